Source: an optimization exercise on an open RTL-to-GDS flow (aim: small area). Production flows keep margins and buffers that such runs may drop.
In this exercise RTL edits were held to simulation tests only and were not proved equivalent to the original.
Runs are listed by start time; runs that overlapped did not see each other's results, and the first one shown may already differ from the original design.
The series may have gaps, and a smaller design here may also do less where the tests do not look.
The clock cells of runs 22 to 41 come from the design's own scripts or RTL, not from TritonCTS.
No driver is modelled on the clock port, so clock power and skew are understated where the tree is cut down; a real chip needs a root buffer or a tree.
Power and IR drop assume default switching activity.

## config.mk

```make
export PLATFORM = sky130hd
export DESIGN_NAME = esaxi
export DESIGN_NICKNAME = esaxi
export VERILOG_FILES = /design/flow/design.v
export SDC_FILE = /design/flow/constraint.sdc
export NUM_CORES = 4
export LEC_CHECK = 0
export CAP_MARGIN = 20
export CORE_MARGIN = 2
export CORE_UTILIZATION = 40
export SLEW_MARGIN = 20
```

## constraint.sdc

```tcl
create_clock -name core_clock -period 10.0 [get_ports {s_axi_aclk}]
set_input_delay 2.0000 -clock core_clock [delete_from_list [all_inputs] [get_ports {s_axi_aclk}]]
set_output_delay 2.0000 -clock core_clock [all_outputs]
set_load 0.01 [all_outputs]
```

## design.v

```verilog
module packet2emesh #(parameter AW = 32,    
		      parameter PW = 104)   
   (
    input [PW-1:0]  packet_in,    
    output 	    write_in,     
    output [1:0]    datamode_in,  
    output [4:0]    ctrlmode_in,  
    output [AW-1:0] dstaddr_in,   
    output [AW-1:0] srcaddr_in,   
    output [AW-1:0] data_in       
    );
   assign write_in          = packet_in[0];
   assign datamode_in[1:0]  = packet_in[2:1];
   assign ctrlmode_in[4:0]  = packet_in[7:3];
   assign dstaddr_in[31:0]  = packet_in[39:8];
   assign data_in[31:0]     = packet_in[71:40];
   assign srcaddr_in[31:0]  = packet_in[103:72];
endmodule  
module emesh2packet #(parameter AW = 32,    
		      parameter PW = 104)   
   (
    input 	    write_out,     
    input [1:0]     datamode_out,  
    input [4:0]     ctrlmode_out,  
    input [AW-1:0]  dstaddr_out,   
    input [AW-1:0]  data_out,      
    input [AW-1:0]  srcaddr_out,   
    output [PW-1:0] packet_out     
    );
   assign packet_out[0]      = write_out;
   assign packet_out[2:1]    = datamode_out[1:0];
   assign packet_out[7:3]    = ctrlmode_out[4:0];
   assign packet_out[39:8]   = dstaddr_out[31:0];
   assign packet_out[71:40]  = data_out[31:0];
   assign packet_out[103:72] = srcaddr_out[31:0];
endmodule  
module esaxi ( 
   wr_access, wr_packet, rd_access, rd_packet, rr_wait, s_axi_arready,
   s_axi_awready, s_axi_bid, s_axi_bresp, s_axi_bvalid, s_axi_rid,
   s_axi_rdata, s_axi_rlast, s_axi_rresp, s_axi_rvalid, s_axi_wready,
   wr_wait, rd_wait, rr_access, rr_packet, s_axi_aclk, s_axi_aresetn,
   s_axi_arid, s_axi_araddr, s_axi_arburst, s_axi_arcache,
   s_axi_arlock, s_axi_arlen, s_axi_arprot, s_axi_arqos, s_axi_arsize,
   s_axi_arvalid, s_axi_awid, s_axi_awaddr, s_axi_awburst,
   s_axi_awcache, s_axi_awlock, s_axi_awlen, s_axi_awprot,
   s_axi_awqos, s_axi_awsize, s_axi_awvalid, s_axi_bready,
   s_axi_rready, s_axi_wid, s_axi_wdata, s_axi_wlast, s_axi_wstrb,
   s_axi_wvalid
   );
   parameter          S_IDW               = 12;
   parameter          PW                  = 104;
   parameter [AW-1:0] RETURN_ADDR         = 0;
   parameter          AW                  = 32;
   parameter          DW                  = 32;
   parameter         TW                  = 16;   
   output 	   wr_access;   
   output [PW-1:0] wr_packet;
   input 	   wr_wait;
   output 	   rd_access;   
   output [PW-1:0] rd_packet;
   input 	   rd_wait;
   input 	   rr_access;         
   input [PW-1:0]  rr_packet;
   output 	   rr_wait;
   input 	  s_axi_aclk;
   input 	  s_axi_aresetn;
   input [S_IDW-1:0] s_axi_arid;     
   input [31:0]    s_axi_araddr;
   input [1:0] 	   s_axi_arburst;
   input [3:0] 	   s_axi_arcache;
   input  	   s_axi_arlock;
   input [7:0] 	   s_axi_arlen;
   input [2:0] 	   s_axi_arprot;
   input [3:0] 	   s_axi_arqos;
   output 	   s_axi_arready;
   input [2:0] 	   s_axi_arsize;
   input 	   s_axi_arvalid;
   input [S_IDW-1:0] s_axi_awid;     
   input [31:0]    s_axi_awaddr;
   input [1:0] 	   s_axi_awburst;
   input [3:0] 	   s_axi_awcache;
   input  	   s_axi_awlock;
   input [7:0] 	   s_axi_awlen;
   input [2:0] 	   s_axi_awprot;
   input [3:0] 	   s_axi_awqos;   
   input [2:0] 	   s_axi_awsize;
   input 	   s_axi_awvalid;
   output 	   s_axi_awready;
   output [S_IDW-1:0] s_axi_bid;     
   output [1:0]     s_axi_bresp;
   output 	    s_axi_bvalid;
   input 	    s_axi_bready;
   output [S_IDW-1:0] s_axi_rid;     
   output [31:0]      s_axi_rdata;
   output 	      s_axi_rlast;   
   output [1:0]       s_axi_rresp;
   output 	      s_axi_rvalid;
   input 	      s_axi_rready;
   input [S_IDW-1:0]  s_axi_wid;     
   input [31:0]       s_axi_wdata;
   input 	      s_axi_wlast;   
   input [3:0] 	      s_axi_wstrb;
   input 	      s_axi_wvalid;
   output 	      s_axi_wready;
   reg 		      s_axi_awready;
   reg 		      s_axi_wready;
   reg 		      s_axi_bvalid;
   reg [1:0] 	      s_axi_bresp;
   reg 		      s_axi_arready;
   reg [31:0] 	      axi_awaddr;   
   reg [1:0] 	      axi_awburst;
   reg [2:0] 	      axi_awsize;
   reg [S_IDW-1:0]    axi_bid;      
   reg [31:0] 	      axi_araddr;
   reg [7:0] 	      axi_arlen;
   reg [1:0] 	      axi_arburst;
   reg [2:0] 	      axi_arsize;
   reg [31:0] 	      s_axi_rdata;
   reg [1:0] 	      s_axi_rresp;
   reg 		      s_axi_rlast;
   reg 		      s_axi_rvalid;
   reg [S_IDW-1:0]      s_axi_rid;
   reg 		      read_active;
   reg [31:0] 	      read_addr;
   reg 		      write_active;
   reg 		      b_wait;       
   reg 		      wr_access;
   reg [1:0] 	      wr_datamode;
   reg [31:0] 	      wr_dstaddr;
   reg [31:0] 	      wr_data;
   reg [31:0] 	      wr_data_reg;
   reg [31:0] 	      wr_dstaddr_reg;
   reg [1:0] 	      wr_datamode_reg;
   reg 		      rd_access;
   reg [1:0] 	      rd_datamode;
   reg [31:0] 	      rd_dstaddr;
   reg [31:0] 	      rd_srcaddr;   
   reg 		      pre_wr_en;     
   reg 		      ractive_reg;   
   reg 		      rnext;
   wire 	      last_wr_beat;
   wire 	      last_rd_beat;
   wire [31:0] 	      rr_mux_data;
   wire [DW-1:0]      rr_data;
   wire [31:0] 	      rr_return_data;
   reg [TW-1:0]       timeout_counter;
   emesh2packet e2p_wr (
		     .packet_out	(wr_packet[PW-1:0]),
		     .write_out		(1'b1),
		     .datamode_out	(wr_datamode[1:0]),
		     .ctrlmode_out	(5'b0),
		     .dstaddr_out	(wr_dstaddr[AW-1:0]),
		     .data_out		(wr_data[DW-1:0]),
		     .srcaddr_out	(32'b0) 
		     );
   emesh2packet e2p_rd (
		     .packet_out	(rd_packet[PW-1:0]),
		     .write_out		(1'b0),
		     .datamode_out	(rd_datamode[1:0]),
		     .ctrlmode_out	(5'b0),
		     .dstaddr_out	(rd_dstaddr[AW-1:0]),
		     .data_out		(32'b0),
		     .srcaddr_out	(rd_srcaddr[AW-1:0])
		     );   
   packet2emesh p2e_rr (
			  .write_in		(),
			  .datamode_in		(),
			  .ctrlmode_in		(),
			  .dstaddr_in		(),
			  .data_in		(rr_data[DW-1:0]),
			  .srcaddr_in		(),
			  .packet_in		(rr_packet[PW-1:0])
			  );
   assign  last_wr_beat = s_axi_wready & s_axi_wvalid & s_axi_wlast;
   always @(posedge s_axi_aclk ) 
     begin
      if(~s_axi_aresetn)  
	begin
           s_axi_awready <= 1'b1;  
           write_active  <= 1'b0;           
	end 
      else 
	begin
           if( ~s_axi_awready & ~write_active & ~b_wait )
             s_axi_awready <= 1'b1;
           else if( s_axi_awvalid )
             s_axi_awready <= 1'b0;
           if( s_axi_awready & s_axi_awvalid )
             write_active <= 1'b1;
           else if( last_wr_beat )
             write_active <= 1'b0;         
	end  
     end  
   always @( posedge s_axi_aclk ) 
     if (~s_axi_aresetn)  
       begin
          axi_bid[S_IDW-1:0] <= 'd0;   
          axi_awaddr[31:0]   <= 32'd0;
          axi_awsize[2:0]    <= 3'd0;
          axi_awburst[1:0]   <= 2'd0;         
       end 
     else 
       begin	  
          if( s_axi_awready & s_axi_awvalid ) 
	    begin	     
	       axi_bid[S_IDW-1:0] <= s_axi_awid[S_IDW-1:0];
               axi_awaddr[31:0]   <= s_axi_awaddr[31:0];
               axi_awsize[2:0]    <= s_axi_awsize[2:0];   
               axi_awburst[1:0]   <= s_axi_awburst[1:0];  
            end 
	  else if( s_axi_wvalid & s_axi_wready ) 
            if( axi_awburst == 2'b01 ) 
	      begin  
		 axi_awaddr[31:2] <= axi_awaddr[31:2] + 32'd1;
		 axi_awaddr[1:0]  <= 2'b0;		 
	      end 
       end  
    assign s_axi_bid = axi_bid;
   always @ (posedge s_axi_aclk)
     if(~s_axi_aresetn) 
       s_axi_wready <= 1'b0;      
     else
       begin
	  if( last_wr_beat )
	    s_axi_wready <= 1'b0;
	  else if( write_active )
	    s_axi_wready <= ~wr_wait;
       end                             
   always @( posedge s_axi_aclk )
     if (~s_axi_aresetn) 
       begin
          s_axi_bvalid      <= 1'b0;
          s_axi_bresp[1:0]  <= 2'b0;
          b_wait            <= 1'b0;         
       end 
     else 
       begin         
         if( last_wr_beat ) 
	   begin
              s_axi_bvalid      <= 1'b1;
              s_axi_bresp[1:0]  <= 2'b0;            
              b_wait            <= ~s_axi_bready;   
         end 
	 else if (s_axi_bready & s_axi_bvalid) 
	   begin	    
              s_axi_bvalid <= 1'b0;
              b_wait       <= 1'b0;            
           end
       end  
   assign  last_rd_beat = s_axi_rvalid & s_axi_rlast & s_axi_rready;
   always @( posedge s_axi_aclk ) 
     if (~s_axi_aresetn) 
       begin	  
         s_axi_arready <= 1'b0;
         read_active   <= 1'b0;         
       end 
     else 
       begin    
          if( ~s_axi_arready & ~read_active )
            s_axi_arready <= 1'b1;
          else if( s_axi_arvalid )
            s_axi_arready <= 1'b0;
          if( s_axi_arready & s_axi_arvalid )
            read_active <= 1'b1;
          else if( last_rd_beat )
            read_active <= 1'b0;         
       end  
   always @( posedge s_axi_aclk ) 
      if (~s_axi_aresetn) 
	begin
           axi_araddr[31:0]   <= 0;
           axi_arlen          <= 8'd0;
           axi_arburst        <= 2'd0;
           axi_arsize[2:0]    <= 3'b0;
           s_axi_rlast        <= 1'b0;
           s_axi_rid[S_IDW-1:0] <= 'd0;         
	end
      else 
	begin         
         if( s_axi_arready & s_axi_arvalid ) 
	   begin	      
              axi_araddr[31:0]   <= s_axi_araddr[31:0];  
              axi_arlen[7:0]     <= s_axi_arlen[7:0];
              axi_arburst        <= s_axi_arburst;
              axi_arsize         <= s_axi_arsize;
              s_axi_rlast        <= ~(|s_axi_arlen[7:0]);
              s_axi_rid[S_IDW-1:0] <= s_axi_arid[S_IDW-1:0];              
         end 
	 else if( s_axi_rvalid & s_axi_rready) 
	   begin	      
              axi_arlen[7:0] <= axi_arlen[7:0] - 1;
              if(axi_arlen[7:0] == 8'd1)
		s_axi_rlast <= 1'b1;              
              if( s_axi_arburst == 2'b01) 
		begin  
		   axi_araddr[31:2] <= axi_araddr[31:2] + 1;
		   axi_araddr[1:0]  <= 2'b0;   
		end
           end  
	end  
   always @( posedge s_axi_aclk ) 
     if (~s_axi_aresetn) 
       begin
          wr_data_reg[31:0]     <= 32'd0;	  
          wr_dstaddr_reg[31:0]  <= 32'd0;	 
          wr_datamode_reg[1:0]  <= 2'd0;
          wr_access             <= 1'b0;
          pre_wr_en               <= 1'b0;
       end 
     else 
       begin
	  pre_wr_en                 <= s_axi_wready & s_axi_wvalid;
          wr_access               <= pre_wr_en;
	  wr_datamode_reg[1:0]    <= axi_awsize[1:0];	
          wr_dstaddr_reg[31:2]    <= axi_awaddr[31:2];  
	  if(s_axi_wstrb[0]) 
	    begin
	       wr_data_reg[31:0]   <= s_axi_wdata[31:0];
	       wr_dstaddr_reg[1:0] <= 2'd0;
	    end
	  else if(s_axi_wstrb[1])
	    begin
	       wr_data_reg[31:0]   <= {8'd0, s_axi_wdata[31:8]};
	       wr_dstaddr_reg[1:0] <= 2'd1;
	    end
	  else if(s_axi_wstrb[2])
	    begin
	       wr_data_reg[31:0]   <= {16'd0, s_axi_wdata[31:16]};
	       wr_dstaddr_reg[1:0] <= 2'd2;
	    end
	  else
	    begin
	       wr_data_reg[31:0]   <= {24'd0, s_axi_wdata[31:24]};
	       wr_dstaddr_reg[1:0] <= 2'd3;
	    end
       end  
   always @( posedge s_axi_aclk )     
     begin
        wr_data[31:0]     <= wr_data_reg[31:0];	  
        wr_dstaddr[31:0]  <= wr_dstaddr_reg[31:0];	  
        wr_datamode[1:0]  <= wr_datamode_reg[1:0];	  
     end
   always @( posedge s_axi_aclk )
     if (~s_axi_aresetn) 
       begin
	  rd_access         <= 1'b0;      
	  rd_datamode[1:0]  <= 2'd0;
	  rd_dstaddr[31:0]  <= 32'd0;
	  rd_srcaddr[31:0]  <= 32'd0;	 
          ractive_reg       <= 1'b0;
          rnext             <= 1'b0;          
      end 
     else
       begin
          ractive_reg       <= read_active;
          rnext             <= s_axi_rvalid & s_axi_rready & ~s_axi_rlast;    
          rd_access         <= ( ~ractive_reg & read_active ) | rnext;       
	  rd_datamode[1:0]  <= axi_arsize[1:0];
	  rd_dstaddr[31:0]  <= axi_araddr[31:0];
	  rd_srcaddr[31:0]  <= RETURN_ADDR;
       end
   assign rr_wait = 1'b0;
   assign rr_return_access     = rr_access | rr_timeout_access;
   assign rr_return_data[31:0] = rr_timeout_access ? 32'hDEADBEEF :
				                         rr_data[31:0];
   always @( posedge s_axi_aclk ) 
      if (!s_axi_aresetn) 
	begin
           s_axi_rvalid       <= 1'b0;
           s_axi_rdata[31:0]  <= 32'd0;
           s_axi_rresp        <= 2'd0;	   
	end 
      else 
	begin
         if( rr_return_access ) 
	   begin
              s_axi_rvalid <= 1'b1;
              s_axi_rresp  <= rr_timeout_access ? 2'b10 : 2'b00;
            case( axi_arsize[1:0] )
              2'b00:   s_axi_rdata[31:0] <= {4{rr_return_data[7:0]}};   
              2'b01:   s_axi_rdata[31:0] <= {2{rr_return_data[15:0]}};  
              default: s_axi_rdata[31:0] <= rr_return_data[31:0];       
            endcase  
           end 
	 else if( s_axi_rready ) 
           s_axi_rvalid <= 1'b0;
	end  
   reg [1:0] timeout_state;     
   always @ (posedge s_axi_aclk)
     if(!s_axi_aresetn)
       timeout_state[1:0] <= 2'b00;
     else
       case(timeout_state[1:0])
	 2'b00    : timeout_state[1:0] <= (s_axi_arvalid & s_axi_arready ) ? 2'b01 : 
						                                     2'b00;
	 2'b01   : timeout_state[1:0] <=  rr_access     ? 2'b00    :
						   counter_expired ? 2'b10 : 
						                     2'b01;
	 2'b10 : timeout_state[1:0] <= 2'b00;	 
	 default : timeout_state[1:0]          <= 2'b00;
       endcase  
   always @ (posedge s_axi_aclk)
     if(timeout_state[1:0]==2'b00)
       timeout_counter[TW-1:0] <= {(TW){1'b1}};   
     else if (timeout_state[1:0]==2'b01)   
       timeout_counter[TW-1:0] <= timeout_counter[TW-1:0] - 1'b1;
   assign counter_expired     = ~(|timeout_counter[TW-1:0]);
   assign rr_timeout_access = (timeout_state[1:0]==2'b10);
endmodule  
```

## run.sh

```bash
#!/bin/bash
# synth_recipe.tcl (not shown) runs the flow's synth.tcl, then flattens the netlist and writes it again
# the make line also repeats each setting of config.mk as NAME=value (left out here)
make -C /OpenROAD-flow-scripts/flow DESIGN_CONFIG=/design/flow/config.mk WORK_HOME=/design/flow/orfs CLKGATE_MAP_FILE= SYNTH_SCRIPT=/design/flow/synth_recipe.tcl finish
```

==> results of run 1 <==
## worst paths after layout
kind / startpoint / end / cells after the start
hold / removal: wr_dstaddr_reg[18] / wr_dstaddr[18] / 0
setup / recovery: s_axi_wstrb[1] / wr_data_reg[21] / 5
setup reg to reg: axi_awaddr[4] / axi_awaddr[17] / 5
hold reg to reg: wr_dstaddr_reg[18] / wr_dstaddr[18] / 0
## power by group through the flow
stage               sequential (mW)  combinational, mW  clock, mW
floorplan                      1.48              0.183          0
global placement               1.47              0.349          0
detailed placement             1.47              0.350          0
CTS                            1.44              0.352       1.37
global route                   1.45              0.384       1.42
finish                         1.44              0.350       1.33
## synthesized netlist by cell type, types with 2 or more instances
cell type    n
a21oi_1    145
nor4_2       4
o221a_2      2
nor4_1       9
nand4_2      2
inv_1       19
clkbuf_1    73
nor3_1      17
o211ai_1     4
and3_1      16
a31oi_1      3
o21ai_0     91
ha_1         6
o22ai_1      2
nand3_1     51
nand4_1     19
a211oi_1    15
or4_1        5
nand2b_1    15
and4b_1      2
buf_1        5
and2_1      65
dfxtp_1    331
nand2_1    156
nor2b_1      5
xor2_1      37
nand3b_1     2
mux2i_1     31
a311oi_1     5
xnor2_1     32
a22oi_1      8
conb_1       2
or2_2        2
or3_1        6
and4_1       6
buf_4      112
nor3_2       9
nand4b_1     2
o21ai_1      2
nor2_1      71
## through the flow
step           cell area, um^2  instances  power (mW)
2_1_floorplan            13300       1514        1.66
3_3_place_gp             16100       2075        1.82
3_5_place_dp             16100       2075        1.82
4_1_cts                  17300       2140        3.17
5_1_grt                  17300       2142        3.26
6_report                 17300       2142        3.13
## critical path, stage by stage
cell and delay, ns:
clkdlybuf4s50_1 1.04, clkinv_1 0.53, nor2_1 0.52, a22oi_1 0.14, nor2_1 0.12
## layer usage
metal  up-vias  wire (um)  track usage, %
li1       5159          -               -
met1      4743      14600            24.4
met2       378      16100            32.2
met3        65       2290            4.19
met4         0       1040            7.46
met5         -          0               0
## logic make-up (layout without fill, tap and decap cells)
kind of cell	after synthesis	after routing	share of synthesized area (%)
muxes	31	31	2.42
other	2	114	0.0585
AOI/OAI and AO/OA	282	282	12.0
DFF	331	331	51.6
buffers and inverters	212	436	9.54
adders and majority gates	6	6	0.585
and+or+nand+nor	471	471	19.1
xor gates and xnor gates	69	69	4.71
## layout make-up
class | instances | area, um^2 | area share, %
diodes | 2 | 5.00 | 0.0289
well taps | 402 | 503 | 2.90
repair buffers | 351 | 3490 | 20.2
clock buffers | 53 | 1070 | 6.16
multi-input cells | 971 | 5410 | 31.2
inverters | 20 | 77.6 | 0.448
clock inverters | 12 | 141 | 0.816
flip-flops and latches | 331 | 6630 | 38.3
==> qor.json, run 1 <==
{
  "global_route": {
    "overflow": 0,
    "grt_pass1_vias": 9559,
    "grt_util_all_layers_pct": 19.3,
    "grt_max_degree": 105,
    "grt_pass1_wl_mm": 51.7,
    "antenna_violations_before_repair": 2
  },
  "placement": {
    "dp.final_hpwl_mm": 23.6,
    "port_buffers": 343,
    "post-place-ws_ns": 5.60,
    "gp_congestion": 0.840
  },
  "status": {
    "status": "finished clean"
  },
  "clock_tree": {
    "cts_made_buffers": 37,
    "clockRootBuffer": "clkbuf_16",
    "tritoncts": "yes",
    "cts_setup_buffers": 0,
    "cts.clk_slew.worst_paths_ns": 0.06,
    "clock_path_buffers": 3,
    "clock_latency_reported_for_the_late_side_of_the_worst_skew_pair_ns": 0.53,
    "cts-hold-fix-buffers": 0,
    "htree_levels": 2,
    "cts_sinks": 331,
    "cts_repair_resize_count": 0
  },
  "pwr": {
    "power_switching_uw": 752,
    "p_comb_share_pct": 11.2,
    "power_per_standard_cell_area_nw_per_um2": 180,
    "intPower_mw": 2.37,
    "clock_power_share_pct": 42.6,
    "share_seq_of_total_power_pct": 46.2,
    "ir_drop_worst_case_vdd_mv": 0.0980,
    "switching_share_pct": 24.1,
    "p_leak_nw": 6.64
  },
  "layout": {
    "layout.cells.most_common": "clkdlybuf4s50_1",
    "final_nets": 2019,
    "drive_gt1_share_pct": 5.29,
    "num-fill-cells": 2892,
    "mostFrequentLayoutCells": "clkdlybuf4s50_1, dfxtp_1, nand2_1",
    "utilization_pct": 54.9,
    "layout-area-overhead-vs-synth_pct": 34.9
  },
  "yosys": {
    "synth_cell_type_count": 55,
    "number_of_synthesized_flops_with_an_enable_pin": 0,
    "synth.largest_area_cell": "dfxtp_1",
    "post_synth.cell_area_avg_um2": 9.15,
    "proportion_of_synthesized_chip_area_in_sequential_cells_pct": 51.6,
    "netlist_top_cells_area": "dfxtp_1, buf_4, a21oi_1",
    "yosys.area.top_type_share_pct": 51.6,
    "synth-async-reset-ratio_pct": 0,
    "yosys_register_bits": 331,
    "ys.warnings.count": 4,
    "mappedNetlistArea_um2": 12800,
    "cell_count_after_synthesis": 1404,
    "synth_top_flop_cell": "dfxtp_1"
  },
  "worst_setup_path": {
    "arrival_time_at_the_worst_endpoint_ns": 4.35,
    "setup.worst_path.start_class": "input pin",
    "cp_data_required_time_ns": 10.46,
    "worst-setup-path-type": "input pin to flop",
    "r2r_slack_ns": 7.82,
    "cp_max_fo": 27,
    "timing.critical_path.to_type": "flop"
  },
  "route": {
    "dr.first_iter.drc_count": 434,
    "routed-via-count": 10300,
    "drt-vias-per-instance": 4.83,
    "wire_per_inst_um": 15.9,
    "iteration_count_of_the_initial_detailed_routing_pass": 6,
    "drtAntennaViolNets": 0,
    "drc": 0,
    "totalWireLength_mm": 34.0
  },
  "timing": {
    "tcrit_tclk_final_pct": 38.9,
    "maxSlewHeadroom_pct": 33.4,
    "fin_tns_setup_ns": 0,
    "timing.final.setup_violations": 0,
    "fmaxAchievable_mhz": 257,
    "grt_setup_unrepaired": "no",
    "clock-skew-final_ns": 0.0204,
    "period_needed_ns": 3.89,
    "final_critical_path_setup_slack_ns": 6.11,
    "fin_worst_hold_slack_ns": 0.318,
    "report.final.slew_viol_count": 0,
    "hold_viol_final": 0,
    "timing_worst_slew_pin_value_ns": 0.999
  },
  "die": {
    "row_count": 65,
    "floorplan.die.width_um": 183,
    "floorplan.die.height_um": 183,
    "initial_utilization_pct": 40.7,
    "floorplan.core_area_um2": 31600,
    "fp.dieArea_um2": 33600,
    "boundaryPins": 578
  },
  "min_path": {
    "min-delay-path-class": "flop to flop"
  },
  "run": {
    "number_of_max_cap_violations": 0
  }
}
==> inputs of run 2 (changes only) <==
==> design.v (replaced) <==
module packet2emesh #(parameter AW = 32,    
		      parameter PW = 104)   
   (
    input [PW-1:0]  packet_in,    
    output 	    write_in,     
    output [1:0]    datamode_in,  
    output [4:0]    ctrlmode_in,  
    output [AW-1:0] dstaddr_in,   
    output [AW-1:0] srcaddr_in,   
    output [AW-1:0] data_in       
    );
   assign write_in          = packet_in[0];
   assign datamode_in[1:0]  = packet_in[2:1];
   assign ctrlmode_in[4:0]  = packet_in[7:3];
   assign dstaddr_in[31:0]  = packet_in[39:8];
   assign data_in[31:0]     = packet_in[71:40];
   assign srcaddr_in[31:0]  = packet_in[103:72];
endmodule  
module emesh2packet #(parameter AW = 32,    
		      parameter PW = 104)   
   (
    input 	    write_out,     
    input [1:0]     datamode_out,  
    input [4:0]     ctrlmode_out,  
    input [AW-1:0]  dstaddr_out,   
    input [AW-1:0]  data_out,      
    input [AW-1:0]  srcaddr_out,   
    output [PW-1:0] packet_out     
    );
   assign packet_out[0]      = write_out;
   assign packet_out[2:1]    = datamode_out[1:0];
   assign packet_out[7:3]    = ctrlmode_out[4:0];
   assign packet_out[39:8]   = dstaddr_out[31:0];
   assign packet_out[71:40]  = data_out[31:0];
   assign packet_out[103:72] = srcaddr_out[31:0];
endmodule  
module esaxi ( 
   wr_access, wr_packet, rd_access, rd_packet, rr_wait, s_axi_arready,
   s_axi_awready, s_axi_bid, s_axi_bresp, s_axi_bvalid, s_axi_rid,
   s_axi_rdata, s_axi_rlast, s_axi_rresp, s_axi_rvalid, s_axi_wready,
   wr_wait, rd_wait, rr_access, rr_packet, s_axi_aclk, s_axi_aresetn,
   s_axi_arid, s_axi_araddr, s_axi_arburst, s_axi_arcache,
   s_axi_arlock, s_axi_arlen, s_axi_arprot, s_axi_arqos, s_axi_arsize,
   s_axi_arvalid, s_axi_awid, s_axi_awaddr, s_axi_awburst,
   s_axi_awcache, s_axi_awlock, s_axi_awlen, s_axi_awprot,
   s_axi_awqos, s_axi_awsize, s_axi_awvalid, s_axi_bready,
   s_axi_rready, s_axi_wid, s_axi_wdata, s_axi_wlast, s_axi_wstrb,
   s_axi_wvalid
   );
   parameter          S_IDW               = 12;
   parameter          PW                  = 104;
   parameter [AW-1:0] RETURN_ADDR         = 0;
   parameter          AW                  = 32;
   parameter          DW                  = 32;
   output 	   wr_access;   
   output [PW-1:0] wr_packet;
   input 	   wr_wait;
   output 	   rd_access;   
   output [PW-1:0] rd_packet;
   input 	   rd_wait;
   input 	   rr_access;         
   input [PW-1:0]  rr_packet;
   output 	   rr_wait;
   input 	  s_axi_aclk;
   input 	  s_axi_aresetn;
   input [S_IDW-1:0] s_axi_arid;     
   input [31:0]    s_axi_araddr;
   input [1:0] 	   s_axi_arburst;
   input [3:0] 	   s_axi_arcache;
   input  	   s_axi_arlock;
   input [7:0] 	   s_axi_arlen;
   input [2:0] 	   s_axi_arprot;
   input [3:0] 	   s_axi_arqos;
   output 	   s_axi_arready;
   input [2:0] 	   s_axi_arsize;
   input 	   s_axi_arvalid;
   input [S_IDW-1:0] s_axi_awid;     
   input [31:0]    s_axi_awaddr;
   input [1:0] 	   s_axi_awburst;
   input [3:0] 	   s_axi_awcache;
   input  	   s_axi_awlock;
   input [7:0] 	   s_axi_awlen;
   input [2:0] 	   s_axi_awprot;
   input [3:0] 	   s_axi_awqos;   
   input [2:0] 	   s_axi_awsize;
   input 	   s_axi_awvalid;
   output 	   s_axi_awready;
   output [S_IDW-1:0] s_axi_bid;     
   output [1:0]     s_axi_bresp;
   output 	    s_axi_bvalid;
   input 	    s_axi_bready;
   output [S_IDW-1:0] s_axi_rid;     
   output [31:0]      s_axi_rdata;
   output 	      s_axi_rlast;   
   output [1:0]       s_axi_rresp;
   output 	      s_axi_rvalid;
   input 	      s_axi_rready;
   input [S_IDW-1:0]  s_axi_wid;     
   input [31:0]       s_axi_wdata;
   input 	      s_axi_wlast;   
   input [3:0] 	      s_axi_wstrb;
   input 	      s_axi_wvalid;
   output 	      s_axi_wready;
   reg 		      s_axi_awready;
   reg 		      s_axi_wready;
   reg 		      s_axi_bvalid;
   reg 		      s_axi_arready;
   reg 		      s_axi_rvalid;
   reg [31:0] 	      s_axi_rdata;
   reg 		      rresp_err;
   reg [S_IDW-1:0]    s_axi_rid;
   reg [S_IDW-1:0]    axi_bid;
   reg 		      wr_access;
   reg 		      rd_access;
   reg 		      write_active;
   reg 		      b_wait;
   reg 		      pre_wr_en;
   reg 		      read_active;
   reg 		      rd_next;       
   wire 	      aw_fire      = s_axi_awready & s_axi_awvalid;
   wire 	      w_fire       = s_axi_wready  & s_axi_wvalid;
   wire 	      last_wr_beat = w_fire & s_axi_wlast;
   wire 	      ar_fire      = s_axi_arready & s_axi_arvalid;
   wire 	      r_fire       = s_axi_rvalid  & s_axi_rready;
   wire 	      last_rd_beat = r_fire & s_axi_rlast;
   always @(posedge s_axi_aclk)
     if (~s_axi_aresetn)
       begin
	  s_axi_awready <= 1'b1;
	  write_active  <= 1'b0;
	  s_axi_wready  <= 1'b0;
	  s_axi_bvalid  <= 1'b0;
	  b_wait        <= 1'b0;
	  pre_wr_en     <= 1'b0;
	  wr_access     <= 1'b0;
       end
     else
       begin
	  if (~s_axi_awready & ~write_active & ~b_wait)
	    s_axi_awready <= 1'b1;
	  else if (s_axi_awvalid)
	    s_axi_awready <= 1'b0;
	  if (aw_fire)
	    write_active <= 1'b1;
	  else if (last_wr_beat)
	    write_active <= 1'b0;
	  if (last_wr_beat)
	    s_axi_wready <= 1'b0;
	  else if (write_active)
	    s_axi_wready <= ~wr_wait;
	  if (last_wr_beat)
	    begin
	       s_axi_bvalid <= 1'b1;
	       b_wait       <= ~s_axi_bready;
	    end
	  else if (s_axi_bready & s_axi_bvalid)
	    begin
	       s_axi_bvalid <= 1'b0;
	       b_wait       <= 1'b0;
	    end
	  pre_wr_en <= w_fire;
	  wr_access <= pre_wr_en;
       end
   assign s_axi_bid   = axi_bid;
   assign s_axi_bresp = 2'b00;
   reg [31:2] 	      wr_addr;
   reg [1:0] 	      wr_size;
   reg 		      wr_incr;
   always @(posedge s_axi_aclk)
     if (s_axi_awready)
       begin
	  axi_bid <= aw_fire ? s_axi_awid : axi_bid;
	  wr_addr <= s_axi_awaddr[31:2];
	  wr_size <= s_axi_awsize[1:0];
	  wr_incr <= (s_axi_awburst == 2'b01);
       end
     else if (wr_access & wr_incr)
       wr_addr <= wr_addr + 30'd1;
   reg [31:0] 	      wr_data_reg, wr_data;
   reg [1:0] 	      wr_lane_reg, wr_lane;
   always @(posedge s_axi_aclk)
     begin
	if (s_axi_wstrb[0])
	  begin
	     wr_data_reg <= s_axi_wdata;
	     wr_lane_reg <= 2'd0;
	  end
	else if (s_axi_wstrb[1])
	  begin
	     wr_data_reg <= {8'd0, s_axi_wdata[31:8]};
	     wr_lane_reg <= 2'd1;
	  end
	else if (s_axi_wstrb[2])
	  begin
	     wr_data_reg <= {16'd0, s_axi_wdata[31:16]};
	     wr_lane_reg <= 2'd2;
	  end
	else
	  begin
	     wr_data_reg <= {24'd0, s_axi_wdata[31:24]};
	     wr_lane_reg <= 2'd3;
	  end
	wr_data <= wr_data_reg;
	wr_lane <= wr_lane_reg;
     end
   emesh2packet e2p_wr (
		     .packet_out	(wr_packet[PW-1:0]),
		     .write_out		(1'b1),
		     .datamode_out	(wr_size[1:0]),
		     .ctrlmode_out	(5'b0),
		     .dstaddr_out	({wr_addr[31:2], wr_lane[1:0]}),
		     .data_out		(wr_data[DW-1:0]),
		     .srcaddr_out	(32'b0)
		     );
   reg [31:0] 	      rd_addr;
   reg [1:0] 	      rd_size;
   reg [7:0] 	      rd_len;
   always @(posedge s_axi_aclk)
     if (~s_axi_aresetn)
       begin
	  s_axi_arready <= 1'b0;
	  read_active   <= 1'b0;
	  rd_next       <= 1'b0;
	  rd_access     <= 1'b0;
       end
     else
       begin
	  if (~s_axi_arready & ~read_active)
	    s_axi_arready <= 1'b1;
	  else if (s_axi_arvalid)
	    s_axi_arready <= 1'b0;
	  if (ar_fire)
	    read_active <= 1'b1;
	  else if (last_rd_beat)
	    read_active <= 1'b0;
	  rd_next   <= ar_fire | (r_fire & ~s_axi_rlast);
	  rd_access <= rd_next;
       end
   always @(posedge s_axi_aclk)
     if (s_axi_arready)
       begin
	  rd_addr   <= s_axi_araddr;
	  rd_size   <= s_axi_arsize[1:0];
	  rd_len    <= s_axi_arlen;
	  s_axi_rid <= s_axi_arid;
       end
     else if (r_fire)
       begin
	  rd_len <= rd_len - 8'd1;
	  if (s_axi_arburst == 2'b01)
	    rd_addr <= {rd_addr[31:2] + 30'd1, 2'b00};
       end
   assign s_axi_rlast = ~(|rd_len);
   emesh2packet e2p_rd (
		     .packet_out	(rd_packet[PW-1:0]),
		     .write_out		(1'b0),
		     .datamode_out	(rd_size[1:0]),
		     .ctrlmode_out	(5'b0),
		     .dstaddr_out	(rd_addr[AW-1:0]),
		     .data_out		(32'b0),
		     .srcaddr_out	(RETURN_ADDR)
		     );
   wire [DW-1:0]      rr_data;
   reg 		      tmo_armed;
   reg 		      tmo_expired;
   reg [15:0] 	      tmo_count;
   packet2emesh p2e_rr (
			  .write_in		(),
			  .datamode_in		(),
			  .ctrlmode_in		(),
			  .dstaddr_in		(),
			  .data_in		(rr_data[DW-1:0]),
			  .srcaddr_in		(),
			  .packet_in		(rr_packet[PW-1:0])
			  );
   assign rr_wait = 1'b0;
   wire 	      rr_return_access = rr_access | tmo_expired;
   wire [31:0] 	      rr_return_data   = tmo_expired ? 32'hDEADBEEF : rr_data;
   always @(posedge s_axi_aclk)
     if (~s_axi_aresetn)
       s_axi_rvalid <= 1'b0;
     else if (rr_return_access)
       s_axi_rvalid <= 1'b1;
     else if (s_axi_rready)
       s_axi_rvalid <= 1'b0;
   always @(posedge s_axi_aclk)
     if (~s_axi_rvalid)
       begin
	  rresp_err <= tmo_expired;
	  case (rd_size)
	    2'b00:   s_axi_rdata <= {4{rr_return_data[7:0]}};
	    2'b01:   s_axi_rdata <= {2{rr_return_data[15:0]}};
	    default: s_axi_rdata <= rr_return_data;
	  endcase
       end
   assign s_axi_rresp = {rresp_err, 1'b0};
   wire tmo_zero = ~(|tmo_count);
   always @(posedge s_axi_aclk)
     if (~s_axi_aresetn)
       begin
	  tmo_armed   <= 1'b0;
	  tmo_expired <= 1'b0;
       end
     else
       begin
	  tmo_armed   <= tmo_armed ? (~rr_access & ~tmo_zero) :
			 (~tmo_expired & ar_fire);
	  tmo_expired <= tmo_armed & ~rr_access & tmo_zero;
       end
   always @(posedge s_axi_aclk)
     if (tmo_armed)
       tmo_count <= tmo_count - 16'd1;
     else
       tmo_count <= 16'hFFFF;
endmodule  
==> run 2 against run 1 <==
Against the previous run: maximum frequency is 11% lower; combinational power is 17% higher; sequential share of layout area is 1.8 points higher.
==> qor.json, run 2 <==
{
  "clock_tree": {
    "clock_path_buffers": 3,
    "htree_levels": 1,
    "cts_sinks": 230,
    "clock_latency_reported_for_the_late_side_of_the_worst_skew_pair_ns": 0.53,
    "cts_setup_buffers": 0,
    "cts-hold-fix-buffers": 0,
    "cts_made_buffers": 26,
    "tritoncts": "yes",
    "clockRootBuffer": "clkbuf_16",
    "cts.clk_slew.worst_paths_ns": 0.06,
    "cts_repair_resize_count": 0
  },
  "pwr": {
    "power_mw": 2.60,
    "ir_drop_worst_case_vdd_mv": 0.165,
    "power_per_standard_cell_area_nw_per_um2": 175,
    "p_leak_nw": 5.63
  },
  "die": {
    "boundaryPins": 578,
    "fp.dieArea_um2": 27700,
    "floorplan.core_area_um2": 26000,
    "floorplan.die.width_um": 166,
    "initial_utilization_pct": 40.6,
    "row_count": 59,
    "floorplan.die.height_um": 166
  },
  "global_route": {
    "grt_pass1_wl_mm": 44.9,
    "overflow": 0,
    "grt_max_degree": 68,
    "antenna_violations_before_repair": 5,
    "grt_util_all_layers_pct": 20.5,
    "grt_pass1_vias": 7769
  },
  "worst_setup_path": {
    "critical-path-max-stage-delay_ns": 0.66,
    "crit_chain": "nor3_1, and4b_1, clkdlybuf4s50_1",
    "reg2reg_from": "s_axi_arready",
    "r2r_slack_ns": 7.55,
    "worst_r2r_endpoint": "rd_addr[15]",
    "worst-setup-path-type": "flop to output port",
    "cp_max_fo": 4,
    "setup.worst_path.start_class": "flop",
    "arrival_time_at_the_worst_endpoint_ns": 2.35,
    "ff2ff_path_depth": 4,
    "timing.critical_path.to_type": "output port",
    "cp_slowest_cell": "clkdlybuf4s50_1",
    "cp_data_required_time_ns": 8.00
  },
  "placement": {
    "dp.final_hpwl_mm": 21.8,
    "port_buffers": 343,
    "post-place-ws_ns": 5.69,
    "gp_congestion": 0.798
  },
  "timing": {
    "maxSlewHeadroom_pct": 32.7,
    "final_critical_path_setup_slack_ns": 5.65,
    "tcrit_tclk_final_pct": 43.5,
    "fin_tns_setup_ns": 0,
    "period_needed_ns": 4.35,
    "clock-skew-final_ns": 0.00696,
    "hold_viol_final": 0,
    "timing.final.setup_violations": 0,
    "grt_setup_unrepaired": "no",
    "fmaxAchievable_mhz": 230,
    "report.final.slew_viol_count": 0,
    "timing_worst_slew_pin_value_ns": 1.01
  },
  "yosys": {
    "ys.warnings.count": 1,
    "netlist_top_cells_area": "edfxtp_1, dfxtp_1, buf_4",
    "synth_top_flop_cell": "edfxtp_1",
    "synth.largest_area_cell": "edfxtp_1",
    "post-synth-top-count-cell": "edfxtp_1",
    "yosys_register_bits": 230,
    "proportion_of_synthesized_chip_area_in_sequential_cells_pct": 56.1,
    "cell_count_after_synthesis": 1004,
    "post_synth.cell_area_avg_um2": 10.5,
    "synth-async-reset-ratio_pct": 0,
    "number_of_synthesized_flops_with_an_enable_pin": 132,
    "synth_cell_type_count": 49,
    "mappedNetlistArea_um2": 10600,
    "synth_top_cells_by_count": "edfxtp_1, buf_4, nand2_1, dfxtp_1, o21ai_0",
    "yosys.area.top_type_share_pct": 37.5
  },
  "min_path": {
    "holdCritStartpoint": "wr_data_reg[10]",
    "min-delay-path-class": "flop to flop",
    "worstHoldEndpoint": "wr_data[10]",
    "timing.hold.worst_path_depth": 0
  },
  "status": {
    "status": "finished clean"
  },
  "layout": {
    "area_occupied_by_registers_um2": 5930,
    "layout.cells.most_common": "clkdlybuf4s50_1",
    "layout-area-overhead-vs-synth_pct": 40.3,
    "multi_input_area_um2": 3980,
    "mostFrequentLayoutCells": "clkdlybuf4s50_1, edfxtp_1, conb_1",
    "largest_register_ffs": 64,
    "num-fill-cells": 2320,
    "drive_gt1_share_pct": 5.24,
    "final_nets": 1642
  },
  "route": {
    "drtAntennaViolNets": 0,
    "drc": 0,
    "drt-vias-per-instance": 4.93,
    "wire_per_inst_um": 17.6,
    "totalWireLength_mm": 29.8,
    "dr.first_iter.drc_count": 601,
    "routed-via-count": 8359,
    "iteration_count_of_the_initial_detailed_routing_pass": 5
  },
  "run": {
    "number_of_max_cap_violations": 0
  }
}
## run 2: cell types whose count changed in the layout (fill, tap and decap cells not counted), sizes merged, moves of 18 or more
cell | previous run | this run
a21oi | 145 | 23
a31oi | 3 | 28
and2 | 65 | 15
clkbuf | 53 | 34
dfxtp | 331 | 98
edfxtp | 0 | 132
mux2i | 31 | 13
nand2 | 156 | 104
o31ai | 0 | 18
or4 | 6 | 24
## run 2: power breakdown
group / switching [mW] / internal [mW] / total [mW]
Clock: 0.384 / 0.645 / 1.03
Sequential: 0.0611 / 1.10 / 1.16
Combinational: 0.191 / 0.217 / 0.409
Total: 0.636 / 1.96 / 2.60
## run 2: area by class of cell
type	instances	share of cell area, %
multi-input cells	710	26.8
inverters	18	0.456
well taps	335	2.83
clock inverters	13	1.29
diodes	5	0.0845
flip-flops and latches	230	40.0
repair buffers	350	23.5
clock buffers	34	4.96
## run 2: critical path, delay by kind of cell (launching register included)
kind                   cells  cell delay (ns)
flip-flops                 1             0.43
buffers and inverters      1             0.66
AND/OR/NAND/NOR            2             0.73
## run 2: cells by family (layout without fill, tap and decap cells)
group	after synthesis	in the layout	synth area share, %
AND/OR/NAND/NOR	355	355	17.4
flip-flops	230	230	56.1
AO/OA/AOI/OAI	178	178	10.3
buffers and inverters	174	415	10.2
XOR/XNOR	41	41	3.40
multiplexers	19	19	1.87
adder cells (fa/ha/maj)	5	5	0.593
other	2	117	0.0711
## run 2: metal layers
metal	vias up	share of wire (%)	track usage [%]
li1	4058	-	-
met1	3928	42	26.3
met2	318	47	33.4
met3	51	7.9	5.89
met4	4	2.9	6.63
met5	-	0.091	0
## run 2: worst max-delay path by stage
stage                          start               to  depth (start not counted)
floorplan           s_axi_arburst[1]       rd_addr[0]                          2
global placement      s_axi_wstrb[1]  wr_data_reg[18]                          4
detailed placement    s_axi_wstrb[1]  wr_data_reg[17]                          4
CTS                        rd_len[2]      s_axi_rlast                          3
global route               rd_len[2]      s_axi_rlast                          3
finish                     rd_len[2]      s_axi_rlast                          3
## run 2: stage by stage
| step | area (um^2) | utilization (%) | cells | hold WS [ns] |
|---|---|---|---|---|
| global route | 14800 | 57.0 | 1692 | 0.325 |
| CTS | 14800 | 56.9 | 1690 | 0.326 |
| finish | 14800 | 57.0 | 1695 | 0.322 |
| detailed placement | 13900 | 53.4 | 1643 | 0.312 |
| floorplan | 11000 | - | 1114 | 0.310 |
| global placement | 13900 | 53.4 | 1643 | 0.310 |
==> inputs of run 3 (changes only) <==
==> flow/run.sh (new file) <==
#!/bin/bash
# Standard ORFS layout (bash standard.sh) with three changes to how the layout is made:
#  - port buffers use the smallest buffer cell (buf_1) instead of the default choice;
#  - constant outputs share tie cells (at most TIE_FANOUT ports per tie cell);
#  - the clock tree uses clkbuf_4 buffers and no dummy loads.
set -euo pipefail
here=$(pwd)
export BUFFER_PORTS_ARGS="-buffer_cell sky130_fd_sc_hd__buf_1"
export SKIP_REPAIR_TIE_FANOUT=1
export POST_FLOORPLAN_TCL="$here/flow/ties.tcl"
export TIE_FANOUT=${TIE_FANOUT:-16}
export CTS_ARGS="-sink_clustering_enable -repair_clock_nets -buf_list sky130_fd_sc_hd__clkbuf_4 -dont_use_dummy_load"
bash standard.sh finish > standard_flow.log 2>&1
==> flow/ties.tcl (new file) <==
# Run after floorplan with SKIP_REPAIR_TIE_FANOUT=1: split the single tie cells
# that synthesis made so that each drives at most TIE_FANOUT loads.
foreach tie_var {TIELO_CELL_AND_PORT TIEHI_CELL_AND_PORT} {
  set tie_cell_name [lindex $::env($tie_var) 0]
  set tie_lib_name [get_name [get_property [lindex [get_lib_cell $tie_cell_name] 0] library]]
  set tie_pin $tie_lib_name/$tie_cell_name/[lindex $::env($tie_var) 1]
  repair_tie_fanout -separation $::env(TIE_SEPARATION) -max_fanout $::env(TIE_FANOUT) $tie_pin
}
==> standard.sh (new file) <==
#!/bin/bash
# synth_recipe.tcl (not shown) runs the flow's synth.tcl, then flattens the netlist and writes it again
# the make line also repeats each setting of config.mk as NAME=value (left out here)
make -C /OpenROAD-flow-scripts/flow DESIGN_CONFIG=/design/flow/config.mk WORK_HOME=/design/flow/orfs CLKGATE_MAP_FILE= SYNTH_SCRIPT=/design/flow/synth_recipe.tcl "${@:-finish}"
removed: run.sh
==> run 3 against run 2 <==
Against the previous run: maximum frequency is 7.7% higher; sequential share of layout area is 8.6 points higher; combinational power down 29%; routed wire length shrank 5.9%; die area stayed put; still clean on timing, DRC and antenna.
==> qor.json, run 3 <==
{
  "clock_tree": {
    "cts.clk_slew.worst_paths_ns": 0.06,
    "tritoncts": "yes",
    "cts_made_buffers": 61,
    "clock_latency_reported_for_the_late_side_of_the_worst_skew_pair_ns": 0.68,
    "htree_levels": 2,
    "cts-hold-fix-buffers": 0,
    "clock_path_buffers": 3,
    "cts_setup_buffers": 0,
    "cts_repair_resize_count": 0,
    "cts_sinks": 230,
    "clockRootBuffer": "clkbuf_4"
  },
  "timing": {
    "grt_setup_unrepaired": "no",
    "report.final.slew_viol_count": 0,
    "tcrit_tclk_final_pct": 40.4,
    "maxSlewHeadroom_pct": 34.5,
    "period_needed_ns": 4.04,
    "timing_worst_slew_pin_value_ns": 0.979,
    "fmaxAchievable_mhz": 247,
    "hold_viol_final": 0,
    "timing.final.setup_violations": 0,
    "clock-skew-final_ns": 0.0698,
    "fin_tns_setup_ns": 0,
    "final_critical_path_setup_slack_ns": 5.96
  },
  "yosys": {
    "synth_top_cells_by_count": "edfxtp_1, buf_4, nand2_1, dfxtp_1, o21ai_0",
    "synth_cell_type_count": 49,
    "ys.warnings.count": 1,
    "proportion_of_synthesized_chip_area_in_sequential_cells_pct": 56.1,
    "mappedNetlistArea_um2": 10600,
    "netlist_top_cells_area": "edfxtp_1, dfxtp_1, buf_4",
    "yosys_register_bits": 230,
    "synth-async-reset-ratio_pct": 0,
    "post_synth.cell_area_avg_um2": 10.5,
    "post-synth-top-count-cell": "edfxtp_1",
    "synth.largest_area_cell": "edfxtp_1",
    "number_of_synthesized_flops_with_an_enable_pin": 132,
    "cell_count_after_synthesis": 1004,
    "yosys.area.top_type_share_pct": 37.5,
    "synth_top_flop_cell": "edfxtp_1"
  },
  "worst_setup_path": {
    "crit_start": "rd_len[2]",
    "r2r_slack_ns": 7.55,
    "setup.worst_path.start_class": "flop",
    "arrival_time_at_the_worst_endpoint_ns": 2.04,
    "timing.critical_path.to_type": "output port",
    "reg2reg_from": "s_axi_arready",
    "cp_max_fo": 4,
    "cp_data_required_time_ns": 8.00,
    "ff2ff_path_depth": 4,
    "worst-setup-path-type": "flop to output port"
  },
  "layout": {
    "layout-area-overhead-vs-synth_pct": 15.5,
    "area_occupied_by_registers_um2": 5930,
    "largest_register_ffs": 64,
    "mostFrequentLayoutCells": "buf_1, edfxtp_1, conb_1",
    "layout.cells.most_common": "buf_1",
    "num-fill-cells": 2580,
    "multi_input_area_um2": 3980,
    "final_nets": 1677,
    "cell_area_after_layout_um2": 12200,
    "drive_gt1_share_pct": 6.65
  },
  "route": {
    "totalWireLength_mm": 28.0,
    "drc": 0,
    "routed-via-count": 8579,
    "iteration_count_of_the_initial_detailed_routing_pass": 5,
    "drtAntennaViolNets": 0,
    "drt-vias-per-instance": 5.03,
    "dr.first_iter.drc_count": 550,
    "wire_per_inst_um": 16.4
  },
  "global_route": {
    "grt_pass1_wl_mm": 43.3,
    "grt_util_all_layers_pct": 19.4,
    "grt_pass1_vias": 8133,
    "overflow": 0,
    "antenna_violations_before_repair": 3,
    "grt_max_degree": 67
  },
  "placement": {
    "dp.final_hpwl_mm": 20.4,
    "post-place-ws_ns": 6.59,
    "gp_congestion": 0.842,
    "place_area_um2": 11700,
    "port_buffers": 343
  },
  "pwr": {
    "ir_drop_worst_case_vdd_mv": 0.128,
    "power_per_standard_cell_area_nw_per_um2": 169,
    "p_leak_nw": 4.52
  },
  "min_path": {
    "holdCritStartpoint": "wr_data_reg[14]",
    "min-delay-path-class": "flop to flop",
    "timing.hold.worst_path_depth": 0
  },
  "die": {
    "fp.dieArea_um2": 27700,
    "row_count": 59,
    "floorplan.core_area_um2": 26000,
    "boundaryPins": 578,
    "initial_utilization_pct": 40.6,
    "floorplan.die.width_um": 166,
    "floorplan.die.height_um": 166
  },
  "status": {
    "status": "finished clean"
  },
  "run": {
    "number_of_max_cap_violations": 0
  }
}
-- run 3: changes by cell type in the layout (fill, tap and decap cells not counted) --
cell	change
clkinv_2	-5
buf_1	+342
clkinv_1	-1
bufinv_16	-5
clkbuf_8	-1
clkbuf_1	-4
inv_4	-2
clkbuf_4	+61
clkbuf_16	-28
clkdlybuf4s50_1	-343
diode_2	-2
-- run 3: kinds of logic (layout without fill, tap and decap cells) --
kind of cell               after synthesis  in the layout  share of synthesized area, %
and+or+nand+nor                        355            355                          17.4
DFF                                    230            230                          56.1
adders and majority gates                5              5                         0.593
xor gates and xnor gates                41             41                          3.40
other                                    2            115                        0.0711
buffers and inverters                  174            429                          10.2
AOI/OAI and AO/OA                      178            178                          10.3
muxes                                   19             19                          1.87
-- run 3: path summary, 6_finish.rpt --
check | end
setup / recovery | s_axi_rlast
hold / removal | wr_data[14]
hold reg to reg | wr_data[14]
setup reg to reg | rd_addr[8]
-- run 3: critical path: stages, from the launching register on --
cell and delay [ns]:
edfxtp_1 0.43, nor3_1 0.39, and4b_1 0.34, buf_1 0.24
-- run 3: layout make-up --
cell class,instances,area share [%]
Antenna cell,3,0.0616
Multi-Input combinational cell,710,32.6
Clock buffer,61,3.75
Timing Repair Buffer,350,11.0
Sequential cell,230,48.6
Tap cell,335,3.44
Inverter,18,0.554
-- run 3: where the power goes --
part | internal (mW) | total (mW) | switching [mW]
Combinational | 0.100 | 0.289 | 0.189
Clock | 0.274 | 0.608 | 0.335
Sequential | 1.10 | 1.16 | 0.0601
-- run 3: stage by stage --
stage	total power, mW	hold slack [ns]	utilization [%]	instances
after global routing	2.17	0.303	46.9	1706
after CTS	2.09	0.295	46.9	1704
after global placement	1.46	0.310	45.1	1643
final	2.06	0.299	46.9	1707
after floorplan	1.37	0.310	-	1004
after detailed placement	1.47	0.312	45.1	1643
-- run 3: per-layer routing --
| layer | GRT usage [%] | vias to the layer above | wire [um] |
|---|---|---|---|
| met3 | 5.58 | 65 | 2420 |
| met5 | 0 | - | 0 |
| met1 | 24.7 | 3998 | 11700 |
| met2 | 30.8 | 392 | 12900 |
| met4 | 8.77 | 0 | 922 |
| li1 | - | 4124 | - |
==> inputs of run 4 (changes only) <==
--- a/design.v
+++ b/design.v
@@ -169,11 +169,13 @@
    always @(posedge s_axi_aclk)
-     if (s_axi_awready)
-       begin
-	  axi_bid <= aw_fire ? s_axi_awid : axi_bid;
-	  wr_addr <= s_axi_awaddr[31:2];
-	  wr_size <= s_axi_awsize[1:0];
-	  wr_incr <= (s_axi_awburst == 2'b01);
-       end
-     else if (wr_access & wr_incr)
-       wr_addr <= wr_addr + 30'd1;
+     begin
+	if (aw_fire)
+	  axi_bid <= s_axi_awid;
+	if (s_axi_awready)
+	  begin
+	     wr_size <= s_axi_awsize[1:0];
+	     wr_incr <= (s_axi_awburst == 2'b01);
+	  end
+	wr_addr <= s_axi_awready ? s_axi_awaddr[31:2] :
+		   wr_addr + {29'd0, wr_access & wr_incr};
+     end
    reg [31:0] 	      wr_data_reg, wr_data;
@@ -238,16 +240,17 @@
        end
+   wire 	      rd_incr = r_fire & (s_axi_arburst == 2'b01);
    always @(posedge s_axi_aclk)
-     if (s_axi_arready)
-       begin
-	  rd_addr   <= s_axi_araddr;
-	  rd_size   <= s_axi_arsize[1:0];
-	  rd_len    <= s_axi_arlen;
-	  s_axi_rid <= s_axi_arid;
-       end
-     else if (r_fire)
-       begin
-	  rd_len <= rd_len - 8'd1;
-	  if (s_axi_arburst == 2'b01)
-	    rd_addr <= {rd_addr[31:2] + 30'd1, 2'b00};
-       end
+     begin
+	if (s_axi_arready)
+	  begin
+	     rd_size   <= s_axi_arsize[1:0];
+	     s_axi_rid <= s_axi_arid;
+	  end
+	rd_addr[31:2] <= s_axi_arready ? s_axi_araddr[31:2] :
+			 rd_addr[31:2] + {29'd0, rd_incr};
+	rd_addr[1:0]  <= s_axi_arready ? s_axi_araddr[1:0] :
+			 rd_addr[1:0] & {2{~rd_incr}};
+	rd_len        <= s_axi_arready ? s_axi_arlen :
+			 rd_len - {7'd0, r_fire};
+     end
    assign s_axi_rlast = ~(|rd_len);
@@ -265,3 +268,3 @@
    reg 		      tmo_expired;
-   reg [15:0] 	      tmo_count;
+   reg [16:0] 	      tmo_count;
    packet2emesh p2e_rr (
@@ -296,3 +299,3 @@
    assign s_axi_rresp = {rresp_err, 1'b0};
-   wire tmo_zero = ~(|tmo_count);
+   wire tmo_zero = &tmo_count;
    always @(posedge s_axi_aclk)
@@ -311,5 +314,5 @@
      if (tmo_armed)
-       tmo_count <= tmo_count - 16'd1;
+       tmo_count <= {tmo_count[15:0], tmo_count[16] ^ tmo_count[13]};
      else
-       tmo_count <= 16'hFFFF;
+       tmo_count <= 17'h001FC;
 endmodule  
==> run 4 against run 3 <==
Against the previous run: the flow now stops in 3_2_place_iop; synthesized cell count shrank 1.8%; synthesized area fell by 7.2%.
==> qor.json, run 4 <==
{
  "yosys": {
    "yosys_register_bits": 231,
    "post_synth.cell_area_avg_um2": 9.94,
    "mappedNetlistArea_um2": 9800,
    "synth-async-reset-ratio_pct": 0,
    "cell_count_after_synthesis": 986,
    "synth_top_flop_cell": "dfxtp_1",
    "number_of_synthesized_flops_with_an_enable_pin": 62,
    "synth_cell_type_count": 49,
    "yosys.area.top_type_share_pct": 34.5,
    "netlist_top_cells_area": "dfxtp_1, edfxtp_1, buf_4",
    "synth.largest_area_cell": "dfxtp_1",
    "synth_top_cells_by_count": "dfxtp_1, buf_4, nand2_1, o21ai_0, nor2_1",
    "post-synth-top-count-cell": "dfxtp_1",
    "ys.warnings.count": 1,
    "proportion_of_synthesized_chip_area_in_sequential_cells_pct": 53.5
  },
  "status": {
    "status": "aborted with a tool error",
    "outcome.stop_stage": "3_2_place_iop",
    "first_error_in_the_log": "[ERROR PPL-0024] Number of IO pins (578) exceeds maximum number of available positions (574). Increase the die perimeter from 642.00um to 786.08um."
  },
  "die": {
    "floorplan.die.width_um": 161,
    "initial_utilization_pct": 40.5,
    "floorplan.die.height_um": 161,
    "row_count": 57
  }
}
==> run 4: logic make-up after synthesis <==
logic type      count (synthesis)  share of synthesized area [%]
xor+xnor                       33                           2.95
fa+ha+maj                       7                          0.894
compound gates                170                           10.7
simple gates                  346                           18.5
mux                            21                           2.25
other cells                     2                         0.0767
flops                         231                           53.5
buf+inv                       176                           11.1
==> inputs of run 5 (changes only) <==
==> flow/run.sh (replaced) <==
#!/bin/bash
# Standard ORFS layout (bash standard.sh) with three changes to how the layout is made:
#  - port buffers use the smallest buffer cell (buf_1) instead of the default choice;
#  - constant outputs keep the one tie cell per value that synthesis made
#    (no repair_tie_fanout);
#  - the clock tree uses clkbuf_4 buffers and no dummy loads.
set -euo pipefail
export BUFFER_PORTS_ARGS="-buffer_cell sky130_fd_sc_hd__buf_1"
export SKIP_REPAIR_TIE_FANOUT=1
export CTS_ARGS="-sink_clustering_enable -repair_clock_nets -buf_list sky130_fd_sc_hd__clkbuf_4 -dont_use_dummy_load"
bash standard.sh finish > standard_flow.log 2>&1
removed: flow/ties.tcl
==> run 5 against run 4 <==
Against the previous run: the run again fails in 3_2_place_iop; synthesized cell count did not move; synthesized area unchanged.
==> qor.json, run 5 <==
{
  "yosys": {
    "synth.largest_area_cell": "dfxtp_1",
    "yosys.area.top_type_share_pct": 34.5,
    "ys.warnings.count": 1,
    "synth_top_cells_by_count": "dfxtp_1, buf_4, nand2_1, o21ai_0, nor2_1",
    "yosys_register_bits": 231,
    "netlist_top_cells_area": "dfxtp_1, edfxtp_1, buf_4",
    "mappedNetlistArea_um2": 9800,
    "post_synth.cell_area_avg_um2": 9.94,
    "post-synth-top-count-cell": "dfxtp_1",
    "synth_top_flop_cell": "dfxtp_1",
    "synth_cell_type_count": 49,
    "number_of_synthesized_flops_with_an_enable_pin": 62,
    "cell_count_after_synthesis": 986,
    "synth-async-reset-ratio_pct": 0,
    "proportion_of_synthesized_chip_area_in_sequential_cells_pct": 53.5
  },
  "status": {
    "first_error_in_the_log": "[ERROR PPL-0024] Number of IO pins (578) exceeds maximum number of available positions (574). Increase the die perimeter from 642.00um to 786.08um.",
    "status": "aborted with a tool error",
    "outcome.stop_stage": "3_2_place_iop"
  },
  "die": {
    "floorplan.die.height_um": 161,
    "initial_utilization_pct": 40.5,
    "floorplan.die.width_um": 161,
    "row_count": 57
  }
}
## run 5: cell counts after synthesis
No cell type changed its count.
## run 5: kinds of logic after synthesis
family,Yosys count,share of synthesized area [%]
mux,21,2.25
xor+xnor,33,2.95
simple gates,346,18.5
other cells,2,0.0767
flops,231,53.5
fa+ha+maj,7,0.894
buf+inv,176,11.1
compound gates,170,10.7
==> inputs of run 6 (changes only) <==
==> flow/run.sh (replaced) <==
#!/bin/bash
# Standard ORFS layout (bash standard.sh) with three changes to how the layout is made:
#  - port buffers use the smallest buffer cell (buf_1) instead of the default choice;
#  - constant outputs share tie cells (at most TIE_FANOUT ports per tie cell);
#  - the clock tree uses clkbuf_4 buffers and no dummy loads.
set -euo pipefail
here=$(pwd)
export BUFFER_PORTS_ARGS="-buffer_cell sky130_fd_sc_hd__buf_1"
export SKIP_REPAIR_TIE_FANOUT=1
export POST_FLOORPLAN_TCL="$here/flow/ties.tcl"
export TIE_FANOUT=${TIE_FANOUT:-16}
export CTS_ARGS="-sink_clustering_enable -repair_clock_nets -buf_list sky130_fd_sc_hd__clkbuf_4 -dont_use_dummy_load"
bash standard.sh finish > standard_flow.log 2>&1
==> flow/ties.tcl (new file) <==
# Run after floorplan with SKIP_REPAIR_TIE_FANOUT=1: split the single tie cells
# that synthesis made so that each drives at most TIE_FANOUT loads.
foreach tie_var {TIELO_CELL_AND_PORT TIEHI_CELL_AND_PORT} {
  set tie_cell_name [lindex $::env($tie_var) 0]
  set tie_lib_name [get_name [get_property [lindex [get_lib_cell $tie_cell_name] 0] library]]
  set tie_pin $tie_lib_name/$tie_cell_name/[lindex $::env($tie_var) 1]
  repair_tie_fanout -separation $::env(TIE_SEPARATION) -max_fanout $::env(TIE_FANOUT) $tie_pin
}
--- a/config.mk
+++ b/config.mk
@@ -9,3 +9,3 @@
 export CORE_MARGIN = 2
-export CORE_UTILIZATION = 40
+export CORE_UTILIZATION = 25
 export SLEW_MARGIN = 20
==> run 6 against run 5 <==
Against the previous run: synthesized cell count is the same; the run now finishes clean; synthesized area is the same.
==> qor.json, run 6 <==
{
  "status": {
    "status": "finished clean"
  },
  "layout": {
    "mostFrequentLayoutCells": "buf_1, dfxtp_1, conb_1",
    "largest_register_ffs": 64,
    "final_nets": 1673,
    "num-fill-cells": 4159,
    "layout-area-overhead-vs-synth_pct": 19.7,
    "layout.cells.most_common": "buf_1",
    "utilization_pct": 30.4,
    "drive_gt1_share_pct": 7.04
  },
  "pwr": {
    "p_leak_nw": 4.51,
    "power_switching_uw": 600,
    "switching_share_pct": 29.0,
    "power_per_standard_cell_area_nw_per_um2": 176,
    "p_comb_share_pct": 14.1,
    "ir_drop_worst_case_vdd_mv": 0.0802,
    "intPower_mw": 1.47,
    "share_seq_of_total_power_pct": 54.4,
    "clock_power_share_pct": 31.5
  },
  "die": {
    "row_count": 72,
    "floorplan.die.height_um": 202,
    "fp.dieArea_um2": 40800,
    "floorplan.core_area_um2": 38600,
    "boundaryPins": 578,
    "floorplan.die.width_um": 202,
    "initial_utilization_pct": 25.3
  },
  "timing": {
    "grt_setup_unrepaired": "no",
    "fin_tns_setup_ns": 0,
    "fin_worst_hold_slack_ns": 0.311,
    "clock-skew-final_ns": 0.0498,
    "fmaxAchievable_mhz": 252,
    "timing_worst_slew_pin_value_ns": 0.903,
    "hold_viol_final": 0,
    "maxSlewHeadroom_pct": 39.8,
    "tcrit_tclk_final_pct": 39.7,
    "timing.final.setup_violations": 0,
    "period_needed_ns": 3.97,
    "report.final.slew_viol_count": 0
  },
  "worst_setup_path": {
    "cp_data_required_time_ns": 8.00,
    "worst-setup-path-type": "flop to output port",
    "reg2reg_from": "s_axi_rvalid",
    "arrival_time_at_the_worst_endpoint_ns": 1.97,
    "cp_max_fo": 4,
    "timing.critical_path.to_type": "output port",
    "worst_r2r_endpoint": "rd_addr[26]",
    "r2r_slack_ns": 7.18,
    "setup.worst_path.start_class": "flop",
    "ff2ff_path_depth": 8
  },
  "yosys": {
    "synth_simple_gate_area_share_pct": 18.5,
    "post-synth-top-count-cell": "dfxtp_1",
    "synth_cell_type_count": 49,
    "proportion_of_synthesized_chip_area_in_sequential_cells_pct": 53.5,
    "post_synth_xor_xnor_area_pct": 2.95,
    "synth-async-reset-ratio_pct": 0,
    "yosys.area.top_type_share_pct": 34.5,
    "synth.mux.area_fraction_pct": 2.25,
    "netlist_top_cells_area": "dfxtp_1, edfxtp_1, buf_4",
    "largest_family_of_logic_cells_by_synthesized_area": "simple AND/OR/NAND/NOR gates",
    "synth_compound_gate_area_share_pct": 10.7,
    "yosys_register_bits": 231,
    "post_synth_adder_cell_area_pct": 0.894,
    "synth_top_flop_cell": "dfxtp_1",
    "mappedNetlistArea_um2": 9800,
    "ys.warnings.count": 1,
    "synth.largest_area_cell": "dfxtp_1",
    "cell_count_after_synthesis": 986,
    "synth_top_cells_by_count": "dfxtp_1, buf_4, nand2_1, o21ai_0, nor2_1",
    "number_of_synthesized_flops_with_an_enable_pin": 62,
    "post_synth.cell_area_avg_um2": 9.94
  },
  "min_path": {
    "holdCritStartpoint": "wr_data_reg[19]",
    "worstHoldEndpoint": "wr_data[19]",
    "timing.hold.worst_path_depth": 0,
    "min-delay-path-class": "flop to flop"
  },
  "clock_tree": {
    "cts-hold-fix-buffers": 0,
    "cts_setup_buffers": 0,
    "htree_levels": 3,
    "cts.clk_slew.worst_paths_ns": 0.05,
    "tritoncts": "yes",
    "clock_path_buffers": 3,
    "clockRootBuffer": "clkbuf_4",
    "cts_repair_resize_count": 0,
    "clock_latency_reported_for_the_late_side_of_the_worst_skew_pair_ns": 0.67,
    "cts_sinks": 231,
    "cts_made_buffers": 68
  },
  "placement": {
    "port_buffers": 343,
    "gp_congestion": 0.877,
    "dp.final_hpwl_mm": 21.2
  },
  "route": {
    "dr.first_iter.drc_count": 289,
    "drc": 0,
    "iteration_count_of_the_initial_detailed_routing_pass": 4,
    "routed-via-count": 8323,
    "drtAntennaViolNets": 0,
    "drt-vias-per-instance": 4.42,
    "wire_per_inst_um": 14.8,
    "totalWireLength_mm": 27.8
  },
  "global_route": {
    "grt_util_all_layers_pct": 13.2,
    "antenna_violations_before_repair": 3,
    "grt_pass1_wl_mm": 42.6,
    "grt_pass1_vias": 8130,
    "overflow": 0,
    "grt_max_degree": 66
  },
  "run": {
    "number_of_max_cap_violations": 0
  }
}
run 6: through the flow:
step	cells	power, mW	setup slack (ns)	area (um^2)
after global placement	1812	1.43	5.31	11200
after floorplan	986	1.33	6.34	9800
after detailed placement	1812	1.43	5.27	11200
after global routing	1884	2.20	5.74	11700
final	1884	2.07	6.03	11700
after CTS	1880	2.11	5.88	11700
run 6: worst max path at each step:
| stage | cells after the start | slack (ns) | to | start |
|---|---|---|---|---|
| 2_1_floorplan | 8 | 6.34 | rd_addr[21] | s_axi_arburst[1] |
| 3_3_place_gp | 9 | 5.31 | rd_addr[30] | s_axi_rready |
| 3_5_place_dp | 9 | 5.27 | rd_addr[30] | s_axi_rready |
| 4_1_cts | 4 | 5.88 | s_axi_rlast | rd_len[4] |
| 5_1_grt | 4 | 5.74 | s_axi_rlast | rd_len[4] |
| 6_report | 4 | 6.03 | s_axi_rlast | rd_len[4] |
run 6: power groups by stage:
stage	Combinational, mW	Sequential, mW	Clock [mW]
floorplan	0.173	1.16	0
global placement	0.290	1.14	0
detailed placement	0.293	1.14	0
CTS	0.294	1.12	0.693
global route	0.327	1.13	0.737
finish	0.292	1.12	0.651
run 6: critical path, cell delays in order, from the launching register on:
cell and delay (ns):
dfxtp_1 0.34, nor4_1 0.42, nand2_1 0.24, inv_1 0.12, buf_1 0.18
run 6: cells by family after synthesis:
group | count (synthesis)
AOI/OAI and AO/OA | 170
xor gates and xnor gates | 33
adders and majority gates | 7
buffers and inverters | 176
DFF | 231
muxes | 21
other | 2
and+or+nand+nor | 346
run 6: final cells by class:
class | count | area [um^2] | area share, %
antenna | 3 | 7.51 | 0.0640
clock buffer | 68 | 510 | 4.35
timing repair buffer | 350 | 1350 | 11.5
inverter | 25 | 93.8 | 0.800
multi-input combinational | 689 | 3870 | 33.0
tap | 518 | 648 | 5.53
sequential | 231 | 5250 | 44.7
run 6: per-layer routing:
| layer | vias up | GRT usage, % | part of all wire [%] |
|---|---|---|---|
| met4 | 4 | 5.04 | 2.3 |
| met1 | 3850 | 15.6 | 41 |
| met2 | 396 | 21.7 | 47 |
| met3 | 58 | 4.97 | 9.5 |
| li1 | 4015 | - | - |
| met5 | - | 0 | 0.093 |
==> inputs of run 7 (changes only) <==
==> flow/run.sh (replaced) <==
#!/bin/bash
# Standard ORFS layout (bash standard.sh) with three changes to how the layout is made:
#  - port buffers use the smallest buffer cell (buf_1) instead of the default choice;
#  - constant outputs keep the one tie cell per value that synthesis made
#    (no repair_tie_fanout);
#  - the clock tree uses clkbuf_4 buffers and no dummy loads.
set -euo pipefail
export BUFFER_PORTS_ARGS="-buffer_cell sky130_fd_sc_hd__buf_1"
export SKIP_REPAIR_TIE_FANOUT=1
export CTS_ARGS="-sink_clustering_enable -repair_clock_nets -buf_list sky130_fd_sc_hd__clkbuf_4 -dont_use_dummy_load"
bash standard.sh finish > standard_flow.log 2>&1
removed: flow/ties.tcl
==> run 7 against run 6 <==
Against the previous run: synthesized cell count unchanged; synthesized area is the same; sequential share of layout area rose by 1.7 points; sequential power about the same; clock skew increased by 0.0071 ns; combinational power grew 2%; largest cell class unchanged; via count decreased by 3.0%; critical path depth unchanged; clock power is 0.9% lower; clock-buffer cell count decreased by 2.
==> qor.json, run 7 <==
{
  "route": {
    "drtAntennaViolNets": 0,
    "routed-via-count": 8077,
    "drt-vias-per-instance": 4.56,
    "drc": 0,
    "wire_per_inst_um": 16.4,
    "totalWireLength_mm": 29.2,
    "iteration_count_of_the_initial_detailed_routing_pass": 5,
    "dr.first_iter.drc_count": 361
  },
  "timing": {
    "period_needed_ns": 3.96,
    "clock-skew-final_ns": 0.0570,
    "maxSlewHeadroom_pct": 36.9,
    "final_critical_path_setup_slack_ns": 6.04,
    "report.final.slew_viol_count": 0,
    "fin_tns_setup_ns": 0,
    "timing.final.setup_violations": 0,
    "tcrit_tclk_final_pct": 39.6,
    "hold_viol_final": 0,
    "timing_worst_slew_pin_value_ns": 0.947,
    "grt_setup_unrepaired": "no",
    "fmaxAchievable_mhz": 253
  },
  "worst_setup_path": {
    "timing.critical_path.to_type": "output port",
    "setup.worst_path.start_class": "flop",
    "cp_data_required_time_ns": 8.00,
    "cp_num_buf_inv": 2,
    "critPathTopFamily": "simple AND/OR/NAND/NOR gates",
    "critical-path-max-stage-delay_ns": 0.41,
    "worst-setup-path-type": "flop to output port",
    "ff2ff_path_depth": 7,
    "crit_chain": "nor4_1, nand2_1, inv_1, buf_1",
    "arrival_time_at_the_worst_endpoint_ns": 1.96,
    "cp_max_fo": 4,
    "cp_slowest_cell": "nor4_1",
    "critical_path_depth": 4
  },
  "yosys": {
    "mappedNetlistArea_um2": 9800,
    "ys.warnings.count": 1,
    "cell_count_after_synthesis": 986,
    "post-synth-top-count-cell": "dfxtp_1",
    "post_synth.cell_area_avg_um2": 9.94,
    "netlist_top_cells_area": "dfxtp_1, edfxtp_1, buf_4",
    "synth_cell_type_count": 49,
    "yosys_register_bits": 231,
    "synth_top_cells_by_count": "dfxtp_1, buf_4, nand2_1, o21ai_0, nor2_1",
    "synth_top_flop_cell": "dfxtp_1",
    "proportion_of_synthesized_chip_area_in_sequential_cells_pct": 53.5,
    "yosys.area.top_type_share_pct": 34.5,
    "number_of_synthesized_flops_with_an_enable_pin": 62,
    "synth-async-reset-ratio_pct": 0,
    "synth.largest_area_cell": "dfxtp_1"
  },
  "clock_tree": {
    "clock_latency_reported_for_the_late_side_of_the_worst_skew_pair_ns": 0.68,
    "cts-hold-fix-buffers": 0,
    "cts_sinks": 231,
    "cts_repair_resize_count": 0,
    "cts.clk_slew.worst_paths_ns": 0.05,
    "htree_levels": 3,
    "clock_path_buffers": 3,
    "tritoncts": "yes",
    "cts_made_buffers": 66,
    "clockRootBuffer": "clkbuf_4",
    "cts_setup_buffers": 0
  },
  "placement": {
    "port_buffers": 343,
    "dp.final_hpwl_mm": 22.0,
    "post-place-ws_ns": 5.60,
    "gp_congestion": 0.874
  },
  "die": {
    "row_count": 72,
    "initial_utilization_pct": 25.3,
    "fp.dieArea_um2": 40800,
    "floorplan.core_area_um2": 38600,
    "boundaryPins": 578,
    "floorplan.die.width_um": 202,
    "floorplan.die.height_um": 202
  },
  "global_route": {
    "grt_pass1_vias": 7962,
    "grt_max_degree": 112,
    "grt_pass1_wl_mm": 43.9,
    "antenna_violations_before_repair": 6,
    "grt_util_all_layers_pct": 14.0,
    "overflow": 0
  },
  "min_path": {
    "timing.hold.worst_path_depth": 0,
    "min-delay-path-class": "flop to flop"
  },
  "pwr": {
    "share_seq_of_total_power_pct": 54.3,
    "p_comb_share_pct": 14.5,
    "intPower_mw": 1.46,
    "clock_power_share_pct": 31.2,
    "power_switching_uw": 609,
    "p_leak_nw": 4.15,
    "power_per_standard_cell_area_nw_per_um2": 183,
    "ir_drop_worst_case_vdd_mv": 0.0959,
    "power_mw": 2.07,
    "switching_share_pct": 29.5
  },
  "layout": {
    "drive_gt1_share_pct": 7.50,
    "largest_register_ffs": 64,
    "final_nets": 1563,
    "num-fill-cells": 4142,
    "layout-area-overhead-vs-synth_pct": 15.4,
    "mostFrequentLayoutCells": "buf_1, dfxtp_1, nand2_1",
    "layout.cells.most_common": "buf_1"
  },
  "run": {
    "number_of_max_cap_violations": 0
  },
  "status": {
    "status": "finished clean"
  }
}
==> run 7: cell counts after synthesis <==
No cell type changed its count.
==> run 7: per-layer routing <==
layer | global-route usage (%) | part of all wire (%) | vias up | wire, um
li1 | - | - | 3913 | -
met1 | 15.0 | 37 | 3720 | 10900
met2 | 24.5 | 49 | 374 | 14400
met3 | 5.47 | 10 | 60 | 2930
met4 | 6.28 | 2.8 | 10 | 826
met5 | 0 | 0.23 | - | 68
==> run 7: final timing paths <==
path,startpoint,endpoint,slack (ns)
setup reg to reg,wr_access,wr_addr[28],7.27
hold reg to reg,wr_data_reg[26],wr_data[26],0.31
hold / removal,wr_data_reg[26],wr_data[26],0.31
setup / recovery,rd_len[4],s_axi_rlast,6.04
==> run 7: kinds of logic (layout without fill, tap and decap cells) <==
kind of cell	Yosys count	in the layout	synth area share, %
flip-flops	231	231	53.5
adder cells (fa/ha/maj)	7	7	0.894
other	2	4	0.0767
XOR/XNOR	33	33	2.95
AO/OA/AOI/OAI	170	170	10.7
buffers and inverters	176	443	11.1
multiplexers	21	21	2.25
AND/OR/NAND/NOR	346	346	18.5
==> run 7: cell type report <==
type	count	area [um^2]	share of cell area, %
tap	518	648	5.73
antenna	2	5.00	0.0443
inverter	25	93.8	0.830
sequential	231	5250	46.4
clock buffer	66	495	4.38
multi-input combinational	579	3460	30.6
timing repair buffer	352	1360	12.0
==> run 7: power by group through the flow <==
stage	sequential, mW	clock (mW)	combinational (mW)
global placement	1.14	0	0.296
floorplan	1.16	0	0.173
CTS	1.12	0.689	0.302
finish	1.12	0.645	0.299
global route	1.13	0.731	0.332
detailed placement	1.14	0	0.301
==> run 7: per-stage QoR <==
stage	instance area [um^2]	cells	utilization [%]	hold slack [ns]
floorplan	9800	986	-	0.310
global placement	10800	1705	28.0	0.311
detailed placement	10800	1705	28.0	0.312
CTS	11300	1771	29.2	0.313
global route	11300	1773	29.2	0.328
finish	11300	1773	29.2	0.315
==> inputs of run 8 (changes only) <==
--- a/design.v
+++ b/design.v
@@ -168,2 +168,14 @@
    reg 		      wr_incr;
+   wire [31:2] 	      wr_carry;
+   wire [31:2] 	      wr_addr_inc;
+   assign wr_carry[2] = wr_access & wr_incr;
+   genvar 	      gi;
+   generate
+      for (gi = 2; gi < 32; gi = gi + 1) begin : g_wr_inc
+	 assign wr_addr_inc[gi] = wr_addr[gi] ^ wr_carry[gi];
+	 if (gi < 31) begin : g_c
+	    assign wr_carry[gi+1] = wr_carry[gi] & wr_addr[gi];
+	 end
+      end
+   endgenerate
    always @(posedge s_axi_aclk)
@@ -177,4 +189,3 @@
 	  end
-	wr_addr <= s_axi_awready ? s_axi_awaddr[31:2] :
-		   wr_addr + {29'd0, wr_access & wr_incr};
+	wr_addr <= s_axi_awready ? s_axi_awaddr[31:2] : wr_addr_inc;
      end
@@ -241,2 +252,22 @@
    wire 	      rd_incr = r_fire & (s_axi_arburst == 2'b01);
+   wire [31:2] 	      rd_carry;
+   wire [31:2] 	      rd_addr_inc;
+   wire [7:0] 	      rd_borrow;
+   wire [7:0] 	      rd_len_dec;
+   assign rd_carry[2]  = rd_incr;
+   assign rd_borrow[0] = r_fire;
+   generate
+      for (gi = 2; gi < 32; gi = gi + 1) begin : g_rd_inc
+	 assign rd_addr_inc[gi] = rd_addr[gi] ^ rd_carry[gi];
+	 if (gi < 31) begin : g_c
+	    assign rd_carry[gi+1] = rd_carry[gi] & rd_addr[gi];
+	 end
+      end
+      for (gi = 0; gi < 8; gi = gi + 1) begin : g_rd_dec
+	 assign rd_len_dec[gi] = rd_len[gi] ^ rd_borrow[gi];
+	 if (gi < 7) begin : g_b
+	    assign rd_borrow[gi+1] = rd_borrow[gi] & ~rd_len[gi];
+	 end
+      end
+   endgenerate
    always @(posedge s_axi_aclk)
@@ -248,8 +279,6 @@
 	  end
-	rd_addr[31:2] <= s_axi_arready ? s_axi_araddr[31:2] :
-			 rd_addr[31:2] + {29'd0, rd_incr};
+	rd_addr[31:2] <= s_axi_arready ? s_axi_araddr[31:2] : rd_addr_inc;
 	rd_addr[1:0]  <= s_axi_arready ? s_axi_araddr[1:0] :
 			 rd_addr[1:0] & {2{~rd_incr}};
-	rd_len        <= s_axi_arready ? s_axi_arlen :
-			 rd_len - {7'd0, r_fire};
+	rd_len        <= s_axi_arready ? s_axi_arlen : rd_len_dec;
      end
--- a/config.mk
+++ b/config.mk
@@ -7,2 +7,3 @@
 export LEC_CHECK = 0
+export ABC_AREA = 1
 export CAP_MARGIN = 20
==> run 8 against run 7 <==
Against the previous run: routed wire length fell by 13%; worst setup slack got worse by 4.0 ns; clock power rose by 1%; highest routed layer unchanged; cell area fell by 5.8%; non-clock buffer count fell by 3; clock skew rose by 0.029 ns; sequential power barely moved; critical endpoint is now rd_addr[31].
==> qor.json, run 8 <==
{
  "status": {
    "status": "finished clean"
  },
  "yosys": {
    "synth_top_cells_by_count": "nand2_1, dfxtp_1, buf_4, inv_1, ha_1",
    "synth.largest_area_cell": "dfxtp_1",
    "mappedNetlistArea_um2": 9220,
    "cell_count_after_synthesis": 924,
    "synth-async-reset-ratio_pct": 0,
    "yosys.area.top_type_share_pct": 36.7,
    "netlist_top_cells_area": "dfxtp_1, edfxtp_1, nand2_1",
    "yosys_register_bits": 231,
    "post-synth-top-count-cell": "nand2_1",
    "proportion_of_synthesized_chip_area_in_sequential_cells_pct": 56.9,
    "synth_top_flop_cell": "dfxtp_1",
    "post_synth.cell_area_avg_um2": 9.97,
    "synth_cell_type_count": 32,
    "ys.warnings.count": 1,
    "number_of_synthesized_flops_with_an_enable_pin": 62
  },
  "worst_setup_path": {
    "worst_r2r_endpoint": "rd_addr[31]",
    "setup.worst_path.start_class": "input pin",
    "cp_max_fo": 4,
    "cp_slowest_cell": "ha_1",
    "critical-path-max-stage-delay_ns": 0.25,
    "timing.critical_path.to_type": "flop",
    "arrival_time_at_the_worst_endpoint_ns": 8.46,
    "timing.critical_path.mode_cell": "ha_1",
    "crit_start": "s_axi_rready",
    "cp_data_required_time_ns": 10.49,
    "crit_end": "rd_addr[31]",
    "reg2reg_from": "s_axi_rvalid",
    "worst-setup-path-type": "input pin to flop",
    "ff2ff_path_depth": 35,
    "r2r_slack_ns": 3.13
  },
  "timing": {
    "timing_worst_slew_pin_value_ns": 0.861,
    "grt_setup_unrepaired": "no",
    "tcrit_tclk_final_pct": 79.7,
    "period_needed_ns": 7.97,
    "fin_tns_setup_ns": 0,
    "maxSlewHeadroom_pct": 42.5,
    "fmaxAchievable_mhz": 125,
    "hold_viol_final": 0,
    "report.final.slew_viol_count": 0,
    "clock-skew-final_ns": 0.0855,
    "timing.final.setup_violations": 0
  },
  "pwr": {
    "clock_power_share_pct": 32.3,
    "ir_drop_worst_case_vdd_mv": 0.103,
    "power_mw": 2.02,
    "switching_share_pct": 28.5,
    "p_comb_share_pct": 13.6,
    "power_switching_uw": 575,
    "p_leak_nw": 4.75,
    "intPower_mw": 1.45,
    "share_seq_of_total_power_pct": 54.1,
    "power_per_standard_cell_area_nw_per_um2": 190
  },
  "placement": {
    "dp.final_hpwl_mm": 19.3,
    "port_buffers": 343,
    "gp_congestion": 0.860
  },
  "clock_tree": {
    "cts_repair_resize_count": 0,
    "cts_setup_buffers": 0,
    "cts_made_buffers": 67,
    "htree_levels": 3,
    "clock_latency_reported_for_the_late_side_of_the_worst_skew_pair_ns": 0.71,
    "cts-hold-fix-buffers": 0,
    "clock_path_buffers": 3,
    "cts_sinks": 231,
    "cts.clk_slew.worst_paths_ns": 0.06,
    "tritoncts": "yes",
    "clockRootBuffer": "clkbuf_4"
  },
  "layout": {
    "layout.cells.most_common": "buf_1",
    "final_nets": 1567,
    "largest_register_ffs": 64,
    "mostFrequentLayoutCells": "buf_1, nand2_1, dfxtp_1",
    "layout-area-overhead-vs-synth_pct": 15.5,
    "utilization_pct": 29.2,
    "num-fill-cells": 3919,
    "drive_gt1_share_pct": 7.76
  },
  "min_path": {
    "min-delay-path-class": "flop to flop"
  },
  "die": {
    "boundaryPins": 578,
    "floorplan.die.height_um": 196,
    "initial_utilization_pct": 25.3,
    "floorplan.die.width_um": 196,
    "floorplan.core_area_um2": 36400,
    "fp.dieArea_um2": 38400,
    "row_count": 70
  },
  "global_route": {
    "grt_pass1_wl_mm": 37.9,
    "antenna_violations_before_repair": 6,
    "grt_max_degree": 112,
    "grt_pass1_vias": 7029,
    "overflow": 0,
    "grt_util_all_layers_pct": 13.1
  },
  "route": {
    "totalWireLength_mm": 25.4,
    "iteration_count_of_the_initial_detailed_routing_pass": 4,
    "drc": 0,
    "dr.first_iter.drc_count": 181,
    "wire_per_inst_um": 15.2,
    "drt-vias-per-instance": 4.14,
    "routed-via-count": 6927,
    "drtAntennaViolNets": 0
  },
  "run": {
    "number_of_max_cap_violations": 0
  }
}
[run 8: per-stage QoR]
step / instances / instance area, um^2 / hold slack [ns] / setup slack, ns
finish: 1672 / 10600 / 0.296 / 2.03
global route: 1671 / 10600 / 0.296 / 1.80
CTS: 1667 / 10600 / 0.296 / 1.94
detailed placement: 1600 / 10100 / 0.312 / 1.21
global placement: 1600 / 10100 / 0.311 / 1.26
floorplan: 924 / 9220 / 0.310 / 2.47
[run 8: worst max-delay path, delay by kind of cell]
family / cells / cell delay, ns
AO/OA/AOI/OAI: 1 / 0.08
XOR/XNOR: 1 / 0.13
adder cells (fa/ha/maj): 29 / 5.61
buffers and inverters: 3 / 0.33
AND/OR/NAND/NOR: 2 / 0.29
[run 8: cells by family after synthesis]
logic type               share of synthesized area, %
buffers and inverters                            13.9
other                                          0.0815
flip-flops                                       56.9
XOR/XNOR                                        0.380
AND/OR/NAND/NOR                                  14.2
AO/OA/AOI/OAI                                    5.69
adder cells (fa/ha/maj)                          8.82
[run 8: power by group through the flow]
| stage | Combinational (mW) | Clock, mW | Sequential (mW) |
|---|---|---|---|
| after global placement | 0.274 | 0 | 1.11 |
| after detailed placement | 0.279 | 0 | 1.11 |
| final | 0.275 | 0.653 | 1.09 |
| after floorplan | 0.156 | 0 | 1.14 |
| after global routing | 0.312 | 0.745 | 1.10 |
| after CTS | 0.280 | 0.689 | 1.09 |
[run 8: worst min-delay path by stage]
| stage | start | endpoint | slack, ns | cells past startpoint |
|---|---|---|---|---|
| 6_report | wr_data_reg[30] | wr_data[30] | 0.30 | 0 |
| 5_1_grt | wr_data_reg[30] | wr_data[30] | 0.30 | 0 |
| 4_1_cts | wr_data_reg[30] | wr_data[30] | 0.30 | 0 |
| 3_5_place_dp | wr_data_reg[30] | wr_data[30] | 0.31 | 0 |
| 3_3_place_gp | wr_data_reg[3] | wr_data[3] | 0.31 | 0 |
| 2_1_floorplan | wr_data_reg[0] | wr_data[0] | 0.31 | 0 |
[run 8: final cells by class]
type | instances | area [um^2] | share of cell area (%)
inverter | 72 | 273 | 2.56
antenna | 5 | 12.5 | 0.118
sequential | 231 | 5250 | 49.3
clock buffer | 67 | 503 | 4.73
multi-input combinational | 480 | 2690 | 25.3
timing repair buffer | 349 | 1330 | 12.5
tap | 468 | 586 | 5.50
[run 8: layer usage]
metal  global-route usage [%]  routed length (um)  vias to the layer above
li1                         -                   -                     3423
met2                     22.9               12200                      345
met4                     6.54                 817                        4
met3                     5.78                2860                       55
met5                        0                  26                        -
met1                     13.3                9450                     3100
==> inputs of run 9 (changes only) <==
--- a/flow/run.sh
+++ b/flow/run.sh
@@ -9,3 +9,3 @@
 export SKIP_REPAIR_TIE_FANOUT=1
-export CTS_ARGS="-sink_clustering_enable -repair_clock_nets -buf_list sky130_fd_sc_hd__clkbuf_4 -dont_use_dummy_load"
+export CTS_ARGS="-sink_clustering_enable -repair_clock_nets -buf_list sky130_fd_sc_hd__clkbuf_8 -sink_clustering_size 12 -sink_clustering_max_diameter 50 -dont_use_dummy_load"
 bash standard.sh finish > standard_flow.log 2>&1
==> run 9 against run 8 <==
Against the previous run: sequential power barely moved; still clean; via count is 3.2% lower; critical endpoint unchanged; combinational power hardly changed; final cell count shrank 2.6%; clock-buffer cell count shrank 39; critical path depth unchanged; register-to-register slack improved by 0.04 ns.
==> qor.json, run 9 <==
{
  "placement": {
    "place.detailed.instances": 1600,
    "port_buffers": 343,
    "gp_congestion": 0.860,
    "dp.final_hpwl_mm": 19.3
  },
  "timing": {
    "tcrit_tclk_final_pct": 80.5,
    "timing.final.setup_violations": 0,
    "report.final.slew_viol_count": 0,
    "grt_setup_unrepaired": "no",
    "hold_viol_final": 0,
    "timing_worst_slew_pin_value_ns": 0.867,
    "period_needed_ns": 8.05,
    "fmaxAchievable_mhz": 124,
    "fin_tns_setup_ns": 0,
    "maxSlewHeadroom_pct": 42.1,
    "clock-skew-final_ns": 0.102
  },
  "route": {
    "drt-vias-per-instance": 4.12,
    "detailroute.wirelength.met3_mm": 2.40,
    "drtAntennaViolNets": 0,
    "iteration_count_of_the_initial_detailed_routing_pass": 6,
    "dr.max_layer_used": "met5",
    "wire_per_inst_um": 15.3,
    "dr.first_iter.drc_count": 201,
    "drc": 0,
    "detailroute.wirelength.met2_mm": 12.2,
    "routed-via-count": 6705,
    "routedLengthMet1_mm": 9.54,
    "totalWireLength_mm": 24.9
  },
  "yosys": {
    "synth_top_flop_cell": "dfxtp_1",
    "synth_top_cells_by_count": "nand2_1, dfxtp_1, buf_4, inv_1, ha_1",
    "number_of_synthesized_flops_with_an_enable_pin": 62,
    "synth-async-reset-ratio_pct": 0,
    "ys.warnings.count": 1,
    "mappedNetlistArea_um2": 9220,
    "netlist_top_cells_area": "dfxtp_1, edfxtp_1, nand2_1",
    "synth_cell_type_count": 32,
    "yosys_register_bits": 231,
    "synth.largest_area_cell": "dfxtp_1",
    "proportion_of_synthesized_chip_area_in_sequential_cells_pct": 56.9,
    "yosys.area.top_type_share_pct": 36.7,
    "post_synth.cell_area_avg_um2": 9.97,
    "post-synth-top-count-cell": "nand2_1",
    "cell_count_after_synthesis": 924
  },
  "clock_tree": {
    "clock_latency_reported_for_the_late_side_of_the_worst_skew_pair_ns": 0.61,
    "cts_setup_buffers": 0,
    "cts_sinks": 231,
    "cts.clk_slew.worst_paths_ns": 0.09,
    "cts_repair_resize_count": 0,
    "htree_levels": 1,
    "clock_path_buffers": 3,
    "clockRootBuffer": "clkbuf_8",
    "cts_made_buffers": 28,
    "cts-hold-fix-buffers": 0,
    "tritoncts": "yes"
  },
  "layout": {
    "layout.cells.most_common": "buf_1",
    "num-fill-cells": 3905,
    "final_nets": 1528,
    "final_non_filler_cell_total": 1628,
    "multi_input_area_um2": 2690,
    "largest_register_ffs": 64,
    "antennaDiodeCount": 0,
    "area_occupied_by_registers_um2": 5250,
    "mostFrequentLayoutCells": "buf_1, nand2_1, dfxtp_1",
    "drive_gt1_share_pct": 4.66,
    "layout-area-overhead-vs-synth_pct": 14.1
  },
  "pwr": {
    "p_leak_nw": 4.64,
    "ir_drop_worst_case_vdd_mv": 0.143,
    "share_seq_of_total_power_pct": 56.8,
    "power_per_standard_cell_area_nw_per_um2": 183,
    "power_switching_uw": 534,
    "p_comb_share_pct": 14.3,
    "intPower_mw": 1.39,
    "clock_power_share_pct": 28.9,
    "switching_share_pct": 27.8
  },
  "die": {
    "boundaryPins": 578,
    "row_count": 70,
    "fp.dieArea_um2": 38400,
    "floorplan.core_area_um2": 36400,
    "floorplan.die.width_um": 196,
    "floorplan.die.height_um": 196,
    "initial_utilization_pct": 25.3
  },
  "global_route": {
    "antenna_violations_before_repair": 4,
    "grt_util_all_layers_pct": 12.5,
    "grt_max_degree": 112,
    "grt_pass1_wl_mm": 36.8,
    "grt_pass1_vias": 6689,
    "overflow": 0
  },
  "worst_setup_path": {
    "critical-path-max-stage-delay_ns": 0.25,
    "cp_slowest_cell": "ha_1",
    "cp_data_required_time_ns": 10.40,
    "setup.worst_path.start_class": "input pin",
    "timing.critical_path.mode_cell": "ha_1",
    "worst-setup-path-type": "input pin to flop",
    "cp_max_fo": 4,
    "timing.critical_path.to_type": "flop",
    "arrival_time_at_the_worst_endpoint_ns": 8.45
  },
  "run": {
    "number_of_max_cap_violations": 0
  },
  "status": {
    "status": "finished clean"
  },
  "min_path": {
    "min-delay-path-class": "flop to flop"
  }
}
[run 9: cell counts after synthesis]
Identical to the previous run, type by type.
[run 9: cell type report]
cell class / count / area share [%]
timing repair buffer: 349 / 12.7
clock buffer: 28 / 3.67
inverter: 72 / 2.59
sequential: 231 / 49.9
tap: 468 / 5.57
multi-input combinational: 480 / 25.6
[run 9: worst paths after layout]
kind | start | end | slack (ns) | depth (start not counted)
max | s_axi_rready | rd_addr[31] | 1.95 | 36
min | wr_data_reg[9] | wr_data[9] | 0.30 | 0
max reg2reg | s_axi_rvalid | rd_addr[31] | 3.17 | 35
min reg2reg | wr_data_reg[9] | wr_data[9] | 0.30 | 0
[run 9: power groups by stage]
stage               Sequential [mW]  Combinational, mW  Clock [mW]
floorplan                      1.14              0.156           0
global placement               1.11              0.274           0
detailed placement             1.11              0.279           0
CTS                            1.09              0.280       0.590
global route                   1.10              0.312       0.617
finish                         1.09              0.274       0.555
[run 9: cells by family after synthesis]
group | Yosys count | share of synthesized area [%]
simple gates | 324 | 14.2
flops | 231 | 56.9
buf+inv | 213 | 13.9
compound gates | 85 | 5.69
fa+ha+maj | 65 | 8.82
xor+xnor | 4 | 0.380
other cells | 2 | 0.0815
[run 9: layer usage]
| metal | vias to the layer above | global-route usage (%) |
|---|---|---|
| li1 | 3321 | - |
| met1 | 3033 | 13.4 |
| met2 | 295 | 23.1 |
| met3 | 52 | 3.87 |
| met4 | 4 | 4.55 |
| met5 | - | 0 |
[run 9: stage by stage]
step / cell area (um^2) / util [%] / hold WS (ns) / worst slack [ns] / total power [mW]
after detailed placement: 10100 / 27.8 / 0.312 / 1.21 / 1.39
after CTS: 10500 / 28.9 / 0.307 / 1.83 / 1.96
after global placement: 10100 / 27.8 / 0.311 / 1.26 / 1.39
after floorplan: 9220 / - / 0.310 / 2.47 / 1.30
after global routing: 10500 / 28.9 / 0.309 / 1.65 / 2.03
final: 10500 / 28.9 / 0.305 / 1.95 / 1.92
[run 9: worst max-delay path: cells and delay by family]
kind / cells / cell delay, ns
compound gates: 1 / 0.08
xor+xnor: 1 / 0.13
fa+ha+maj: 29 / 5.62
buf+inv: 3 / 0.33
simple gates: 2 / 0.29
==> inputs of run 10 (changes only) <==
--- a/flow/run.sh
+++ b/flow/run.sh
@@ -9,3 +9,3 @@
 export SKIP_REPAIR_TIE_FANOUT=1
-export CTS_ARGS="-sink_clustering_enable -repair_clock_nets -buf_list sky130_fd_sc_hd__clkbuf_8 -sink_clustering_size 12 -sink_clustering_max_diameter 50 -dont_use_dummy_load"
+export CTS_ARGS="-sink_clustering_enable -repair_clock_nets -buf_list sky130_fd_sc_hd__clkbuf_16 -sink_clustering_size 20 -sink_clustering_max_diameter 60 -dont_use_dummy_load"
 bash standard.sh finish > standard_flow.log 2>&1
==> run 10 against run 9 <==
Against the previous run: flip-flop and latch count unchanged; first-iteration DRC count up 4.0%; sequential share of layout area down 0.89 points; via count about the same; total power up 9.0%; final cell count down 0.31%.
==> qor.json, run 10 <==
{
  "placement": {
    "post-place-ws_ns": 1.21,
    "gp_congestion": 0.860,
    "port_buffers": 343,
    "dp.final_hpwl_mm": 19.3
  },
  "clock_tree": {
    "htree_levels": 1,
    "cts_sinks": 231,
    "clock_path_buffers": 3,
    "clock_latency_reported_for_the_late_side_of_the_worst_skew_pair_ns": 0.55,
    "cts_setup_buffers": 0,
    "cts-hold-fix-buffers": 0,
    "cts_repair_resize_count": 0,
    "clockRootBuffer": "clkbuf_16",
    "cts_made_buffers": 23,
    "cts.clk_slew.worst_paths_ns": 0.06,
    "tritoncts": "yes"
  },
  "worst_setup_path": {
    "cp_max_fo": 4,
    "worst-setup-path-type": "input pin to flop",
    "cp_data_required_time_ns": 10.34,
    "cp_num_buf_inv": 3,
    "critPathTopFamily": "adder cells",
    "critical-path-max-stage-delay_ns": 0.25,
    "critical_path_depth": 36,
    "timing.critical_path.to_type": "flop",
    "timing.critical_path.mode_cell": "ha_1",
    "arrival_time_at_the_worst_endpoint_ns": 8.44,
    "cp_slowest_cell": "ha_1",
    "setup.worst_path.start_class": "input pin",
    "ff2ff_path_depth": 35
  },
  "timing": {
    "clock-skew-final_ns": 0.0850,
    "fin_tns_setup_ns": 0,
    "period_needed_ns": 8.10,
    "fmaxAchievable_mhz": 123,
    "timing.final.setup_violations": 0,
    "report.final.slew_viol_count": 0,
    "grt_setup_unrepaired": "no",
    "final_critical_path_setup_slack_ns": 1.90,
    "tcrit_tclk_final_pct": 81.0,
    "maxSlewHeadroom_pct": 42.5,
    "timing_worst_slew_pin_value_ns": 0.861,
    "hold_viol_final": 0
  },
  "pwr": {
    "p_leak_nw": 4.73,
    "p_comb_share_pct": 13.1,
    "switching_share_pct": 26.4,
    "ir_drop_worst_case_vdd_mv": 0.108,
    "intPower_mw": 1.54,
    "power_per_standard_cell_area_nw_per_um2": 196,
    "share_seq_of_total_power_pct": 52.2,
    "power_switching_uw": 552,
    "clock_power_share_pct": 34.7
  },
  "yosys": {
    "yosys_register_bits": 231,
    "synth.largest_area_cell": "dfxtp_1",
    "largest_family_of_logic_cells_by_synthesized_area": "simple AND/OR/NAND/NOR gates",
    "post-synth-top-count-cell": "nand2_1",
    "ys.warnings.count": 1,
    "cell_count_after_synthesis": 924,
    "synth-async-reset-ratio_pct": 0,
    "synth_cell_type_count": 32,
    "synth_simple_gate_area_share_pct": 14.2,
    "proportion_of_synthesized_chip_area_in_sequential_cells_pct": 56.9,
    "synth_top_flop_cell": "dfxtp_1",
    "yosys.area.top_type_share_pct": 36.7,
    "post_synth_xor_xnor_area_pct": 0.380,
    "synth_top_cells_by_count": "nand2_1, dfxtp_1, buf_4, inv_1, ha_1",
    "post_synth_adder_cell_area_pct": 8.82,
    "netlist_top_cells_area": "dfxtp_1, edfxtp_1, nand2_1",
    "synth.mux.area_fraction_pct": 0,
    "mappedNetlistArea_um2": 9220,
    "number_of_synthesized_flops_with_an_enable_pin": 62,
    "post_synth.cell_area_avg_um2": 9.97,
    "synth_compound_gate_area_share_pct": 5.69
  },
  "layout": {
    "final_nets": 1523,
    "layout.cells.most_common": "buf_1",
    "multi_input_area_um2": 2690,
    "antennaDiodeCount": 0,
    "mostFrequentLayoutCells": "buf_1, nand2_1, dfxtp_1",
    "largest_register_ffs": 64,
    "drive_gt1_share_pct": 4.24,
    "layout-area-overhead-vs-synth_pct": 16.1,
    "area_occupied_by_registers_um2": 5250,
    "num-fill-cells": 3878
  },
  "die": {
    "floorplan.die.height_um": 196,
    "boundaryPins": 578,
    "floorplan.die.width_um": 196,
    "fp.dieArea_um2": 38400,
    "row_count": 70,
    "floorplan.core_area_um2": 36400,
    "initial_utilization_pct": 25.3
  },
  "route": {
    "drt-vias-per-instance": 4.13,
    "drtAntennaViolNets": 0,
    "wire_per_inst_um": 15.3,
    "dr.first_iter.drc_count": 209,
    "drc": 0,
    "routed-via-count": 6702,
    "totalWireLength_mm": 24.9,
    "iteration_count_of_the_initial_detailed_routing_pass": 4
  },
  "status": {
    "status": "finished clean"
  },
  "min_path": {
    "timing.hold.worst_path_depth": 0,
    "min-delay-path-class": "flop to flop"
  },
  "global_route": {
    "antenna_violations_before_repair": 4,
    "grt_pass1_vias": 6613,
    "grt_pass1_wl_mm": 36.8,
    "grt_max_degree": 112,
    "grt_util_all_layers_pct": 12.5,
    "overflow": 0
  },
  "run": {
    "number_of_max_cap_violations": 0
  }
}
==> run 10: cell count changes in the layout (fill, tap and decap cells not counted), sizes merged <==
| cell | change |
|---|---|
| clkbuf | -5 |
==> run 10: layout make-up <==
| class | count | area share (%) |
|---|---|---|
| well taps | 468 | 5.47 |
| flip-flops and latches | 231 | 49.0 |
| inverters | 72 | 2.55 |
| repair buffers | 349 | 12.5 |
| multi-input cells | 480 | 25.1 |
| clock buffers | 23 | 5.38 |
==> run 10: layer usage <==
metal | up-vias | track usage, % | routed length, um
li1 | 3320 | - | -
met1 | 3043 | 13.4 | 9490
met2 | 291 | 23.1 | 12200
met3 | 44 | 4.04 | 2540
met4 | 4 | 4.04 | 593
met5 | - | 0 | 28
==> run 10: power by group through the flow <==
stage	clock network (mW)	registers [mW]	logic [mW]
finish	0.727	1.09	0.275
global route	0.791	1.10	0.312
CTS	0.757	1.09	0.280
detailed placement	0	1.11	0.279
global placement	0	1.11	0.274
floorplan	0	1.14	0.156
==> run 10: cell families (layout without fill, tap and decap cells) <==
| group | Yosys count | after routing |
|---|---|---|
| XOR/XNOR | 4 | 4 |
| AND/OR/NAND/NOR | 324 | 324 |
| AO/OA/AOI/OAI | 85 | 85 |
| flip-flops | 231 | 231 |
| adder cells (fa/ha/maj) | 65 | 65 |
| buffers and inverters | 213 | 444 |
| other | 2 | 2 |
==> run 10: through the flow <==
stage / area (um^2) / utilization, % / hold slack (ns) / instances / total power [mW]
final: 10700 / 29.4 / 0.301 / 1623 / 2.09
after global routing: 10700 / 29.4 / 0.306 / 1623 / 2.20
after CTS: 10700 / 29.4 / 0.303 / 1623 / 2.13
after detailed placement: 10100 / 27.8 / 0.312 / 1600 / 1.39
after global placement: 10100 / 27.8 / 0.311 / 1600 / 1.39
after floorplan: 9220 / - / 0.310 / 924 / 1.30
==> run 10: worst register-to-register path, delay by kind of cell, from the launching register on <==
family,cells,cell delay [ns]
flip-flops,1,0.32
XOR/XNOR,1,0.13
AO/OA/AOI/OAI,1,0.08
buffers and inverters,2,0.25
AND/OR/NAND/NOR,2,0.29
adder cells (fa/ha/maj),29,5.61
==> run 10: path summary, 6_finish.rpt <==
check / start / end / slack (ns)
max reg2reg: s_axi_rvalid / rd_addr[31] / 3.12
min reg2reg: wr_data_reg[31] / wr_data[31] / 0.30
max: s_axi_rready / rd_addr[31] / 1.90
min: wr_data_reg[31] / wr_data[31] / 0.30
==> inputs of run 11 (changes only) <==
==> flow/run.sh (replaced) <==
#!/bin/bash
# Standard ORFS layout (bash standard.sh) with these changes to how the layout is made:
#  - synthesis is synth_recipe.tcl unchanged, except that Yosys's abc call maps
#    the logic with flow/area.abc (an area-oriented ABC script);
#  - port buffers use the smallest buffer cell (buf_1);
#  - constant outputs keep the one tie cell per value that synthesis made
#    (no repair_tie_fanout);
#  - the clock tree uses clkbuf_8 buffers, sink clusters of up to 12 flops
#    within 50 um, and no dummy loads.
set -euo pipefail
here=$(pwd)
export FLOW_SYNTH_TCL="$here/synth_recipe.tcl"
export MY_ABC_SCRIPT="$here/flow/area.abc"
export BUFFER_PORTS_ARGS="-buffer_cell sky130_fd_sc_hd__buf_1"
export SKIP_REPAIR_TIE_FANOUT=1
export CTS_ARGS="-sink_clustering_enable -repair_clock_nets -buf_list sky130_fd_sc_hd__clkbuf_8 -sink_clustering_size 12 -sink_clustering_max_diameter 50 -dont_use_dummy_load"
bash standard.sh SYNTH_SCRIPT="$here/flow/synth_wrap.tcl" finish > standard_flow.log 2>&1
==> flow/area.abc (new file) <==
strash
dch
amap
topo
==> flow/synth_wrap.tcl (new file) <==
proc abc {args} {
  set i [lsearch -exact $args -script]
  if {$i >= 0 && [info exists ::env(MY_ABC_SCRIPT)] && $::env(MY_ABC_SCRIPT) ne ""} {
    lset args [expr {$i + 1}] $::env(MY_ABC_SCRIPT)
  }
  yosys abc {*}$args
}
source $::env(FLOW_SYNTH_TCL)
==> run 11 against run 10 <==
Against the previous run: still clean; global-route usage down 1.2 points; via count shrank 6.8%; clock skew decreased by 0.0032 ns; routed wire length is 11% lower; synthesized cell count shrank 20%; sequential power about the same; critical path depth is the same; clock-buffer cell count rose by 4; utilization grew 0.14 points; cell area decreased by 4.7%; first-iteration DRC count fell by 3.8%; sequential share of layout area up 2.4 points; critical path type unchanged; largest power group unchanged.
==> qor.json, run 11 <==
{
  "status": {
    "status": "finished clean"
  },
  "die": {
    "row_count": 68,
    "floorplan.die.height_um": 191,
    "fp.dieArea_um2": 36600,
    "floorplan.core_area_um2": 34500,
    "floorplan.die.width_um": 191,
    "initial_utilization_pct": 25.4,
    "boundaryPins": 578
  },
  "route": {
    "drtAntennaViolNets": 0,
    "iteration_count_of_the_initial_detailed_routing_pass": 6,
    "drc": 0,
    "wire_per_inst_um": 15.2,
    "totalWireLength_mm": 22.2,
    "drt-vias-per-instance": 4.30,
    "dr.first_iter.drc_count": 201,
    "routed-via-count": 6248
  },
  "layout": {
    "antennaDiodeCount": 0,
    "layout.cells.most_common": "buf_1",
    "utilization_pct": 29.5,
    "final_nets": 1366,
    "layout-area-overhead-vs-synth_pct": 16.3,
    "largest_register_ffs": 64,
    "drive_gt1_share_pct": 3.41,
    "final_non_filler_cell_total": 1453,
    "mostFrequentLayoutCells": "buf_1, dfxtp_1, ha_1"
  },
  "clock_tree": {
    "htree_levels": 1,
    "clock_latency_reported_for_the_late_side_of_the_worst_skew_pair_ns": 0.59,
    "cts-hold-fix-buffers": 0,
    "cts_made_buffers": 27,
    "cts_sinks": 231,
    "cts_setup_buffers": 0,
    "tritoncts": "yes",
    "cts.clk_slew.worst_paths_ns": 0.07,
    "cts_repair_resize_count": 0,
    "clock_path_buffers": 3,
    "clockRootBuffer": "clkbuf_8"
  },
  "placement": {
    "post-place-ws_ns": 1.39,
    "gp_congestion": 0.800,
    "dp.final_hpwl_mm": 16.8,
    "place.detailed.instances": 1426,
    "port_buffers": 343
  },
  "min_path": {
    "min-delay-path-class": "flop to flop",
    "worstHoldEndpoint": "wr_data[11]",
    "timing.hold.worst_path_depth": 0,
    "holdCritStartpoint": "wr_data_reg[11]"
  },
  "timing": {
    "fin_tns_setup_ns": 0,
    "clock-skew-final_ns": 0.0818,
    "hold_viol_final": 0,
    "timing_worst_slew_pin_value_ns": 0.975,
    "tcrit_tclk_final_pct": 79.0,
    "fmaxAchievable_mhz": 127,
    "maxSlewHeadroom_pct": 34.7,
    "timing.final.setup_violations": 0,
    "fin_worst_hold_slack_ns": 0.328,
    "final_critical_path_setup_slack_ns": 2.10,
    "period_needed_ns": 7.90,
    "report.final.slew_viol_count": 0,
    "grt_setup_unrepaired": "no"
  },
  "worst_setup_path": {
    "arrival_time_at_the_worst_endpoint_ns": 8.37,
    "ff2ff_path_depth": 37,
    "critPathTopFamily": "adder cells",
    "reg2reg_from": "s_axi_rvalid",
    "worst-setup-path-type": "input pin to flop",
    "timing.critical_path.to_type": "flop",
    "cp_slowest_cell": "ha_1",
    "cp_data_required_time_ns": 10.47,
    "cp_max_fo": 4,
    "setup.worst_path.start_class": "input pin",
    "timing.critical_path.mode_cell": "ha_1",
    "cp_num_buf_inv": 1,
    "worst_r2r_endpoint": "rd_addr[31]",
    "critical-path-max-stage-delay_ns": 0.29,
    "r2r_slack_ns": 2.85
  },
  "global_route": {
    "antenna_violations_before_repair": 0,
    "grt_pass1_wl_mm": 32.2,
    "grt_util_all_layers_pct": 11.3,
    "overflow": 0,
    "grt_max_degree": 112,
    "grt_pass1_vias": 6097
  },
  "pwr": {
    "share_seq_of_total_power_pct": 57.7,
    "power_per_standard_cell_area_nw_per_um2": 186,
    "ir_drop_worst_case_vdd_mv": 0.107,
    "power_switching_uw": 508,
    "p_comb_share_pct": 13.9,
    "clock_power_share_pct": 28.4,
    "switching_share_pct": 26.8,
    "p_leak_nw": 3.95,
    "intPower_mw": 1.39
  },
  "yosys": {
    "yosys_register_bits": 231,
    "netlist_top_cells_area": "dfxtp_1, edfxtp_1, buf_4",
    "post-synth-top-count-cell": "dfxtp_1",
    "number_of_synthesized_flops_with_an_enable_pin": 62,
    "mappedNetlistArea_um2": 8770,
    "synth-async-reset-ratio_pct": 0,
    "synth_top_flop_cell": "dfxtp_1",
    "yosys.area.top_type_share_pct": 38.6,
    "proportion_of_synthesized_chip_area_in_sequential_cells_pct": 59.8,
    "cell_count_after_synthesis": 735,
    "synth_cell_type_count": 33,
    "synth_top_cells_by_count": "dfxtp_1, buf_4, ha_1, edfxtp_1",
    "synth.largest_area_cell": "dfxtp_1",
    "post_synth.cell_area_avg_um2": 11.9,
    "ys.warnings.count": 1
  },
  "run": {
    "number_of_max_cap_violations": 0
  }
}
[run 11: how the worst max path moves through the flow]
stage,startpoint,endpoint,slack (ns),depth (start not counted)
final,s_axi_rready,rd_addr[31],2.10,36
after global routing,s_axi_rready,rd_addr[31],1.78,36
after CTS,s_axi_rready,rd_addr[31],2.03,36
after global placement,s_axi_rready,rd_addr[31],1.41,36
after detailed placement,s_axi_rready,rd_addr[31],1.39,36
after floorplan,s_axi_rready,rd_addr[31],2.33,35
[run 11: cell families after synthesis]
logic type | after synthesis | synth area share (%)
adders and majority gates | 65 | 9.27
and+or+nand+nor | 130 | 6.65
AOI/OAI and AO/OA | 148 | 12.5
buffers and inverters | 159 | 11.6
DFF | 231 | 59.8
other | 2 | 0.0856
[run 11: final cells by class]
cell class	count	area, um^2
Multi-Input combinational cell	345	2500
Clock buffer	27	372
Sequential cell	231	5250
Timing Repair Buffer	349	1330
Fill cell	3669	24300
Inverter	46	173
Tap cell	455	569
[run 11: power groups by stage]
| stage | clock network, mW | logic [mW] | registers, mW |
|---|---|---|---|
| 2_1_floorplan | 0 | 0.142 | 1.15 |
| 3_3_place_gp | 0 | 0.262 | 1.11 |
| 3_5_place_dp | 0 | 0.265 | 1.11 |
| 4_1_cts | 0.573 | 0.266 | 1.09 |
| 5_1_grt | 0.608 | 0.295 | 1.10 |
| 6_report | 0.539 | 0.263 | 1.09 |
[run 11: per-stage QoR]
step / total power [mW] / area, um^2
finish: 1.89 / 10200
global route: 2.00 / 10200
CTS: 1.93 / 10200
detailed placement: 1.38 / 9820
global placement: 1.37 / 9820
floorplan: 1.29 / 8770
[run 11: worst register-to-register path: cells and delay by family (launching register included)]
kind                       cells  cell delay (ns)
AOI/OAI and AO/OA              2             0.20
DFF                            1             0.32
buffers and inverters          2             0.42
adders and majority gates     29             5.60
and+or+nand+nor                4             0.52
[run 11: metal layers]
layer	up-vias	share of wire [%]	track usage [%]
met2	288	47	19.5
met3	46	9.4	3.47
li1	3012	-	-
met5	-	0	0
met4	0	4.5	5.65
met1	2902	39	12.5
==> inputs of run 12 (changes only) <==
--- a/design.v
+++ b/design.v
@@ -193,24 +193,19 @@
    reg [1:0] 	      wr_lane_reg, wr_lane;
+   wire 	      ln0 = s_axi_wstrb[0];
+   wire 	      ln1 = ~s_axi_wstrb[0] & s_axi_wstrb[1];
+   wire 	      ln2 = ~s_axi_wstrb[0] & ~s_axi_wstrb[1] & s_axi_wstrb[2];
+   wire 	      ln3 = ~s_axi_wstrb[0] & ~s_axi_wstrb[1] & ~s_axi_wstrb[2];
+   wire [7:0] 	      wb0 = s_axi_wdata[7:0];
+   wire [7:0] 	      wb1 = s_axi_wdata[15:8];
+   wire [7:0] 	      wb2 = s_axi_wdata[23:16];
+   wire [7:0] 	      wb3 = s_axi_wdata[31:24];
    always @(posedge s_axi_aclk)
      begin
-	if (s_axi_wstrb[0])
-	  begin
-	     wr_data_reg <= s_axi_wdata;
-	     wr_lane_reg <= 2'd0;
-	  end
-	else if (s_axi_wstrb[1])
-	  begin
-	     wr_data_reg <= {8'd0, s_axi_wdata[31:8]};
-	     wr_lane_reg <= 2'd1;
-	  end
-	else if (s_axi_wstrb[2])
-	  begin
-	     wr_data_reg <= {16'd0, s_axi_wdata[31:16]};
-	     wr_lane_reg <= 2'd2;
-	  end
-	else
-	  begin
-	     wr_data_reg <= {24'd0, s_axi_wdata[31:24]};
-	     wr_lane_reg <= 2'd3;
-	  end
+	wr_data_reg[7:0]   <= ({8{ln0}} & wb0) | ({8{ln1}} & wb1) |
+			      ({8{ln2}} & wb2) | ({8{ln3}} & wb3);
+	wr_data_reg[15:8]  <= ({8{ln0}} & wb1) | ({8{ln1}} & wb2) |
+			      ({8{ln2}} & wb3);
+	wr_data_reg[23:16] <= ({8{ln0}} & wb2) | ({8{ln1}} & wb3);
+	wr_data_reg[31:24] <= ({8{ln0}} & wb3);
+	wr_lane_reg        <= {ln2 | ln3, ln1 | ln3};
 	wr_data <= wr_data_reg;
@@ -297,3 +292,2 @@
    reg 		      tmo_expired;
-   reg [16:0] 	      tmo_count;
    packet2emesh p2e_rr (
@@ -317,2 +311,11 @@
        s_axi_rvalid <= 1'b0;
+   reg [31:0] 	      rr_fmt;
+   always @(*)
+     case (rd_size)
+       2'b00:   rr_fmt = {4{rr_return_data[7:0]}};
+       2'b01:   rr_fmt = {2{rr_return_data[15:0]}};
+       default: rr_fmt = rr_return_data;
+     endcase
+   wire [16:0] 	      tmo_count = s_axi_rdata[16:0];
+   wire 	      tmo_zero  = &tmo_count;
    always @(posedge s_axi_aclk)
@@ -320,11 +323,12 @@
        begin
-	  rresp_err <= tmo_expired;
-	  case (rd_size)
-	    2'b00:   s_axi_rdata <= {4{rr_return_data[7:0]}};
-	    2'b01:   s_axi_rdata <= {2{rr_return_data[15:0]}};
-	    default: s_axi_rdata <= rr_return_data;
-	  endcase
+	  rresp_err          <= tmo_expired;
+	  s_axi_rdata[31:17] <= rr_fmt[31:17];
+	  if (rr_return_access)
+	    s_axi_rdata[16:0] <= rr_fmt[16:0];
+	  else if (tmo_armed)
+	    s_axi_rdata[16:0] <= {tmo_count[15:0], tmo_count[16] ^ tmo_count[13]};
+	  else
+	    s_axi_rdata[16:0] <= 17'h001FC;
        end
    assign s_axi_rresp = {rresp_err, 1'b0};
-   wire tmo_zero = &tmo_count;
    always @(posedge s_axi_aclk)
@@ -341,7 +345,2 @@
        end
-   always @(posedge s_axi_aclk)
-     if (tmo_armed)
-       tmo_count <= {tmo_count[15:0], tmo_count[16] ^ tmo_count[13]};
-     else
-       tmo_count <= 17'h001FC;
 endmodule  
==> run 12 against run 11 <==
Against the previous run: hold slack worse by 0.015 ns; cell area shrank 3.3%; synthesized cell count shrank 1.6%; clock skew decreased by 0.034 ns; total power decreased by 3.0%; register-to-register slack hardly changed; utilization is essentially flat; final cell count decreased by 1.3%; die area fell by 3.7%; combinational power increased by 5%; synthesized area decreased by 3.8%; critical endpoint unchanged.
==> qor.json, run 12 <==
{
  "global_route": {
    "grt_max_degree": 112,
    "overflow": 0,
    "grt_pass1_vias": 6359,
    "grt.met2_usage_pct": 22.1,
    "grt.busiest_layer": "met2",
    "antenna_violations_before_repair": 0,
    "grt_util_met3_pct": 4.10,
    "grtUsageMet1_pct": 14.1,
    "grt_util_all_layers_pct": 12.6,
    "grt_pass1_wl_mm": 35.3
  },
  "timing": {
    "period_needed_ns": 7.94,
    "report.final.slew_viol_count": 0,
    "maxSlewHeadroom_pct": 34.9,
    "tcrit_tclk_final_pct": 79.4,
    "clock-skew-final_ns": 0.0482,
    "fin_tns_setup_ns": 0,
    "timing.final.setup_violations": 0,
    "hold_viol_final": 0,
    "fin_worst_hold_slack_ns": 0.313,
    "timing_worst_slew_pin_value_ns": 0.976,
    "grt_setup_unrepaired": "no",
    "fmaxAchievable_mhz": 126
  },
  "die": {
    "fp.dieArea_um2": 35200,
    "floorplan.core_area_um2": 33400,
    "floorplan.die.width_um": 188,
    "boundaryPins": 578,
    "floorplan.die.height_um": 188,
    "initial_utilization_pct": 25.3,
    "row_count": 67
  },
  "worst_setup_path": {
    "setup.worst_path.start_class": "input pin",
    "critPathTopFamily": "adder cells",
    "cp_num_buf_inv": 1,
    "critical-path-max-stage-delay_ns": 0.29,
    "timing.critical_path.mode_cell": "ha_1",
    "cp_data_required_time_ns": 10.45,
    "cp_max_fo": 4,
    "timing.critical_path.to_type": "flop",
    "cp_slowest_cell": "ha_1",
    "worst-setup-path-type": "input pin to flop",
    "arrival_time_at_the_worst_endpoint_ns": 8.39
  },
  "yosys": {
    "yosys_register_bits": 214,
    "synth_top_flop_cell": "dfxtp_1",
    "proportion_of_synthesized_chip_area_in_sequential_cells_pct": 58.1,
    "post_synth_xor_xnor_area_pct": 0,
    "synth_simple_gate_area_share_pct": 5.75,
    "synth_compound_gate_area_share_pct": 14.2,
    "number_of_synthesized_flops_with_an_enable_pin": 62,
    "synth-async-reset-ratio_pct": 0,
    "cell_count_after_synthesis": 723,
    "synth.mux.area_fraction_pct": 0,
    "largest_family_of_logic_cells_by_synthesized_area": "compound AO/OA/AOI/OAI gates",
    "synth.largest_area_cell": "dfxtp_1",
    "synth_cell_type_count": 33,
    "synth_top_cells_by_count": "dfxtp_1, buf_4, ha_1, nor2_1, edfxtp_1",
    "yosys.area.top_type_share_pct": 36.1,
    "mappedNetlistArea_um2": 8440,
    "ys.warnings.count": 1,
    "post_synth.cell_area_avg_um2": 11.7,
    "post-synth-top-count-cell": "dfxtp_1",
    "post_synth_adder_cell_area_pct": 9.64,
    "netlist_top_cells_area": "dfxtp_1, edfxtp_1, buf_4"
  },
  "placement": {
    "gp_congestion": 0.877,
    "port_buffers": 343,
    "dp.final_hpwl_mm": 17.6,
    "place_area_um2": 9480,
    "place.detailed.instances": 1406
  },
  "pwr": {
    "p_leak_nw": 3.85,
    "power_per_standard_cell_area_nw_per_um2": 186,
    "power_mw": 1.84,
    "ir_drop_worst_case_vdd_mv": 0.0878
  },
  "clock_tree": {
    "cts_setup_buffers": 0,
    "tritoncts": "yes",
    "cts_repair_resize_count": 0,
    "clockRootBuffer": "clkbuf_8",
    "cts-hold-fix-buffers": 0,
    "clock_path_buffers": 3,
    "clock_latency_reported_for_the_late_side_of_the_worst_skew_pair_ns": 0.56,
    "cts_made_buffers": 28,
    "cts_sinks": 214,
    "cts.clk_slew.worst_paths_ns": 0.08,
    "htree_levels": 1
  },
  "layout": {
    "antennaDiodeCount": 0,
    "final_non_filler_cell_total": 1434,
    "mostFrequentLayoutCells": "buf_1, dfxtp_1, ha_1",
    "cell_area_after_layout_um2": 9860,
    "layout.cells.most_common": "buf_1",
    "layout-area-overhead-vs-synth_pct": 16.9,
    "largest_register_ffs": 64,
    "drive_gt1_share_pct": 3.45,
    "final_nets": 1354,
    "num-fill-cells": 3554
  },
  "route": {
    "drt-vias-per-instance": 4.38,
    "totalWireLength_mm": 23.2,
    "drc": 0,
    "routed-via-count": 6284,
    "wire_per_inst_um": 16.2,
    "dr.first_iter.drc_count": 256,
    "iteration_count_of_the_initial_detailed_routing_pass": 7,
    "drtAntennaViolNets": 0
  },
  "status": {
    "status": "finished clean"
  },
  "min_path": {
    "min-delay-path-class": "flop to flop"
  },
  "run": {
    "number_of_max_cap_violations": 0
  }
}
-- run 12: cell count changes after synthesis, sizes merged, moves of 5 or more --
cell | previous run | this run
o21bai | 0 | 5
o22ai | 0 | 20
a21oi | 10 | 19
o21ai | 42 | 26
nor2b | 14 | 4
or2 | 8 | 1
dfxtp | 169 | 152
-- run 12: stage by stage --
| step | util [%] | setup slack [ns] |
|---|---|---|
| 2_1_floorplan | - | 2.33 |
| 4_1_cts | 29.6 | 1.99 |
| 6_report | 29.6 | 2.06 |
| 3_5_place_dp | 28.4 | 1.37 |
| 3_3_place_gp | 28.4 | 1.40 |
| 5_1_grt | 29.6 | 1.73 |
-- run 12: layout make-up --
type | instances | area [um^2] | share of cell area (%)
multi-input cells | 347 | 2500 | 25.4
inverters | 49 | 184 | 1.86
repair buffers | 348 | 1330 | 13.4
well taps | 448 | 561 | 5.68
flip-flops and latches | 214 | 4910 | 49.7
clock buffers | 28 | 385 | 3.91
-- run 12: path summary, 6_finish.rpt --
kind | startpoint | end | slack (ns) | cells past startpoint
worst max-delay path | s_axi_rready | rd_addr[31] | 2.06 | 36
worst min-delay path | wr_data_reg[10] | wr_data[10] | 0.31 | 0
worst max register to register | s_axi_rvalid | rd_addr[31] | 2.85 | 37
worst min register to register | wr_data_reg[10] | wr_data[10] | 0.31 | 0
-- run 12: metal layers --
| metal | up-vias | part of all wire, % |
|---|---|---|
| met5 | - | 0 |
| met4 | 0 | 3.8 |
| li1 | 2993 | - |
| met1 | 2924 | 38 |
| met3 | 54 | 9.6 |
| met2 | 313 | 48 |
-- run 12: cell families (layout without fill, tap and decap cells) --
| logic type | count (synthesis) | count (layout) |
|---|---|---|
| fa+ha+maj | 65 | 65 |
| simple gates | 117 | 117 |
| buf+inv | 162 | 425 |
| compound gates | 163 | 163 |
| other cells | 2 | 2 |
| flops | 214 | 214 |
-- run 12: power by group --
part | leakage, nW | internal [mW] | switching [mW]
sequential | 1.89 | 0.985 | 0.0411
combinational | 1.75 | 0.100 | 0.176
clock | 0.201 | 0.246 | 0.289
total | 3.85 | 1.33 | 0.506
==> inputs of run 13 (changes only) <==
--- a/config.mk
+++ b/config.mk
@@ -11,2 +11,3 @@
 export CORE_UTILIZATION = 25
+export PLACE_DENSITY = 0.85
 export SLEW_MARGIN = 20
==> run 13 against run 12 <==
Against the previous run: still clean; hold slack got worse by 0.013 ns; final cell count barely moved; die area did not move; critical path depth did not move.
==> qor.json, run 13 <==
{
  "status": {
    "status": "finished clean"
  },
  "timing": {
    "fmaxAchievable_mhz": 125,
    "tcrit_tclk_final_pct": 80.2,
    "maxSlewHeadroom_pct": 35.3,
    "hold_viol_final": 0,
    "clock-skew-final_ns": 0.0803,
    "period_needed_ns": 8.02,
    "report.final.slew_viol_count": 0,
    "timing_worst_slew_pin_value_ns": 0.969,
    "fin_tns_setup_ns": 0,
    "grt_setup_unrepaired": "no",
    "timing.final.setup_violations": 0
  },
  "global_route": {
    "grt_pass1_vias": 6488,
    "grt_pass1_wl_mm": 35.4,
    "overflow": 0,
    "antenna_violations_before_repair": 1,
    "grt_util_all_layers_pct": 12.7,
    "grt_max_degree": 112
  },
  "route": {
    "routed-via-count": 6450,
    "drc": 0,
    "totalWireLength_mm": 23.8,
    "drt-vias-per-instance": 4.49,
    "dr.first_iter.drc_count": 316,
    "wire_per_inst_um": 16.6,
    "iteration_count_of_the_initial_detailed_routing_pass": 5,
    "drtAntennaViolNets": 0
  },
  "yosys": {
    "yosys_register_bits": 214,
    "mappedNetlistArea_um2": 8440,
    "post-synth-top-count-cell": "dfxtp_1",
    "yosys.area.top_type_share_pct": 36.1,
    "synth.largest_area_cell": "dfxtp_1",
    "ys.warnings.count": 1,
    "synth_top_flop_cell": "dfxtp_1",
    "cell_count_after_synthesis": 723,
    "synth-async-reset-ratio_pct": 0,
    "proportion_of_synthesized_chip_area_in_sequential_cells_pct": 58.1,
    "synth_top_cells_by_count": "dfxtp_1, buf_4, ha_1, nor2_1, edfxtp_1",
    "netlist_top_cells_area": "dfxtp_1, edfxtp_1, buf_4",
    "number_of_synthesized_flops_with_an_enable_pin": 62,
    "post_synth.cell_area_avg_um2": 11.7,
    "synth_cell_type_count": 33
  },
  "clock_tree": {
    "cts.clk_slew.worst_paths_ns": 0.08,
    "clock_path_buffers": 3,
    "clockRootBuffer": "clkbuf_8",
    "cts-hold-fix-buffers": 0,
    "cts_made_buffers": 26,
    "cts_setup_buffers": 0,
    "tritoncts": "yes",
    "htree_levels": 1,
    "clock_latency_reported_for_the_late_side_of_the_worst_skew_pair_ns": 0.57,
    "cts_sinks": 214,
    "cts_repair_resize_count": 0
  },
  "layout": {
    "layout.cells.most_common": "buf_1",
    "num-fill-cells": 3414,
    "mostFrequentLayoutCells": "buf_1, dfxtp_1, ha_1",
    "layout-area-overhead-vs-synth_pct": 16.7,
    "cell_area_after_layout_um2": 9850,
    "final_nets": 1353,
    "drive_gt1_share_pct": 3.35,
    "largest_register_ffs": 64
  },
  "die": {
    "floorplan.die.width_um": 188,
    "row_count": 67,
    "floorplan.core_area_um2": 33400,
    "boundaryPins": 578,
    "initial_utilization_pct": 25.3,
    "floorplan.die.height_um": 188,
    "fp.dieArea_um2": 35200
  },
  "worst_setup_path": {
    "critical-path-max-stage-delay_ns": 0.25,
    "worst-setup-path-type": "input pin to flop",
    "cp_data_required_time_ns": 10.43,
    "critical_path_depth": 36,
    "timing.critical_path.to_type": "flop",
    "setup.worst_path.start_class": "input pin",
    "critPathTopFamily": "adder cells",
    "arrival_time_at_the_worst_endpoint_ns": 8.45,
    "ff2ff_path_depth": 37,
    "cp_slowest_cell": "ha_1",
    "timing.critical_path.mode_cell": "ha_1",
    "cp_num_buf_inv": 1,
    "cp_max_fo": 4
  },
  "placement": {
    "gp_congestion": 0.905,
    "dp.final_hpwl_mm": 18.6,
    "port_buffers": 343,
    "place_area_um2": 9490
  },
  "pwr": {
    "p_leak_nw": 3.84,
    "power_per_standard_cell_area_nw_per_um2": 185,
    "ir_drop_worst_case_vdd_mv": 0.109
  },
  "min_path": {
    "timing.hold.worst_path_depth": 0,
    "min-delay-path-class": "flop to flop"
  },
  "run": {
    "number_of_max_cap_violations": 0
  }
}
==> run 13: cell counts after synthesis <==
Identical to the previous run, type by type.
==> run 13: logic make-up (layout without fill, tap and decap cells) <==
logic type      after synthesis  in the layout  share of synthesized area (%)
other cells                   2              4                         0.0890
fa+ha+maj                    65             65                           9.64
buf+inv                     162            424                           12.2
compound gates              163            163                           14.2
simple gates                117            117                           5.75
flops                       214            214                           58.1
==> run 13: final cells by class <==
type / instances / area [um^2] / share of cell area [%]
Tap cell: 448 / 561 / 5.69
Multi-Input combinational cell: 347 / 2500 / 25.4
Timing Repair Buffer: 349 / 1330 / 13.5
Inverter: 49 / 184 / 1.87
Antenna cell: 2 / 5.00 / 0.0508
Clock buffer: 26 / 358 / 3.63
Sequential cell: 214 / 4910 / 49.8
==> run 13: path summary, 6_finish.rpt <==
kind,from,end,slack (ns)
max,s_axi_rready,rd_addr[31],1.98
min,wr_data_reg[20],wr_data[20],0.30
max reg2reg,s_axi_rvalid,rd_addr[31],2.79
min reg2reg,wr_data_reg[20],wr_data[20],0.30
==> run 13: worst reg2reg max path, delay by kind of cell (launching register included) <==
family / cells / cell delay [ns]
fa+ha+maj: 29 / 5.62
compound gates: 2 / 0.20
flops: 1 / 0.32
buf+inv: 2 / 0.43
simple gates: 4 / 0.54
==> run 13: through the flow <==
step | worst slack (ns) | hold WS [ns] | total power [mW] | std cells | utilization (%)
CTS | 1.82 | 0.298 | 1.85 | 1433 | 29.5
floorplan | 2.33 | 0.310 | 1.23 | 723 | -
global route | 1.60 | 0.306 | 1.91 | 1434 | 29.5
finish | 1.98 | 0.300 | 1.82 | 1435 | 29.5
global placement | 1.34 | 0.311 | 1.32 | 1407 | 28.4
detailed placement | 1.25 | 0.312 | 1.33 | 1407 | 28.4
==> run 13: per-layer routing <==
layer / routed length (um) / vias to the layer above / track usage, %
met4: 863 / 0 / 4.94
li1: - / 3005 / -
met1: 8870 / 3018 / 14.0
met3: 2140 / 60 / 3.22
met2: 12000 / 367 / 23.5
met5: 0 / - / 0
==> run 13: where the power goes <==
group	switching (mW)	internal, mW	total, mW
clock network	0.284	0.228	0.512
registers	0.0432	0.985	1.03
logic	0.180	0.101	0.282
total	0.507	1.31	1.82
==> inputs of run 14 (changes only) <==
--- a/flow/run.sh
+++ b/flow/run.sh
@@ -15,3 +15,3 @@
 export SKIP_REPAIR_TIE_FANOUT=1
-export CTS_ARGS="-sink_clustering_enable -repair_clock_nets -buf_list sky130_fd_sc_hd__clkbuf_8 -sink_clustering_size 12 -sink_clustering_max_diameter 50 -dont_use_dummy_load"
+export CTS_ARGS="-sink_clustering_enable -repair_clock_nets -buf_list sky130_fd_sc_hd__clkbuf_8 -sink_clustering_size 16 -sink_clustering_max_diameter 40 -dont_use_dummy_load"
 bash standard.sh SYNTH_SCRIPT="$here/flow/synth_wrap.tcl" finish > standard_flow.log 2>&1
==> run 14 against run 13 <==
Against the previous run: still clean on timing, DRC and antenna; clock-buffer cell count rose by 3; synthesized area did not move; sequential power barely moved; non-clock buffer count did not move; die area did not move; sequential share of layout area fell by 0.21 points; highest routed layer unchanged.
==> qor.json, run 14 <==
{
  "global_route": {
    "grt_max_degree": 112,
    "grt_pass1_vias": 6522,
    "overflow": 0,
    "antenna_violations_before_repair": 2,
    "grt_util_all_layers_pct": 12.8,
    "grt_pass1_wl_mm": 35.3
  },
  "yosys": {
    "cell_count_after_synthesis": 723,
    "post-synth-top-count-cell": "dfxtp_1",
    "yosys.area.top_type_share_pct": 36.1,
    "synth_top_flop_cell": "dfxtp_1",
    "synth-async-reset-ratio_pct": 0,
    "proportion_of_synthesized_chip_area_in_sequential_cells_pct": 58.1,
    "number_of_synthesized_flops_with_an_enable_pin": 62,
    "netlist_top_cells_area": "dfxtp_1, edfxtp_1, buf_4",
    "yosys_register_bits": 214,
    "synth_cell_type_count": 33,
    "synth.largest_area_cell": "dfxtp_1",
    "synth_top_cells_by_count": "dfxtp_1, buf_4, ha_1, nor2_1, edfxtp_1",
    "mappedNetlistArea_um2": 8440,
    "ys.warnings.count": 1,
    "post_synth.cell_area_avg_um2": 11.7
  },
  "pwr": {
    "ir_drop_worst_case_vdd_mv": 0.107,
    "p_leak_nw": 3.86,
    "power_per_standard_cell_area_nw_per_um2": 187
  },
  "layout": {
    "final_nets": 1356,
    "drive_gt1_share_pct": 3.64,
    "layout-area-overhead-vs-synth_pct": 17.2,
    "num-fill-cells": 3421,
    "largest_register_ffs": 64,
    "layout.cells.most_common": "buf_1",
    "cell_area_after_layout_um2": 9890,
    "mostFrequentLayoutCells": "buf_1, dfxtp_1, ha_1",
    "final_non_filler_cell_total": 1438
  },
  "die": {
    "floorplan.die.height_um": 188,
    "initial_utilization_pct": 25.3,
    "boundaryPins": 578,
    "floorplan.die.width_um": 188,
    "floorplan.core_area_um2": 33400,
    "row_count": 67,
    "fp.dieArea_um2": 35200
  },
  "worst_setup_path": {
    "cp_data_required_time_ns": 10.43,
    "crit_end": "rd_addr[31]",
    "r2r_slack_ns": 2.73,
    "cp_max_fo": 4,
    "setup.worst_path.start_class": "input pin",
    "arrival_time_at_the_worst_endpoint_ns": 8.50,
    "crit_start": "s_axi_rready",
    "worst_r2r_endpoint": "rd_addr[31]",
    "ff2ff_path_depth": 37,
    "timing.critical_path.to_type": "flop",
    "reg2reg_from": "s_axi_rvalid",
    "timing.critical_path.mode_cell": "ha_1",
    "worst-setup-path-type": "input pin to flop",
    "cp_slowest_cell": "ha_1",
    "critical-path-max-stage-delay_ns": 0.26
  },
  "clock_tree": {
    "cts.clk_slew.worst_paths_ns": 0.07,
    "clock_path_buffers": 3,
    "htree_levels": 1,
    "tritoncts": "yes",
    "clock_latency_reported_for_the_late_side_of_the_worst_skew_pair_ns": 0.58,
    "cts-hold-fix-buffers": 0,
    "cts_repair_resize_count": 0,
    "clockRootBuffer": "clkbuf_8",
    "cts_sinks": 214,
    "cts_made_buffers": 29,
    "cts_setup_buffers": 0
  },
  "timing": {
    "fmaxAchievable_mhz": 124,
    "fin_tns_setup_ns": 0,
    "period_needed_ns": 8.07,
    "grt_setup_unrepaired": "no",
    "tcrit_tclk_final_pct": 80.7,
    "clock-skew-final_ns": 0.0849,
    "timing.final.setup_violations": 0,
    "final_critical_path_setup_slack_ns": 1.93,
    "maxSlewHeadroom_pct": 37.3,
    "hold_viol_final": 0,
    "timing_worst_slew_pin_value_ns": 0.940,
    "report.final.slew_viol_count": 0
  },
  "placement": {
    "dp.final_hpwl_mm": 18.6,
    "port_buffers": 343,
    "place.detailed.instances": 1407,
    "place_area_um2": 9490,
    "gp_congestion": 0.905,
    "post-place-ws_ns": 1.25
  },
  "status": {
    "status": "finished clean"
  },
  "min_path": {
    "min-delay-path-class": "flop to flop"
  },
  "route": {
    "totalWireLength_mm": 23.8,
    "wire_per_inst_um": 16.6,
    "routed-via-count": 6451,
    "drtAntennaViolNets": 0,
    "drc": 0,
    "iteration_count_of_the_initial_detailed_routing_pass": 5,
    "drt-vias-per-instance": 4.49,
    "dr.first_iter.drc_count": 291
  },
  "run": {
    "number_of_max_cap_violations": 0
  }
}
## run 14: cell types whose count changed in the layout (fill, tap and decap cells not counted)
cell | previous run | this run
clkbuf_8 | 26 | 29
## run 14: power breakdown
part / internal, mW / total, mW / switching, mW
clock: 0.254 / 0.534 / 0.280
sequential: 0.986 / 1.03 / 0.0434
combinational: 0.101 / 0.282 / 0.181
## run 14: logic make-up (layout without fill, tap and decap cells)
family          after synthesis  after routing  synth area share (%)
compound gates              163            163                  14.2
fa+ha+maj                    65             65                  9.64
buf+inv                     162            427                  12.2
flops                       214            214                  58.1
other cells                   2              4                0.0890
simple gates                117            117                  5.75
## run 14: through the flow
| stage | total power [mW] | utilization (%) | hold slack, ns |
|---|---|---|---|
| after floorplan | 1.23 | - | 0.310 |
| after global placement | 1.32 | 28.4 | 0.311 |
| after detailed placement | 1.33 | 28.4 | 0.312 |
| after CTS | 1.87 | 29.6 | 0.296 |
| after global routing | 1.94 | 29.6 | 0.303 |
| final | 1.85 | 29.6 | 0.298 |
## run 14: how the worst min path moves through the flow
stage	start	end	slack, ns	cells past startpoint
6_report	wr_data_reg[20]	wr_data[20]	0.30	0
5_1_grt	wr_data_reg[20]	wr_data[20]	0.30	0
3_3_place_gp	wr_lane_reg[1]	wr_lane[1]	0.31	0
3_5_place_dp	wr_data_reg[20]	wr_data[20]	0.31	0
2_1_floorplan	wr_data_reg[0]	wr_data[0]	0.31	0
4_1_cts	wr_data_reg[20]	wr_data[20]	0.30	0
## run 14: layout make-up
| class | instances | area, um^2 | area share [%] |
|---|---|---|---|
| Tap cell | 448 | 561 | 5.67 |
| Clock buffer | 29 | 399 | 4.04 |
| Multi-Input combinational cell | 347 | 2500 | 25.3 |
| Sequential cell | 214 | 4910 | 49.6 |
| Inverter | 49 | 184 | 1.86 |
| Antenna cell | 2 | 5.00 | 0.0506 |
| Timing Repair Buffer | 349 | 1330 | 13.5 |
## run 14: critical path, delay by kind of cell
kind                     cells  cell delay, ns
AO/OA/AOI/OAI                2            0.20
buffers and inverters        1            0.10
AND/OR/NAND/NOR              4            0.55
adder cells (fa/ha/maj)     29            5.64
## run 14: routing by layer
| layer | wire length [um] | vias up | global-route usage (%) |
|---|---|---|---|
| li1 | - | 3001 | - |
| met1 | 8750 | 2982 | 13.7 |
| met2 | 11500 | 389 | 22.5 |
| met3 | 2280 | 79 | 3.78 |
| met4 | 1240 | 0 | 7.45 |
| met5 | 0 | - | 0 |
==> inputs of run 15 (changes only) <==
--- a/flow/run.sh
+++ b/flow/run.sh
@@ -15,3 +15,3 @@
 export SKIP_REPAIR_TIE_FANOUT=1
-export CTS_ARGS="-sink_clustering_enable -repair_clock_nets -buf_list sky130_fd_sc_hd__clkbuf_8 -sink_clustering_size 16 -sink_clustering_max_diameter 40 -dont_use_dummy_load"
+export CTS_ARGS="-sink_clustering_enable -repair_clock_nets -buf_list sky130_fd_sc_hd__clkbuf_16 -sink_clustering_size 24 -sink_clustering_max_diameter 40 -dont_use_dummy_load"
 bash standard.sh SYNTH_SCRIPT="$here/flow/synth_wrap.tcl" finish > standard_flow.log 2>&1
==> run 15 against run 14 <==
Against the previous run: still clean; final cell count did not move; clock skew fell by 0.021 ns; sequential power barely moved; clock power rose by 53%; die area did not move; clock-buffer cell count did not move; combinational power barely moved; hold slack improved by 0.0059 ns; via count rose by 1.3%; register-to-register slack got worse by 0.04 ns; largest cell class unchanged; largest power group unchanged.
==> qor.json, run 15 <==
{
  "status": {
    "status": "finished clean"
  },
  "timing": {
    "clock-skew-final_ns": 0.0643,
    "report.final.slew_viol_count": 0,
    "fmaxAchievable_mhz": 123,
    "maxSlewHeadroom_pct": 35.3,
    "timing.final.setup_violations": 0,
    "timing_worst_slew_pin_value_ns": 0.969,
    "fin_worst_hold_slack_ns": 0.304,
    "grt_setup_unrepaired": "no",
    "fin_tns_setup_ns": 0,
    "tcrit_tclk_final_pct": 81.2,
    "period_needed_ns": 8.12,
    "hold_viol_final": 0
  },
  "worst_setup_path": {
    "ff2ff_path_depth": 37,
    "worst-setup-path-type": "input pin to flop",
    "critical-path-max-stage-delay_ns": 0.27,
    "timing.critical_path.mode_cell": "ha_1",
    "cp_data_required_time_ns": 10.40,
    "reg2reg_from": "s_axi_rvalid",
    "setup.worst_path.start_class": "input pin",
    "cp_max_fo": 4,
    "crit_start": "s_axi_rready",
    "cp_slowest_cell": "ha_1",
    "worst_r2r_endpoint": "rd_addr[31]",
    "r2r_slack_ns": 2.69,
    "arrival_time_at_the_worst_endpoint_ns": 8.52,
    "timing.critical_path.to_type": "flop"
  },
  "clock_tree": {
    "cts_made_buffers": 29,
    "htree_levels": 1,
    "cts_sinks": 214,
    "clockRootBuffer": "clkbuf_16",
    "cts_setup_buffers": 0,
    "cts-hold-fix-buffers": 0,
    "cts.clk_slew.worst_paths_ns": 0.05,
    "clock_latency_reported_for_the_late_side_of_the_worst_skew_pair_ns": 0.55,
    "cts_repair_resize_count": 0,
    "clock_path_buffers": 3,
    "tritoncts": "yes"
  },
  "global_route": {
    "grt_util_all_layers_pct": 13.0,
    "grt_pass1_vias": 6593,
    "grt_pass1_wl_mm": 35.8,
    "overflow": 0,
    "antenna_violations_before_repair": 2,
    "grt_max_degree": 112
  },
  "route": {
    "wire_per_inst_um": 16.8,
    "iteration_count_of_the_initial_detailed_routing_pass": 5,
    "drc": 0,
    "dr.first_iter.drc_count": 265,
    "drtAntennaViolNets": 0,
    "totalWireLength_mm": 24.1,
    "routed-via-count": 6533,
    "drt-vias-per-instance": 4.54
  },
  "yosys": {
    "synth_cell_type_count": 33,
    "synth_top_cells_by_count": "dfxtp_1, buf_4, ha_1, nor2_1, edfxtp_1",
    "ys.warnings.count": 1,
    "cell_count_after_synthesis": 723,
    "synth.largest_area_cell": "dfxtp_1",
    "post_synth.cell_area_avg_um2": 11.7,
    "netlist_top_cells_area": "dfxtp_1, edfxtp_1, buf_4",
    "yosys.area.top_type_share_pct": 36.1,
    "proportion_of_synthesized_chip_area_in_sequential_cells_pct": 58.1,
    "mappedNetlistArea_um2": 8440,
    "number_of_synthesized_flops_with_an_enable_pin": 62,
    "synth_top_flop_cell": "dfxtp_1",
    "post-synth-top-count-cell": "dfxtp_1",
    "yosys_register_bits": 214,
    "synth-async-reset-ratio_pct": 0
  },
  "pwr": {
    "ir_drop_worst_case_vdd_mv": 0.125,
    "power_per_standard_cell_area_nw_per_um2": 209,
    "p_leak_nw": 4.01
  },
  "placement": {
    "port_buffers": 343,
    "dp.final_hpwl_mm": 18.6,
    "place_area_um2": 9490,
    "gp_congestion": 0.905
  },
  "layout": {
    "layout-area-overhead-vs-synth_pct": 21.1,
    "layout.cells.most_common": "buf_1",
    "drive_gt1_share_pct": 3.64,
    "cell_area_after_layout_um2": 10200,
    "final_nets": 1356,
    "mostFrequentLayoutCells": "buf_1, dfxtp_1, ha_1",
    "largest_register_ffs": 64,
    "utilization_pct": 30.6
  },
  "die": {
    "fp.dieArea_um2": 35200,
    "floorplan.die.width_um": 188,
    "boundaryPins": 578,
    "row_count": 67,
    "initial_utilization_pct": 25.3,
    "floorplan.core_area_um2": 33400,
    "floorplan.die.height_um": 188
  },
  "min_path": {
    "worstHoldEndpoint": "wr_data[20]",
    "holdCritStartpoint": "wr_data_reg[20]",
    "timing.hold.worst_path_depth": 0,
    "min-delay-path-class": "flop to flop"
  },
  "run": {
    "number_of_max_cap_violations": 0
  }
}
run 15: power by group:
group | switching (mW) | leakage [nW] | internal [mW]
combinational | 0.181 | 1.76 | 0.102
clock | 0.319 | 0.357 | 0.499
sequential | 0.0437 | 1.89 | 0.987
total | 0.544 | 4.01 | 1.59
run 15: how the worst max path moves through the flow:
stage | to | slack [ns]
after global placement | rd_addr[31] | 1.34
final | rd_addr[31] | 1.88
after detailed placement | rd_addr[31] | 1.25
after global routing | rd_addr[31] | 1.49
after floorplan | rd_addr[31] | 2.33
after CTS | rd_addr[31] | 1.74
run 15: cells by family (layout without fill, tap and decap cells):
kind of cell,after synthesis,count (layout),synth area share [%]
AOI/OAI and AO/OA,163,163,14.2
adders and majority gates,65,65,9.64
and+or+nand+nor,117,117,5.75
other,2,4,0.0890
DFF,214,214,58.1
buffers and inverters,162,427,12.2
run 15: routing by layer:
metal | part of all wire [%] | global-route usage, % | wire length (um)
met5 | 0 | 0 | 0
met4 | 5.5 | 7.93 | 1330
met3 | 9.2 | 3.54 | 2210
met2 | 49 | 22.8 | 11700
met1 | 37 | 13.9 | 8860
run 15: layout make-up:
class	count	area, um^2
timing repair buffer	349	1330
clock buffer	29	726
multi-input combinational	347	2500
inverter	49	184
tap	448	561
sequential	214	4910
antenna	2	5.00
fill	3367	23100
run 15: critical path, delay by kind of cell:
family	cells	cell delay (ns)
adder cells (fa/ha/maj)	29	5.65
AND/OR/NAND/NOR	4	0.57
AO/OA/AOI/OAI	2	0.20
buffers and inverters	1	0.10
run 15: per-stage QoR:
| stage | power [mW] | setup slack, ns | cells |
|---|---|---|---|
| 2_1_floorplan | 1.23 | 2.33 | 723 |
| 4_1_cts | 2.16 | 1.74 | 1436 |
| 3_3_place_gp | 1.32 | 1.34 | 1407 |
| 3_5_place_dp | 1.33 | 1.25 | 1407 |
| 5_1_grt | 2.23 | 1.49 | 1438 |
| 6_report | 2.13 | 1.88 | 1438 |
==> inputs of run 16 (changes only) <==
--- a/flow/run.sh
+++ b/flow/run.sh
@@ -15,3 +15,3 @@
 export SKIP_REPAIR_TIE_FANOUT=1
-export CTS_ARGS="-sink_clustering_enable -repair_clock_nets -buf_list sky130_fd_sc_hd__clkbuf_16 -sink_clustering_size 24 -sink_clustering_max_diameter 40 -dont_use_dummy_load"
+export CTS_ARGS="-sink_clustering_enable -repair_clock_nets -buf_list sky130_fd_sc_hd__clkbuf_4 sky130_fd_sc_hd__clkbuf_8 sky130_fd_sc_hd__clkbuf_16 -sink_clustering_size 16 -sink_clustering_max_diameter 40 -dont_use_dummy_load"
 bash standard.sh SYNTH_SCRIPT="$here/flow/synth_wrap.tcl" finish > standard_flow.log 2>&1
==> run 16 against run 15 <==
Against the previous run: the run now fails in 4_1_cts; synthesized cell count unchanged; synthesized area unchanged.
==> qor.json, run 16 <==
{
  "status": {
    "status": "aborted with a tool error",
    "outcome.stop_stage": "4_1_cts",
    "first_error_in_the_log": "[ERROR STA-0564] clock_tree_synthesis positional arguments not supported."
  },
  "yosys": {
    "ys.warnings.count": 1,
    "cell_count_after_synthesis": 723,
    "synth.largest_area_cell": "dfxtp_1",
    "netlist_top_cells_area": "dfxtp_1, edfxtp_1, buf_4",
    "synth-async-reset-ratio_pct": 0,
    "proportion_of_synthesized_chip_area_in_sequential_cells_pct": 58.1,
    "post-synth-top-count-cell": "dfxtp_1",
    "mappedNetlistArea_um2": 8440,
    "synth_cell_type_count": 33,
    "yosys_register_bits": 214,
    "synth_top_flop_cell": "dfxtp_1",
    "yosys.area.top_type_share_pct": 36.1,
    "number_of_synthesized_flops_with_an_enable_pin": 62,
    "post_synth.cell_area_avg_um2": 11.7,
    "synth_top_cells_by_count": "dfxtp_1, buf_4, ha_1, nor2_1, edfxtp_1"
  },
  "die": {
    "initial_utilization_pct": 25.3,
    "floorplan.die.width_um": 188,
    "boundaryPins": 578,
    "floorplan.die.height_um": 188,
    "row_count": 67
  },
  "placement": {
    "dp.final_hpwl_mm": 18.6,
    "port_buffers": 343,
    "gp_congestion": 0.905
  }
}
-- run 16: worst min-delay path by stage --
| stage | start | end | slack (ns) | depth (start not counted) |
|---|---|---|---|---|
| after detailed placement | wr_data_reg[20] | wr_data[20] | 0.31 | 0 |
| after floorplan | wr_data_reg[0] | wr_data[0] | 0.31 | 0 |
| after global placement | wr_lane_reg[1] | wr_lane[1] | 0.31 | 0 |
-- run 16: through the flow --
stage / hold slack [ns] / cell area, um^2 / worst slack [ns] / util, % / instances
2_1_floorplan: 0.310 / 8440 / 2.33 / - / 723
3_3_place_gp: 0.311 / 9490 / 1.34 / 28.4 / 1407
3_5_place_dp: 0.312 / 9490 / 1.25 / 28.4 / 1407
-- run 16: logic make-up after synthesis --
logic type / share of synthesized area (%)
buffers and inverters: 12.2
other: 0.0890
flip-flops: 58.1
AO/OA/AOI/OAI: 14.2
adder cells (fa/ha/maj): 9.64
AND/OR/NAND/NOR: 5.75
-- run 16: power groups by stage --
stage | registers (mW) | logic [mW] | clock network (mW)
2_1_floorplan | 1.08 | 0.149 | 0
3_3_place_gp | 1.04 | 0.273 | 0
3_5_place_dp | 1.05 | 0.283 | 0
==> inputs of run 17 (changes only) <==
--- a/flow/run.sh
+++ b/flow/run.sh
@@ -15,3 +15,3 @@
 export SKIP_REPAIR_TIE_FANOUT=1
-export CTS_ARGS="-sink_clustering_enable -repair_clock_nets -buf_list sky130_fd_sc_hd__clkbuf_4 sky130_fd_sc_hd__clkbuf_8 sky130_fd_sc_hd__clkbuf_16 -sink_clustering_size 16 -sink_clustering_max_diameter 40 -dont_use_dummy_load"
+export CTS_ARGS="-sink_clustering_enable -repair_clock_nets -buf_list sky130_fd_sc_hd__clkbuf_8 -sink_clustering_size 18 -sink_clustering_max_diameter 50 -dont_use_dummy_load"
 bash standard.sh SYNTH_SCRIPT="$here/flow/synth_wrap.tcl" finish > standard_flow.log 2>&1
==> run 17 against run 16 <==
Against the previous run: now clean on timing, DRC and antenna; synthesized cell count is the same; synthesized area is the same.
==> qor.json, run 17 <==
{
  "global_route": {
    "grt.busiest_layer": "met2",
    "grt_util_all_layers_pct": 12.7,
    "overflow": 0,
    "grtUsageMet1_pct": 14.0,
    "grt.met2_usage_pct": 23.3,
    "grt_max_degree": 112,
    "grt_util_met3_pct": 3.44,
    "grt_pass1_vias": 6423,
    "antenna_violations_before_repair": 1,
    "grt_pass1_wl_mm": 35.2
  },
  "timing": {
    "maxSlewHeadroom_pct": 37.0,
    "period_needed_ns": 8.04,
    "hold_viol_final": 0,
    "grt_setup_unrepaired": "no",
    "fmaxAchievable_mhz": 124,
    "clock-skew-final_ns": 0.0747,
    "report.final.slew_viol_count": 0,
    "timing_worst_slew_pin_value_ns": 0.944,
    "timing.final.setup_violations": 0,
    "fin_tns_setup_ns": 0,
    "tcrit_tclk_final_pct": 80.4
  },
  "run": {
    "number_of_max_cap_violations": 0
  },
  "route": {
    "routed-via-count": 6393,
    "drt-vias-per-instance": 4.47,
    "totalWireLength_mm": 23.8,
    "drc": 0,
    "dr.first_iter.drc_count": 281,
    "iteration_count_of_the_initial_detailed_routing_pass": 5,
    "drtAntennaViolNets": 0,
    "wire_per_inst_um": 16.7
  },
  "yosys": {
    "synth_top_flop_cell": "dfxtp_1",
    "synth_top_cells_by_count": "dfxtp_1, buf_4, ha_1, nor2_1, edfxtp_1",
    "yosys.area.top_type_share_pct": 36.1,
    "synth-async-reset-ratio_pct": 0,
    "mappedNetlistArea_um2": 8440,
    "number_of_synthesized_flops_with_an_enable_pin": 62,
    "cell_count_after_synthesis": 723,
    "ys.warnings.count": 1,
    "synth_cell_type_count": 33,
    "post-synth-top-count-cell": "dfxtp_1",
    "proportion_of_synthesized_chip_area_in_sequential_cells_pct": 58.1,
    "yosys_register_bits": 214,
    "post_synth.cell_area_avg_um2": 11.7,
    "netlist_top_cells_area": "dfxtp_1, edfxtp_1, buf_4",
    "synth.largest_area_cell": "dfxtp_1"
  },
  "worst_setup_path": {
    "cp_max_fo": 4,
    "cp_slowest_cell": "ha_1",
    "setup.worst_path.start_class": "input pin",
    "arrival_time_at_the_worst_endpoint_ns": 8.47,
    "critical-path-max-stage-delay_ns": 0.26,
    "timing.critical_path.to_type": "flop",
    "critPathTopFamily": "adder cells",
    "timing.critical_path.mode_cell": "ha_1",
    "cp_data_required_time_ns": 10.43,
    "worst-setup-path-type": "input pin to flop",
    "cp_num_buf_inv": 1
  },
  "clock_tree": {
    "clock_path_buffers": 3,
    "clockRootBuffer": "clkbuf_8",
    "cts_sinks": 214,
    "htree_levels": 1,
    "tritoncts": "yes",
    "cts_setup_buffers": 0,
    "clock_latency_reported_for_the_late_side_of_the_worst_skew_pair_ns": 0.55,
    "cts.clk_slew.worst_paths_ns": 0.10,
    "cts_made_buffers": 22,
    "cts_repair_resize_count": 0,
    "cts-hold-fix-buffers": 0
  },
  "layout": {
    "final_nets": 1349,
    "largest_register_ffs": 64,
    "area_occupied_by_registers_um2": 4910,
    "layout-area-overhead-vs-synth_pct": 16.0,
    "layout.cells.most_common": "buf_1",
    "mostFrequentLayoutCells": "buf_1, dfxtp_1, ha_1",
    "num-fill-cells": 3414,
    "multi_input_area_um2": 2500,
    "cell_area_after_layout_um2": 9790,
    "drive_gt1_share_pct": 2.96
  },
  "pwr": {
    "p_leak_nw": 3.81,
    "power_per_standard_cell_area_nw_per_um2": 182,
    "ir_drop_worst_case_vdd_mv": 0.105
  },
  "die": {
    "floorplan.die.width_um": 188,
    "fp.dieArea_um2": 35200,
    "floorplan.die.height_um": 188,
    "floorplan.core_area_um2": 33400,
    "row_count": 67,
    "boundaryPins": 578,
    "initial_utilization_pct": 25.3
  },
  "placement": {
    "gp_congestion": 0.905,
    "place_area_um2": 9490,
    "dp.final_hpwl_mm": 18.6,
    "port_buffers": 343
  },
  "min_path": {
    "min-delay-path-class": "flop to flop"
  },
  "status": {
    "status": "finished clean"
  }
}
[run 17: cell counts after synthesis]
Identical to the previous run, type by type.
[run 17: power breakdown]
group,switching (mW),internal (mW)
clock network,0.275,0.195
registers,0.0433,0.984
logic,0.180,0.101
[run 17: metal layers]
layer	vias up	wire length, um
met2	339	11800
li1	2983	-
met4	0	819
met1	3011	9020
met3	60	2170
met5	-	0
[run 17: logic make-up after synthesis]
| logic type | Yosys count | share of synthesized area [%] |
|---|---|---|
| fa+ha+maj | 65 | 9.64 |
| simple gates | 117 | 5.75 |
| other cells | 2 | 0.0890 |
| flops | 214 | 58.1 |
| buf+inv | 162 | 12.2 |
| compound gates | 163 | 14.2 |
[run 17: worst paths after layout]
kind | from | endpoint | slack (ns) | depth (start not counted)
min | wr_data_reg[4] | wr_data[4] | 0.32 | 0
max reg2reg | s_axi_rvalid | rd_addr[31] | 2.75 | 37
max | s_axi_rready | rd_addr[31] | 1.96 | 36
min reg2reg | wr_data_reg[4] | wr_data[4] | 0.32 | 0
[run 17: area by class of cell]
type / count / area share, %
Sequential cell: 214 / 50.1
Clock buffer: 22 / 3.09
Multi-Input combinational cell: 347 / 25.6
Inverter: 49 / 1.88
Timing Repair Buffer: 349 / 13.6
Tap cell: 448 / 5.73
Antenna cell: 1 / 0.0256
[run 17: worst register-to-register path: cells and delay by family, from the launching register on]
kind	cells	cell delay [ns]
and+or+nand+nor	4	0.55
buffers and inverters	2	0.43
adders and majority gates	29	5.63
DFF	1	0.34
AOI/OAI and AO/OA	2	0.20
[run 17: stage by stage]
stage | utilization [%] | total power, mW | setup slack [ns] | hold slack (ns) | cells
finish | 29.3 | 1.78 | 1.96 | 0.315 | 1430
global route | 29.3 | 1.87 | 1.60 | 0.313 | 1430
CTS | 29.3 | 1.80 | 1.81 | 0.313 | 1429
detailed placement | 28.4 | 1.33 | 1.25 | 0.312 | 1407
global placement | 28.4 | 1.32 | 1.34 | 0.311 | 1407
floorplan | - | 1.23 | 2.33 | 0.310 | 723
==> inputs of run 18 (changes only) <==
--- a/flow/run.sh
+++ b/flow/run.sh
@@ -15,3 +15,3 @@
 export SKIP_REPAIR_TIE_FANOUT=1
-export CTS_ARGS="-sink_clustering_enable -repair_clock_nets -buf_list sky130_fd_sc_hd__clkbuf_8 -sink_clustering_size 18 -sink_clustering_max_diameter 50 -dont_use_dummy_load"
+export CTS_ARGS="-sink_clustering_enable -repair_clock_nets -buf_list sky130_fd_sc_hd__clkbuf_8 -sink_clustering_size 20 -sink_clustering_max_diameter 60 -dont_use_dummy_load"
 bash standard.sh SYNTH_SCRIPT="$here/flow/synth_wrap.tcl" finish > standard_flow.log 2>&1
--- a/config.mk
+++ b/config.mk
@@ -8,3 +8,3 @@
 export ABC_AREA = 1
-export CAP_MARGIN = 20
+export CAP_MARGIN = 0
 export CORE_MARGIN = 2
@@ -12,2 +12,2 @@
 export PLACE_DENSITY = 0.85
-export SLEW_MARGIN = 20
+export SLEW_MARGIN = 0
==> run 18 against run 17 <==
Against the previous run: synthesized area unchanged; global-route usage barely moved; hold slack worse by 0.059 ns; total power shrank 1.9%; maximum frequency is 0.66% higher; largest cell class unchanged; flip-flop and latch count is the same; still clean; critical path depth is the same.
==> qor.json, run 18 <==
{
  "status": {
    "status": "finished clean"
  },
  "timing": {
    "timing_worst_slew_pin_value_ns": 0.957,
    "timing.final.setup_violations": 0,
    "period_needed_ns": 7.99,
    "fmaxAchievable_mhz": 125,
    "hold_viol_final": 0,
    "fin_tns_setup_ns": 0,
    "grt_setup_unrepaired": "no",
    "report.final.slew_viol_count": 0,
    "tcrit_tclk_final_pct": 79.9,
    "clock-skew-final_ns": 0.0839,
    "maxSlewHeadroom_pct": 36.1
  },
  "yosys": {
    "yosys_register_bits": 214,
    "proportion_of_synthesized_chip_area_in_sequential_cells_pct": 58.1,
    "post_synth.cell_area_avg_um2": 11.7,
    "synth_top_cells_by_count": "dfxtp_1, buf_4, ha_1, nor2_1, edfxtp_1",
    "netlist_top_cells_area": "dfxtp_1, edfxtp_1, buf_4",
    "yosys.area.top_type_share_pct": 36.1,
    "cell_count_after_synthesis": 723,
    "synth_cell_type_count": 33,
    "ys.warnings.count": 1,
    "number_of_synthesized_flops_with_an_enable_pin": 62,
    "post-synth-top-count-cell": "dfxtp_1",
    "synth-async-reset-ratio_pct": 0,
    "mappedNetlistArea_um2": 8440,
    "synth_top_flop_cell": "dfxtp_1",
    "synth.largest_area_cell": "dfxtp_1"
  },
  "die": {
    "row_count": 67,
    "floorplan.die.width_um": 188,
    "initial_utilization_pct": 25.3,
    "fp.dieArea_um2": 35200,
    "boundaryPins": 578,
    "floorplan.core_area_um2": 33400,
    "floorplan.die.height_um": 188
  },
  "route": {
    "wire_per_inst_um": 16.6,
    "routed-via-count": 6343,
    "iteration_count_of_the_initial_detailed_routing_pass": 5,
    "drt-vias-per-instance": 4.44,
    "drc": 0,
    "drtAntennaViolNets": 0,
    "totalWireLength_mm": 23.7,
    "dr.first_iter.drc_count": 267
  },
  "worst_setup_path": {
    "worst-setup-path-type": "input pin to flop",
    "critical-path-max-stage-delay_ns": 0.26,
    "cp_max_fo": 4,
    "timing.critical_path.to_type": "flop",
    "setup.worst_path.start_class": "input pin",
    "timing.critical_path.mode_cell": "ha_1",
    "cp_slowest_cell": "ha_1",
    "cp_data_required_time_ns": 10.46,
    "arrival_time_at_the_worst_endpoint_ns": 8.45
  },
  "global_route": {
    "grt_util_all_layers_pct": 12.7,
    "grt_max_degree": 112,
    "grt_pass1_wl_mm": 35.2,
    "grt_pass1_vias": 6373,
    "antenna_violations_before_repair": 1,
    "overflow": 0
  },
  "layout": {
    "mostFrequentLayoutCells": "buf_1, dfxtp_1, ha_1",
    "layout-area-overhead-vs-synth_pct": 15.5,
    "drive_gt1_share_pct": 2.66,
    "utilization_pct": 29.2,
    "final_nets": 1346,
    "num-fill-cells": 3417,
    "largest_register_ffs": 64,
    "layout.cells.most_common": "buf_1"
  },
  "clock_tree": {
    "cts.clk_slew.worst_paths_ns": 0.12,
    "cts-hold-fix-buffers": 0,
    "tritoncts": "yes",
    "cts_made_buffers": 19,
    "clockRootBuffer": "clkbuf_8",
    "htree_levels": 1,
    "cts_setup_buffers": 0,
    "cts_sinks": 214,
    "clock_path_buffers": 3,
    "clock_latency_reported_for_the_late_side_of_the_worst_skew_pair_ns": 0.55,
    "cts_repair_resize_count": 0
  },
  "pwr": {
    "power_per_standard_cell_area_nw_per_um2": 179,
    "p_leak_nw": 3.79,
    "ir_drop_worst_case_vdd_mv": 0.124,
    "power_mw": 1.75
  },
  "run": {
    "number_of_max_cap_violations": 0
  },
  "placement": {
    "dp.final_hpwl_mm": 18.6,
    "gp_congestion": 0.905,
    "port_buffers": 343
  },
  "min_path": {
    "min-delay-path-class": "flop to flop"
  }
}
-- run 18: cell types whose count changed in the layout (fill, tap and decap cells not counted), sizes merged --
cell    before  now
clkbuf      22   19
-- run 18: path summary, 6_finish.rpt --
path,from,endpoint,slack [ns],depth (start not counted)
hold reg to reg,wr_data_reg[21],wr_data[21],0.26,0
setup reg to reg,s_axi_rvalid,rd_addr[31],2.78,37
setup / recovery,s_axi_rready,rd_addr[31],2.01,36
hold / removal,wr_data_reg[21],wr_data[21],0.26,0
-- run 18: per-stage QoR --
step | cell area (um^2) | std cells | setup WS (ns) | hold slack, ns
floorplan | 8440 | 723 | 2.33 | 0.310
global placement | 9490 | 1407 | 1.34 | 0.311
detailed placement | 9490 | 1407 | 1.25 | 0.312
CTS | 9750 | 1426 | 1.85 | 0.259
global route | 9750 | 1427 | 1.62 | 0.257
finish | 9750 | 1427 | 2.01 | 0.256
-- run 18: critical path: cells and delay by family --
family,cells,cell delay [ns]
buffers and inverters,1,0.10
AO/OA/AOI/OAI,2,0.20
AND/OR/NAND/NOR,4,0.54
adder cells (fa/ha/maj),29,5.61
-- run 18: cells by family (layout without fill, tap and decap cells) --
kind of cell	Yosys count	in the layout	synth area share, %
AOI/OAI and AO/OA	163	163	14.2
adders and majority gates	65	65	9.64
buffers and inverters	162	417	12.2
DFF	214	214	58.1
other	2	3	0.0890
and+or+nand+nor	117	117	5.75
-- run 18: metal layers --
layer  GRT usage (%)  up-vias  wire length [um]
li1                -     2977                 -
met2            23.3      358             11800
met3            2.83       58              1870
met4            5.60        0              1060
met1            13.9     2950              8930
met5               0        -                 0
-- run 18: power by group --
group          switching, mW  internal (mW)  leakage (nW)
clock network          0.267          0.170         0.137
registers             0.0431          0.984          1.89
logic                  0.180          0.101          1.76
total                  0.490           1.26          3.79
-- run 18: layout make-up --
cell class | instances | area [um^2] | area share [%]
diodes | 1 | 2.50 | 0.0257
inverters | 49 | 184 | 1.89
well taps | 448 | 561 | 5.75
multi-input cells | 347 | 2500 | 25.7
clock buffers | 19 | 262 | 2.68
flip-flops and latches | 214 | 4910 | 50.3
repair buffers | 349 | 1330 | 13.7
==> inputs of run 19 (changes only) <==
--- a/config.mk
+++ b/config.mk
@@ -8,3 +8,3 @@
 export ABC_AREA = 1
-export CAP_MARGIN = 0
+export CAP_MARGIN = 20
 export CORE_MARGIN = 2
@@ -12,2 +12,2 @@
 export PLACE_DENSITY = 0.85
-export SLEW_MARGIN = 0
+export SLEW_MARGIN = 20
==> run 19 against run 18 <==
Against the previous run: maximum frequency stayed put; cell area stayed put; first-iteration DRC count stayed put; flip-flop and latch count stayed put; critical path type unchanged; critical endpoint unchanged.
==> qor.json, run 19 <==
{
  "global_route": {
    "grt_pass1_wl_mm": 35.2,
    "grt_util_all_layers_pct": 12.7,
    "antenna_violations_before_repair": 1,
    "grt_max_degree": 112,
    "overflow": 0,
    "grt_pass1_vias": 6373
  },
  "clock_tree": {
    "cts-hold-fix-buffers": 0,
    "cts_made_buffers": 19,
    "clock_path_buffers": 3,
    "cts_setup_buffers": 0,
    "cts_repair_resize_count": 0,
    "cts_sinks": 214,
    "tritoncts": "yes",
    "clock_latency_reported_for_the_late_side_of_the_worst_skew_pair_ns": 0.55,
    "htree_levels": 1,
    "cts.clk_slew.worst_paths_ns": 0.12,
    "clockRootBuffer": "clkbuf_8"
  },
  "layout": {
    "layout-area-overhead-vs-synth_pct": 15.5,
    "final_nets": 1346,
    "layout.cells.most_common": "buf_1",
    "cell_area_after_layout_um2": 9750,
    "mostFrequentLayoutCells": "buf_1, dfxtp_1, ha_1",
    "largest_register_ffs": 64,
    "multi_input_area_um2": 2500,
    "drive_gt1_share_pct": 2.66,
    "num-fill-cells": 3417,
    "area_occupied_by_registers_um2": 4910
  },
  "yosys": {
    "synth_top_cells_by_count": "dfxtp_1, buf_4, ha_1, nor2_1, edfxtp_1",
    "netlist_top_cells_area": "dfxtp_1, edfxtp_1, buf_4",
    "yosys_register_bits": 214,
    "synth_cell_type_count": 33,
    "post_synth.cell_area_avg_um2": 11.7,
    "proportion_of_synthesized_chip_area_in_sequential_cells_pct": 58.1,
    "synth-async-reset-ratio_pct": 0,
    "post-synth-top-count-cell": "dfxtp_1",
    "yosys.area.top_type_share_pct": 36.1,
    "synth_top_flop_cell": "dfxtp_1",
    "number_of_synthesized_flops_with_an_enable_pin": 62,
    "cell_count_after_synthesis": 723,
    "ys.warnings.count": 1,
    "mappedNetlistArea_um2": 8440,
    "synth.largest_area_cell": "dfxtp_1"
  },
  "timing": {
    "period_needed_ns": 7.99,
    "grt_setup_unrepaired": "no",
    "fin_tns_setup_ns": 0,
    "hold_viol_final": 0,
    "fmaxAchievable_mhz": 125,
    "clock-skew-final_ns": 0.0839,
    "final_critical_path_setup_slack_ns": 2.01,
    "maxSlewHeadroom_pct": 36.1,
    "tcrit_tclk_final_pct": 79.9,
    "timing_worst_slew_pin_value_ns": 0.957,
    "timing.final.setup_violations": 0,
    "fin_worst_hold_slack_ns": 0.256,
    "report.final.slew_viol_count": 0
  },
  "pwr": {
    "intPower_mw": 1.26,
    "p_leak_nw": 3.79,
    "p_comb_share_pct": 16.1,
    "power_switching_uw": 490,
    "switching_share_pct": 28.1,
    "clock_power_share_pct": 25.0,
    "power_per_standard_cell_area_nw_per_um2": 179,
    "ir_drop_worst_case_vdd_mv": 0.124,
    "share_seq_of_total_power_pct": 58.9
  },
  "die": {
    "row_count": 67,
    "floorplan.die.height_um": 188,
    "initial_utilization_pct": 25.3,
    "floorplan.core_area_um2": 33400,
    "boundaryPins": 578,
    "floorplan.die.width_um": 188,
    "fp.dieArea_um2": 35200
  },
  "min_path": {
    "holdCritStartpoint": "wr_data_reg[21]",
    "min-delay-path-class": "flop to flop",
    "timing.hold.worst_path_depth": 0,
    "worstHoldEndpoint": "wr_data[21]"
  },
  "route": {
    "totalWireLength_mm": 23.7,
    "dr.first_iter.drc_count": 267,
    "drt-vias-per-instance": 4.44,
    "drc": 0,
    "wire_per_inst_um": 16.6,
    "iteration_count_of_the_initial_detailed_routing_pass": 5,
    "drtAntennaViolNets": 0,
    "routed-via-count": 6343
  },
  "run": {
    "number_of_max_cap_violations": 0
  },
  "worst_setup_path": {
    "cp_slowest_cell": "ha_1",
    "r2r_slack_ns": 2.78,
    "timing.critical_path.mode_cell": "ha_1",
    "arrival_time_at_the_worst_endpoint_ns": 8.45,
    "worst-setup-path-type": "input pin to flop",
    "worst_r2r_endpoint": "rd_addr[31]",
    "cp_max_fo": 4,
    "reg2reg_from": "s_axi_rvalid",
    "timing.critical_path.to_type": "flop",
    "setup.worst_path.start_class": "input pin",
    "critical-path-max-stage-delay_ns": 0.26,
    "cp_data_required_time_ns": 10.46,
    "ff2ff_path_depth": 37
  },
  "placement": {
    "post-place-ws_ns": 1.25,
    "place_area_um2": 9490,
    "gp_congestion": 0.905,
    "dp.final_hpwl_mm": 18.6,
    "port_buffers": 343
  },
  "status": {
    "status": "finished clean"
  }
}
==> run 19: cell counts in the layout (fill, tap and decap cells not counted) <==
Identical to the previous run, type by type.
==> run 19: power by group through the flow <==
| stage | logic (mW) | clock network [mW] | registers [mW] |
|---|---|---|---|
| after floorplan | 0.149 | 0 | 1.08 |
| after global placement | 0.273 | 0 | 1.04 |
| after detailed placement | 0.283 | 0 | 1.05 |
| after CTS | 0.284 | 0.460 | 1.03 |
| after global routing | 0.310 | 0.485 | 1.04 |
| final | 0.281 | 0.437 | 1.03 |
==> run 19: area by class of cell <==
cell class | instances | area share, %
flip-flops and latches | 214 | 50.3
inverters | 49 | 1.89
multi-input cells | 347 | 25.7
diodes | 1 | 0.0257
well taps | 448 | 5.75
clock buffers | 19 | 2.68
repair buffers | 349 | 13.7
==> run 19: critical path: cells and delay by family <==
kind / cells / cell delay (ns)
simple gates: 4 / 0.54
fa+ha+maj: 29 / 5.61
buf+inv: 1 / 0.10
compound gates: 2 / 0.20
==> run 19: how the worst max path moves through the flow <==
stage                            start           to  slack [ns]
final                     s_axi_rready  rd_addr[31]        2.01
after global routing      s_axi_rready  rd_addr[31]        1.62
after CTS                 s_axi_rready  rd_addr[31]        1.85
after detailed placement  s_axi_rready  rd_addr[31]        1.25
after global placement    s_axi_rready  rd_addr[31]        1.34
after floorplan           s_axi_rready  rd_addr[31]        2.33
==> run 19: logic make-up after synthesis <==
family | synth area share, %
AO/OA/AOI/OAI | 14.2
adder cells (fa/ha/maj) | 9.64
buffers and inverters | 12.2
flip-flops | 58.1
other | 0.0890
AND/OR/NAND/NOR | 5.75
==> run 19: per-stage QoR <==
stage / util, % / cells / total power, mW
after CTS: 29.2 / 1426 / 1.77
after global routing: 29.2 / 1427 / 1.83
after global placement: 28.4 / 1407 / 1.32
after detailed placement: 28.4 / 1407 / 1.33
final: 29.2 / 1427 / 1.75
after floorplan: - / 723 / 1.23
==> run 19: routing by layer <==
layer  global-route usage (%)  share of wire [%]  vias to the layer above
met5                        0                  0                        -
met2                     23.3                 50                      358
met1                     13.9                 38                     2950
met3                     2.83                7.9                       58
met4                     5.60                4.5                        0
li1                         -                  -                     2977
==> inputs of run 20 (changes only) <==
--- a/flow/run.sh
+++ b/flow/run.sh
@@ -15,3 +15,3 @@
 export SKIP_REPAIR_TIE_FANOUT=1
-export CTS_ARGS="-sink_clustering_enable -repair_clock_nets -buf_list sky130_fd_sc_hd__clkbuf_8 -sink_clustering_size 20 -sink_clustering_max_diameter 60 -dont_use_dummy_load"
+export CTS_ARGS="-sink_clustering_enable -repair_clock_nets -buf_list sky130_fd_sc_hd__clkbuf_8 -sink_clustering_size 20 -sink_clustering_max_diameter 60 -sink_clustering_levels 1 -dont_use_dummy_load"
 bash standard.sh SYNTH_SCRIPT="$here/flow/synth_wrap.tcl" finish > standard_flow.log 2>&1
==> run 20 against run 19 <==
Against the previous run: utilization did not move; maximum frequency unchanged; via count is the same; die area unchanged; clock power hardly changed; global-route usage stayed put.
==> qor.json, run 20 <==
{
  "status": {
    "status": "finished clean"
  },
  "route": {
    "iteration_count_of_the_initial_detailed_routing_pass": 5,
    "wire_per_inst_um": 16.6,
    "drc": 0,
    "routed-via-count": 6343,
    "drtAntennaViolNets": 0,
    "totalWireLength_mm": 23.7,
    "drt-vias-per-instance": 4.44,
    "dr.first_iter.drc_count": 267
  },
  "global_route": {
    "grt_util_all_layers_pct": 12.7,
    "grt_pass1_vias": 6373,
    "grt_max_degree": 112,
    "antenna_violations_before_repair": 1,
    "grt.met2_usage_pct": 23.3,
    "grt_pass1_wl_mm": 35.2,
    "grt.busiest_layer": "met2",
    "grt_util_met3_pct": 2.83,
    "overflow": 0,
    "grtUsageMet1_pct": 13.9
  },
  "clock_tree": {
    "cts_setup_buffers": 0,
    "clock_path_buffers": 3,
    "cts.clk_slew.worst_paths_ns": 0.12,
    "htree_levels": 1,
    "cts_made_buffers": 19,
    "cts_repair_resize_count": 0,
    "cts_sinks": 214,
    "cts-hold-fix-buffers": 0,
    "tritoncts": "yes",
    "clock_latency_reported_for_the_late_side_of_the_worst_skew_pair_ns": 0.55,
    "clockRootBuffer": "clkbuf_8"
  },
  "run": {
    "number_of_max_cap_violations": 0
  },
  "layout": {
    "layout.cells.most_common": "buf_1",
    "final_nets": 1346,
    "utilization_pct": 29.2,
    "final_non_filler_cell_total": 1427,
    "largest_register_ffs": 64,
    "drive_gt1_share_pct": 2.66,
    "num-fill-cells": 3417,
    "mostFrequentLayoutCells": "buf_1, dfxtp_1, ha_1",
    "layout-area-overhead-vs-synth_pct": 15.5
  },
  "yosys": {
    "synth.largest_area_cell": "dfxtp_1",
    "post_synth.cell_area_avg_um2": 11.7,
    "synth_top_cells_by_count": "dfxtp_1, buf_4, ha_1, nor2_1, edfxtp_1",
    "yosys_register_bits": 214,
    "proportion_of_synthesized_chip_area_in_sequential_cells_pct": 58.1,
    "post_synth_adder_cell_area_pct": 9.64,
    "cell_count_after_synthesis": 723,
    "ys.warnings.count": 1,
    "post_synth_xor_xnor_area_pct": 0,
    "number_of_synthesized_flops_with_an_enable_pin": 62,
    "synth.mux.area_fraction_pct": 0,
    "mappedNetlistArea_um2": 8440,
    "yosys.area.top_type_share_pct": 36.1,
    "largest_family_of_logic_cells_by_synthesized_area": "compound AO/OA/AOI/OAI gates",
    "synth-async-reset-ratio_pct": 0,
    "post-synth-top-count-cell": "dfxtp_1",
    "synth_compound_gate_area_share_pct": 14.2,
    "synth_simple_gate_area_share_pct": 5.75,
    "netlist_top_cells_area": "dfxtp_1, edfxtp_1, buf_4",
    "synth_cell_type_count": 33,
    "synth_top_flop_cell": "dfxtp_1"
  },
  "die": {
    "row_count": 67,
    "floorplan.core_area_um2": 33400,
    "initial_utilization_pct": 25.3,
    "floorplan.die.height_um": 188,
    "fp.dieArea_um2": 35200,
    "floorplan.die.width_um": 188,
    "boundaryPins": 578
  },
  "placement": {
    "port_buffers": 343,
    "dp.final_hpwl_mm": 18.6,
    "post-place-ws_ns": 1.25,
    "place.detailed.instances": 1407,
    "gp_congestion": 0.905
  },
  "worst_setup_path": {
    "ff2ff_path_depth": 37,
    "worst_r2r_endpoint": "rd_addr[31]",
    "timing.critical_path.to_type": "flop",
    "r2r_slack_ns": 2.78,
    "crit_end": "rd_addr[31]",
    "crit_start": "s_axi_rready",
    "worst-setup-path-type": "input pin to flop",
    "arrival_time_at_the_worst_endpoint_ns": 8.45,
    "cp_slowest_cell": "ha_1",
    "critical-path-max-stage-delay_ns": 0.26,
    "setup.worst_path.start_class": "input pin",
    "timing.critical_path.mode_cell": "ha_1",
    "cp_max_fo": 4,
    "reg2reg_from": "s_axi_rvalid",
    "cp_data_required_time_ns": 10.46
  },
  "timing": {
    "grt_setup_unrepaired": "no",
    "fmaxAchievable_mhz": 125,
    "fin_tns_setup_ns": 0,
    "timing_worst_slew_pin_value_ns": 0.957,
    "clock-skew-final_ns": 0.0839,
    "tcrit_tclk_final_pct": 79.9,
    "report.final.slew_viol_count": 0,
    "hold_viol_final": 0,
    "timing.final.setup_violations": 0,
    "period_needed_ns": 7.99,
    "maxSlewHeadroom_pct": 36.1,
    "final_critical_path_setup_slack_ns": 2.01
  },
  "pwr": {
    "power_mw": 1.75,
    "power_per_standard_cell_area_nw_per_um2": 179,
    "p_leak_nw": 3.79,
    "ir_drop_worst_case_vdd_mv": 0.124
  },
  "min_path": {
    "min-delay-path-class": "flop to flop"
  }
}
[run 20: worst min path at each step]
stage,from,to,slack (ns),cells past startpoint
floorplan,wr_data_reg[0],wr_data[0],0.31,0
global placement,wr_lane_reg[1],wr_lane[1],0.31,0
detailed placement,wr_data_reg[20],wr_data[20],0.31,0
CTS,wr_data_reg[20],wr_data[20],0.26,0
global route,wr_data_reg[21],wr_data[21],0.26,0
finish,wr_data_reg[21],wr_data[21],0.26,0
[run 20: cell type report]
| type | instances | area [um^2] | share of cell area (%) |
|---|---|---|---|
| flip-flops and latches | 214 | 4910 | 50.3 |
| inverters | 49 | 184 | 1.89 |
| clock buffers | 19 | 262 | 2.68 |
| repair buffers | 349 | 1330 | 13.7 |
| multi-input cells | 347 | 2500 | 25.7 |
| well taps | 448 | 561 | 5.75 |
| diodes | 1 | 2.50 | 0.0257 |
[run 20: logic make-up after synthesis]
group           Yosys count
flops                   214
compound gates          163
buf+inv                 162
simple gates            117
fa+ha+maj                65
other cells               2
[run 20: through the flow]
stage,cell area [um^2],hold WS [ns]
after global placement,9490,0.311
after detailed placement,9490,0.312
after global routing,9750,0.257
after floorplan,8440,0.310
after CTS,9750,0.259
final,9750,0.256
[run 20: report_power, final]
part           switching, mW  internal, mW
logic                  0.180         0.101
registers             0.0431         0.984
clock network          0.267         0.170
[run 20: layer usage]
layer / up-vias / share of wire [%]
met1: 2950 / 38
li1: 2977 / -
met2: 358 / 50
met4: 0 / 4.5
met5: - / 0
met3: 58 / 7.9
[run 20: worst max-delay path, delay by kind of cell]
kind | cells | cell delay, ns
buf+inv | 1 | 0.10
fa+ha+maj | 29 | 5.61
simple gates | 4 | 0.54
compound gates | 2 | 0.20
==> inputs of run 21 (changes only) <==
--- a/flow/run.sh
+++ b/flow/run.sh
@@ -15,3 +15,3 @@
 export SKIP_REPAIR_TIE_FANOUT=1
-export CTS_ARGS="-sink_clustering_enable -repair_clock_nets -buf_list sky130_fd_sc_hd__clkbuf_8 -sink_clustering_size 20 -sink_clustering_max_diameter 60 -sink_clustering_levels 1 -dont_use_dummy_load"
+export CTS_ARGS="-sink_clustering_enable -repair_clock_nets -buf_list sky130_fd_sc_hd__clkbuf_8 -sink_clustering_size 20 -sink_clustering_max_diameter 60 -balance_levels -dont_use_dummy_load"
 bash standard.sh SYNTH_SCRIPT="$here/flow/synth_wrap.tcl" finish > standard_flow.log 2>&1
==> run 21 against run 20 <==
Against the previous run: flip-flop and latch count unchanged; hold slack unchanged; synthesized area unchanged; die area unchanged; total power unchanged; clock skew unchanged; synthesized cell count unchanged; sequential share of layout area unchanged; via count unchanged; still clean; critical path type unchanged; non-clock buffer count unchanged.
==> qor.json, run 21 <==
{
  "global_route": {
    "grt_util_all_layers_pct": 12.7,
    "grt_pass1_wl_mm": 35.2,
    "antenna_violations_before_repair": 1,
    "grt_pass1_vias": 6373,
    "overflow": 0,
    "grt_max_degree": 112
  },
  "timing": {
    "report.final.slew_viol_count": 0,
    "maxSlewHeadroom_pct": 36.1,
    "hold_viol_final": 0,
    "grt_setup_unrepaired": "no",
    "fmaxAchievable_mhz": 125,
    "timing_worst_slew_pin_value_ns": 0.957,
    "tcrit_tclk_final_pct": 79.9,
    "period_needed_ns": 7.99,
    "timing.final.setup_violations": 0,
    "clock-skew-final_ns": 0.0839,
    "fin_tns_setup_ns": 0
  },
  "placement": {
    "dp.final_hpwl_mm": 18.6,
    "gp_congestion": 0.905,
    "port_buffers": 343
  },
  "clock_tree": {
    "clock_path_buffers": 3,
    "htree_levels": 1,
    "cts_sinks": 214,
    "clock_latency_reported_for_the_late_side_of_the_worst_skew_pair_ns": 0.55,
    "cts_repair_resize_count": 0,
    "cts-hold-fix-buffers": 0,
    "cts_made_buffers": 19,
    "clockRootBuffer": "clkbuf_8",
    "tritoncts": "yes",
    "cts.clk_slew.worst_paths_ns": 0.12,
    "cts_setup_buffers": 0
  },
  "worst_setup_path": {
    "arrival_time_at_the_worst_endpoint_ns": 8.45,
    "setup.worst_path.start_class": "input pin",
    "timing.critical_path.to_type": "flop",
    "critical-path-max-stage-delay_ns": 0.26,
    "worst-setup-path-type": "input pin to flop",
    "cp_max_fo": 4,
    "r2r_slack_ns": 2.78,
    "cp_data_required_time_ns": 10.46,
    "cp_slowest_cell": "ha_1",
    "timing.critical_path.mode_cell": "ha_1"
  },
  "layout": {
    "mostFrequentLayoutCells": "buf_1, dfxtp_1, ha_1",
    "drive_gt1_share_pct": 2.66,
    "layout-area-overhead-vs-synth_pct": 15.5,
    "num-fill-cells": 3417,
    "layout.cells.most_common": "buf_1",
    "largest_register_ffs": 64,
    "final_nets": 1346
  },
  "yosys": {
    "proportion_of_synthesized_chip_area_in_sequential_cells_pct": 58.1,
    "synth_top_cells_by_count": "dfxtp_1, buf_4, ha_1, nor2_1, edfxtp_1",
    "mappedNetlistArea_um2": 8440,
    "synth_cell_type_count": 33,
    "post_synth.cell_area_avg_um2": 11.7,
    "yosys_register_bits": 214,
    "synth.largest_area_cell": "dfxtp_1",
    "netlist_top_cells_area": "dfxtp_1, edfxtp_1, buf_4",
    "synth-async-reset-ratio_pct": 0,
    "cell_count_after_synthesis": 723,
    "yosys.area.top_type_share_pct": 36.1,
    "post-synth-top-count-cell": "dfxtp_1",
    "ys.warnings.count": 1,
    "synth_top_flop_cell": "dfxtp_1",
    "number_of_synthesized_flops_with_an_enable_pin": 62
  },
  "die": {
    "fp.dieArea_um2": 35200,
    "initial_utilization_pct": 25.3,
    "floorplan.die.width_um": 188,
    "row_count": 67,
    "floorplan.core_area_um2": 33400,
    "floorplan.die.height_um": 188,
    "boundaryPins": 578
  },
  "pwr": {
    "power_mw": 1.75,
    "power_per_standard_cell_area_nw_per_um2": 179,
    "ir_drop_worst_case_vdd_mv": 0.124,
    "p_leak_nw": 3.79
  },
  "min_path": {
    "min-delay-path-class": "flop to flop"
  },
  "route": {
    "wire_per_inst_um": 16.6,
    "dr.first_iter.drc_count": 267,
    "totalWireLength_mm": 23.7,
    "drc": 0,
    "drtAntennaViolNets": 0,
    "iteration_count_of_the_initial_detailed_routing_pass": 5,
    "routed-via-count": 6343,
    "drt-vias-per-instance": 4.44
  },
  "run": {
    "number_of_max_cap_violations": 0
  },
  "status": {
    "status": "finished clean"
  }
}
run 21: cell counts in the layout (fill, tap and decap cells not counted):
Identical to the previous run, type by type.
run 21: kinds of logic (layout without fill, tap and decap cells):
group / count (synthesis) / after routing / synth area share [%]
DFF: 214 / 214 / 58.1
adders and majority gates: 65 / 65 / 9.64
buffers and inverters: 162 / 417 / 12.2
AOI/OAI and AO/OA: 163 / 163 / 14.2
and+or+nand+nor: 117 / 117 / 5.75
other: 2 / 3 / 0.0890
run 21: area by class of cell:
class	instances	area [um^2]	share of cell area [%]
inverter	49	184	1.89
antenna	1	2.50	0.0257
sequential	214	4910	50.3
multi-input combinational	347	2500	25.7
clock buffer	19	262	2.68
timing repair buffer	349	1330	13.7
tap	448	561	5.75
run 21: per-stage QoR:
stage / util (%) / instance area [um^2] / instances / hold WS [ns] / setup slack (ns)
finish: 29.2 / 9750 / 1427 / 0.256 / 2.01
detailed placement: 28.4 / 9490 / 1407 / 0.312 / 1.25
global placement: 28.4 / 9490 / 1407 / 0.311 / 1.34
global route: 29.2 / 9750 / 1427 / 0.257 / 1.62
floorplan: - / 8440 / 723 / 0.310 / 2.33
CTS: 29.2 / 9750 / 1426 / 0.259 / 1.85
run 21: layer usage:
metal / up-vias / GRT usage, % / share of wire [%]
li1: 2977 / - / -
met1: 2950 / 13.9 / 38
met2: 358 / 23.3 / 50
met3: 58 / 2.83 / 7.9
met4: 0 / 5.60 / 4.5
met5: - / 0 / 0
run 21: where the power goes:
part	total, mW	switching [mW]	internal (mW)
registers	1.03	0.0431	0.984
clock network	0.437	0.267	0.170
logic	0.281	0.180	0.101
run 21: path summary, 6_finish.rpt:
kind                            cells after the start          end             from
worst max-delay path                               36  rd_addr[31]     s_axi_rready
worst min register to register                      0  wr_data[21]  wr_data_reg[21]
worst min-delay path                                0  wr_data[21]  wr_data_reg[21]
worst max register to register                     37  rd_addr[31]     s_axi_rvalid
run 21: critical path, delay by kind of cell:
| family | cells | cell delay [ns] |
|---|---|---|
| AO/OA/AOI/OAI | 2 | 0.20 |
| adder cells (fa/ha/maj) | 29 | 5.61 |
| buffers and inverters | 1 | 0.10 |
| AND/OR/NAND/NOR | 4 | 0.54 |
==> inputs of run 22 (changes only) <==
--- a/flow/run.sh
+++ b/flow/run.sh
@@ -7,4 +7,5 @@
 #    (no repair_tie_fanout);
-#  - the clock tree uses clkbuf_8 buffers, sink clusters of up to 12 flops
-#    within 50 um, and no dummy loads.
+#  - the clock tree is built by flow/cts_manual.tcl (a PRE_CTS hook): groups of
+#    at most MY_CTS_MAX_SINKS flip-flops, one leaf buffer per group, one root
+#    buffer; the rest of the CTS step (legalisation, timing repair) is ORFS's.
 set -euo pipefail
@@ -15,3 +16,7 @@
 export SKIP_REPAIR_TIE_FANOUT=1
-export CTS_ARGS="-sink_clustering_enable -repair_clock_nets -buf_list sky130_fd_sc_hd__clkbuf_8 -sink_clustering_size 20 -sink_clustering_max_diameter 60 -balance_levels -dont_use_dummy_load"
+export PRE_CTS_TCL="$here/flow/cts_manual.tcl"
+export MY_CTS_CLOCK=s_axi_aclk
+export MY_CTS_LEAF=sky130_fd_sc_hd__clkbuf_8
+export MY_CTS_ROOT=sky130_fd_sc_hd__clkbuf_8
+export MY_CTS_MAX_SINKS=${MY_CTS_MAX_SINKS:-16}
 bash standard.sh SYNTH_SCRIPT="$here/flow/synth_wrap.tcl" finish > standard_flow.log 2>&1
==> flow/cts_manual.tcl (new file) <==
# PRE_CTS hook: build a two-level clock tree by hand, then make the
# clock_tree_synthesis call in cts.tcl a no-op. The flip-flops are split into
# compact groups of at most MY_CTS_MAX_SINKS (recursive cuts across the longer
# side at the sink count's proportion); each group gets a leaf buffer at its
# centre, and one root buffer at the centre of the leaves drives all leaves
# from the clock port.
set cts_max_sinks $::env(MY_CTS_MAX_SINKS)
set db [ord::get_db]
set block [ord::get_db_block]
set leaf_master [$db findMaster $::env(MY_CTS_LEAF)]
set root_master [$db findMaster $::env(MY_CTS_ROOT)]
set clk_net [$block findNet $::env(MY_CTS_CLOCK)]

set sinks {}
foreach it [$clk_net getITerms] {
  set bb [[$it getInst] getBBox]
  lappend sinks [list $it [expr {([$bb xMin] + [$bb xMax]) / 2}] [expr {([$bb yMin] + [$bb yMax]) / 2}]]
}

proc cts_split { sinks maxs } {
  set n [llength $sinks]
  if { $n <= $maxs } { return [list $sinks] }
  set k [expr {($n + $maxs - 1) / $maxs}]
  set k1 [expr {$k / 2}]
  set xs [lmap s $sinks {lindex $s 1}]
  set ys [lmap s $sinks {lindex $s 2}]
  set w [expr {[tcl::mathfunc::max {*}$xs] - [tcl::mathfunc::min {*}$xs]}]
  set h [expr {[tcl::mathfunc::max {*}$ys] - [tcl::mathfunc::min {*}$ys]}]
  set axis [expr {$w >= $h ? 1 : 2}]
  set sorted [lsort -integer -index $axis $sinks]
  set n1 [expr {int(round(double($n) * $k1 / $k))}]
  return [concat [cts_split [lrange $sorted 0 [expr {$n1 - 1}]] $maxs] \
                 [cts_split [lrange $sorted $n1 end] $maxs]]
}

proc cts_place { inst cx cy } {
  set m [$inst getMaster]
  $inst setLocation [expr {$cx - [$m getWidth] / 2}] [expr {$cy - [$m getHeight] / 2}]
  $inst setPlacementStatus PLACED
}

set groups [cts_split $sinks $cts_max_sinks]
set root_net [odb::dbNet_create $block "clknet_root"]
$root_net setSigType CLOCK
set i 0
set lx 0
set ly 0
foreach g $groups {
  set cx 0
  set cy 0
  foreach s $g {
    set cx [expr {$cx + [lindex $s 1]}]
    set cy [expr {$cy + [lindex $s 2]}]
  }
  set cx [expr {$cx / [llength $g]}]
  set cy [expr {$cy / [llength $g]}]
  set lx [expr {$lx + $cx}]
  set ly [expr {$ly + $cy}]
  set leaf [odb::dbInst_create $block $leaf_master "clkbuf_leaf_$i"]
  cts_place $leaf $cx $cy
  set net [odb::dbNet_create $block "clknet_leaf_$i"]
  $net setSigType CLOCK
  foreach s $g {
    set it [lindex $s 0]
    $it disconnect
    $it connect $net
  }
  [$leaf findITerm X] connect $net
  [$leaf findITerm A] connect $root_net
  puts "manual CTS: leaf $i with [llength $g] sinks at ($cx, $cy)"
  incr i
}
set root [odb::dbInst_create $block $root_master "clkbuf_root"]
cts_place $root [expr {$lx / $i}] [expr {$ly / $i}]
[$root findITerm X] connect $root_net
[$root findITerm A] connect $clk_net
$clk_net setSigType CLOCK
puts "manual CTS: $i leaves, root at ([expr {$lx / $i}], [expr {$ly / $i}])"

global_connect
set_propagated_clock [all_clocks]

proc clock_tree_synthesis { args } {
  puts "clock_tree_synthesis skipped: the clock tree was built by cts_manual.tcl"
}
==> run 22 against run 21 <==
Against the previous run: sequential share of layout area increased by 0.29 points; largest power group unchanged; global-route usage decreased by 0.15 points; clock skew is 0.057 ns lower; routed wire length rose by 0.53%; synthesized cell count is the same; final cell count decreased by 0.28%; via count grew 0.30%; die area stayed put; worst setup slack got worse by 0.080 ns; cell area shrank 0.56%; first-iteration DRC count up 22%; clock power down 8.2%.
==> qor.json, run 22 <==
{
  "status": {
    "status": "finished clean"
  },
  "placement": {
    "port_buffers": 343,
    "place_area_um2": 9490,
    "dp.final_hpwl_mm": 18.6,
    "gp_congestion": 0.905
  },
  "clock_tree": {
    "cts_setup_buffers": 0,
    "clock_latency_reported_for_the_late_side_of_the_worst_skew_pair_ns": 0.53,
    "cts.clk_slew.worst_paths_ns": 0.11,
    "cts-hold-fix-buffers": 0,
    "cts_repair_resize_count": 0
  },
  "die": {
    "boundaryPins": 578,
    "floorplan.die.height_um": 188,
    "fp.dieArea_um2": 35200,
    "floorplan.core_area_um2": 33400,
    "row_count": 67,
    "floorplan.die.width_um": 188,
    "initial_utilization_pct": 25.3
  },
  "worst_setup_path": {
    "setup.worst_path.start_class": "input pin",
    "cp_data_required_time_ns": 10.41,
    "timing.critical_path.mode_cell": "ha_1",
    "cp_slowest_cell": "ha_1",
    "arrival_time_at_the_worst_endpoint_ns": 8.48,
    "cp_max_fo": 4,
    "worst-setup-path-type": "input pin to flop",
    "critical-path-max-stage-delay_ns": 0.28,
    "timing.critical_path.to_type": "flop"
  },
  "route": {
    "drtAntennaViolNets": 0,
    "dr.first_iter.drc_count": 325,
    "totalWireLength_mm": 23.8,
    "wire_per_inst_um": 16.7,
    "drt-vias-per-instance": 4.47,
    "iteration_count_of_the_initial_detailed_routing_pass": 5,
    "drc": 0,
    "routed-via-count": 6362
  },
  "timing": {
    "report.final.slew_viol_count": 0,
    "fin_tns_setup_ns": 0,
    "hold_viol_final": 0,
    "period_needed_ns": 8.07,
    "grt_setup_unrepaired": "no",
    "timing_worst_slew_pin_value_ns": 0.941,
    "timing.final.setup_violations": 0,
    "clock-skew-final_ns": 0.0272,
    "maxSlewHeadroom_pct": 37.2,
    "tcrit_tclk_final_pct": 80.7,
    "fmaxAchievable_mhz": 124
  },
  "global_route": {
    "overflow": 0,
    "grt_max_degree": 112,
    "grt_pass1_vias": 6379,
    "grt_pass1_wl_mm": 35.2,
    "antenna_violations_before_repair": 2,
    "grt_util_all_layers_pct": 12.5
  },
  "pwr": {
    "power_per_standard_cell_area_nw_per_um2": 176,
    "ir_drop_worst_case_vdd_mv": 0.130,
    "power_mw": 1.71,
    "p_leak_nw": 3.76
  },
  "run": {
    "number_of_max_cap_violations": 0
  },
  "yosys": {
    "synth_top_flop_cell": "dfxtp_1",
    "post-synth-top-count-cell": "dfxtp_1",
    "synth-async-reset-ratio_pct": 0,
    "synth.largest_area_cell": "dfxtp_1",
    "netlist_top_cells_area": "dfxtp_1, edfxtp_1, buf_4",
    "cell_count_after_synthesis": 723,
    "yosys_register_bits": 214,
    "synth_cell_type_count": 33,
    "synth_top_cells_by_count": "dfxtp_1, buf_4, ha_1, nor2_1, edfxtp_1",
    "mappedNetlistArea_um2": 8440,
    "ys.warnings.count": 1,
    "yosys.area.top_type_share_pct": 36.1,
    "post_synth.cell_area_avg_um2": 11.7,
    "number_of_synthesized_flops_with_an_enable_pin": 62,
    "proportion_of_synthesized_chip_area_in_sequential_cells_pct": 58.1
  },
  "layout": {
    "final_nets": 1342,
    "mostFrequentLayoutCells": "buf_1, dfxtp_1, ha_1",
    "multi_input_area_um2": 2500,
    "area_occupied_by_registers_um2": 4910,
    "largest_register_ffs": 64,
    "num-fill-cells": 3424,
    "layout-area-overhead-vs-synth_pct": 14.9,
    "layout.cells.most_common": "buf_1",
    "cell_area_after_layout_um2": 9690,
    "drive_gt1_share_pct": 2.26
  },
  "min_path": {
    "min-delay-path-class": "flop to flop"
  }
}
-- run 22: cells by family after synthesis --
kind of cell	count (synthesis)	synth area share [%]
DFF	214	58.1
AOI/OAI and AO/OA	163	14.2
buffers and inverters	162	12.2
and+or+nand+nor	117	5.75
adders and majority gates	65	9.64
other	2	0.0890
-- run 22: worst max-delay path: cells and delay by family --
kind / cells / cell delay, ns
compound gates: 1 / 0.21
fa+ha+maj: 29 / 5.77
buf+inv: 1 / 0.10
simple gates: 3 / 0.43
-- run 22: final timing paths --
check,startpoint,endpoint,slack [ns],cells past startpoint
min,wr_data_reg[24],wr_data[24],0.33,0
max,s_axi_rready,rd_addr[30],1.93,34
max reg2reg,s_axi_rvalid,rd_addr[30],2.74,35
min reg2reg,wr_data_reg[24],wr_data[24],0.33,0
-- run 22: report_power, final --
| group | internal, mW | switching (mW) |
|---|---|---|
| clock | 0.133 | 0.268 |
| sequential | 0.984 | 0.0433 |
| combinational | 0.101 | 0.181 |
-- run 22: layout make-up --
class,count,share of cell area (%)
Inverter,49,1.90
Buffer,15,2.13
Timing Repair Buffer,349,13.7
Multi-Input combinational cell,347,25.8
Tap cell,448,5.78
Sequential cell,214,50.6
Antenna cell,1,0.0258
-- run 22: metal layers --
layer | track usage, % | routed length (um) | vias to the layer above
met3 | 2.86 | 2100 | 72
met1 | 13.9 | 8890 | 2960
met5 | 0 | 17 | -
met4 | 6.33 | 1320 | 2
li1 | - | - | 2972
met2 | 22.4 | 11500 | 356
-- run 22: per-stage QoR --
step / utilization, % / setup slack (ns) / instances / hold WS, ns
5_1_grt: 29.1 / 1.59 / 1423 / 0.333
2_1_floorplan: - / 2.33 / 723 / 0.310
3_5_place_dp: 28.4 / 1.25 / 1407 / 0.312
3_3_place_gp: 28.4 / 1.34 / 1407 / 0.311
4_1_cts: 29.0 / 1.83 / 1422 / 0.329
6_report: 29.1 / 1.93 / 1423 / 0.328
==> inputs of run 23 (changes only) <==
--- a/flow/run.sh
+++ b/flow/run.sh
@@ -20,3 +20,3 @@
 export MY_CTS_ROOT=sky130_fd_sc_hd__clkbuf_8
-export MY_CTS_MAX_SINKS=${MY_CTS_MAX_SINKS:-16}
+export MY_CTS_MAX_SINKS=${MY_CTS_MAX_SINKS:-18}
 bash standard.sh SYNTH_SCRIPT="$here/flow/synth_wrap.tcl" finish > standard_flow.log 2>&1
==> run 23 against run 22 <==
Against the previous run: sequential share of layout area up 0.13 points; maximum frequency down 0.21%; sequential power hardly changed; flip-flop and latch count is the same; synthesized area unchanged; critical path depth up 2; synthesized cell count is the same; combinational power hardly changed; largest power group unchanged; clock power down 7.0%; still clean on timing, DRC and antenna; largest cell class unchanged.
==> qor.json, run 23 <==
{
  "layout": {
    "multi_input_area_um2": 2500,
    "mostFrequentLayoutCells": "buf_1, dfxtp_1, ha_1",
    "area_occupied_by_registers_um2": 4910,
    "largest_register_ffs": 64,
    "drive_gt1_share_pct": 2.06,
    "layout-area-overhead-vs-synth_pct": 14.6,
    "num-fill-cells": 3431,
    "final_nets": 1340,
    "layout.cells.most_common": "buf_1"
  },
  "global_route": {
    "grt_max_degree": 112,
    "grt_pass1_vias": 6359,
    "grt_pass1_wl_mm": 35.1,
    "grt_util_all_layers_pct": 12.5,
    "overflow": 0,
    "antenna_violations_before_repair": 2
  },
  "die": {
    "initial_utilization_pct": 25.3,
    "row_count": 67,
    "floorplan.die.height_um": 188,
    "boundaryPins": 578,
    "fp.dieArea_um2": 35200,
    "floorplan.die.width_um": 188,
    "floorplan.core_area_um2": 33400
  },
  "worst_setup_path": {
    "crit_end": "rd_addr[31]",
    "cp_slowest_cell": "ha_1",
    "cp_data_required_time_ns": 10.40,
    "timing.critical_path.to_type": "flop",
    "crit_start": "s_axi_rready",
    "setup.worst_path.start_class": "input pin",
    "worst-setup-path-type": "input pin to flop",
    "timing.critical_path.mode_cell": "ha_1",
    "worst_r2r_endpoint": "rd_addr[31]",
    "arrival_time_at_the_worst_endpoint_ns": 8.49,
    "reg2reg_from": "s_axi_rvalid",
    "critical-path-max-stage-delay_ns": 0.26,
    "cp_max_fo": 4,
    "r2r_slack_ns": 2.72,
    "ff2ff_path_depth": 37
  },
  "timing": {
    "fmaxAchievable_mhz": 124,
    "clock-skew-final_ns": 0.0207,
    "timing.final.setup_violations": 0,
    "maxSlewHeadroom_pct": 37.0,
    "fin_tns_setup_ns": 0,
    "tcrit_tclk_final_pct": 80.9,
    "timing_worst_slew_pin_value_ns": 0.944,
    "report.final.slew_viol_count": 0,
    "grt_setup_unrepaired": "no",
    "fin_worst_hold_slack_ns": 0.333,
    "period_needed_ns": 8.09,
    "hold_viol_final": 0
  },
  "clock_tree": {
    "cts_setup_buffers": 0,
    "cts-hold-fix-buffers": 0,
    "clock_latency_reported_for_the_late_side_of_the_worst_skew_pair_ns": 0.51,
    "cts.clk_slew.worst_paths_ns": 0.11,
    "cts_repair_resize_count": 0
  },
  "yosys": {
    "netlist_top_cells_area": "dfxtp_1, edfxtp_1, buf_4",
    "proportion_of_synthesized_chip_area_in_sequential_cells_pct": 58.1,
    "post-synth-top-count-cell": "dfxtp_1",
    "yosys.area.top_type_share_pct": 36.1,
    "synth_top_flop_cell": "dfxtp_1",
    "synth_top_cells_by_count": "dfxtp_1, buf_4, ha_1, nor2_1, edfxtp_1",
    "yosys_register_bits": 214,
    "mappedNetlistArea_um2": 8440,
    "post_synth.cell_area_avg_um2": 11.7,
    "number_of_synthesized_flops_with_an_enable_pin": 62,
    "synth_cell_type_count": 33,
    "synth-async-reset-ratio_pct": 0,
    "ys.warnings.count": 1,
    "synth.largest_area_cell": "dfxtp_1",
    "cell_count_after_synthesis": 723
  },
  "route": {
    "dr.first_iter.drc_count": 235,
    "drtAntennaViolNets": 0,
    "iteration_count_of_the_initial_detailed_routing_pass": 5,
    "totalWireLength_mm": 23.8,
    "routed-via-count": 6348,
    "wire_per_inst_um": 16.7,
    "drt-vias-per-instance": 4.46,
    "drc": 0
  },
  "placement": {
    "port_buffers": 343,
    "dp.final_hpwl_mm": 18.6,
    "gp_congestion": 0.905
  },
  "run": {
    "number_of_max_cap_violations": 0
  },
  "pwr": {
    "p_leak_nw": 3.74,
    "power_per_standard_cell_area_nw_per_um2": 174,
    "ir_drop_worst_case_vdd_mv": 0.134
  },
  "min_path": {
    "min-delay-path-class": "flop to flop"
  },
  "status": {
    "status": "finished clean"
  }
}
-- run 23: cell count changes in the layout (fill, tap and decap cells not counted) --
| cell | before | now |
|---|---|---|
| diode_2 | 1 | 2 |
| clkbuf_8 | 15 | 13 |
-- run 23: critical path, delay by kind of cell --
kind / cells / cell delay, ns
AND/OR/NAND/NOR: 4 / 0.54
adder cells (fa/ha/maj): 29 / 5.66
buffers and inverters: 1 / 0.09
AO/OA/AOI/OAI: 2 / 0.20
-- run 23: how the worst min path moves through the flow --
stage | cells past startpoint | slack, ns | from | end
finish | 0 | 0.33 | wr_data_reg[30] | wr_data[30]
global route | 0 | 0.34 | wr_data_reg[15] | wr_data[15]
CTS | 0 | 0.34 | wr_data_reg[0] | wr_data[0]
detailed placement | 0 | 0.31 | wr_data_reg[20] | wr_data[20]
global placement | 0 | 0.31 | wr_lane_reg[1] | wr_lane[1]
floorplan | 0 | 0.31 | wr_data_reg[0] | wr_data[0]
-- run 23: layout make-up --
type / instances / area share [%]
buffer: 13 / 1.85
multi-input combinational: 347 / 25.9
sequential: 214 / 50.7
antenna: 2 / 0.0518
timing repair buffer: 349 / 13.8
inverter: 49 / 1.90
tap: 448 / 5.80
-- run 23: through the flow --
stage                     power [mW]  util [%]  area (um^2)  instances  setup WS, ns
after floorplan                 1.23         -         8440        723          2.33
after global placement          1.32      28.4         9490       1407          1.34
after detailed placement        1.33      28.4         9490       1407          1.25
after CTS                       1.71      29.0         9660       1420          1.79
after global routing            1.77      29.0         9670       1422          1.54
final                           1.68      29.0         9670       1422          1.91
-- run 23: where the power goes --
group | leakage (nW) | total, mW | switching [mW] | internal [mW]
logic | 1.76 | 0.282 | 0.181 | 0.101
registers | 1.89 | 1.03 | 0.0435 | 0.984
clock network | 0.0935 | 0.373 | 0.256 | 0.117
total | 3.74 | 1.68 | 0.481 | 1.20
-- run 23: logic make-up after synthesis --
kind of cell	after synthesis	synth area share (%)
flip-flops	214	58.1
buffers and inverters	162	12.2
AO/OA/AOI/OAI	163	14.2
AND/OR/NAND/NOR	117	5.75
adder cells (fa/ha/maj)	65	9.64
other	2	0.0890
-- run 23: per-layer routing --
metal	wire length, um	GRT usage [%]
met3	2170	2.83
met2	11700	22.9
met5	0	0
met4	1180	5.72
met1	8780	13.8
==> inputs of run 24 (changes only) <==
--- a/flow/run.sh
+++ b/flow/run.sh
@@ -20,3 +20,4 @@
 export MY_CTS_ROOT=sky130_fd_sc_hd__clkbuf_8
-export MY_CTS_MAX_SINKS=${MY_CTS_MAX_SINKS:-18}
+export MY_CTS_MAX_SINKS=${MY_CTS_MAX_SINKS:-24}
+export MY_CTS_MAX_HP_UM=${MY_CTS_MAX_HP_UM:-60}
 bash standard.sh SYNTH_SCRIPT="$here/flow/synth_wrap.tcl" finish > standard_flow.log 2>&1
--- a/flow/cts_manual.tcl
+++ b/flow/cts_manual.tcl
@@ -2,3 +2,4 @@
 # clock_tree_synthesis call in cts.tcl a no-op. The flip-flops are split into
-# compact groups of at most MY_CTS_MAX_SINKS (recursive cuts across the longer
+# compact groups of at most MY_CTS_MAX_SINKS within a bounding box of at most
+# MY_CTS_MAX_HP_UM half-perimeter (recursive cuts across the longer
 # side at the sink count's proportion); each group gets a leaf buffer at its
@@ -19,7 +20,4 @@
 
-proc cts_split { sinks maxs } {
+proc cts_split { sinks maxs maxhp } {
   set n [llength $sinks]
-  if { $n <= $maxs } { return [list $sinks] }
-  set k [expr {($n + $maxs - 1) / $maxs}]
-  set k1 [expr {$k / 2}]
   set xs [lmap s $sinks {lindex $s 1}]
@@ -28,2 +26,5 @@
   set h [expr {[tcl::mathfunc::max {*}$ys] - [tcl::mathfunc::min {*}$ys]}]
+  if { $n <= $maxs && $w + $h <= $maxhp } { return [list $sinks] }
+  set k [expr {max(2, ($n + $maxs - 1) / $maxs)}]
+  set k1 [expr {$k / 2}]
   set axis [expr {$w >= $h ? 1 : 2}]
@@ -31,4 +32,4 @@
   set n1 [expr {int(round(double($n) * $k1 / $k))}]
-  return [concat [cts_split [lrange $sorted 0 [expr {$n1 - 1}]] $maxs] \
-                 [cts_split [lrange $sorted $n1 end] $maxs]]
+  return [concat [cts_split [lrange $sorted 0 [expr {$n1 - 1}]] $maxs $maxhp] \
+                 [cts_split [lrange $sorted $n1 end] $maxs $maxhp]]
 }
@@ -41,3 +42,4 @@
 
-set groups [cts_split $sinks $cts_max_sinks]
+set cts_max_hp [expr {int($::env(MY_CTS_MAX_HP_UM) * [$block getDbUnitsPerMicron])}]
+set groups [cts_split $sinks $cts_max_sinks $cts_max_hp]
 set root_net [odb::dbNet_create $block "clknet_root"]
@@ -69,3 +71,6 @@
   [$leaf findITerm A] connect $root_net
-  puts "manual CTS: leaf $i with [llength $g] sinks at ($cx, $cy)"
+  set gx [lmap s $g {lindex $s 1}]
+  set gy [lmap s $g {lindex $s 2}]
+  set hp [expr {([tcl::mathfunc::max {*}$gx] - [tcl::mathfunc::min {*}$gx] + [tcl::mathfunc::max {*}$gy] - [tcl::mathfunc::min {*}$gy]) / 1000.0}]
+  puts "manual CTS: leaf $i with [llength $g] sinks at ($cx, $cy), half-perimeter $hp um"
   incr i
==> run 24 against run 23 <==
Against the previous run: routed wire length is 0.58% higher; largest power group unchanged; largest cell class unchanged; worst setup slack gained 0.14 ns; combinational power barely moved; cell area up 1.8%; sequential share of layout area fell by 0.91 points; still clean on timing, DRC and antenna.
==> qor.json, run 24 <==
{
  "timing": {
    "fmaxAchievable_mhz": 126,
    "period_needed_ns": 7.95,
    "grt_setup_unrepaired": "no",
    "final_critical_path_setup_slack_ns": 2.05,
    "timing_worst_slew_pin_value_ns": 0.956,
    "clock-skew-final_ns": 0.0557,
    "report.final.slew_viol_count": 0,
    "maxSlewHeadroom_pct": 36.2,
    "fin_tns_setup_ns": 0,
    "timing.final.setup_violations": 0,
    "tcrit_tclk_final_pct": 79.5,
    "hold_viol_final": 0
  },
  "layout": {
    "mostFrequentLayoutCells": "buf_1, dfxtp_1, ha_1",
    "largest_register_ffs": 64,
    "utilization_pct": 29.5,
    "multi_input_area_um2": 2500,
    "drive_gt1_share_pct": 3.35,
    "layout.cells.most_common": "buf_1",
    "final_non_filler_cell_total": 1434,
    "final_nets": 1353,
    "layout-area-overhead-vs-synth_pct": 16.7,
    "area_occupied_by_registers_um2": 4910,
    "num-fill-cells": 3406
  },
  "worst_setup_path": {
    "r2r_slack_ns": 2.77,
    "arrival_time_at_the_worst_endpoint_ns": 8.45,
    "timing.critical_path.to_type": "flop",
    "cp_num_buf_inv": 1,
    "critical-path-max-stage-delay_ns": 0.27,
    "critPathTopFamily": "adder cells",
    "worst-setup-path-type": "input pin to flop",
    "critical_path_depth": 36,
    "setup.worst_path.start_class": "input pin",
    "ff2ff_path_depth": 37,
    "timing.critical_path.mode_cell": "ha_1",
    "cp_data_required_time_ns": 10.51,
    "cp_slowest_cell": "ha_1",
    "cp_max_fo": 4
  },
  "global_route": {
    "grt_pass1_wl_mm": 35.2,
    "grt_util_all_layers_pct": 12.5,
    "grt_pass1_vias": 6441,
    "overflow": 0,
    "grt_max_degree": 112,
    "antenna_violations_before_repair": 1
  },
  "die": {
    "row_count": 67,
    "floorplan.core_area_um2": 33400,
    "floorplan.die.height_um": 188,
    "boundaryPins": 578,
    "fp.dieArea_um2": 35200,
    "initial_utilization_pct": 25.3,
    "floorplan.die.width_um": 188
  },
  "yosys": {
    "synth_cell_type_count": 33,
    "ys.warnings.count": 1,
    "post-synth-top-count-cell": "dfxtp_1",
    "number_of_synthesized_flops_with_an_enable_pin": 62,
    "mappedNetlistArea_um2": 8440,
    "yosys.area.top_type_share_pct": 36.1,
    "synth-async-reset-ratio_pct": 0,
    "synth.largest_area_cell": "dfxtp_1",
    "synth_top_cells_by_count": "dfxtp_1, buf_4, ha_1, nor2_1, edfxtp_1",
    "proportion_of_synthesized_chip_area_in_sequential_cells_pct": 58.1,
    "cell_count_after_synthesis": 723,
    "post_synth.cell_area_avg_um2": 11.7,
    "yosys_register_bits": 214,
    "netlist_top_cells_area": "dfxtp_1, edfxtp_1, buf_4",
    "synth_top_flop_cell": "dfxtp_1"
  },
  "clock_tree": {
    "clock_latency_reported_for_the_late_side_of_the_worst_skew_pair_ns": 0.61,
    "cts-hold-fix-buffers": 0,
    "cts_setup_buffers": 0,
    "cts_repair_resize_count": 0,
    "cts.clk_slew.worst_paths_ns": 0.08
  },
  "placement": {
    "port_buffers": 343,
    "place.detailed.instances": 1407,
    "post-place-ws_ns": 1.25,
    "gp_congestion": 0.905,
    "dp.final_hpwl_mm": 18.6
  },
  "pwr": {
    "power_per_standard_cell_area_nw_per_um2": 185,
    "p_leak_nw": 3.84,
    "ir_drop_worst_case_vdd_mv": 0.114
  },
  "route": {
    "iteration_count_of_the_initial_detailed_routing_pass": 7,
    "totalWireLength_mm": 23.9,
    "wire_per_inst_um": 16.7,
    "drtAntennaViolNets": 0,
    "drc": 0,
    "routed-via-count": 6436,
    "dr.first_iter.drc_count": 316,
    "drt-vias-per-instance": 4.49
  },
  "min_path": {
    "min-delay-path-class": "flop to flop",
    "timing.hold.worst_path_depth": 0
  },
  "run": {
    "number_of_max_cap_violations": 0
  },
  "status": {
    "status": "finished clean"
  }
}
-- run 24: path summary, 6_finish.rpt --
path                                       from          end
worst max-delay path               s_axi_rready  rd_addr[31]
worst min-delay path            wr_data_reg[29]  wr_data[29]
worst max register to register     s_axi_rvalid  rd_addr[31]
worst min register to register  wr_data_reg[29]  wr_data[29]
-- run 24: logic make-up (layout without fill, tap and decap cells) --
logic type               count (synthesis)  count (layout)  share of synthesized area, %
AO/OA/AOI/OAI                          163             163                          14.2
adder cells (fa/ha/maj)                 65              65                          9.64
AND/OR/NAND/NOR                        117             117                          5.75
other                                    2               3                        0.0890
flip-flops                             214             214                          58.1
buffers and inverters                  162             424                          12.2
-- run 24: where the power goes --
part,leakage [nW],switching (mW),total (mW),internal [mW]
Clock,0.187,0.283,0.509,0.226
Sequential,1.89,0.0432,1.03,0.985
Combinational,1.76,0.180,0.282,0.101
-- run 24: per-stage QoR --
stage / power [mW] / hold slack [ns] / area, um^2
2_1_floorplan: 1.23 / 0.310 / 8440
3_3_place_gp: 1.32 / 0.311 / 9490
3_5_place_dp: 1.33 / 0.312 / 9490
4_1_cts: 1.84 / 0.309 / 9840
5_1_grt: 1.91 / 0.325 / 9850
6_report: 1.82 / 0.310 / 9850
-- run 24: layout make-up --
cell class              count  share of cell area, %
repair buffers            349                   13.5
inverters                  49                   1.87
multi-input cells         347                   25.4
well taps                 448                   5.69
diodes                      1                 0.0254
flip-flops and latches    214                   49.8
plain buffers              26                   3.63
-- run 24: layer usage --
layer	GRT usage, %	part of all wire (%)	up-vias
met3	3.18	9.8	71
met2	22.8	49	376
li1	-	-	2986
met5	0	0	-
met4	5.45	4.7	0
met1	13.7	37	3003
==> inputs of run 25 (changes only) <==
--- a/flow/run.sh
+++ b/flow/run.sh
@@ -20,3 +20,3 @@
 export MY_CTS_ROOT=sky130_fd_sc_hd__clkbuf_8
-export MY_CTS_MAX_SINKS=${MY_CTS_MAX_SINKS:-24}
+export MY_CTS_MAX_SINKS=${MY_CTS_MAX_SINKS:-20}
 export MY_CTS_MAX_HP_UM=${MY_CTS_MAX_HP_UM:-60}
==> run 25 against run 24 <==
Against the previous run: still clean on timing, DRC and antenna; clock power rose by 15%; sequential share of layout area shrank 0.56 points; total power increased by 4.4%; sequential power is essentially flat; worst setup slack got worse by 0.0069 ns; utilization increased by 0.34 points; register-to-register slack lost 0.04 ns; highest routed layer unchanged.
==> qor.json, run 25 <==
{
  "yosys": {
    "yosys_register_bits": 214,
    "number_of_synthesized_flops_with_an_enable_pin": 62,
    "cell_count_after_synthesis": 723,
    "proportion_of_synthesized_chip_area_in_sequential_cells_pct": 58.1,
    "synth-async-reset-ratio_pct": 0,
    "synth.largest_area_cell": "dfxtp_1",
    "synth_top_flop_cell": "dfxtp_1",
    "ys.warnings.count": 1,
    "post-synth-top-count-cell": "dfxtp_1",
    "mappedNetlistArea_um2": 8440,
    "synth_cell_type_count": 33,
    "yosys.area.top_type_share_pct": 36.1,
    "synth_top_cells_by_count": "dfxtp_1, buf_4, ha_1, nor2_1, edfxtp_1",
    "netlist_top_cells_area": "dfxtp_1, edfxtp_1, buf_4",
    "post_synth.cell_area_avg_um2": 11.7
  },
  "layout": {
    "final_non_filler_cell_total": 1443,
    "mostFrequentLayoutCells": "buf_1, dfxtp_1, ha_1",
    "largest_register_ffs": 64,
    "layout.cells.most_common": "buf_1",
    "drive_gt1_share_pct": 4.13,
    "layout-area-overhead-vs-synth_pct": 18.0,
    "final_nets": 1361
  },
  "die": {
    "initial_utilization_pct": 25.3,
    "floorplan.die.width_um": 188,
    "floorplan.core_area_um2": 33400,
    "floorplan.die.height_um": 188,
    "row_count": 67,
    "boundaryPins": 578,
    "fp.dieArea_um2": 35200
  },
  "worst_setup_path": {
    "timing.critical_path.to_type": "flop",
    "cp_slowest_cell": "ha_1",
    "arrival_time_at_the_worst_endpoint_ns": 8.50,
    "cp_num_buf_inv": 1,
    "critical-path-max-stage-delay_ns": 0.26,
    "cp_data_required_time_ns": 10.55,
    "worst-setup-path-type": "input pin to flop",
    "setup.worst_path.start_class": "input pin",
    "cp_max_fo": 4,
    "timing.critical_path.mode_cell": "ha_1",
    "critPathTopFamily": "adder cells"
  },
  "route": {
    "drt-vias-per-instance": 4.49,
    "drc": 0,
    "routed-via-count": 6485,
    "iteration_count_of_the_initial_detailed_routing_pass": 5,
    "totalWireLength_mm": 23.9,
    "drtAntennaViolNets": 0,
    "dr.first_iter.drc_count": 307,
    "wire_per_inst_um": 16.6
  },
  "timing": {
    "fmaxAchievable_mhz": 126,
    "final_critical_path_setup_slack_ns": 2.05,
    "maxSlewHeadroom_pct": 36.0,
    "tcrit_tclk_final_pct": 79.5,
    "grt_setup_unrepaired": "no",
    "timing_worst_slew_pin_value_ns": 0.959,
    "clock-skew-final_ns": 0.0638,
    "timing.final.setup_violations": 0,
    "period_needed_ns": 7.95,
    "fin_tns_setup_ns": 0,
    "report.final.slew_viol_count": 0,
    "hold_viol_final": 0
  },
  "global_route": {
    "grt_pass1_vias": 6526,
    "grt_util_all_layers_pct": 12.6,
    "antenna_violations_before_repair": 2,
    "grt_max_degree": 112,
    "overflow": 0,
    "grt_pass1_wl_mm": 35.5
  },
  "placement": {
    "dp.final_hpwl_mm": 18.6,
    "post-place-ws_ns": 1.25,
    "place.detailed.instances": 1407,
    "port_buffers": 343,
    "gp_congestion": 0.905
  },
  "clock_tree": {
    "cts-hold-fix-buffers": 0,
    "cts.clk_slew.worst_paths_ns": 0.11,
    "cts_setup_buffers": 0,
    "cts_repair_resize_count": 0,
    "clock_latency_reported_for_the_late_side_of_the_worst_skew_pair_ns": 0.66
  },
  "min_path": {
    "min-delay-path-class": "flop to flop"
  },
  "pwr": {
    "power_per_standard_cell_area_nw_per_um2": 191,
    "power_mw": 1.90,
    "ir_drop_worst_case_vdd_mv": 0.133,
    "p_leak_nw": 3.89
  },
  "run": {
    "number_of_max_cap_violations": 0
  },
  "status": {
    "status": "finished clean"
  }
}
==> run 25: cell types whose count changed in the layout (fill, tap and decap cells not counted) <==
cell and change:
clkbuf_8 +8, diode_2 +1
==> run 25: power breakdown <==
group	total (mW)	internal (mW)	switching [mW]
sequential	1.03	0.986	0.0429
combinational	0.282	0.101	0.181
clock	0.587	0.293	0.294
total	1.90	1.38	0.518
==> run 25: logic make-up (layout without fill, tap and decap cells) <==
group	after synthesis	count (layout)	share of synthesized area, %
compound gates	163	163	14.2
fa+ha+maj	65	65	9.64
buf+inv	162	432	12.2
flops	214	214	58.1
other cells	2	4	0.0890
simple gates	117	117	5.75
==> run 25: final timing paths <==
path                   start  cells past startpoint          end  slack (ns)
min reg2reg  wr_data_reg[15]                      0  wr_data[15]        0.29
max reg2reg     s_axi_rvalid                     37  rd_addr[31]        2.73
min          wr_data_reg[15]                      0  wr_data[15]        0.29
max             s_axi_rready                     36  rd_addr[31]        2.05
==> run 25: stage by stage <==
step / util [%] / hold WS, ns / cell area, um^2
after global placement: 28.4 / 0.311 / 9490
after detailed placement: 28.4 / 0.312 / 9490
final: 29.8 / 0.288 / 9960
after global routing: 29.8 / 0.281 / 9960
after CTS: 29.8 / 0.285 / 9950
after floorplan: - / 0.310 / 8440
==> run 25: area by class of cell <==
class	instances	area (um^2)
fillers	3399	23400
flip-flops and latches	214	4910
multi-input cells	347	2500
repair buffers	349	1330
well taps	448	561
plain buffers	34	468
inverters	49	184
diodes	2	5.00
==> run 25: per-layer routing <==
layer	GRT usage [%]	vias up	part of all wire, %
met5	0	-	0
met4	6.69	0	5.0
met3	3.13	70	9.4
met2	22.3	389	48
met1	13.9	3013	37
li1	-	3013	-
==> inputs of run 26 (changes only) <==
--- a/flow/run.sh
+++ b/flow/run.sh
@@ -20,4 +20,4 @@
 export MY_CTS_ROOT=sky130_fd_sc_hd__clkbuf_8
-export MY_CTS_MAX_SINKS=${MY_CTS_MAX_SINKS:-20}
-export MY_CTS_MAX_HP_UM=${MY_CTS_MAX_HP_UM:-60}
+export MY_CTS_MAX_SINKS=${MY_CTS_MAX_SINKS:-18}
+export MY_CTS_MAX_HP_UM=${MY_CTS_MAX_HP_UM:-1000}
 bash standard.sh SYNTH_SCRIPT="$here/flow/synth_wrap.tcl" finish > standard_flow.log 2>&1
--- a/config.mk
+++ b/config.mk
@@ -11,2 +11,4 @@
 export CORE_UTILIZATION = 25
+export GPL_ROUTABILITY_DRIVEN = 0
+export GPL_TIMING_DRIVEN = 0
 export PLACE_DENSITY = 0.85
==> run 26 against run 25 <==
Against the previous run: cell area rose by 5.7%; worst setup slack got worse by 0.11 ns; still clean on timing, DRC and antenna; combinational power rose by about 10%; global-route usage rose by 0.19 points; synthesized area did not move; largest cell class unchanged.
==> qor.json, run 26 <==
{
  "timing": {
    "timing_worst_slew_pin_value_ns": 1.04,
    "timing.final.setup_violations": 0,
    "clock-skew-final_ns": 0.0145,
    "fin_tns_setup_ns": 0,
    "fmaxAchievable_mhz": 124,
    "grt_setup_unrepaired": "no",
    "period_needed_ns": 8.07,
    "maxSlewHeadroom_pct": 30.8,
    "hold_viol_final": 0,
    "report.final.slew_viol_count": 0,
    "tcrit_tclk_final_pct": 80.7
  },
  "worst_setup_path": {
    "critical_path_depth": 36,
    "worst-setup-path-type": "input pin to flop",
    "critical-path-max-stage-delay_ns": 0.31,
    "crit_start": "s_axi_rready",
    "cp_max_fo": 4,
    "ff2ff_path_depth": 36,
    "cp_slowest_cell": "ha_1",
    "critPathTopFamily": "adder cells",
    "arrival_time_at_the_worst_endpoint_ns": 8.47,
    "reg2reg_from": "s_axi_rvalid",
    "timing.critical_path.mode_cell": "ha_1",
    "timing.critical_path.to_type": "flop",
    "cp_num_buf_inv": 1,
    "worst_r2r_endpoint": "rd_addr[31]",
    "setup.worst_path.start_class": "input pin",
    "crit_end": "rd_addr[31]",
    "r2r_slack_ns": 2.86,
    "cp_data_required_time_ns": 10.40
  },
  "clock_tree": {
    "clock_latency_reported_for_the_late_side_of_the_worst_skew_pair_ns": 0.49,
    "cts-hold-fix-buffers": 0,
    "cts_setup_buffers": 0,
    "cts.clk_slew.worst_paths_ns": 0.11,
    "cts_repair_resize_count": 0
  },
  "placement": {
    "place_area_um2": 10300,
    "place.detailed.instances": 1516,
    "dp.final_hpwl_mm": 19.3,
    "port_buffers": 343
  },
  "layout": {
    "num-fill-cells": 3412,
    "mostFrequentLayoutCells": "buf_1, dfxtp_1, buf_4",
    "drive_gt1_share_pct": 12.1,
    "layout.cells.most_common": "buf_1",
    "final_non_filler_cell_total": 1530,
    "final_nets": 1449,
    "layout-area-overhead-vs-synth_pct": 24.7,
    "cell_area_after_layout_um2": 10500,
    "largest_register_ffs": 64,
    "utilization_pct": 31.5
  },
  "die": {
    "floorplan.core_area_um2": 33400,
    "fp.dieArea_um2": 35200,
    "row_count": 67,
    "initial_utilization_pct": 25.3,
    "floorplan.die.width_um": 188,
    "floorplan.die.height_um": 188,
    "boundaryPins": 578
  },
  "route": {
    "routed-via-count": 6723,
    "drc": 0,
    "dr.first_iter.drc_count": 282,
    "drtAntennaViolNets": 0,
    "totalWireLength_mm": 24.4,
    "iteration_count_of_the_initial_detailed_routing_pass": 5,
    "drt-vias-per-instance": 4.39,
    "wire_per_inst_um": 15.9
  },
  "yosys": {
    "synth_cell_type_count": 33,
    "synth.largest_area_cell": "dfxtp_1",
    "post_synth.cell_area_avg_um2": 11.7,
    "netlist_top_cells_area": "dfxtp_1, edfxtp_1, buf_4",
    "mappedNetlistArea_um2": 8440,
    "synth_top_cells_by_count": "dfxtp_1, buf_4, ha_1, nor2_1, edfxtp_1",
    "cell_count_after_synthesis": 723,
    "ys.warnings.count": 1,
    "synth-async-reset-ratio_pct": 0,
    "synth_top_flop_cell": "dfxtp_1",
    "post-synth-top-count-cell": "dfxtp_1",
    "yosys_register_bits": 214,
    "yosys.area.top_type_share_pct": 36.1,
    "number_of_synthesized_flops_with_an_enable_pin": 62,
    "proportion_of_synthesized_chip_area_in_sequential_cells_pct": 58.1
  },
  "min_path": {
    "min-delay-path-class": "flop to flop"
  },
  "pwr": {
    "ir_drop_worst_case_vdd_mv": 0.121,
    "p_leak_nw": 4.35,
    "power_mw": 1.71,
    "power_per_standard_cell_area_nw_per_um2": 163
  },
  "global_route": {
    "grt_max_degree": 112,
    "grt_util_all_layers_pct": 12.8,
    "antenna_violations_before_repair": 1,
    "grt_pass1_wl_mm": 36.3,
    "overflow": 0,
    "grt_pass1_vias": 6613
  },
  "status": {
    "status": "finished clean"
  },
  "run": {
    "number_of_max_cap_violations": 0
  }
}
==> run 26: logic make-up after synthesis <==
logic type	Yosys count	share of synthesized area, %
DFF	214	58.1
and+or+nand+nor	117	5.75
AOI/OAI and AO/OA	163	14.2
buffers and inverters	162	12.2
other	2	0.0890
adders and majority gates	65	9.64
==> run 26: cell type report <==
| cell class | instances | area (um^2) | area share (%) |
|---|---|---|---|
| tap | 448 | 561 | 5.33 |
| inverter | 49 | 185 | 1.76 |
| sequential | 214 | 4910 | 46.7 |
| buffer | 126 | 1030 | 9.76 |
| multi-input combinational | 347 | 2500 | 23.8 |
| antenna | 1 | 2.50 | 0.0238 |
| timing repair buffer | 345 | 1340 | 12.7 |
==> run 26: worst min-delay path by stage <==
stage               slack (ns)  cells after the start             from           to
floorplan                 0.31                      0   wr_data_reg[0]   wr_data[0]
CTS                       0.34                      0  wr_data_reg[31]  wr_data[31]
global route              0.34                      0   wr_data_reg[2]   wr_data[2]
detailed placement        0.31                      0  wr_data_reg[31]  wr_data[31]
finish                    0.33                      0  wr_data_reg[20]  wr_data[20]
global placement          0.31                      0   wr_data_reg[7]   wr_data[7]
==> run 26: where the power goes <==
group	total [mW]	internal [mW]	leakage [nW]	switching (mW)
clock network	0.371	0.117	0.0935	0.254
registers	1.03	0.984	1.89	0.0496
logic	0.311	0.129	2.37	0.182
total	1.71	1.23	4.35	0.485
==> run 26: stage by stage <==
stage | setup slack (ns) | hold WS, ns
floorplan | 2.33 | 0.310
global placement | 1.31 | 0.311
detailed placement | 1.29 | 0.312
CTS | 1.86 | 0.337
global route | 1.60 | 0.342
finish | 1.93 | 0.334
==> run 26: routing by layer <==
| metal | track usage [%] | part of all wire (%) | routed length (um) |
|---|---|---|---|
| met1 | 14.9 | 38 | 9320 |
| met2 | 24.2 | 51 | 12500 |
| met5 | 0 | 0 | 0 |
| met3 | 2.23 | 8.1 | 1980 |
| met4 | 3.18 | 2.3 | 552 |
==> inputs of run 27 (changes only) <==
--- a/config.mk
+++ b/config.mk
@@ -13,3 +13,3 @@
 export GPL_TIMING_DRIVEN = 0
-export PLACE_DENSITY = 0.85
+export PLACE_DENSITY = 0.95
 export SLEW_MARGIN = 20
==> run 27 against run 26 <==
Against the previous run: clock power about the same; clock skew up 0.0060 ns; cell area down 0.48%; combinational power down 4%; register-to-register slack worse by 0.16 ns; worst setup slack better by 0.10 ns; first-iteration DRC count up 29%; utilization down 0.15 points; largest power group unchanged; global-route usage down 0.27 points; sequential power about the same; largest cell class unchanged; synthesized area unchanged; still clean; critical path type unchanged.
==> qor.json, run 27 <==
{
  "clock_tree": {
    "cts-hold-fix-buffers": 0,
    "clock_latency_reported_for_the_late_side_of_the_worst_skew_pair_ns": 0.50,
    "cts_setup_buffers": 0,
    "cts_repair_resize_count": 0,
    "cts.clk_slew.worst_paths_ns": 0.12
  },
  "die": {
    "initial_utilization_pct": 25.3,
    "fp.dieArea_um2": 35200,
    "floorplan.die.width_um": 188,
    "floorplan.die.height_um": 188,
    "floorplan.core_area_um2": 33400,
    "boundaryPins": 578,
    "row_count": 67
  },
  "worst_setup_path": {
    "r2r_slack_ns": 2.70,
    "timing.critical_path.mode_cell": "ha_1",
    "setup.worst_path.start_class": "input pin",
    "cp_slowest_cell": "ha_1",
    "worst-setup-path-type": "input pin to flop",
    "critical-path-max-stage-delay_ns": 0.27,
    "arrival_time_at_the_worst_endpoint_ns": 8.36,
    "cp_max_fo": 4,
    "timing.critical_path.to_type": "flop",
    "cp_data_required_time_ns": 10.40
  },
  "timing": {
    "timing_worst_slew_pin_value_ns": 1.03,
    "fin_tns_setup_ns": 0,
    "tcrit_tclk_final_pct": 79.7,
    "report.final.slew_viol_count": 0,
    "clock-skew-final_ns": 0.0205,
    "period_needed_ns": 7.97,
    "hold_viol_final": 0,
    "maxSlewHeadroom_pct": 31.6,
    "timing.final.setup_violations": 0,
    "fmaxAchievable_mhz": 125,
    "grt_setup_unrepaired": "no",
    "fin_worst_hold_slack_ns": 0.335
  },
  "route": {
    "drc": 0,
    "drt-vias-per-instance": 4.51,
    "wire_per_inst_um": 15.8,
    "totalWireLength_mm": 24.1,
    "dr.first_iter.drc_count": 363,
    "drtAntennaViolNets": 0,
    "iteration_count_of_the_initial_detailed_routing_pass": 6,
    "routed-via-count": 6884
  },
  "status": {
    "status": "finished clean"
  },
  "global_route": {
    "grt_util_all_layers_pct": 12.5,
    "grt_pass1_wl_mm": 35.8,
    "grt_pass1_vias": 6682,
    "grt_max_degree": 112,
    "overflow": 0,
    "antenna_violations_before_repair": 2
  },
  "layout": {
    "utilization_pct": 31.4,
    "num-fill-cells": 3406,
    "drive_gt1_share_pct": 12.0,
    "mostFrequentLayoutCells": "buf_1, dfxtp_1, buf_4",
    "largest_register_ffs": 64,
    "layout.cells.most_common": "buf_1",
    "layout-area-overhead-vs-synth_pct": 24.1,
    "antennaDiodeCount": 0,
    "final_nets": 1447
  },
  "run": {
    "number_of_max_cap_violations": 0
  },
  "yosys": {
    "mappedNetlistArea_um2": 8440,
    "proportion_of_synthesized_chip_area_in_sequential_cells_pct": 58.1,
    "synth_top_cells_by_count": "dfxtp_1, buf_4, ha_1, nor2_1, edfxtp_1",
    "yosys.area.top_type_share_pct": 36.1,
    "yosys_register_bits": 214,
    "post_synth.cell_area_avg_um2": 11.7,
    "number_of_synthesized_flops_with_an_enable_pin": 62,
    "synth-async-reset-ratio_pct": 0,
    "synth.largest_area_cell": "dfxtp_1",
    "synth_cell_type_count": 33,
    "ys.warnings.count": 1,
    "post-synth-top-count-cell": "dfxtp_1",
    "cell_count_after_synthesis": 723,
    "netlist_top_cells_area": "dfxtp_1, edfxtp_1, buf_4",
    "synth_top_flop_cell": "dfxtp_1"
  },
  "pwr": {
    "power_per_standard_cell_area_nw_per_um2": 164,
    "ir_drop_worst_case_vdd_mv": 0.130,
    "p_leak_nw": 4.33
  },
  "placement": {
    "dp.final_hpwl_mm": 18.9,
    "port_buffers": 343
  },
  "min_path": {
    "min-delay-path-class": "flop to flop"
  }
}
==> run 27: cell counts after synthesis <==
No cell type changed its count.
==> run 27: cell families after synthesis <==
family,share of synthesized area [%]
AO/OA/AOI/OAI,14.2
other,0.0890
buffers and inverters,12.2
AND/OR/NAND/NOR,5.75
adder cells (fa/ha/maj),9.64
flip-flops,58.1
==> run 27: path summary, 6_finish.rpt <==
check / cells past startpoint / start / endpoint
max: 36 / s_axi_rready / rd_addr[31]
min: 0 / wr_data_reg[10] / wr_data[10]
max reg2reg: 36 / s_axi_rvalid / rd_addr[31]
min reg2reg: 0 / wr_data_reg[10] / wr_data[10]
==> run 27: layout make-up <==
class	instances	area, um^2	share of cell area, %
multi-input cells	347	2500	23.9
inverters	49	185	1.77
flip-flops and latches	214	4910	46.9
well taps	448	561	5.35
plain buffers	126	1030	9.81
repair buffers	343	1290	12.3
==> run 27: metal layers <==
layer / GRT usage, % / wire [um]
met5: 0 / 0
met4: 4.42 / 933
met3: 2.17 / 2170
met2: 23.1 / 11900
met1: 14.6 / 9130
==> run 27: worst max-delay path: cells and delay by family <==
kind | cells | cell delay (ns)
adder cells (fa/ha/maj) | 29 | 5.54
AND/OR/NAND/NOR | 4 | 0.53
AO/OA/AOI/OAI | 2 | 0.21
buffers and inverters | 1 | 0.09
==> run 27: report_power, final <==
part / switching [mW] / internal, mW / total (mW)
Clock: 0.257 / 0.117 / 0.374
Sequential: 0.0549 / 0.984 / 1.04
Combinational: 0.173 / 0.127 / 0.300
==> run 27: metrics by stage <==
step / area, um^2 / instances / setup slack (ns) / total power [mW]
finish: 10500 / 1527 / 2.03 / 1.71
global route: 10500 / 1527 / 1.71 / 1.80
CTS: 10500 / 1527 / 1.96 / 1.74
detailed placement: 10300 / 1514 / 1.37 / 1.36
global placement: 10300 / 1514 / 1.49 / 1.34
floorplan: 8440 / 723 / 2.33 / 1.23
==> inputs of run 28 (changes only) <==
--- a/flow/run.sh
+++ b/flow/run.sh
@@ -16,2 +16,3 @@
 export SKIP_REPAIR_TIE_FANOUT=1
+export PLACE_PINS_ARGS="${MY_PLACE_PINS_ARGS:--min_distance 1 -min_distance_in_tracks}"
 export PRE_CTS_TCL="$here/flow/cts_manual.tcl"
--- a/config.mk
+++ b/config.mk
@@ -10,6 +10,4 @@
 export CORE_MARGIN = 2
-export CORE_UTILIZATION = 25
-export GPL_ROUTABILITY_DRIVEN = 0
-export GPL_TIMING_DRIVEN = 0
-export PLACE_DENSITY = 0.95
+export CORE_UTILIZATION = 45
+export PLACE_DENSITY = 0.85
 export SLEW_MARGIN = 20
==> run 28 against run 27 <==
Against the previous run: total power fell by 2.8%; combinational power fell by 8.7%; first-iteration DRC count rose by 21%; via count fell by 8.2%.
==> qor.json, run 28 <==
{
  "global_route": {
    "grt_pass1_wl_mm": 30.1,
    "grt_pass1_vias": 5900,
    "grt_max_degree": 112,
    "grt_util_all_layers_pct": 18.3,
    "overflow": 0,
    "antenna_violations_before_repair": 0
  },
  "timing": {
    "fin_worst_hold_slack_ns": 0.332,
    "maxSlewHeadroom_pct": 37.1,
    "period_needed_ns": 7.96,
    "timing.final.setup_violations": 0,
    "grt_setup_unrepaired": "no",
    "report.final.slew_viol_count": 0,
    "hold_viol_final": 0,
    "clock-skew-final_ns": 0.00948,
    "fin_tns_setup_ns": 0,
    "timing_worst_slew_pin_value_ns": 0.940,
    "fmaxAchievable_mhz": 126,
    "tcrit_tclk_final_pct": 79.6
  },
  "die": {
    "boundaryPins": 578,
    "initial_utilization_pct": 45.4,
    "floorplan.die.height_um": 141,
    "floorplan.die.width_um": 141,
    "row_count": 50,
    "fp.dieArea_um2": 19900,
    "floorplan.core_area_um2": 18600
  },
  "worst_setup_path": {
    "worst_r2r_endpoint": "rd_addr[31]",
    "crit_end": "rd_addr[31]",
    "crit_start": "s_axi_rready",
    "setup.worst_path.start_class": "input pin",
    "worst-setup-path-type": "input pin to flop",
    "reg2reg_from": "s_axi_rvalid",
    "cp_max_fo": 4,
    "critical-path-max-stage-delay_ns": 0.24,
    "r2r_slack_ns": 3.39,
    "timing.critical_path.mode_cell": "ha_1",
    "cp_slowest_cell": "ha_1",
    "timing.critical_path.to_type": "flop",
    "ff2ff_path_depth": 36,
    "arrival_time_at_the_worst_endpoint_ns": 8.33,
    "cp_data_required_time_ns": 10.37
  },
  "route": {
    "iteration_count_of_the_initial_detailed_routing_pass": 6,
    "dr.first_iter.drc_count": 441,
    "drt-vias-per-instance": 5.24,
    "drtAntennaViolNets": 0,
    "routed-via-count": 6317,
    "drc": 0,
    "totalWireLength_mm": 20.1,
    "wire_per_inst_um": 16.7
  },
  "layout": {
    "largest_register_ffs": 64,
    "layout-area-overhead-vs-synth_pct": 11.3,
    "mostFrequentLayoutCells": "buf_1, dfxtp_1, ha_1",
    "area_occupied_by_registers_um2": 4910,
    "multi_input_area_um2": 2500,
    "final_nets": 1339,
    "drive_gt1_share_pct": 1.96,
    "antennaDiodeCount": 0,
    "layout.cells.most_common": "buf_1",
    "final_non_filler_cell_total": 1205,
    "utilization_pct": 50.5,
    "num-fill-cells": 1677
  },
  "placement": {
    "gp_congestion": 0.895,
    "place.detailed.instances": 1192,
    "port_buffers": 343,
    "dp.final_hpwl_mm": 15.0
  },
  "clock_tree": {
    "cts_repair_resize_count": 0,
    "cts_setup_buffers": 0,
    "cts.clk_slew.worst_paths_ns": 0.11,
    "clock_latency_reported_for_the_late_side_of_the_worst_skew_pair_ns": 0.47,
    "cts-hold-fix-buffers": 0
  },
  "yosys": {
    "yosys_register_bits": 214,
    "netlist_top_cells_area": "dfxtp_1, edfxtp_1, buf_4",
    "synth_cell_type_count": 33,
    "synth.largest_area_cell": "dfxtp_1",
    "yosys.area.top_type_share_pct": 36.1,
    "synth_top_flop_cell": "dfxtp_1",
    "mappedNetlistArea_um2": 8440,
    "ys.warnings.count": 1,
    "post-synth-top-count-cell": "dfxtp_1",
    "cell_count_after_synthesis": 723,
    "proportion_of_synthesized_chip_area_in_sequential_cells_pct": 58.1,
    "post_synth.cell_area_avg_um2": 11.7,
    "synth_top_cells_by_count": "dfxtp_1, buf_4, ha_1, nor2_1, edfxtp_1",
    "number_of_synthesized_flops_with_an_enable_pin": 62,
    "synth-async-reset-ratio_pct": 0
  },
  "min_path": {
    "min-delay-path-class": "flop to flop",
    "holdCritStartpoint": "wr_data_reg[14]"
  },
  "pwr": {
    "power_mw": 1.67,
    "power_per_standard_cell_area_nw_per_um2": 177,
    "ir_drop_worst_case_vdd_mv": 0.110,
    "p_leak_nw": 3.74
  },
  "status": {
    "status": "finished clean"
  },
  "run": {
    "number_of_max_cap_violations": 0
  }
}
[run 28: cell counts after synthesis]
Identical to the previous run, type by type.
[run 28: area by class of cell]
| cell class | count | share of cell area, % |
|---|---|---|
| multi-input cells | 347 | 26.7 |
| inverters | 49 | 1.96 |
| repair buffers | 348 | 14.1 |
| plain buffers | 13 | 1.91 |
| well taps | 234 | 3.12 |
| flip-flops and latches | 214 | 52.3 |
[run 28: critical path, delay by kind of cell]
kind / cells / cell delay [ns]
compound gates: 2 / 0.20
buf+inv: 1 / 0.11
fa+ha+maj: 29 / 5.48
simple gates: 4 / 0.52
[run 28: worst min-delay path by stage]
stage	endpoint	cells after the start
floorplan	wr_data[0]	0
global placement	wr_data[22]	0
detailed placement	wr_data[24]	0
CTS	wr_data[14]	0
global route	wr_data[3]	0
finish	wr_data[14]	0
[run 28: stage by stage]
stage,worst slack (ns),area [um^2]
CTS,1.99,9390
global placement,1.57,9210
finish,2.04,9390
global route,1.79,9390
detailed placement,1.50,9210
floorplan,2.33,8440
[run 28: cells by family after synthesis]
| kind of cell | after synthesis | share of synthesized area [%] |
|---|---|---|
| AOI/OAI and AO/OA | 163 | 14.2 |
| buffers and inverters | 162 | 12.2 |
| adders and majority gates | 65 | 9.64 |
| and+or+nand+nor | 117 | 5.75 |
| other | 2 | 0.0890 |
| DFF | 214 | 58.1 |
[run 28: power by group]
part           internal (mW)  switching (mW)  total, mW
registers              0.984          0.0407       1.02
logic                  0.100           0.174      0.274
clock network          0.117           0.250      0.367
total                   1.20           0.464       1.67
[run 28: per-layer routing]
metal	wire, um	track usage (%)
met3	2250	3.80
met5	0	0
met4	483	3.47
met2	9580	32.7
met1	7790	23.3
==> inputs of run 29 (changes only) <==
--- a/flow/run.sh
+++ b/flow/run.sh
@@ -21,3 +21,3 @@
 export MY_CTS_ROOT=sky130_fd_sc_hd__clkbuf_8
-export MY_CTS_MAX_SINKS=${MY_CTS_MAX_SINKS:-18}
+export MY_CTS_MAX_SINKS=${MY_CTS_MAX_SINKS:-22}
 export MY_CTS_MAX_HP_UM=${MY_CTS_MAX_HP_UM:-1000}
--- a/config.mk
+++ b/config.mk
@@ -10,3 +10,3 @@
 export CORE_MARGIN = 2
-export CORE_UTILIZATION = 45
+export CORE_UTILIZATION = 55
 export PLACE_DENSITY = 0.85
==> run 29 against run 28 <==
Against the previous run: cell area down 0.99%; critical path depth unchanged; worst setup slack better by 0.24 ns; routed wire length fell by 4.3%; synthesized area is the same; register-to-register slack got worse by 0.27 ns; maximum frequency rose by 3.1%; clock skew up 0.00089 ns; final cell count decreased by 4.1%; still clean; flip-flop and latch count unchanged; hold slack improved by 0.0053 ns; critical path type unchanged; first-iteration DRC count grew 9.5%.
==> qor.json, run 29 <==
{
  "die": {
    "floorplan.core_area_um2": 15100,
    "row_count": 45,
    "fp.dieArea_um2": 16400,
    "floorplan.die.width_um": 128,
    "boundaryPins": 578,
    "initial_utilization_pct": 55.9,
    "floorplan.die.height_um": 128
  },
  "worst_setup_path": {
    "cp_data_required_time_ns": 10.35,
    "timing.critical_path.mode_cell": "ha_1",
    "cp_max_fo": 4,
    "cp_slowest_cell": "ha_1",
    "setup.worst_path.start_class": "input pin",
    "arrival_time_at_the_worst_endpoint_ns": 8.07,
    "critical-path-max-stage-delay_ns": 0.20,
    "timing.critical_path.to_type": "flop",
    "worst-setup-path-type": "input pin to flop"
  },
  "global_route": {
    "overflow": 0,
    "grtUsageMet1_pct": 27.2,
    "grt.met2_usage_pct": 38.4,
    "grt_max_degree": 112,
    "grt_util_all_layers_pct": 21.8,
    "grt_pass1_vias": 5807,
    "grt_pass1_wl_mm": 29.2,
    "antenna_violations_before_repair": 0,
    "grt.busiest_layer": "met2",
    "grt_util_met3_pct": 4.51
  },
  "timing": {
    "fin_tns_setup_ns": 0,
    "fmaxAchievable_mhz": 129,
    "timing.final.setup_violations": 0,
    "timing_worst_slew_pin_value_ns": 0.976,
    "grt_setup_unrepaired": "no",
    "maxSlewHeadroom_pct": 34.5,
    "hold_viol_final": 0,
    "tcrit_tclk_final_pct": 77.3,
    "period_needed_ns": 7.73,
    "clock-skew-final_ns": 0.0104,
    "report.final.slew_viol_count": 0
  },
  "yosys": {
    "post-synth-top-count-cell": "dfxtp_1",
    "ys.warnings.count": 1,
    "yosys_register_bits": 214,
    "number_of_synthesized_flops_with_an_enable_pin": 62,
    "post_synth.cell_area_avg_um2": 11.7,
    "mappedNetlistArea_um2": 8440,
    "synth_top_flop_cell": "dfxtp_1",
    "synth-async-reset-ratio_pct": 0,
    "synth.largest_area_cell": "dfxtp_1",
    "proportion_of_synthesized_chip_area_in_sequential_cells_pct": 58.1,
    "synth_cell_type_count": 33,
    "cell_count_after_synthesis": 723,
    "yosys.area.top_type_share_pct": 36.1,
    "netlist_top_cells_area": "dfxtp_1, edfxtp_1, buf_4",
    "synth_top_cells_by_count": "dfxtp_1, buf_4, ha_1, nor2_1, edfxtp_1"
  },
  "clock_tree": {
    "clock_latency_reported_for_the_late_side_of_the_worst_skew_pair_ns": 0.44,
    "cts_setup_buffers": 0,
    "cts_repair_resize_count": 0,
    "cts-hold-fix-buffers": 0,
    "cts.clk_slew.worst_paths_ns": 0.12
  },
  "layout": {
    "utilization_pct": 61.6,
    "drive_gt1_share_pct": 1.65,
    "final_nets": 1336,
    "layout.cells.most_common": "buf_1",
    "antennaDiodeCount": 0,
    "final_non_filler_cell_total": 1156,
    "num-fill-cells": 1245,
    "area_occupied_by_registers_um2": 4910,
    "mostFrequentLayoutCells": "buf_1, dfxtp_1, ha_1",
    "largest_register_ffs": 64,
    "multi_input_area_um2": 2500,
    "layout-area-overhead-vs-synth_pct": 10.2
  },
  "status": {
    "status": "finished clean"
  },
  "route": {
    "drtAntennaViolNets": 0,
    "wire_per_inst_um": 16.7,
    "iteration_count_of_the_initial_detailed_routing_pass": 6,
    "dr.first_iter.drc_count": 483,
    "routed-via-count": 6313,
    "drt-vias-per-instance": 5.46,
    "drc": 0,
    "totalWireLength_mm": 19.2
  },
  "placement": {
    "place.detailed.instances": 1145,
    "port_buffers": 343,
    "gp_congestion": 0.877,
    "dp.final_hpwl_mm": 14.6
  },
  "pwr": {
    "power_per_standard_cell_area_nw_per_um2": 176,
    "ir_drop_worst_case_vdd_mv": 0.152,
    "p_leak_nw": 3.72
  },
  "min_path": {
    "min-delay-path-class": "flop to flop"
  },
  "run": {
    "number_of_max_cap_violations": 0
  }
}
-- run 29: cells by family after synthesis --
group | count (synthesis) | share of synthesized area [%]
DFF | 214 | 58.1
AOI/OAI and AO/OA | 163 | 14.2
buffers and inverters | 162 | 12.2
and+or+nand+nor | 117 | 5.75
adders and majority gates | 65 | 9.64
other | 2 | 0.0890
-- run 29: worst max-delay path: cells and delay by family --
| kind | cells | cell delay (ns) |
|---|---|---|
| adder cells (fa/ha/maj) | 29 | 5.33 |
| AND/OR/NAND/NOR | 4 | 0.47 |
| AO/OA/AOI/OAI | 2 | 0.21 |
| buffers and inverters | 1 | 0.08 |
-- run 29: per-layer routing --
layer  vias up  part of all wire (%)  wire length (um)
met5         -                     0                 0
met1      2948                    38              7340
met4         0                   3.6               687
met2       347                    49              9410
li1       2963                     -                 -
met3        55                   9.4              1810
-- run 29: report_power, final --
group	total, mW	switching (mW)	internal (mW)
combinational	0.273	0.173	0.100
sequential	1.02	0.0390	0.984
clock	0.337	0.236	0.100
-- run 29: worst paths after layout --
path	start	endpoint	slack (ns)	cells past startpoint
hold / removal	wr_data_reg[23]	wr_data[23]	0.34	0
setup / recovery	s_axi_rready	rd_addr[31]	2.27	36
hold reg to reg	wr_data_reg[23]	wr_data[23]	0.34	0
setup reg to reg	s_axi_rvalid	rd_addr[31]	3.12	37
-- run 29: cell type report --
type                            instances  share of cell area (%)
Buffer                                 11                    1.63
Inverter                               49                    1.98
Multi-Input combinational cell        347                    26.9
Sequential cell                       214                    52.8
Tap cell                              188                    2.53
Timing Repair Buffer                  347                    14.2
-- run 29: per-stage QoR --
step	cell area, um^2	hold slack (ns)	power, mW	worst slack [ns]
4_1_cts	9300	0.338	1.64	2.24
3_3_place_gp	9150	0.311	1.30	1.85
5_1_grt	9300	0.338	1.71	1.96
3_5_place_dp	9150	0.312	1.32	1.76
6_report	9300	0.337	1.63	2.27
2_1_floorplan	8440	0.310	1.23	2.33
==> inputs of run 30 (changes only) <==
--- a/flow/run.sh
+++ b/flow/run.sh
@@ -21,3 +21,3 @@
 export MY_CTS_ROOT=sky130_fd_sc_hd__clkbuf_8
-export MY_CTS_MAX_SINKS=${MY_CTS_MAX_SINKS:-22}
+export MY_CTS_MAX_SINKS=${MY_CTS_MAX_SINKS:-18}
 export MY_CTS_MAX_HP_UM=${MY_CTS_MAX_HP_UM:-1000}
==> run 30 against run 29 <==
Against the previous run: synthesized cell count is the same; final cell count grew 0.17%; synthesized area is the same; critical endpoint unchanged; highest routed layer unchanged; combinational power is essentially flat; maximum frequency is essentially flat; first-iteration DRC count shrank 6.6%; largest cell class unchanged; total power grew 1.4%; clock skew shrank 0.0017 ns; sequential power is essentially flat; register-to-register slack is essentially flat.
==> qor.json, run 30 <==
{
  "yosys": {
    "largest_family_of_logic_cells_by_synthesized_area": "compound AO/OA/AOI/OAI gates",
    "synth_compound_gate_area_share_pct": 14.2,
    "number_of_synthesized_flops_with_an_enable_pin": 62,
    "synth_cell_type_count": 33,
    "post-synth-top-count-cell": "dfxtp_1",
    "yosys.area.top_type_share_pct": 36.1,
    "synth_top_flop_cell": "dfxtp_1",
    "synth_simple_gate_area_share_pct": 5.75,
    "mappedNetlistArea_um2": 8440,
    "proportion_of_synthesized_chip_area_in_sequential_cells_pct": 58.1,
    "synth-async-reset-ratio_pct": 0,
    "ys.warnings.count": 1,
    "synth.mux.area_fraction_pct": 0,
    "yosys_register_bits": 214,
    "netlist_top_cells_area": "dfxtp_1, edfxtp_1, buf_4",
    "cell_count_after_synthesis": 723,
    "synth_top_cells_by_count": "dfxtp_1, buf_4, ha_1, nor2_1, edfxtp_1",
    "post_synth_adder_cell_area_pct": 9.64,
    "synth.largest_area_cell": "dfxtp_1",
    "post_synth_xor_xnor_area_pct": 0,
    "post_synth.cell_area_avg_um2": 11.7
  },
  "worst_setup_path": {
    "cp_slowest_cell": "ha_1",
    "reg2reg_from": "s_axi_rvalid",
    "timing.critical_path.mode_cell": "ha_1",
    "cp_data_required_time_ns": 10.35,
    "r2r_slack_ns": 3.13,
    "worst_r2r_endpoint": "rd_addr[31]",
    "arrival_time_at_the_worst_endpoint_ns": 8.08,
    "setup.worst_path.start_class": "input pin",
    "timing.critical_path.to_type": "flop",
    "critical-path-max-stage-delay_ns": 0.20,
    "cp_max_fo": 4,
    "ff2ff_path_depth": 37,
    "crit_start": "s_axi_rready",
    "worst-setup-path-type": "input pin to flop"
  },
  "min_path": {
    "min-delay-path-class": "flop to flop",
    "holdCritStartpoint": "wr_data_reg[5]",
    "timing.hold.worst_path_depth": 0,
    "worstHoldEndpoint": "wr_data[5]"
  },
  "route": {
    "drt-vias-per-instance": 5.43,
    "routed-via-count": 6291,
    "totalWireLength_mm": 19.2,
    "drtAntennaViolNets": 0,
    "iteration_count_of_the_initial_detailed_routing_pass": 7,
    "drc": 0,
    "dr.first_iter.drc_count": 451,
    "wire_per_inst_um": 16.6
  },
  "die": {
    "floorplan.die.height_um": 128,
    "floorplan.core_area_um2": 15100,
    "floorplan.die.width_um": 128,
    "row_count": 45,
    "boundaryPins": 578,
    "fp.dieArea_um2": 16400,
    "initial_utilization_pct": 55.9
  },
  "layout": {
    "drive_gt1_share_pct": 1.86,
    "layout-area-overhead-vs-synth_pct": 10.5,
    "layout.cells.most_common": "buf_1",
    "final_nets": 1338,
    "mostFrequentLayoutCells": "buf_1, dfxtp_1, ha_1",
    "largest_register_ffs": 64,
    "final_non_filler_cell_total": 1158,
    "antennaDiodeCount": 0
  },
  "timing": {
    "fin_tns_setup_ns": 0,
    "report.final.slew_viol_count": 0,
    "tcrit_tclk_final_pct": 77.2,
    "grt_setup_unrepaired": "no",
    "timing_worst_slew_pin_value_ns": 0.970,
    "fmaxAchievable_mhz": 129,
    "clock-skew-final_ns": 0.00868,
    "period_needed_ns": 7.72,
    "hold_viol_final": 0,
    "maxSlewHeadroom_pct": 34.9,
    "timing.final.setup_violations": 0
  },
  "clock_tree": {
    "cts-hold-fix-buffers": 0,
    "cts.clk_slew.worst_paths_ns": 0.11,
    "cts_repair_resize_count": 0,
    "clock_latency_reported_for_the_late_side_of_the_worst_skew_pair_ns": 0.45,
    "cts_setup_buffers": 0
  },
  "global_route": {
    "grt_max_degree": 112,
    "overflow": 0,
    "grt_util_all_layers_pct": 21.6,
    "grt_pass1_wl_mm": 28.9,
    "antenna_violations_before_repair": 0,
    "grt_pass1_vias": 5811
  },
  "run": {
    "number_of_max_cap_violations": 0
  },
  "status": {
    "status": "finished clean"
  },
  "placement": {
    "dp.final_hpwl_mm": 14.6,
    "gp_congestion": 0.877,
    "place.detailed.instances": 1145,
    "port_buffers": 343
  },
  "pwr": {
    "p_leak_nw": 3.73,
    "ir_drop_worst_case_vdd_mv": 0.135,
    "power_per_standard_cell_area_nw_per_um2": 178,
    "power_mw": 1.66
  }
}
[run 30: cell counts after synthesis]
Identical to the previous run, type by type.
[run 30: kinds of logic (layout without fill, tap and decap cells)]
kind of cell | count (synthesis) | in the layout
DFF | 214 | 214
AOI/OAI and AO/OA | 163 | 163
buffers and inverters | 162 | 409
and+or+nand+nor | 117 | 117
adders and majority gates | 65 | 65
other | 2 | 2
[run 30: worst max-delay path by stage]
stage / slack, ns / end / cells after the start
3_3_place_gp: 1.85 / rd_addr[31] / 36
4_1_cts: 2.25 / rd_addr[31] / 36
6_report: 2.28 / rd_addr[31] / 36
2_1_floorplan: 2.33 / rd_addr[31] / 35
5_1_grt: 1.97 / rd_addr[31] / 36
3_5_place_dp: 1.76 / rd_addr[31] / 36
[run 30: layout make-up]
type                       instances  area (um^2)
buffer                            13          179
fill                            1235         5770
inverter                          49          184
multi-input combinational        347         2500
sequential                       214         4910
tap                              188          235
timing repair buffer             347         1320
[run 30: power breakdown]
part           total [mW]  internal [mW]  switching (mW)
clock network       0.359          0.117           0.242
logic               0.273          0.100           0.173
registers            1.02          0.984          0.0390
[run 30: layer usage]
layer	GRT usage, %	part of all wire (%)
met1	26.6	38
met2	38.3	49
met3	4.34	9.1
met4	6.85	3.6
met5	0	0
[run 30: per-stage QoR]
step / hold WS [ns] / util [%] / worst slack, ns / cell area [um^2]
after floorplan: 0.310 / - / 2.33 / 8440
after global placement: 0.311 / 60.6 / 1.85 / 9150
after detailed placement: 0.312 / 60.6 / 1.76 / 9150
after CTS: 0.335 / 61.8 / 2.25 / 9320
after global routing: 0.339 / 61.8 / 1.97 / 9320
final: 0.336 / 61.8 / 2.28 / 9320
[run 30: critical path, delay by kind of cell]
kind / cells / cell delay [ns]
AO/OA/AOI/OAI: 2 / 0.21
adder cells (fa/ha/maj): 29 / 5.33
buffers and inverters: 1 / 0.08
AND/OR/NAND/NOR: 4 / 0.47
==> inputs of run 31 (changes only) <==
--- a/flow/run.sh
+++ b/flow/run.sh
@@ -21,3 +21,3 @@
 export MY_CTS_ROOT=sky130_fd_sc_hd__clkbuf_8
-export MY_CTS_MAX_SINKS=${MY_CTS_MAX_SINKS:-18}
+export MY_CTS_MAX_SINKS=${MY_CTS_MAX_SINKS:-20}
 export MY_CTS_MAX_HP_UM=${MY_CTS_MAX_HP_UM:-1000}
==> run 31 against run 30 <==
Against the previous run: cell area decreased by 0.15%; global-route usage grew 0.13 points; critical endpoint unchanged; critical path depth unchanged; still clean.
==> qor.json, run 31 <==
{
  "yosys": {
    "synth_compound_gate_area_share_pct": 14.2,
    "synth.largest_area_cell": "dfxtp_1",
    "yosys_register_bits": 214,
    "post_synth_adder_cell_area_pct": 9.64,
    "synth.mux.area_fraction_pct": 0,
    "synth_cell_type_count": 33,
    "number_of_synthesized_flops_with_an_enable_pin": 62,
    "ys.warnings.count": 1,
    "proportion_of_synthesized_chip_area_in_sequential_cells_pct": 58.1,
    "mappedNetlistArea_um2": 8440,
    "yosys.area.top_type_share_pct": 36.1,
    "netlist_top_cells_area": "dfxtp_1, edfxtp_1, buf_4",
    "post_synth_xor_xnor_area_pct": 0,
    "cell_count_after_synthesis": 723,
    "synth_top_flop_cell": "dfxtp_1",
    "largest_family_of_logic_cells_by_synthesized_area": "compound AO/OA/AOI/OAI gates",
    "post_synth.cell_area_avg_um2": 11.7,
    "synth_top_cells_by_count": "dfxtp_1, buf_4, ha_1, nor2_1, edfxtp_1",
    "post-synth-top-count-cell": "dfxtp_1",
    "synth-async-reset-ratio_pct": 0,
    "synth_simple_gate_area_share_pct": 5.75
  },
  "pwr": {
    "p_leak_nw": 3.73,
    "clock_power_share_pct": 21.2,
    "p_comb_share_pct": 16.6,
    "share_seq_of_total_power_pct": 62.2,
    "ir_drop_worst_case_vdd_mv": 0.146,
    "intPower_mw": 1.19,
    "power_mw": 1.64,
    "power_per_standard_cell_area_nw_per_um2": 177,
    "power_switching_uw": 451,
    "switching_share_pct": 27.4
  },
  "layout": {
    "area_occupied_by_registers_um2": 4910,
    "cell_area_after_layout_um2": 9310,
    "mostFrequentLayoutCells": "buf_1, dfxtp_1, ha_1",
    "final_nets": 1337,
    "drive_gt1_share_pct": 1.75,
    "multi_input_area_um2": 2500,
    "antennaDiodeCount": 0,
    "largest_register_ffs": 64,
    "layout-area-overhead-vs-synth_pct": 10.3,
    "final_non_filler_cell_total": 1157,
    "layout.cells.most_common": "buf_1",
    "num-fill-cells": 1238
  },
  "timing": {
    "fmaxAchievable_mhz": 129,
    "hold_viol_final": 0,
    "final_critical_path_setup_slack_ns": 2.28,
    "period_needed_ns": 7.72,
    "fin_tns_setup_ns": 0,
    "tcrit_tclk_final_pct": 77.2,
    "maxSlewHeadroom_pct": 34.4,
    "timing.final.setup_violations": 0,
    "clock-skew-final_ns": 0.0129,
    "grt_setup_unrepaired": "no",
    "report.final.slew_viol_count": 0,
    "timing_worst_slew_pin_value_ns": 0.978
  },
  "worst_setup_path": {
    "timing.critical_path.to_type": "flop",
    "cp_data_required_time_ns": 10.35,
    "r2r_slack_ns": 3.13,
    "critical-path-max-stage-delay_ns": 0.20,
    "setup.worst_path.start_class": "input pin",
    "ff2ff_path_depth": 37,
    "worst_r2r_endpoint": "rd_addr[31]",
    "worst-setup-path-type": "input pin to flop",
    "reg2reg_from": "s_axi_rvalid",
    "timing.critical_path.mode_cell": "ha_1",
    "cp_max_fo": 4,
    "arrival_time_at_the_worst_endpoint_ns": 8.07,
    "cp_slowest_cell": "ha_1"
  },
  "die": {
    "boundaryPins": 578,
    "floorplan.die.width_um": 128,
    "row_count": 45,
    "floorplan.core_area_um2": 15100,
    "floorplan.die.height_um": 128,
    "fp.dieArea_um2": 16400,
    "initial_utilization_pct": 55.9
  },
  "route": {
    "drt-vias-per-instance": 5.42,
    "drtAntennaViolNets": 0,
    "totalWireLength_mm": 19.2,
    "drc": 0,
    "dr.first_iter.drc_count": 491,
    "wire_per_inst_um": 16.6,
    "routed-via-count": 6276,
    "iteration_count_of_the_initial_detailed_routing_pass": 5
  },
  "placement": {
    "post-place-ws_ns": 1.76,
    "dp.final_hpwl_mm": 14.6,
    "gp_congestion": 0.877,
    "place.detailed.instances": 1145,
    "port_buffers": 343,
    "place_area_um2": 9150
  },
  "clock_tree": {
    "cts-hold-fix-buffers": 0,
    "cts_repair_resize_count": 0,
    "cts.clk_slew.worst_paths_ns": 0.11,
    "clock_latency_reported_for_the_late_side_of_the_worst_skew_pair_ns": 0.45,
    "cts_setup_buffers": 0
  },
  "global_route": {
    "antenna_violations_before_repair": 0,
    "grt_pass1_vias": 5826,
    "overflow": 0,
    "grt_util_all_layers_pct": 21.8,
    "grt_max_degree": 112,
    "grt_pass1_wl_mm": 29.1
  },
  "run": {
    "number_of_max_cap_violations": 0
  },
  "min_path": {
    "min-delay-path-class": "flop to flop",
    "timing.hold.worst_path_depth": 0,
    "holdCritStartpoint": "wr_data_reg[23]",
    "worstHoldEndpoint": "wr_data[23]"
  },
  "status": {
    "status": "finished clean"
  }
}
## run 31: cell counts after synthesis
Identical to the previous run, type by type.
## run 31: cells by family after synthesis
| kind of cell | after synthesis |
|---|---|
| AO/OA/AOI/OAI | 163 |
| AND/OR/NAND/NOR | 117 |
| flip-flops | 214 |
| adder cells (fa/ha/maj) | 65 |
| other | 2 |
| buffers and inverters | 162 |
## run 31: layout make-up
| type | count | share of cell area (%) |
|---|---|---|
| timing repair buffer | 347 | 14.2 |
| multi-input combinational | 347 | 26.9 |
| inverter | 49 | 1.98 |
| sequential | 214 | 52.7 |
| buffer | 12 | 1.77 |
| tap | 188 | 2.53 |
## run 31: stage by stage
stage	hold WS [ns]	utilization (%)
3_3_place_gp	0.311	60.6
3_5_place_dp	0.312	60.6
2_1_floorplan	0.310	-
4_1_cts	0.338	61.7
5_1_grt	0.341	61.7
6_report	0.333	61.7
## run 31: worst max-delay path by stage
stage	from	to	slack, ns	depth (start not counted)
after detailed placement	s_axi_rready	rd_addr[31]	1.76	36
after CTS	s_axi_rready	rd_addr[31]	2.25	36
after floorplan	s_axi_rready	rd_addr[31]	2.33	35
final	s_axi_rready	rd_addr[31]	2.28	36
after global routing	s_axi_rready	rd_addr[31]	1.97	36
after global placement	s_axi_rready	rd_addr[31]	1.85	36
## run 31: power groups by stage
stage          logic (mW)  clock network (mW)  registers (mW)
2_1_floorplan       0.149                   0            1.08
6_report            0.273               0.348            1.02
3_3_place_gp        0.264                   0            1.04
4_1_cts             0.274               0.359            1.02
3_5_place_dp        0.272                   0            1.04
5_1_grt             0.303               0.385            1.03
## run 31: critical path, delay by kind of cell
kind            cells  cell delay [ns]
compound gates      2             0.21
fa+ha+maj          29             5.33
buf+inv             1             0.08
simple gates        4             0.47
## run 31: metal layers
layer	routed length (um)	global-route usage, %	vias to the layer above
met2	9370	38.4	343
met4	692	6.85	0
met5	0	0	-
met1	7390	27.0	2915
li1	-	-	2965
met3	1760	4.26	53
==> inputs of run 32 (changes only) <==
--- a/flow/run.sh
+++ b/flow/run.sh
@@ -21,3 +21,3 @@
 export MY_CTS_ROOT=sky130_fd_sc_hd__clkbuf_8
-export MY_CTS_MAX_SINKS=${MY_CTS_MAX_SINKS:-20}
+export MY_CTS_MAX_SINKS=${MY_CTS_MAX_SINKS:-18}
 export MY_CTS_MAX_HP_UM=${MY_CTS_MAX_HP_UM:-1000}
==> flow/area.abc (replaced) <==
strash
rewrite
refactor
balance
dch
amap -m
topo
==> run 32 against run 31 <==
Against the previous run: still clean; utilization increased by 0.34 points; cell area increased by 0.55%; global-route usage decreased by 0.13 points; critical path type unchanged; first-iteration DRC count decreased by 15%; final cell count unchanged; critical path depth increased by 1; sequential share of layout area decreased by 0.29 points; highest routed layer unchanged; via count increased by 0.81%; maximum frequency decreased by 1.7%; total power increased by 1.1%.
==> qor.json, run 32 <==
{
  "route": {
    "drt-vias-per-instance": 5.47,
    "dr.first_iter.drc_count": 419,
    "routed-via-count": 6327,
    "drtAntennaViolNets": 0,
    "iteration_count_of_the_initial_detailed_routing_pass": 6,
    "wire_per_inst_um": 16.7,
    "drc": 0,
    "totalWireLength_mm": 19.3
  },
  "die": {
    "boundaryPins": 578,
    "row_count": 45,
    "initial_utilization_pct": 55.9,
    "floorplan.core_area_um2": 15100,
    "fp.dieArea_um2": 16300,
    "floorplan.die.height_um": 128,
    "floorplan.die.width_um": 128
  },
  "timing": {
    "clock-skew-final_ns": 0.00859,
    "period_needed_ns": 7.85,
    "final_critical_path_setup_slack_ns": 2.15,
    "tcrit_tclk_final_pct": 78.5,
    "hold_viol_final": 0,
    "timing_worst_slew_pin_value_ns": 0.874,
    "grt_setup_unrepaired": "no",
    "maxSlewHeadroom_pct": 41.7,
    "timing.final.setup_violations": 0,
    "fin_tns_setup_ns": 0,
    "report.final.slew_viol_count": 0,
    "fin_worst_hold_slack_ns": 0.334,
    "fmaxAchievable_mhz": 127
  },
  "yosys": {
    "synth_top_flop_cell": "dfxtp_1",
    "number_of_synthesized_flops_with_an_enable_pin": 62,
    "yosys_register_bits": 214,
    "synth_cell_type_count": 34,
    "cell_count_after_synthesis": 721,
    "ys.warnings.count": 1,
    "synth.largest_area_cell": "dfxtp_1",
    "yosys.area.top_type_share_pct": 36.1,
    "netlist_top_cells_area": "dfxtp_1, edfxtp_1, buf_4",
    "mappedNetlistArea_um2": 8430,
    "synth-async-reset-ratio_pct": 0,
    "synth_top_cells_by_count": "dfxtp_1, buf_4, ha_1, nor2_1, edfxtp_1",
    "post_synth.cell_area_avg_um2": 11.7,
    "proportion_of_synthesized_chip_area_in_sequential_cells_pct": 58.2,
    "post-synth-top-count-cell": "dfxtp_1"
  },
  "pwr": {
    "ir_drop_worst_case_vdd_mv": 0.114,
    "p_leak_nw": 3.75,
    "power_mw": 1.66,
    "power_per_standard_cell_area_nw_per_um2": 178
  },
  "placement": {
    "port_buffers": 343,
    "gp_congestion": 0.905,
    "post-place-ws_ns": 1.60,
    "dp.final_hpwl_mm": 14.6,
    "place_area_um2": 9180,
    "place.detailed.instances": 1144
  },
  "run": {
    "number_of_max_cap_violations": 0
  },
  "worst_setup_path": {
    "arrival_time_at_the_worst_endpoint_ns": 8.20,
    "setup.worst_path.start_class": "input pin",
    "crit_end": "rd_addr[31]",
    "worst-setup-path-type": "input pin to flop",
    "cp_data_required_time_ns": 10.35,
    "r2r_slack_ns": 3.44,
    "crit_start": "s_axi_rready",
    "cp_slowest_cell": "ha_1",
    "critical-path-max-stage-delay_ns": 0.21,
    "reg2reg_from": "s_axi_rvalid",
    "ff2ff_path_depth": 36,
    "timing.critical_path.mode_cell": "ha_1",
    "worst_r2r_endpoint": "rd_addr[31]",
    "timing.critical_path.to_type": "flop",
    "cp_max_fo": 3
  },
  "layout": {
    "final_nets": 1337,
    "area_occupied_by_registers_um2": 4910,
    "cell_area_after_layout_um2": 9360,
    "num-fill-cells": 1235,
    "drive_gt1_share_pct": 1.96,
    "antennaDiodeCount": 0,
    "layout-area-overhead-vs-synth_pct": 11.1,
    "mostFrequentLayoutCells": "buf_1, dfxtp_1, ha_1",
    "largest_register_ffs": 64,
    "multi_input_area_um2": 2510,
    "final_non_filler_cell_total": 1157,
    "utilization_pct": 62.0,
    "layout.cells.most_common": "buf_1"
  },
  "global_route": {
    "grt_max_degree": 112,
    "grt_pass1_wl_mm": 28.9,
    "grt_util_all_layers_pct": 21.6,
    "overflow": 0,
    "antenna_violations_before_repair": 1,
    "grt_pass1_vias": 5957
  },
  "clock_tree": {
    "clock_latency_reported_for_the_late_side_of_the_worst_skew_pair_ns": 0.45,
    "cts_repair_resize_count": 0,
    "cts.clk_slew.worst_paths_ns": 0.11,
    "cts_setup_buffers": 0,
    "cts-hold-fix-buffers": 0
  },
  "status": {
    "status": "finished clean"
  },
  "min_path": {
    "min-delay-path-class": "flop to flop"
  }
}
## run 32: metal layers
layer / global-route usage (%) / wire, um / share of wire, % / vias to the layer above
met5: 0 / 0 / 0 / -
met4: 5.95 / 620 / 3.2 / 0
met3: 3.38 / 1670 / 8.6 / 53
met2: 39.9 / 9620 / 50 / 339
met1: 26.3 / 7390 / 38 / 2968
li1: - / - / - / 2967
## run 32: cell type report
cell class / count / area share (%)
multi-input combinational: 349 / 26.8
sequential: 214 / 52.4
timing repair buffer: 348 / 14.6
tap: 188 / 2.51
inverter: 45 / 1.80
buffer: 13 / 1.91
## run 32: cell families (layout without fill, tap and decap cells)
group           after synthesis  count (layout)  synth area share (%)
compound gates              166             166                  14.3
other cells                   2               2                0.0891
fa+ha+maj                    65              65                  9.65
buf+inv                     158             406                  12.1
simple gates                116             116                  5.69
flops                       214             214                  58.2
## run 32: worst min-delay path by stage
stage	endpoint	startpoint	cells past startpoint
6_report	wr_data[17]	wr_data_reg[17]	0
5_1_grt	wr_data[11]	wr_data_reg[11]	0
4_1_cts	wr_data[17]	wr_data_reg[17]	0
3_5_place_dp	wr_data[24]	wr_data_reg[24]	0
3_3_place_gp	wr_data[5]	wr_data_reg[5]	0
2_1_floorplan	wr_data[0]	wr_data_reg[0]	0
## run 32: critical path, delay by kind of cell
family          cells  cell delay (ns)
simple gates        4             0.42
fa+ha+maj          29             5.35
buf+inv             2             0.24
compound gates      2             0.19
## run 32: power breakdown
part	total, mW	internal [mW]	switching, mW	leakage [nW]
registers	1.02	0.984	0.0397	1.89
logic	0.276	0.103	0.173	1.76
clock network	0.362	0.117	0.245	0.0935
==> inputs of run 33 (changes only) <==
--- a/design.v
+++ b/design.v
@@ -109,3 +109,2 @@
    reg [31:0] 	      s_axi_rdata;
-   reg 		      rresp_err;
    reg [S_IDW-1:0]    s_axi_rid;
@@ -224,3 +223,3 @@
    reg [1:0] 	      rd_size;
-   reg [7:0] 	      rd_len;
+   reg [7:0] 	      rd_left_n;     
    always @(posedge s_axi_aclk)
@@ -249,6 +248,6 @@
    wire [31:2] 	      rd_addr_inc;
-   wire [7:0] 	      rd_borrow;
-   wire [7:0] 	      rd_len_dec;
+   wire [7:0] 	      rd_lcarry;
+   wire [7:0] 	      rd_left_n_inc;
    assign rd_carry[2]  = rd_incr;
-   assign rd_borrow[0] = r_fire;
+   assign rd_lcarry[0] = r_fire;
    generate
@@ -260,6 +259,6 @@
       end
-      for (gi = 0; gi < 8; gi = gi + 1) begin : g_rd_dec
-	 assign rd_len_dec[gi] = rd_len[gi] ^ rd_borrow[gi];
+      for (gi = 0; gi < 8; gi = gi + 1) begin : g_rd_left
+	 assign rd_left_n_inc[gi] = rd_left_n[gi] ^ rd_lcarry[gi];
 	 if (gi < 7) begin : g_b
-	    assign rd_borrow[gi+1] = rd_borrow[gi] & ~rd_len[gi];
+	    assign rd_lcarry[gi+1] = rd_lcarry[gi] & rd_left_n[gi];
 	 end
@@ -277,5 +276,5 @@
 			 rd_addr[1:0] & {2{~rd_incr}};
-	rd_len        <= s_axi_arready ? s_axi_arlen : rd_len_dec;
+	rd_left_n     <= s_axi_arready ? ~s_axi_arlen : rd_left_n_inc;
      end
-   assign s_axi_rlast = ~(|rd_len);
+   assign s_axi_rlast = &rd_left_n;
    emesh2packet e2p_rd (
@@ -291,3 +290,3 @@
    reg 		      tmo_armed;
-   reg 		      tmo_expired;
+   reg 		      tmo_err;       
    packet2emesh p2e_rr (
@@ -302,4 +301,5 @@
    assign rr_wait = 1'b0;
-   wire 	      rr_return_access = rr_access | tmo_expired;
-   wire [31:0] 	      rr_return_data   = tmo_expired ? 32'hDEADBEEF : rr_data;
+   wire 	      tmo_fire         = tmo_err & ~s_axi_rvalid;
+   wire 	      rr_return_access = rr_access | tmo_fire;
+   wire [31:0] 	      rr_return_data   = tmo_err ? 32'hDEADBEEF : rr_data;
    always @(posedge s_axi_aclk)
@@ -323,3 +323,2 @@
        begin
-	  rresp_err          <= tmo_expired;
 	  s_axi_rdata[31:17] <= rr_fmt[31:17];
@@ -332,3 +331,3 @@
        end
-   assign s_axi_rresp = {rresp_err, 1'b0};
+   assign s_axi_rresp = {tmo_err, 1'b0};
    always @(posedge s_axi_aclk)
@@ -336,4 +335,4 @@
        begin
-	  tmo_armed   <= 1'b0;
-	  tmo_expired <= 1'b0;
+	  tmo_armed <= 1'b0;
+	  tmo_err   <= 1'b0;
        end
@@ -341,5 +340,6 @@
        begin
-	  tmo_armed   <= tmo_armed ? (~rr_access & ~tmo_zero) :
-			 (~tmo_expired & ar_fire);
-	  tmo_expired <= tmo_armed & ~rr_access & tmo_zero;
+	  tmo_armed <= tmo_armed ? (~rr_access & ~tmo_zero) :
+		       (~tmo_err & ar_fire);
+	  tmo_err   <= (tmo_armed & ~rr_access & tmo_zero) |
+		       (tmo_err & ~r_fire);
        end
==> flow/area.abc (replaced) <==
strash
dch
amap
topo
==> run 33 against run 32 <==
Against the previous run: still clean on timing, DRC and antenna; sequential power about the same; register-to-register slack worse by 0.09 ns; clock power is essentially flat; utilization is 0.22 points lower; critical path type unchanged; highest routed layer unchanged.
==> qor.json, run 33 <==
{
  "yosys": {
    "synth.largest_area_cell": "dfxtp_1",
    "netlist_top_cells_area": "dfxtp_1, edfxtp_1, buf_4",
    "yosys_register_bits": 213,
    "mappedNetlistArea_um2": 8390,
    "synth_top_cells_by_count": "dfxtp_1, buf_4, nor2_1, ha_1, edfxtp_1",
    "synth_cell_type_count": 36,
    "number_of_synthesized_flops_with_an_enable_pin": 61,
    "ys.warnings.count": 1,
    "cell_count_after_synthesis": 716,
    "post-synth-top-count-cell": "dfxtp_1",
    "synth-async-reset-ratio_pct": 0,
    "yosys.area.top_type_share_pct": 36.2,
    "post_synth.cell_area_avg_um2": 11.7,
    "synth_top_flop_cell": "dfxtp_1",
    "proportion_of_synthesized_chip_area_in_sequential_cells_pct": 58.1
  },
  "global_route": {
    "grt_pass1_vias": 5976,
    "grt_util_all_layers_pct": 21.9,
    "antenna_violations_before_repair": 0,
    "grt_pass1_wl_mm": 29.3,
    "grt_max_degree": 112,
    "overflow": 0
  },
  "timing": {
    "fin_worst_hold_slack_ns": 0.328,
    "report.final.slew_viol_count": 0,
    "timing.final.setup_violations": 0,
    "grt_setup_unrepaired": "no",
    "fin_tns_setup_ns": 0,
    "period_needed_ns": 7.94,
    "clock-skew-final_ns": 0.0143,
    "fmaxAchievable_mhz": 126,
    "hold_viol_final": 0,
    "maxSlewHeadroom_pct": 26.8,
    "timing_worst_slew_pin_value_ns": 1.10,
    "tcrit_tclk_final_pct": 79.4
  },
  "placement": {
    "gp_congestion": 0.867,
    "place.detailed.instances": 1140,
    "port_buffers": 343,
    "dp.final_hpwl_mm": 14.7
  },
  "worst_setup_path": {
    "arrival_time_at_the_worst_endpoint_ns": 8.30,
    "cp_max_fo": 3,
    "critical-path-max-stage-delay_ns": 0.21,
    "timing.critical_path.to_type": "flop",
    "worst-setup-path-type": "input pin to flop",
    "setup.worst_path.start_class": "input pin",
    "timing.critical_path.mode_cell": "ha_1",
    "cp_slowest_cell": "ha_1",
    "cp_data_required_time_ns": 10.37
  },
  "layout": {
    "layout-area-overhead-vs-synth_pct": 10.7,
    "layout.cells.most_common": "buf_1",
    "final_nets": 1333,
    "largest_register_ffs": 64,
    "final_non_filler_cell_total": 1153,
    "drive_gt1_share_pct": 2.07,
    "antennaDiodeCount": 0,
    "mostFrequentLayoutCells": "buf_1, dfxtp_1, nor2_1"
  },
  "route": {
    "wire_per_inst_um": 16.8,
    "iteration_count_of_the_initial_detailed_routing_pass": 7,
    "drtAntennaViolNets": 0,
    "drc": 0,
    "routed-via-count": 6379,
    "drt-vias-per-instance": 5.53,
    "dr.first_iter.drc_count": 472,
    "totalWireLength_mm": 19.4
  },
  "clock_tree": {
    "clock_latency_reported_for_the_late_side_of_the_worst_skew_pair_ns": 0.46,
    "cts.clk_slew.worst_paths_ns": 0.11,
    "cts-hold-fix-buffers": 0,
    "cts_setup_buffers": 0,
    "cts_repair_resize_count": 0
  },
  "status": {
    "status": "finished clean"
  },
  "pwr": {
    "ir_drop_worst_case_vdd_mv": 0.115,
    "power_per_standard_cell_area_nw_per_um2": 178,
    "p_leak_nw": 3.72
  },
  "min_path": {
    "min-delay-path-class": "flop to flop"
  },
  "die": {
    "initial_utilization_pct": 55.8,
    "floorplan.die.height_um": 128,
    "fp.dieArea_um2": 16300,
    "boundaryPins": 578,
    "floorplan.core_area_um2": 15000,
    "floorplan.die.width_um": 128,
    "row_count": 45
  },
  "run": {
    "number_of_max_cap_violations": 0
  }
}
## run 33: cell count changes in the layout (fill, tap and decap cells not counted), moves of 2 or more
cell and delta:
nor2_1 +6, o221ai_1 +5, buf_16 -2, o22ai_1 +4, a21o_1 -2, nand4_1 +2, o21ai_0 -10, a222oi_1 -2
clkinv_1 -2, buf_4 +3, nand2_1 -3
## run 33: power by group
group          internal [mW]  switching (mW)
clock                  0.117           0.243
sequential             0.979          0.0410
combinational          0.100           0.172
total                   1.20           0.456
## run 33: routing by layer
layer  global-route usage, %  vias up  wire length, um
li1                        -     2954                -
met1                    26.7     2939             7400
met2                    38.9      408             9350
met3                    3.64       78             1760
met4                    8.73        0              920
met5                       0        -                0
## run 33: cells by family after synthesis
family	after synthesis	synth area share (%)
buf+inv	156	12.0
xor+xnor	1	0.104
fa+ha+maj	65	9.69
flops	213	58.1
compound gates	161	14.2
simple gates	118	5.78
other cells	2	0.0895
## run 33: worst paths after layout
check	end	from	slack, ns	cells after the start
setup reg to reg	rd_addr[31]	s_axi_rvalid	3.35	36
setup / recovery	rd_addr[31]	s_axi_rready	2.06	37
hold / removal	wr_data[8]	wr_data_reg[8]	0.33	0
hold reg to reg	wr_data[8]	wr_data_reg[8]	0.33	0
## run 33: layout make-up
class	instances	area, um^2
fill	1200	5740
sequential	213	4880
multi-input combinational	347	2510
timing repair buffer	349	1330
tap	188	235
buffer	13	179
inverter	43	161
## run 33: stage by stage
step	util, %	power (mW)	setup slack (ns)	cell area [um^2]
global route	61.8	1.73	1.74	9290
floorplan	-	1.22	2.34	8390
CTS	61.8	1.66	2.02	9290
finish	61.8	1.65	2.06	9290
global placement	60.6	1.29	1.67	9110
detailed placement	60.6	1.31	1.51	9110
## run 33: worst max-delay path, delay by kind of cell
| family | cells | cell delay (ns) |
|---|---|---|
| buf+inv | 2 | 0.28 |
| compound gates | 2 | 0.20 |
| fa+ha+maj | 29 | 5.41 |
| simple gates | 4 | 0.42 |
==> inputs of run 34 (changes only) <==
--- a/config.mk
+++ b/config.mk
@@ -10,3 +10,3 @@
 export CORE_MARGIN = 2
-export CORE_UTILIZATION = 55
+export CORE_UTILIZATION = 65
 export PLACE_DENSITY = 0.85
==> run 34 against run 33 <==
Against the previous run: still clean on timing, DRC and antenna; final cell count down 1.4%; die area decreased by 15%; routed wire length up 2.8%; utilization grew 12 points; synthesized area unchanged; critical endpoint unchanged.
==> qor.json, run 34 <==
{
  "worst_setup_path": {
    "r2r_slack_ns": 3.55,
    "timing.critical_path.mode_cell": "ha_1",
    "setup.worst_path.start_class": "input pin",
    "cp_num_buf_inv": 2,
    "ff2ff_path_depth": 36,
    "arrival_time_at_the_worst_endpoint_ns": 8.08,
    "worst-setup-path-type": "input pin to flop",
    "critical-path-max-stage-delay_ns": 0.19,
    "timing.critical_path.to_type": "flop",
    "cp_data_required_time_ns": 10.35,
    "reg2reg_from": "s_axi_rvalid",
    "worst_r2r_endpoint": "rd_addr[31]",
    "critPathTopFamily": "adder cells",
    "cp_slowest_cell": "ha_1",
    "cp_max_fo": 3
  },
  "route": {
    "totalWireLength_mm": 20.0,
    "dr.first_iter.drc_count": 500,
    "iteration_count_of_the_initial_detailed_routing_pass": 8,
    "routed-via-count": 6344,
    "drtAntennaViolNets": 0,
    "wire_per_inst_um": 17.6,
    "drc": 0,
    "drt-vias-per-instance": 5.58
  },
  "timing": {
    "tcrit_tclk_final_pct": 77.4,
    "timing.final.setup_violations": 0,
    "fin_tns_setup_ns": 0,
    "fin_worst_hold_slack_ns": 0.333,
    "fmaxAchievable_mhz": 129,
    "final_critical_path_setup_slack_ns": 2.26,
    "grt_setup_unrepaired": "no",
    "timing_worst_slew_pin_value_ns": 0.981,
    "clock-skew-final_ns": 0.0103,
    "hold_viol_final": 0,
    "period_needed_ns": 7.74,
    "maxSlewHeadroom_pct": 34.5,
    "report.final.slew_viol_count": 0
  },
  "yosys": {
    "proportion_of_synthesized_chip_area_in_sequential_cells_pct": 58.1,
    "yosys_register_bits": 213,
    "number_of_synthesized_flops_with_an_enable_pin": 61,
    "netlist_top_cells_area": "dfxtp_1, edfxtp_1, buf_4",
    "synth_top_cells_by_count": "dfxtp_1, buf_4, nor2_1, ha_1, edfxtp_1",
    "mappedNetlistArea_um2": 8390,
    "cell_count_after_synthesis": 716,
    "synth-async-reset-ratio_pct": 0,
    "synth_top_flop_cell": "dfxtp_1",
    "post_synth.cell_area_avg_um2": 11.7,
    "synth.largest_area_cell": "dfxtp_1",
    "ys.warnings.count": 1,
    "synth_cell_type_count": 36,
    "yosys.area.top_type_share_pct": 36.2,
    "post-synth-top-count-cell": "dfxtp_1"
  },
  "placement": {
    "dp.final_hpwl_mm": 15.1,
    "gp_congestion": 0.890,
    "place_area_um2": 9090,
    "post-place-ws_ns": 1.81,
    "place.detailed.instances": 1124,
    "port_buffers": 343
  },
  "global_route": {
    "grt_pass1_vias": 6032,
    "antenna_violations_before_repair": 0,
    "grt_util_all_layers_pct": 27.4,
    "grt_max_degree": 112,
    "overflow": 0,
    "grt_pass1_wl_mm": 31.0
  },
  "pwr": {
    "power_per_standard_cell_area_nw_per_um2": 178,
    "power_switching_uw": 453,
    "clock_power_share_pct": 21.4,
    "p_leak_nw": 3.72,
    "ir_drop_worst_case_vdd_mv": 0.156,
    "switching_share_pct": 27.4,
    "share_seq_of_total_power_pct": 61.8,
    "intPower_mw": 1.20,
    "p_comb_share_pct": 16.8
  },
  "layout": {
    "drive_gt1_share_pct": 2.07,
    "layout-area-overhead-vs-synth_pct": 10.5,
    "final_non_filler_cell_total": 1137,
    "cell_area_after_layout_um2": 9280,
    "largest_register_ffs": 64,
    "mostFrequentLayoutCells": "buf_1, dfxtp_1, nor2_1",
    "antennaDiodeCount": 0,
    "layout.cells.most_common": "buf_1",
    "final_nets": 1333
  },
  "die": {
    "boundaryPins": 578,
    "floorplan.die.height_um": 118,
    "initial_utilization_pct": 66.5,
    "floorplan.core_area_um2": 12600,
    "floorplan.die.width_um": 118,
    "row_count": 41,
    "fp.dieArea_um2": 13800
  },
  "clock_tree": {
    "cts_setup_buffers": 0,
    "clock_latency_reported_for_the_late_side_of_the_worst_skew_pair_ns": 0.44,
    "cts.clk_slew.worst_paths_ns": 0.11,
    "cts_repair_resize_count": 0,
    "cts-hold-fix-buffers": 0
  },
  "min_path": {
    "timing.hold.worst_path_depth": 0,
    "min-delay-path-class": "flop to flop",
    "worstHoldEndpoint": "wr_data[8]",
    "holdCritStartpoint": "wr_data_reg[8]"
  },
  "status": {
    "status": "finished clean"
  },
  "run": {
    "number_of_max_cap_violations": 0
  }
}
run 34: cell counts after synthesis:
No cell type changed its count.
run 34: power groups by stage:
| stage | Combinational (mW) | Clock (mW) | Sequential [mW] |
|---|---|---|---|
| after floorplan | 0.147 | 0 | 1.07 |
| after global placement | 0.264 | 0 | 1.03 |
| after detailed placement | 0.272 | 0 | 1.04 |
| after CTS | 0.274 | 0.363 | 1.02 |
| after global routing | 0.304 | 0.394 | 1.03 |
| final | 0.277 | 0.353 | 1.02 |
run 34: worst max path at each step:
stage / from / end / slack (ns) / cells after the start
6_report: s_axi_rready / rd_addr[31] / 2.26 / 37
5_1_grt: s_axi_rready / rd_addr[31] / 1.88 / 37
4_1_cts: s_axi_rready / rd_addr[30] / 2.27 / 35
3_5_place_dp: s_axi_rready / rd_addr[30] / 1.81 / 35
3_3_place_gp: s_axi_rready / rd_addr[31] / 1.85 / 37
2_1_floorplan: s_axi_rready / rd_addr[31] / 2.34 / 36
run 34: area by class of cell:
class | instances | area, um^2
tap | 172 | 215
multi-input combinational | 347 | 2510
buffer | 13 | 179
inverter | 43 | 161
fill | 941 | 3340
timing repair buffer | 349 | 1330
sequential | 213 | 4870
run 34: kinds of logic after synthesis:
logic type	synth area share (%)
flip-flops	58.1
AO/OA/AOI/OAI	14.2
buffers and inverters	12.0
AND/OR/NAND/NOR	5.78
adder cells (fa/ha/maj)	9.69
other	0.0895
XOR/XNOR	0.104
run 34: metrics by stage:
step	power, mW	util [%]
after floorplan	1.22	-
after global placement	1.30	72.1
after detailed placement	1.31	72.1
after CTS	1.66	73.5
after global routing	1.73	73.5
final	1.65	73.5
run 34: layer usage:
layer	GRT usage, %	vias up	part of all wire [%]
met4	8.66	0	3.8
met3	5.33	62	9.8
met5	0	-	0
met1	36.0	2991	39
li1	-	2961	-
met2	46.0	330	48
==> inputs of run 35 (changes only) <==
--- a/config.mk
+++ b/config.mk
@@ -10,4 +10,4 @@
 export CORE_MARGIN = 2
-export CORE_UTILIZATION = 65
-export PLACE_DENSITY = 0.85
+export CORE_UTILIZATION = 55
+export PLACE_DENSITY = 0.7
 export SLEW_MARGIN = 20
==> run 35 against run 34 <==
Against the previous run: global-route usage fell by 5.7 points; largest cell class unchanged; utilization fell by 12 points; clock skew rose by 0.0047 ns.
==> qor.json, run 35 <==
{
  "status": {
    "status": "finished clean"
  },
  "clock_tree": {
    "clock_latency_reported_for_the_late_side_of_the_worst_skew_pair_ns": 0.45,
    "cts-hold-fix-buffers": 0,
    "cts_setup_buffers": 0,
    "cts.clk_slew.worst_paths_ns": 0.11,
    "cts_repair_resize_count": 0
  },
  "timing": {
    "tcrit_tclk_final_pct": 77.9,
    "fmaxAchievable_mhz": 128,
    "fin_worst_hold_slack_ns": 0.323,
    "report.final.slew_viol_count": 0,
    "grt_setup_unrepaired": "no",
    "period_needed_ns": 7.79,
    "timing.final.setup_violations": 0,
    "hold_viol_final": 0,
    "fin_tns_setup_ns": 0,
    "timing_worst_slew_pin_value_ns": 1.03,
    "maxSlewHeadroom_pct": 31.5,
    "clock-skew-final_ns": 0.0149,
    "final_critical_path_setup_slack_ns": 2.21
  },
  "route": {
    "drt-vias-per-instance": 5.34,
    "totalWireLength_mm": 19.4,
    "wire_per_inst_um": 16.8,
    "drc": 0,
    "routed-via-count": 6164,
    "drtAntennaViolNets": 0,
    "iteration_count_of_the_initial_detailed_routing_pass": 6,
    "dr.first_iter.drc_count": 356
  },
  "layout": {
    "layout.cells.most_common": "buf_1",
    "drive_gt1_share_pct": 2.17,
    "mostFrequentLayoutCells": "buf_1, dfxtp_1, nor2_1",
    "num-fill-cells": 1323,
    "antennaDiodeCount": 0,
    "cell_area_after_layout_um2": 9300,
    "layout-area-overhead-vs-synth_pct": 10.8,
    "final_nets": 1334,
    "final_non_filler_cell_total": 1154,
    "largest_register_ffs": 64
  },
  "yosys": {
    "netlist_top_cells_area": "dfxtp_1, edfxtp_1, buf_4",
    "post_synth.cell_area_avg_um2": 11.7,
    "synth_top_cells_by_count": "dfxtp_1, buf_4, nor2_1, ha_1, edfxtp_1",
    "synth_top_flop_cell": "dfxtp_1",
    "ys.warnings.count": 1,
    "cell_count_after_synthesis": 716,
    "post-synth-top-count-cell": "dfxtp_1",
    "yosys.area.top_type_share_pct": 36.2,
    "mappedNetlistArea_um2": 8390,
    "proportion_of_synthesized_chip_area_in_sequential_cells_pct": 58.1,
    "synth-async-reset-ratio_pct": 0,
    "yosys_register_bits": 213,
    "number_of_synthesized_flops_with_an_enable_pin": 61,
    "synth_cell_type_count": 36,
    "synth.largest_area_cell": "dfxtp_1"
  },
  "die": {
    "row_count": 45,
    "initial_utilization_pct": 55.8,
    "floorplan.die.width_um": 128,
    "fp.dieArea_um2": 16300,
    "boundaryPins": 578,
    "floorplan.core_area_um2": 15000,
    "floorplan.die.height_um": 128
  },
  "placement": {
    "place_area_um2": 9120,
    "dp.final_hpwl_mm": 14.6,
    "gp_congestion": 0.832,
    "port_buffers": 343,
    "post-place-ws_ns": 1.71,
    "place.detailed.instances": 1141
  },
  "worst_setup_path": {
    "worst_r2r_endpoint": "rd_addr[31]",
    "critical_path_depth": 37,
    "critical-path-max-stage-delay_ns": 0.19,
    "cp_max_fo": 3,
    "crit_end": "rd_addr[31]",
    "cp_num_buf_inv": 2,
    "worst-setup-path-type": "input pin to flop",
    "cp_slowest_cell": "ha_1",
    "timing.critical_path.to_type": "flop",
    "setup.worst_path.start_class": "input pin",
    "timing.critical_path.mode_cell": "ha_1",
    "ff2ff_path_depth": 36,
    "arrival_time_at_the_worst_endpoint_ns": 8.13,
    "crit_start": "s_axi_rready",
    "reg2reg_from": "s_axi_rvalid",
    "critPathTopFamily": "adder cells",
    "r2r_slack_ns": 3.51,
    "cp_data_required_time_ns": 10.34
  },
  "min_path": {
    "min-delay-path-class": "flop to flop"
  },
  "global_route": {
    "overflow": 0,
    "grt_pass1_wl_mm": 28.7,
    "grt_util_all_layers_pct": 21.7,
    "grt_pass1_vias": 5699,
    "antenna_violations_before_repair": 0,
    "grt_max_degree": 112
  },
  "pwr": {
    "power_per_standard_cell_area_nw_per_um2": 177,
    "ir_drop_worst_case_vdd_mv": 0.143,
    "p_leak_nw": 3.73
  },
  "run": {
    "number_of_max_cap_violations": 0
  }
}
run 35: cell type report:
type,count,area (um^2),area share (%)
Sequential cell,213,4880,52.4
Tap cell,188,235,2.53
Buffer,13,179,1.92
Timing Repair Buffer,350,1340,14.4
Multi-Input combinational cell,347,2510,27.0
Inverter,43,161,1.74
run 35: how the worst min path moves through the flow:
stage | startpoint | to | slack, ns | cells past startpoint
floorplan | wr_data_reg[0] | wr_data[0] | 0.31 | 0
global placement | wr_data_reg[20] | wr_data[20] | 0.31 | 0
detailed placement | wr_data_reg[28] | wr_data[28] | 0.31 | 0
CTS | wr_data_reg[24] | wr_data[24] | 0.33 | 0
global route | wr_data_reg[16] | wr_data[16] | 0.34 | 0
finish | wr_data_reg[24] | wr_data[24] | 0.32 | 0
run 35: through the flow:
step | utilization (%) | power, mW
after detailed placement | 60.7 | 1.31
after floorplan | - | 1.22
after global routing | 61.9 | 1.72
final | 61.9 | 1.64
after global placement | 60.7 | 1.30
after CTS | 61.9 | 1.66
run 35: metal layers:
metal  wire length (um)  global-route usage (%)
met1               7440                    26.6
met2               9390                    37.9
met3               1670                    3.69
met4                914                    8.99
met5                  0                       0
run 35: kinds of logic (layout without fill, tap and decap cells):
logic type                 after synthesis  after routing  share of synthesized area [%]
xor gates and xnor gates                 1              1                          0.104
adders and majority gates               65             65                           9.69
AOI/OAI and AO/OA                      161            161                           14.2
DFF                                    213            213                           58.1
other                                    2              2                         0.0895
buffers and inverters                  156            406                           12.0
and+or+nand+nor                        118            118                           5.78
run 35: report_power, final:
group / total (mW) / internal, mW / switching, mW / leakage (nW)
combinational: 0.271 / 0.0996 / 0.171 / 1.75
sequential: 1.02 / 0.979 / 0.0383 / 1.88
clock: 0.356 / 0.117 / 0.239 / 0.0935
total: 1.64 / 1.20 / 0.448 / 3.73
run 35: worst reg2reg max path: cells and delay by family, from the launching register on:
kind	cells	cell delay, ns
buf+inv	1	0.16
fa+ha+maj	29	5.29
simple gates	4	0.39
compound gates	2	0.20
flops	1	0.34
==> inputs of run 36 (changes only) <==
--- a/config.mk
+++ b/config.mk
@@ -11,3 +11,3 @@
 export CORE_UTILIZATION = 55
-export PLACE_DENSITY = 0.7
+export PLACE_DENSITY = 0.95
 export SLEW_MARGIN = 20
==> run 36 against run 35 <==
Against the previous run: total power is 0.58% higher; global-route usage is 0.46 points higher; maximum frequency is 2.5% lower; synthesized cell count stayed put; critical path depth stayed put; largest cell class unchanged; worst setup slack worse by 0.20 ns; largest power group unchanged; clock skew is 0.0065 ns lower; register-to-register slack worse by 0.23 ns; synthesized area stayed put.
==> qor.json, run 36 <==
{
  "status": {
    "status": "finished clean"
  },
  "global_route": {
    "grt_max_degree": 112,
    "grt_pass1_vias": 6135,
    "grt_pass1_wl_mm": 29.4,
    "grt_util_all_layers_pct": 22.1,
    "overflow": 0,
    "antenna_violations_before_repair": 1
  },
  "clock_tree": {
    "cts_repair_resize_count": 0,
    "cts-hold-fix-buffers": 0,
    "cts.clk_slew.worst_paths_ns": 0.11,
    "cts_setup_buffers": 0,
    "clock_latency_reported_for_the_late_side_of_the_worst_skew_pair_ns": 0.46
  },
  "route": {
    "drc": 0,
    "drtAntennaViolNets": 0,
    "drt-vias-per-instance": 5.61,
    "dr.first_iter.drc_count": 444,
    "routed-via-count": 6476,
    "totalWireLength_mm": 19.9,
    "iteration_count_of_the_initial_detailed_routing_pass": 9,
    "wire_per_inst_um": 17.2
  },
  "yosys": {
    "synth_top_flop_cell": "dfxtp_1",
    "synth-async-reset-ratio_pct": 0,
    "cell_count_after_synthesis": 716,
    "synth.mux.area_fraction_pct": 0,
    "proportion_of_synthesized_chip_area_in_sequential_cells_pct": 58.1,
    "yosys.area.top_type_share_pct": 36.2,
    "netlist_top_cells_area": "dfxtp_1, edfxtp_1, buf_4",
    "post_synth_xor_xnor_area_pct": 0.104,
    "synth_compound_gate_area_share_pct": 14.2,
    "synth.largest_area_cell": "dfxtp_1",
    "number_of_synthesized_flops_with_an_enable_pin": 61,
    "synth_simple_gate_area_share_pct": 5.78,
    "mappedNetlistArea_um2": 8390,
    "synth_cell_type_count": 36,
    "largest_family_of_logic_cells_by_synthesized_area": "compound AO/OA/AOI/OAI gates",
    "post_synth_adder_cell_area_pct": 9.69,
    "post-synth-top-count-cell": "dfxtp_1",
    "post_synth.cell_area_avg_um2": 11.7,
    "ys.warnings.count": 1,
    "synth_top_cells_by_count": "dfxtp_1, buf_4, nor2_1, ha_1, edfxtp_1",
    "yosys_register_bits": 213
  },
  "timing": {
    "period_needed_ns": 7.99,
    "maxSlewHeadroom_pct": 26.9,
    "timing_worst_slew_pin_value_ns": 1.10,
    "grt_setup_unrepaired": "no",
    "clock-skew-final_ns": 0.00846,
    "tcrit_tclk_final_pct": 79.9,
    "timing.final.setup_violations": 0,
    "fin_tns_setup_ns": 0,
    "hold_viol_final": 0,
    "fmaxAchievable_mhz": 125,
    "report.final.slew_viol_count": 0
  },
  "placement": {
    "dp.final_hpwl_mm": 14.9,
    "gp_congestion": 0.896,
    "port_buffers": 343
  },
  "run": {
    "number_of_max_cap_violations": 0
  },
  "worst_setup_path": {
    "cp_max_fo": 3,
    "worst_r2r_endpoint": "rd_addr[31]",
    "worst-setup-path-type": "input pin to flop",
    "cp_data_required_time_ns": 10.37,
    "crit_end": "rd_addr[31]",
    "critical-path-max-stage-delay_ns": 0.23,
    "r2r_slack_ns": 3.28,
    "timing.critical_path.to_type": "flop",
    "arrival_time_at_the_worst_endpoint_ns": 8.36,
    "reg2reg_from": "s_axi_rvalid",
    "crit_start": "s_axi_rready",
    "setup.worst_path.start_class": "input pin",
    "cp_slowest_cell": "clkinv_1",
    "timing.critical_path.mode_cell": "ha_1",
    "ff2ff_path_depth": 36
  },
  "layout": {
    "final_nets": 1334,
    "mostFrequentLayoutCells": "buf_1, dfxtp_1, nor2_1",
    "num-fill-cells": 1165,
    "layout-area-overhead-vs-synth_pct": 10.8,
    "drive_gt1_share_pct": 2.17,
    "layout.cells.most_common": "buf_1",
    "largest_register_ffs": 64,
    "area_occupied_by_registers_um2": 4880,
    "multi_input_area_um2": 2510
  },
  "min_path": {
    "holdCritStartpoint": "wr_data_reg[15]",
    "timing.hold.worst_path_depth": 0,
    "min-delay-path-class": "flop to flop"
  },
  "pwr": {
    "power_per_standard_cell_area_nw_per_um2": 178,
    "p_leak_nw": 3.73,
    "ir_drop_worst_case_vdd_mv": 0.156,
    "power_mw": 1.65
  },
  "die": {
    "row_count": 45,
    "boundaryPins": 578,
    "floorplan.die.height_um": 128,
    "fp.dieArea_um2": 16300,
    "floorplan.die.width_um": 128,
    "floorplan.core_area_um2": 15000,
    "initial_utilization_pct": 55.8
  }
}
-- run 36: cell counts after synthesis --
No cell type changed its count.
-- run 36: how the worst min path moves through the flow --
stage	slack [ns]	endpoint
final	0.34	wr_data[15]
after global placement	0.31	wr_data[11]
after CTS	0.33	wr_data[28]
after floorplan	0.31	wr_data[0]
after global routing	0.34	wr_data[28]
after detailed placement	0.31	wr_data[28]
-- run 36: per-layer routing --
layer | vias to the layer above | global-route usage (%) | part of all wire, %
met5 | - | 0 | 0
met4 | 0 | 7.11 | 4.2
met3 | 85 | 3.85 | 9.4
met2 | 379 | 41.9 | 49
met1 | 3054 | 25.3 | 37
li1 | 2958 | - | -
-- run 36: worst max-delay path: cells and delay by family --
kind / cells / cell delay (ns)
buffers and inverters: 2 / 0.32
AND/OR/NAND/NOR: 4 / 0.43
adder cells (fa/ha/maj): 29 / 5.41
AO/OA/AOI/OAI: 2 / 0.21
-- run 36: cells by family (layout without fill, tap and decap cells) --
group / after synthesis / after routing
AOI/OAI and AO/OA: 161 / 161
xor gates and xnor gates: 1 / 1
adders and majority gates: 65 / 65
buffers and inverters: 156 / 406
DFF: 213 / 213
other: 2 / 3
and+or+nand+nor: 118 / 118
-- run 36: stage by stage --
step                      util (%)  instance area [um^2]  instances  hold WS, ns  setup slack, ns
after floorplan                  -                  8390        716        0.310             2.34
after global placement        60.7                  9120       1141        0.310             1.72
after detailed placement      60.7                  9120       1141        0.312             1.51
after CTS                     61.9                  9300       1154        0.332             2.00
after global routing          61.9                  9300       1154        0.340             1.72
final                         61.9                  9300       1155        0.335             2.01
-- run 36: area by class of cell --
type                            count  share of cell area, %
Sequential cell                   213                   52.4
Timing Repair Buffer              350                   14.4
Inverter                           43                   1.73
Tap cell                          188                   2.53
Multi-Input combinational cell    347                   27.0
Antenna cell                        1                 0.0269
Buffer                             13                   1.92
-- run 36: where the power goes --
part	switching, mW	leakage [nW]	internal, mW	total (mW)
Sequential	0.0418	1.88	0.979	1.02
Clock	0.243	0.0935	0.117	0.360
Combinational	0.172	1.75	0.100	0.272
Total	0.457	3.73	1.20	1.65
==> inputs of run 37 (changes only) <==
--- a/flow/run.sh
+++ b/flow/run.sh
@@ -21,3 +21,3 @@
 export MY_CTS_ROOT=sky130_fd_sc_hd__clkbuf_8
-export MY_CTS_MAX_SINKS=${MY_CTS_MAX_SINKS:-18}
+export MY_CTS_MAX_SINKS=${MY_CTS_MAX_SINKS:-20}
 export MY_CTS_MAX_HP_UM=${MY_CTS_MAX_HP_UM:-1000}
--- a/config.mk
+++ b/config.mk
@@ -11,3 +11,3 @@
 export CORE_UTILIZATION = 55
-export PLACE_DENSITY = 0.95
+export PLACE_DENSITY = 0.85
 export SLEW_MARGIN = 20
==> run 37 against run 36 <==
Against the previous run: cell area shrank 0.26%; sequential power is essentially flat; die area is the same; synthesized cell count is the same; worst setup slack gained 0.054 ns; flip-flop and latch count is the same; via count shrank 2.5%; maximum frequency grew 0.68%; total power shrank 0.80%; combinational power is essentially flat.
==> qor.json, run 37 <==
{
  "run": {
    "number_of_max_cap_violations": 0
  },
  "yosys": {
    "post-synth-top-count-cell": "dfxtp_1",
    "number_of_synthesized_flops_with_an_enable_pin": 61,
    "synth_cell_type_count": 36,
    "yosys.area.top_type_share_pct": 36.2,
    "synth_top_flop_cell": "dfxtp_1",
    "ys.warnings.count": 1,
    "proportion_of_synthesized_chip_area_in_sequential_cells_pct": 58.1,
    "synth_top_cells_by_count": "dfxtp_1, buf_4, nor2_1, ha_1, edfxtp_1",
    "synth.largest_area_cell": "dfxtp_1",
    "mappedNetlistArea_um2": 8390,
    "post_synth.cell_area_avg_um2": 11.7,
    "yosys_register_bits": 213,
    "netlist_top_cells_area": "dfxtp_1, edfxtp_1, buf_4",
    "cell_count_after_synthesis": 716,
    "synth-async-reset-ratio_pct": 0
  },
  "clock_tree": {
    "cts_setup_buffers": 0,
    "cts_repair_resize_count": 0,
    "cts.clk_slew.worst_paths_ns": 0.12,
    "clock_latency_reported_for_the_late_side_of_the_worst_skew_pair_ns": 0.46,
    "cts-hold-fix-buffers": 0
  },
  "layout": {
    "layout.cells.most_common": "buf_1",
    "largest_register_ffs": 64,
    "drive_gt1_share_pct": 1.97,
    "antennaDiodeCount": 0,
    "mostFrequentLayoutCells": "buf_1, dfxtp_1, nor2_1",
    "final_nets": 1332,
    "final_non_filler_cell_total": 1152,
    "num-fill-cells": 1211,
    "layout-area-overhead-vs-synth_pct": 10.6
  },
  "worst_setup_path": {
    "timing.critical_path.to_type": "flop",
    "cp_data_required_time_ns": 10.35,
    "cp_max_fo": 3,
    "setup.worst_path.start_class": "input pin",
    "worst-setup-path-type": "input pin to flop",
    "critical-path-max-stage-delay_ns": 0.21,
    "arrival_time_at_the_worst_endpoint_ns": 8.29,
    "cp_slowest_cell": "ha_1",
    "timing.critical_path.mode_cell": "ha_1"
  },
  "route": {
    "routed-via-count": 6316,
    "drc": 0,
    "totalWireLength_mm": 19.4,
    "drtAntennaViolNets": 0,
    "wire_per_inst_um": 16.8,
    "iteration_count_of_the_initial_detailed_routing_pass": 8,
    "drt-vias-per-instance": 5.48,
    "dr.first_iter.drc_count": 488
  },
  "timing": {
    "report.final.slew_viol_count": 0,
    "maxSlewHeadroom_pct": 29.0,
    "period_needed_ns": 7.94,
    "fmaxAchievable_mhz": 126,
    "timing.final.setup_violations": 0,
    "grt_setup_unrepaired": "no",
    "timing_worst_slew_pin_value_ns": 1.07,
    "hold_viol_final": 0,
    "fin_tns_setup_ns": 0,
    "clock-skew-final_ns": 0.0147,
    "tcrit_tclk_final_pct": 79.4
  },
  "global_route": {
    "grt_util_all_layers_pct": 21.8,
    "grt_pass1_wl_mm": 29.1,
    "grt_pass1_vias": 5940,
    "antenna_violations_before_repair": 0,
    "overflow": 0,
    "grt_max_degree": 112
  },
  "pwr": {
    "clock_power_share_pct": 21.2,
    "p_leak_nw": 3.72,
    "intPower_mw": 1.19,
    "power_switching_uw": 452,
    "power_mw": 1.64,
    "ir_drop_worst_case_vdd_mv": 0.114,
    "power_per_standard_cell_area_nw_per_um2": 177,
    "p_comb_share_pct": 16.6,
    "switching_share_pct": 27.6,
    "share_seq_of_total_power_pct": 62.2
  },
  "placement": {
    "port_buffers": 343,
    "dp.final_hpwl_mm": 14.7,
    "place.detailed.instances": 1140,
    "gp_congestion": 0.867
  },
  "die": {
    "floorplan.die.height_um": 128,
    "floorplan.die.width_um": 128,
    "initial_utilization_pct": 55.8,
    "row_count": 45,
    "fp.dieArea_um2": 16300,
    "boundaryPins": 578,
    "floorplan.core_area_um2": 15000
  },
  "min_path": {
    "min-delay-path-class": "flop to flop"
  },
  "status": {
    "status": "finished clean"
  }
}
==> run 37: power by group through the flow <==
stage	registers, mW	clock network (mW)	logic, mW
detailed placement	1.04	0	0.270
global placement	1.03	0	0.261
finish	1.02	0.348	0.272
floorplan	1.07	0	0.147
global route	1.03	0.389	0.300
CTS	1.02	0.360	0.271
==> run 37: cells by family (layout without fill, tap and decap cells) <==
family / Yosys count / after routing / share of synthesized area, %
AO/OA/AOI/OAI: 161 / 161 / 14.2
other: 2 / 2 / 0.0895
buffers and inverters: 156 / 404 / 12.0
adder cells (fa/ha/maj): 65 / 65 / 9.69
flip-flops: 213 / 213 / 58.1
AND/OR/NAND/NOR: 118 / 118 / 5.78
XOR/XNOR: 1 / 1 / 0.104
==> run 37: worst max-delay path, delay by kind of cell <==
| kind | cells | cell delay (ns) |
|---|---|---|
| AND/OR/NAND/NOR | 4 | 0.41 |
| buffers and inverters | 2 | 0.28 |
| adder cells (fa/ha/maj) | 29 | 5.41 |
| AO/OA/AOI/OAI | 2 | 0.20 |
==> run 37: final timing paths <==
kind                        from  depth (start not counted)          end  slack (ns)
setup / recovery    s_axi_rready                         37  rd_addr[31]        2.06
hold / removal    wr_lane_reg[0]                          0   wr_lane[0]        0.33
setup reg to reg    s_axi_rvalid                         36  rd_addr[31]        3.34
hold reg to reg   wr_lane_reg[0]                          0   wr_lane[0]        0.33
==> run 37: layer usage <==
layer / GRT usage (%) / routed length (um) / vias to the layer above
met4: 8.60 / 852 / 0
li1: - / - / 2951
met1: 26.7 / 7500 / 2937
met2: 38.9 / 9390 / 358
met3: 3.22 / 1640 / 70
met5: 0 / 0 / -
==> run 37: final cells by class <==
type	count	area [um^2]	share of cell area, %
sequential	213	4880	52.5
multi-input combinational	347	2510	27.0
timing repair buffer	349	1330	14.4
tap	188	235	2.53
buffer	12	165	1.78
inverter	43	161	1.74
==> run 37: metrics by stage <==
step / instance area [um^2] / worst slack [ns] / hold slack (ns) / utilization [%]
after floorplan: 8390 / 2.34 / 0.310 / -
final: 9280 / 2.06 / 0.330 / 61.7
after global routing: 9280 / 1.73 / 0.342 / 61.7
after detailed placement: 9110 / 1.51 / 0.312 / 60.6
after CTS: 9280 / 2.00 / 0.329 / 61.7
after global placement: 9110 / 1.67 / 0.310 / 60.6
==> inputs of run 38 (changes only) <==
--- a/flow/run.sh
+++ b/flow/run.sh
@@ -16,2 +16,3 @@
 export SKIP_REPAIR_TIE_FANOUT=1
+export REMOVE_ABC_BUFFERS=1
 export PLACE_PINS_ARGS="${MY_PLACE_PINS_ARGS:--min_distance 1 -min_distance_in_tracks}"
--- a/config.mk
+++ b/config.mk
@@ -11,2 +11,3 @@
 export CORE_UTILIZATION = 55
+export GPL_TIMING_DRIVEN = 0
 export PLACE_DENSITY = 0.85
==> run 38 against run 37 <==
Against the previous run: sequential power hardly changed; clock skew about the same; cell area is 0.16% lower; via count is 1.9% lower; maximum frequency increased by 3.2%; critical endpoint unchanged; first-iteration DRC count fell by 22%; critical path depth stayed put; largest power group unchanged; clock power fell by 1%; hold slack improved by 0.0017 ns; flip-flop and latch count unchanged; critical path type unchanged; routed wire length fell by 0.90%.
==> qor.json, run 38 <==
{
  "worst_setup_path": {
    "critPathTopFamily": "adder cells",
    "cp_num_buf_inv": 2,
    "crit_start": "s_axi_rready",
    "cp_data_required_time_ns": 10.35,
    "crit_end": "rd_addr[31]",
    "worst_r2r_endpoint": "rd_addr[31]",
    "timing.critical_path.to_type": "flop",
    "arrival_time_at_the_worst_endpoint_ns": 8.05,
    "critical_path_depth": 37,
    "cp_slowest_cell": "ha_1",
    "worst-setup-path-type": "input pin to flop",
    "cp_max_fo": 3,
    "ff2ff_path_depth": 36,
    "setup.worst_path.start_class": "input pin",
    "r2r_slack_ns": 3.59,
    "timing.critical_path.mode_cell": "ha_1",
    "critical-path-max-stage-delay_ns": 0.20,
    "reg2reg_from": "s_axi_rvalid"
  },
  "timing": {
    "timing.final.setup_violations": 0,
    "final_critical_path_setup_slack_ns": 2.30,
    "tcrit_tclk_final_pct": 77.0,
    "clock-skew-final_ns": 0.0147,
    "fmaxAchievable_mhz": 130,
    "maxSlewHeadroom_pct": 34.4,
    "timing_worst_slew_pin_value_ns": 0.984,
    "period_needed_ns": 7.70,
    "grt_setup_unrepaired": "no",
    "fin_tns_setup_ns": 0,
    "report.final.slew_viol_count": 0,
    "hold_viol_final": 0
  },
  "clock_tree": {
    "cts.clk_slew.worst_paths_ns": 0.11,
    "cts-hold-fix-buffers": 0,
    "cts_repair_resize_count": 0,
    "cts_setup_buffers": 0,
    "clock_latency_reported_for_the_late_side_of_the_worst_skew_pair_ns": 0.45
  },
  "yosys": {
    "mappedNetlistArea_um2": 8390,
    "yosys.area.top_type_share_pct": 36.2,
    "post-synth-top-count-cell": "dfxtp_1",
    "synth-async-reset-ratio_pct": 0,
    "synth_top_cells_by_count": "dfxtp_1, buf_4, nor2_1, ha_1, edfxtp_1",
    "cell_count_after_synthesis": 716,
    "proportion_of_synthesized_chip_area_in_sequential_cells_pct": 58.1,
    "ys.warnings.count": 1,
    "number_of_synthesized_flops_with_an_enable_pin": 61,
    "synth.largest_area_cell": "dfxtp_1",
    "post_synth.cell_area_avg_um2": 11.7,
    "synth_cell_type_count": 36,
    "netlist_top_cells_area": "dfxtp_1, edfxtp_1, buf_4",
    "synth_top_flop_cell": "dfxtp_1",
    "yosys_register_bits": 213
  },
  "global_route": {
    "overflow": 0,
    "antenna_violations_before_repair": 0,
    "grt.met2_usage_pct": 36.9,
    "grt.busiest_layer": "met2",
    "grtUsageMet1_pct": 26.1,
    "grt_util_all_layers_pct": 22.1,
    "grt_util_met3_pct": 8.04,
    "grt_pass1_vias": 6002,
    "grt_max_degree": 112,
    "grt_pass1_wl_mm": 29.4
  },
  "placement": {
    "gp_congestion": 0.936,
    "place.detailed.instances": 1136,
    "dp.final_hpwl_mm": 14.6,
    "port_buffers": 343,
    "post-place-ws_ns": 1.78
  },
  "route": {
    "wire_per_inst_um": 16.7,
    "drc": 0,
    "iteration_count_of_the_initial_detailed_routing_pass": 7,
    "drtAntennaViolNets": 0,
    "dr.first_iter.drc_count": 383,
    "drt-vias-per-instance": 5.40,
    "routed-via-count": 6198,
    "totalWireLength_mm": 19.2
  },
  "layout": {
    "drive_gt1_share_pct": 1.88,
    "mostFrequentLayoutCells": "buf_1, dfxtp_1, nor2_1",
    "multi_input_area_um2": 2510,
    "num-fill-cells": 1233,
    "layout-area-overhead-vs-synth_pct": 10.4,
    "layout.cells.most_common": "buf_1",
    "final_non_filler_cell_total": 1148,
    "final_nets": 1328,
    "largest_register_ffs": 64,
    "area_occupied_by_registers_um2": 4880,
    "antennaDiodeCount": 0
  },
  "die": {
    "initial_utilization_pct": 55.8,
    "floorplan.core_area_um2": 15000,
    "row_count": 45,
    "floorplan.die.height_um": 128,
    "floorplan.die.width_um": 128,
    "boundaryPins": 578,
    "fp.dieArea_um2": 16300
  },
  "pwr": {
    "power_mw": 1.63,
    "power_per_standard_cell_area_nw_per_um2": 176,
    "ir_drop_worst_case_vdd_mv": 0.140,
    "p_leak_nw": 3.70
  },
  "status": {
    "status": "finished clean"
  },
  "min_path": {
    "timing.hold.worst_path_depth": 0,
    "min-delay-path-class": "flop to flop"
  },
  "run": {
    "number_of_max_cap_violations": 0
  }
}
==> run 38: metal layers <==
metal  share of wire, %  vias to the layer above
met1                 38                     2829
li1                   -                     2944
met4                4.6                        0
met2                 45                      354
met5                  0                        -
met3                 12                       71
==> run 38: final cells by class <==
type                       instances  share of cell area (%)
sequential                       213                    52.6
multi-input combinational        347                    27.1
timing repair buffer             345                    14.2
tap                              188                    2.54
buffer                            12                    1.78
inverter                          43                    1.76
==> run 38: power by group <==
group	switching (mW)	internal [mW]	total (mW)	leakage (nW)
logic	0.166	0.0995	0.266	1.74
clock network	0.235	0.109	0.344	0.0863
registers	0.0453	0.979	1.02	1.88
==> run 38: cells by family (layout without fill, tap and decap cells) <==
kind of cell	count (synthesis)	count (layout)	synth area share (%)
other cells	2	2	0.0895
flops	213	213	58.1
simple gates	118	118	5.78
fa+ha+maj	65	65	9.69
xor+xnor	1	1	0.104
buf+inv	156	400	12.0
compound gates	161	161	14.2
==> run 38: per-stage QoR <==
step | hold WS (ns) | cell area (um^2) | util (%)
2_1_floorplan | 0.310 | 7550 | -
3_3_place_gp | 0.310 | 9070 | 60.3
3_5_place_dp | 0.312 | 9100 | 60.5
4_1_cts | 0.336 | 9270 | 61.6
5_1_grt | 0.338 | 9270 | 61.6
6_report | 0.332 | 9270 | 61.6
==> run 38: worst reg2reg max path: cells and delay by family, from the launching register on <==
kind,cells,cell delay (ns)
buffers and inverters,1,0.14
AO/OA/AOI/OAI,2,0.20
adder cells (fa/ha/maj),29,5.27
AND/OR/NAND/NOR,4,0.38
flip-flops,1,0.35
==> run 38: worst min-delay path by stage <==
stage / from / slack, ns / end
floorplan: wr_data_reg[0] / 0.31 / wr_data[0]
global placement: wr_data_reg[0] / 0.31 / wr_data[0]
detailed placement: wr_data_reg[31] / 0.31 / wr_data[31]
CTS: wr_data_reg[8] / 0.34 / wr_data[8]
global route: wr_data_reg[7] / 0.34 / wr_data[7]
finish: wr_data_reg[7] / 0.33 / wr_data[7]
==> inputs of run 39 (changes only) <==
==> flow/run.sh (replaced) <==
#!/bin/bash
# Standard ORFS layout (bash standard.sh), with these changes to how the layout is made:
#  - synthesis is synth_recipe.tcl unchanged, except that Yosys's abc call maps the
#    logic with flow/area.abc (an area-oriented ABC script) instead of ORFS's script;
#  - constant outputs keep the one tie cell per value that synthesis made
#    (no repair_tie_fanout);
#  - I/O pins may sit one routing track apart (the default is two), so the die
#    can be smaller;
#  - port buffers use the smallest buffer cell (buf_1);
#  - the clock tree is built by flow/cts_manual.tcl (a PRE_CTS hook): groups of at
#    most MY_CTS_MAX_SINKS flip-flops, one clkbuf_8 per group, one clkbuf_8 root
#    driven by the clock port; the rest of the CTS step (legalisation, timing
#    repair) is ORFS's.
# Each ORFS step writes its full log under orfs/logs/; make's output goes to
# standard_flow.log here.
set -euo pipefail
here=$(pwd)
export FLOW_SYNTH_TCL="$here/synth_recipe.tcl"
export MY_ABC_SCRIPT="$here/flow/area.abc"
export REMOVE_ABC_BUFFERS=1
export SKIP_REPAIR_TIE_FANOUT=1
export PLACE_PINS_ARGS="-min_distance 1 -min_distance_in_tracks"
export BUFFER_PORTS_ARGS="-buffer_cell sky130_fd_sc_hd__buf_1"
export PRE_CTS_TCL="$here/flow/cts_manual.tcl"
export MY_CTS_CLOCK=s_axi_aclk
export MY_CTS_LEAF=sky130_fd_sc_hd__clkbuf_8
export MY_CTS_ROOT=sky130_fd_sc_hd__clkbuf_8
export MY_CTS_MAX_SINKS=20
export MY_CTS_MAX_HP_UM=1000
bash standard.sh SYNTH_SCRIPT="$here/flow/synth_wrap.tcl" finish > standard_flow.log 2>&1
--- a/flow/cts_manual.tcl
+++ b/flow/cts_manual.tcl
@@ -1,8 +1 @@
-# PRE_CTS hook: build a two-level clock tree by hand, then make the
-# clock_tree_synthesis call in cts.tcl a no-op. The flip-flops are split into
-# compact groups of at most MY_CTS_MAX_SINKS within a bounding box of at most
-# MY_CTS_MAX_HP_UM half-perimeter (recursive cuts across the longer
-# side at the sink count's proportion); each group gets a leaf buffer at its
-# centre, and one root buffer at the centre of the leaves drives all leaves
-# from the clock port.
 set cts_max_sinks $::env(MY_CTS_MAX_SINKS)
@@ -11,3 +4,3 @@
 set leaf_master [$db findMaster $::env(MY_CTS_LEAF)]
-set root_master [$db findMaster $::env(MY_CTS_ROOT)]
+set root_name $::env(MY_CTS_ROOT)
 set clk_net [$block findNet $::env(MY_CTS_CLOCK)]
@@ -44,4 +37,8 @@
 set groups [cts_split $sinks $cts_max_sinks $cts_max_hp]
-set root_net [odb::dbNet_create $block "clknet_root"]
-$root_net setSigType CLOCK
+if { $root_name eq "" } {
+  set root_net $clk_net
+} else {
+  set root_net [odb::dbNet_create $block "clknet_root"]
+  $root_net setSigType CLOCK
+}
 set i 0
@@ -77,6 +74,8 @@
 }
-set root [odb::dbInst_create $block $root_master "clkbuf_root"]
-cts_place $root [expr {$lx / $i}] [expr {$ly / $i}]
-[$root findITerm X] connect $root_net
-[$root findITerm A] connect $clk_net
+if { $root_name ne "" } {
+  set root [odb::dbInst_create $block [$db findMaster $root_name] "clkbuf_root"]
+  cts_place $root [expr {$lx / $i}] [expr {$ly / $i}]
+  [$root findITerm X] connect $root_net
+  [$root findITerm A] connect $clk_net
+}
 $clk_net setSigType CLOCK
--- a/flow/synth_wrap.tcl
+++ b/flow/synth_wrap.tcl
@@ -1 +1,3 @@
+# Synthesis script for the flow: the standard flow's synth_recipe.tcl unchanged, except that
+# Yosys's abc call runs the ABC script named by MY_ABC_SCRIPT in place of ORFS's.
 proc abc {args} {
==> run 39 against run 38 <==
Against the previous run: still clean on timing, DRC and antenna; register-to-register slack about the same; total power unchanged; global-route usage unchanged; critical path depth unchanged; maximum frequency unchanged; routed wire length unchanged; utilization unchanged; clock power about the same; sequential power about the same; first-iteration DRC count unchanged; flip-flop and latch count unchanged; critical endpoint unchanged.
==> qor.json, run 39 <==
{
  "route": {
    "drtAntennaViolNets": 0,
    "dr.max_layer_used": "met4",
    "wire_per_inst_um": 16.7,
    "drc": 0,
    "routed-via-count": 6198,
    "detailroute.wirelength.met3_mm": 2.28,
    "detailroute.wirelength.met2_mm": 8.74,
    "totalWireLength_mm": 19.2,
    "iteration_count_of_the_initial_detailed_routing_pass": 7,
    "routedLengthMet1_mm": 7.30,
    "dr.first_iter.drc_count": 383,
    "drt-vias-per-instance": 5.40
  },
  "pwr": {
    "ir_drop_worst_case_vdd_mv": 0.140,
    "power_per_standard_cell_area_nw_per_um2": 176,
    "p_leak_nw": 3.70
  },
  "clock_tree": {
    "cts_setup_buffers": 0,
    "cts.clk_slew.worst_paths_ns": 0.11,
    "cts_repair_resize_count": 0,
    "cts-hold-fix-buffers": 0,
    "clock_latency_reported_for_the_late_side_of_the_worst_skew_pair_ns": 0.45
  },
  "worst_setup_path": {
    "crit_start": "s_axi_rready",
    "critical-path-max-stage-delay_ns": 0.20,
    "cp_max_fo": 3,
    "timing.critical_path.mode_cell": "ha_1",
    "worst-setup-path-type": "input pin to flop",
    "cp_data_required_time_ns": 10.35,
    "cp_slowest_cell": "ha_1",
    "arrival_time_at_the_worst_endpoint_ns": 8.05,
    "ff2ff_path_depth": 36,
    "reg2reg_from": "s_axi_rvalid",
    "timing.critical_path.to_type": "flop",
    "setup.worst_path.start_class": "input pin"
  },
  "yosys": {
    "proportion_of_synthesized_chip_area_in_sequential_cells_pct": 58.1,
    "number_of_synthesized_flops_with_an_enable_pin": 61,
    "netlist_top_cells_area": "dfxtp_1, edfxtp_1, buf_4",
    "synth_top_cells_by_count": "dfxtp_1, buf_4, nor2_1, ha_1, edfxtp_1",
    "yosys_register_bits": 213,
    "post_synth_xor_xnor_area_pct": 0.104,
    "yosys.area.top_type_share_pct": 36.2,
    "synth.largest_area_cell": "dfxtp_1",
    "synth_simple_gate_area_share_pct": 5.78,
    "post-synth-top-count-cell": "dfxtp_1",
    "post_synth_adder_cell_area_pct": 9.69,
    "largest_family_of_logic_cells_by_synthesized_area": "compound AO/OA/AOI/OAI gates",
    "cell_count_after_synthesis": 716,
    "ys.warnings.count": 1,
    "synth.mux.area_fraction_pct": 0,
    "synth_compound_gate_area_share_pct": 14.2,
    "synth-async-reset-ratio_pct": 0,
    "post_synth.cell_area_avg_um2": 11.7,
    "synth_top_flop_cell": "dfxtp_1",
    "synth_cell_type_count": 36,
    "mappedNetlistArea_um2": 8390
  },
  "layout": {
    "antennaDiodeCount": 0,
    "cell_area_after_layout_um2": 9270,
    "num-fill-cells": 1233,
    "layout.cells.most_common": "buf_1",
    "drive_gt1_share_pct": 1.88,
    "largest_register_ffs": 64,
    "mostFrequentLayoutCells": "buf_1, dfxtp_1, nor2_1",
    "layout-area-overhead-vs-synth_pct": 10.4,
    "area_occupied_by_registers_um2": 4880,
    "multi_input_area_um2": 2510,
    "final_nets": 1328
  },
  "die": {
    "floorplan.die.width_um": 128,
    "boundaryPins": 578,
    "initial_utilization_pct": 55.8,
    "floorplan.core_area_um2": 15000,
    "row_count": 45,
    "fp.dieArea_um2": 16300,
    "floorplan.die.height_um": 128
  },
  "global_route": {
    "grt_max_degree": 112,
    "overflow": 0,
    "grt_pass1_vias": 6002,
    "grt_util_all_layers_pct": 22.1,
    "grt_pass1_wl_mm": 29.4,
    "antenna_violations_before_repair": 0
  },
  "timing": {
    "timing.final.setup_violations": 0,
    "fin_tns_setup_ns": 0,
    "hold_viol_final": 0,
    "tcrit_tclk_final_pct": 77.0,
    "final_critical_path_setup_slack_ns": 2.30,
    "timing_worst_slew_pin_value_ns": 0.984,
    "clock-skew-final_ns": 0.0147,
    "maxSlewHeadroom_pct": 34.4,
    "fmaxAchievable_mhz": 130,
    "grt_setup_unrepaired": "no",
    "period_needed_ns": 7.70,
    "report.final.slew_viol_count": 0
  },
  "placement": {
    "place_area_um2": 9100,
    "port_buffers": 343,
    "dp.final_hpwl_mm": 14.6,
    "post-place-ws_ns": 1.78,
    "gp_congestion": 0.936
  },
  "min_path": {
    "min-delay-path-class": "flop to flop",
    "timing.hold.worst_path_depth": 0,
    "holdCritStartpoint": "wr_data_reg[7]"
  },
  "run": {
    "number_of_max_cap_violations": 0
  },
  "status": {
    "status": "finished clean"
  }
}
## run 39: where the power goes
| group | switching [mW] | leakage, nW | total, mW | internal [mW] |
|---|---|---|---|---|
| registers | 0.0453 | 1.88 | 1.02 | 0.979 |
| clock network | 0.235 | 0.0863 | 0.344 | 0.109 |
| logic | 0.166 | 1.74 | 0.266 | 0.0995 |
## run 39: area by class of cell
type                       instances  area share (%)
sequential                       213            52.6
inverter                          43            1.76
buffer                            12            1.78
multi-input combinational        347            27.1
tap                              188            2.54
timing repair buffer             345            14.2
## run 39: stage by stage
step,hold slack [ns],instances,util [%],total power [mW]
floorplan,0.310,603,-,1.19
global placement,0.310,1134,60.3,1.30
detailed placement,0.312,1136,60.5,1.31
CTS,0.336,1148,61.6,1.65
global route,0.338,1148,61.6,1.72
finish,0.332,1148,61.6,1.63
## run 39: critical path, delay by kind of cell
family / cells / cell delay, ns
buf+inv: 2 / 0.22
compound gates: 2 / 0.20
simple gates: 4 / 0.38
fa+ha+maj: 29 / 5.27
## run 39: final timing paths
path                                    end  slack [ns]
worst max-delay path            rd_addr[31]        2.30
worst min-delay path             wr_data[7]        0.33
worst max register to register  rd_addr[31]        3.59
worst min register to register   wr_data[7]        0.33
## run 39: cell families after synthesis
kind of cell / count (synthesis)
other: 2
xor gates and xnor gates: 1
buffers and inverters: 156
AOI/OAI and AO/OA: 161
adders and majority gates: 65
DFF: 213
and+or+nand+nor: 118
## run 39: per-layer routing
layer	track usage, %	up-vias
met2	36.9	354
met3	8.04	71
met1	26.1	2829
li1	-	2944
met5	0	-
met4	8.86	0
==> inputs of run 40 (changes only) <==
==> flow/area.abc (replaced) <==
strash
dch
amap -m
topo
==> run 40 against run 39 <==
Against the previous run: worst setup slack lost 0.17 ns; final cell count shrank 0.26%; sequential share of layout area is essentially flat; first-iteration DRC count grew 19%; synthesized area is essentially flat; cell area is essentially flat; die area is essentially flat; largest power group unchanged.
==> qor.json, run 40 <==
{
  "status": {
    "status": "finished clean"
  },
  "timing": {
    "clock-skew-final_ns": 0.00928,
    "hold_viol_final": 0,
    "maxSlewHeadroom_pct": 31.1,
    "timing.final.setup_violations": 0,
    "fin_tns_setup_ns": 0,
    "tcrit_tclk_final_pct": 78.7,
    "timing_worst_slew_pin_value_ns": 1.03,
    "grt_setup_unrepaired": "no",
    "fmaxAchievable_mhz": 127,
    "report.final.slew_viol_count": 0,
    "period_needed_ns": 7.87
  },
  "yosys": {
    "synth_cell_type_count": 33,
    "synth_top_cells_by_count": "dfxtp_1, buf_4, ha_1, nor2_1, edfxtp_1",
    "synth.largest_area_cell": "dfxtp_1",
    "post_synth.cell_area_avg_um2": 11.8,
    "synth-async-reset-ratio_pct": 0,
    "yosys_register_bits": 213,
    "synth_top_flop_cell": "dfxtp_1",
    "yosys.area.top_type_share_pct": 36.2,
    "netlist_top_cells_area": "dfxtp_1, edfxtp_1, buf_4",
    "post-synth-top-count-cell": "dfxtp_1",
    "ys.warnings.count": 1,
    "number_of_synthesized_flops_with_an_enable_pin": 61,
    "mappedNetlistArea_um2": 8400,
    "proportion_of_synthesized_chip_area_in_sequential_cells_pct": 58.0,
    "cell_count_after_synthesis": 713
  },
  "run": {
    "number_of_max_cap_violations": 0
  },
  "route": {
    "iteration_count_of_the_initial_detailed_routing_pass": 5,
    "drt-vias-per-instance": 5.43,
    "routed-via-count": 6215,
    "totalWireLength_mm": 19.0,
    "wire_per_inst_um": 16.6,
    "drc": 0,
    "dr.first_iter.drc_count": 454,
    "drtAntennaViolNets": 0
  },
  "layout": {
    "utilization_pct": 61.5,
    "layout.cells.most_common": "buf_1",
    "antennaDiodeCount": 0,
    "layout-area-overhead-vs-synth_pct": 10.4,
    "largest_register_ffs": 64,
    "drive_gt1_share_pct": 1.88,
    "final_nets": 1325,
    "mostFrequentLayoutCells": "buf_1, dfxtp_1, ha_1"
  },
  "worst_setup_path": {
    "crit_end": "rd_addr[31]",
    "cp_slowest_cell": "ha_1",
    "worst-setup-path-type": "input pin to flop",
    "cp_data_required_time_ns": 10.35,
    "crit_start": "s_axi_rready",
    "ff2ff_path_depth": 36,
    "cp_max_fo": 3,
    "timing.critical_path.mode_cell": "ha_1",
    "timing.critical_path.to_type": "flop",
    "r2r_slack_ns": 3.39,
    "critical-path-max-stage-delay_ns": 0.19,
    "worst_r2r_endpoint": "rd_addr[31]",
    "reg2reg_from": "s_axi_rvalid",
    "arrival_time_at_the_worst_endpoint_ns": 8.22,
    "setup.worst_path.start_class": "input pin"
  },
  "clock_tree": {
    "cts_setup_buffers": 0,
    "clock_latency_reported_for_the_late_side_of_the_worst_skew_pair_ns": 0.45,
    "cts.clk_slew.worst_paths_ns": 0.11,
    "cts_repair_resize_count": 0,
    "cts-hold-fix-buffers": 0
  },
  "pwr": {
    "power_per_standard_cell_area_nw_per_um2": 177,
    "p_leak_nw": 3.70,
    "ir_drop_worst_case_vdd_mv": 0.151
  },
  "die": {
    "boundaryPins": 578,
    "initial_utilization_pct": 55.7,
    "floorplan.core_area_um2": 15100,
    "row_count": 45,
    "floorplan.die.height_um": 128,
    "floorplan.die.width_um": 128,
    "fp.dieArea_um2": 16300
  },
  "min_path": {
    "holdCritStartpoint": "wr_data_reg[31]",
    "min-delay-path-class": "flop to flop"
  },
  "placement": {
    "gp_congestion": 0.912,
    "dp.final_hpwl_mm": 14.4,
    "port_buffers": 343
  },
  "global_route": {
    "grt_max_degree": 112,
    "grt_util_all_layers_pct": 21.9,
    "grt_pass1_wl_mm": 29.2,
    "overflow": 0,
    "grt_pass1_vias": 6106,
    "antenna_violations_before_repair": 2
  }
}
[run 40: cell type report]
| cell class | count | area (um^2) |
|---|---|---|
| flip-flops and latches | 213 | 4880 |
| fillers | 1248 | 5820 |
| multi-input cells | 345 | 2520 |
| repair buffers | 345 | 1320 |
| well taps | 188 | 235 |
| inverters | 42 | 159 |
| plain buffers | 12 | 165 |
[run 40: report_power, final]
| group | switching (mW) | internal [mW] | total, mW |
|---|---|---|---|
| Clock | 0.239 | 0.109 | 0.347 |
| Combinational | 0.164 | 0.0998 | 0.263 |
| Sequential | 0.0477 | 0.979 | 1.03 |
| Total | 0.450 | 1.19 | 1.64 |
[run 40: logic make-up after synthesis]
group                      Yosys count  share of synthesized area (%)
AOI/OAI and AO/OA                  166                           14.7
xor gates and xnor gates             1                          0.104
adders and majority gates           65                           9.68
buffers and inverters              155                           12.0
DFF                                213                           58.0
other                                2                         0.0894
and+or+nand+nor                    111                           5.47
[run 40: routing by layer]
metal	wire length [um]	vias to the layer above	share of wire (%)	global-route usage [%]
li1	-	2946	-	-
met4	899	2	4.7	8.92
met5	17	-	0.089	0
met1	7360	2874	39	26.4
met3	1910	72	10	6.28
met2	8830	321	46	37.0
[run 40: worst max-delay path: cells and delay by family]
kind | cells | cell delay [ns]
buffers and inverters | 2 | 0.25
adder cells (fa/ha/maj) | 29 | 5.35
AND/OR/NAND/NOR | 4 | 0.40
AO/OA/AOI/OAI | 2 | 0.19
[run 40: worst min path at each step]
| stage | to | slack, ns | cells past startpoint |
|---|---|---|---|
| floorplan | wr_data[0] | 0.31 | 0 |
| global placement | wr_lane[0] | 0.31 | 0 |
| detailed placement | wr_data[28] | 0.31 | 0 |
| CTS | wr_data[24] | 0.34 | 0 |
| global route | wr_data[28] | 0.34 | 0 |
| finish | wr_data[31] | 0.34 | 0 |
[run 40: metrics by stage]
stage	hold slack [ns]	setup WS (ns)	cells	power, mW	cell area (um^2)
floorplan	0.310	2.34	600	1.19	7550
global placement	0.310	1.79	1131	1.29	9080
detailed placement	0.313	1.65	1133	1.31	9110
CTS	0.338	2.10	1145	1.65	9270
global route	0.341	1.68	1145	1.71	9270
finish	0.336	2.13	1145	1.64	9270
==> inputs of run 41 (changes only) <==
==> flow/area.abc (replaced) <==
strash
dch -f
amap
topo
==> run 41 against run 40 <==
Against the previous run: still clean; final cell count up 0.96%; combinational power down 2%; total power down 0.27%; die area up 0.10%; worst setup slack better by 0.042 ns; critical path type unchanged; critical endpoint unchanged; largest cell class unchanged; largest power group unchanged.
==> qor.json, run 41 <==
{
  "status": {
    "status": "finished clean"
  },
  "route": {
    "drt-vias-per-instance": 5.42,
    "totalWireLength_mm": 18.5,
    "routed-via-count": 6264,
    "wire_per_inst_um": 16.0,
    "dr.first_iter.drc_count": 404,
    "drtAntennaViolNets": 0,
    "drc": 0,
    "iteration_count_of_the_initial_detailed_routing_pass": 5
  },
  "yosys": {
    "synth_top_cells_by_count": "dfxtp_1, buf_4, nor2_1, ha_1, edfxtp_1",
    "cell_count_after_synthesis": 726,
    "synth.largest_area_cell": "dfxtp_1",
    "synth_cell_type_count": 30,
    "mappedNetlistArea_um2": 8410,
    "synth_top_flop_cell": "dfxtp_1",
    "post_synth.cell_area_avg_um2": 11.6,
    "number_of_synthesized_flops_with_an_enable_pin": 61,
    "ys.warnings.count": 1,
    "synth-async-reset-ratio_pct": 0,
    "proportion_of_synthesized_chip_area_in_sequential_cells_pct": 58.0,
    "yosys_register_bits": 213,
    "yosys.area.top_type_share_pct": 36.2,
    "netlist_top_cells_area": "dfxtp_1, edfxtp_1, buf_4",
    "post-synth-top-count-cell": "dfxtp_1"
  },
  "clock_tree": {
    "cts-hold-fix-buffers": 0,
    "cts.clk_slew.worst_paths_ns": 0.11,
    "clock_latency_reported_for_the_late_side_of_the_worst_skew_pair_ns": 0.45,
    "cts_setup_buffers": 0,
    "cts_repair_resize_count": 0
  },
  "die": {
    "fp.dieArea_um2": 16300,
    "floorplan.core_area_um2": 15100,
    "initial_utilization_pct": 55.7,
    "floorplan.die.width_um": 128,
    "row_count": 45,
    "floorplan.die.height_um": 128,
    "boundaryPins": 578
  },
  "pwr": {
    "power_switching_uw": 447,
    "ir_drop_worst_case_vdd_mv": 0.134,
    "p_comb_share_pct": 15.8,
    "share_seq_of_total_power_pct": 63.1,
    "clock_power_share_pct": 21.1,
    "p_leak_nw": 3.57,
    "switching_share_pct": 27.4,
    "power_per_standard_cell_area_nw_per_um2": 176,
    "intPower_mw": 1.19
  },
  "timing": {
    "hold_viol_final": 0,
    "fin_tns_setup_ns": 0,
    "grt_setup_unrepaired": "no",
    "tcrit_tclk_final_pct": 78.2,
    "fin_worst_hold_slack_ns": 0.337,
    "timing_worst_slew_pin_value_ns": 0.923,
    "report.final.slew_viol_count": 0,
    "timing.final.setup_violations": 0,
    "maxSlewHeadroom_pct": 38.1,
    "fmaxAchievable_mhz": 128,
    "clock-skew-final_ns": 0.0147,
    "period_needed_ns": 7.82
  },
  "layout": {
    "largest_register_ffs": 64,
    "layout-area-overhead-vs-synth_pct": 10.0,
    "final_nets": 1336,
    "num-fill-cells": 1257,
    "antennaDiodeCount": 0,
    "drive_gt1_share_pct": 1.55,
    "mostFrequentLayoutCells": "buf_1, dfxtp_1, nor2_1",
    "layout.cells.most_common": "buf_1"
  },
  "min_path": {
    "min-delay-path-class": "flop to flop"
  },
  "worst_setup_path": {
    "critPathTopFamily": "adder cells",
    "setup.worst_path.start_class": "input pin",
    "critical-path-max-stage-delay_ns": 0.20,
    "cp_num_buf_inv": 2,
    "timing.critical_path.to_type": "flop",
    "cp_data_required_time_ns": 10.32,
    "cp_slowest_cell": "ha_1",
    "timing.critical_path.mode_cell": "ha_1",
    "worst-setup-path-type": "input pin to flop",
    "cp_max_fo": 3,
    "arrival_time_at_the_worst_endpoint_ns": 8.15
  },
  "global_route": {
    "grt_max_degree": 112,
    "grt_util_all_layers_pct": 20.9,
    "grt_pass1_vias": 5933,
    "antenna_violations_before_repair": 0,
    "grt_pass1_wl_mm": 28.0,
    "overflow": 0
  },
  "placement": {
    "gp_congestion": 0.842,
    "dp.final_hpwl_mm": 13.9,
    "port_buffers": 343
  },
  "run": {
    "number_of_max_cap_violations": 0
  }
}
-- run 41: kinds of logic (layout without fill, tap and decap cells) --
group,Yosys count,after routing,synth area share (%)
flip-flops,213,213,58.0
buffers and inverters,159,401,12.1
AO/OA/AOI/OAI,158,158,13.9
AND/OR/NAND/NOR,129,129,6.25
adder cells (fa/ha/maj),65,65,9.67
other,2,2,0.0893
-- run 41: metrics by stage --
| stage | instance area (um^2) | util, % | total power, mW | instances | setup WS, ns |
|---|---|---|---|---|---|
| after detailed placement | 9090 | 60.2 | 1.31 | 1144 | 1.69 |
| after CTS | 9260 | 61.3 | 1.65 | 1156 | 2.18 |
| after global placement | 9080 | 60.2 | 1.30 | 1144 | 1.73 |
| after global routing | 9260 | 61.3 | 1.72 | 1156 | 1.86 |
| after floorplan | 7560 | - | 1.19 | 613 | 2.34 |
| final | 9260 | 61.3 | 1.63 | 1156 | 2.18 |
-- run 41: area by class of cell --
type	instances	area, um^2	share of cell area, %
Timing Repair Buffer	343	1290	13.9
Tap cell	188	235	2.54
Inverter	46	173	1.87
Buffer	12	165	1.78
Sequential cell	213	4880	52.7
Multi-Input combinational cell	354	2510	27.2
-- run 41: power by group through the flow --
stage / Clock [mW] / Combinational [mW] / Sequential, mW
after global routing: 0.387 / 0.288 / 1.04
after floorplan: 0 / 0.117 / 1.08
after CTS: 0.364 / 0.258 / 1.03
after detailed placement: 0 / 0.257 / 1.05
after global placement: 0 / 0.250 / 1.05
final: 0.345 / 0.258 / 1.03
-- run 41: worst paths after layout --
path | slack [ns] | end | depth (start not counted) | from
setup reg to reg | 3.44 | rd_addr[31] | 35 | s_axi_rvalid
hold / removal | 0.34 | wr_data[19] | 0 | wr_data_reg[19]
setup / recovery | 2.18 | rd_addr[31] | 36 | s_axi_rready
hold reg to reg | 0.34 | wr_data[19] | 0 | wr_data_reg[19]
-- run 41: layer usage --
metal | GRT usage [%] | vias to the layer above | part of all wire, %
met3 | 6.18 | 40 | 11
met5 | 2.48 | - | 0.31
met4 | 4.85 | 2 | 2.6
met2 | 38.4 | 325 | 49
met1 | 23.8 | 2925 | 37
li1 | - | 2972 | -

==> static timing again, ports no longer ideal <==
The results above use ideal ports. As a check the final layouts listed here were re-extracted and re-timed, cells and wires unchanged. Step 1 (the two cells are an assumption about what drives the block):
set clk [get_ports {s_axi_aclk}]
set_driving_cell -lib_cell sky130_fd_sc_hd__clkbuf_16 $clk
set_driving_cell -lib_cell sky130_fd_sc_hd__buf_2 [delete_from_list [all_inputs] $clk]
Step 2, shift: input delay + t, output delay - t, t = (earliest + latest rising clock arrival at the registers) / 2. This alone moves slack from input paths to output paths. Slacks: ideal ports / drivers / drivers and shift; pairs: ideal ports / drivers.
run	t, ns	setup WS [ns]	slew at the worst register clock pin (ns)
run 1	0.566	6.108 / 6.126 / 5.560	0.06 / 0.06
run 2	0.573	5.647 / 5.601 / 5.660	0.06 / 0.06
run 3	0.690	5.959 / 5.918 / 6.593	0.07 / 0.07
run 6	0.691	6.031 / 5.992 / 5.343	0.06 / 0.06
run 7	0.704	6.044 / 5.989 / 5.645	0.06 / 0.06
run 8	0.710	2.026 / 2.041 / 1.332	0.07 / 0.07
run 9	0.600	1.951 / 1.965 / 1.365	0.09 / 0.09
run 10	0.556	1.899 / 1.916 / 1.360	0.08 / 0.08
run 11	0.594	2.104 / 2.119 / 1.525	0.08 / 0.08
run 12	0.585	2.063 / 2.069 / 1.484	0.08 / 0.08
run 13	0.571	1.980 / 2.000 / 1.430	0.08 / 0.08
run 14	0.590	1.930 / 1.953 / 1.363	0.08 / 0.08
run 15	0.566	1.876 / 1.901 / 1.335	0.06 / 0.06
run 17	0.561	1.958 / 1.981 / 1.420	0.10 / 0.10
run 18	0.548	2.011 / 2.032 / 1.483	0.12 / 0.12
run 19	0.548	2.011 / 2.032 / 1.483	0.12 / 0.12
run 20	0.548	2.011 / 2.032 / 1.483	0.12 / 0.12
run 21	0.548	2.011 / 2.032 / 1.483	0.12 / 0.12
run 22	0.557	1.931 / 1.946 / 1.389	0.12 / 0.12
run 23	0.536	1.914 / 1.929 / 1.393	0.13 / 0.13
run 24	0.621	2.053 / 2.070 / 1.449	0.08 / 0.08
run 25	0.683	2.046 / 2.064 / 1.381	0.11 / 0.11
run 26	0.526	1.931 / 1.941 / 1.415	0.12 / 0.12
run 27	0.522	2.032 / 2.043 / 1.521	0.13 / 0.13
run 28	0.502	2.035 / 2.048 / 1.546	0.11 / 0.11
run 29	0.478	2.274 / 2.267 / 1.789	0.12 / 0.12
run 30	0.486	2.276 / 2.263 / 1.777	0.11 / 0.11
run 31	0.484	2.276 / 2.263 / 1.779	0.12 / 0.12
run 32	0.484	2.146 / 2.134 / 1.649	0.11 / 0.11
run 33	0.494	2.065 / 2.059 / 1.565	0.11 / 0.11
run 34	0.474	2.264 / 2.240 / 1.766	0.11 / 0.11
run 35	0.481	2.208 / 2.193 / 1.712	0.11 / 0.11
run 36	0.496	2.007 / 2.001 / 1.505	0.11 / 0.11
run 37	0.492	2.061 / 2.052 / 1.560	0.12 / 0.12
run 38	0.479	2.305 / 2.290 / 1.811	0.12 / 0.12
run 39	0.479	2.305 / 2.290 / 1.811	0.12 / 0.12
run 40	0.485	2.134 / 2.130 / 1.644	0.12 / 0.12
run 41	0.478	2.176 / 2.159 / 1.681	0.12 / 0.12
After both steps setup and hold are still met in every run listed. For run 8, which loses most, drivers alone change the setup slack by +0.015 ns; drivers and shift together by -0.694 ns.
